From an optimization exercise on the open Yosys and OpenROAD flow, aimed at small area; shortcuts taken in it are not production practice.
In this exercise RTL edits were held to simulation tests only and were not proved equivalent to the original.
Order is by start time. A run may have started before the one above it ended, and the first run may already hold edits.
Not every run is shown, and edits may drop behaviour that the tests do not exercise.
Power is estimated from default activity; no workload was simulated.

File: flow/run.sh
#!/bin/bash
# synth_recipe.tcl (not shown) runs the flow's synth.tcl, then flattens the netlist and writes it again
# the make line also repeats each setting of config.mk as NAME=value (left out here)
make -C /OpenROAD-flow-scripts/flow DESIGN_CONFIG=/design/flow/config.mk WORK_HOME=/design/flow/orfs CLKGATE_MAP_FILE= SYNTH_SCRIPT=/design/flow/synth_recipe.tcl finish
File: flow/config.mk
export PLATFORM = sky130hd
export DESIGN_NAME = Calculator
export DESIGN_NICKNAME = Calculator
export VERILOG_FILES = /design/flow/design.v
export SDC_FILE = /design/flow/constraint.sdc
export NUM_CORES = 4
export LEC_CHECK = 0
export CAP_MARGIN = 20
export CORE_MARGIN = 2
export CORE_UTILIZATION = 40
export SLEW_MARGIN = 20
File: flow/constraint.sdc
create_clock -name core_clock -period 20.0 [get_ports {clk}]
set_input_delay 4.0000 -clock core_clock [delete_from_list [all_inputs] [get_ports {clk}]]
set_output_delay 4.0000 -clock core_clock [all_outputs]
set_load 0.01 [all_outputs]
File: flow/design.v
module HADD(x,y,S,C);
input  x,y;
output  S,C;
assign S= x^y;
assign C=x&y; 
endmodule
module FADD(x,y,cin,sum,cout);  
input   cin,x,y;
output  sum,cout;
wire  w1,w2,w3;
HADD H1(x,y,w1,w2);
HADD H2(w1,cin,sum,w3);
assign cout=w2|w3;
endmodule
module ToEightBitExtender(in_data,sign,out_data);  
input [7:0] in_data;
input  sign;
output reg [7:0] out_data;
integer i;
always @(*) begin
if(in_data[7]==0|in_data[7]==1) out_data=in_data;
   else begin
 casez (in_data)
        8'b1???????: out_data = in_data;                     
        8'b01??????: out_data = {in_data[6:0], 1'b0};        
        8'b001?????: out_data = {in_data[5:0], 2'b0};         
        8'b0001????: out_data = {in_data[4:0], 3'b0};         
        8'b00001???: out_data = {in_data[3:0], 4'b0};        
        8'b000001??: out_data = {in_data[2:0], 5'b0};        
        8'b0000001?: out_data = {in_data[1:0], 6'b0};         
        8'b00000001: out_data = {in_data[0], 7'b0};          
        default: out_data = 8'b0;                             
  endcase
end
if (in_data==8'b0) out_data=out_data;
else if(~sign) out_data=~out_data+1;
end
endmodule
module OperatorPlus(ResNum,InpNum,ResSign,InpSign,res,sign_out);  
input [1:0] InpNum;
input [7:0] ResNum;
input ResSign,InpSign;
output [7:0] res;
output sign_out;
wire cout;
wire [7:0] ToNum1,ToNum2,temp_res;
wire [6:0] c;
ToEightBitExtender v1(ResNum,ResSign,ToNum1);
ToEightBitExtender v2(InpNum,InpSign,ToNum2);
FADD f1(ToNum1[0],ToNum2[0],1'b0,temp_res[0],c[0]);
FADD f2(ToNum1[1],ToNum2[1],c[0],temp_res[1],c[1]);
FADD f3(ToNum1[2],ToNum2[2],c[1],temp_res[2],c[2]);
FADD f4(ToNum1[3],ToNum2[3],c[2],temp_res[3],c[3]);
FADD f5(ToNum1[4],ToNum2[4],c[3],temp_res[4],c[4]); 
FADD f6(ToNum1[5],ToNum2[5],c[4],temp_res[5],c[5]);
FADD f7(ToNum1[6],ToNum2[6],c[5],temp_res[6],c[6]);
FADD f8(ToNum1[7],ToNum2[7],c[6],temp_res[7],cout);
assign {res,sign_out}=(InpSign==1&ResSign==1)? {temp_res,1'b1}:(((InpSign==0&ResSign==1)|(InpSign==1&ResSign==0))&cout==0&InpNum!=2'b0&ResNum!=8'b0)?{~temp_res+1'b1,1'b0} :(((InpSign==0&ResSign==1)|(InpSign==1&ResSign==0))&cout==1&InpNum!=2'b0&ResNum!=8'b0)?{temp_res,1'b1}:(InpSign==0&ResSign==0)? {~temp_res+1'b1,1'b0}:(((InpSign==0&ResSign==1)|(InpSign==1&ResSign==0))&InpNum==2'b0)?((ResSign==0)?{~temp_res+1'b1,1'b0}:{temp_res,1'b1}):(ResNum==8'b0)? ((InpSign==0)?{~temp_res+1'b1,1'b0}:{temp_res,1'b1}) :{8'b0,1'b1}; 
endmodule
module OperatorMinus(ResNum,InpNum,ResSign,InpSign,res,sign_out);
input [1:0] InpNum;
input [7:0] ResNum;
input InpSign,ResSign;
output [7:0] res;
output sign_out;
reg MSign1;
always @(*) begin
    if(ResSign==1&InpSign==1&InpNum==2'b0) MSign1=0;
    else MSign1=InpSign;
end
OperatorPlus p(ResNum,InpNum,ResSign,~MSign1,res,sign_out);
endmodule
module binary_to_bcd (binary_in,units,tens,hundreds);
    input [7:0] binary_in;  
    output reg [3:0] units;  
    output reg [3:0] tens;   
    output reg [3:0] hundreds ;
    reg [19:0] shift_register; 
    integer i;
    always @(*) begin
        shift_register = 20'b0;
        shift_register[7:0] = binary_in; 
        for (i = 0; i < 8; i = i + 1) begin
            if (shift_register[19:16] >= 5)
                shift_register[19:16] = shift_register[19:16] + 3; 
            if (shift_register[15:12] >= 5)
                shift_register[15:12] = shift_register[15:12] + 3; 
            if (shift_register[11:8] >= 5)
                shift_register[11:8] = shift_register[11:8] + 3; 
            shift_register = shift_register << 1;
        end
        hundreds = shift_register[19:16];
        tens = shift_register[15:12];
        units = shift_register[11:8];
    end
endmodule
module OperatorMultiply(a,b,sign1,sign2,p,sign_out);
    input [1:0] a;        
    input [6:0] b;         
    input sign1,sign2;           
    output [7:0] p;       
    output sign_out;
    wire [7:0] ToNum2; 
    wire [7:0] mo, me;
    wire [8:0] c;          
    ToEightBitExtender E2 (
        .in_data(b),
        .sign(1'b1),
        .out_data(ToNum2)
    );
    assign mo = ToNum2 & {8{a[0]}};            
    assign me = (ToNum2 & {8{a[1]}}) << 1;     
    FADD F0 (
        .x(mo[0]),
        .y(me[0]),
        .cin(1'b0),
        .sum(p[0]),
        .cout(c[0])
    );
    genvar i;
    generate
        for (i = 1; i < 8; i = i + 1) begin : FADD_loop
            FADD F1 (
                .x(mo[i]),   
                .y(me[i]),    
                .cin(c[i-1]), 
                .sum(p[i]),      
                .cout(c[i])    
            );
        end
    endgenerate
    assign sign_out = (a==2'b0 | b==7'b0)? (1'b1) : ~(sign1 ^ sign2);
endmodule
module OperatorDivision (
    input [7:0] Num,        
    input [1:0] Den, 
    input NumSign,
    input DenSign,      
    output reg [7:0] Division,
    output reg SignOut,
    output reg ZeroFlag 
);
    reg [8:0] Remainder;    
    reg [15:0] N;
    reg[7:0] TempDem;         
    reg [7:0] Diff;
    integer i;   
    wire [7:0]ToNum; 
    ToEightBitExtender T1(Num,1'b1,ToNum);
    always @(*) begin
        N = {8'b0,ToNum[7:0]};
        TempDem={6'b0,Den[1:0]};     
        SignOut= (Num==7'b0 | Den==2'b0) ? 1'b1 :~(NumSign^DenSign);  
        if (Den == 2'b00) begin
            Division = 8'b0;
            ZeroFlag = 1'b1;
        end else begin
          ZeroFlag = 1'b0; end
            for (i = 7; i >= 0; i = i - 1) begin
             N = N << 1;  
            Diff=N[15:8]-TempDem[7:0];
                if (Diff[7]==1'b1) begin
                    Division[i] = 1'b0; 
                end else begin
                    Division[i] = 1'b1;
                     N[15:8]=Diff; 
                end
            end
    end
endmodule
module Manager (
    input [1:0] num1,  
    input [7:0] num2, 
    input sign1, sign2,
    input  [1:0]operation_select,
    output [7:0] result, 
    output sign_out, 
    output reg ZeroFlag
);
    wire [7:0] add_res, sub_res,mul_res,div_res;
    wire add_sign, sub_sign,mul_sign,div_sign;
    OperatorPlus adder (num2,num1,sign2,sign1,add_res,add_sign);
    OperatorMinus subtractor (num2,num1,sign2,sign1,sub_res,sub_sign);
    OperatorMultiply multiplier (
        .a(num1),
        .b(num2),
        .sign1(sign1),
        .sign2(sign2),
        .p(mul_res),
        .sign_out(mul_sign)
    );
OperatorDivision Div( num2,num1,sign2,sign1,div_res,div_sign);
   always@(*)begin
     if(operation_select==2'b10&num1==0 ) ZeroFlag=1'b1;
    else ZeroFlag=1'b0;
    end
    assign result = (operation_select == 2'b00) ? add_res :
                    (operation_select == 2'b01) ? sub_res : (operation_select == 2'b11)?
                     mul_res : (ZeroFlag==1)? 8'b0 : div_res;
    assign sign_out = (operation_select == 2'b00) ? add_sign :
                      (operation_select == 2'b01) ? sub_sign :
                      (operation_select == 2'b11) ? mul_sign : div_sign;
endmodule
module seven_segment (
    input [3:0] inp,
    output reg [6:0] out 
);
    always @(*) begin
        case (inp)
           4'b0000: out=7'b1000000;
           4'b0001: out=7'b1111001;
           4'b0010: out=7'b0100100;
           4'b0011: out=7'b0110000;
           4'b0100: out=7'b0011001;
           4'b0101: out=7'b0010010;
           4'b0110: out=7'b0000010;
           4'b0111: out=7'b1111000;
           4'b1000: out=7'b0000000;
           4'b1001: out=7'b0010000;
           default: out=7'b1000000;
        endcase
    end
endmodule
module seven_segment_Sign (
    input inp,  
    output reg [6:0] out 
);
    always @(*) begin
        if (inp == 1'b0) out = 7'b0111111;
        else out = 7'b1111111;
    end
endmodule
module seven_segment_controller (
    input [7:0] final_result,   
    input [1:0] current_number, 
    output [6:0] seg1,  
    output [6:0] seg2,  
    output [6:0] seg3,  
    output [6:0] seg4  
);
    wire [3:0] result_units, result_tens, result_hundreds;
    wire [7:0] ToNum;
    reg [3:0] ToInp;
    always @(*)
    begin
        ToInp = {2'b0, current_number};
    end
    ToEightBitExtender T1 (final_result,1'b1,ToNum);
    binary_to_bcd bcd_converter (
        .binary_in(ToNum),
        .units(result_units),
        .tens(result_tens),
        .hundreds(result_hundreds)
    );
    seven_segment display1 (.inp(result_units), .out(seg1));
    seven_segment display2 (.inp(result_tens), .out(seg2));
    seven_segment display3 (.inp(result_hundreds), .out(seg3));
    seven_segment display4 (.inp(ToInp), .out(seg4));
endmodule
module Calculator (
    input clk,
    input rst,
    input [1:0] InpNum,        
    input InpSign,            
    input [1:0] OP,            
    output wire [6:0] InpSeg,  
    output reg [6:0] ResSegUnits,  
    output reg [6:0] ResSegTens,  
    output reg [6:0] ResSegHundreds,
    output wire [6:0]SignSeg,
	 output reg [6:0]ResSignSeg,
    output reg ZeroFlag,
    output reg SignFlag,
    output reg zeroResult
);
    reg[1:0] PreOP;
    reg[7:0] num2;     
    reg sign2;          
    wire[7:0] manager_result; 
    wire manager_sign_out;     
    wire[6:0] UnitSeg,TenSeg,HundSeg; 
    wire Zero_Flag;
	 wire [6:0] Res_Sign_seg;
    integer counter;
    Manager manager_inst (
        .num1(InpNum),
        .num2(num2),
        .sign1(InpSign),
        .sign2(sign2),
        .operation_select(PreOP),
        .result(manager_result),
        .sign_out(manager_sign_out),
        .ZeroFlag(Zero_Flag)
    );
seven_segment_controller ssc (
        .final_result(manager_result),
        .current_number(InpNum),
        .seg1(UnitSeg),
        .seg2(TenSeg),
        .seg3(HundSeg),
        .seg4(InpSeg)
    );
    seven_segment_Sign SS(
        .inp(InpSign),
        .out(SignSeg)
    );
	 seven_segment_Sign CC(
        .inp(manager_sign_out),
        .out(Res_Sign_seg)
    );
   always @(posedge clk) begin
        if(rst) counter <= 0;
        else if(counter==0)begin SignFlag=InpSign;  PreOP=OP; num2=InpNum; sign2=InpSign; counter=counter+1; end
        else if (counter < 4)
        begin           
            ResSegUnits<=UnitSeg;
            ResSegTens<=TenSeg;
            ResSegHundreds<=HundSeg;
            SignFlag<=manager_sign_out;
            num2 <= manager_result;        
            sign2 <= manager_sign_out;  
            PreOP<=OP;   
            ZeroFlag<=Zero_Flag;
				ResSignSeg<=Res_Sign_seg;
            if(num2==8'b0) zeroResult=1; else zeroResult=0;
            counter <= counter + 1;         
        end 
        else if (counter == 4)
        begin
            ResSegUnits<=UnitSeg;
            ResSegTens<=TenSeg;
            ResSegHundreds<=HundSeg;
            SignFlag<=manager_sign_out;
            ZeroFlag<=Zero_Flag;
				ResSignSeg<=Res_Sign_seg;
             if(num2==8'b0) zeroResult=1; else zeroResult=0;
            counter <= counter+1;
        end
   end
endmodule
==> results.yml, run 1 <==
timing:
  final.period_utilization_pct: 87.7
  fmax_mhz: 57.0
  tns_ns: 0
  hold_ws_ns: 0.487
  fin_worst_skew_ns: 0.0103
  rsz0062_at_grt: "no"
  fin_crit_ns: 17.54
  setup_violations: 0
  hold_viol: 0
  drv_slew: 0
  worst_pin_slew_ns: 1.10
  maxSlewHeadroom_pct: 26.0
die:
  num_rows: 51
  dieArea_sq_um: 21000
  die-width_um: 145
  initial_utilization_pct: 40.9
  die_h_um: 145
  num_io_pins: 52
  coreArea_sq_um: 19500
setup_path:
  critPathLaunchType: "primary input"
  cp_max_fo: 11
  path_class: "in -> reg"
  cpMostUsedCell: "ha_1"
  slowest_delay_ns: 0.89
  cp.arrival_ns: 17.62
  crit_slowest_cell: "clkdlybuf4s50_1"
  end_kind: "register"
  r2r_slack_ns: 6.19
  required_ns: 20.08
yosys:
  synthArstFlopShare_pct: 0
  syn_avg_cell_area_sq_um: 8.44
  yosysMostFrequentCell: "nor2_1"
  yosys.area.top_type: "edfxtp_1"
  seq_area_frac_synth_pct: 20.9
  synthFlopType: "edfxtp_1"
  ys_seq_elements: 66
  netlist.area_leader.share_pct: 12.8
  synth_enable_flop_cells: 34
  synth_area_sq_um: 7960
  synth_cell_type_count: 117
  synth_area_leaders: "edfxtp_1 13%, ha_1 10%, dfxtp_1 8.1%, fa_1 6.3%, nor2_1 4.5%"
  synth.yosys.warnings: 12
  synth_cells: 943
  synthTopCellsByCount: "96 x nor2_1, 84 x inv_1, 69 x nand2_1"
placed_design:
  port_buffers: 37
  dp_hpwl_um: 15000
  post_dp_cell_area_sq_um: 8460
  gp_congestion: 0.947
  dp_cells: 1220
layout:
  final_layout_size_suffix_gt1_share_pct: 9.68
  num-nets-final: 1062
  post-route-cell-area_sq_um: 8740
  area_growth_pct: 9.89
  n_antenna_cell: 0
  final_cells: 1236
detailed_routing:
  vias: 6985
  route.detailed.drc: 0
  firstDrtPassIters: 5
  ant_nets: 0
  viasPerCell: 5.65
  drt_iter0_drc: 593
  wl_per_cell_um: 15.9
  wl_um: 19700
clocking:
  post_cts_buffers: 0
  post_cts_resized: 0
  htree_levels: 3
  cts_root_buffer: "clkbuf_16"
  cts_inserted_buffers: 9
  clock-sinks: 66
  hold_buffers: 0
  cts_buffer_depth: 2
  clkTransAtPathRegs_ns: 0.06
  clk_latency_ns: 0.34
  cts_tree: "done"
global_route:
  first_global_vias: 6538
  grt_overflow_total: 0
  grt_start_max_net_pins: 35
  grt_usage_pct: 18.8
  grt_pass1_wl_um: 33000
  antenna_found_initial: 0
run:
  maxCapViolations: 0
hold_path:
  hold_path_class: "reg -> reg"
run_status:
  outcome: "timing/DRC/antenna clean"
-- per-layer routing --
layer | track usage (%) | up-vias | wire length [um] | part of all wire (%)
li1 | - | 3440 | - | -
met3 | 3.40 | 23 | 990 | 5.0
met5 | 0 | - | 0 | 0
met2 | 30.5 | 183 | 9050 | 46
met1 | 26.3 | 3339 | 9380 | 48
met4 | 3.61 | 0 | 226 | 1.2
-- stage by stage --
| stage | setup slack, ns | util [%] |
|---|---|---|
| 2_1_floorplan | 4.24 | - |
| 3_3_place_gp | 2.80 | 43.5 |
| 3_5_place_dp | 2.24 | 43.5 |
| 4_1_cts | 2.53 | 44.9 |
| 5_1_grt | 1.36 | 44.9 |
| 6_report | 2.46 | 44.9 |
-- final timing paths --
kind	start	cells past startpoint	end
worst max-delay path	InpNum[1]	52	ResSegUnits[3]$_SDFFCE_PN0P_
worst max register to register	num2[7]$_SDFFCE_PP0P_	53	ResSegUnits[3]$_SDFFCE_PN0P_
worst min-delay path	counter[31]$_SDFFE_PP0N_	2	counter[31]$_SDFFE_PP0N_
worst min register to register	counter[31]$_SDFFE_PP0N_	2	counter[31]$_SDFFE_PP0N_
-- worst max-delay path, delay by kind of cell --
| family | cells | cell delay [ns] |
|---|---|---|
| AOI/OAI and AO/OA | 18 | 4.73 |
| and+or+nand+nor | 13 | 3.38 |
| adders and majority gates | 9 | 2.54 |
| muxes | 6 | 1.54 |
| buffers and inverters | 6 | 1.40 |
-- cells by family (layout without fill, tap and decap cells) --
family	after synthesis	in the layout	share of synthesized area, %
flip-flops	66	66	20.9
XOR/XNOR	44	44	4.84
other	2	14	0.0944
buffers and inverters	131	147	7.86
AND/OR/NAND/NOR	336	336	22.5
multiplexers	35	35	5.03
AO/OA/AOI/OAI	239	239	22.3
adder cells (fa/ha/maj)	90	90	16.5
-- registers in the layout, indices dropped and copies added (netlist names), 2 cells and up --
signal and flops:
counter 32, num2 8, ResSegTens 7, ResSegUnits 7, ResSegHundreds 5, PreOP 2
-- layout make-up --
type                       instances  area, sq um
multi-input combinational        758         5720
fill                            1911        10700
inverter                          86          323
clock inverter                     5         26.3
clock buffer                      11          254
sequential                        66         1660
tap                              265          332
timing repair buffer              45          430
-- cells in the final DEF, fill, tap and decap left out, types with 10 or more instances in the layout --
| cell type | instances |
|---|---|
| nor2_1 | 96 |
| inv_1 | 84 |
| nand2_1 | 69 |
| ha_1 | 64 |
| o21ai_0 | 46 |
| a21oi_1 | 43 |
| clkdlybuf4s50_1 | 37 |
| edfxtp_1 | 34 |
| dfxtp_1 | 32 |
| nor3_1 | 31 |
| xor2_1 | 25 |
| fa_1 | 25 |
| nand3_1 | 19 |
| xnor2_1 | 19 |
| mux2i_1 | 17 |
| and3_1 | 14 |
| conb_1 | 14 |
| a31oi_1 | 13 |
| nor2b_1 | 11 |
| or3_1 | 11 |
| mux2_2 | 11 |
| nand2b_1 | 10 |
| o22ai_1 | 10 |
| clkbuf_16 | 10 |
Power of run 1 is not shown: default switching activity piles up to over one toggle a cycle in this logic, so the estimate is an artifact.
==> run 2: changes to the inputs <==
==> flow/design.v (replaced) <==
module Calculator (
    input clk,
    input rst,
    input [1:0] InpNum,
    input InpSign,
    input [1:0] OP,
    output [6:0] InpSeg,
    output [6:0] ResSegUnits,
    output [6:0] ResSegTens,
    output [6:0] ResSegHundreds,
    output [6:0] SignSeg,
    output [6:0] ResSignSeg,
    output reg ZeroFlag,
    output SignFlag,
    output reg zeroResult
);
    reg [2:0] c;
    reg [1:0] pop;
    reg [3:0] U, T;
    reg [1:0] H;
    reg S;
    function [6:0] seg;
        input [3:0] d;
        begin
            seg[0] = ~((~d[0] & ~d[2]) | (d[1]) | (d[0] & d[2]) | (d[3]));
            seg[1] = ~((~d[2]) | (~d[0] & ~d[1]) | (d[0] & d[1]));
            seg[2] = (~d[0] & d[1] & ~d[2]);
            seg[3] = (d[0] & ~d[1] & ~d[2] & ~d[3]) | (~d[0] & ~d[1] & d[2]) | (d[0] & d[1] & d[2]);
            seg[4] = (d[0]) | (~d[1] & d[2]);
            seg[5] = (d[0] & ~d[2] & ~d[3]) | (d[1] & ~d[2]) | (d[0] & d[1]);
            seg[6] = (~d[1] & ~d[2] & ~d[3]) | (d[0] & d[1] & d[2]);
        end
    endfunction
    wire [1:0] n = InpNum;
    wire s = InpSign;
    wire ld = ~c[2] & ~c[0];
    wire hold = c[2] & ~c[1];
    wire t = s ^ pop[0];
    wire same = (t == S);
    wire [1:0] m = pop[1] ? pop : {1'b0, ~same};
    wire nz = n[1] | n[0];
    wire Z = (T == 4'd0) && (U == 4'd0);
    wire smr = (T == 4'd0) && (U[3:2] == 2'd0);
    wire lt = smr && (U[1:0] < n);
    wire eq = smr && (U[1:0] == n);
    wire sas = same ? S : (lt ? ~S : ((eq & nz) ? 1'b1 : S));
    wire smd = (nz & ~Z) ? (S ~^ s) : 1'b1;
    wire sg = ld ? s : (pop[1] ? smd : sas);
    wire [9:0] nx;
    wire [1:0] r, k; wire [3:0] nu, nt; wire [1:0] nh;
    assign r[0] = (~T[0] & ~T[1] & ~T[2] & ~T[3] & ~m[1]) | (T[0] & ~n[0] & n[1] & ~m[0]) | (T[0] & ~T[1] & ~T[2] & n[1] & ~m[0]) | (~T[0] & T[2] & n[0] & n[1] & m[1]);
    assign r[1] = ~((~n[1]) | (~n[0]) | (m[0]) | (T[0] & ~T[2]) | (~T[0] & ~T[1] & ~T[3]));
    assign nu[0] = ~((U[0] & n[0] & ~m[1]) | (~U[0] & ~n[0] & ~m[1]) | (~n[0] & ~n[1] & m[1]) | (~U[0] & ~n[1] & m[1]) | (~U[1] & ~n[0] & m[1] & ~r[0]) | (~n[0] & m[0] & m[1]) | (~U[0] & m[0] & m[1]) | (U[1] & ~n[0] & m[1] & r[0]) | (~U[0] & ~U[1] & U[2] & n[0] & m[1] & r[0]) | (~U[0] & ~U[2] & n[0] & m[1] & ~r[0] & ~r[1]) | (~U[0] & U[2] & m[1] & r[1]) | (U[3] & n[0] & ~m[0] & m[1] & r[0]) | (U[1] & ~U[2] & ~m[0] & m[1] & r[0]) | (U[1] & U[2] & n[0] & n[1] & ~m[0] & m[1] & ~r[0] & ~r[1]) | (~U[1] & U[2] & ~m[0] & m[1] & r[1]) | (~U[0] & ~U[1] & ~U[3] & m[1] & r[1]) | (~U[1] & ~U[2] & ~U[3] & n[1] & ~m[0] & m[1] & ~r[0] & ~r[1]));
    assign nu[1] = ~((~U[1] & ~n[0] & ~n[1]) | (U[0] & U[1] & n[0] & ~n[1] & ~m[0] & ~m[1]) | (~U[0] & ~U[1] & ~n[1] & ~m[0]) | (U[3] & ~n[0] & ~m[0]) | (U[0] & ~U[1] & ~n[1] & m[0]) | (~U[0] & U[1] & n[0] & ~n[1] & m[0] & ~m[1]) | (U[1] & ~n[0] & n[1] & ~m[1]) | (~U[0] & ~U[1] & U[2] & n[0] & n[1] & m[0] & ~m[1]) | (~n[0] & ~n[1] & m[1]) | (~U[1] & ~n[1] & m[1]) | (U[0] & U[3] & ~n[0] & m[1]) | (U[1] & U[2] & n[0] & n[1] & m[0] & m[1]) | (U[0] & ~U[1] & ~U[3] & n[0] & n[1] & ~m[0] & ~m[1]) | (~U[1] & ~U[2] & ~n[0] & ~m[0] & m[1]) | (U[3] & ~m[0] & m[1] & r[1]) | (U[0] & U[2] & n[1] & m[0] & m[1]) | (~U[0] & U[1] & n[1] & ~m[0] & ~m[1]) | (U[0] & U[1] & n[0] & n[1] & m[0]) | (~U[0] & ~U[1] & ~U[2] & ~U[3] & m[0] & m[1]) | (~U[0] & U[3] & n[0] & n[1] & ~m[1]) | (U[1] & U[2] & n[1] & ~m[0] & r[0]) | (~U[1] & U[2] & n[0] & ~m[0] & m[1]) | (~U[2] & ~U[3] & n[1] & ~m[0] & m[1] & ~r[0] & ~r[1]) | (U[3] & ~n[1] & ~m[0]) | (~U[0] & U[3] & n[0] & m[0] & m[1]) | (~U[1] & U[2] & ~n[0] & m[0] & m[1]) | (~U[0] & ~U[2] & ~U[3] & ~n[0] & m[0] & m[1]) | (U[1] & U[2] & n[1] & ~m[0] & r[1]) | (~U[1] & ~U[2] & ~U[3] & ~n[1] & m[0]) | (U[1] & ~U[2] & n[1] & m[0] & ~m[1]) | (U[1] & n[0] & ~m[0] & m[1] & r[0]) | (~U[2] & ~U[3] & ~n[0] & n[1] & m[0] & ~m[1] & ~r[0]) | (U[1] & U[2] & n[1] & ~m[0] & ~m[1]) | (U[0] & ~U[1] & ~U[2] & ~U[3] & m[0] & ~m[1] & ~r[0]) | (U[0] & ~U[1] & ~U[2] & ~U[3] & ~n[0] & m[0] & ~m[1]));
    assign nu[2] = ~((~U[2] & ~n[0] & ~n[1]) | (U[0] & U[1] & U[2] & n[0] & ~m[0] & ~m[1]) | (~n[0] & ~n[1] & m[1]) | (U[3] & ~m[0] & ~m[1]) | (U[3] & ~n[0] & ~m[0] & r[0]) | (~U[2] & ~n[1] & m[1]) | (~U[1] & ~U[3] & ~n[0] & n[1] & m[0]) | (U[0] & ~U[2] & ~U[3] & n[0] & m[0]) | (~U[3] & n[1] & ~m[0] & m[1] & ~r[0] & ~r[1]) | (~U[0] & ~U[2] & ~U[3] & ~n[1]) | (U[1] & U[2] & n[1] & ~m[0] & ~m[1]) | (~U[0] & U[2] & n[0] & n[1] & m[0]) | (~U[0] & ~U[1] & ~U[2] & ~m[0] & ~m[1]) | (U[1] & ~U[2] & m[0] & ~m[1]) | (U[0] & ~U[1] & ~U[2] & ~n[1]) | (U[0] & ~U[1] & U[2] & n[0] & n[1] & ~m[1]) | (~U[0] & U[1] & U[2] & ~n[0] & m[1]) | (U[3] & n[0] & ~m[0] & ~r[0]) | (U[2] & ~m[0] & m[1] & r[1]) | (U[0] & U[3] & ~n[0] & m[0] & m[1]) | (~U[1] & ~U[2] & ~U[3] & m[0] & m[1]) | (~U[1] & ~U[2] & ~U[3] & ~n[0] & ~m[1]) | (U[1] & U[2] & n[0] & n[1] & m[0] & m[1]) | (~U[0] & ~U[1] & ~U[2] & ~U[3] & n[0] & r[0]) | (~U[0] & ~U[1] & U[2] & n[0] & m[0] & ~m[1]) | (U[1] & U[2] & ~n[0] & ~m[0] & m[1]) | (~U[1] & ~U[2] & ~U[3] & n[0] & m[1] & r[0]));
    assign nu[3] = ~((~U[3] & ~n[0] & ~n[1]) | (~U[0] & U[3] & n[0] & m[0] & ~m[1]) | (U[3] & n[1] & ~m[1]) | (U[2] & m[0] & ~m[1]) | (~n[0] & ~n[1] & m[1]) | (U[1] & ~n[0] & m[0]) | (U[0] & U[1] & n[0] & n[1] & ~m[1]) | (U[0] & U[2] & m[0]) | (~U[2] & ~U[3] & ~m[0]) | (~U[3] & ~n[1] & m[1]) | (~U[1] & n[0] & n[1] & m[0] & m[1]) | (~U[1] & U[2] & ~n[0] & ~m[0]) | (n[0] & n[1] & ~m[0] & m[1] & ~r[1]) | (~U[0] & ~U[2] & n[1] & m[0] & m[1]) | (~U[3] & m[0] & ~m[1] & r[0]) | (~U[1] & U[2] & ~n[1]) | (~U[0] & U[1] & ~n[1]) | (~U[0] & ~U[1] & n[0] & n[1] & ~m[1]) | (~U[2] & ~U[3] & ~n[0] & m[1]) | (~n[0] & ~m[0] & m[1] & ~r[0]) | (U[0] & U[3] & n[0] & ~m[0] & ~m[1]) | (U[0] & ~U[3] & ~n[1] & m[0]));
    assign k[0] = ~((~n[0] & ~n[1]) | (U[1] & ~n[1]) | (U[3] & m[0] & ~m[1]) | (~U[2] & ~U[3] & m[1]) | (~U[1] & ~U[3] & ~m[0]) | (U[1] & ~n[0] & ~m[1]) | (~n[1] & m[1]) | (U[2] & m[0] & ~m[1]) | (~U[2] & ~U[3] & r[0]) | (U[3] & n[0] & m[1]) | (~U[0] & ~U[3] & ~m[0]) | (U[0] & U[1] & n[0] & m[0]) | (~U[0] & U[3] & ~n[1]) | (~U[0] & ~U[1] & U[2] & ~n[0]) | (U[0] & U[1] & ~U[2]) | (U[0] & ~U[3] & ~n[1]));
    assign k[1] = ~((~m[1]) | (~n[1]) | (~n[0]) | (~U[1] & ~U[3]) | (U[1] & ~U[2]) | (~U[0] & U[2]));
    assign nt[0] = (~T[0] & k[0] & ~m[1]) | (T[0] & n[0] & ~n[1] & m[1]) | (T[0] & ~k[0] & ~m[1]) | (T[1] & ~n[0] & n[1] & ~m[0] & m[1]) | (k[0] & ~n[0] & m[0] & m[1]) | (T[0] & ~k[0] & n[0] & m[0]) | (~T[0] & k[0] & m[0]) | (T[2] & n[0] & n[1] & ~m[0] & m[1]) | (T[0] & T[1] & n[1] & ~m[0]);
    assign nt[1] = (T[1] & ~k[0] & ~m[1]) | (T[2] & ~n[0] & n[1] & ~m[0] & m[1]) | (T[3] & ~n[0] & n[1] & m[0]) | (T[0] & k[0] & ~m[0] & ~m[1]) | (T[1] & ~m[0] & ~m[1]) | (T[3] & n[0] & n[1] & ~m[0] & m[1]) | (T[0] & T[1] & ~m[1]) | (~T[0] & ~T[1] & k[1] & m[0]) | (T[1] & n[0] & ~n[1] & m[1]) | (T[0] & ~T[2] & ~n[0] & n[1] & m[0] & m[1]) | (T[2] & k[0] & n[0] & m[0]) | (~T[0] & T[1] & ~k[1] & n[0] & m[0] & m[1]) | (T[3] & k[0] & m[0]) | (T[0] & ~T[1] & ~k[0] & ~k[1] & n[0] & n[1] & m[0] & m[1]);
    assign nt[2] = (T[1] & ~n[0] & n[1] & m[0] & m[1]) | (T[2] & ~m[1]) | (T[3] & ~n[0] & n[1] & m[1]) | (~T[0] & T[1] & ~k[1] & n[1] & m[0] & m[1]) | (T[2] & n[0] & ~n[1]) | (T[0] & k[1] & m[0]) | (T[3] & n[1] & m[0]) | (T[0] & ~T[1] & k[0] & n[0] & m[0] & m[1]);
    assign nt[3] = (T[1] & k[1] & m[0]) | (T[0] & T[1] & ~k[0] & n[0] & n[1] & m[0] & m[1]) | (T[3] & n[0] & ~n[1]) | (T[3] & ~k[0] & ~m[1]) | (T[2] & k[0] & ~n[0] & m[0]);
    assign nh[0] = ~((~m[0]) | (~n[1]) | (~m[1]) | (~T[2] & ~T[3] & ~k[0]) | (k[0] & ~n[0]) | (~T[1] & ~T[2] & n[0]) | (~T[0] & T[1]));
    assign nh[1] = (T[3] & n[0] & n[1] & m[0] & m[1]);
    assign nx = ld ? {6'd0, 2'd0, n} : {nh, nt, nu};
    always @(posedge clk) begin
        if (rst) c <= 3'd0;
        else c <= {c[1] | c[2], c[0], ~c[2]};
        if (!hold) begin
            {H, T, U} <= nx;
            S <= sg;
            ZeroFlag <= (pop == 2'b10) && !nz;
            zeroResult <= Z;
        end
        pop <= OP;
    end
    assign ResSegUnits = seg(U);
    assign ResSegTens = seg(T);
    assign ResSegHundreds = seg({2'b0, H});
    assign InpSeg = seg({2'b0, n});
    assign SignSeg = {InpSign, 6'b111111};
    assign ResSignSeg = {S, 6'b111111};
    assign SignFlag = S;
endmodule
==> run 2 against run 1 <==
Now fails the layout checks on DRC; via count fell by 56%; worst hold slack got worse by 0.013 ns; utilization rose by 1.5 points.
==> results.yml, run 2 <==
pwr:
  switchingPower_mw: 0.120
  p_sw_share_pct: 48.0
  power_mw: 0.249
  ir_drop_v: 0.0000389
  p_seq_share_pct: 24.2
  power_density_nw_per_um2: 83.7
  p_int_mw: 0.130
  combPwrFrac_pct: 62.6
  clkPwrFrac_pct: 13.2
  cellLeakagePower_nw: 1.08
timing:
  fin_worst_skew_ns: 0.00762
  worst_pin_slew_ns: 1.00
  fin_crit_ns: 10.02
  maxSlewHeadroom_pct: 32.9
  hold_viol: 0
  drv_slew: 0
  rsz0062_at_grt: "no"
  final.period_utilization_pct: 50.1
  tns_ns: 0
  hold_ws_ns: 0.474
  fmax_mhz: 99.8
  setup_violations: 0
global_route:
  grt_overflow_total: 0
  grt_pass1_wl_um: 14400
  first_global_vias: 2647
  grt_usage_pct: 24.3
  grt_start_max_net_pins: 53
  antenna_found_initial: 0
clocking:
  cts_buffer_depth: 2
  cts_inserted_buffers: 3
  clk_latency_ns: 0.27
  cts_tree: "done"
  hold_buffers: 0
  htree_levels: 1
  post_cts_resized: 0
  clock-sinks: 18
  clkTransAtPathRegs_ns: 0.08
  cts_root_buffer: "clkbuf_8"
  post_cts_buffers: 0
die:
  initial_utilization_pct: 41.7
  die-width_um: 85.8
  die_h_um: 85.8
  num_io_pins: 52
  coreArea_sq_um: 6420
  num_rows: 29
  dieArea_sq_um: 7360
yosys:
  synth_area_sq_um: 2680
  yosys.area.top_type: "edfxtp_1"
  synth_enable_flop_cells: 13
  synth_area_leaders: "edfxtp_1 15%, buf_4 5.9%, nand2_1 5.2%, nor2_1 4.9%, a21oi_1 4.9%"
  ys_seq_elements: 18
  synth_cells: 384
  synth.yosys.warnings: 1
  synth_cell_type_count: 67
  synthTopCellsByCount: "37 x nand2_1, 35 x nor2_1, 26 x a21oi_1, 26 x o21ai_0, 22 x clkbuf_1"
  synthArstFlopShare_pct: 0
  syn_avg_cell_area_sq_um: 6.97
  synthFlopType: "edfxtp_1"
  seq_area_frac_synth_pct: 18.3
  yosysMostFrequentCell: "nand2_1"
  netlist.area_leader.share_pct: 14.6
detailed_routing:
  viasPerCell: 6.62
  vias: 3065
  wl_um: 8960
  firstDrtPassIters: 56
  ant_nets: 0
  drt_iter0_drc: 407
  wl_per_cell_um: 19.4
  route.detailed.drc: 1
layout:
  num-nets-final: 399
  area_growth_pct: 11.4
  n_antenna_cell: 0
  fillers: 679
  final_layout_size_suffix_gt1_share_pct: 5.96
  final_cell_mix: "37 x nand2_1, 37 x clkdlybuf4s50_1, 35 x nor2_1"
hold_path:
  hold_path_class: "reg -> reg"
setup_path:
  cp.arrival_ns: 6.02
  cpMostUsedCell: "clkdlybuf4s50_1"
  slowest_delay_ns: 0.58
  crit_slowest_cell: "clkdlybuf4s50_1"
  crit_chain: "clkdlybuf4s50_1 > buf_4 > inv_1 > nor2_1 > clkdlybuf4s50_1"
  cp_max_fo: 37
  end_kind: "output pin"
  critPathLaunchType: "primary input"
  path_class: "in -> out"
  required_ns: 16.00
placed_design:
  dp_hpwl_um: 5940
  port_buffers: 37
  gp_congestion: 0.960
run_status:
  outcome: "complete, but fails checks"
  failed_checks: "DRC"
run:
  maxCapViolations: 0
run 2: path summary, 6_finish.rpt:
kind                   start                 end  slack, ns  cells past startpoint
max                InpNum[0]           InpSeg[0]       9.98                      5
min          c[1]$_SDFF_PP0_     c[2]$_SDFF_PP0_       0.47                      2
max reg2reg      S$_DFFE_PP_  T[1]$_SDFFCE_PP0N_      17.11                      8
min reg2reg  c[1]$_SDFF_PP0_     c[2]$_SDFF_PP0_       0.47                      2
run 2: final cells by class:
cell class | count | area [sq um] | share of cell area [%]
clock buffers | 4 | 55.1 | 1.85
inverters | 13 | 48.8 | 1.64
multi-input cells | 307 | 1870 | 62.7
flip-flops and latches | 18 | 490 | 16.4
well taps | 77 | 96.3 | 3.23
repair buffers | 44 | 423 | 14.2
run 2: critical path, delay by kind of cell:
family,cells,cell delay [ns]
buf+inv,4,1.72
simple gates,1,0.27
run 2: kinds of logic after synthesis:
family / count (synthesis) / share of synthesized area (%)
AO/OA/AOI/OAI: 130 / 33.3
XOR/XNOR: 7 / 2.85
adder cells (fa/ha/maj): 5 / 2.34
buffers and inverters: 71 / 13.6
flip-flops: 18 / 18.3
multiplexers: 5 / 1.92
other: 2 / 0.281
AND/OR/NAND/NOR: 146 / 27.4
run 2: stage by stage:
| stage | std cells | instance area [sq um] | setup slack, ns | util [%] |
|---|---|---|---|---|
| global route | 463 | 2980 | 9.85 | 46.4 |
| global placement | 459 | 2930 | 10.05 | 45.6 |
| floorplan | 396 | 2720 | 11.18 | - |
| detailed placement | 459 | 2930 | 10.03 | 45.6 |
| CTS | 463 | 2980 | 10.01 | 46.4 |
| finish | 463 | 2980 | 9.98 | 46.4 |
run 2: power groups by stage:
stage          Combinational, mW  Clock [mW]  Sequential, mW
4_1_cts                    0.154      0.0328          0.0601
5_1_grt                    0.170      0.0334          0.0618
3_3_place_gp               0.154           0          0.0607
2_1_floorplan              0.113           0          0.0515
6_report                   0.156      0.0328          0.0604
3_5_place_dp               0.153           0          0.0609
run 2: per-layer routing:
metal | share of wire, % | global-route usage [%] | up-vias
li1 | - | - | 1399
met1 | 44 | 35.8 | 1469
met2 | 46 | 36.8 | 183
met3 | 9.6 | 3.85 | 14
met4 | 1.1 | 6.35 | 0
met5 | 0 | 0 | -
==> run 3: changes to the inputs <==
==> flow/design.v (replaced) <==
module Calculator (
    input clk,
    input rst,
    input [1:0] InpNum,
    input InpSign,
    input [1:0] OP,
    output [6:0] InpSeg,
    output [6:0] ResSegUnits,
    output [6:0] ResSegTens,
    output [6:0] ResSegHundreds,
    output [6:0] SignSeg,
    output [6:0] ResSignSeg,
    output reg ZeroFlag,
    output SignFlag,
    output reg zeroResult
);
    reg [2:0] c;
    reg [1:0] pop;
    reg [3:0] U, T;
    reg [1:0] H;
    reg S;
    wire [3:0] nU, nT;
    wire [1:0] nH;
    wire nS, nZF, nZR, hold;
    wire [2:0] nc;
    calc_comb cc (
        .U(U), .T(T), .H(H), .S(S), .pop(pop), .c(c), .n(InpNum), .s(InpSign),
        .nU(nU), .nT(nT), .nH(nH), .nS(nS), .nZF(nZF), .nZR(nZR), .nc(nc), .hold(hold), .rst(rst),
        .segU(ResSegUnits), .segT(ResSegTens), .segH(ResSegHundreds), .segI(InpSeg));
    always @(posedge clk) begin
        c <= nc;
        pop <= OP;
        if (!hold) begin
            U <= nU;
            T <= nT;
            H <= nH;
            S <= nS;
            ZeroFlag <= nZF;
            zeroResult <= nZR;
        end
    end
    assign SignSeg = {InpSign, 6'b111111};
    assign ResSignSeg = {S, 6'b111111};
    assign SignFlag = S;
endmodule
module calc_comb (
    input [3:0] U,
    input [3:0] T,
    input [1:0] H,
    input [1:0] pop,
    input [2:0] c,
    input [1:0] n,
    output [3:0] nU,
    output [3:0] nT,
    output [1:0] nH,
    output [2:0] nc,
    output [6:0] segU,
    output [6:0] segT,
    output [6:0] segH,
    output [6:0] segI,
    input S,
    input s,
    input rst,
    output nS,
    output nZF,
    output nZR,
    output hold
);
  wire _0000_;
  wire _0001_;
  wire _0002_;
  wire _0003_;
  wire _0004_;
  wire _0005_;
  wire _0006_;
  wire _0007_;
  wire _0008_;
  wire _0009_;
  wire _0010_;
  wire _0011_;
  wire _0012_;
  wire _0013_;
  wire _0014_;
  wire _0015_;
  wire _0016_;
  wire _0017_;
  wire _0018_;
  wire _0019_;
  wire _0020_;
  wire _0021_;
  wire _0022_;
  wire _0023_;
  wire _0024_;
  wire _0025_;
  wire _0026_;
  wire _0027_;
  wire _0028_;
  wire _0029_;
  wire _0030_;
  wire _0031_;
  wire _0032_;
  wire _0033_;
  wire _0034_;
  wire _0035_;
  wire _0036_;
  wire _0037_;
  wire _0038_;
  wire _0039_;
  wire _0040_;
  wire _0041_;
  wire _0042_;
  wire _0043_;
  wire _0044_;
  wire _0045_;
  wire _0046_;
  wire _0047_;
  wire _0048_;
  wire _0049_;
  wire _0050_;
  wire _0051_;
  wire _0052_;
  wire _0053_;
  wire _0054_;
  wire _0055_;
  wire _0056_;
  wire _0057_;
  wire _0058_;
  wire _0059_;
  wire _0060_;
  wire _0061_;
  wire _0062_;
  wire _0063_;
  wire _0064_;
  wire _0065_;
  wire _0066_;
  wire _0067_;
  wire _0068_;
  wire _0069_;
  wire _0070_;
  wire _0071_;
  wire _0072_;
  wire _0073_;
  wire _0074_;
  wire _0075_;
  wire _0076_;
  wire _0077_;
  wire _0078_;
  wire _0079_;
  wire _0080_;
  wire _0081_;
  wire _0082_;
  wire _0083_;
  wire _0084_;
  wire _0085_;
  wire _0086_;
  wire _0087_;
  wire _0088_;
  wire _0089_;
  wire _0090_;
  wire _0091_;
  wire _0092_;
  wire _0093_;
  wire _0094_;
  wire _0095_;
  wire _0096_;
  wire _0097_;
  wire _0098_;
  wire _0099_;
  wire _0100_;
  wire _0101_;
  wire _0102_;
  wire _0103_;
  wire _0104_;
  wire _0105_;
  wire _0106_;
  wire _0107_;
  wire _0108_;
  wire _0109_;
  wire _0110_;
  wire _0111_;
  wire _0112_;
  wire _0113_;
  wire _0114_;
  wire _0115_;
  wire _0116_;
  wire _0117_;
  wire _0118_;
  wire _0119_;
  wire _0120_;
  wire _0121_;
  wire _0122_;
  wire _0123_;
  wire _0124_;
  wire _0125_;
  wire _0126_;
  wire _0127_;
  wire _0128_;
  wire _0129_;
  wire _0130_;
  wire _0131_;
  wire _0132_;
  wire _0133_;
  wire _0134_;
  wire _0135_;
  wire _0136_;
  wire _0137_;
  wire _0138_;
  wire _0139_;
  wire _0140_;
  wire _0141_;
  wire _0142_;
  wire _0143_;
  wire _0144_;
  wire _0145_;
  wire _0146_;
  wire _0147_;
  wire _0148_;
  wire _0149_;
  wire _0150_;
  wire _0151_;
  wire _0152_;
  wire _0153_;
  wire _0154_;
  wire _0155_;
  wire _0156_;
  wire _0157_;
  wire _0158_;
  wire _0159_;
  wire _0160_;
  wire _0161_;
  wire _0162_;
  wire _0163_;
  wire _0164_;
  wire _0165_;
  wire _0166_;
  wire _0167_;
  wire _0168_;
  wire _0169_;
  wire _0170_;
  wire _0171_;
  wire _0172_;
  wire _0173_;
  wire _0174_;
  wire _0175_;
  wire _0176_;
  wire _0177_;
  wire _0178_;
  wire _0179_;
  wire _0180_;
  wire _0181_;
  wire _0182_;
  wire _0183_;
  wire _0184_;
  wire _0185_;
  wire _0186_;
  wire _0187_;
  wire _0188_;
  wire _0189_;
  wire _0190_;
  wire _0191_;
  wire _0192_;
  wire _0193_;
  wire _0194_;
  wire _0195_;
  wire _0196_;
  wire _0197_;
  wire _0198_;
  wire _0199_;
  wire _0200_;
  wire _0201_;
  wire _0202_;
  wire _0203_;
  wire _0204_;
  wire _0205_;
  wire _0206_;
  wire _0207_;
  wire _0208_;
  wire _0209_;
  wire _0210_;
  wire _0211_;
  wire _0212_;
  wire _0213_;
  wire _0214_;
  wire _0215_;
  wire _0216_;
  wire _0217_;
  wire _0218_;
  wire _0219_;
  wire _0220_;
  wire _0221_;
  wire _0222_;
  wire _0223_;
  wire _0224_;
  wire _0225_;
  wire _0226_;
  wire _0227_;
  wire _0228_;
  wire _0229_;
  wire _0230_;
  wire _0231_;
  wire _0232_;
  wire _0233_;
  wire _0234_;
  wire _0235_;
  wire _0236_;
  wire _0237_;
  wire _0238_;
  wire _0239_;
  wire _0240_;
  wire _0241_;
  wire _0242_;
  wire _0243_;
  wire _0244_;
  wire _0245_;
  wire _0246_;
  wire _0247_;
  wire _0248_;
  wire _0249_;
  wire _0250_;
  wire _0251_;
  wire _0252_;
  wire _0253_;
  wire _0254_;
  wire _0255_;
  wire _0256_;
  wire _0257_;
  wire _0258_;
  wire _0259_;
  wire _0260_;
  wire _0261_;
  wire _0262_;
  wire _0263_;
  wire _0264_;
  wire _0265_;
  wire _0266_;
  wire _0267_;
  wire _0268_;
  wire _0269_;
  wire _0270_;
  wire _0271_;
  wire _0272_;
  wire _0273_;
  wire _0274_;
  wire _0275_;
  wire _0276_;
  wire _0277_;
  wire _0278_;
  wire _0279_;
  wire _0280_;
  wire _0281_;
  wire _0282_;
  wire _0283_;
  wire _0284_;
  wire _0285_;
  wire _0286_;
  wire _0287_;
  wire _0288_;
  wire _0289_;
  wire _0290_;
  wire _0291_;
  wire _0292_;
  wire _0293_;
  wire _0294_;
  wire _0295_;
  wire _0296_;
  wire _0297_;
  wire _0298_;
  wire _0299_;
  wire _0300_;
  wire _0301_;
  wire _0302_;
  wire _0303_;
  wire _0304_;
  wire _0305_;
  wire _0306_;
  wire _0307_;
  wire _0308_;
  wire _0309_;
  wire _0310_;
  wire _0311_;
  wire _0312_;
  wire _0313_;
  wire _0314_;
  wire _0315_;
  wire _0316_;
  wire _0317_;
  wire _0318_;
  wire _0319_;
  wire _0320_;
  wire _0321_;
  wire _0322_;
  wire _0323_;
  wire _0324_;
  wire _0325_;
  wire _0326_;
  wire _0327_;
  wire _0328_;
  wire _0329_;
  wire _0330_;
  wire _0331_;
  wire _0332_;
  wire _0333_;
  wire _0334_;
  wire _0335_;
  wire _0336_;
  wire _0337_;
  wire _0338_;
  wire _0339_;
  wire _0340_;
  wire _0341_;
  wire _0342_;
  wire _0343_;
  wire _0344_;
  wire _0345_;
  wire _0346_;
  wire _0347_;
  wire _0348_;
  wire _0349_;
  wire _0350_;
  wire _0351_;
  wire _0352_;
  wire _0353_;
  wire _0354_;
  wire new_n101;
  wire new_n102;
  wire new_n103;
  wire new_n104;
  wire new_n105;
  wire new_n106;
  wire new_n107;
  wire new_n108;
  wire new_n109;
  wire new_n110;
  wire new_n111;
  wire new_n112;
  wire new_n113;
  wire new_n114;
  wire new_n115;
  wire new_n116;
  wire new_n117;
  wire new_n118;
  wire new_n119;
  wire new_n120;
  wire new_n121;
  wire new_n122;
  wire new_n123;
  wire new_n124;
  wire new_n125;
  wire new_n127;
  wire new_n128;
  wire new_n129;
  wire new_n130;
  wire new_n131;
  wire new_n132;
  wire new_n133;
  wire new_n134;
  wire new_n135;
  wire new_n136;
  wire new_n137;
  wire new_n138;
  wire new_n139;
  wire new_n140;
  wire new_n141;
  wire new_n142;
  wire new_n143;
  wire new_n144;
  wire new_n145;
  wire new_n146;
  wire new_n147;
  wire new_n148;
  wire new_n149;
  wire new_n150;
  wire new_n151;
  wire new_n152;
  wire new_n153;
  wire new_n154;
  wire new_n155;
  wire new_n156;
  wire new_n157;
  wire new_n158;
  wire new_n160;
  wire new_n161;
  wire new_n162;
  wire new_n163;
  wire new_n164;
  wire new_n165;
  wire new_n166;
  wire new_n167;
  wire new_n168;
  wire new_n169;
  wire new_n170;
  wire new_n171;
  wire new_n172;
  wire new_n173;
  wire new_n174;
  wire new_n175;
  wire new_n176;
  wire new_n177;
  wire new_n178;
  wire new_n179;
  wire new_n180;
  wire new_n181;
  wire new_n182;
  wire new_n183;
  wire new_n184;
  wire new_n185;
  wire new_n186;
  wire new_n187;
  wire new_n188;
  wire new_n189;
  wire new_n190;
  wire new_n191;
  wire new_n192;
  wire new_n193;
  wire new_n194;
  wire new_n195;
  wire new_n196;
  wire new_n197;
  wire new_n198;
  wire new_n199;
  wire new_n200;
  wire new_n201;
  wire new_n202;
  wire new_n204;
  wire new_n205;
  wire new_n206;
  wire new_n207;
  wire new_n208;
  wire new_n209;
  wire new_n210;
  wire new_n211;
  wire new_n212;
  wire new_n213;
  wire new_n214;
  wire new_n215;
  wire new_n216;
  wire new_n217;
  wire new_n218;
  wire new_n219;
  wire new_n220;
  wire new_n221;
  wire new_n222;
  wire new_n223;
  wire new_n224;
  wire new_n225;
  wire new_n226;
  wire new_n227;
  wire new_n228;
  wire new_n229;
  wire new_n230;
  wire new_n231;
  wire new_n232;
  wire new_n233;
  wire new_n234;
  wire new_n235;
  wire new_n236;
  wire new_n237;
  wire new_n238;
  wire new_n239;
  wire new_n241;
  wire new_n242;
  wire new_n243;
  wire new_n244;
  wire new_n246;
  wire new_n247;
  wire new_n248;
  wire new_n249;
  wire new_n250;
  wire new_n251;
  wire new_n252;
  wire new_n253;
  wire new_n254;
  wire new_n255;
  wire new_n256;
  wire new_n257;
  wire new_n258;
  wire new_n259;
  wire new_n260;
  wire new_n262;
  wire new_n263;
  wire new_n264;
  wire new_n265;
  wire new_n266;
  wire new_n267;
  wire new_n268;
  wire new_n269;
  wire new_n272;
  wire new_n273;
  wire new_n274;
  wire new_n275;
  wire new_n276;
  wire new_n277;
  wire new_n278;
  wire new_n279;
  wire new_n280;
  wire new_n281;
  wire new_n282;
  wire new_n283;
  wire new_n284;
  wire new_n285;
  wire new_n286;
  wire new_n288;
  wire new_n289;
  wire new_n290;
  wire new_n291;
  wire new_n292;
  wire new_n293;
  wire new_n294;
  wire new_n295;
  wire new_n296;
  wire new_n297;
  wire new_n298;
  wire new_n299;
  wire new_n300;
  wire new_n301;
  wire new_n302;
  wire new_n303;
  wire new_n305;
  wire new_n306;
  wire new_n307;
  wire new_n308;
  wire new_n309;
  wire new_n310;
  wire new_n311;
  wire new_n312;
  wire new_n313;
  wire new_n314;
  wire new_n316;
  wire new_n317;
  wire new_n318;
  wire new_n319;
  wire new_n320;
  wire new_n321;
  wire new_n322;
  wire new_n323;
  wire new_n325;
  wire new_n326;
  wire new_n327;
  wire new_n328;
  wire new_n329;
  wire new_n330;
  wire new_n331;
  wire new_n332;
  wire new_n333;
  wire new_n334;
  wire new_n335;
  wire new_n336;
  wire new_n337;
  wire new_n339;
  wire new_n340;
  wire new_n341;
  wire new_n342;
  wire new_n343;
  wire new_n344;
  wire new_n345;
  wire new_n346;
  wire new_n347;
  wire new_n348;
  wire new_n350;
  wire new_n351;
  wire new_n352;
  wire new_n353;
  wire new_n354;
  wire new_n355;
  wire new_n358;
  wire new_n359;
  wire new_n360;
  wire new_n361;
  wire new_n362;
  wire new_n363;
  wire new_n364;
  wire new_n365;
  wire new_n367;
  wire new_n368;
  wire new_n369;
  wire new_n370;
  wire new_n371;
  wire new_n372;
  wire new_n374;
  wire new_n378;
  wire new_n385;
  wire new_n388;
  wire new_n67;
  wire new_n68;
  wire new_n69;
  wire new_n70;
  wire new_n71;
  wire new_n72;
  wire new_n73;
  wire new_n74;
  wire new_n75;
  wire new_n76;
  wire new_n77;
  wire new_n78;
  wire new_n79;
  wire new_n81;
  wire new_n82;
  wire new_n83;
  wire new_n84;
  wire new_n85;
  wire new_n86;
  wire new_n87;
  wire new_n89;
  wire new_n90;
  wire new_n91;
  wire new_n92;
  wire new_n94;
  wire new_n95;
  wire new_n96;
  wire new_n97;
  wire new_n98;
  wire new_n99;
  assign new_n102 = new_n75 & _0000_;
  assign new_n103 = _0001_ & _0002_;
  assign new_n104 = _0003_ & _0004_;
  assign new_n105 = U[1]  & n[0] ;
  assign new_n106 = _0005_ & _0006_;
  assign new_n107 = _0007_ & new_n106;
  assign new_n108 = T[0]  & _0008_;
  assign new_n109 = _0009_ & _0010_;
  assign new_n110 = _0011_ & _0012_;
  assign new_n111 = _0013_ & _0014_;
  assign new_n112 = _0015_ & new_n111;
  assign new_n113 = _0016_ & new_n112;
  assign new_n114 = new_n70 & _0017_;
  assign new_n115 = U[0]  & n[0] ;
  assign new_n116 = pop[1]  & _0018_;
  assign new_n117 = new_n115 & new_n116;
  assign new_n118 = n[0]  & new_n68;
  assign new_n119 = _0019_ & _0020_;
  assign new_n120 = _0021_ & n[0] ;
  assign new_n121 = U[0]  & _0022_;
  assign new_n122 = _0023_ & _0024_;
  assign new_n123 = new_n119 & _0025_;
  assign new_n124 = _0026_ & _0027_;
  assign new_n125 = _0028_ & new_n124;
  assign new_n127 = U[1]  & n[1] ;
  assign new_n128 = _0030_ & _0031_;
  assign new_n129 = _0032_ & _0033_;
  assign new_n130 = _0034_ & _0035_;
  assign new_n131 = pop[0]  & s;
  assign new_n132 = _0036_ & _0037_;
  assign new_n133 = S & _0038_;
  assign new_n134 = _0039_ & new_n132;
  assign new_n135 = _0040_ & _0041_;
  assign new_n136 = new_n120 & _0042_;
  assign new_n137 = new_n115 & new_n135;
  assign new_n138 = _0043_ & _0044_;
  assign new_n139 = _0045_ & new_n138;
  assign new_n140 = new_n129 & _0046_;
  assign new_n141 = _0047_ & _0048_;
  assign new_n142 = _0049_ & _0050_;
  assign new_n143 = new_n139 & new_n142;
  assign new_n144 = n[1]  & _0051_;
  assign new_n145 = U[1]  & _0052_;
  assign new_n146 = _0053_ & _0054_;
  assign new_n147 = _0055_ & _0056_;
  assign new_n148 = _0057_ & new_n147;
  assign new_n149 = _0058_ & _0059_;
  assign new_n150 = new_n77 & new_n144;
  assign new_n151 = _0060_ & _0061_;
  assign new_n152 = _0062_ & new_n151;
  assign new_n153 = _0063_ & new_n152;
  assign new_n154 = _0064_ & new_n78;
  assign new_n155 = T[1]  & _0065_;
  assign new_n156 = _0066_ & _0067_;
  assign new_n157 = T[0]  & T[1] ;
  assign new_n158 = _0068_ & _0069_;
  assign segT[6]  = _0070_ & _0071_;
  assign new_n160 = new_n154 & segT[6] ;
  assign new_n161 = _0072_ & _0073_;
  assign new_n162 = new_n153 & new_n161;
  assign new_n163 = new_n135 & _0074_;
  assign new_n164 = _0075_ & new_n163;
  assign new_n165 = _0076_ & _0077_;
  assign new_n166 = _0078_ & _0079_;
  assign new_n167 = new_n153 & new_n166;
  assign new_n168 = new_n165 & _0080_;
  assign new_n169 = new_n141 & new_n168;
  assign new_n170 = _0081_ & _0082_;
  assign new_n171 = new_n119 & _0083_;
  assign new_n172 = _0084_ & new_n171;
  assign new_n173 = _0085_ & _0086_;
  assign new_n174 = new_n86 & new_n173;
  assign new_n175 = _0087_ & _0088_;
  assign new_n176 = _0089_ & _0090_;
  assign new_n177 = _0091_ & _0092_;
  assign new_n178 = new_n75 & _0093_;
  assign new_n179 = U[2]  & new_n107;
  assign new_n180 = _0094_ & _0095_;
  assign new_n181 = _0096_ & _0097_;
  assign new_n182 = _0098_ & _0099_;
  assign new_n183 = _0100_ & new_n182;
  assign new_n184 = new_n70 & _0101_;
  assign new_n185 = _0102_ & U[3] ;
  assign new_n186 = _0103_ & _0104_;
  assign new_n187 = _0105_ & _0106_;
  assign new_n188 = new_n97 & new_n106;
  assign new_n189 = _0107_ & n[0] ;
  assign new_n190 = new_n92 & new_n189;
  assign new_n191 = pop[0]  & n[1] ;
  assign new_n192 = new_n69 & new_n191;
  assign new_n193 = _0108_ & new_n192;
  assign new_n194 = _0109_ & new_n193;
  assign new_n195 = _0110_ & new_n194;
  assign new_n196 = U[3]  & _0111_;
  assign new_n197 = _0112_ & new_n105;
  assign new_n198 = _0113_ & new_n197;
  assign new_n199 = _0114_ & _0115_;
  assign new_n200 = _0116_ & new_n199;
  assign new_n201 = _0117_ & _0118_;
  assign new_n202 = _0119_ & new_n201;
  assign nU[1]  = _0120_ & new_n202;
  assign new_n204 = new_n78 & new_n141;
  assign new_n205 = U[2]  & _0121_;
  assign new_n206 = _0122_ & _0123_;
  assign new_n207 = new_n161 & _0124_;
  assign new_n208 = _0125_ & new_n207;
  assign new_n209 = U[3]  & _0126_;
  assign new_n210 = _0127_ & _0128_;
  assign new_n211 = _0129_ & _0130_;
  assign new_n212 = U[2]  & new_n211;
  assign new_n213 = new_n135 & _0131_;
  assign new_n214 = _0132_ & _0133_;
  assign new_n215 = new_n209 & _0134_;
  assign new_n216 = _0135_ & _0136_;
  assign new_n217 = _0137_ & _0138_;
  assign new_n218 = _0139_ & new_n217;
  assign new_n219 = _0140_ & _0141_;
  assign new_n220 = new_n119 & _0142_;
  assign new_n221 = n[1]  & new_n75;
  assign new_n222 = _0143_ & new_n108;
  assign new_n223 = _0144_ & _0145_;
  assign new_n224 = _0146_ & new_n223;
  assign new_n225 = _0147_ & _0148_;
  assign new_n226 = new_n78 & new_n225;
  assign new_n227 = U[1]  & _0149_;
  assign new_n228 = _0150_ & _0151_;
  assign new_n229 = new_n108 & _0152_;
  assign new_n230 = U[3]  & new_n103;
  assign new_n231 = new_n67 & _0153_;
  assign new_n232 = _0154_ & new_n231;
  assign new_n233 = _0155_ & new_n232;
  assign new_n234 = _0156_ & _0157_;
  assign new_n235 = _0158_ & _0159_;
  assign new_n236 = _0160_ & _0161_;
  assign new_n237 = _0162_ & _0163_;
  assign new_n238 = _0164_ & _0165_;
  assign new_n239 = new_n191 & _0166_;
  assign new_n241 = new_n69 & segI[5] ;
  assign new_n242 = _0167_ & new_n241;
  assign new_n243 = _0168_ & new_n242;
  assign new_n244 = _0169_ & new_n243;
  assign new_n246 = _0170_ & new_n225;
  assign new_n247 = n[1]  & _0171_;
  assign new_n248 = _0172_ & _0173_;
  assign new_n249 = U[0]  & U[2] ;
  assign new_n250 = pop[0]  & _0174_;
  assign new_n251 = _0175_ & new_n250;
  assign new_n252 = _0176_ & new_n251;
  assign new_n253 = _0177_ & _0178_;
  assign new_n254 = new_n241 & _0179_;
  assign new_n255 = U[3]  & _0180_;
  assign new_n256 = new_n153 & _0181_;
  assign new_n257 = _0182_ & new_n256;
  assign new_n258 = _0183_ & _0184_;
  assign new_n259 = new_n119 & _0185_;
  assign new_n260 = _0186_ & new_n259;
  assign new_n262 = U[2]  & new_n101;
  assign new_n263 = n[1]  & new_n262;
  assign new_n264 = _0187_ & _0188_;
  assign new_n265 = T[0]  & new_n263;
  assign new_n266 = n[0]  & _0189_;
  assign new_n267 = _0190_ & new_n266;
  assign new_n268 = U[2]  & _0191_;
  assign new_n269 = U[0]  & new_n79;
  assign segU[0]  = new_n173 & segU[3] ;
  assign new_n272 = _0192_ & _0193_;
  assign new_n273 = _0194_ & new_n272;
  assign new_n274 = _0195_ & _0196_;
  assign new_n275 = _0197_ & new_n274;
  assign new_n276 = _0198_ & n[0] ;
  assign new_n277 = T[1]  & _0199_;
  assign new_n278 = T[2]  & n[0] ;
  assign new_n279 = new_n67 & _0200_;
  assign new_n280 = _0201_ & new_n279;
  assign new_n281 = new_n241 & _0202_;
  assign new_n282 = _0203_ & new_n281;
  assign new_n283 = _0204_ & new_n165;
  assign new_n284 = T[0]  & _0205_;
  assign new_n285 = new_n119 & _0206_;
  assign new_n286 = _0207_ & new_n285;
  assign new_n288 = _0208_ & n[0] ;
  assign new_n289 = _0209_ & _0210_;
  assign new_n290 = T[1]  & new_n289;
  assign new_n291 = _0211_ & _0212_;
  assign new_n292 = T[0]  & _0213_;
  assign new_n293 = _0214_ & _0215_;
  assign new_n294 = _0216_ & new_n293;
  assign new_n295 = new_n288 & _0217_;
  assign new_n296 = _0218_ & _0219_;
  assign new_n297 = _0220_ & new_n296;
  assign new_n298 = new_n192 & _0221_;
  assign new_n299 = _0222_ & new_n298;
  assign new_n300 = T[3]  & n[0] ;
  assign new_n301 = T[2]  & _0223_;
  assign new_n302 = _0224_ & _0225_;
  assign new_n303 = new_n70 & _0226_;
  assign segI[0]  = n[0]  & _0227_;
  assign new_n305 = pop[1]  & _0228_;
  assign new_n306 = T[1]  & _0229_;
  assign new_n307 = _0230_ & new_n306;
  assign new_n308 = _0231_ & _0232_;
  assign new_n309 = _0233_ & new_n308;
  assign new_n310 = _0234_ & _0235_;
  assign new_n311 = new_n119 & _0236_;
  assign new_n312 = _0237_ & new_n311;
  assign new_n313 = new_n309 & _0238_;
  assign new_n314 = _0239_ & new_n312;
  assign nT[1]  = _0240_ & _0241_;
  assign new_n316 = T[2]  & _0242_;
  assign new_n317 = n[0]  & new_n289;
  assign new_n318 = T[1]  & _0243_;
  assign new_n319 = n[0]  & new_n292;
  assign new_n320 = _0244_ & _0245_;
  assign new_n321 = new_n318 & new_n319;
  assign new_n322 = new_n191 & _0246_;
  assign new_n323 = _0247_ & new_n322;
  assign segI[2]  = _0248_ & n[1] ;
  assign new_n325 = _0249_ & _0250_;
  assign new_n326 = T[3]  & _0251_;
  assign new_n327 = _0252_ & _0253_;
  assign new_n328 = _0254_ & new_n327;
  assign new_n329 = pop[1]  & _0255_;
  assign new_n330 = _0256_ & _0257_;
  assign new_n331 = _0258_ & _0259_;
  assign new_n332 = _0260_ & _0261_;
  assign new_n333 = _0262_ & new_n332;
  assign new_n334 = _0263_ & new_n333;
  assign new_n335 = _0264_ & new_n334;
  assign new_n336 = new_n330 & _0265_;
  assign new_n337 = _0266_ & _0267_;
  assign nT[2]  = _0268_ & new_n337;
  assign new_n339 = new_n84 & new_n334;
  assign new_n340 = T[3]  & _0269_;
  assign new_n341 = T[2]  & new_n273;
  assign new_n342 = T[1]  & new_n317;
  assign new_n343 = _0270_ & _0271_;
  assign new_n344 = new_n192 & _0272_;
  assign new_n345 = _0273_ & _0274_;
  assign new_n346 = _0275_ & new_n345;
  assign new_n347 = new_n339 & _0276_;
  assign new_n348 = _0277_ & _0278_;
  assign nT[3]  = _0279_ & new_n348;
  assign new_n350 = n[0]  & new_n262;
  assign new_n351 = new_n156 & _0280_;
  assign new_n352 = _0281_ & _0282_;
  assign new_n353 = _0283_ & _0284_;
  assign new_n354 = new_n192 & _0285_;
  assign new_n355 = _0286_ & new_n354;
  assign nH[0]  = _0287_ & new_n355;
  assign nH[1]  = new_n192 & new_n300;
  assign new_n358 = new_n147 & new_n160;
  assign new_n359 = S & _0288_;
  assign new_n360 = new_n132 & segI[5] ;
  assign new_n361 = _0289_ & new_n360;
  assign new_n362 = new_n160 & new_n361;
  assign new_n363 = new_n119 & _0290_;
  assign new_n364 = _0291_ & new_n363;
  assign new_n365 = _0292_ & new_n68;
  assign nZR = _0293_ & new_n160;
  assign new_n367 = _0294_ & s;
  assign new_n368 = S & _0295_;
  assign new_n369 = _0296_ & _0297_;
  assign new_n370 = new_n241 & _0298_;
  assign new_n371 = _0299_ & new_n370;
  assign new_n372 = _0300_ & _0301_;
  assign nS = _0302_ & new_n372;
  assign new_n374 = _0303_ & pop[1] ;
  assign nZF = _0304_ & new_n374;
  assign nc[0]  = _0305_ & _0306_;
  assign nc[1]  = c[0]  & _0307_;
  assign new_n378 = _0308_ & _0309_;
  assign nc[2]  = _0310_ & _0311_;
  assign hold = _0312_ & c[2] ;
  assign segU[2]  = U[1]  & new_n236;
  assign segT[0]  = _0313_ & new_n85;
  assign segT[1]  = T[2]  & new_n331;
  assign segT[2]  = _0314_ & new_n155;
  assign new_n385 = T[2]  & _0315_;
  assign new_n388 = T[0]  & _0316_;
  assign segH[0]  = H[0]  & _0317_;
  assign segH[2]  = _0318_ & H[1] ;
  assign new_n67 = _0319_ & n[1] ;
  assign new_n68 = _0320_ & _0321_;
  assign new_n69 = pop[1]  & _0322_;
  assign new_n70 = new_n67 & new_n69;
  assign new_n71 = _0324_ & _0323_;
  assign new_n72 = _0325_ & new_n71;
  assign new_n73 = T[0]  & _0326_;
  assign new_n74 = n[0]  & _0327_;
  assign new_n75 = _0328_ & new_n74;
  assign new_n76 = U[0]  & U[1] ;
  assign new_n77 = U[2]  & new_n76;
  assign new_n78 = _0329_ & _0330_;
  assign new_n79 = _0331_ & new_n78;
  assign new_n81 = _0332_ & _0333_;
  assign new_n82 = _0334_ & _0335_;
  assign new_n83 = _0336_ & T[2] ;
  assign new_n84 = _0337_ & _0338_;
  assign new_n85 = _0339_ & _0340_;
  assign new_n86 = n[0]  & _0341_;
  assign new_n87 = _0342_ & U[2] ;
  assign new_n89 = new_n86 & segU[4] ;
  assign new_n90 = _0343_ & new_n89;
  assign new_n91 = _0344_ & _0345_;
  assign new_n92 = _0346_ & _0347_;
  assign segU[1]  = U[2]  & new_n92;
  assign new_n94 = _0348_ & _0349_;
  assign new_n95 = n[0]  & new_n85;
  assign new_n96 = _0350_ & new_n95;
  assign new_n97 = _0351_ & U[2] ;
  assign new_n98 = U[1]  & _0352_;
  assign new_n99 = U[0]  & new_n78;
  assign new_n101 = _0353_ & _0354_;
  assign _0000_ = ~ new_n101;
  assign _0001_ = ~ T[0] ;
  assign _0002_ = ~ n[0] ;
  assign _0003_ = ~ U[1] ;
  assign _0004_ = ~ n[0] ;
  assign _0005_ = ~ new_n104;
  assign _0006_ = ~ new_n105;
  assign _0007_ = ~ new_n103;
  assign _0008_ = ~ n[0] ;
  assign _0009_ = ~ new_n106;
  assign _0010_ = ~ new_n108;
  assign _0011_ = ~ new_n107;
  assign _0012_ = ~ new_n109;
  assign _0013_ = ~ new_n102;
  assign _0014_ = ~ new_n110;
  assign _0015_ = ~ new_n96;
  assign _0016_ = ~ new_n90;
  assign _0017_ = ~ new_n113;
  assign _0018_ = ~ new_n67;
  assign _0019_ = ~ pop[1] ;
  assign _0020_ = ~ new_n68;
  assign _0021_ = ~ U[0] ;
  assign _0022_ = ~ n[0] ;
  assign _0023_ = ~ new_n120;
  assign _0024_ = ~ new_n121;
  assign _0025_ = ~ new_n122;
  assign _0026_ = ~ new_n118;
  assign _0027_ = ~ new_n123;
  assign _0028_ = ~ new_n117;
  assign _0029_ = ~ new_n125;
  assign _0030_ = ~ U[1] ;
  assign _0031_ = ~ n[1] ;
  assign _0032_ = ~ new_n127;
  assign _0033_ = ~ new_n128;
  assign _0034_ = ~ pop[0] ;
  assign _0035_ = ~ s;
  assign _0036_ = ~ new_n130;
  assign _0037_ = ~ new_n131;
  assign _0038_ = ~ new_n132;
  assign _0039_ = ~ S;
  assign _0040_ = ~ new_n133;
  assign _0041_ = ~ new_n134;
  assign _0042_ = ~ new_n135;
  assign _0043_ = ~ new_n136;
  assign _0044_ = ~ new_n137;
  assign _0045_ = ~ new_n129;
  assign _0046_ = ~ new_n138;
  assign _0047_ = ~ new_n139;
  assign _0048_ = ~ new_n140;
  assign _0049_ = ~ U[2] ;
  assign _0050_ = ~ n[1] ;
  assign _0051_ = ~ new_n121;
  assign _0052_ = ~ new_n144;
  assign _0053_ = ~ new_n120;
  assign _0054_ = ~ new_n129;
  assign _0055_ = ~ new_n145;
  assign _0056_ = ~ new_n146;
  assign _0057_ = ~ U[2] ;
  assign _0058_ = ~ new_n135;
  assign _0059_ = ~ new_n148;
  assign _0060_ = ~ new_n149;
  assign _0061_ = ~ new_n150;
  assign _0062_ = ~ new_n143;
  assign _0063_ = ~ U[3] ;
  assign _0064_ = ~ T[0] ;
  assign _0065_ = ~ T[2] ;
  assign _0066_ = ~ T[2] ;
  assign _0067_ = ~ T[3] ;
  assign _0068_ = ~ new_n156;
  assign _0069_ = ~ new_n157;
  assign _0070_ = ~ new_n155;
  assign _0071_ = ~ new_n158;
  assign _0072_ = ~ new_n135;
  assign _0073_ = ~ new_n160;
  assign _0074_ = ~ new_n143;
  assign _0075_ = ~ new_n153;
  assign _0076_ = ~ new_n162;
  assign _0077_ = ~ new_n164;
  assign _0078_ = ~ new_n122;
  assign _0079_ = ~ new_n135;
  assign _0080_ = ~ new_n167;
  assign _0081_ = ~ new_n141;
  assign _0082_ = ~ new_n168;
  assign _0083_ = ~ new_n170;
  assign _0084_ = ~ new_n169;
  assign _0085_ = ~ U[1] ;
  assign _0086_ = ~ U[3] ;
  assign _0087_ = ~ U[2] ;
  assign _0088_ = ~ new_n107;
  assign _0089_ = ~ new_n174;
  assign _0090_ = ~ new_n175;
  assign _0091_ = ~ new_n75;
  assign _0092_ = ~ new_n176;
  assign _0093_ = ~ new_n78;
  assign _0094_ = ~ new_n105;
  assign _0095_ = ~ new_n179;
  assign _0096_ = ~ new_n86;
  assign _0097_ = ~ new_n180;
  assign _0098_ = ~ new_n178;
  assign _0099_ = ~ new_n181;
  assign _0100_ = ~ new_n177;
  assign _0101_ = ~ new_n183;
  assign _0102_ = ~ U[0] ;
  assign _0103_ = ~ new_n99;
  assign _0104_ = ~ new_n185;
  assign _0105_ = ~ n[0] ;
  assign _0106_ = ~ new_n186;
  assign _0107_ = ~ U[2] ;
  assign _0108_ = ~ new_n190;
  assign _0109_ = ~ new_n188;
  assign _0110_ = ~ new_n187;
  assign _0111_ = ~ pop[0] ;
  assign _0112_ = ~ new_n68;
  assign _0113_ = ~ new_n196;
  assign _0114_ = ~ n[1] ;
  assign _0115_ = ~ new_n119;
  assign _0116_ = ~ new_n198;
  assign _0117_ = ~ new_n195;
  assign _0118_ = ~ new_n200;
  assign _0119_ = ~ new_n184;
  assign _0120_ = ~ new_n172;
  assign _0121_ = ~ new_n147;
  assign _0122_ = ~ new_n148;
  assign _0123_ = ~ new_n205;
  assign _0124_ = ~ new_n206;
  assign _0125_ = ~ new_n204;
  assign _0126_ = ~ new_n141;
  assign _0127_ = ~ new_n115;
  assign _0128_ = ~ new_n127;
  assign _0129_ = ~ new_n128;
  assign _0130_ = ~ new_n210;
  assign _0131_ = ~ new_n212;
  assign _0132_ = ~ new_n209;
  assign _0133_ = ~ new_n213;
  assign _0134_ = ~ new_n212;
  assign _0135_ = ~ U[2] ;
  assign _0136_ = ~ new_n211;
  assign _0137_ = ~ new_n215;
  assign _0138_ = ~ new_n216;
  assign _0139_ = ~ new_n214;
  assign _0140_ = ~ new_n208;
  assign _0141_ = ~ new_n218;
  assign _0142_ = ~ new_n219;
  assign _0143_ = ~ new_n87;
  assign _0144_ = ~ new_n142;
  assign _0145_ = ~ new_n222;
  assign _0146_ = ~ new_n221;
  assign _0147_ = ~ pop[0] ;
  assign _0148_ = ~ new_n224;
  assign _0149_ = ~ U[2] ;
  assign _0150_ = ~ new_n173;
  assign _0151_ = ~ new_n227;
  assign _0152_ = ~ new_n228;
  assign _0153_ = ~ new_n230;
  assign _0154_ = ~ new_n229;
  assign _0155_ = ~ new_n95;
  assign _0156_ = ~ new_n79;
  assign _0157_ = ~ new_n233;
  assign _0158_ = ~ new_n226;
  assign _0159_ = ~ new_n234;
  assign _0160_ = ~ U[0] ;
  assign _0161_ = ~ U[2] ;
  assign _0162_ = ~ new_n106;
  assign _0163_ = ~ new_n236;
  assign _0164_ = ~ new_n97;
  assign _0165_ = ~ new_n237;
  assign _0166_ = ~ new_n238;
  assign _0167_ = ~ new_n142;
  assign _0168_ = ~ new_n239;
  assign _0169_ = ~ new_n235;
  assign _0170_ = ~ new_n78;
  assign _0171_ = ~ new_n237;
  assign _0172_ = ~ U[3] ;
  assign _0173_ = ~ new_n144;
  assign _0174_ = ~ new_n249;
  assign _0175_ = ~ new_n248;
  assign _0176_ = ~ new_n247;
  assign _0177_ = ~ new_n246;
  assign _0178_ = ~ new_n252;
  assign _0179_ = ~ new_n253;
  assign _0180_ = ~ new_n152;
  assign _0181_ = ~ new_n220;
  assign _0182_ = ~ nU[1] ;
  assign _0183_ = ~ new_n255;
  assign _0184_ = ~ new_n257;
  assign _0185_ = ~ new_n160;
  assign _0186_ = ~ new_n258;
  assign _0187_ = ~ T[0] ;
  assign _0188_ = ~ new_n263;
  assign _0189_ = ~ new_n265;
  assign _0190_ = ~ new_n264;
  assign _0191_ = ~ new_n92;
  assign _0192_ = ~ n[0] ;
  assign _0193_ = ~ new_n78;
  assign _0194_ = ~ segU[0] ;
  assign _0195_ = ~ new_n67;
  assign _0196_ = ~ new_n273;
  assign _0197_ = ~ new_n267;
  assign _0198_ = ~ T[0] ;
  assign _0199_ = ~ new_n276;
  assign _0200_ = ~ new_n278;
  assign _0201_ = ~ new_n277;
  assign _0202_ = ~ new_n280;
  assign _0203_ = ~ new_n275;
  assign _0204_ = ~ T[0] ;
  assign _0205_ = ~ new_n165;
  assign _0206_ = ~ new_n284;
  assign _0207_ = ~ new_n283;
  assign _0208_ = ~ T[2] ;
  assign _0209_ = ~ new_n154;
  assign _0210_ = ~ new_n262;
  assign _0211_ = ~ T[1] ;
  assign _0212_ = ~ new_n289;
  assign _0213_ = ~ new_n78;
  assign _0214_ = ~ new_n291;
  assign _0215_ = ~ new_n292;
  assign _0216_ = ~ new_n290;
  assign _0217_ = ~ new_n294;
  assign _0218_ = ~ T[3] ;
  assign _0219_ = ~ n[0] ;
  assign _0220_ = ~ new_n73;
  assign _0221_ = ~ new_n297;
  assign _0222_ = ~ new_n295;
  assign _0223_ = ~ n[0] ;
  assign _0224_ = ~ new_n300;
  assign _0225_ = ~ new_n301;
  assign _0226_ = ~ new_n302;
  assign _0227_ = ~ n[1] ;
  assign _0228_ = ~ segI[0] ;
  assign _0229_ = ~ new_n68;
  assign _0230_ = ~ new_n305;
  assign _0231_ = ~ new_n303;
  assign _0232_ = ~ new_n307;
  assign _0233_ = ~ new_n299;
  assign _0234_ = ~ new_n154;
  assign _0235_ = ~ new_n292;
  assign _0236_ = ~ new_n310;
  assign _0237_ = ~ new_n165;
  assign _0238_ = ~ new_n312;
  assign _0239_ = ~ new_n309;
  assign _0240_ = ~ new_n313;
  assign _0241_ = ~ new_n314;
  assign _0242_ = ~ new_n305;
  assign _0243_ = ~ new_n317;
  assign _0244_ = ~ new_n318;
  assign _0245_ = ~ new_n319;
  assign _0246_ = ~ new_n321;
  assign _0247_ = ~ new_n320;
  assign _0248_ = ~ n[0] ;
  assign _0249_ = ~ new_n191;
  assign _0250_ = ~ segI[2] ;
  assign _0251_ = ~ new_n325;
  assign _0252_ = ~ new_n68;
  assign _0253_ = ~ new_n326;
  assign _0254_ = ~ new_n323;
  assign _0255_ = ~ new_n328;
  assign _0256_ = ~ new_n316;
  assign _0257_ = ~ new_n329;
  assign _0258_ = ~ new_n71;
  assign _0259_ = ~ new_n157;
  assign _0260_ = ~ pop[1] ;
  assign _0261_ = ~ new_n331;
  assign _0262_ = ~ new_n310;
  assign _0263_ = ~ new_n165;
  assign _0264_ = ~ new_n330;
  assign _0265_ = ~ new_n334;
  assign _0266_ = ~ new_n68;
  assign _0267_ = ~ new_n336;
  assign _0268_ = ~ new_n335;
  assign _0269_ = ~ new_n305;
  assign _0270_ = ~ new_n341;
  assign _0271_ = ~ new_n342;
  assign _0272_ = ~ new_n343;
  assign _0273_ = ~ new_n340;
  assign _0274_ = ~ new_n344;
  assign _0275_ = ~ new_n339;
  assign _0276_ = ~ new_n345;
  assign _0277_ = ~ new_n68;
  assign _0278_ = ~ new_n347;
  assign _0279_ = ~ new_n346;
  assign _0280_ = ~ new_n350;
  assign _0281_ = ~ T[1] ;
  assign _0282_ = ~ new_n288;
  assign _0283_ = ~ new_n157;
  assign _0284_ = ~ new_n352;
  assign _0285_ = ~ new_n353;
  assign _0286_ = ~ new_n273;
  assign _0287_ = ~ new_n351;
  assign _0288_ = ~ new_n358;
  assign _0289_ = ~ new_n145;
  assign _0290_ = ~ new_n362;
  assign _0291_ = ~ new_n359;
  assign _0292_ = ~ s;
  assign _0293_ = ~ segU[5] ;
  assign _0294_ = ~ S;
  assign _0295_ = ~ s;
  assign _0296_ = ~ new_n367;
  assign _0297_ = ~ new_n368;
  assign _0298_ = ~ new_n369;
  assign _0299_ = ~ nZR;
  assign _0300_ = ~ new_n365;
  assign _0301_ = ~ new_n371;
  assign _0302_ = ~ new_n364;
  assign _0303_ = ~ pop[0] ;
  assign _0304_ = ~ segI[5] ;
  assign _0305_ = ~ c[2] ;
  assign _0306_ = ~ rst;
  assign _0307_ = ~ rst;
  assign _0308_ = ~ c[1] ;
  assign _0309_ = ~ c[2] ;
  assign _0310_ = ~ rst;
  assign _0311_ = ~ new_n378;
  assign _0312_ = ~ c[1] ;
  assign _0313_ = ~ T[3] ;
  assign _0314_ = ~ T[0] ;
  assign _0315_ = ~ new_n331;
  assign _0316_ = ~ new_n158;
  assign _0317_ = ~ H[1] ;
  assign _0318_ = ~ H[0] ;
  assign segH[6]  = ~ H[1] ;
  assign segI[6]  = ~ n[1] ;
  assign _0319_ = ~ pop[0] ;
  assign _0320_ = ~ c[0] ;
  assign _0321_ = ~ c[2] ;
  assign _0322_ = ~ new_n68;
  assign _0323_ = ~ T[1] ;
  assign _0324_ = ~ T[0] ;
  assign _0325_ = ~ T[3] ;
  assign _0326_ = ~ T[2] ;
  assign _0327_ = ~ new_n73;
  assign _0328_ = ~ new_n72;
  assign _0329_ = ~ U[2] ;
  assign _0330_ = ~ U[3] ;
  assign _0331_ = ~ U[1] ;
  assign _0332_ = ~ new_n75;
  assign _0333_ = ~ segU[6] ;
  assign _0334_ = ~ U[3] ;
  assign _0335_ = ~ new_n81;
  assign _0336_ = ~ T[0] ;
  assign _0337_ = ~ new_n73;
  assign _0338_ = ~ new_n83;
  assign _0339_ = ~ T[1] ;
  assign _0340_ = ~ new_n84;
  assign _0341_ = ~ new_n85;
  assign _0342_ = ~ U[1] ;
  assign _0343_ = ~ new_n82;
  assign _0344_ = ~ U[0] ;
  assign _0345_ = ~ U[1] ;
  assign _0346_ = ~ new_n76;
  assign _0347_ = ~ new_n91;
  assign _0348_ = ~ segU[6] ;
  assign _0349_ = ~ segU[1] ;
  assign _0350_ = ~ new_n94;
  assign _0351_ = ~ U[0] ;
  assign _0352_ = ~ new_n97;
  assign _0353_ = ~ U[3] ;
  assign _0354_ = ~ segU[5] ;
  assign nU[0]  = new_n114 | _0029_;
  assign segI[5]  = n[0]  | n[1] ;
  assign nU[2]  = new_n220 | new_n244;
  assign nU[3]  = new_n254 | new_n260;
  assign segU[3]  = new_n268 | new_n269;
  assign nT[0]  = new_n282 | new_n286;
  assign segT[3]  = segT[0]  | new_n385;
  assign segT[4]  = T[0]  | new_n385;
  assign segT[5]  = new_n155 | new_n388;
  assign segH[5]  = H[0]  | H[1] ;
  assign segU[6]  = new_n77 | new_n79;
  assign segU[4]  = U[0]  | new_n87;
  assign segU[5]  = new_n98 | new_n99;
  assign segI[4]  = n[0] ;
  assign segI[3]  = segI[0] ;
  assign segI[1]  = 1'h0;
  assign segH[4]  = H[0] ;
  assign segH[3]  = segH[0] ;
  assign segH[1]  = 1'h0;
endmodule
--- a/flow/config.mk
+++ b/flow/config.mk
@@ -9,3 +9,3 @@
 export CORE_MARGIN = 2
-export CORE_UTILIZATION = 40
+export CORE_UTILIZATION = 25
 export SLEW_MARGIN = 20
==> run 3 against run 2 <==
The run now finishes clean; sequential cell count unchanged; power up 7.2%; global-route usage down 11 points; highest routed layer unchanged.
==> results.yml, run 3 <==
run_status:
  outcome: "timing/DRC/antenna clean"
timing:
  setup_violations: 0
  tns_ns: 0
  fin_crit_ns: 9.81
  hold_viol: 0
  drv_slew: 0
  hold_ws_ns: 0.466
  fin_worst_skew_ns: 0.00523
  final.period_utilization_pct: 49.1
  worst_pin_slew_ns: 0.682
  fmax_mhz: 102
  rsz0062_at_grt: "no"
  maxSlewHeadroom_pct: 54.4
yosys:
  synthFlopType: "edfxtp_1"
  syn_avg_cell_area_sq_um: 7.97
  synth_area_sq_um: 2210
  synth_enable_flop_cells: 13
  synthTopCellsByCount: "30 x nor2_1, 22 x buf_4, 18 x nand2_1, 18 x o21ai_0, 15 x inv_1"
  ys_seq_elements: 18
  yosysMostFrequentCell: "nor2_1"
  synth_cells: 278
  seq_area_frac_synth_pct: 22.1
  synth_area_leaders: "edfxtp_1 18%, ha_1 7.9%, buf_4 7.5%, nor2_1 5.1%, dfxtp_1 4.5%"
  netlist.area_leader.share_pct: 17.6
  yosys.area.top_type: "edfxtp_1"
  synthArstFlopShare_pct: 0
  synth.yosys.warnings: 1
  synth_cell_type_count: 62
setup_path:
  slowest_delay_ns: 0.91
  cp_max_fo: 19
  critPathLaunchType: "primary input"
  crit_buf_inv: 3
  cp_top_family: "buffers and inverters"
  path_class: "in -> out"
  cp.arrival_ns: 5.81
  crit_slowest_cell: "clkdlybuf4s50_1"
  required_ns: 16.00
  end_kind: "output pin"
  cpMostUsedCell: "clkdlybuf4s50_1"
  crit_chain: "clkdlybuf4s50_1 > inv_1 > nor2_1 > clkdlybuf4s50_1"
clocking:
  clk_latency_ns: 0.26
  htree_levels: 1
  cts_inserted_buffers: 3
  clkTransAtPathRegs_ns: 0.07
  cts_root_buffer: "clkbuf_8"
  clock-sinks: 18
  cts_tree: "done"
  post_cts_resized: 0
  post_cts_buffers: 0
  hold_buffers: 0
  cts_buffer_depth: 2
detailed_routing:
  firstDrtPassIters: 4
  viasPerCell: 5.29
  vias: 2126
  wl_um: 6390
  route.detailed.drc: 0
  ant_nets: 0
  drt_iter0_drc: 210
  wl_per_cell_um: 15.9
die:
  die_h_um: 98.1
  dieArea_sq_um: 9630
  die-width_um: 98.1
  initial_utilization_pct: 25.6
  num_io_pins: 52
  coreArea_sq_um: 8640
  num_rows: 34
pwr:
  power_density_nw_per_um2: 104
  ir_drop_v: 0.0000387
  cellLeakagePower_nw: 1.01
layout:
  final_cells: 402
  final_common_cell: "clkdlybuf4s50_1"
  post-route-cell-area_sq_um: 2570
  num-nets-final: 316
  n_antenna_cell: 0
  utilization_pct: 29.7
  final_layout_size_suffix_gt1_share_pct: 5.78
  final_cell_mix: "37 x clkdlybuf4s50_1, 30 x nor2_1, 18 x o21ai_0, 18 x nand2_1, 15 x inv_1"
  area_growth_pct: 15.9
global_route:
  first_global_vias: 1954
  antenna_found_initial: 0
  grt_start_max_net_pins: 30
  grt_overflow_total: 0
  grt_pass1_wl_um: 10200
  grt_usage_pct: 12.9
placed_design:
  dp_cells: 398
  gp_congestion: 0.921
  post_dp_cell_area_sq_um: 2510
  dp_hpwl_um: 4780
  port_buffers: 37
hold_path:
  hold_path_class: "reg -> reg"
run:
  maxCapViolations: 0
==> run 3: changes by cell type after synthesis, moves of 11 or more <==
cell	previous run	this run
nor3_1	19	7
clkbuf_1	22	6
o22ai_1	11	0
nand2_1	37	18
a21oi_1	26	13
==> run 3: kinds of logic after synthesis <==
group | synth area share, %
buf+inv | 14.5
mux | 1.92
flops | 22.1
compound gates | 25.0
fa+ha+maj | 7.91
xor+xnor | 5.08
other cells | 0.339
simple gates | 23.1
==> run 3: worst reg2reg max path, cell delays in order, from the launching register on <==
cell     delay (ns)
dfxtp_1        0.68
xnor3_2        0.51
mux2i_1        0.18
ha_1           0.16
nor3b_1        0.37
nor3_1         0.16
a41oi_1        0.30
mux2i_1        0.24
a21o_1         0.16
a21oi_2        0.05
==> run 3: worst paths after layout <==
| path | start | endpoint | slack (ns) | cells past startpoint |
|---|---|---|---|---|
| max | InpNum[1] | InpSeg[2] | 10.19 | 4 |
| max reg2reg | pop[0]$_DFF_P_ | U[3]$_DFFE_PN_ | 16.95 | 9 |
| min | c[1]$_DFF_P_ | c[2]$_DFF_P_ | 0.47 | 2 |
| min reg2reg | c[1]$_DFF_P_ | c[2]$_DFF_P_ | 0.47 | 2 |
==> run 3: per-stage QoR <==
| stage | worst slack, ns | total power, mW |
|---|---|---|
| after global routing | 10.07 | 0.287 |
| after floorplan | 11.20 | 0.179 |
| final | 10.19 | 0.268 |
| after global placement | 10.26 | 0.234 |
| after detailed placement | 10.20 | 0.235 |
| after CTS | 10.20 | 0.266 |
==> run 3: per-layer routing <==
metal  vias to the layer above  global-route usage (%)  wire, um
li1                       1008                       -         -
met1                      1032                    18.4      2990
met2                        80                    21.1      3060
met3                         6                    1.43       284
met4                         0                    2.88        61
met5                         -                       0         0
==> run 3: final cells by class <==
type | count | area (sq um)
Sequential cell | 18 | 490
Inverter | 16 | 60.1
Clock buffer | 4 | 55.1
Multi-Input combinational cell | 218 | 1450
Tap cell | 108 | 135
Fill cell | 955 | 6070
Timing Repair Buffer | 38 | 378
==> run 3: report_power, final <==
group	internal, mW	leakage (nW)	switching [mW]	total [mW]
combinational	0.0778	0.795	0.0904	0.168
clock	0.0175	0.0288	0.0127	0.0302
sequential	0.0488	0.187	0.0203	0.0691
==> run 4: changes to the inputs <==
==> flow/flow/run.sh (new file) <==
#!/bin/bash
# Own layout flow: the standard synthesis, then an area-oriented re-mapping of the
# combinational logic (registers and tie cells kept as the standard synthesis made them),
# then the standard layout with the smallest buffer on each port.
set -euo pipefail
W=$(pwd)
R=$W/orfs/results/$FLOW_PLATFORM/Calculator/base
LIB=$FLOW_HOME/platforms/$FLOW_PLATFORM/lib/sky130_fd_sc_hd__tt_025C_1v80.lib
bash standard.sh synth > $W/log_standard_synth.txt 2>&1
cp $R/1_2_yosys.v $W/std_1_2_yosys.v
cat > $W/remap.abc <<EOA
strash
&get -n
&deepsyn -T 60
&put
dch -f
map -a
topo
EOA
cat > $W/remap.ys <<EOY
read_liberty -ignore_miss_func $LIB
read_verilog $W/std_1_2_yosys.v
hierarchy -top $FLOW_TOP
blackbox sky130_fd_sc_hd__*df* sky130_fd_sc_hd__*dl* sky130_fd_sc_hd__conb_1
flatten
hierarchy -top $FLOW_TOP
opt_clean
abc -liberty $LIB -script $W/remap.abc -dont_use sky130_fd_sc_hd__probe* -dont_use sky130_fd_sc_hd__lpflow*
opt_clean
hilomap -singleton -hicell sky130_fd_sc_hd__conb_1 HI -locell sky130_fd_sc_hd__conb_1 LO
insbuf -buf sky130_fd_sc_hd__buf_4 A X
splitnets
opt_clean -purge
stat -liberty $LIB
write_verilog -noattr -nohex -nodec $R/1_2_yosys.v
EOY
yosys -s $W/remap.ys > $W/log_remap_yosys.txt 2>&1
touch $R/1_2_yosys.v
bash standard.sh 'BUFFER_PORTS_ARGS=-buffer_cell sky130_fd_sc_hd__buf_1' finish > $W/log_standard_finish.txt 2>&1
==> flow/standard.sh (new file) <==
#!/bin/bash
# synth_recipe.tcl (not shown) runs the flow's synth.tcl, then flattens the netlist and writes it again
# the make line also repeats each setting of config.mk as NAME=value (left out here)
make -C /OpenROAD-flow-scripts/flow DESIGN_CONFIG=/design/flow/config.mk WORK_HOME=/design/flow/orfs CLKGATE_MAP_FILE= SYNTH_SCRIPT=/design/flow/synth_recipe.tcl "${@:-finish}"
removed: flow/run.sh
==> run 4 against run 3 <==
Fmax grew 2.4%; final cell count grew 5.2%; utilization shrank 1.5 points; worst setup slack gained 0.23 ns; combinational power shrank 26%; clock power shrank 17%; global-route usage grew 2.1 points; sequential share of layout area grew 5.2 points; highest routed layer unchanged.
==> results.yml, run 4 <==
run_status:
  outcome: "timing/DRC/antenna clean"
run:
  maxCapViolations: 0
yosys:
  synth_cells: 290
  syn_avg_cell_area_sq_um: 6.23
  synth.yosys.warnings: 1
  synth_area_sq_um: 1810
global_route:
  first_global_vias: 1763
  grt_pass1_wl_um: 9290
  grt_usage_pct: 15.0
  antenna_found_initial: 0
  grt_start_max_net_pins: 18
  grt_overflow_total: 0
placed_design:
  dp_hpwl_um: 4610
  post_dp_cell_area_sq_um: 1970
  gp_congestion: 0.942
  port_buffers: 37
hold_path:
  min_from: "c[0]$_DFF_P_"
  hold_path_class: "reg -> reg"
die:
  die_h_um: 89.0
  dieArea_sq_um: 7930
  initial_utilization_pct: 25.3
  num_rows: 31
  die-width_um: 89.0
  num_io_pins: 52
  coreArea_sq_um: 7140
pwr:
  cellLeakagePower_nw: 0.727
  switchingPower_mw: 0.111
  p_sw_share_pct: 52.9
  p_int_mw: 0.0991
  combPwrFrac_pct: 58.8
  power_mw: 0.210
  p_seq_share_pct: 29.3
  clkPwrFrac_pct: 11.9
  ir_drop_v: 0.0000494
  power_density_nw_per_um2: 104
clocking:
  cts_root_buffer: "clkbuf_8"
  clk_latency_ns: 0.25
  clock-sinks: 18
  clkTransAtPathRegs_ns: 0.06
  post_cts_buffers: 0
  cts_tree: "done"
  cts_inserted_buffers: 3
  htree_levels: 1
  hold_buffers: 0
  post_cts_resized: 0
  cts_buffer_depth: 2
layout:
  n_antenna_cell: 0
  final_cell_mix: "64 x nor2_1, 48 x clkinv_1, 43 x nand2_1"
  final_common_cell: "nor2_1"
  final_layout_size_suffix_gt1_share_pct: 2.47
  area_growth_pct: 11.6
  num-nets-final: 332
  post-route-cell-area_sq_um: 2020
  fillers: 840
timing:
  tns_ns: 0
  drv_slew: 0
  fin_crit_ns: 9.58
  hold_ws_ns: 0.423
  fin_worst_skew_ns: 0.00492
  hold_viol: 0
  rsz0062_at_grt: "no"
  maxSlewHeadroom_pct: 56.5
  fmax_mhz: 104
  final.period_utilization_pct: 47.9
  worst_pin_slew_ns: 0.637
  setup_violations: 0
setup_path:
  end_kind: "output pin"
  cp_max_fo: 17
  critPathLaunchType: "primary input"
  path_class: "in -> out"
  required_ns: 16.00
  regToRegStartpoint: "T[0]$_DFFE_PN_"
  crit_start: "InpNum[0]"
  cp.arrival_ns: 5.58
detailed_routing:
  wl_um: 5950
  firstDrtPassIters: 5
  drt_iter0_drc: 147
  wl_per_cell_um: 14.1
  viasPerCell: 4.97
  vias: 2104
  route.detailed.drc: 0
  ant_nets: 0
-- run 4: path summary, 6_finish.rpt --
check                                 endpoint  slack (ns)  cells after the start
worst min-delay path              c[1]$_DFF_P_        0.42                      2
worst min register to register    c[1]$_DFF_P_        0.42                      2
worst max-delay path                 InpSeg[3]       10.42                      4
worst max register to register  U[3]$_DFFE_PN_       16.07                     17
-- run 4: final cells by class --
type                            count  area [sq um]  area share (%)
Timing Repair Buffer               38           146            7.25
Clock inverter                      1          3.75           0.186
Clock buffer                        3          41.3            2.05
Inverter                           47           176            8.74
Sequential cell                    18           490            24.3
Tap cell                           99           124            6.14
Multi-Input combinational cell    217          1040            51.3
-- run 4: power groups by stage --
stage | clock, mW | combinational (mW) | sequential [mW]
floorplan | 0 | 0.0876 | 0.0574
global placement | 0 | 0.121 | 0.0618
detailed placement | 0 | 0.122 | 0.0613
CTS | 0.0257 | 0.122 | 0.0609
global route | 0.0273 | 0.139 | 0.0623
finish | 0.0250 | 0.124 | 0.0616
-- run 4: metrics by stage --
stage,instances,worst slack (ns),utilization (%)
final,423,10.42,28.3
after global routing,423,10.27,28.3
after CTS,423,10.44,28.3
after detailed placement,419,10.45,27.6
after global placement,419,10.51,27.6
after floorplan,302,11.26,-
-- run 4: per-layer routing --
metal | up-vias | part of all wire [%] | GRT usage [%]
li1 | 1022 | - | -
met1 | 978 | 49 | 24.3
met2 | 100 | 43 | 21.6
met3 | 4 | 7.7 | 0.739
met4 | 0 | 0.29 | 3.26
met5 | - | 0 | 0
-- run 4: worst max-delay path, stage by stage --
cell and delay, ns:
buf_1 0.43, clkinv_1 0.59, nor2_1 0.37, buf_1 0.18
==> run 5: changes to the inputs <==
==> flow/design.v (replaced) <==
module Calculator (
    input clk,
    input rst,
    input [1:0] InpNum,
    input InpSign,
    input [1:0] OP,
    output [6:0] InpSeg,
    output [6:0] ResSegUnits,
    output [6:0] ResSegTens,
    output [6:0] ResSegHundreds,
    output [6:0] SignSeg,
    output [6:0] ResSignSeg,
    output reg ZeroFlag,
    output SignFlag,
    output reg zeroResult
);
    reg [2:0] c;
    reg [1:0] pop;
    reg [3:0] U, T;
    reg [1:0] H;
    reg S;
    wire [3:0] nU, nT;
    wire [1:0] nH;
    wire nS, nZF, nZR, hold;
    wire [2:0] nc;
    calc_comb cc (
        .U(U), .T(T), .H(H), .S(S), .pop(pop), .c(c), .ni(InpNum), .s(InpSign),
        .nU(nU), .nT(nT), .nH(nH), .nS(nS), .nZF(nZF), .nZR(nZR), .nc(nc), .hold(hold), .rst(rst),
        .segU(ResSegUnits), .segT(ResSegTens), .segH(ResSegHundreds), .segI(InpSeg));
    always @(posedge clk) begin
        c <= nc;
        pop <= OP;
        U <= nU;
        T <= nT;
        H <= nH;
        S <= nS;
        if (!hold) begin
            ZeroFlag <= nZF;
            zeroResult <= nZR;
        end
    end
    assign SignSeg = {InpSign, 6'b111111};
    assign ResSignSeg = {S, 6'b111111};
    assign SignFlag = S;
endmodule
module calc_comb (
    input [3:0] U,
    input [3:0] T,
    input [1:0] H,
    input [1:0] pop,
    input [2:0] c,
    input [1:0] ni,
    output [3:0] nU,
    output [3:0] nT,
    output [1:0] nH,
    output [2:0] nc,
    output [6:0] segU,
    output [6:0] segT,
    output [6:0] segH,
    output [6:0] segI,
    input S,
    input s,
    input rst,
    output nS,
    output nZF,
    output nZR,
    output hold
);
  wire _0000_;
  wire _0001_;
  wire _0002_;
  wire _0003_;
  wire _0004_;
  wire _0005_;
  wire _0006_;
  wire _0007_;
  wire _0008_;
  wire _0009_;
  wire _0010_;
  wire _0011_;
  wire _0012_;
  wire _0013_;
  wire _0014_;
  wire _0015_;
  wire _0016_;
  wire _0017_;
  wire _0018_;
  wire _0019_;
  wire _0020_;
  wire _0021_;
  wire _0022_;
  wire _0023_;
  wire _0024_;
  wire _0025_;
  wire _0026_;
  wire _0027_;
  wire _0028_;
  wire _0029_;
  wire _0030_;
  wire _0031_;
  wire _0032_;
  wire _0033_;
  wire _0034_;
  wire _0035_;
  wire _0036_;
  wire _0037_;
  wire _0038_;
  wire _0039_;
  wire _0040_;
  wire _0041_;
  wire _0042_;
  wire _0043_;
  wire _0044_;
  wire _0045_;
  wire _0046_;
  wire _0047_;
  wire _0048_;
  wire _0049_;
  wire _0050_;
  wire _0051_;
  wire _0052_;
  wire _0053_;
  wire _0054_;
  wire _0055_;
  wire _0056_;
  wire _0057_;
  wire _0058_;
  wire _0059_;
  wire _0060_;
  wire _0061_;
  wire _0062_;
  wire _0063_;
  wire _0064_;
  wire _0065_;
  wire _0066_;
  wire _0067_;
  wire _0068_;
  wire _0069_;
  wire _0070_;
  wire _0071_;
  wire _0072_;
  wire _0073_;
  wire _0074_;
  wire _0075_;
  wire _0076_;
  wire _0077_;
  wire _0078_;
  wire _0079_;
  wire _0080_;
  wire _0081_;
  wire _0082_;
  wire _0083_;
  wire _0084_;
  wire _0085_;
  wire _0086_;
  wire _0087_;
  wire _0088_;
  wire _0089_;
  wire _0090_;
  wire _0091_;
  wire _0092_;
  wire _0093_;
  wire _0094_;
  wire _0095_;
  wire _0096_;
  wire _0097_;
  wire _0098_;
  wire _0099_;
  wire _0100_;
  wire _0101_;
  wire _0102_;
  wire _0103_;
  wire _0104_;
  wire _0105_;
  wire _0106_;
  wire _0107_;
  wire _0108_;
  wire _0109_;
  wire _0110_;
  wire _0111_;
  wire _0112_;
  wire _0113_;
  wire _0114_;
  wire _0115_;
  wire _0116_;
  wire _0117_;
  wire _0118_;
  wire _0119_;
  wire _0120_;
  wire _0121_;
  wire _0122_;
  wire _0123_;
  wire _0124_;
  wire _0125_;
  wire _0126_;
  wire _0127_;
  wire _0128_;
  wire _0129_;
  wire _0130_;
  wire _0131_;
  wire _0132_;
  wire _0133_;
  wire _0134_;
  wire _0135_;
  wire _0136_;
  wire _0137_;
  wire _0138_;
  wire _0139_;
  wire _0140_;
  wire _0141_;
  wire _0142_;
  wire _0143_;
  wire _0144_;
  wire _0145_;
  wire _0146_;
  wire _0147_;
  wire _0148_;
  wire _0149_;
  wire _0150_;
  wire _0151_;
  wire _0152_;
  wire _0153_;
  wire _0154_;
  wire _0155_;
  wire _0156_;
  wire _0157_;
  wire _0158_;
  wire _0159_;
  wire _0160_;
  wire _0161_;
  wire _0162_;
  wire _0163_;
  wire _0164_;
  wire _0165_;
  wire _0166_;
  wire _0167_;
  wire _0168_;
  wire _0169_;
  wire _0170_;
  wire _0171_;
  wire _0172_;
  wire _0173_;
  wire _0174_;
  wire _0175_;
  wire _0176_;
  wire _0177_;
  wire _0178_;
  wire _0179_;
  wire _0180_;
  wire _0181_;
  wire _0182_;
  wire _0183_;
  wire _0184_;
  wire _0185_;
  wire _0186_;
  wire _0187_;
  wire _0188_;
  wire _0189_;
  wire _0190_;
  wire _0191_;
  wire _0192_;
  wire _0193_;
  wire _0194_;
  wire _0195_;
  wire _0196_;
  wire _0197_;
  wire _0198_;
  wire _0199_;
  wire _0200_;
  wire _0201_;
  wire _0202_;
  wire _0203_;
  wire _0204_;
  wire _0205_;
  wire _0206_;
  wire _0207_;
  wire _0208_;
  wire _0209_;
  wire _0210_;
  wire _0211_;
  wire _0212_;
  wire _0213_;
  wire _0214_;
  wire _0215_;
  wire _0216_;
  wire _0217_;
  wire _0218_;
  wire _0219_;
  wire _0220_;
  wire _0221_;
  wire _0222_;
  wire _0223_;
  wire _0224_;
  wire _0225_;
  wire _0226_;
  wire _0227_;
  wire _0228_;
  wire _0229_;
  wire _0230_;
  wire _0231_;
  wire _0232_;
  wire _0233_;
  wire _0234_;
  wire _0235_;
  wire _0236_;
  wire _0237_;
  wire _0238_;
  wire _0239_;
  wire _0240_;
  wire _0241_;
  wire _0242_;
  wire _0243_;
  wire _0244_;
  wire _0245_;
  wire _0246_;
  wire _0247_;
  wire _0248_;
  wire _0249_;
  wire _0250_;
  wire _0251_;
  wire _0252_;
  wire _0253_;
  wire _0254_;
  wire _0255_;
  wire _0256_;
  wire _0257_;
  wire _0258_;
  wire _0259_;
  wire _0260_;
  wire _0261_;
  wire _0262_;
  wire _0263_;
  wire _0264_;
  wire _0265_;
  wire _0266_;
  wire _0267_;
  wire _0268_;
  wire _0269_;
  wire _0270_;
  wire _0271_;
  wire _0272_;
  wire _0273_;
  wire _0274_;
  wire _0275_;
  wire _0276_;
  wire _0277_;
  wire _0278_;
  wire _0279_;
  wire _0280_;
  wire _0281_;
  wire _0282_;
  wire _0283_;
  wire _0284_;
  wire _0285_;
  wire _0286_;
  wire _0287_;
  wire _0288_;
  wire _0289_;
  wire _0290_;
  wire _0291_;
  wire _0292_;
  wire _0293_;
  wire _0294_;
  wire _0295_;
  wire _0296_;
  wire _0297_;
  wire _0298_;
  wire _0299_;
  wire _0300_;
  wire _0301_;
  wire _0302_;
  wire _0303_;
  wire _0304_;
  wire _0305_;
  wire _0306_;
  wire _0307_;
  wire _0308_;
  wire _0309_;
  wire _0310_;
  wire _0311_;
  wire _0312_;
  wire _0313_;
  wire _0314_;
  wire _0315_;
  wire _0316_;
  wire _0317_;
  wire _0318_;
  wire _0319_;
  wire _0320_;
  wire _0321_;
  wire _0322_;
  wire _0323_;
  wire _0324_;
  wire _0325_;
  wire _0326_;
  wire _0327_;
  wire _0328_;
  wire _0329_;
  wire _0330_;
  wire _0331_;
  wire _0332_;
  wire _0333_;
  wire _0334_;
  wire _0335_;
  wire _0336_;
  wire _0337_;
  wire _0338_;
  wire _0339_;
  wire _0340_;
  wire _0341_;
  wire _0342_;
  wire _0343_;
  wire _0344_;
  wire _0345_;
  wire _0346_;
  wire _0347_;
  wire _0348_;
  wire _0349_;
  wire _0350_;
  wire _0351_;
  wire _0352_;
  wire _0353_;
  wire _0354_;
  wire _0355_;
  wire _0356_;
  wire _0357_;
  wire _0358_;
  wire new_n100;
  wire new_n101;
  wire new_n102;
  wire new_n103;
  wire new_n104;
  wire new_n105;
  wire new_n106;
  wire new_n107;
  wire new_n109;
  wire new_n110;
  wire new_n111;
  wire new_n112;
  wire new_n113;
  wire new_n114;
  wire new_n115;
  wire new_n116;
  wire new_n117;
  wire new_n118;
  wire new_n119;
  wire new_n120;
  wire new_n121;
  wire new_n122;
  wire new_n123;
  wire new_n124;
  wire new_n125;
  wire new_n126;
  wire new_n128;
  wire new_n129;
  wire new_n130;
  wire new_n131;
  wire new_n132;
  wire new_n133;
  wire new_n134;
  wire new_n135;
  wire new_n136;
  wire new_n137;
  wire new_n138;
  wire new_n139;
  wire new_n140;
  wire new_n141;
  wire new_n142;
  wire new_n143;
  wire new_n144;
  wire new_n145;
  wire new_n146;
  wire new_n147;
  wire new_n148;
  wire new_n149;
  wire new_n150;
  wire new_n151;
  wire new_n152;
  wire new_n153;
  wire new_n154;
  wire new_n155;
  wire new_n156;
  wire new_n157;
  wire new_n158;
  wire new_n159;
  wire new_n160;
  wire new_n161;
  wire new_n162;
  wire new_n163;
  wire new_n164;
  wire new_n165;
  wire new_n166;
  wire new_n167;
  wire new_n168;
  wire new_n169;
  wire new_n170;
  wire new_n171;
  wire new_n172;
  wire new_n173;
  wire new_n174;
  wire new_n175;
  wire new_n176;
  wire new_n177;
  wire new_n178;
  wire new_n179;
  wire new_n180;
  wire new_n181;
  wire new_n182;
  wire new_n183;
  wire new_n184;
  wire new_n185;
  wire new_n186;
  wire new_n187;
  wire new_n188;
  wire new_n189;
  wire new_n190;
  wire new_n191;
  wire new_n192;
  wire new_n193;
  wire new_n194;
  wire new_n195;
  wire new_n196;
  wire new_n197;
  wire new_n198;
  wire new_n199;
  wire new_n200;
  wire new_n201;
  wire new_n202;
  wire new_n203;
  wire new_n204;
  wire new_n205;
  wire new_n206;
  wire new_n207;
  wire new_n208;
  wire new_n209;
  wire new_n210;
  wire new_n211;
  wire new_n213;
  wire new_n214;
  wire new_n215;
  wire new_n216;
  wire new_n217;
  wire new_n218;
  wire new_n219;
  wire new_n220;
  wire new_n221;
  wire new_n222;
  wire new_n224;
  wire new_n225;
  wire new_n226;
  wire new_n227;
  wire new_n228;
  wire new_n229;
  wire new_n230;
  wire new_n231;
  wire new_n232;
  wire new_n233;
  wire new_n234;
  wire new_n235;
  wire new_n236;
  wire new_n237;
  wire new_n238;
  wire new_n239;
  wire new_n240;
  wire new_n242;
  wire new_n243;
  wire new_n245;
  wire new_n246;
  wire new_n247;
  wire new_n248;
  wire new_n249;
  wire new_n250;
  wire new_n251;
  wire new_n252;
  wire new_n253;
  wire new_n254;
  wire new_n255;
  wire new_n256;
  wire new_n257;
  wire new_n258;
  wire new_n259;
  wire new_n260;
  wire new_n261;
  wire new_n262;
  wire new_n263;
  wire new_n264;
  wire new_n265;
  wire new_n267;
  wire new_n268;
  wire new_n269;
  wire new_n270;
  wire new_n271;
  wire new_n272;
  wire new_n273;
  wire new_n274;
  wire new_n275;
  wire new_n276;
  wire new_n277;
  wire new_n278;
  wire new_n279;
  wire new_n280;
  wire new_n281;
  wire new_n282;
  wire new_n283;
  wire new_n284;
  wire new_n285;
  wire new_n286;
  wire new_n287;
  wire new_n289;
  wire new_n290;
  wire new_n291;
  wire new_n292;
  wire new_n293;
  wire new_n294;
  wire new_n295;
  wire new_n296;
  wire new_n297;
  wire new_n298;
  wire new_n299;
  wire new_n300;
  wire new_n301;
  wire new_n302;
  wire new_n303;
  wire new_n304;
  wire new_n305;
  wire new_n306;
  wire new_n307;
  wire new_n308;
  wire new_n309;
  wire new_n310;
  wire new_n311;
  wire new_n312;
  wire new_n313;
  wire new_n314;
  wire new_n315;
  wire new_n317;
  wire new_n318;
  wire new_n319;
  wire new_n320;
  wire new_n321;
  wire new_n322;
  wire new_n323;
  wire new_n324;
  wire new_n325;
  wire new_n326;
  wire new_n327;
  wire new_n328;
  wire new_n329;
  wire new_n330;
  wire new_n331;
  wire new_n332;
  wire new_n333;
  wire new_n335;
  wire new_n336;
  wire new_n337;
  wire new_n338;
  wire new_n339;
  wire new_n340;
  wire new_n341;
  wire new_n342;
  wire new_n343;
  wire new_n344;
  wire new_n345;
  wire new_n346;
  wire new_n347;
  wire new_n348;
  wire new_n349;
  wire new_n351;
  wire new_n352;
  wire new_n353;
  wire new_n354;
  wire new_n355;
  wire new_n356;
  wire new_n357;
  wire new_n359;
  wire new_n360;
  wire new_n362;
  wire new_n363;
  wire new_n364;
  wire new_n365;
  wire new_n366;
  wire new_n367;
  wire new_n368;
  wire new_n369;
  wire new_n370;
  wire new_n371;
  wire new_n372;
  wire new_n373;
  wire new_n374;
  wire new_n375;
  wire new_n376;
  wire new_n378;
  wire new_n379;
  wire new_n380;
  wire new_n382;
  wire new_n386;
  wire new_n395;
  wire new_n396;
  wire new_n398;
  wire new_n401;
  wire new_n67;
  wire new_n69;
  wire new_n70;
  wire new_n71;
  wire new_n73;
  wire new_n74;
  wire new_n75;
  wire new_n76;
  wire new_n77;
  wire new_n78;
  wire new_n80;
  wire new_n81;
  wire new_n82;
  wire new_n83;
  wire new_n84;
  wire new_n85;
  wire new_n86;
  wire new_n87;
  wire new_n89;
  wire new_n90;
  wire new_n91;
  wire new_n92;
  wire new_n93;
  wire new_n94;
  wire new_n95;
  wire new_n96;
  wire new_n97;
  wire new_n98;
  wire new_n99;
  assign new_n100 = U[1]  & _0000_;
  assign new_n101 = _0001_ & _0002_;
  assign new_n102 = new_n97 & new_n101;
  assign new_n103 = new_n93 & _0003_;
  assign new_n104 = new_n91 & _0004_;
  assign new_n105 = new_n80 & new_n96;
  assign new_n106 = _0005_ & new_n99;
  assign new_n107 = U[1]  & _0006_;
  assign new_n109 = _0007_ & _0008_;
  assign new_n110 = new_n105 & _0009_;
  assign new_n111 = _0010_ & new_n103;
  assign new_n112 = _0011_ & _0012_;
  assign new_n113 = _0013_ & new_n112;
  assign new_n114 = new_n71 & _0014_;
  assign new_n115 = ni[0]  & _0015_;
  assign new_n116 = _0016_ & _0017_;
  assign new_n117 = U[0]  & new_n116;
  assign new_n118 = _0018_ & new_n117;
  assign new_n119 = _0019_ & ni[1] ;
  assign new_n120 = U[3]  & _0020_;
  assign new_n121 = new_n119 & _0021_;
  assign new_n122 = U[0]  & _0022_;
  assign new_n123 = new_n70 & _0023_;
  assign new_n124 = new_n115 & _0024_;
  assign new_n125 = _0025_ & new_n124;
  assign new_n126 = _0026_ & _0027_;
  assign new_n128 = _0029_ & _0030_;
  assign new_n129 = S & s;
  assign new_n130 = _0031_ & _0032_;
  assign new_n131 = pop[0]  & _0033_;
  assign new_n132 = _0034_ & new_n130;
  assign new_n133 = _0035_ & _0036_;
  assign new_n134 = _0037_ & new_n133;
  assign new_n135 = U[0]  & _0038_;
  assign new_n136 = new_n115 & _0039_;
  assign new_n137 = _0040_ & new_n136;
  assign new_n138 = ni[1]  & new_n137;
  assign new_n139 = ni[1]  & _0041_;
  assign new_n140 = _0042_ & _0043_;
  assign new_n141 = _0044_ & _0045_;
  assign new_n142 = U[1]  & _0046_;
  assign new_n143 = _0047_ & new_n141;
  assign new_n144 = _0048_ & _0049_;
  assign new_n145 = U[1]  & _0050_;
  assign new_n146 = _0051_ & new_n133;
  assign new_n147 = _0052_ & _0053_;
  assign new_n148 = _0054_ & new_n147;
  assign new_n149 = _0055_ & _0056_;
  assign new_n150 = _0057_ & new_n149;
  assign new_n151 = new_n144 & new_n150;
  assign new_n152 = new_n133 & _0058_;
  assign new_n153 = U[2]  & _0059_;
  assign new_n154 = _0060_ & new_n153;
  assign new_n155 = _0061_ & _0062_;
  assign new_n156 = new_n152 & _0063_;
  assign new_n157 = _0064_ & new_n115;
  assign new_n158 = _0065_ & new_n139;
  assign new_n159 = _0066_ & _0067_;
  assign new_n160 = _0068_ & ni[1] ;
  assign new_n161 = _0069_ & _0070_;
  assign new_n162 = _0071_ & _0072_;
  assign new_n163 = _0073_ & new_n162;
  assign new_n164 = _0074_ & new_n163;
  assign new_n165 = _0075_ & _0076_;
  assign new_n166 = new_n94 & new_n165;
  assign new_n167 = new_n164 & _0077_;
  assign new_n168 = _0078_ & _0079_;
  assign new_n169 = nU[0]  & new_n164;
  assign new_n170 = new_n168 & _0080_;
  assign new_n171 = _0081_ & _0082_;
  assign new_n172 = new_n144 & new_n170;
  assign new_n173 = new_n116 & _0083_;
  assign new_n174 = _0084_ & new_n173;
  assign new_n175 = _0085_ & _0086_;
  assign new_n176 = _0087_ & new_n175;
  assign new_n177 = _0088_ & _0089_;
  assign new_n178 = _0090_ & _0091_;
  assign new_n179 = segI[2]  & _0092_;
  assign new_n180 = _0093_ & _0094_;
  assign new_n181 = ni[1]  & _0095_;
  assign new_n182 = _0096_ & _0097_;
  assign new_n183 = _0098_ & ni[0] ;
  assign new_n184 = _0099_ & _0100_;
  assign new_n185 = _0101_ & _0102_;
  assign new_n186 = ni[1]  & new_n185;
  assign new_n187 = ni[0]  & _0103_;
  assign new_n188 = _0104_ & new_n187;
  assign new_n189 = _0105_ & _0106_;
  assign new_n190 = pop[0]  & new_n70;
  assign new_n191 = _0107_ & new_n190;
  assign new_n192 = ni[1]  & new_n67;
  assign new_n193 = segI[2]  & _0108_;
  assign new_n194 = U[2]  & ni[1] ;
  assign new_n195 = _0109_ & _0110_;
  assign new_n196 = _0111_ & _0112_;
  assign new_n197 = ni[0]  & _0113_;
  assign new_n198 = _0114_ & _0115_;
  assign new_n199 = U[1]  & new_n160;
  assign new_n200 = ni[0]  & new_n86;
  assign new_n201 = _0116_ & _0117_;
  assign new_n202 = _0118_ & _0119_;
  assign new_n203 = new_n93 & new_n202;
  assign new_n204 = _0120_ & _0121_;
  assign new_n205 = ni[0]  & _0122_;
  assign new_n206 = _0123_ & _0124_;
  assign new_n207 = _0125_ & _0126_;
  assign new_n208 = new_n71 & _0127_;
  assign new_n209 = new_n204 & new_n208;
  assign new_n210 = _0128_ & _0129_;
  assign new_n211 = _0130_ & new_n210;
  assign new_n213 = _0132_ & _0133_;
  assign new_n214 = new_n204 & _0134_;
  assign new_n215 = new_n85 & _0135_;
  assign new_n216 = T[0]  & _0136_;
  assign new_n217 = _0137_ & _0138_;
  assign new_n218 = segI[2]  & _0139_;
  assign new_n219 = _0140_ & new_n218;
  assign new_n220 = _0141_ & _0142_;
  assign new_n221 = _0143_ & new_n220;
  assign new_n222 = _0144_ & _0145_;
  assign segI[0]  = ni[0]  & _0146_;
  assign new_n224 = U[2]  & segI[0] ;
  assign new_n225 = pop[0]  & ni[1] ;
  assign new_n226 = U[1]  & _0147_;
  assign new_n227 = new_n185 & _0148_;
  assign new_n228 = new_n225 & _0149_;
  assign new_n229 = _0150_ & _0151_;
  assign new_n230 = new_n228 & new_n229;
  assign new_n231 = _0152_ & _0153_;
  assign new_n232 = _0154_ & new_n231;
  assign new_n233 = new_n70 & _0155_;
  assign new_n234 = new_n144 & _0156_;
  assign new_n235 = _0157_ & _0158_;
  assign new_n236 = _0159_ & new_n235;
  assign new_n237 = _0160_ & _0161_;
  assign new_n238 = new_n234 & new_n236;
  assign new_n239 = new_n116 & _0162_;
  assign new_n240 = _0163_ & new_n239;
  assign new_n242 = pop[0]  & new_n80;
  assign new_n243 = _0164_ & _0165_;
  assign new_n245 = new_n70 & segI[5] ;
  assign new_n246 = _0166_ & pop[0] ;
  assign new_n247 = U[2]  & _0167_;
  assign new_n248 = _0168_ & new_n247;
  assign new_n249 = _0169_ & _0170_;
  assign new_n250 = _0171_ & U[2] ;
  assign new_n251 = T[0]  & _0172_;
  assign new_n252 = new_n249 & _0173_;
  assign new_n253 = _0174_ & _0175_;
  assign new_n254 = _0176_ & new_n253;
  assign new_n255 = new_n245 & new_n254;
  assign new_n256 = _0177_ & new_n255;
  assign new_n257 = new_n133 & new_n144;
  assign new_n258 = _0178_ & _0179_;
  assign new_n259 = new_n153 & _0180_;
  assign new_n260 = U[3]  & new_n149;
  assign new_n261 = _0181_ & new_n260;
  assign new_n262 = _0182_ & _0183_;
  assign new_n263 = _0184_ & new_n262;
  assign new_n264 = new_n116 & _0185_;
  assign new_n265 = _0186_ & new_n264;
  assign new_n267 = _0187_ & _0188_;
  assign new_n268 = new_n109 & new_n205;
  assign new_n269 = _0189_ & _0190_;
  assign new_n270 = new_n225 & _0191_;
  assign new_n271 = T[0]  & ni[0] ;
  assign new_n272 = _0192_ & _0193_;
  assign new_n273 = T[0]  & T[1] ;
  assign new_n274 = T[2]  & ni[0] ;
  assign new_n275 = _0194_ & _0195_;
  assign new_n276 = T[1]  & _0196_;
  assign new_n277 = new_n119 & _0197_;
  assign new_n278 = new_n275 & new_n277;
  assign new_n279 = _0198_ & _0199_;
  assign new_n280 = _0200_ & _0201_;
  assign new_n281 = new_n270 & new_n279;
  assign new_n282 = new_n70 & _0202_;
  assign new_n283 = _0203_ & new_n282;
  assign new_n284 = _0204_ & new_n168;
  assign new_n285 = T[0]  & _0205_;
  assign new_n286 = new_n116 & _0206_;
  assign new_n287 = _0207_ & new_n286;
  assign new_n289 = _0208_ & _0209_;
  assign new_n290 = new_n175 & _0210_;
  assign new_n291 = new_n271 & _0211_;
  assign new_n292 = _0212_ & _0213_;
  assign new_n293 = new_n175 & _0214_;
  assign new_n294 = _0215_ & _0216_;
  assign new_n295 = _0217_ & _0218_;
  assign new_n296 = _0219_ & new_n295;
  assign new_n297 = new_n242 & _0220_;
  assign new_n298 = _0221_ & _0222_;
  assign new_n299 = _0223_ & _0224_;
  assign new_n300 = _0225_ & _0226_;
  assign new_n301 = _0227_ & _0228_;
  assign new_n302 = new_n119 & new_n300;
  assign new_n303 = _0229_ & _0230_;
  assign new_n304 = _0231_ & new_n303;
  assign new_n305 = _0232_ & _0233_;
  assign new_n306 = new_n245 & _0234_;
  assign new_n307 = _0235_ & new_n306;
  assign new_n308 = _0236_ & new_n307;
  assign new_n309 = _0237_ & _0238_;
  assign new_n310 = T[0]  & _0239_;
  assign new_n311 = _0240_ & _0241_;
  assign new_n312 = T[1]  & new_n311;
  assign new_n313 = _0242_ & _0243_;
  assign new_n314 = new_n116 & _0244_;
  assign new_n315 = _0245_ & new_n314;
  assign new_n317 = _0246_ & _0247_;
  assign new_n318 = _0248_ & T[1] ;
  assign new_n319 = new_n175 & new_n318;
  assign new_n320 = _0249_ & _0250_;
  assign new_n321 = _0251_ & new_n320;
  assign new_n322 = _0252_ & new_n321;
  assign new_n323 = _0253_ & _0254_;
  assign new_n324 = T[2]  & segI[0] ;
  assign new_n325 = _0255_ & _0256_;
  assign new_n326 = _0257_ & new_n119;
  assign new_n327 = new_n70 & _0258_;
  assign new_n328 = _0259_ & new_n327;
  assign new_n329 = _0260_ & new_n311;
  assign new_n330 = T[2]  & new_n329;
  assign new_n331 = _0261_ & _0262_;
  assign new_n332 = new_n116 & _0263_;
  assign new_n333 = _0264_ & new_n332;
  assign new_n335 = new_n83 & new_n329;
  assign new_n336 = _0265_ & _0266_;
  assign new_n337 = T[3]  & new_n335;
  assign new_n338 = new_n116 & _0267_;
  assign new_n339 = _0268_ & new_n338;
  assign new_n340 = T[3]  & new_n70;
  assign new_n341 = segI[0]  & new_n340;
  assign new_n342 = new_n70 & new_n225;
  assign new_n343 = T[2]  & new_n267;
  assign new_n344 = new_n175 & _0269_;
  assign new_n345 = T[1]  & _0270_;
  assign new_n346 = new_n269 & new_n345;
  assign new_n347 = _0271_ & _0272_;
  assign new_n348 = new_n342 & _0273_;
  assign new_n349 = _0274_ & _0275_;
  assign new_n351 = H[0]  & new_n116;
  assign new_n352 = new_n165 & _0277_;
  assign new_n353 = ni[0]  & new_n275;
  assign new_n354 = _0278_ & _0279_;
  assign new_n355 = new_n342 & new_n354;
  assign new_n356 = _0280_ & new_n355;
  assign new_n357 = _0281_ & new_n356;
  assign new_n359 = new_n242 & new_n340;
  assign new_n360 = H[1]  & new_n116;
  assign new_n362 = new_n163 & new_n166;
  assign new_n363 = S & _0282_;
  assign new_n364 = U[0]  & new_n226;
  assign new_n365 = _0283_ & _0284_;
  assign new_n366 = pop[0]  & s;
  assign new_n367 = _0285_ & _0286_;
  assign new_n368 = new_n166 & new_n367;
  assign new_n369 = _0287_ & new_n368;
  assign new_n370 = _0288_ & _0289_;
  assign new_n371 = new_n162 & _0290_;
  assign new_n372 = new_n369 & new_n371;
  assign new_n373 = new_n116 & _0291_;
  assign new_n374 = _0292_ & new_n373;
  assign new_n375 = _0293_ & new_n67;
  assign new_n376 = _0294_ & new_n87;
  assign nZR = new_n166 & new_n376;
  assign new_n378 = new_n130 & new_n245;
  assign new_n379 = _0295_ & new_n378;
  assign new_n380 = _0296_ & _0297_;
  assign nS = _0298_ & new_n380;
  assign new_n382 = _0299_ & pop[1] ;
  assign nZF = new_n370 & new_n382;
  assign nc[0]  = _0300_ & _0301_;
  assign nc[1]  = c[0]  & _0302_;
  assign new_n386 = _0303_ & _0304_;
  assign nc[2]  = _0305_ & _0306_;
  assign segU[0]  = new_n86 & _0307_;
  assign segU[2]  = U[1]  & new_n184;
  assign segT[0]  = _0309_ & new_n84;
  assign segT[1]  = T[2]  & new_n292;
  assign segT[2]  = _0310_ & new_n318;
  assign new_n395 = _0311_ & _0312_;
  assign new_n396 = T[1]  & _0313_;
  assign segT[6]  = _0314_ & _0315_;
  assign new_n398 = T[0]  & _0316_;
  assign segT[3]  = _0317_ & segT[4] ;
  assign new_n401 = _0318_ & _0319_;
  assign segT[5]  = _0320_ & _0321_;
  assign segH[0]  = H[0]  & _0322_;
  assign segH[2]  = _0323_ & H[1] ;
  assign new_n67 = _0324_ & _0325_;
  assign hold = _0326_ & c[2] ;
  assign new_n69 = pop[1]  & _0327_;
  assign new_n70 = _0328_ & new_n69;
  assign new_n71 = _0329_ & new_n70;
  assign segI[2]  = _0330_ & ni[1] ;
  assign new_n73 = U[1]  & segI[2] ;
  assign new_n74 = U[1]  & U[2] ;
  assign new_n75 = U[0]  & new_n74;
  assign new_n76 = _0331_ & U[2] ;
  assign new_n77 = _0332_ & new_n76;
  assign new_n78 = _0333_ & _0334_;
  assign segU[1]  = U[2]  & new_n78;
  assign new_n80 = ni[0]  & ni[1] ;
  assign new_n81 = T[0]  & _0335_;
  assign new_n82 = _0336_ & T[2] ;
  assign new_n83 = _0337_ & _0338_;
  assign new_n84 = _0339_ & _0340_;
  assign new_n85 = new_n80 & new_n84;
  assign new_n86 = _0341_ & _0342_;
  assign new_n87 = _0343_ & new_n86;
  assign new_n89 = new_n85 & _0344_;
  assign new_n90 = _0345_ & new_n89;
  assign new_n91 = _0346_ & _0347_;
  assign new_n92 = T[0]  & segI[2] ;
  assign new_n93 = _0348_ & _0349_;
  assign new_n94 = _0350_ & _0351_;
  assign new_n95 = _0352_ & new_n94;
  assign new_n96 = _0353_ & _0354_;
  assign new_n97 = new_n80 & _0355_;
  assign new_n98 = _0356_ & _0357_;
  assign new_n99 = U[0]  & _0358_;
  assign _0000_ = ~ new_n99;
  assign _0001_ = ~ new_n98;
  assign _0002_ = ~ new_n100;
  assign _0003_ = ~ new_n102;
  assign _0004_ = ~ new_n103;
  assign _0005_ = ~ U[3] ;
  assign _0006_ = ~ new_n76;
  assign _0007_ = ~ U[3] ;
  assign _0008_ = ~ segU[5] ;
  assign _0009_ = ~ new_n109;
  assign _0010_ = ~ new_n91;
  assign _0011_ = ~ new_n110;
  assign _0012_ = ~ new_n111;
  assign _0013_ = ~ new_n104;
  assign _0014_ = ~ new_n113;
  assign _0015_ = ~ hold;
  assign _0016_ = ~ new_n67;
  assign _0017_ = ~ new_n69;
  assign _0018_ = ~ new_n115;
  assign _0019_ = ~ pop[0] ;
  assign _0020_ = ~ new_n84;
  assign _0021_ = ~ new_n120;
  assign _0022_ = ~ new_n121;
  assign _0023_ = ~ new_n122;
  assign _0024_ = ~ new_n117;
  assign _0025_ = ~ new_n123;
  assign _0026_ = ~ new_n118;
  assign _0027_ = ~ new_n125;
  assign _0028_ = ~ new_n126;
  assign _0029_ = ~ S;
  assign _0030_ = ~ s;
  assign _0031_ = ~ new_n128;
  assign _0032_ = ~ new_n129;
  assign _0033_ = ~ new_n130;
  assign _0034_ = ~ pop[0] ;
  assign _0035_ = ~ new_n131;
  assign _0036_ = ~ new_n132;
  assign _0037_ = ~ U[0] ;
  assign _0038_ = ~ new_n133;
  assign _0039_ = ~ new_n135;
  assign _0040_ = ~ new_n134;
  assign _0041_ = ~ hold;
  assign _0042_ = ~ new_n137;
  assign _0043_ = ~ new_n139;
  assign _0044_ = ~ new_n138;
  assign _0045_ = ~ new_n140;
  assign _0046_ = ~ new_n141;
  assign _0047_ = ~ U[1] ;
  assign _0048_ = ~ new_n142;
  assign _0049_ = ~ new_n143;
  assign _0050_ = ~ new_n133;
  assign _0051_ = ~ U[1] ;
  assign _0052_ = ~ new_n145;
  assign _0053_ = ~ new_n146;
  assign _0054_ = ~ new_n140;
  assign _0055_ = ~ new_n138;
  assign _0056_ = ~ new_n148;
  assign _0057_ = ~ U[2] ;
  assign _0058_ = ~ new_n151;
  assign _0059_ = ~ new_n149;
  assign _0060_ = ~ new_n144;
  assign _0061_ = ~ U[3] ;
  assign _0062_ = ~ new_n154;
  assign _0063_ = ~ new_n155;
  assign _0064_ = ~ U[0] ;
  assign _0065_ = ~ U[1] ;
  assign _0066_ = ~ new_n157;
  assign _0067_ = ~ new_n158;
  assign _0068_ = ~ U[2] ;
  assign _0069_ = ~ new_n98;
  assign _0070_ = ~ new_n160;
  assign _0071_ = ~ U[3] ;
  assign _0072_ = ~ new_n161;
  assign _0073_ = ~ new_n159;
  assign _0074_ = ~ new_n133;
  assign _0075_ = ~ T[2] ;
  assign _0076_ = ~ T[3] ;
  assign _0077_ = ~ new_n166;
  assign _0078_ = ~ new_n156;
  assign _0079_ = ~ new_n167;
  assign _0080_ = ~ new_n169;
  assign _0081_ = ~ new_n144;
  assign _0082_ = ~ new_n170;
  assign _0083_ = ~ new_n172;
  assign _0084_ = ~ new_n171;
  assign _0085_ = ~ U[3] ;
  assign _0086_ = ~ new_n75;
  assign _0087_ = ~ segU[1] ;
  assign _0088_ = ~ U[0] ;
  assign _0089_ = ~ new_n176;
  assign _0090_ = ~ new_n106;
  assign _0091_ = ~ new_n177;
  assign _0092_ = ~ new_n178;
  assign _0093_ = ~ new_n76;
  assign _0094_ = ~ new_n99;
  assign _0095_ = ~ new_n180;
  assign _0096_ = ~ U[1] ;
  assign _0097_ = ~ new_n181;
  assign _0098_ = ~ U[1] ;
  assign _0099_ = ~ U[0] ;
  assign _0100_ = ~ U[2] ;
  assign _0101_ = ~ new_n183;
  assign _0102_ = ~ new_n184;
  assign _0103_ = ~ new_n186;
  assign _0104_ = ~ new_n182;
  assign _0105_ = ~ new_n179;
  assign _0106_ = ~ new_n188;
  assign _0107_ = ~ new_n189;
  assign _0108_ = ~ new_n98;
  assign _0109_ = ~ U[3] ;
  assign _0110_ = ~ new_n194;
  assign _0111_ = ~ new_n97;
  assign _0112_ = ~ new_n195;
  assign _0113_ = ~ new_n196;
  assign _0114_ = ~ new_n193;
  assign _0115_ = ~ new_n197;
  assign _0116_ = ~ new_n199;
  assign _0117_ = ~ new_n200;
  assign _0118_ = ~ new_n105;
  assign _0119_ = ~ new_n201;
  assign _0120_ = ~ new_n198;
  assign _0121_ = ~ new_n203;
  assign _0122_ = ~ new_n98;
  assign _0123_ = ~ new_n74;
  assign _0124_ = ~ new_n205;
  assign _0125_ = ~ new_n93;
  assign _0126_ = ~ new_n206;
  assign _0127_ = ~ new_n207;
  assign _0128_ = ~ new_n192;
  assign _0129_ = ~ new_n209;
  assign _0130_ = ~ new_n191;
  assign _0131_ = ~ new_n211;
  assign _0132_ = ~ new_n105;
  assign _0133_ = ~ new_n199;
  assign _0134_ = ~ new_n213;
  assign _0135_ = ~ new_n87;
  assign _0136_ = ~ new_n86;
  assign _0137_ = ~ U[3] ;
  assign _0138_ = ~ T[0] ;
  assign _0139_ = ~ new_n217;
  assign _0140_ = ~ new_n216;
  assign _0141_ = ~ new_n215;
  assign _0142_ = ~ new_n219;
  assign _0143_ = ~ new_n214;
  assign _0144_ = ~ pop[0] ;
  assign _0145_ = ~ new_n221;
  assign _0146_ = ~ ni[1] ;
  assign _0147_ = ~ ni[0] ;
  assign _0148_ = ~ new_n226;
  assign _0149_ = ~ new_n227;
  assign _0150_ = ~ new_n76;
  assign _0151_ = ~ new_n87;
  assign _0152_ = ~ new_n224;
  assign _0153_ = ~ new_n230;
  assign _0154_ = ~ new_n222;
  assign _0155_ = ~ new_n232;
  assign _0156_ = ~ new_n168;
  assign _0157_ = ~ new_n150;
  assign _0158_ = ~ new_n164;
  assign _0159_ = ~ new_n153;
  assign _0160_ = ~ new_n234;
  assign _0161_ = ~ new_n236;
  assign _0162_ = ~ new_n238;
  assign _0163_ = ~ new_n237;
  assign _0164_ = ~ new_n196;
  assign _0165_ = ~ new_n242;
  assign _0166_ = ~ U[0] ;
  assign _0167_ = ~ new_n119;
  assign _0168_ = ~ new_n246;
  assign _0169_ = ~ pop[0] ;
  assign _0170_ = ~ ni[0] ;
  assign _0171_ = ~ U[1] ;
  assign _0172_ = ~ new_n250;
  assign _0173_ = ~ new_n251;
  assign _0174_ = ~ new_n248;
  assign _0175_ = ~ new_n252;
  assign _0176_ = ~ new_n228;
  assign _0177_ = ~ new_n243;
  assign _0178_ = ~ U[3] ;
  assign _0179_ = ~ new_n257;
  assign _0180_ = ~ new_n258;
  assign _0181_ = ~ new_n152;
  assign _0182_ = ~ new_n167;
  assign _0183_ = ~ new_n261;
  assign _0184_ = ~ new_n259;
  assign _0185_ = ~ new_n234;
  assign _0186_ = ~ new_n263;
  assign _0187_ = ~ ni[0] ;
  assign _0188_ = ~ new_n176;
  assign _0189_ = ~ new_n267;
  assign _0190_ = ~ new_n268;
  assign _0191_ = ~ new_n269;
  assign _0192_ = ~ new_n119;
  assign _0193_ = ~ new_n271;
  assign _0194_ = ~ new_n273;
  assign _0195_ = ~ new_n274;
  assign _0196_ = ~ ni[0] ;
  assign _0197_ = ~ new_n276;
  assign _0198_ = ~ new_n272;
  assign _0199_ = ~ new_n278;
  assign _0200_ = ~ new_n270;
  assign _0201_ = ~ new_n279;
  assign _0202_ = ~ new_n281;
  assign _0203_ = ~ new_n280;
  assign _0204_ = ~ T[0] ;
  assign _0205_ = ~ new_n168;
  assign _0206_ = ~ new_n285;
  assign _0207_ = ~ new_n284;
  assign _0208_ = ~ T[1] ;
  assign _0209_ = ~ new_n269;
  assign _0210_ = ~ new_n289;
  assign _0211_ = ~ new_n290;
  assign _0212_ = ~ new_n94;
  assign _0213_ = ~ new_n273;
  assign _0214_ = ~ new_n292;
  assign _0215_ = ~ new_n94;
  assign _0216_ = ~ new_n175;
  assign _0217_ = ~ new_n293;
  assign _0218_ = ~ new_n294;
  assign _0219_ = ~ new_n291;
  assign _0220_ = ~ new_n296;
  assign _0221_ = ~ new_n249;
  assign _0222_ = ~ new_n297;
  assign _0223_ = ~ T[2] ;
  assign _0224_ = ~ new_n298;
  assign _0225_ = ~ ni[0] ;
  assign _0226_ = ~ new_n81;
  assign _0227_ = ~ new_n119;
  assign _0228_ = ~ new_n300;
  assign _0229_ = ~ T[3] ;
  assign _0230_ = ~ new_n302;
  assign _0231_ = ~ new_n301;
  assign _0232_ = ~ T[1] ;
  assign _0233_ = ~ ni[1] ;
  assign _0234_ = ~ new_n305;
  assign _0235_ = ~ new_n304;
  assign _0236_ = ~ new_n299;
  assign _0237_ = ~ T[0] ;
  assign _0238_ = ~ new_n167;
  assign _0239_ = ~ new_n156;
  assign _0240_ = ~ new_n309;
  assign _0241_ = ~ new_n310;
  assign _0242_ = ~ T[1] ;
  assign _0243_ = ~ new_n311;
  assign _0244_ = ~ new_n313;
  assign _0245_ = ~ new_n312;
  assign _0246_ = ~ segI[2] ;
  assign _0247_ = ~ new_n225;
  assign _0248_ = ~ T[0] ;
  assign _0249_ = ~ T[3] ;
  assign _0250_ = ~ new_n276;
  assign _0251_ = ~ new_n319;
  assign _0252_ = ~ new_n291;
  assign _0253_ = ~ new_n317;
  assign _0254_ = ~ new_n322;
  assign _0255_ = ~ new_n323;
  assign _0256_ = ~ new_n324;
  assign _0257_ = ~ T[3] ;
  assign _0258_ = ~ new_n326;
  assign _0259_ = ~ new_n325;
  assign _0260_ = ~ new_n292;
  assign _0261_ = ~ T[2] ;
  assign _0262_ = ~ new_n329;
  assign _0263_ = ~ new_n331;
  assign _0264_ = ~ new_n330;
  assign _0265_ = ~ T[3] ;
  assign _0266_ = ~ new_n335;
  assign _0267_ = ~ new_n337;
  assign _0268_ = ~ new_n336;
  assign _0269_ = ~ new_n271;
  assign _0270_ = ~ new_n344;
  assign _0271_ = ~ new_n343;
  assign _0272_ = ~ new_n346;
  assign _0273_ = ~ new_n347;
  assign _0274_ = ~ new_n341;
  assign _0275_ = ~ new_n348;
  assign _0276_ = ~ new_n349;
  assign _0277_ = ~ new_n268;
  assign _0278_ = ~ new_n318;
  assign _0279_ = ~ new_n353;
  assign _0280_ = ~ new_n267;
  assign _0281_ = ~ new_n352;
  assign _0282_ = ~ new_n362;
  assign _0283_ = ~ pop[0] ;
  assign _0284_ = ~ s;
  assign _0285_ = ~ new_n365;
  assign _0286_ = ~ new_n366;
  assign _0287_ = ~ new_n364;
  assign _0288_ = ~ new_n115;
  assign _0289_ = ~ new_n139;
  assign _0290_ = ~ new_n370;
  assign _0291_ = ~ new_n372;
  assign _0292_ = ~ new_n363;
  assign _0293_ = ~ s;
  assign _0294_ = ~ U[0] ;
  assign _0295_ = ~ nZR;
  assign _0296_ = ~ new_n375;
  assign _0297_ = ~ new_n379;
  assign _0298_ = ~ new_n374;
  assign _0299_ = ~ pop[0] ;
  assign _0300_ = ~ c[2] ;
  assign _0301_ = ~ rst;
  assign _0302_ = ~ rst;
  assign _0303_ = ~ c[1] ;
  assign _0304_ = ~ c[2] ;
  assign _0305_ = ~ rst;
  assign _0306_ = ~ new_n386;
  assign _0307_ = ~ new_n180;
  assign _0308_ = ~ new_n78;
  assign _0309_ = ~ T[3] ;
  assign _0310_ = ~ T[2] ;
  assign _0311_ = ~ new_n165;
  assign _0312_ = ~ new_n273;
  assign _0313_ = ~ T[2] ;
  assign _0314_ = ~ new_n395;
  assign _0315_ = ~ new_n396;
  assign _0316_ = ~ segT[6] ;
  assign _0317_ = ~ new_n398;
  assign _0318_ = ~ T[1] ;
  assign _0319_ = ~ segT[0] ;
  assign _0320_ = ~ new_n82;
  assign _0321_ = ~ new_n401;
  assign _0322_ = ~ H[1] ;
  assign _0323_ = ~ H[0] ;
  assign segH[6]  = ~ H[1] ;
  assign segI[6]  = ~ ni[1] ;
  assign _0324_ = ~ c[0] ;
  assign _0325_ = ~ c[2] ;
  assign _0326_ = ~ c[1] ;
  assign _0327_ = ~ hold;
  assign _0328_ = ~ new_n67;
  assign _0329_ = ~ pop[0] ;
  assign _0330_ = ~ ni[0] ;
  assign _0331_ = ~ U[0] ;
  assign _0332_ = ~ U[1] ;
  assign _0333_ = ~ new_n75;
  assign _0334_ = ~ new_n77;
  assign _0335_ = ~ T[2] ;
  assign _0336_ = ~ T[0] ;
  assign _0337_ = ~ new_n81;
  assign _0338_ = ~ new_n82;
  assign _0339_ = ~ T[1] ;
  assign _0340_ = ~ new_n83;
  assign _0341_ = ~ U[1] ;
  assign _0342_ = ~ U[3] ;
  assign _0343_ = ~ U[2] ;
  assign _0344_ = ~ segU[6] ;
  assign _0345_ = ~ segU[1] ;
  assign _0346_ = ~ new_n73;
  assign _0347_ = ~ new_n90;
  assign _0348_ = ~ new_n85;
  assign _0349_ = ~ new_n92;
  assign _0350_ = ~ T[0] ;
  assign _0351_ = ~ T[1] ;
  assign _0352_ = ~ T[3] ;
  assign _0353_ = ~ new_n81;
  assign _0354_ = ~ new_n95;
  assign _0355_ = ~ new_n96;
  assign _0356_ = ~ U[1] ;
  assign _0357_ = ~ U[2] ;
  assign _0358_ = ~ U[2] ;
  assign segU[5]  = new_n106 | new_n107;
  assign nU[0]  = new_n114 | _0028_;
  assign nU[1]  = new_n174 | _0131_;
  assign nU[2]  = new_n233 | new_n240;
  assign segI[5]  = ni[0]  | ni[1] ;
  assign nU[3]  = new_n256 | new_n265;
  assign nT[0]  = new_n283 | new_n287;
  assign nT[1]  = new_n308 | new_n315;
  assign nT[2]  = new_n328 | new_n333;
  assign nT[3]  = new_n339 | _0276_;
  assign nH[0]  = new_n351 | new_n357;
  assign nH[1]  = new_n359 | new_n360;
  assign segU[3]  = _0308_ | segU[0] ;
  assign segU[4]  = U[0]  | new_n250;
  assign segT[4]  = T[0]  | new_n84;
  assign segH[5]  = H[0]  | H[1] ;
  assign segU[6]  = new_n75 | new_n87;
  assign segI[4]  = ni[0] ;
  assign segI[3]  = segI[0] ;
  assign segI[1]  = 1'h0;
  assign segH[4]  = H[0] ;
  assign segH[3]  = segH[0] ;
  assign segH[1]  = 1'h0;
endmodule
==> run 5 against run 4 <==
Still clean; utilization down 0.057 points; die area fell by 5.4%; final area is 6.6% lower; critical endpoint is now InpSeg[0].
==> results.yml, run 5 <==
detailed_routing:
  drt_iter0_drc: 341
  route.detailed.drc: 0
  firstDrtPassIters: 7
  wl_per_cell_um: 12.9
  wl_um: 5180
  vias: 2049
  ant_nets: 0
  viasPerCell: 5.08
pwr:
  clkPwrFrac_pct: 15.1
  p_sw_share_pct: 52.7
  power_mw: 0.183
  p_int_mw: 0.0868
  p_seq_share_pct: 28.5
  cellLeakagePower_nw: 0.720
  combPwrFrac_pct: 56.4
  power_density_nw_per_um2: 97.2
  switchingPower_mw: 0.0966
  ir_drop_v: 0.0000233
timing:
  setup_violations: 0
  hold_viol: 0
  fin_worst_skew_ns: 0.00357
  fmax_mhz: 106
  drv_slew: 0
  setup_slack_ns: 10.57
  final.period_utilization_pct: 47.2
  rsz0062_at_grt: "no"
  worst_pin_slew_ns: 0.647
  tns_ns: 0
  maxSlewHeadroom_pct: 56.7
  fin_crit_ns: 9.43
die:
  die_h_um: 86.6
  num_rows: 30
  die-width_um: 86.6
  dieArea_sq_um: 7500
  initial_utilization_pct: 25.5
  num_io_pins: 52
  coreArea_sq_um: 6680
layout:
  num-nets-final: 331
  n_antenna_cell: 0
  multiInputGateArea_sq_um: 1030
  regArea_sq_um: 380
  final_cell_mix: "65 x nor2_1, 53 x clkinv_1, 37 x buf_1"
  area_growth_pct: 10.5
  final_layout_size_suffix_gt1_share_pct: 1.55
  fillers: 769
  final_common_cell: "nor2_1"
  utilization_pct: 28.2
global_route:
  antenna_found_initial: 0
  grt_start_max_net_pins: 17
  first_global_vias: 1812
  grt_overflow_total: 0
  grt_usage_pct: 13.8
  grt_pass1_wl_um: 8470
placed_design:
  dp_hpwl_um: 4170
  gp_congestion: 0.986
  port_buffers: 37
  pre_cts_slack_ns: 10.62
clocking:
  cts_root_buffer: "clkbuf_8"
  hold_buffers: 0
  clkTransAtPathRegs_ns: 0.08
  cts_tree: "done"
  post_cts_buffers: 0
  post_cts_resized: 0
  htree_levels: 1
  clk_latency_ns: 0.26
  cts_inserted_buffers: 3
  cts_buffer_depth: 2
  clock-sinks: 18
setup_path:
  required_ns: 16.00
  critPathLaunchType: "primary input"
  reg2reg_to: "U[1]$_DFF_P_"
  cpMostUsedCell: "buf_1"
  cp_max_fo: 16
  crit_slowest_cell: "clkinv_1"
  regToRegStartpoint: "T[0]$_DFF_P_"
  slowest_delay_ns: 0.49
  crit_end: "InpSeg[0]"
  cp.depth: 4
  cp.arrival_ns: 5.43
  crit_chain: "buf_1 > clkinv_1 > nor2_1 > buf_1"
  end_kind: "output pin"
  reg2reg_depth: 16
  r2r_slack_ns: 16.27
  cp_top_family: "buffers and inverters"
  crit_buf_inv: 3
  crit_start: "InpNum[0]"
  path_class: "in -> out"
yosys:
  syn_avg_cell_area_sq_um: 5.88
  synth.yosys.warnings: 1
  synth_area_sq_um: 1710
  synth_cells: 290
hold_path:
  hold_path_class: "reg -> reg"
run_status:
  outcome: "timing/DRC/antenna clean"
run:
  maxCapViolations: 0
==> run 5: layer usage <==
layer	track usage [%]	wire [um]
met2	22.1	2460
met3	2.86	369
met4	5.11	79
met1	18.1	2280
met5	0	0
==> run 5: power groups by stage <==
stage	Clock (mW)	Sequential (mW)	Combinational (mW)
floorplan	0	0.0510	0.0752
global placement	0	0.0530	0.103
detailed placement	0	0.0528	0.102
CTS	0.0278	0.0519	0.102
global route	0.0293	0.0533	0.117
finish	0.0278	0.0522	0.103
==> run 5: worst min-delay path by stage <==
| stage | start | end | slack (ns) | cells after the start |
|---|---|---|---|---|
| 2_1_floorplan | c[0]$_DFF_P_ | c[1]$_DFF_P_ | 0.40 | 2 |
| 3_3_place_gp | c[0]$_DFF_P_ | c[1]$_DFF_P_ | 0.41 | 2 |
| 3_5_place_dp | c[0]$_DFF_P_ | c[1]$_DFF_P_ | 0.41 | 2 |
| 4_1_cts | c[0]$_DFF_P_ | c[1]$_DFF_P_ | 0.42 | 2 |
| 5_1_grt | c[0]$_DFF_P_ | c[1]$_DFF_P_ | 0.44 | 2 |
| 6_report | c[0]$_DFF_P_ | c[1]$_DFF_P_ | 0.42 | 2 |
==> run 5: layout make-up <==
class                           instances  share of cell area [%]
Tap cell                               80                    5.31
Sequential cell                        18                    20.2
Timing Repair Buffer                   37                    7.37
Inverter                               52                    10.4
Clock buffer                            3                    2.19
Clock inverter                          1                   0.199
Multi-Input combinational cell        212                    54.4
==> run 5: tightest hold or removal path: stages (launching register included) <==
cell,delay (ns)
dfxtp_1,0.32
clkinv_1,0.04
nor2_1,0.03
==> run 5: through the flow <==
stage / cells / hold WS (ns) / area (sq um)
2_1_floorplan: 302 / 0.398 / 1750
3_3_place_gp: 399 / 0.409 / 1840
3_5_place_dp: 399 / 0.412 / 1840
4_1_cts: 403 / 0.423 / 1890
5_1_grt: 403 / 0.440 / 1890
6_report: 403 / 0.421 / 1890
==> run 6: changes to the inputs <==
==> flow/design.v (replaced) <==
module Calculator (
    input clk,
    input rst,
    input [1:0] InpNum,
    input InpSign,
    input [1:0] OP,
    output [6:0] InpSeg,
    output [6:0] ResSegUnits,
    output [6:0] ResSegTens,
    output [6:0] ResSegHundreds,
    output [6:0] SignSeg,
    output [6:0] ResSignSeg,
    output reg ZeroFlag,
    output SignFlag,
    output reg zeroResult
);
    reg [2:0] c;
    reg [1:0] pop;
    reg [3:0] U, T;
    reg S;
    wire [3:0] nU, nT;
    wire nS, nZF, nZR, hold;
    wire [2:0] nc;
    calc_comb cc (
        .U(U), .T(T), .S(S), .pop(pop), .c(c), .ni(InpNum), .s(InpSign),
        .nU(nU), .nT(nT), .nS(nS), .nZF(nZF), .nZR(nZR), .nc(nc), .hold(hold), .rst(rst),
        .segU(ResSegUnits), .segT(ResSegTens), .segH(ResSegHundreds), .segI(InpSeg));
    always @(posedge clk) begin
        c <= nc;
        pop <= OP;
        U <= nU;
        T <= nT;
        S <= nS;
        if (!hold) begin
            ZeroFlag <= nZF;
            zeroResult <= nZR;
        end
    end
    assign SignSeg = {InpSign, 6'b111111};
    assign ResSignSeg = {S, 6'b111111};
    assign SignFlag = S;
endmodule
module calc_comb (
    input [3:0] U,
    input [3:0] T,
    input [1:0] pop,
    input [2:0] c,
    input [1:0] ni,
    output [3:0] nU,
    output [3:0] nT,
    output [2:0] nc,
    output [6:0] segU,
    output [6:0] segT,
    output [6:0] segH,
    output [6:0] segI,
    input S,
    input s,
    input rst,
    output nS,
    output nZF,
    output nZR,
    output hold
);
  wire _000_;
  wire _001_;
  wire _002_;
  wire _003_;
  wire _004_;
  wire _005_;
  wire _006_;
  wire _007_;
  wire _008_;
  wire _009_;
  wire _010_;
  wire _011_;
  wire _012_;
  wire _013_;
  wire _014_;
  wire _015_;
  wire _016_;
  wire _017_;
  wire _018_;
  wire _019_;
  wire _020_;
  wire _021_;
  wire _022_;
  wire _023_;
  wire _024_;
  wire _025_;
  wire _026_;
  wire _027_;
  wire _028_;
  wire _029_;
  wire _030_;
  wire _031_;
  wire _032_;
  wire _033_;
  wire _034_;
  wire _035_;
  wire _036_;
  wire _037_;
  wire _038_;
  wire _039_;
  wire _040_;
  wire _041_;
  wire _042_;
  wire _043_;
  wire _044_;
  wire _045_;
  wire _046_;
  wire _047_;
  wire _048_;
  wire _049_;
  wire _050_;
  wire _051_;
  wire _052_;
  wire _053_;
  wire _054_;
  wire _055_;
  wire _056_;
  wire _057_;
  wire _058_;
  wire _059_;
  wire _060_;
  wire _061_;
  wire _062_;
  wire _063_;
  wire _064_;
  wire _065_;
  wire _066_;
  wire _067_;
  wire _068_;
  wire _069_;
  wire _070_;
  wire _071_;
  wire _072_;
  wire _073_;
  wire _074_;
  wire _075_;
  wire _076_;
  wire _077_;
  wire _078_;
  wire _079_;
  wire _080_;
  wire _081_;
  wire _082_;
  wire _083_;
  wire _084_;
  wire _085_;
  wire _086_;
  wire _087_;
  wire _088_;
  wire _089_;
  wire _090_;
  wire _091_;
  wire _092_;
  wire _093_;
  wire _094_;
  wire _095_;
  wire _096_;
  wire _097_;
  wire _098_;
  wire _099_;
  wire _100_;
  wire _101_;
  wire _102_;
  wire _103_;
  wire _104_;
  wire _105_;
  wire _106_;
  wire _107_;
  wire _108_;
  wire _109_;
  wire _110_;
  wire _111_;
  wire _112_;
  wire _113_;
  wire _114_;
  wire _115_;
  wire _116_;
  wire _117_;
  wire _118_;
  wire _119_;
  wire _120_;
  wire _121_;
  wire _122_;
  wire _123_;
  wire _124_;
  wire _125_;
  wire _126_;
  wire _127_;
  wire _128_;
  wire _129_;
  wire _130_;
  wire _131_;
  wire _132_;
  wire _133_;
  wire _134_;
  wire _135_;
  wire _136_;
  wire _137_;
  wire _138_;
  wire _139_;
  wire _140_;
  wire _141_;
  wire _142_;
  wire _143_;
  wire _144_;
  wire _145_;
  wire _146_;
  wire _147_;
  wire _148_;
  wire _149_;
  wire _150_;
  wire _151_;
  wire _152_;
  wire _153_;
  wire _154_;
  wire _155_;
  wire _156_;
  wire _157_;
  wire _158_;
  wire _159_;
  wire _160_;
  wire _161_;
  wire _162_;
  wire _163_;
  wire _164_;
  wire _165_;
  wire _166_;
  wire _167_;
  wire _168_;
  wire _169_;
  wire _170_;
  wire _171_;
  wire _172_;
  wire _173_;
  wire _174_;
  wire _175_;
  wire _176_;
  wire _177_;
  wire _178_;
  wire _179_;
  wire _180_;
  wire _181_;
  wire _182_;
  wire _183_;
  wire _184_;
  wire _185_;
  wire _186_;
  wire _187_;
  wire _188_;
  wire _189_;
  wire _190_;
  wire _191_;
  wire _192_;
  wire _193_;
  wire _194_;
  wire _195_;
  wire _196_;
  wire _197_;
  wire _198_;
  wire _199_;
  wire _200_;
  wire _201_;
  wire _202_;
  wire _203_;
  wire _204_;
  wire _205_;
  wire _206_;
  wire _207_;
  wire _208_;
  wire _209_;
  wire _210_;
  wire _211_;
  wire _212_;
  wire _213_;
  wire _214_;
  wire _215_;
  wire _216_;
  wire _217_;
  wire _218_;
  wire _219_;
  wire _220_;
  wire _221_;
  wire _222_;
  wire _223_;
  wire _224_;
  wire _225_;
  wire _226_;
  wire _227_;
  wire _228_;
  wire _229_;
  wire _230_;
  wire _231_;
  wire _232_;
  wire _233_;
  wire _234_;
  wire _235_;
  wire _236_;
  wire _237_;
  wire _238_;
  wire _239_;
  wire _240_;
  wire _241_;
  wire _242_;
  wire _243_;
  wire _244_;
  wire _245_;
  wire _246_;
  wire _247_;
  wire _248_;
  wire _249_;
  wire _250_;
  wire _251_;
  wire _252_;
  wire _253_;
  wire _254_;
  wire _255_;
  wire _256_;
  wire _257_;
  wire _258_;
  wire _259_;
  wire _260_;
  wire _261_;
  wire _262_;
  wire _263_;
  wire _264_;
  wire _265_;
  wire _266_;
  wire _267_;
  wire _268_;
  wire _269_;
  wire _270_;
  wire _271_;
  wire _272_;
  wire _273_;
  wire _274_;
  wire _275_;
  wire _276_;
  wire _277_;
  wire _278_;
  wire _279_;
  wire _280_;
  wire _281_;
  wire _282_;
  wire _283_;
  wire _284_;
  wire _285_;
  wire _286_;
  wire _287_;
  wire _288_;
  wire _289_;
  wire _290_;
  wire _291_;
  wire _292_;
  wire _293_;
  wire _294_;
  wire _295_;
  wire _296_;
  wire _297_;
  wire _298_;
  wire _299_;
  wire _300_;
  wire _301_;
  wire _302_;
  wire _303_;
  wire _304_;
  wire _305_;
  wire _306_;
  wire _307_;
  wire _308_;
  wire _309_;
  wire _310_;
  wire _311_;
  wire _312_;
  wire _313_;
  wire _314_;
  wire _315_;
  wire _316_;
  wire _317_;
  wire _318_;
  wire _319_;
  wire _320_;
  wire _321_;
  wire _322_;
  wire _323_;
  wire _324_;
  wire _325_;
  wire _326_;
  wire _327_;
  wire _328_;
  wire _329_;
  wire _330_;
  wire _331_;
  wire _332_;
  wire _333_;
  wire _334_;
  wire _335_;
  wire _336_;
  wire _337_;
  wire new_n100;
  wire new_n101;
  wire new_n102;
  wire new_n103;
  wire new_n104;
  wire new_n105;
  wire new_n106;
  wire new_n107;
  wire new_n108;
  wire new_n109;
  wire new_n110;
  wire new_n111;
  wire new_n112;
  wire new_n113;
  wire new_n114;
  wire new_n115;
  wire new_n116;
  wire new_n117;
  wire new_n118;
  wire new_n119;
  wire new_n120;
  wire new_n121;
  wire new_n123;
  wire new_n124;
  wire new_n125;
  wire new_n126;
  wire new_n127;
  wire new_n128;
  wire new_n129;
  wire new_n130;
  wire new_n131;
  wire new_n132;
  wire new_n133;
  wire new_n134;
  wire new_n135;
  wire new_n136;
  wire new_n137;
  wire new_n138;
  wire new_n139;
  wire new_n140;
  wire new_n141;
  wire new_n142;
  wire new_n143;
  wire new_n144;
  wire new_n145;
  wire new_n146;
  wire new_n147;
  wire new_n148;
  wire new_n149;
  wire new_n150;
  wire new_n151;
  wire new_n152;
  wire new_n153;
  wire new_n154;
  wire new_n155;
  wire new_n156;
  wire new_n157;
  wire new_n158;
  wire new_n159;
  wire new_n160;
  wire new_n161;
  wire new_n162;
  wire new_n163;
  wire new_n164;
  wire new_n165;
  wire new_n166;
  wire new_n167;
  wire new_n168;
  wire new_n169;
  wire new_n170;
  wire new_n172;
  wire new_n173;
  wire new_n174;
  wire new_n175;
  wire new_n176;
  wire new_n177;
  wire new_n178;
  wire new_n179;
  wire new_n180;
  wire new_n181;
  wire new_n182;
  wire new_n183;
  wire new_n184;
  wire new_n185;
  wire new_n186;
  wire new_n187;
  wire new_n188;
  wire new_n189;
  wire new_n190;
  wire new_n191;
  wire new_n192;
  wire new_n193;
  wire new_n194;
  wire new_n195;
  wire new_n196;
  wire new_n197;
  wire new_n199;
  wire new_n200;
  wire new_n201;
  wire new_n202;
  wire new_n203;
  wire new_n204;
  wire new_n205;
  wire new_n206;
  wire new_n207;
  wire new_n208;
  wire new_n209;
  wire new_n210;
  wire new_n211;
  wire new_n212;
  wire new_n213;
  wire new_n214;
  wire new_n215;
  wire new_n216;
  wire new_n217;
  wire new_n218;
  wire new_n219;
  wire new_n220;
  wire new_n221;
  wire new_n222;
  wire new_n223;
  wire new_n225;
  wire new_n226;
  wire new_n227;
  wire new_n228;
  wire new_n229;
  wire new_n230;
  wire new_n231;
  wire new_n232;
  wire new_n233;
  wire new_n234;
  wire new_n235;
  wire new_n236;
  wire new_n237;
  wire new_n238;
  wire new_n239;
  wire new_n240;
  wire new_n241;
  wire new_n242;
  wire new_n243;
  wire new_n245;
  wire new_n246;
  wire new_n247;
  wire new_n248;
  wire new_n249;
  wire new_n250;
  wire new_n251;
  wire new_n252;
  wire new_n253;
  wire new_n254;
  wire new_n255;
  wire new_n256;
  wire new_n257;
  wire new_n258;
  wire new_n259;
  wire new_n260;
  wire new_n261;
  wire new_n262;
  wire new_n263;
  wire new_n264;
  wire new_n265;
  wire new_n266;
  wire new_n267;
  wire new_n269;
  wire new_n270;
  wire new_n271;
  wire new_n272;
  wire new_n273;
  wire new_n274;
  wire new_n275;
  wire new_n276;
  wire new_n277;
  wire new_n278;
  wire new_n279;
  wire new_n280;
  wire new_n281;
  wire new_n282;
  wire new_n283;
  wire new_n284;
  wire new_n285;
  wire new_n286;
  wire new_n287;
  wire new_n288;
  wire new_n289;
  wire new_n290;
  wire new_n291;
  wire new_n292;
  wire new_n294;
  wire new_n295;
  wire new_n296;
  wire new_n297;
  wire new_n298;
  wire new_n299;
  wire new_n300;
  wire new_n301;
  wire new_n302;
  wire new_n303;
  wire new_n304;
  wire new_n305;
  wire new_n306;
  wire new_n307;
  wire new_n308;
  wire new_n309;
  wire new_n311;
  wire new_n312;
  wire new_n313;
  wire new_n314;
  wire new_n315;
  wire new_n316;
  wire new_n317;
  wire new_n318;
  wire new_n319;
  wire new_n320;
  wire new_n321;
  wire new_n322;
  wire new_n324;
  wire new_n325;
  wire new_n327;
  wire new_n328;
  wire new_n329;
  wire new_n330;
  wire new_n331;
  wire new_n332;
  wire new_n333;
  wire new_n334;
  wire new_n335;
  wire new_n337;
  wire new_n341;
  wire new_n343;
  wire new_n350;
  wire new_n351;
  wire new_n352;
  wire new_n357;
  wire new_n360;
  wire new_n361;
  wire new_n63;
  wire new_n65;
  wire new_n66;
  wire new_n67;
  wire new_n68;
  wire new_n69;
  wire new_n70;
  wire new_n71;
  wire new_n72;
  wire new_n73;
  wire new_n74;
  wire new_n75;
  wire new_n76;
  wire new_n77;
  wire new_n78;
  wire new_n79;
  wire new_n80;
  wire new_n81;
  wire new_n82;
  wire new_n83;
  wire new_n84;
  wire new_n85;
  wire new_n86;
  wire new_n87;
  wire new_n88;
  wire new_n89;
  wire new_n90;
  wire new_n91;
  wire new_n93;
  wire new_n94;
  wire new_n95;
  wire new_n96;
  wire new_n97;
  wire new_n98;
  wire new_n99;
  assign new_n101 = U[0]  & ni[0] ;
  assign new_n102 = _000_ & _001_;
  assign new_n103 = new_n101 & _002_;
  assign new_n104 = U[1]  & ni[0] ;
  assign new_n105 = _003_ & _004_;
  assign new_n106 = _005_ & _006_;
  assign new_n107 = _007_ & ni[0] ;
  assign new_n108 = new_n106 & _008_;
  assign new_n109 = _009_ & new_n108;
  assign new_n110 = _010_ & _011_;
  assign new_n111 = _012_ & _013_;
  assign new_n112 = U[2]  & ni[0] ;
  assign new_n113 = _014_ & _015_;
  assign new_n114 = new_n112 & _016_;
  assign new_n115 = ni[0]  & _017_;
  assign new_n116 = _018_ & _019_;
  assign new_n117 = _020_ & _021_;
  assign new_n118 = new_n100 & _022_;
  assign new_n119 = new_n68 & _023_;
  assign new_n120 = _024_ & new_n119;
  assign new_n121 = _025_ & new_n120;
  assign nU[0]  = _026_ & _027_;
  assign new_n123 = new_n85 & new_n86;
  assign new_n124 = new_n86 & _028_;
  assign new_n125 = _029_ & _030_;
  assign new_n126 = _031_ & _032_;
  assign new_n127 = U[1]  & _033_;
  assign new_n128 = U[2]  & new_n105;
  assign new_n129 = _034_ & new_n106;
  assign new_n130 = _035_ & _036_;
  assign new_n131 = _037_ & new_n130;
  assign new_n132 = _038_ & _039_;
  assign new_n133 = _040_ & _041_;
  assign new_n134 = U[3]  & _042_;
  assign new_n135 = _043_ & new_n134;
  assign new_n136 = new_n69 & new_n86;
  assign new_n137 = pop[0]  & _044_;
  assign new_n138 = _045_ & new_n137;
  assign new_n139 = _046_ & U[2] ;
  assign new_n140 = new_n106 & new_n139;
  assign new_n141 = _047_ & _048_;
  assign new_n142 = new_n107 & new_n141;
  assign new_n143 = _049_ & _050_;
  assign new_n144 = new_n138 & new_n143;
  assign new_n145 = new_n65 & _051_;
  assign new_n146 = _052_ & new_n145;
  assign new_n147 = _053_ & _054_;
  assign new_n148 = ni[1]  & _055_;
  assign new_n149 = _056_ & _057_;
  assign new_n150 = S & s;
  assign new_n151 = _058_ & _059_;
  assign new_n152 = pop[0]  & _060_;
  assign new_n153 = _061_ & new_n151;
  assign new_n154 = _062_ & _063_;
  assign new_n155 = new_n71 & _064_;
  assign new_n156 = new_n101 & new_n154;
  assign new_n157 = _065_ & _066_;
  assign new_n158 = ni[1]  & _067_;
  assign new_n159 = _068_ & new_n157;
  assign new_n160 = new_n75 & _069_;
  assign new_n161 = _070_ & new_n160;
  assign new_n162 = _071_ & new_n161;
  assign new_n163 = U[1]  & _072_;
  assign new_n164 = _073_ & _074_;
  assign new_n165 = new_n154 & new_n160;
  assign new_n166 = _075_ & new_n165;
  assign new_n167 = _076_ & _077_;
  assign new_n168 = U[3]  & _078_;
  assign new_n169 = new_n164 & _079_;
  assign new_n170 = new_n154 & _080_;
  assign new_n172 = new_n65 & _081_;
  assign new_n173 = _082_ & _083_;
  assign new_n174 = _084_ & new_n173;
  assign new_n175 = U[2]  & new_n166;
  assign new_n176 = _085_ & _086_;
  assign new_n177 = new_n174 & _087_;
  assign new_n178 = new_n170 & new_n177;
  assign new_n179 = _088_ & _089_;
  assign new_n180 = ni[1]  & _090_;
  assign new_n181 = U[1]  & _091_;
  assign new_n182 = new_n75 & segI[5] ;
  assign new_n183 = _092_ & new_n182;
  assign new_n184 = _093_ & new_n183;
  assign new_n185 = _094_ & new_n184;
  assign new_n186 = new_n86 & new_n185;
  assign new_n187 = new_n81 & new_n97;
  assign new_n188 = new_n86 & new_n187;
  assign new_n189 = new_n173 & _095_;
  assign new_n190 = new_n186 & new_n189;
  assign new_n191 = _096_ & _097_;
  assign new_n192 = _098_ & new_n186;
  assign new_n193 = new_n191 & _099_;
  assign new_n194 = _100_ & _101_;
  assign new_n195 = new_n164 & new_n193;
  assign new_n196 = new_n174 & _102_;
  assign new_n197 = _103_ & new_n196;
  assign new_n199 = new_n164 & _104_;
  assign new_n200 = _105_ & new_n185;
  assign new_n201 = U[3]  & new_n200;
  assign new_n202 = _106_ & _107_;
  assign new_n203 = _108_ & _109_;
  assign new_n204 = new_n173 & _110_;
  assign new_n205 = _111_ & new_n204;
  assign new_n206 = _112_ & new_n205;
  assign new_n207 = new_n199 & _113_;
  assign new_n208 = _114_ & _115_;
  assign new_n209 = _116_ & new_n208;
  assign new_n210 = pop[0]  & new_n67;
  assign new_n211 = U[0]  & _117_;
  assign new_n212 = _118_ & _119_;
  assign new_n213 = _120_ & new_n212;
  assign new_n214 = new_n210 & _121_;
  assign new_n215 = _122_ & _123_;
  assign new_n216 = _124_ & new_n105;
  assign new_n217 = _125_ & _126_;
  assign new_n218 = _127_ & new_n217;
  assign new_n219 = new_n100 & new_n218;
  assign new_n220 = _128_ & _129_;
  assign new_n221 = new_n68 & _130_;
  assign new_n222 = _131_ & new_n221;
  assign new_n223 = _132_ & _133_;
  assign nU[2]  = _134_ & new_n223;
  assign new_n225 = new_n177 & _135_;
  assign new_n226 = _136_ & new_n225;
  assign new_n227 = U[3]  & _137_;
  assign new_n228 = new_n175 & new_n227;
  assign new_n229 = _138_ & _139_;
  assign new_n230 = _140_ & _141_;
  assign new_n231 = U[0]  & _142_;
  assign new_n232 = _143_ & _144_;
  assign new_n233 = _145_ & _146_;
  assign new_n234 = _147_ & new_n233;
  assign new_n235 = new_n210 & new_n234;
  assign new_n236 = _148_ & U[2] ;
  assign new_n237 = T[0]  & _149_;
  assign new_n238 = _150_ & new_n237;
  assign new_n239 = _151_ & _152_;
  assign new_n240 = _153_ & _154_;
  assign new_n241 = new_n68 & new_n240;
  assign new_n242 = _155_ & _156_;
  assign new_n243 = _157_ & new_n242;
  assign new_n245 = _159_ & new_n216;
  assign new_n246 = _160_ & _161_;
  assign new_n247 = _162_ & _163_;
  assign new_n248 = T[0]  & _164_;
  assign new_n249 = _165_ & _166_;
  assign new_n250 = U[2]  & new_n90;
  assign new_n251 = _167_ & _168_;
  assign new_n252 = T[0]  & _169_;
  assign new_n253 = new_n112 & new_n252;
  assign new_n254 = new_n251 & new_n253;
  assign new_n255 = _170_ & ni[0] ;
  assign new_n256 = _171_ & new_n255;
  assign new_n257 = _172_ & _173_;
  assign new_n258 = new_n210 & new_n257;
  assign new_n259 = _174_ & new_n258;
  assign new_n260 = T[0]  & new_n174;
  assign new_n261 = T[1]  & _175_;
  assign new_n262 = _176_ & _177_;
  assign new_n263 = new_n68 & _178_;
  assign new_n264 = _179_ & _180_;
  assign new_n265 = _181_ & new_n264;
  assign new_n266 = new_n191 & _182_;
  assign new_n267 = _183_ & new_n265;
  assign new_n269 = T[1]  & new_n173;
  assign new_n270 = _184_ & _185_;
  assign new_n271 = T[3]  & _186_;
  assign new_n272 = _187_ & _188_;
  assign new_n273 = _189_ & new_n272;
  assign new_n274 = new_n210 & new_n273;
  assign new_n275 = _190_ & new_n256;
  assign new_n276 = new_n107 & new_n252;
  assign new_n277 = _191_ & _192_;
  assign new_n278 = T[1]  & _193_;
  assign new_n279 = _194_ & _195_;
  assign new_n280 = new_n251 & _196_;
  assign new_n281 = _197_ & _198_;
  assign new_n282 = new_n274 & new_n281;
  assign new_n283 = _199_ & _200_;
  assign new_n284 = _201_ & ni[0] ;
  assign new_n285 = _202_ & _203_;
  assign new_n286 = new_n68 & _204_;
  assign new_n287 = T[0]  & _205_;
  assign new_n288 = _206_ & _207_;
  assign new_n289 = _208_ & _209_;
  assign new_n290 = _210_ & _211_;
  assign new_n291 = new_n283 & _212_;
  assign new_n292 = _213_ & new_n290;
  assign nT[1]  = _214_ & _215_;
  assign new_n294 = _216_ & T[1] ;
  assign new_n295 = _217_ & _218_;
  assign new_n296 = new_n289 & new_n295;
  assign new_n297 = T[2]  & new_n296;
  assign new_n298 = _219_ & _220_;
  assign new_n299 = new_n174 & _221_;
  assign new_n300 = _222_ & new_n299;
  assign new_n301 = _223_ & _224_;
  assign new_n302 = _225_ & new_n301;
  assign new_n303 = _226_ & _227_;
  assign new_n304 = _228_ & _229_;
  assign new_n305 = T[1]  & new_n304;
  assign new_n306 = _230_ & _231_;
  assign new_n307 = _232_ & _233_;
  assign new_n308 = new_n67 & _234_;
  assign new_n309 = _235_ & new_n308;
  assign new_n311 = T[1]  & _236_;
  assign new_n312 = _237_ & _238_;
  assign new_n313 = new_n210 & _239_;
  assign new_n314 = _240_ & T[2] ;
  assign new_n315 = T[1]  & _241_;
  assign new_n316 = _242_ & _243_;
  assign new_n317 = new_n296 & new_n316;
  assign new_n318 = _244_ & new_n317;
  assign new_n319 = T[3]  & _245_;
  assign new_n320 = _246_ & _247_;
  assign new_n321 = _248_ & new_n173;
  assign new_n322 = _249_ & new_n321;
  assign new_n324 = _250_ & new_n63;
  assign new_n325 = new_n184 & new_n188;
  assign nZR = _251_ & new_n188;
  assign new_n327 = new_n151 & _252_;
  assign new_n328 = new_n65 & _253_;
  assign new_n329 = S & _254_;
  assign new_n330 = _255_ & _256_;
  assign new_n331 = new_n186 & _257_;
  assign new_n332 = new_n325 & _258_;
  assign new_n333 = _259_ & _260_;
  assign new_n334 = new_n173 & _261_;
  assign new_n335 = _262_ & new_n334;
  assign nS = _263_ & _264_;
  assign new_n337 = _265_ & pop[1] ;
  assign nZF = _266_ & new_n337;
  assign nc[0]  = _267_ & _268_;
  assign nc[1]  = c[0]  & _269_;
  assign new_n341 = _270_ & _271_;
  assign nc[2]  = _272_ & _273_;
  assign new_n343 = U[2]  & _274_;
  assign segU[0]  = new_n251 & segU[3] ;
  assign segU[1]  = U[2]  & new_n141;
  assign segU[2]  = _275_ & new_n89;
  assign new_n350 = _276_ & new_n314;
  assign new_n351 = T[0]  & _277_;
  assign new_n352 = new_n316 & new_n351;
  assign segT[0]  = _278_ & segT[3] ;
  assign segT[1]  = T[2]  & _279_;
  assign segT[2]  = _280_ & new_n315;
  assign new_n357 = _281_ & _282_;
  assign new_n360 = _284_ & _285_;
  assign new_n361 = _286_ & _287_;
  assign segT[6]  = _288_ & new_n361;
  assign segH[0]  = T[1]  & T[3] ;
  assign segH[2]  = T[3]  & new_n314;
  assign segH[5]  = T[3]  & _289_;
  assign segI[0]  = ni[0]  & _290_;
  assign segI[2]  = _291_ & ni[1] ;
  assign new_n63 = _292_ & _293_;
  assign hold = _294_ & c[2] ;
  assign new_n65 = pop[1]  & _295_;
  assign new_n66 = ni[1]  & new_n65;
  assign new_n67 = _296_ & new_n66;
  assign new_n68 = _297_ & new_n67;
  assign new_n69 = U[0]  & _298_;
  assign new_n70 = _299_ & new_n69;
  assign new_n71 = _300_ & ni[0] ;
  assign new_n72 = _301_ & new_n71;
  assign new_n73 = _302_ & _303_;
  assign new_n74 = _304_ & _305_;
  assign new_n75 = _306_ & _307_;
  assign new_n76 = U[0]  & _308_;
  assign new_n77 = _309_ & _310_;
  assign new_n78 = ni[0]  & _311_;
  assign new_n79 = _312_ & _313_;
  assign new_n80 = _314_ & new_n79;
  assign new_n81 = _315_ & _316_;
  assign new_n82 = _317_ & new_n81;
  assign new_n83 = T[0]  & _318_;
  assign new_n84 = ni[0]  & _319_;
  assign new_n85 = _320_ & new_n84;
  assign new_n86 = _321_ & _322_;
  assign new_n87 = _323_ & new_n86;
  assign new_n88 = U[0]  & new_n87;
  assign new_n89 = U[1]  & _324_;
  assign new_n90 = U[0]  & U[1] ;
  assign new_n91 = _325_ & _326_;
  assign new_n93 = _328_ & _329_;
  assign new_n94 = new_n85 & _330_;
  assign new_n95 = T[2]  & ni[0] ;
  assign new_n96 = _331_ & _332_;
  assign new_n97 = _333_ & _334_;
  assign new_n98 = T[0]  & ni[0] ;
  assign new_n99 = _335_ & new_n98;
  assign new_n100 = _336_ & _337_;
  assign _000_ = ~ U[3] ;
  assign _001_ = ~ new_n89;
  assign _002_ = ~ new_n102;
  assign _003_ = ~ U[1] ;
  assign _004_ = ~ ni[0] ;
  assign _005_ = ~ new_n104;
  assign _006_ = ~ new_n105;
  assign _007_ = ~ U[2] ;
  assign _008_ = ~ new_n107;
  assign _009_ = ~ new_n85;
  assign _010_ = ~ new_n103;
  assign _011_ = ~ new_n109;
  assign _012_ = ~ new_n100;
  assign _013_ = ~ new_n110;
  assign _014_ = ~ U[0] ;
  assign _015_ = ~ U[1] ;
  assign _016_ = ~ new_n113;
  assign _017_ = ~ new_n86;
  assign _018_ = ~ U[1] ;
  assign _019_ = ~ new_n115;
  assign _020_ = ~ new_n114;
  assign _021_ = ~ new_n116;
  assign _022_ = ~ new_n117;
  assign _023_ = ~ new_n118;
  assign _024_ = ~ new_n111;
  assign _025_ = ~ new_n94;
  assign _026_ = ~ new_n80;
  assign _027_ = ~ new_n121;
  assign _028_ = ~ new_n100;
  assign _029_ = ~ new_n85;
  assign _030_ = ~ new_n124;
  assign _031_ = ~ new_n123;
  assign _032_ = ~ new_n125;
  assign _033_ = ~ new_n100;
  assign _034_ = ~ U[2] ;
  assign _035_ = ~ new_n128;
  assign _036_ = ~ new_n129;
  assign _037_ = ~ new_n127;
  assign _038_ = ~ new_n126;
  assign _039_ = ~ new_n131;
  assign _040_ = ~ pop[0] ;
  assign _041_ = ~ new_n132;
  assign _042_ = ~ ni[0] ;
  assign _043_ = ~ U[0] ;
  assign _044_ = ~ new_n136;
  assign _045_ = ~ new_n135;
  assign _046_ = ~ U[0] ;
  assign _047_ = ~ new_n90;
  assign _048_ = ~ new_n113;
  assign _049_ = ~ new_n140;
  assign _050_ = ~ new_n142;
  assign _051_ = ~ new_n144;
  assign _052_ = ~ new_n133;
  assign _053_ = ~ new_n63;
  assign _054_ = ~ new_n146;
  assign _055_ = ~ new_n147;
  assign _056_ = ~ S;
  assign _057_ = ~ s;
  assign _058_ = ~ new_n149;
  assign _059_ = ~ new_n150;
  assign _060_ = ~ new_n151;
  assign _061_ = ~ pop[0] ;
  assign _062_ = ~ new_n152;
  assign _063_ = ~ new_n153;
  assign _064_ = ~ new_n154;
  assign _065_ = ~ new_n155;
  assign _066_ = ~ new_n156;
  assign _067_ = ~ new_n157;
  assign _068_ = ~ ni[1] ;
  assign _069_ = ~ new_n159;
  assign _070_ = ~ new_n158;
  assign _071_ = ~ U[1] ;
  assign _072_ = ~ new_n161;
  assign _073_ = ~ new_n162;
  assign _074_ = ~ new_n163;
  assign _075_ = ~ new_n162;
  assign _076_ = ~ U[2] ;
  assign _077_ = ~ new_n166;
  assign _078_ = ~ new_n167;
  assign _079_ = ~ new_n168;
  assign _080_ = ~ new_n169;
  assign _081_ = ~ segI[5] ;
  assign _082_ = ~ new_n63;
  assign _083_ = ~ new_n172;
  assign _084_ = ~ new_n66;
  assign _085_ = ~ U[3] ;
  assign _086_ = ~ new_n175;
  assign _087_ = ~ new_n176;
  assign _088_ = ~ new_n71;
  assign _089_ = ~ new_n162;
  assign _090_ = ~ new_n69;
  assign _091_ = ~ new_n180;
  assign _092_ = ~ new_n181;
  assign _093_ = ~ new_n154;
  assign _094_ = ~ new_n179;
  assign _095_ = ~ new_n188;
  assign _096_ = ~ new_n178;
  assign _097_ = ~ new_n190;
  assign _098_ = ~ new_n79;
  assign _099_ = ~ new_n192;
  assign _100_ = ~ new_n164;
  assign _101_ = ~ new_n193;
  assign _102_ = ~ new_n195;
  assign _103_ = ~ new_n194;
  assign _104_ = ~ new_n191;
  assign _105_ = ~ U[2] ;
  assign _106_ = ~ new_n167;
  assign _107_ = ~ new_n185;
  assign _108_ = ~ new_n201;
  assign _109_ = ~ new_n202;
  assign _110_ = ~ new_n175;
  assign _111_ = ~ new_n203;
  assign _112_ = ~ new_n199;
  assign _113_ = ~ new_n205;
  assign _114_ = ~ new_n67;
  assign _115_ = ~ new_n207;
  assign _116_ = ~ new_n206;
  assign _117_ = ~ new_n106;
  assign _118_ = ~ new_n87;
  assign _119_ = ~ new_n139;
  assign _120_ = ~ new_n211;
  assign _121_ = ~ new_n213;
  assign _122_ = ~ new_n100;
  assign _123_ = ~ new_n134;
  assign _124_ = ~ U[3] ;
  assign _125_ = ~ new_n89;
  assign _126_ = ~ new_n115;
  assign _127_ = ~ new_n216;
  assign _128_ = ~ new_n215;
  assign _129_ = ~ new_n219;
  assign _130_ = ~ new_n123;
  assign _131_ = ~ new_n220;
  assign _132_ = ~ new_n214;
  assign _133_ = ~ new_n222;
  assign _134_ = ~ new_n209;
  assign _135_ = ~ new_n200;
  assign _136_ = ~ new_n170;
  assign _137_ = ~ new_n63;
  assign _138_ = ~ new_n190;
  assign _139_ = ~ new_n228;
  assign _140_ = ~ new_n164;
  assign _141_ = ~ new_n229;
  assign _142_ = ~ U[2] ;
  assign _143_ = ~ new_n139;
  assign _144_ = ~ new_n231;
  assign _145_ = ~ new_n106;
  assign _146_ = ~ new_n136;
  assign _147_ = ~ new_n232;
  assign _148_ = ~ U[1] ;
  assign _149_ = ~ ni[0] ;
  assign _150_ = ~ new_n236;
  assign _151_ = ~ new_n85;
  assign _152_ = ~ new_n238;
  assign _153_ = ~ new_n86;
  assign _154_ = ~ new_n239;
  assign _155_ = ~ new_n235;
  assign _156_ = ~ new_n241;
  assign _157_ = ~ new_n230;
  assign _158_ = ~ new_n243;
  assign _159_ = ~ U[0] ;
  assign _160_ = ~ new_n86;
  assign _161_ = ~ new_n245;
  assign _162_ = ~ T[2] ;
  assign _163_ = ~ ni[0] ;
  assign _164_ = ~ new_n247;
  assign _165_ = ~ new_n246;
  assign _166_ = ~ new_n248;
  assign _167_ = ~ U[3] ;
  assign _168_ = ~ new_n250;
  assign _169_ = ~ T[1] ;
  assign _170_ = ~ T[0] ;
  assign _171_ = ~ new_n251;
  assign _172_ = ~ new_n254;
  assign _173_ = ~ new_n256;
  assign _174_ = ~ new_n249;
  assign _175_ = ~ new_n255;
  assign _176_ = ~ new_n95;
  assign _177_ = ~ new_n261;
  assign _178_ = ~ new_n262;
  assign _179_ = ~ new_n260;
  assign _180_ = ~ new_n263;
  assign _181_ = ~ new_n259;
  assign _182_ = ~ new_n265;
  assign _183_ = ~ new_n191;
  assign _184_ = ~ new_n67;
  assign _185_ = ~ new_n269;
  assign _186_ = ~ ni[0] ;
  assign _187_ = ~ new_n95;
  assign _188_ = ~ new_n237;
  assign _189_ = ~ new_n271;
  assign _190_ = ~ T[1] ;
  assign _191_ = ~ new_n112;
  assign _192_ = ~ new_n255;
  assign _193_ = ~ new_n277;
  assign _194_ = ~ new_n276;
  assign _195_ = ~ new_n278;
  assign _196_ = ~ new_n279;
  assign _197_ = ~ new_n275;
  assign _198_ = ~ new_n280;
  assign _199_ = ~ new_n270;
  assign _200_ = ~ new_n282;
  assign _201_ = ~ T[3] ;
  assign _202_ = ~ new_n247;
  assign _203_ = ~ new_n284;
  assign _204_ = ~ new_n285;
  assign _205_ = ~ new_n178;
  assign _206_ = ~ T[0] ;
  assign _207_ = ~ new_n190;
  assign _208_ = ~ new_n287;
  assign _209_ = ~ new_n288;
  assign _210_ = ~ new_n286;
  assign _211_ = ~ new_n289;
  assign _212_ = ~ new_n290;
  assign _213_ = ~ new_n283;
  assign _214_ = ~ new_n291;
  assign _215_ = ~ new_n292;
  assign _216_ = ~ T[0] ;
  assign _217_ = ~ new_n252;
  assign _218_ = ~ new_n294;
  assign _219_ = ~ T[2] ;
  assign _220_ = ~ new_n296;
  assign _221_ = ~ new_n298;
  assign _222_ = ~ new_n297;
  assign _223_ = ~ T[2] ;
  assign _224_ = ~ T[3] ;
  assign _225_ = ~ new_n115;
  assign _226_ = ~ new_n81;
  assign _227_ = ~ new_n302;
  assign _228_ = ~ new_n98;
  assign _229_ = ~ new_n256;
  assign _230_ = ~ new_n303;
  assign _231_ = ~ new_n305;
  assign _232_ = ~ pop[0] ;
  assign _233_ = ~ new_n271;
  assign _234_ = ~ new_n307;
  assign _235_ = ~ new_n306;
  assign _236_ = ~ new_n304;
  assign _237_ = ~ T[2] ;
  assign _238_ = ~ new_n311;
  assign _239_ = ~ new_n312;
  assign _240_ = ~ T[1] ;
  assign _241_ = ~ T[2] ;
  assign _242_ = ~ new_n314;
  assign _243_ = ~ new_n315;
  assign _244_ = ~ T[3] ;
  assign _245_ = ~ new_n317;
  assign _246_ = ~ new_n318;
  assign _247_ = ~ new_n319;
  assign _248_ = ~ new_n68;
  assign _249_ = ~ new_n320;
  assign _250_ = ~ s;
  assign _251_ = ~ segU[5] ;
  assign _252_ = ~ nZR;
  assign _253_ = ~ new_n327;
  assign _254_ = ~ new_n65;
  assign _255_ = ~ new_n328;
  assign _256_ = ~ new_n329;
  assign _257_ = ~ new_n330;
  assign _258_ = ~ new_n331;
  assign _259_ = ~ new_n325;
  assign _260_ = ~ new_n330;
  assign _261_ = ~ new_n333;
  assign _262_ = ~ new_n332;
  assign _263_ = ~ new_n324;
  assign _264_ = ~ new_n335;
  assign _265_ = ~ pop[0] ;
  assign _266_ = ~ segI[5] ;
  assign _267_ = ~ c[2] ;
  assign _268_ = ~ rst;
  assign _269_ = ~ rst;
  assign _270_ = ~ c[1] ;
  assign _271_ = ~ c[2] ;
  assign _272_ = ~ rst;
  assign _273_ = ~ new_n341;
  assign _274_ = ~ new_n141;
  assign _275_ = ~ U[0] ;
  assign _276_ = ~ T[0] ;
  assign _277_ = ~ T[3] ;
  assign _278_ = ~ T[1] ;
  assign _279_ = ~ new_n295;
  assign _280_ = ~ T[0] ;
  assign _281_ = ~ new_n83;
  assign _282_ = ~ new_n314;
  assign _283_ = ~ new_n357;
  assign _284_ = ~ T[1] ;
  assign _285_ = ~ new_n301;
  assign _286_ = ~ new_n294;
  assign _287_ = ~ new_n315;
  assign _288_ = ~ new_n360;
  assign _289_ = ~ new_n97;
  assign _290_ = ~ ni[1] ;
  assign _291_ = ~ ni[0] ;
  assign segH[6]  = ~ segH[2] ;
  assign segI[6]  = ~ ni[1] ;
  assign _292_ = ~ c[0] ;
  assign _293_ = ~ c[2] ;
  assign _294_ = ~ c[1] ;
  assign _295_ = ~ hold;
  assign _296_ = ~ new_n63;
  assign _297_ = ~ pop[0] ;
  assign _298_ = ~ ni[0] ;
  assign _299_ = ~ new_n63;
  assign _300_ = ~ U[0] ;
  assign _301_ = ~ hold;
  assign _302_ = ~ new_n70;
  assign _303_ = ~ new_n72;
  assign _304_ = ~ new_n65;
  assign _305_ = ~ new_n73;
  assign _306_ = ~ pop[1] ;
  assign _307_ = ~ hold;
  assign _308_ = ~ new_n75;
  assign _309_ = ~ new_n63;
  assign _310_ = ~ new_n76;
  assign _311_ = ~ new_n77;
  assign _312_ = ~ new_n74;
  assign _313_ = ~ new_n78;
  assign _314_ = ~ new_n68;
  assign _315_ = ~ T[0] ;
  assign _316_ = ~ T[3] ;
  assign _317_ = ~ T[1] ;
  assign _318_ = ~ T[2] ;
  assign _319_ = ~ new_n83;
  assign _320_ = ~ new_n82;
  assign _321_ = ~ U[2] ;
  assign _322_ = ~ U[3] ;
  assign _323_ = ~ U[1] ;
  assign _324_ = ~ U[2] ;
  assign _325_ = ~ new_n89;
  assign _326_ = ~ new_n90;
  assign _327_ = ~ new_n91;
  assign _328_ = ~ U[3] ;
  assign _329_ = ~ segU[5] ;
  assign _330_ = ~ new_n93;
  assign _331_ = ~ T[0] ;
  assign _332_ = ~ new_n95;
  assign _333_ = ~ T[1] ;
  assign _334_ = ~ T[2] ;
  assign _335_ = ~ new_n97;
  assign _336_ = ~ new_n96;
  assign _337_ = ~ new_n99;
  assign segI[5]  = ni[0]  | ni[1] ;
  assign nU[1]  = new_n148 | new_n197;
  assign nU[3]  = new_n226 | _158_;
  assign nT[0]  = new_n266 | new_n267;
  assign nT[2]  = new_n300 | new_n309;
  assign nT[3]  = new_n313 | new_n322;
  assign segU[3]  = new_n88 | new_n343;
  assign segU[4]  = U[0]  | new_n236;
  assign segU[6]  = new_n87 | new_n250;
  assign segT[3]  = new_n350 | new_n352;
  assign segT[4]  = new_n351 | _283_;
  assign segT[5]  = new_n315 | new_n352;
  assign segU[5]  = new_n88 | _327_;
  assign segI[4]  = ni[0] ;
  assign segI[3]  = segI[0] ;
  assign segI[1]  = 1'h0;
  assign segH[4]  = segH[0] ;
  assign segH[3]  = segH[0] ;
  assign segH[1]  = 1'h0;
endmodule
==> run 6 against run 5 <==
Wire length decreased by 7.4%; global-route usage increased by 0.26 points; power decreased by 7.8%; still clean; utilization increased by 0.89 points; final cell count decreased by 6.7%; largest cell class unchanged; sequential cell count decreased by 2; die area decreased by 7.6%; first-iteration DRC count decreased by 42%; register-to-register slack improved by 0.03 ns; critical path depth unchanged; count of clock-buffer cells in the layout increased by 1.
==> results.yml, run 6 <==
yosys:
  syn_avg_cell_area_sq_um: 5.86
  synth_area_sq_um: 1570
  synth_cells: 268
  synth.yosys.warnings: 1
layout:
  final_common_cell: "nor2_1"
  final_cells: 376
  fillers: 675
  area_growth_pct: 11.0
  num-nets-final: 309
  final_layout_size_suffix_gt1_share_pct: 1.99
  n_antenna_cell: 0
  final_cell_mix: "59 x nor2_1, 40 x clkinv_1, 37 x buf_1"
setup_path:
  cp.depth: 4
  reg2reg_to: "T[3]$_DFF_P_"
  path_class: "in -> out"
  r2r_slack_ns: 16.30
  reg2reg_depth: 18
  cp.arrival_ns: 5.56
  crit_buf_inv: 3
  slowest_delay_ns: 0.56
  required_ns: 16.00
  regToRegStartpoint: "pop[0]$_DFF_P_"
  cp_max_fo: 15
  end_kind: "output pin"
  critPathLaunchType: "primary input"
  cp_top_family: "buffers and inverters"
  crit_slowest_cell: "clkinv_1"
  cpMostUsedCell: "buf_1"
  crit_chain: "buf_1 > clkinv_1 > nor2_1 > buf_1"
clocking:
  cts_inserted_buffers: 3
  cts_tree: "done"
  post_cts_resized: 0
  post_cts_buffers: 0
  clkTransAtPathRegs_ns: 0.06
  hold_buffers: 0
  cts_root_buffer: "clkbuf_8"
  clock-sinks: 16
  clk_latency_ns: 0.26
  cts_buffer_depth: 2
  htree_levels: 1
detailed_routing:
  ant_nets: 0
  route.detailed.drc: 0
  wl_um: 4800
  drt_iter0_drc: 199
  viasPerCell: 4.97
  vias: 1869
  firstDrtPassIters: 5
  wl_per_cell_um: 12.8
run:
  maxCapViolations: 0
timing:
  maxSlewHeadroom_pct: 49.7
  worst_pin_slew_ns: 0.746
  fin_crit_ns: 9.56
  drv_slew: 0
  fmax_mhz: 105
  hold_viol: 0
  fin_worst_skew_ns: 0.0102
  hold_ws_ns: 0.423
  tns_ns: 0
  rsz0062_at_grt: "no"
  final.period_utilization_pct: 47.8
  setup_violations: 0
die:
  num_io_pins: 52
  dieArea_sq_um: 6940
  coreArea_sq_um: 5990
  initial_utilization_pct: 26.2
  die-width_um: 83.3
  num_rows: 28
  die_h_um: 83.3
pwr:
  combPwrFrac_pct: 55.5
  power_mw: 0.169
  p_seq_share_pct: 28.5
  p_sw_share_pct: 52.0
  clkPwrFrac_pct: 16.1
  p_int_mw: 0.0812
  cellLeakagePower_nw: 0.640
  switchingPower_mw: 0.0878
  power_density_nw_per_um2: 96.9
  ir_drop_v: 0.0000242
run_status:
  outcome: "timing/DRC/antenna clean"
global_route:
  antenna_found_initial: 0
  grt_usage_pct: 14.0
  grt_start_max_net_pins: 16
  grt_pass1_wl_um: 8010
  grt_overflow_total: 0
  first_global_vias: 1629
placed_design:
  dp_hpwl_um: 3900
  dp_cells: 372
  gp_congestion: 0.917
  port_buffers: 37
hold_path:
  min_from: "c[0]$_DFF_P_"
  hold_path_class: "reg -> reg"
  min_to: "c[1]$_DFF_P_"
  whs_path_depth: 2
==> run 6: changes by cell type in the layout (fill, tap and decap cells not counted), moves of 3 or more <==
cell      change
clkinv_1     -13
nor2_1        -6
nor3_1        +5
a21oi_1       +3
o211ai_1      -3
==> run 6: power by group through the flow <==
stage          Combinational [mW]  Sequential, mW  Clock, mW
2_1_floorplan              0.0684          0.0467          0
3_3_place_gp               0.0947          0.0490          0
3_5_place_dp               0.0934          0.0485          0
4_1_cts                    0.0939          0.0478     0.0275
5_1_grt                     0.107          0.0493     0.0288
6_report                   0.0938          0.0482     0.0272
==> run 6: worst max path at each step <==
stage                         start        end  slack [ns]
final                     InpNum[0]  InpSeg[3]       10.44
after floorplan           InpNum[0]  InpSeg[3]       11.32
after detailed placement  InpNum[0]  InpSeg[0]       10.45
after global routing      InpNum[0]  InpSeg[3]       10.26
after global placement    InpNum[0]  InpSeg[0]       10.51
after CTS                 InpNum[0]  InpSeg[0]       10.44
==> run 6: area by class of cell <==
class	count	area, sq um	area share [%]
multi-input cells	204	976	56.0
flip-flops and latches	16	340	19.5
inverters	40	150	8.61
repair buffers	37	139	7.96
well taps	75	93.8	5.38
clock buffers	4	45.0	2.58
==> run 6: worst min-delay path, delay by kind of cell, from the launching register on <==
kind	cells	cell delay (ns)
flip-flops	1	0.32
AND/OR/NAND/NOR	1	0.03
buffers and inverters	1	0.04
==> run 6: metrics by stage <==
step / util, % / instance area (sq um) / worst slack (ns)
finish: 29.1 / 1740 / 10.44
global placement: 28.4 / 1700 / 10.51
global route: 29.1 / 1740 / 10.26
floorplan: - / 1620 / 11.32
CTS: 29.1 / 1740 / 10.44
detailed placement: 28.4 / 1700 / 10.45
==> run 6: metal layers <==
layer	routed length (um)	global-route usage (%)
met4	108	4.92
met5	0	0
met1	2110	19.0
met2	2240	22.1
met3	335	2.78
==> run 7: changes to the inputs <==
--- a/flow/flow/run.sh
+++ b/flow/flow/run.sh
@@ -38,2 +38,2 @@
 touch $R/1_2_yosys.v
-bash standard.sh 'BUFFER_PORTS_ARGS=-buffer_cell sky130_fd_sc_hd__buf_1' finish > $W/log_standard_finish.txt 2>&1
+bash standard.sh 'BUFFER_PORTS_ARGS=-buffer_cell sky130_fd_sc_hd__buf_1' SKIP_REPAIR_TIE_FANOUT=1 finish > $W/log_standard_finish.txt 2>&1
==> run 7 against run 6 <==
Synthesized area is the same; power grew 0.14%; count of clock-buffer cells in the layout shrank 1; non-clock buffer count grew 1; synthesized cell count is the same; sequential cell count is the same.
==> results.yml, run 7 <==
pwr:
  cellLeakagePower_nw: 0.606
  power_density_nw_per_um2: 99.2
  ir_drop_v: 0.0000339
setup_path:
  required_ns: 16.00
  slowest_delay_ns: 0.40
  end_kind: "output pin"
  cp_top_family: "buffers and inverters"
  cp_max_fo: 15
  cpMostUsedCell: "buf_1"
  crit_buf_inv: 4
  crit_slowest_cell: "clkinv_1"
  crit_chain: "buf_1 > buf_4 > clkinv_1 > nor2_1 > buf_1"
  cp.arrival_ns: 5.17
  path_class: "in -> out"
  critPathLaunchType: "primary input"
detailed_routing:
  wl_per_cell_um: 13.4
  ant_nets: 0
  route.detailed.drc: 0
  vias: 1803
  firstDrtPassIters: 4
  viasPerCell: 4.94
  wl_um: 4890
  drt_iter0_drc: 108
layout:
  final_cell_mix: "59 x nor2_1, 41 x clkinv_1, 37 x buf_1"
  final_layout_size_suffix_gt1_share_pct: 2.41
  n_antenna_cell: 0
  num-nets-final: 298
  final_cells: 365
  final_common_cell: "nor2_1"
  area_growth_pct: 8.60
clocking:
  post_cts_buffers: 0
  cts_root_buffer: "clkbuf_8"
  cts_inserted_buffers: 3
  cts_buffer_depth: 2
  post_cts_resized: 0
  hold_buffers: 0
  cts_tree: "done"
  clock-sinks: 16
  clkTransAtPathRegs_ns: 0.08
  htree_levels: 1
  clk_latency_ns: 0.26
placed_design:
  dp_cells: 361
  gp_congestion: 0.879
  port_buffers: 37
  dp_hpwl_um: 3810
global_route:
  grt_pass1_wl_um: 8050
  first_global_vias: 1713
  antenna_found_initial: 0
  grt_start_max_net_pins: 16
  grt_usage_pct: 14.0
  grt_overflow_total: 0
timing:
  hold_viol: 0
  tns_ns: 0
  fin_crit_ns: 9.17
  drv_slew: 0
  fmax_mhz: 109
  rsz0062_at_grt: "no"
  maxSlewHeadroom_pct: 52.7
  fin_worst_skew_ns: 0.00363
  setup_violations: 0
  final.period_utilization_pct: 45.9
  worst_pin_slew_ns: 0.702
die:
  die_h_um: 83.3
  num_rows: 28
  num_io_pins: 52
  dieArea_sq_um: 6940
  die-width_um: 83.3
  coreArea_sq_um: 5990
  initial_utilization_pct: 26.2
run:
  maxCapViolations: 0
yosys:
  synth_area_sq_um: 1570
  synth_cells: 268
  syn_avg_cell_area_sq_um: 5.86
  synth.yosys.warnings: 1
hold_path:
  hold_path_class: "reg -> reg"
run_status:
  outcome: "timing/DRC/antenna clean"
-- run 7: cell type report --
| type | count | area [sq um] |
|---|---|---|
| clock inverters | 1 | 3.75 |
| clock buffers | 3 | 41.3 |
| fillers | 693 | 4280 |
| inverters | 40 | 150 |
| repair buffers | 38 | 146 |
| well taps | 75 | 93.8 |
| multi-input cells | 192 | 931 |
| flip-flops and latches | 16 | 340 |
-- run 7: per-stage QoR --
stage / total power [mW] / worst slack (ns) / cell area [sq um] / hold slack (ns) / util, %
after floorplan: 0.115 / 11.32 / 1570 / 0.398 / -
after global placement: 0.143 / 10.89 / 1660 / 0.412 / 27.7
after detailed placement: 0.142 / 10.84 / 1660 / 0.425 / 27.7
after CTS: 0.169 / 10.84 / 1710 / 0.437 / 28.5
after global routing: 0.185 / 10.70 / 1710 / 0.445 / 28.5
final: 0.169 / 10.83 / 1710 / 0.428 / 28.5
-- run 7: power breakdown --
part           switching, mW  total, mW  internal (mW)  leakage, nW
registers            0.00990     0.0484         0.0385        0.138
clock network         0.0136     0.0273         0.0137       0.0231
logic                 0.0649     0.0936         0.0287        0.445
total                 0.0885      0.169         0.0809        0.606
-- run 7: final timing paths --
kind	cells after the start	to	from	slack, ns
setup / recovery	5	InpSeg[3]	InpNum[0]	10.83
hold / removal	2	c[1]$_DFF_P_	c[0]$_DFF_P_	0.43
setup reg to reg	18	T[3]$_DFF_P_	pop[0]$_DFF_P_	16.32
hold reg to reg	2	c[1]$_DFF_P_	c[0]$_DFF_P_	0.43
-- run 7: metal layers --
layer	part of all wire, %	GRT usage [%]	wire, um
met5	0	0	0
met4	1.6	4.17	76
met3	6.5	3.18	316
met2	50	25.4	2430
met1	42	16.2	2070
-- run 7: worst reg2reg max path: cells and delay by family, from the launching register on --
family	cells	cell delay, ns
buffers and inverters	4	0.50
XOR/XNOR	1	0.18
AO/OA/AOI/OAI	6	1.56
flip-flops	1	0.41
AND/OR/NAND/NOR	7	0.93
==> run 8: changes to the inputs <==
==> flow/flow/run.sh (replaced) <==
#!/bin/bash
# Own layout flow: the standard synthesis, then an area-oriented re-mapping of the
# combinational logic (registers and tie cells kept as the standard synthesis made them),
# then the standard layout with the smallest buffer on each port, and one tie cell per
# constant value instead of one per constant output.
set -uo pipefail
W=$(pwd)
R=$W/orfs/results/$FLOW_PLATFORM/Calculator/base
LIB=$FLOW_HOME/platforms/$FLOW_PLATFORM/lib/sky130_fd_sc_hd__tt_025C_1v80.lib
bash standard.sh synth > $W/log_standard_synth.txt 2>&1 || exit 1
cp $R/1_2_yosys.v $W/std_1_2_yosys.v
# candidate ABC scripts for the re-mapping; the smallest result that completes is used
# (mfs3 sometimes stops on an internal assertion, so several seeds and a plain one are tried)
for i in 1 2 3 4 5; do
  printf 'strash\n&get -n\n&deepsyn -T 20 -S %d\n&put\ndch -f\nmap -a\ntopo\nmfs3 -ae\ntopo\nmfs3 -aer\ntopo\n' $((i*7)) > $W/remap$i.abc
done
printf 'strash\n&get -n\n&deepsyn -T 20\n&put\ndch -f\nmap -a\ntopo\n' > $W/remap6.abc
best=""; besta=""
for i in 1 2 3 4 5 6; do
cat > $W/remap$i.ys <<EOY
read_liberty -ignore_miss_func $LIB
read_verilog $W/std_1_2_yosys.v
hierarchy -top $FLOW_TOP
blackbox sky130_fd_sc_hd__*df* sky130_fd_sc_hd__conb_1
flatten
hierarchy -top $FLOW_TOP
opt_clean
abc -liberty $LIB -script $W/remap$i.abc -dont_use sky130_fd_sc_hd__probe* -dont_use sky130_fd_sc_hd__lpflow*
opt_clean
tee -o $W/remap$i.stat stat -liberty $LIB
hilomap -singleton -hicell sky130_fd_sc_hd__conb_1 HI -locell sky130_fd_sc_hd__conb_1 LO
insbuf -buf sky130_fd_sc_hd__buf_4 A X
splitnets
opt_clean -purge
write_verilog -noattr -nohex -nodec $W/remap$i.v
EOY
  if yosys -s $W/remap$i.ys > $W/log_remap${i}_yosys.txt 2>&1 && [ -s $W/remap$i.v ]; then
    a=$(awk '/Chip area/{print $NF}' $W/remap$i.stat)
    echo "remap $i: area $a" >> $W/log_remap_choice.txt
    if [ -z "$best" ] || awk "BEGIN{exit !($a < $besta)}"; then best=$i; besta=$a; fi
  else
    echo "remap $i: failed" >> $W/log_remap_choice.txt
  fi
done
if [ -n "$best" ]; then
  echo "using remap $best" >> $W/log_remap_choice.txt
  cp $W/remap$best.v $R/1_2_yosys.v
  touch $R/1_2_yosys.v
fi
bash standard.sh 'BUFFER_PORTS_ARGS=-buffer_cell sky130_fd_sc_hd__buf_1' SKIP_REPAIR_TIE_FANOUT=1 finish > $W/log_standard_finish.txt 2>&1
--- a/flow/config.mk
+++ b/flow/config.mk
@@ -10,2 +10,3 @@
 export CORE_UTILIZATION = 25
+export CTS_BUF_LIST = sky130_fd_sc_hd__clkbuf_4
 export SLEW_MARGIN = 20
==> run 8 against run 7 <==
Critical path depth did not move; final area fell by 0.73%; power fell by 21%; utilization fell by 0.37 points; critical path type unchanged; largest cell class unchanged.
==> results.yml, run 8 <==
pwr:
  power_density_nw_per_um2: 78.9
  clkPwrFrac_pct: 14.3
  cellLeakagePower_nw: 0.609
  p_int_mw: 0.0662
  switchingPower_mw: 0.0674
  ir_drop_v: 0.0000305
  p_seq_share_pct: 33.5
  combPwrFrac_pct: 52.2
  p_sw_share_pct: 50.5
  power_mw: 0.134
yosys:
  synth_cells: 265
  synth.yosys.warnings: 1
  synth_area_sq_um: 1580
  syn_avg_cell_area_sq_um: 5.95
global_route:
  grt_usage_pct: 12.7
  first_global_vias: 1555
  grt_overflow_total: 0
  antenna_found_initial: 0
  grt_pass1_wl_um: 7420
  grt_start_max_net_pins: 18
layout:
  final_common_cell: "nor2_1"
  post-route-cell-area_sq_um: 1690
  regArea_sq_um: 340
  final_cell_mix: "56 x nor2_1, 46 x clkinv_1, 37 x buf_1"
  fillers: 712
  area_growth_pct: 7.37
  n_antenna_cell: 0
  utilization_pct: 28.1
  multiInputGateArea_sq_um: 918
  final_cells: 362
  final_layout_size_suffix_gt1_share_pct: 2.09
  num-nets-final: 295
setup_path:
  cp_top_family: "buffers and inverters"
  cpMostUsedCell: "buf_1"
  slowest_delay_ns: 0.39
  crit_chain: "buf_1 > buf_4 > clkinv_1 > nor2_1 > buf_1"
  end_kind: "output pin"
  cp.arrival_ns: 5.17
  path_class: "in -> out"
  crit_slowest_cell: "clkinv_1"
  required_ns: 16.00
  critPathLaunchType: "primary input"
  crit_buf_inv: 4
  cp_max_fo: 17
clocking:
  cts_inserted_buffers: 3
  htree_levels: 1
  clock-sinks: 16
  cts_tree: "done"
  post_cts_resized: 0
  clk_latency_ns: 0.30
  cts_root_buffer: "clkbuf_4"
  post_cts_buffers: 0
  clkTransAtPathRegs_ns: 0.10
  hold_buffers: 0
  cts_buffer_depth: 2
timing:
  rsz0062_at_grt: "no"
  fin_worst_skew_ns: 0.000832
  drv_slew: 0
  fmax_mhz: 109
  hold_ws_ns: 0.428
  tns_ns: 0
  fin_crit_ns: 9.17
  final.period_utilization_pct: 45.8
  setup_violations: 0
  hold_viol: 0
  setup_slack_ns: 10.83
run_status:
  outcome: "timing/DRC/antenna clean"
placed_design:
  dp_hpwl_um: 3590
  port_buffers: 37
  post_dp_cell_area_sq_um: 1670
  pre_cts_slack_ns: 10.84
  gp_congestion: 0.881
  dp_cells: 358
detailed_routing:
  route.detailed.drc: 0
  ant_nets: 0
  wl_um: 4520
  drt_iter0_drc: 120
  vias: 1801
  viasPerCell: 4.98
  wl_per_cell_um: 12.5
  firstDrtPassIters: 4
die:
  die-width_um: 83.4
  die_h_um: 83.4
  num_rows: 28
  initial_utilization_pct: 26.2
  num_io_pins: 52
  dieArea_sq_um: 6960
  coreArea_sq_um: 6030
hold_path:
  hold_path_class: "reg -> reg"
run:
  maxCapViolations: 0
## run 8: final timing paths
path                            slack (ns)  cells after the start           start            to
worst max-delay path                 10.83                      5       InpNum[0]     InpSeg[3]
worst min-delay path                  0.43                      2    c[0]$_DFF_P_  c[1]$_DFF_P_
worst max register to register       16.54                     22  pop[0]$_DFF_P_  T[3]$_DFF_P_
worst min register to register        0.43                      2    c[0]$_DFF_P_  c[1]$_DFF_P_
## run 8: metal layers
| metal | GRT usage [%] | routed length (um) | vias up |
|---|---|---|---|
| met5 | 0 | 0 | - |
| met2 | 18.6 | 1910 | 91 |
| met1 | 18.2 | 2110 | 775 |
| met4 | 3.37 | 95 | 0 |
| li1 | - | - | 922 |
| met3 | 3.38 | 404 | 13 |
## run 8: power by group through the flow
stage	Combinational, mW	Clock [mW]	Sequential [mW]
6_report	0.0698	0.0191	0.0448
5_1_grt	0.0783	0.0211	0.0453
3_5_place_dp	0.0691	0	0.0452
4_1_cts	0.0694	0.0199	0.0444
2_1_floorplan	0.0526	0	0.0439
3_3_place_gp	0.0689	0	0.0453
## run 8: cell type report
cell class / instances / share of cell area, %
multi-input cells: 184 / 54.2
repair buffers: 38 / 8.64
well taps: 75 / 5.54
inverters: 45 / 9.97
clock buffers: 3 / 1.33
clock inverters: 1 / 0.222
flip-flops and latches: 16 / 20.1
## run 8: tightest hold or removal path, cell delays in order (launching register included)
cell      delay [ns]
dfxtp_1         0.33
clkinv_1        0.04
nor2_1          0.03
==> run 9: changes to the inputs <==
--- a/flow/flow/run.sh
+++ b/flow/flow/run.sh
@@ -13,8 +13,9 @@
 # (mfs3 sometimes stops on an internal assertion, so several seeds and a plain one are tried)
-for i in 1 2 3 4 5; do
-  printf 'strash\n&get -n\n&deepsyn -T 20 -S %d\n&put\ndch -f\nmap -a\ntopo\nmfs3 -ae\ntopo\nmfs3 -aer\ntopo\n' $((i*7)) > $W/remap$i.abc
+for i in 1 2 3 4 5 6; do
+  if [ $((i % 2)) = 1 ]; then m='mfs3 -a'; else m='mfs3 -ae'; fi
+  printf 'strash\n&get -n\n&deepsyn -T 20\n&put\ndch -f\nmap -a\ntopo\n%s\ntopo\n' "$m" > $W/remap$i.abc
 done
-printf 'strash\n&get -n\n&deepsyn -T 20\n&put\ndch -f\nmap -a\ntopo\n' > $W/remap6.abc
+printf 'strash\n&get -n\n&deepsyn -T 20\n&put\ndch -f\nmap -a\ntopo\n' > $W/remap7.abc
 best=""; besta=""
-for i in 1 2 3 4 5 6; do
+for i in 1 2 3 4 5 6 7; do
 cat > $W/remap$i.ys <<EOY
==> run 9 against run 8 <==
Still clean on timing, DRC and antenna; power up 8.7%; die area fell by 2.4%; sequential power is 4.9% higher; utilization decreased by 0.30 points; count of clock-buffer cells in the layout did not move; final cell count fell by 7.2%; fmax shrank 4.8%; sequential share of layout area grew 0.58 points; largest cell class unchanged.
==> results.yml, run 9 <==
clocking:
  htree_levels: 1
  cts_inserted_buffers: 3
  cts_root_buffer: "clkbuf_4"
  clk_latency_ns: 0.31
  hold_buffers: 0
  post_cts_resized: 0
  cts_tree: "done"
  cts_buffer_depth: 2
  post_cts_buffers: 0
  clock-sinks: 16
  clkTransAtPathRegs_ns: 0.10
placed_design:
  port_buffers: 37
  pre_cts_slack_ns: 10.43
  post_dp_cell_area_sq_um: 1620
  dp_hpwl_um: 3440
  dp_cells: 332
  gp_congestion: 0.928
pwr:
  p_sw_share_pct: 50.7
  p_int_mw: 0.0715
  combPwrFrac_pct: 54.3
  switchingPower_mw: 0.0737
  power_density_nw_per_um2: 88.2
  power_mw: 0.145
  p_seq_share_pct: 32.4
  ir_drop_v: 0.0000357
  cellLeakagePower_nw: 0.572
  clkPwrFrac_pct: 13.3
setup_path:
  regToRegStartpoint: "pop[0]$_DFF_P_"
  critPathLaunchType: "primary input"
  cp_max_fo: 15
  path_class: "in -> out"
  cp.arrival_ns: 5.63
  required_ns: 16.00
  crit_start: "InpNum[0]"
  end_kind: "output pin"
detailed_routing:
  viasPerCell: 5.04
  firstDrtPassIters: 5
  drt_iter0_drc: 124
  vias: 1695
  wl_met2_um: 1930
  dr_wl_met3_um: 320
  wl_per_cell_um: 13.1
  ant_nets: 0
  wl_met1_um: 2090
  routed.top_layer: "met4"
  route.detailed.drc: 0
  wl_um: 4390
timing:
  maxSlewHeadroom_pct: 53.2
  fmax_mhz: 104
  worst_pin_slew_ns: 0.702
  setup_slack_ns: 10.37
  hold_ws_ns: 0.473
  rsz0062_at_grt: "no"
  tns_ns: 0
  setup_violations: 0
  fin_worst_skew_ns: 0.0215
  hold_viol: 0
  fin_crit_ns: 9.63
  final.period_utilization_pct: 48.2
  drv_slew: 0
die:
  initial_utilization_pct: 26.0
  dieArea_sq_um: 6790
  num_rows: 28
  num_io_pins: 52
  die-width_um: 82.4
  coreArea_sq_um: 5920
  die_h_um: 82.4
yosys:
  synth_area_sq_um: 1540
  synth_cells: 240
  synth.yosys.warnings: 1
  syn_avg_cell_area_sq_um: 6.41
global_route:
  grt_pass1_wl_um: 6840
  grt_usage_pct: 12.8
  grt_overflow_total: 0
  antenna_found_initial: 0
  grt_start_max_net_pins: 16
  first_global_vias: 1444
layout:
  final_cell_mix: "45 x nor2_1, 37 x buf_1, 27 x clkinv_1"
  final_common_cell: "nor2_1"
  post-route-cell-area_sq_um: 1650
  num-nets-final: 269
  area_growth_pct: 7.08
  n_antenna_cell: 0
  final_layout_size_suffix_gt1_share_pct: 1.15
  multiInputGateArea_sq_um: 950
  utilization_pct: 27.8
  fillers: 667
  regArea_sq_um: 340
  final_cells: 336
run_status:
  outcome: "timing/DRC/antenna clean"
hold_path:
  hold_path_class: "reg -> reg"
  min_from: "c[1]$_DFF_P_"
run:
  maxCapViolations: 0
==> run 9: cell count changes in the layout (fill, tap and decap cells not counted), sizes merged, moves of 5 or more <==
cell and delta:
and2 +7, clkinv -19, nand2 -12, nand2b +5
nor2 -11, nor2b +5
==> run 9: metal layers <==
layer | up-vias | GRT usage [%]
met4 | 0 | 3.50
met2 | 65 | 19.4
met5 | - | 0
li1 | 861 | -
met1 | 765 | 18.1
met3 | 4 | 2.83
==> run 9: final timing paths <==
check	slack, ns	end	cells past startpoint
max	10.37	InpSeg[0]	4
min	0.47	c[2]$_DFF_P_	2
min reg2reg	0.47	c[2]$_DFF_P_	2
max reg2reg	16.76	T[3]$_DFF_P_	15
==> run 9: cell type report <==
type	count	share of cell area, %
inverter	26	5.93
multi-input combinational	178	57.7
tap	75	5.70
timing repair buffer	37	8.43
clock buffer	3	1.37
clock inverter	1	0.228
sequential	16	20.7
==> run 9: power groups by stage <==
stage / registers [mW] / clock network [mW] / logic (mW)
3_5_place_dp: 0.0478 / 0 / 0.0786
2_1_floorplan: 0.0456 / 0 / 0.0597
6_report: 0.0470 / 0.0193 / 0.0788
4_1_cts: 0.0469 / 0.0195 / 0.0787
3_3_place_gp: 0.0475 / 0 / 0.0782
5_1_grt: 0.0477 / 0.0215 / 0.0893
==> run 9: worst max-delay path: stages <==
cell	delay [ns]
buf_1	0.52
clkinv_1	0.60
nor2_1	0.32
buf_1	0.18
==> run 10: changes to the inputs <==
--- a/flow/flow/run.sh
+++ b/flow/flow/run.sh
@@ -13,9 +13,14 @@
 # (mfs3 sometimes stops on an internal assertion, so several seeds and a plain one are tried)
+S1='dch -f\namap -F 5 -A 4\ntopo\nmfs3 -ae\ntopo'
+S2='dch -f\namap -F 5 -A 4\ntopo\nmfs3 -a\ntopo'
+S3='dch -f\namap -F 10 -A 10\ntopo\nmfs3 -a\ntopo'
+S4='dch -f\namap -F 5 -A 4\ntopo'
+S5='dch -f\nmap -a\ntopo\nmfs3 -a\ntopo'
+S6='dch -f\nmap -a\ntopo'
 for i in 1 2 3 4 5 6; do
-  if [ $((i % 2)) = 1 ]; then m='mfs3 -a'; else m='mfs3 -ae'; fi
-  printf 'strash\n&get -n\n&deepsyn -T 20\n&put\ndch -f\nmap -a\ntopo\n%s\ntopo\n' "$m" > $W/remap$i.abc
+  eval "m=\$S$i"
+  printf 'strash\n&get -n\n&deepsyn -T 20\n&put\n%b\n' "$m" > $W/remap$i.abc
 done
-printf 'strash\n&get -n\n&deepsyn -T 20\n&put\ndch -f\nmap -a\ntopo\n' > $W/remap7.abc
 best=""; besta=""
-for i in 1 2 3 4 5 6 7; do
+for i in 1 2 3 4 5 6; do
 cat > $W/remap$i.ys <<EOY
@@ -32,3 +37,3 @@
 hilomap -singleton -hicell sky130_fd_sc_hd__conb_1 HI -locell sky130_fd_sc_hd__conb_1 LO
-insbuf -buf sky130_fd_sc_hd__buf_4 A X
+insbuf -buf sky130_fd_sc_hd__buf_1 A X
 splitnets
--- a/flow/config.mk
+++ b/flow/config.mk
@@ -10,3 +10,3 @@
 export CORE_UTILIZATION = 25
-export CTS_BUF_LIST = sky130_fd_sc_hd__clkbuf_4
+export CTS_BUF_LIST = sky130_fd_sc_hd__clkbuf_4 sky130_fd_sc_hd__clkbuf_8
 export SLEW_MARGIN = 20
==> run 10 against run 9 <==
Still clean on timing, DRC and antenna; sequential cell count is the same; sequential power shrank 3%; worst hold slack lost 0.014 ns; first-iteration DRC count is 69% higher; critical path type unchanged.
==> results.yml, run 10 <==
detailed_routing:
  wl_per_cell_um: 13.5
  drt_iter0_drc: 210
  viasPerCell: 5.14
  ant_nets: 0
  wl_um: 4530
  firstDrtPassIters: 4
  vias: 1726
  route.detailed.drc: 0
placed_design:
  port_buffers: 37
  gp_congestion: 0.874
  dp_hpwl_um: 3500
die:
  die_h_um: 79.8
  num_rows: 27
  num_io_pins: 52
  initial_utilization_pct: 25.9
  die-width_um: 79.8
  dieArea_sq_um: 6370
  coreArea_sq_um: 5540
setup_path:
  cp.arrival_ns: 5.10
  end_kind: "output pin"
  path_class: "in -> out"
  required_ns: 16.00
  cp_max_fo: 18
  critPathLaunchType: "primary input"
layout:
  final_cell_mix: "52 x nor2_1, 37 x buf_1, 32 x clkinv_1"
  utilization_pct: 29.7
  area_growth_pct: 14.4
  final_layout_size_suffix_gt1_share_pct: 1.52
  fillers: 653
  num-nets-final: 272
  n_antenna_cell: 0
  final_common_cell: "nor2_1"
timing:
  fin_worst_skew_ns: 0.00994
  setup_violations: 0
  tns_ns: 0
  hold_ws_ns: 0.459
  worst_pin_slew_ns: 0.629
  drv_slew: 0
  hold_viol: 0
  final.period_utilization_pct: 45.5
  fin_crit_ns: 9.10
  fmax_mhz: 110
  rsz0062_at_grt: "no"
  maxSlewHeadroom_pct: 57.7
yosys:
  synth_cells: 242
  synth_area_sq_um: 1440
  synth.yosys.warnings: 1
  syn_avg_cell_area_sq_um: 5.94
global_route:
  antenna_found_initial: 0
  first_global_vias: 1580
  grt_start_max_net_pins: 19
  grt_overflow_total: 0
  grt_usage_pct: 14.5
  grt_pass1_wl_um: 7500
pwr:
  cellLeakagePower_nw: 0.554
  power_density_nw_per_um2: 88.0
  ir_drop_v: 0.0000309
  power_mw: 0.145
clocking:
  clock-sinks: 16
  htree_levels: 1
  post_cts_buffers: 0
  cts_buffer_depth: 2
  clk_latency_ns: 0.25
  post_cts_resized: 0
  cts_tree: "done"
  hold_buffers: 0
  cts_inserted_buffers: 3
  clkTransAtPathRegs_ns: 0.06
  cts_root_buffer: "clkbuf_8"
run_status:
  outcome: "timing/DRC/antenna clean"
hold_path:
  hold_path_class: "reg -> reg"
run:
  maxCapViolations: 0
-- run 10: cell type report --
type	count	area [sq um]	area share, %
Clock buffer	3	41.3	2.51
Sequential cell	16	340	20.7
Tap cell	72	90.1	5.48
Multi-Input combinational cell	175	905	55.1
Timing Repair Buffer	38	146	8.91
Inverter	31	116	7.08
Clock inverter	1	3.75	0.228
-- run 10: power by group --
group	total, mW	switching [mW]	internal [mW]	leakage [nW]
logic	0.0739	0.0503	0.0236	0.393
clock network	0.0253	0.0117	0.0136	0.0231
registers	0.0454	0.00766	0.0377	0.138
-- run 10: metal layers --
layer | up-vias | global-route usage, % | share of wire, %
met5 | - | 0 | 0
met4 | 0 | 2.88 | 0.75
met3 | 4 | 3.28 | 7.5
met2 | 65 | 24.0 | 46
met1 | 775 | 19.4 | 46
li1 | 882 | - | -
-- run 10: through the flow --
| stage | cell area [sq um] | std cells | worst slack [ns] |
|---|---|---|---|
| detailed placement | 1600 | 332 | 10.93 |
| global placement | 1600 | 332 | 10.96 |
| floorplan | 1440 | 242 | 11.37 |
| CTS | 1640 | 336 | 10.93 |
| global route | 1640 | 336 | 10.83 |
| finish | 1640 | 336 | 10.90 |
-- run 10: path summary, 6_finish.rpt --
check	startpoint	end	slack (ns)	cells past startpoint
setup reg to reg	S$_DFF_P_	T[3]$_DFF_P_	15.49	21
hold / removal	c[2]$_DFF_P_	c[0]$_DFF_P_	0.46	1
setup / recovery	InpNum[0]	InpSeg[0]	10.90	5
hold reg to reg	c[2]$_DFF_P_	c[0]$_DFF_P_	0.46	1
-- run 10: worst max-delay path: stages --
cell and delay, ns:
buf_1 0.07, buf_4 0.23, clkinv_1 0.33, nor2_1 0.29, buf_1 0.18
==> run 11: changes to the inputs <==
--- a/flow/flow/run.sh
+++ b/flow/flow/run.sh
@@ -19,8 +19,12 @@
 S6='dch -f\nmap -a\ntopo'
-for i in 1 2 3 4 5 6; do
-  eval "m=\$S$i"
-  printf 'strash\n&get -n\n&deepsyn -T 20\n&put\n%b\n' "$m" > $W/remap$i.abc
+# each mapping script with the default &deepsyn seed, and the first one with a few more seeds
+N=0
+for ks in 1:0 2:0 3:0 4:0 5:0 6:0 1:5 1:17 1:29 1:41 1:53 1:67; do
+  N=$((N+1))
+  k=${ks%%:*}; sd=${ks##*:}
+  eval "m=\$S$k"
+  printf 'strash\n&get -n\n&deepsyn -T 20 -S %d\n&put\n%b\n' $sd "$m" > $W/remap$N.abc
 done
-best=""; besta=""
-for i in 1 2 3 4 5 6; do
+run_one() {
+local i=$1
 cat > $W/remap$i.ys <<EOY
@@ -42,3 +46,12 @@
 EOY
-  if yosys -s $W/remap$i.ys > $W/log_remap${i}_yosys.txt 2>&1 && [ -s $W/remap$i.v ]; then
+yosys -s $W/remap$i.ys > $W/log_remap${i}_yosys.txt 2>&1
+}
+for i in $(seq 1 $N); do
+  run_one $i &
+  if [ $((i % 4)) = 0 ]; then wait; fi
+done
+wait
+best=""; besta=""
+for i in $(seq 1 $N); do
+  if [ -s $W/remap$i.v ] && [ -s $W/remap$i.stat ] && ! grep -q "ERROR" $W/log_remap${i}_yosys.txt; then
     a=$(awk '/Chip area/{print $NF}' $W/remap$i.stat)
--- a/flow/config.mk
+++ b/flow/config.mk
@@ -10,3 +10,5 @@
 export CORE_UTILIZATION = 25
-export CTS_BUF_LIST = sky130_fd_sc_hd__clkbuf_4 sky130_fd_sc_hd__clkbuf_8
+export CTS_BUF_LIST = sky130_fd_sc_hd__clkbuf_4
+export CTS_CLUSTER_DIAMETER = 40
+export CTS_CLUSTER_SIZE = 8
 export SLEW_MARGIN = 20
==> run 11 against run 10 <==
Still clean on timing, DRC and antenna; wire length is 1.9% higher; clock skew is 0.0049 ns lower; sequential power is 31% higher; first-iteration DRC count shrank 39%; worst setup slack worse by 0.011 ns; count of clock-buffer cells in the layout is the same; synthesized area grew 2.1%; fmax fell by 0.11%; sequential share of layout area is 0.23 points lower; register-to-register slack improved by 1.3 ns; critical path depth is the same; worst hold slack improved by 0.0022 ns; critical endpoint unchanged.
==> results.yml, run 11 <==
layout:
  n_antenna_cell: 0
  area_growth_pct: 13.3
  post-route-cell-area_sq_um: 1660
  final_common_cell: "nor2_1"
  num-nets-final: 274
  final_cells: 338
  fillers: 625
  final_cell_mix: "50 x nor2_1, 37 x buf_1, 30 x clkinv_1"
  final_layout_size_suffix_gt1_share_pct: 1.88
clocking:
  cts_root_buffer: "clkbuf_4"
  cts_tree: "done"
  cts_buffer_depth: 2
  hold_buffers: 0
  post_cts_resized: 0
  clock-sinks: 16
  post_cts_buffers: 0
  clkTransAtPathRegs_ns: 0.09
  clk_latency_ns: 0.29
  cts_inserted_buffers: 3
  htree_levels: 1
timing:
  hold_viol: 0
  fmax_mhz: 110
  rsz0062_at_grt: "no"
  drv_slew: 0
  hold_ws_ns: 0.461
  final.period_utilization_pct: 45.5
  setup_violations: 0
  tns_ns: 0
  fin_crit_ns: 9.11
  maxSlewHeadroom_pct: 65.2
  worst_pin_slew_ns: 0.521
  fin_worst_skew_ns: 0.00501
setup_path:
  end_kind: "output pin"
  required_ns: 16.00
  path_class: "in -> out"
  cp_max_fo: 17
  critPathLaunchType: "primary input"
  cp.arrival_ns: 5.11
placed_design:
  port_buffers: 37
  gp_congestion: 0.874
  post_dp_cell_area_sq_um: 1640
  dp_hpwl_um: 3610
  dp_cells: 334
pwr:
  cellLeakagePower_nw: 0.538
  ir_drop_v: 0.0000347
  p_seq_share_pct: 27.6
  p_int_mw: 0.0960
  power_density_nw_per_um2: 129
  clkPwrFrac_pct: 8.3
  switchingPower_mw: 0.119
  p_sw_share_pct: 55.4
  combPwrFrac_pct: 64.1
detailed_routing:
  firstDrtPassIters: 4
  route.detailed.drc: 0
  wl_um: 4620
  vias: 1786
  viasPerCell: 5.28
  drt_iter0_drc: 128
  ant_nets: 0
  wl_per_cell_um: 13.7
die:
  num_io_pins: 52
  die_h_um: 80.6
  die-width_um: 80.6
  dieArea_sq_um: 6490
  initial_utilization_pct: 26.3
  coreArea_sq_um: 5570
  num_rows: 27
global_route:
  grt_start_max_net_pins: 18
  antenna_found_initial: 0
  grt_usage_pct: 14.3
  first_global_vias: 1599
  grt_pass1_wl_um: 7320
  grt_overflow_total: 0
yosys:
  synth_cells: 243
  synth_area_sq_um: 1470
  syn_avg_cell_area_sq_um: 6.03
  synth.yosys.warnings: 1
hold_path:
  hold_path_class: "reg -> reg"
run:
  maxCapViolations: 0
run_status:
  outcome: "timing/DRC/antenna clean"
-- run 11: cell types whose count changed in the layout (fill, tap and decap cells not counted), moves of 3 or more --
cell / previous run / this run
nand2_1: 19 / 6
o22ai_1: 8 / 14
a21oi_1: 11 / 23
nor3_1: 6 / 11
o221ai_1: 5 / 1
clkbuf_8: 3 / 0
clkbuf_4: 0 / 3
-- run 11: critical path: stages --
cell	delay (ns)
buf_1	0.07
buf_4	0.20
clkinv_1	0.38
nor2_1	0.28
buf_1	0.18
-- run 11: metrics by stage --
stage	utilization [%]	setup slack, ns	power, mW
3_3_place_gp	29.3	10.94	0.196
3_5_place_dp	29.3	10.91	0.196
2_1_floorplan	-	11.27	0.156
4_1_cts	29.8	10.91	0.214
6_report	29.8	10.89	0.215
5_1_grt	29.8	10.79	0.235
-- run 11: path summary, 6_finish.rpt --
check,startpoint,end,slack [ns],cells past startpoint
setup / recovery,InpNum[0],InpSeg[0],10.89,5
hold / removal,c[1]$_DFF_P_,c[2]$_DFF_P_,0.46,2
setup reg to reg,S$_DFF_P_,U[1]$_DFF_P_,16.76,13
hold reg to reg,c[1]$_DFF_P_,c[2]$_DFF_P_,0.46,2
-- run 11: per-layer routing --
metal / vias up / share of wire, % / GRT usage (%) / wire length (um)
met2: 62 / 46 / 23.8 / 2120
met4: 0 / 1.2 / 4.07 / 57
met1: 809 / 45 / 18.1 / 2070
li1: 906 / - / - / -
met3: 9 / 7.9 / 3.37 / 364
met5: - / 0 / 0 / 0
-- run 11: layout make-up --
| type | count | area, sq um | share of cell area [%] |
|---|---|---|---|
| Tap cell | 72 | 90.1 | 5.42 |
| Clock inverter | 1 | 3.75 | 0.226 |
| Timing Repair Buffer | 39 | 154 | 9.26 |
| Sequential cell | 16 | 340 | 20.5 |
| Inverter | 29 | 109 | 6.55 |
| Clock buffer | 3 | 22.5 | 1.36 |
| Multi-Input combinational cell | 178 | 942 | 56.7 |
-- run 11: power by group through the flow --
stage / combinational [mW] / sequential [mW] / clock [mW]
after floorplan: 0.102 / 0.0545 / 0
after global placement: 0.136 / 0.0598 / 0
after detailed placement: 0.137 / 0.0595 / 0
after CTS: 0.137 / 0.0586 / 0.0182
after global routing: 0.154 / 0.0611 / 0.0194
final: 0.138 / 0.0594 / 0.0178
==> run 12: changes to the inputs <==
--- a/flow/config.mk
+++ b/flow/config.mk
@@ -11,4 +11,3 @@
 export CTS_BUF_LIST = sky130_fd_sc_hd__clkbuf_4
-export CTS_CLUSTER_DIAMETER = 40
-export CTS_CLUSTER_SIZE = 8
+export CTS_CLUSTER_SIZE = 6
 export SLEW_MARGIN = 20
==> run 12 against run 11 <==
Sequential share of layout area unchanged; clock power about the same; critical path type unchanged; count of clock-buffer cells in the layout unchanged; fmax unchanged; clock skew unchanged; first-iteration DRC count unchanged; worst hold slack unchanged.
==> results.yml, run 12 <==
global_route:
  grtUsageMet2_pct: 23.8
  grt_pass1_wl_um: 7320
  first_global_vias: 1599
  grt_usage_pct: 14.3
  antenna_found_initial: 0
  grt_util_met1_pct: 18.1
  grt_util_met3_pct: 3.37
  grt_overflow_total: 0
  busiest_layer: "met2"
  grt_start_max_net_pins: 18
clocking:
  cts_inserted_buffers: 3
  cts_buffer_depth: 2
  clock-sinks: 16
  post_cts_resized: 0
  cts_root_buffer: "clkbuf_4"
  clkTransAtPathRegs_ns: 0.09
  post_cts_buffers: 0
  htree_levels: 1
  clk_latency_ns: 0.29
  cts_tree: "done"
  hold_buffers: 0
layout:
  final_cell_mix: "50 x nor2_1, 37 x buf_1, 30 x clkinv_1"
  final_layout_size_suffix_gt1_share_pct: 1.88
  fillers: 625
  num-nets-final: 274
  area_growth_pct: 13.3
  n_antenna_cell: 0
  final_common_cell: "nor2_1"
pwr:
  power_density_nw_per_um2: 129
  ir_drop_v: 0.0000347
  cellLeakagePower_nw: 0.538
die:
  coreArea_sq_um: 5570
  dieArea_sq_um: 6490
  die_h_um: 80.6
  initial_utilization_pct: 26.3
  die-width_um: 80.6
  num_rows: 27
  num_io_pins: 52
detailed_routing:
  viasPerCell: 5.28
  route.detailed.drc: 0
  ant_nets: 0
  drt_iter0_drc: 128
  wl_per_cell_um: 13.7
  wl_um: 4620
  vias: 1786
  firstDrtPassIters: 4
hold_path:
  hold_path_class: "reg -> reg"
yosys:
  synth.yosys.warnings: 1
  synth_cells: 243
  syn_avg_cell_area_sq_um: 6.03
  synth_area_sq_um: 1470
timing:
  drv_slew: 0
  fmax_mhz: 110
  fin_worst_skew_ns: 0.00501
  setup_violations: 0
  setup_slack_ns: 10.89
  fin_crit_ns: 9.11
  tns_ns: 0
  hold_viol: 0
  worst_pin_slew_ns: 0.521
  maxSlewHeadroom_pct: 65.2
  final.period_utilization_pct: 45.5
  rsz0062_at_grt: "no"
placed_design:
  port_buffers: 37
  pre_cts_slack_ns: 10.91
  gp_congestion: 0.874
  dp_hpwl_um: 3610
setup_path:
  end_kind: "output pin"
  cp_max_fo: 17
  required_ns: 16.00
  path_class: "in -> out"
  cp.arrival_ns: 5.11
  critPathLaunchType: "primary input"
run_status:
  outcome: "timing/DRC/antenna clean"
run:
  maxCapViolations: 0
==> run 12: final timing paths <==
check / slack (ns) / cells past startpoint / to / startpoint
max: 10.89 / 5 / InpSeg[0] / InpNum[0]
min: 0.46 / 2 / c[2]$_DFF_P_ / c[1]$_DFF_P_
max reg2reg: 16.76 / 13 / U[1]$_DFF_P_ / S$_DFF_P_
min reg2reg: 0.46 / 2 / c[2]$_DFF_P_ / c[1]$_DFF_P_
==> run 12: layer usage <==
layer | vias to the layer above | routed length, um
met5 | - | 0
met4 | 0 | 57
met3 | 9 | 364
met2 | 62 | 2120
met1 | 809 | 2070
li1 | 906 | -
==> run 12: stage by stage <==
step	power [mW]	std cells	hold slack, ns	util (%)	cell area [sq um]
6_report	0.215	338	0.461	29.8	1660
5_1_grt	0.235	338	0.483	29.8	1660
4_1_cts	0.214	338	0.470	29.8	1660
3_5_place_dp	0.196	334	0.447	29.3	1640
3_3_place_gp	0.196	334	0.443	29.3	1640
2_1_floorplan	0.156	243	0.426	-	1470
==> run 12: cell type report <==
type	count	area, sq um	area share (%)
Timing Repair Buffer	39	154	9.26
Clock buffer	3	22.5	1.36
Multi-Input combinational cell	178	942	56.7
Sequential cell	16	340	20.5
Inverter	29	109	6.55
Clock inverter	1	3.75	0.226
Tap cell	72	90.1	5.42
==> run 12: worst max-delay path: stages <==
cell and delay (ns):
buf_1 0.07, buf_4 0.20, clkinv_1 0.38, nor2_1 0.28
buf_1 0.18
==> run 12: power breakdown <==
group	switching, mW	internal [mW]	leakage, nW	total, mW
clock	0.0105	0.00727	0.0154	0.0178
sequential	0.0191	0.0403	0.140	0.0594
combinational	0.0895	0.0484	0.383	0.138
total	0.119	0.0960	0.538	0.215
==> run 13: changes to the inputs <==
==> flow/design.v (replaced) <==
module Calculator (
    input clk,
    input rst,
    input [1:0] InpNum,
    input InpSign,
    input [1:0] OP,
    output [6:0] InpSeg,
    output [6:0] ResSegUnits,
    output [6:0] ResSegTens,
    output [6:0] ResSegHundreds,
    output [6:0] SignSeg,
    output [6:0] ResSignSeg,
    output reg ZeroFlag,
    output SignFlag,
    output reg zeroResult
);
    reg [2:0] c;
    reg [1:0] pop;
    reg [3:0] U, T;
    reg S;
    wire [3:0] nU, nT;
    wire nS, nZF, nZR, hold;
    wire [2:0] nc;
    calc_comb cc (
        .U(U), .T(T), .S(S), .pop(pop), .c(c), .ni(InpNum), .s(InpSign),
        .nU(nU), .nT(nT), .nS(nS), .nZF(nZF), .nZR(nZR), .nc(nc), .hold(hold), .rst(rst),
        .segU(ResSegUnits), .segT(ResSegTens), .segH(ResSegHundreds), .segI(InpSeg));
    always @(posedge clk) begin
        c <= nc;
        pop <= OP;
        U <= nU;
        T <= nT;
        S <= nS;
        if (!hold) begin
            ZeroFlag <= nZF;
            zeroResult <= nZR;
        end
    end
    assign SignSeg = {InpSign, 6'b111111};
    assign ResSignSeg = {S, 6'b111111};
    assign SignFlag = S;
endmodule
module calc_comb (
    input [3:0] U,
    input [3:0] T,
    input [1:0] pop,
    input [2:0] c,
    input [1:0] ni,
    output [3:0] nU,
    output [3:0] nT,
    output [2:0] nc,
    output [6:0] segU,
    output [6:0] segT,
    output [6:0] segH,
    output [6:0] segI,
    input S,
    input s,
    input rst,
    output nS,
    output nZF,
    output nZR,
    output hold
);
  wire _000_;
  wire _001_;
  wire _002_;
  wire _003_;
  wire _004_;
  wire _005_;
  wire _006_;
  wire _007_;
  wire _008_;
  wire _009_;
  wire _010_;
  wire _011_;
  wire _012_;
  wire _013_;
  wire _014_;
  wire _015_;
  wire _016_;
  wire _017_;
  wire _018_;
  wire _019_;
  wire _020_;
  wire _021_;
  wire _022_;
  wire _023_;
  wire _024_;
  wire _025_;
  wire _026_;
  wire _027_;
  wire _028_;
  wire _029_;
  wire _030_;
  wire _031_;
  wire _032_;
  wire _033_;
  wire _034_;
  wire _035_;
  wire _036_;
  wire _037_;
  wire _038_;
  wire _039_;
  wire _040_;
  wire _041_;
  wire _042_;
  wire _043_;
  wire _044_;
  wire _045_;
  wire _046_;
  wire _047_;
  wire _048_;
  wire _049_;
  wire _050_;
  wire _051_;
  wire _052_;
  wire _053_;
  wire _054_;
  wire _055_;
  wire _056_;
  wire _057_;
  wire _058_;
  wire _059_;
  wire _060_;
  wire _061_;
  wire _062_;
  wire _063_;
  wire _064_;
  wire _065_;
  wire _066_;
  wire _067_;
  wire _068_;
  wire _069_;
  wire _070_;
  wire _071_;
  wire _072_;
  wire _073_;
  wire _074_;
  wire _075_;
  wire _076_;
  wire _077_;
  wire _078_;
  wire _079_;
  wire _080_;
  wire _081_;
  wire _082_;
  wire _083_;
  wire _084_;
  wire _085_;
  wire _086_;
  wire _087_;
  wire _088_;
  wire _089_;
  wire _090_;
  wire _091_;
  wire _092_;
  wire _093_;
  wire _094_;
  wire _095_;
  wire _096_;
  wire _097_;
  wire _098_;
  wire _099_;
  wire _100_;
  wire _101_;
  wire _102_;
  wire _103_;
  wire _104_;
  wire _105_;
  wire _106_;
  wire _107_;
  wire _108_;
  wire _109_;
  wire _110_;
  wire _111_;
  wire _112_;
  wire _113_;
  wire _114_;
  wire _115_;
  wire _116_;
  wire _117_;
  wire _118_;
  wire _119_;
  wire _120_;
  wire _121_;
  wire _122_;
  wire _123_;
  wire _124_;
  wire _125_;
  wire _126_;
  wire _127_;
  wire _128_;
  wire _129_;
  wire _130_;
  wire _131_;
  wire _132_;
  wire _133_;
  wire _134_;
  wire _135_;
  wire _136_;
  wire _137_;
  wire _138_;
  wire _139_;
  wire _140_;
  wire _141_;
  wire _142_;
  wire _143_;
  wire _144_;
  wire _145_;
  wire _146_;
  wire _147_;
  wire _148_;
  wire _149_;
  wire _150_;
  wire _151_;
  wire _152_;
  wire _153_;
  wire _154_;
  wire _155_;
  wire _156_;
  wire _157_;
  wire _158_;
  wire _159_;
  wire _160_;
  wire _161_;
  wire _162_;
  wire _163_;
  wire _164_;
  wire _165_;
  wire _166_;
  wire _167_;
  wire _168_;
  wire _169_;
  wire _170_;
  wire _171_;
  wire _172_;
  wire _173_;
  wire _174_;
  wire _175_;
  wire _176_;
  wire _177_;
  wire _178_;
  wire _179_;
  wire _180_;
  wire _181_;
  wire _182_;
  wire _183_;
  wire _184_;
  wire _185_;
  wire _186_;
  wire _187_;
  wire _188_;
  wire _189_;
  wire _190_;
  wire _191_;
  wire _192_;
  wire _193_;
  wire _194_;
  wire _195_;
  wire _196_;
  wire _197_;
  wire _198_;
  wire _199_;
  wire _200_;
  wire _201_;
  wire _202_;
  wire _203_;
  wire _204_;
  wire _205_;
  wire _206_;
  wire _207_;
  wire _208_;
  wire _209_;
  wire _210_;
  wire _211_;
  wire _212_;
  wire _213_;
  wire _214_;
  wire _215_;
  wire _216_;
  wire _217_;
  wire _218_;
  wire _219_;
  wire _220_;
  wire _221_;
  wire _222_;
  wire _223_;
  wire _224_;
  wire _225_;
  wire _226_;
  wire _227_;
  wire _228_;
  wire _229_;
  wire _230_;
  wire _231_;
  wire _232_;
  wire _233_;
  wire _234_;
  wire _235_;
  wire _236_;
  wire _237_;
  wire _238_;
  wire _239_;
  wire _240_;
  wire _241_;
  wire _242_;
  wire _243_;
  wire _244_;
  wire _245_;
  wire _246_;
  wire _247_;
  wire _248_;
  wire _249_;
  wire _250_;
  wire _251_;
  wire _252_;
  wire _253_;
  wire _254_;
  wire _255_;
  wire _256_;
  wire _257_;
  wire _258_;
  wire _259_;
  wire _260_;
  wire _261_;
  wire _262_;
  wire _263_;
  wire _264_;
  wire _265_;
  wire _266_;
  wire _267_;
  wire _268_;
  wire _269_;
  wire _270_;
  wire _271_;
  wire _272_;
  wire _273_;
  wire _274_;
  wire _275_;
  wire _276_;
  wire _277_;
  wire _278_;
  wire _279_;
  wire _280_;
  wire _281_;
  wire _282_;
  wire _283_;
  wire _284_;
  wire _285_;
  wire _286_;
  wire _287_;
  wire _288_;
  wire _289_;
  wire _290_;
  wire _291_;
  wire _292_;
  wire _293_;
  wire _294_;
  wire _295_;
  wire _296_;
  wire _297_;
  wire _298_;
  wire _299_;
  wire _300_;
  wire _301_;
  wire _302_;
  wire _303_;
  wire _304_;
  wire _305_;
  wire _306_;
  wire _307_;
  wire _308_;
  wire _309_;
  wire _310_;
  wire _311_;
  wire _312_;
  wire _313_;
  wire _314_;
  wire _315_;
  wire _316_;
  wire _317_;
  wire _318_;
  wire _319_;
  wire _320_;
  wire _321_;
  wire _322_;
  wire _323_;
  wire _324_;
  wire _325_;
  wire _326_;
  wire _327_;
  wire _328_;
  wire _329_;
  wire _330_;
  wire _331_;
  wire _332_;
  wire _333_;
  wire _334_;
  wire _335_;
  wire _336_;
  wire _337_;
  wire _338_;
  wire _339_;
  wire _340_;
  wire _341_;
  wire _342_;
  wire _343_;
  wire new_n100;
  wire new_n101;
  wire new_n102;
  wire new_n103;
  wire new_n104;
  wire new_n105;
  wire new_n107;
  wire new_n108;
  wire new_n109;
  wire new_n110;
  wire new_n111;
  wire new_n112;
  wire new_n113;
  wire new_n114;
  wire new_n116;
  wire new_n117;
  wire new_n118;
  wire new_n119;
  wire new_n120;
  wire new_n121;
  wire new_n122;
  wire new_n123;
  wire new_n124;
  wire new_n125;
  wire new_n126;
  wire new_n128;
  wire new_n129;
  wire new_n130;
  wire new_n131;
  wire new_n132;
  wire new_n133;
  wire new_n134;
  wire new_n135;
  wire new_n136;
  wire new_n137;
  wire new_n138;
  wire new_n139;
  wire new_n140;
  wire new_n141;
  wire new_n142;
  wire new_n143;
  wire new_n144;
  wire new_n145;
  wire new_n146;
  wire new_n147;
  wire new_n148;
  wire new_n149;
  wire new_n150;
  wire new_n151;
  wire new_n152;
  wire new_n153;
  wire new_n154;
  wire new_n155;
  wire new_n156;
  wire new_n157;
  wire new_n158;
  wire new_n159;
  wire new_n160;
  wire new_n161;
  wire new_n162;
  wire new_n163;
  wire new_n164;
  wire new_n165;
  wire new_n166;
  wire new_n167;
  wire new_n168;
  wire new_n169;
  wire new_n170;
  wire new_n171;
  wire new_n172;
  wire new_n173;
  wire new_n174;
  wire new_n175;
  wire new_n176;
  wire new_n177;
  wire new_n178;
  wire new_n179;
  wire new_n180;
  wire new_n181;
  wire new_n182;
  wire new_n183;
  wire new_n184;
  wire new_n185;
  wire new_n186;
  wire new_n187;
  wire new_n188;
  wire new_n189;
  wire new_n190;
  wire new_n191;
  wire new_n194;
  wire new_n196;
  wire new_n197;
  wire new_n198;
  wire new_n199;
  wire new_n200;
  wire new_n201;
  wire new_n202;
  wire new_n203;
  wire new_n204;
  wire new_n205;
  wire new_n206;
  wire new_n207;
  wire new_n208;
  wire new_n209;
  wire new_n210;
  wire new_n211;
  wire new_n212;
  wire new_n213;
  wire new_n214;
  wire new_n215;
  wire new_n216;
  wire new_n217;
  wire new_n218;
  wire new_n219;
  wire new_n220;
  wire new_n221;
  wire new_n222;
  wire new_n224;
  wire new_n225;
  wire new_n226;
  wire new_n227;
  wire new_n228;
  wire new_n229;
  wire new_n230;
  wire new_n231;
  wire new_n232;
  wire new_n234;
  wire new_n235;
  wire new_n236;
  wire new_n237;
  wire new_n238;
  wire new_n239;
  wire new_n240;
  wire new_n241;
  wire new_n242;
  wire new_n243;
  wire new_n244;
  wire new_n245;
  wire new_n246;
  wire new_n247;
  wire new_n249;
  wire new_n250;
  wire new_n251;
  wire new_n252;
  wire new_n253;
  wire new_n254;
  wire new_n255;
  wire new_n256;
  wire new_n257;
  wire new_n258;
  wire new_n259;
  wire new_n261;
  wire new_n262;
  wire new_n263;
  wire new_n264;
  wire new_n265;
  wire new_n266;
  wire new_n267;
  wire new_n268;
  wire new_n269;
  wire new_n270;
  wire new_n271;
  wire new_n272;
  wire new_n274;
  wire new_n275;
  wire new_n276;
  wire new_n277;
  wire new_n278;
  wire new_n279;
  wire new_n280;
  wire new_n281;
  wire new_n282;
  wire new_n283;
  wire new_n284;
  wire new_n285;
  wire new_n286;
  wire new_n287;
  wire new_n288;
  wire new_n289;
  wire new_n290;
  wire new_n291;
  wire new_n292;
  wire new_n293;
  wire new_n294;
  wire new_n295;
  wire new_n297;
  wire new_n298;
  wire new_n299;
  wire new_n300;
  wire new_n301;
  wire new_n302;
  wire new_n303;
  wire new_n304;
  wire new_n305;
  wire new_n306;
  wire new_n307;
  wire new_n309;
  wire new_n310;
  wire new_n311;
  wire new_n312;
  wire new_n313;
  wire new_n314;
  wire new_n315;
  wire new_n316;
  wire new_n317;
  wire new_n318;
  wire new_n319;
  wire new_n320;
  wire new_n322;
  wire new_n324;
  wire new_n325;
  wire new_n326;
  wire new_n327;
  wire new_n328;
  wire new_n329;
  wire new_n330;
  wire new_n331;
  wire new_n332;
  wire new_n333;
  wire new_n334;
  wire new_n335;
  wire new_n336;
  wire new_n337;
  wire new_n338;
  wire new_n339;
  wire new_n340;
  wire new_n341;
  wire new_n343;
  wire new_n347;
  wire new_n353;
  wire new_n354;
  wire new_n355;
  wire new_n360;
  wire new_n363;
  wire new_n63;
  wire new_n64;
  wire new_n65;
  wire new_n66;
  wire new_n67;
  wire new_n68;
  wire new_n69;
  wire new_n70;
  wire new_n71;
  wire new_n72;
  wire new_n73;
  wire new_n74;
  wire new_n75;
  wire new_n76;
  wire new_n77;
  wire new_n78;
  wire new_n79;
  wire new_n80;
  wire new_n81;
  wire new_n82;
  wire new_n83;
  wire new_n84;
  wire new_n85;
  wire new_n86;
  wire new_n87;
  wire new_n88;
  wire new_n89;
  wire new_n90;
  wire new_n91;
  wire new_n92;
  wire new_n93;
  wire new_n94;
  wire new_n95;
  wire new_n97;
  wire new_n98;
  wire new_n99;
  assign new_n101 = _000_ & new_n100;
  assign new_n102 = _001_ & _002_;
  assign new_n103 = _003_ & _004_;
  assign new_n104 = _005_ & U[2] ;
  assign new_n105 = _006_ & _007_;
  assign segU[6]  = _008_ & new_n105;
  assign new_n107 = U[0]  & segU[6] ;
  assign new_n108 = new_n86 & _009_;
  assign new_n109 = _010_ & new_n108;
  assign new_n110 = new_n70 & new_n92;
  assign new_n111 = _011_ & _012_;
  assign new_n112 = new_n101 & new_n111;
  assign new_n113 = _013_ & new_n112;
  assign new_n114 = ni[0]  & new_n95;
  assign segI[0]  = ni[0]  & _014_;
  assign new_n116 = new_n97 & _015_;
  assign new_n117 = _016_ & _017_;
  assign new_n118 = pop[0]  & ni[0] ;
  assign new_n119 = _018_ & _019_;
  assign new_n120 = _020_ & ni[0] ;
  assign new_n121 = _021_ & new_n120;
  assign new_n122 = _022_ & _023_;
  assign new_n123 = U[0]  & _024_;
  assign new_n124 = _025_ & _026_;
  assign new_n125 = _027_ & _028_;
  assign new_n126 = _029_ & _030_;
  assign new_n128 = _032_ & _033_;
  assign new_n129 = new_n93 & new_n128;
  assign new_n130 = U[1]  & _034_;
  assign new_n131 = U[2]  & new_n76;
  assign new_n132 = _035_ & _036_;
  assign new_n133 = _037_ & _038_;
  assign new_n134 = _039_ & _040_;
  assign new_n135 = new_n86 & _041_;
  assign new_n136 = _042_ & _043_;
  assign new_n137 = _044_ & new_n136;
  assign new_n138 = _045_ & new_n137;
  assign new_n139 = ni[0]  & new_n66;
  assign new_n140 = new_n73 & _046_;
  assign new_n141 = _047_ & new_n140;
  assign new_n142 = _048_ & _049_;
  assign new_n143 = _050_ & new_n142;
  assign new_n144 = U[0]  & _051_;
  assign new_n145 = pop[0]  & _052_;
  assign new_n146 = _053_ & new_n145;
  assign new_n147 = _054_ & _055_;
  assign new_n148 = _056_ & new_n147;
  assign new_n149 = new_n99 & _057_;
  assign new_n150 = ni[1]  & _058_;
  assign new_n151 = _059_ & _060_;
  assign new_n152 = pop[0]  & s;
  assign new_n153 = _061_ & _062_;
  assign new_n154 = _063_ & _064_;
  assign new_n155 = S & new_n153;
  assign new_n156 = _065_ & _066_;
  assign new_n157 = U[0]  & new_n156;
  assign new_n158 = _067_ & _068_;
  assign new_n159 = new_n121 & _069_;
  assign new_n160 = _070_ & new_n159;
  assign new_n161 = _071_ & _072_;
  assign new_n162 = ni[1]  & new_n160;
  assign new_n163 = _073_ & _074_;
  assign new_n164 = U[1]  & new_n163;
  assign new_n165 = _075_ & _076_;
  assign new_n166 = _077_ & _078_;
  assign new_n167 = U[1]  & _079_;
  assign new_n168 = _080_ & new_n156;
  assign new_n169 = _081_ & _082_;
  assign new_n170 = _083_ & new_n169;
  assign new_n171 = _084_ & _085_;
  assign new_n172 = _086_ & new_n171;
  assign new_n173 = _087_ & new_n171;
  assign new_n174 = _088_ & _089_;
  assign new_n175 = new_n172 & new_n174;
  assign new_n176 = new_n80 & new_n89;
  assign new_n177 = new_n175 & _090_;
  assign new_n178 = _091_ & _092_;
  assign new_n179 = _093_ & new_n178;
  assign new_n180 = U[3]  & _094_;
  assign new_n181 = U[2]  & new_n171;
  assign new_n182 = new_n166 & new_n181;
  assign new_n183 = _095_ & _096_;
  assign new_n184 = _097_ & _098_;
  assign new_n185 = _099_ & _100_;
  assign new_n186 = new_n125 & new_n175;
  assign new_n187 = new_n185 & _101_;
  assign new_n188 = new_n166 & _102_;
  assign new_n189 = _103_ & new_n187;
  assign new_n190 = new_n117 & _104_;
  assign new_n191 = _105_ & new_n190;
  assign new_n194 = new_n128 & new_n176;
  assign nZR = _106_ & new_n194;
  assign new_n196 = U[2]  & _107_;
  assign new_n197 = _108_ & _109_;
  assign new_n198 = _110_ & _111_;
  assign new_n199 = _112_ & new_n184;
  assign new_n200 = _113_ & new_n199;
  assign new_n201 = new_n198 & _114_;
  assign new_n202 = _115_ & _116_;
  assign new_n203 = new_n166 & new_n175;
  assign new_n204 = new_n117 & _117_;
  assign new_n205 = _118_ & new_n204;
  assign new_n206 = new_n71 & _119_;
  assign new_n207 = new_n86 & new_n128;
  assign new_n208 = _120_ & new_n63;
  assign new_n209 = ni[0]  & _121_;
  assign new_n210 = _122_ & _123_;
  assign new_n211 = _124_ & new_n210;
  assign new_n212 = new_n92 & _125_;
  assign new_n213 = _126_ & _127_;
  assign new_n214 = _128_ & new_n213;
  assign new_n215 = new_n101 & _129_;
  assign new_n216 = pop[0]  & new_n100;
  assign new_n217 = _130_ & new_n128;
  assign new_n218 = new_n216 & _131_;
  assign new_n219 = U[0]  & _132_;
  assign new_n220 = _133_ & _134_;
  assign new_n221 = new_n218 & new_n220;
  assign new_n222 = _135_ & _136_;
  assign new_n224 = U[3]  & new_n173;
  assign new_n225 = _138_ & _139_;
  assign new_n226 = _140_ & new_n225;
  assign new_n227 = new_n117 & new_n226;
  assign new_n228 = new_n185 & new_n227;
  assign new_n229 = new_n79 & new_n117;
  assign new_n230 = new_n166 & new_n229;
  assign new_n231 = _141_ & new_n230;
  assign new_n232 = _142_ & new_n231;
  assign segI[2]  = _143_ & ni[1] ;
  assign new_n234 = _144_ & segI[2] ;
  assign new_n235 = _145_ & _146_;
  assign new_n236 = _147_ & new_n116;
  assign new_n237 = _148_ & _149_;
  assign new_n238 = _150_ & _151_;
  assign new_n239 = _152_ & _153_;
  assign new_n240 = _154_ & new_n239;
  assign new_n241 = new_n236 & new_n240;
  assign new_n242 = _155_ & new_n241;
  assign new_n243 = _156_ & _157_;
  assign new_n244 = _158_ & _159_;
  assign new_n245 = new_n218 & new_n244;
  assign new_n246 = _160_ & _161_;
  assign new_n247 = _162_ & new_n246;
  assign new_n249 = T[0]  & _164_;
  assign new_n250 = _165_ & new_n185;
  assign new_n251 = new_n117 & _166_;
  assign new_n252 = _167_ & new_n251;
  assign new_n253 = T[0]  & T[1] ;
  assign new_n254 = ni[0]  & new_n253;
  assign new_n255 = T[1]  & segI[2] ;
  assign new_n256 = _168_ & _169_;
  assign new_n257 = _170_ & _171_;
  assign new_n258 = _172_ & _173_;
  assign new_n259 = new_n236 & _174_;
  assign segU[1]  = _175_ & _176_;
  assign new_n261 = _177_ & _178_;
  assign new_n262 = _179_ & _180_;
  assign new_n263 = _181_ & _182_;
  assign new_n264 = _183_ & _184_;
  assign new_n265 = ni[0]  & _185_;
  assign new_n266 = new_n262 & _186_;
  assign new_n267 = T[0]  & _187_;
  assign new_n268 = _188_ & new_n267;
  assign new_n269 = _189_ & _190_;
  assign new_n270 = _191_ & new_n269;
  assign new_n271 = new_n216 & _192_;
  assign new_n272 = _193_ & _194_;
  assign new_n274 = _196_ & new_n265;
  assign new_n275 = _197_ & _198_;
  assign new_n276 = _199_ & _200_;
  assign new_n277 = _201_ & _202_;
  assign new_n278 = _203_ & _204_;
  assign new_n279 = _205_ & _206_;
  assign new_n280 = _207_ & new_n279;
  assign new_n281 = _208_ & new_n280;
  assign new_n282 = _209_ & new_n278;
  assign new_n283 = new_n184 & new_n253;
  assign new_n284 = _210_ & _211_;
  assign new_n285 = _212_ & new_n284;
  assign new_n286 = T[0]  & _213_;
  assign new_n287 = new_n265 & _214_;
  assign new_n288 = _215_ & new_n287;
  assign new_n289 = _216_ & _217_;
  assign new_n290 = new_n216 & _218_;
  assign new_n291 = new_n117 & new_n285;
  assign new_n292 = _219_ & ni[0] ;
  assign new_n293 = _220_ & _221_;
  assign new_n294 = new_n101 & new_n293;
  assign new_n295 = _222_ & _223_;
  assign new_n297 = T[3]  & _225_;
  assign new_n298 = pop[0]  & _226_;
  assign new_n299 = _227_ & new_n298;
  assign new_n300 = _228_ & _229_;
  assign new_n301 = new_n100 & _230_;
  assign new_n302 = new_n177 & new_n278;
  assign new_n303 = _231_ & _232_;
  assign new_n304 = _233_ & new_n303;
  assign new_n305 = T[2]  & _234_;
  assign new_n306 = new_n117 & _235_;
  assign new_n307 = _236_ & new_n306;
  assign new_n309 = _237_ & _238_;
  assign new_n310 = T[1]  & new_n265;
  assign new_n311 = new_n309 & _239_;
  assign new_n312 = new_n216 & _240_;
  assign new_n313 = T[1]  & _241_;
  assign new_n314 = _242_ & T[2] ;
  assign new_n315 = _243_ & _244_;
  assign new_n316 = _245_ & new_n315;
  assign new_n317 = _246_ & _247_;
  assign new_n318 = T[3]  & new_n316;
  assign new_n319 = new_n117 & _248_;
  assign new_n320 = _249_ & new_n319;
  assign new_n322 = _250_ & _251_;
  assign new_n324 = _252_ & segI[5] ;
  assign new_n325 = _253_ & new_n324;
  assign new_n326 = _254_ & _255_;
  assign new_n327 = _256_ & _257_;
  assign new_n328 = s & _258_;
  assign new_n329 = _259_ & _260_;
  assign new_n330 = _261_ & new_n329;
  assign new_n331 = new_n175 & new_n176;
  assign new_n332 = S & _262_;
  assign new_n333 = U[0]  & _263_;
  assign new_n334 = ni[1]  & _264_;
  assign new_n335 = U[1]  & _265_;
  assign new_n336 = _266_ & segI[5] ;
  assign new_n337 = new_n153 & new_n336;
  assign new_n338 = new_n194 & new_n337;
  assign new_n339 = _267_ & new_n338;
  assign new_n340 = new_n98 & _268_;
  assign new_n341 = _269_ & new_n340;
  assign nS = _270_ & _271_;
  assign new_n343 = _272_ & pop[1] ;
  assign nZF = _273_ & new_n343;
  assign nc[0]  = _274_ & _275_;
  assign nc[1]  = c[0]  & _276_;
  assign new_n347 = _277_ & _278_;
  assign nc[2]  = _279_ & _280_;
  assign segU[0]  = new_n102 & _281_;
  assign segU[2]  = _282_ & new_n66;
  assign new_n353 = T[0]  & _283_;
  assign new_n354 = new_n315 & new_n353;
  assign new_n355 = _284_ & new_n314;
  assign segT[0]  = _285_ & segT[3] ;
  assign segT[1]  = T[2]  & new_n279;
  assign segT[2]  = _286_ & new_n313;
  assign new_n360 = _287_ & _288_;
  assign new_n363 = _290_ & _291_;
  assign segT[6]  = _292_ & _293_;
  assign segH[0]  = T[1]  & T[3] ;
  assign segH[2]  = T[3]  & new_n314;
  assign segH[5]  = T[3]  & _294_;
  assign new_n63 = _295_ & _296_;
  assign new_n64 = _297_ & U[2] ;
  assign new_n65 = _298_ & new_n64;
  assign new_n66 = U[1]  & _299_;
  assign new_n67 = _300_ & ni[0] ;
  assign new_n68 = _301_ & new_n67;
  assign new_n69 = _302_ & new_n68;
  assign new_n70 = _303_ & _304_;
  assign new_n71 = U[3]  & _305_;
  assign new_n72 = U[0]  & _306_;
  assign new_n73 = _307_ & _308_;
  assign new_n74 = new_n70 & _309_;
  assign new_n75 = U[1]  & ni[0] ;
  assign new_n76 = _310_ & _311_;
  assign new_n77 = _312_ & ni[0] ;
  assign new_n78 = new_n76 & _313_;
  assign new_n79 = _314_ & _315_;
  assign new_n80 = _316_ & _317_;
  assign new_n81 = _318_ & _319_;
  assign new_n82 = _320_ & _321_;
  assign new_n83 = _322_ & _323_;
  assign new_n84 = T[0]  & _324_;
  assign new_n85 = ni[0]  & _325_;
  assign new_n86 = _326_ & new_n85;
  assign new_n87 = T[2]  & ni[0] ;
  assign new_n88 = _327_ & _328_;
  assign new_n89 = _329_ & _330_;
  assign new_n90 = ni[0]  & _331_;
  assign new_n91 = T[0]  & new_n90;
  assign new_n92 = _332_ & _333_;
  assign new_n93 = _334_ & _335_;
  assign new_n94 = new_n79 & new_n93;
  assign new_n95 = _336_ & _337_;
  assign hold = _338_ & c[2] ;
  assign new_n97 = pop[1]  & _339_;
  assign new_n98 = _340_ & _341_;
  assign new_n99 = ni[1]  & _342_;
  assign new_n100 = _343_ & new_n99;
  assign _000_ = ~ pop[0] ;
  assign _001_ = ~ U[1] ;
  assign _002_ = ~ U[3] ;
  assign _003_ = ~ U[2] ;
  assign _004_ = ~ new_n102;
  assign _005_ = ~ U[0] ;
  assign _006_ = ~ new_n64;
  assign _007_ = ~ new_n104;
  assign _008_ = ~ new_n103;
  assign _009_ = ~ new_n103;
  assign _010_ = ~ new_n107;
  assign _011_ = ~ new_n109;
  assign _012_ = ~ new_n110;
  assign _013_ = ~ new_n94;
  assign _014_ = ~ ni[1] ;
  assign _015_ = ~ segI[0] ;
  assign _016_ = ~ new_n95;
  assign _017_ = ~ new_n116;
  assign _018_ = ~ new_n117;
  assign _019_ = ~ new_n118;
  assign _020_ = ~ pop[1] ;
  assign _021_ = ~ hold;
  assign _022_ = ~ new_n119;
  assign _023_ = ~ new_n121;
  assign _024_ = ~ new_n122;
  assign _025_ = ~ U[0] ;
  assign _026_ = ~ new_n121;
  assign _027_ = ~ new_n123;
  assign _028_ = ~ new_n124;
  assign _029_ = ~ new_n114;
  assign _030_ = ~ new_n125;
  assign _031_ = ~ new_n126;
  assign _032_ = ~ U[2] ;
  assign _033_ = ~ U[3] ;
  assign _034_ = ~ new_n92;
  assign _035_ = ~ new_n64;
  assign _036_ = ~ new_n76;
  assign _037_ = ~ new_n131;
  assign _038_ = ~ new_n132;
  assign _039_ = ~ new_n130;
  assign _040_ = ~ new_n133;
  assign _041_ = ~ new_n128;
  assign _042_ = ~ pop[0] ;
  assign _043_ = ~ new_n135;
  assign _044_ = ~ new_n134;
  assign _045_ = ~ new_n129;
  assign _046_ = ~ new_n139;
  assign _047_ = ~ new_n131;
  assign _048_ = ~ U[2] ;
  assign _049_ = ~ new_n71;
  assign _050_ = ~ new_n75;
  assign _051_ = ~ new_n143;
  assign _052_ = ~ new_n144;
  assign _053_ = ~ new_n141;
  assign _054_ = ~ new_n95;
  assign _055_ = ~ new_n146;
  assign _056_ = ~ new_n138;
  assign _057_ = ~ new_n148;
  assign _058_ = ~ hold;
  assign _059_ = ~ pop[0] ;
  assign _060_ = ~ s;
  assign _061_ = ~ new_n151;
  assign _062_ = ~ new_n152;
  assign _063_ = ~ S;
  assign _064_ = ~ new_n153;
  assign _065_ = ~ new_n154;
  assign _066_ = ~ new_n155;
  assign _067_ = ~ U[0] ;
  assign _068_ = ~ new_n156;
  assign _069_ = ~ new_n158;
  assign _070_ = ~ new_n157;
  assign _071_ = ~ new_n150;
  assign _072_ = ~ new_n160;
  assign _073_ = ~ new_n161;
  assign _074_ = ~ new_n162;
  assign _075_ = ~ U[1] ;
  assign _076_ = ~ new_n163;
  assign _077_ = ~ new_n164;
  assign _078_ = ~ new_n165;
  assign _079_ = ~ new_n156;
  assign _080_ = ~ U[1] ;
  assign _081_ = ~ new_n167;
  assign _082_ = ~ new_n168;
  assign _083_ = ~ new_n162;
  assign _084_ = ~ new_n161;
  assign _085_ = ~ new_n170;
  assign _086_ = ~ U[2] ;
  assign _087_ = ~ new_n156;
  assign _088_ = ~ U[3] ;
  assign _089_ = ~ new_n173;
  assign _090_ = ~ new_n176;
  assign _091_ = ~ U[2] ;
  assign _092_ = ~ new_n171;
  assign _093_ = ~ new_n166;
  assign _094_ = ~ new_n179;
  assign _095_ = ~ new_n180;
  assign _096_ = ~ new_n182;
  assign _097_ = ~ new_n156;
  assign _098_ = ~ new_n183;
  assign _099_ = ~ new_n177;
  assign _100_ = ~ new_n184;
  assign _101_ = ~ new_n186;
  assign _102_ = ~ new_n187;
  assign _103_ = ~ new_n166;
  assign _104_ = ~ new_n189;
  assign _105_ = ~ new_n188;
  assign _106_ = ~ segU[5] ;
  assign _107_ = ~ new_n171;
  assign _108_ = ~ new_n172;
  assign _109_ = ~ new_n196;
  assign _110_ = ~ nZR;
  assign _111_ = ~ new_n197;
  assign _112_ = ~ new_n166;
  assign _113_ = ~ new_n198;
  assign _114_ = ~ new_n199;
  assign _115_ = ~ new_n200;
  assign _116_ = ~ new_n201;
  assign _117_ = ~ new_n203;
  assign _118_ = ~ new_n202;
  assign _119_ = ~ new_n92;
  assign _120_ = ~ U[3] ;
  assign _121_ = ~ new_n128;
  assign _122_ = ~ new_n66;
  assign _123_ = ~ new_n209;
  assign _124_ = ~ new_n208;
  assign _125_ = ~ new_n211;
  assign _126_ = ~ new_n207;
  assign _127_ = ~ new_n212;
  assign _128_ = ~ new_n206;
  assign _129_ = ~ new_n214;
  assign _130_ = ~ U[1] ;
  assign _131_ = ~ new_n217;
  assign _132_ = ~ new_n76;
  assign _133_ = ~ new_n104;
  assign _134_ = ~ new_n219;
  assign _135_ = ~ new_n215;
  assign _136_ = ~ new_n221;
  assign _137_ = ~ new_n222;
  assign _138_ = ~ new_n172;
  assign _139_ = ~ new_n174;
  assign _140_ = ~ new_n224;
  assign _141_ = ~ new_n226;
  assign _142_ = ~ new_n185;
  assign _143_ = ~ ni[0] ;
  assign _144_ = ~ new_n64;
  assign _145_ = ~ new_n86;
  assign _146_ = ~ new_n234;
  assign _147_ = ~ new_n95;
  assign _148_ = ~ T[2] ;
  assign _149_ = ~ segI[2] ;
  assign _150_ = ~ T[0] ;
  assign _151_ = ~ new_n237;
  assign _152_ = ~ pop[0] ;
  assign _153_ = ~ new_n128;
  assign _154_ = ~ new_n238;
  assign _155_ = ~ new_n235;
  assign _156_ = ~ new_n72;
  assign _157_ = ~ new_n104;
  assign _158_ = ~ new_n76;
  assign _159_ = ~ new_n243;
  assign _160_ = ~ new_n242;
  assign _161_ = ~ new_n245;
  assign _162_ = ~ new_n232;
  assign _163_ = ~ new_n247;
  assign _164_ = ~ new_n185;
  assign _165_ = ~ T[0] ;
  assign _166_ = ~ new_n250;
  assign _167_ = ~ new_n249;
  assign _168_ = ~ new_n87;
  assign _169_ = ~ new_n255;
  assign _170_ = ~ pop[0] ;
  assign _171_ = ~ new_n256;
  assign _172_ = ~ new_n254;
  assign _173_ = ~ new_n257;
  assign _174_ = ~ new_n258;
  assign _175_ = ~ new_n65;
  assign _176_ = ~ new_n105;
  assign _177_ = ~ new_n131;
  assign _178_ = ~ segU[1] ;
  assign _179_ = ~ U[3] ;
  assign _180_ = ~ new_n261;
  assign _181_ = ~ new_n128;
  assign _182_ = ~ new_n262;
  assign _183_ = ~ T[0] ;
  assign _184_ = ~ new_n263;
  assign _185_ = ~ new_n264;
  assign _186_ = ~ new_n265;
  assign _187_ = ~ new_n81;
  assign _188_ = ~ new_n262;
  assign _189_ = ~ new_n71;
  assign _190_ = ~ new_n268;
  assign _191_ = ~ new_n266;
  assign _192_ = ~ new_n270;
  assign _193_ = ~ new_n259;
  assign _194_ = ~ new_n271;
  assign _195_ = ~ new_n272;
  assign _196_ = ~ new_n262;
  assign _197_ = ~ ni[0] ;
  assign _198_ = ~ new_n80;
  assign _199_ = ~ new_n90;
  assign _200_ = ~ new_n275;
  assign _201_ = ~ new_n274;
  assign _202_ = ~ new_n276;
  assign _203_ = ~ T[0] ;
  assign _204_ = ~ T[1] ;
  assign _205_ = ~ new_n253;
  assign _206_ = ~ new_n278;
  assign _207_ = ~ new_n184;
  assign _208_ = ~ new_n250;
  assign _209_ = ~ new_n177;
  assign _210_ = ~ new_n282;
  assign _211_ = ~ new_n283;
  assign _212_ = ~ new_n281;
  assign _213_ = ~ new_n128;
  assign _214_ = ~ new_n286;
  assign _215_ = ~ new_n285;
  assign _216_ = ~ new_n277;
  assign _217_ = ~ new_n288;
  assign _218_ = ~ new_n289;
  assign _219_ = ~ T[3] ;
  assign _220_ = ~ new_n81;
  assign _221_ = ~ new_n292;
  assign _222_ = ~ new_n291;
  assign _223_ = ~ new_n294;
  assign _224_ = ~ new_n295;
  assign _225_ = ~ ni[0] ;
  assign _226_ = ~ new_n83;
  assign _227_ = ~ new_n287;
  assign _228_ = ~ new_n297;
  assign _229_ = ~ new_n299;
  assign _230_ = ~ new_n300;
  assign _231_ = ~ new_n283;
  assign _232_ = ~ new_n302;
  assign _233_ = ~ T[2] ;
  assign _234_ = ~ new_n303;
  assign _235_ = ~ new_n305;
  assign _236_ = ~ new_n304;
  assign _237_ = ~ T[2] ;
  assign _238_ = ~ T[3] ;
  assign _239_ = ~ new_n310;
  assign _240_ = ~ new_n311;
  assign _241_ = ~ T[2] ;
  assign _242_ = ~ T[1] ;
  assign _243_ = ~ new_n313;
  assign _244_ = ~ new_n314;
  assign _245_ = ~ new_n303;
  assign _246_ = ~ T[3] ;
  assign _247_ = ~ new_n316;
  assign _248_ = ~ new_n318;
  assign _249_ = ~ new_n317;
  assign _250_ = ~ S;
  assign _251_ = ~ s;
  assign _252_ = ~ new_n322;
  assign _253_ = ~ nZR;
  assign _254_ = ~ new_n95;
  assign _255_ = ~ new_n325;
  assign _256_ = ~ S;
  assign _257_ = ~ new_n95;
  assign _258_ = ~ new_n327;
  assign _259_ = ~ new_n98;
  assign _260_ = ~ new_n328;
  assign _261_ = ~ new_n326;
  assign _262_ = ~ new_n331;
  assign _263_ = ~ ni[0] ;
  assign _264_ = ~ new_n333;
  assign _265_ = ~ new_n334;
  assign _266_ = ~ hold;
  assign _267_ = ~ new_n335;
  assign _268_ = ~ new_n339;
  assign _269_ = ~ new_n332;
  assign _270_ = ~ new_n330;
  assign _271_ = ~ new_n341;
  assign _272_ = ~ pop[0] ;
  assign _273_ = ~ segI[5] ;
  assign _274_ = ~ c[2] ;
  assign _275_ = ~ rst;
  assign _276_ = ~ rst;
  assign _277_ = ~ c[1] ;
  assign _278_ = ~ c[2] ;
  assign _279_ = ~ rst;
  assign _280_ = ~ new_n347;
  assign _281_ = ~ new_n243;
  assign _282_ = ~ U[0] ;
  assign _283_ = ~ T[3] ;
  assign _284_ = ~ T[0] ;
  assign _285_ = ~ T[1] ;
  assign _286_ = ~ T[0] ;
  assign _287_ = ~ new_n84;
  assign _288_ = ~ new_n314;
  assign _289_ = ~ new_n360;
  assign _290_ = ~ new_n253;
  assign _291_ = ~ new_n309;
  assign _292_ = ~ new_n313;
  assign _293_ = ~ new_n363;
  assign _294_ = ~ new_n89;
  assign segH[6]  = ~ segH[2] ;
  assign segI[6]  = ~ ni[1] ;
  assign _295_ = ~ U[1] ;
  assign _296_ = ~ ni[0] ;
  assign _297_ = ~ U[1] ;
  assign _298_ = ~ U[0] ;
  assign _299_ = ~ U[2] ;
  assign _300_ = ~ U[3] ;
  assign _301_ = ~ new_n66;
  assign _302_ = ~ new_n65;
  assign _303_ = ~ new_n63;
  assign _304_ = ~ new_n69;
  assign _305_ = ~ ni[0] ;
  assign _306_ = ~ U[2] ;
  assign _307_ = ~ new_n71;
  assign _308_ = ~ new_n72;
  assign _309_ = ~ new_n73;
  assign _310_ = ~ new_n63;
  assign _311_ = ~ new_n75;
  assign _312_ = ~ U[2] ;
  assign _313_ = ~ new_n77;
  assign _314_ = ~ new_n74;
  assign _315_ = ~ new_n78;
  assign _316_ = ~ T[0] ;
  assign _317_ = ~ T[3] ;
  assign _318_ = ~ T[2] ;
  assign _319_ = ~ ni[0] ;
  assign _320_ = ~ new_n80;
  assign _321_ = ~ new_n81;
  assign _322_ = ~ T[1] ;
  assign _323_ = ~ new_n82;
  assign _324_ = ~ T[2] ;
  assign _325_ = ~ new_n84;
  assign _326_ = ~ new_n83;
  assign _327_ = ~ T[0] ;
  assign _328_ = ~ new_n87;
  assign _329_ = ~ T[1] ;
  assign _330_ = ~ T[2] ;
  assign _331_ = ~ new_n89;
  assign _332_ = ~ new_n88;
  assign _333_ = ~ new_n91;
  assign _334_ = ~ new_n86;
  assign _335_ = ~ new_n92;
  assign _336_ = ~ c[0] ;
  assign _337_ = ~ c[2] ;
  assign _338_ = ~ c[1] ;
  assign _339_ = ~ hold;
  assign _340_ = ~ new_n95;
  assign _341_ = ~ new_n97;
  assign _342_ = ~ new_n98;
  assign _343_ = ~ new_n95;
  assign nU[0]  = new_n113 | _031_;
  assign nU[1]  = new_n149 | new_n191;
  assign segU[5]  = new_n66 | new_n107;
  assign nU[2]  = new_n205 | _137_;
  assign nU[3]  = new_n228 | _163_;
  assign nT[0]  = new_n252 | _195_;
  assign nT[1]  = new_n290 | _224_;
  assign nT[2]  = new_n301 | new_n307;
  assign nT[3]  = new_n312 | new_n320;
  assign segI[5]  = ni[0]  | ni[1] ;
  assign segU[3]  = new_n65 | new_n107;
  assign segU[4]  = U[0]  | new_n64;
  assign segT[3]  = new_n354 | new_n355;
  assign segT[4]  = new_n353 | _289_;
  assign segT[5]  = new_n313 | new_n354;
  assign segI[4]  = ni[0] ;
  assign segI[3]  = segI[0] ;
  assign segI[1]  = 1'h0;
  assign segH[4]  = segH[0] ;
  assign segH[3]  = segH[0] ;
  assign segH[1]  = 1'h0;
endmodule
--- a/flow/flow/run.sh
+++ b/flow/flow/run.sh
@@ -25,3 +25,3 @@
   eval "m=\$S$k"
-  printf 'strash\n&get -n\n&deepsyn -T 20 -S %d\n&put\n%b\n' $sd "$m" > $W/remap$N.abc
+  printf 'strash\n&get -n\n&deepsyn -T 30 -S %d\n&put\n%b\n' $sd "$m" > $W/remap$N.abc
 done
--- a/flow/config.mk
+++ b/flow/config.mk
@@ -11,3 +11,2 @@
 export CTS_BUF_LIST = sky130_fd_sc_hd__clkbuf_4
-export CTS_CLUSTER_SIZE = 6
 export SLEW_MARGIN = 20
==> run 13 against run 12 <==
Global-route usage down 0.22 points; clock skew rose by 0.0053 ns; first-iteration DRC count is 10% higher; power shrank 32%; worst setup slack better by 0.053 ns; still clean; largest power group unchanged; synthesized area shrank 2.4%; critical endpoint is now InpSeg[3]; sequential power decreased by 21%.
==> results.yml, run 13 <==
run_status:
  outcome: "timing/DRC/antenna clean"
clocking:
  hold_buffers: 0
  cts_root_buffer: "clkbuf_4"
  cts_tree: "done"
  clock-sinks: 16
  cts_inserted_buffers: 3
  cts_buffer_depth: 2
  htree_levels: 1
  post_cts_resized: 0
  clk_latency_ns: 0.29
  clkTransAtPathRegs_ns: 0.08
  post_cts_buffers: 0
die:
  num_io_pins: 52
  die-width_um: 79.7
  coreArea_sq_um: 5510
  dieArea_sq_um: 6350
  initial_utilization_pct: 26.0
  num_rows: 27
  die_h_um: 79.7
layout:
  utilization_pct: 29.5
  fillers: 637
  final_cell_mix: "50 x nor2_1, 37 x buf_1, 28 x o21ai_0"
  num-nets-final: 267
  area_growth_pct: 13.4
  final_cells: 331
  final_common_cell: "nor2_1"
  post-route-cell-area_sq_um: 1620
  regArea_sq_um: 340
  final_layout_size_suffix_gt1_share_pct: 1.93
  multiInputGateArea_sq_um: 922
  n_antenna_cell: 0
global_route:
  first_global_vias: 1568
  antenna_found_initial: 0
  grt_pass1_wl_um: 7180
  grt_start_max_net_pins: 18
  grt_overflow_total: 0
  grt_usage_pct: 14.0
setup_path:
  critPathLaunchType: "primary input"
  r2r_slack_ns: 16.30
  regToRegStartpoint: "pop[0]$_DFF_P_"
  reg2reg_depth: 18
  cp_max_fo: 17
  reg2reg_to: "T[2]$_DFF_P_"
  required_ns: 16.00
  cp.arrival_ns: 5.06
  path_class: "in -> out"
  end_kind: "output pin"
pwr:
  power_density_nw_per_um2: 89.9
  power_mw: 0.146
  ir_drop_v: 0.0000208
  cellLeakagePower_nw: 0.544
detailed_routing:
  wl_um: 4440
  viasPerCell: 5.37
  route.detailed.drc: 0
  ant_nets: 0
  vias: 1778
  firstDrtPassIters: 6
  wl_per_cell_um: 13.4
  drt_iter0_drc: 141
yosys:
  synth_area_sq_um: 1430
  synth.yosys.warnings: 1
  synth_cells: 237
  syn_avg_cell_area_sq_um: 6.04
timing:
  setup_slack_ns: 10.94
  hold_ws_ns: 0.454
  fmax_mhz: 110
  tns_ns: 0
  worst_pin_slew_ns: 0.575
  fin_crit_ns: 9.06
  hold_viol: 0
  maxSlewHeadroom_pct: 61.5
  rsz0062_at_grt: "no"
  drv_slew: 0
  setup_violations: 0
  fin_worst_skew_ns: 0.0103
  final.period_utilization_pct: 45.3
placed_design:
  port_buffers: 37
  dp_cells: 327
  gp_congestion: 0.898
  pre_cts_slack_ns: 10.93
  dp_hpwl_um: 3380
  post_dp_cell_area_sq_um: 1590
hold_path:
  min_to: "c[0]$_DFF_P_"
  whs_path_depth: 1
  min_from: "c[2]$_DFF_P_"
  hold_path_class: "reg -> reg"
run:
  maxCapViolations: 0
run 13: worst max-delay path, cell delays in order:
cell      delay [ns]
buf_1           0.06
buf_4           0.21
clkinv_1        0.34
nor2_1          0.26
buf_1           0.17
run 13: metal layers:
layer	global-route usage, %	share of wire [%]	vias up
met4	3.79	1.3	0
met5	0	0	-
met3	3.39	10	6
met2	23.3	45	104
li1	-	-	878
met1	18.1	43	790
run 13: how the worst max path moves through the flow:
stage | startpoint | to | slack, ns | cells after the start
6_report | InpNum[0] | InpSeg[3] | 10.94 | 5
5_1_grt | InpNum[0] | InpSeg[0] | 10.77 | 5
4_1_cts | InpNum[0] | InpSeg[0] | 10.93 | 5
3_5_place_dp | InpNum[0] | InpSeg[0] | 10.93 | 5
3_3_place_gp | InpNum[0] | InpSeg[0] | 10.95 | 5
2_1_floorplan | InpNum[0] | InpSeg[3] | 11.33 | 3
run 13: layout make-up:
type	instances	share of cell area [%]
well taps	72	5.55
inverters	25	5.78
multi-input cells	176	56.8
repair buffers	38	9.02
flip-flops and latches	16	21.0
clock buffers	4	1.85
run 13: power by group:
part           internal (mW)  switching [mW]  total (mW)
clock network        0.00911         0.00991      0.0190
logic                 0.0264          0.0533      0.0797
registers             0.0375         0.00957      0.0471
total                 0.0731          0.0728       0.146
==> run 14: changes to the inputs <==
==> flow/design.v: back to that of run 6 <==
==> run 14 against run 13 <==
Final area about the same; worst setup slack worse by 0.022 ns; first-iteration DRC count up 43%; non-clock buffer count unchanged; utilization down 0.16 points; critical path depth unchanged; clock power down 2%; via count down 2.2%; clock skew up 0.012 ns; final cell count up 1.5%; still clean; sequential power down 4%.
==> results.yml, run 14 <==
run_status:
  outcome: "timing/DRC/antenna clean"
timing:
  tns_ns: 0
  drv_slew: 0
  setup_violations: 0
  maxSlewHeadroom_pct: 58.6
  final.period_utilization_pct: 45.4
  rsz0062_at_grt: "no"
  hold_viol: 0
  fin_worst_skew_ns: 0.0223
  fmax_mhz: 110
  worst_pin_slew_ns: 0.615
  fin_crit_ns: 9.08
detailed_routing:
  viasPerCell: 5.17
  wl_met2_um: 2100
  route.detailed.drc: 0
  wl_um: 4530
  ant_nets: 0
  dr_wl_met3_um: 331
  wl_per_cell_um: 13.5
  drt_iter0_drc: 201
  firstDrtPassIters: 4
  wl_met1_um: 2060
  vias: 1738
  routed.top_layer: "met4"
setup_path:
  crit_slowest_cell: "clkinv_1"
  critPathLaunchType: "primary input"
  path_class: "in -> out"
  required_ns: 16.00
  cpMostUsedCell: "buf_1"
  end_kind: "output pin"
  r2r_slack_ns: 15.48
  regToRegStartpoint: "S$_DFF_P_"
  crit_buf_inv: 4
  cp_top_family: "buffers and inverters"
  cp.arrival_ns: 5.08
  reg2reg_to: "T[3]$_DFF_P_"
  cp_max_fo: 18
  slowest_delay_ns: 0.32
  crit_chain: "buf_1 > buf_4 > clkinv_1 > nor2_1 > buf_1"
  reg2reg_depth: 21
layout:
  fillers: 655
  area_growth_pct: 13.1
  final_common_cell: "nor2_1"
  final_layout_size_suffix_gt1_share_pct: 1.52
  num-nets-final: 272
  multiInputGateArea_sq_um: 905
  n_antenna_cell: 0
  regArea_sq_um: 340
  final_cell_mix: "52 x nor2_1, 37 x buf_1, 32 x clkinv_1"
clocking:
  clk_latency_ns: 0.30
  cts_tree: "done"
  post_cts_resized: 0
  cts_buffer_depth: 2
  clkTransAtPathRegs_ns: 0.12
  cts_inserted_buffers: 3
  post_cts_buffers: 0
  clock-sinks: 16
  cts_root_buffer: "clkbuf_4"
  htree_levels: 1
  hold_buffers: 0
run:
  maxCapViolations: 0
yosys:
  syn_avg_cell_area_sq_um: 5.94
  synth.yosys.warnings: 1
  synth_area_sq_um: 1440
  synth_cells: 242
die:
  coreArea_sq_um: 5540
  initial_utilization_pct: 25.9
  dieArea_sq_um: 6370
  die_h_um: 79.8
  num_io_pins: 52
  die-width_um: 79.8
  num_rows: 27
hold_path:
  hold_path_class: "reg -> reg"
  min_from: "c[0]$_DFF_P_"
  min_to: "c[1]$_DFF_P_"
  whs_path_depth: 1
pwr:
  power_mw: 0.138
  ir_drop_v: 0.0000265
  cellLeakagePower_nw: 0.546
  power_density_nw_per_um2: 84.8
placed_design:
  gp_congestion: 0.874
  dp_hpwl_um: 3500
  port_buffers: 37
global_route:
  grt_pass1_wl_um: 7470
  grt_overflow_total: 0
  grt_start_max_net_pins: 19
  grt_usage_pct: 14.5
  first_global_vias: 1579
  antenna_found_initial: 0
run 14: cell count changes in the layout (fill, tap and decap cells not counted), sizes merged, moves of 3 or more:
cell    delta
o21bai     -3
clkinv     +7
a22oi      +3
o22ai      +3
a21oi      -7
run 14: cell type report:
cell class / count / share of cell area, %
clock buffer: 3 / 1.39
clock inverter: 1 / 0.231
inverter: 31 / 7.16
multi-input combinational: 175 / 55.7
sequential: 16 / 21.0
tap: 72 / 5.55
timing repair buffer: 38 / 9.01
run 14: worst max path at each step:
stage | startpoint | end | cells past startpoint
floorplan | InpNum[0] | InpSeg[3] | 3
global placement | InpNum[0] | InpSeg[3] | 5
detailed placement | InpNum[0] | InpSeg[0] | 5
CTS | InpNum[0] | InpSeg[0] | 5
global route | InpNum[0] | InpSeg[0] | 5
finish | InpNum[0] | InpSeg[0] | 5
run 14: per-stage QoR:
stage          area [sq um]  utilization, %  hold WS [ns]  cells  setup WS (ns)
6_report               1620            29.3         0.448    336          10.92
5_1_grt                1620            29.3         0.488    336          10.83
4_1_cts                1620            29.3         0.461    336          10.93
3_5_place_dp           1600            28.8         0.451    332          10.93
3_3_place_gp           1600            28.8         0.445    332          10.96
2_1_floorplan          1440               -         0.426    242          11.37
run 14: report_power, final:
part	internal [mW]	switching, mW
clock network	0.00725	0.0114
logic	0.0236	0.0502
registers	0.0377	0.00763
run 14: metal layers:
layer	track usage (%)	up-vias
li1	-	880
met1	19.2	789
met2	24.0	63
met3	3.28	6
met4	2.88	0
met5	0	-
==> run 15: changes to the inputs <==
--- a/flow/config.mk
+++ b/flow/config.mk
@@ -9,4 +9,5 @@
 export CORE_MARGIN = 2
-export CORE_UTILIZATION = 25
+export CORE_UTILIZATION = 30
 export CTS_BUF_LIST = sky130_fd_sc_hd__clkbuf_4
+export PLACE_DENSITY = 0.75
 export SLEW_MARGIN = 20
==> run 15 against run 14 <==
First-iteration DRC count down 19%; synthesized cell count unchanged; power rose by 0.72%; utilization up 5.1 points; worst hold slack gained 0.022 ns; wire length down 6.7%; final cell count decreased by 5.4%; sequential cell count did not move; register-to-register slack lost 0.08 ns; fmax grew 2.4%; clock power increased by 8%; non-clock buffer count unchanged.
==> results.yml, run 15 <==
run_status:
  outcome: "timing/DRC/antenna clean"
timing:
  fmax_mhz: 113
  tns_ns: 0
  final.period_utilization_pct: 44.3
  hold_viol: 0
  rsz0062_at_grt: "no"
  hold_ws_ns: 0.470
  fin_crit_ns: 8.87
  worst_pin_slew_ns: 0.633
  fin_worst_skew_ns: 0.0231
  maxSlewHeadroom_pct: 57.4
  setup_slack_ns: 11.13
  setup_violations: 0
  drv_slew: 0
setup_path:
  crit_start: "InpNum[0]"
  cp.arrival_ns: 4.87
  critPathLaunchType: "primary input"
  slowest_delay_ns: 0.30
  cp_max_fo: 11
  crit_chain: "buf_1 > clkinv_1 > nor2_1 > buf_1"
  end_kind: "output pin"
  required_ns: 16.00
  crit_slowest_cell: "nor2_1"
  regToRegStartpoint: "S$_DFF_P_"
  path_class: "in -> out"
  cpMostUsedCell: "buf_1"
clocking:
  cts_buffer_depth: 2
  clk_latency_ns: 0.30
  post_cts_buffers: 0
  hold_buffers: 0
  post_cts_resized: 0
  htree_levels: 1
  cts_inserted_buffers: 3
  clkTransAtPathRegs_ns: 0.08
  cts_root_buffer: "clkbuf_4"
  clock-sinks: 16
  cts_tree: "done"
layout:
  multiInputGateArea_sq_um: 905
  num-nets-final: 272
  area_growth_pct: 11.8
  final_common_cell: "nor2_1"
  regArea_sq_um: 340
  utilization_pct: 34.4
  n_antenna_cell: 0
  fillers: 520
  final_cell_mix: "52 x nor2_1, 37 x buf_1, 31 x clkinv_1"
  final_layout_size_suffix_gt1_share_pct: 1.89
  post-route-cell-area_sq_um: 1610
die:
  die-width_um: 73.2
  initial_utilization_pct: 30.8
  die_h_um: 73.2
  dieArea_sq_um: 5360
  coreArea_sq_um: 4660
  num_rows: 25
  num_io_pins: 52
pwr:
  cellLeakagePower_nw: 0.549
  ir_drop_v: 0.0000307
  power_density_nw_per_um2: 86.4
placed_design:
  pre_cts_slack_ns: 11.15
  post_dp_cell_area_sq_um: 1580
  gp_congestion: 0.925
  dp_hpwl_um: 3270
  port_buffers: 37
detailed_routing:
  wl_um: 4220
  ant_nets: 0
  vias: 1805
  wl_per_cell_um: 13.3
  viasPerCell: 5.68
  drt_iter0_drc: 163
  firstDrtPassIters: 5
  route.detailed.drc: 0
run:
  maxCapViolations: 0
yosys:
  synth_cells: 242
  synth.yosys.warnings: 1
  synth_area_sq_um: 1440
  syn_avg_cell_area_sq_um: 5.94
global_route:
  grt_overflow_total: 0
  grt_usage_pct: 16.0
  grt_pass1_wl_um: 6910
  first_global_vias: 1510
  grt_start_max_net_pins: 18
  antenna_found_initial: 0
hold_path:
  min_from: "c[2]$_DFF_P_"
  hold_path_class: "reg -> reg"
## run 15: final cells by class
type	instances	share of cell area, %
Inverter	31	7.25
Clock buffer	4	1.87
Tap cell	54	4.21
Multi-Input combinational cell	175	56.4
Timing Repair Buffer	38	9.12
Sequential cell	16	21.2
## run 15: layer usage
metal	global-route usage [%]	wire [um]	vias up
met2	25.5	1890	84
met1	21.9	1970	821
met4	3.70	48	0
li1	-	-	889
met5	0	0	-
met3	3.59	320	11
## run 15: final timing paths
path	to	slack, ns	cells after the start
max reg2reg	T[3]$_DFF_P_	15.40	21
max	InpSeg[0]	11.13	4
min	c[0]$_DFF_P_	0.47	1
min reg2reg	c[0]$_DFF_P_	0.47	1
## run 15: power by group
group          total, mW  switching (mW)  internal (mW)
registers         0.0455         0.00781         0.0377
logic             0.0732          0.0496         0.0236
clock network     0.0200          0.0109        0.00911
## run 15: critical path: cells and delay by family
family / cells / cell delay, ns
buffers and inverters: 3 / 0.56
and+or+nand+nor: 1 / 0.30
## run 15: through the flow
step,cells,total power [mW]
floorplan,242,0.0975
global placement,314,0.117
detailed placement,314,0.118
CTS,318,0.139
global route,318,0.150
finish,318,0.139
==> run 16: changes to the inputs <==
--- a/flow/config.mk
+++ b/flow/config.mk
@@ -9,5 +9,5 @@
 export CORE_MARGIN = 2
-export CORE_UTILIZATION = 30
+export CORE_UTILIZATION = 25
 export CTS_BUF_LIST = sky130_fd_sc_hd__clkbuf_4
-export PLACE_DENSITY = 0.75
+export PLACE_DENSITY = 0.8
 export SLEW_MARGIN = 20
==> run 16 against run 15 <==
Via count rose by 1.4%; final cell count rose by 4.7%; global-route usage shrank 1.8 points; sequential power hardly changed; register-to-register slack worse by 0.07 ns; synthesized area up 0.44%; wire length increased by 7.5%; critical path depth grew 1; power increased by 3.2%; sequential share of layout area down 0.33 points; final area up 1.6%; critical endpoint unchanged.
==> results.yml, run 16 <==
yosys:
  synth.yosys.warnings: 1
  synth_cells: 239
  synth_area_sq_um: 1440
  syn_avg_cell_area_sq_um: 6.04
detailed_routing:
  firstDrtPassIters: 5
  ant_nets: 0
  wl_um: 4540
  route.detailed.drc: 0
  wl_per_cell_um: 13.6
  drt_iter0_drc: 138
  vias: 1830
  viasPerCell: 5.50
layout:
  fillers: 643
  num-nets-final: 269
  final_layout_size_suffix_gt1_share_pct: 1.53
  multiInputGateArea_sq_um: 922
  final_cell_mix: "48 x nor2_1, 37 x buf_1, 29 x clkinv_1"
  final_common_cell: "nor2_1"
  n_antenna_cell: 0
  utilization_pct: 29.4
  regArea_sq_um: 340
  area_growth_pct: 13.0
global_route:
  grt_overflow_total: 0
  antenna_found_initial: 0
  grt_start_max_net_pins: 22
  grt_pass1_wl_um: 7490
  first_global_vias: 1646
  grt_usage_pct: 14.2
pwr:
  cellLeakagePower_nw: 0.547
  p_int_mw: 0.0703
  p_sw_share_pct: 50.9
  power_density_nw_per_um2: 87.8
  ir_drop_v: 0.0000350
  p_seq_share_pct: 31.7
  switchingPower_mw: 0.0729
  combPwrFrac_pct: 55.8
  clkPwrFrac_pct: 12.5
run:
  maxCapViolations: 0
die:
  coreArea_sq_um: 5540
  dieArea_sq_um: 6390
  die-width_um: 80.0
  initial_utilization_pct: 26.0
  num_io_pins: 52
  die_h_um: 80.0
  num_rows: 27
clocking:
  clock-sinks: 16
  clk_latency_ns: 0.28
  cts_root_buffer: "clkbuf_4"
  clkTransAtPathRegs_ns: 0.10
  cts_buffer_depth: 2
  post_cts_buffers: 0
  htree_levels: 1
  hold_buffers: 0
  post_cts_resized: 0
  cts_inserted_buffers: 3
  cts_tree: "done"
timing:
  fin_crit_ns: 9.09
  fmax_mhz: 110
  fin_worst_skew_ns: 0.000845
  hold_viol: 0
  final.period_utilization_pct: 45.4
  hold_ws_ns: 0.471
  setup_violations: 0
  worst_pin_slew_ns: 0.754
  drv_slew: 0
  maxSlewHeadroom_pct: 49.1
  rsz0062_at_grt: "no"
  tns_ns: 0
setup_path:
  cp_max_fo: 21
  critPathLaunchType: "primary input"
  path_class: "in -> out"
  cp.arrival_ns: 5.09
  end_kind: "output pin"
  required_ns: 16.00
placed_design:
  dp_hpwl_um: 3450
  port_buffers: 37
  gp_congestion: 0.912
run_status:
  outcome: "timing/DRC/antenna clean"
hold_path:
  hold_path_class: "reg -> reg"
run 16: layout make-up:
| cell class | instances | area share (%) |
|---|---|---|
| Clock buffer | 3 | 1.38 |
| Clock inverter | 1 | 0.230 |
| Inverter | 28 | 6.45 |
| Multi-Input combinational cell | 175 | 56.6 |
| Sequential cell | 16 | 20.9 |
| Tap cell | 72 | 5.53 |
| Timing Repair Buffer | 38 | 8.98 |
run 16: critical path, stage by stage:
cell      delay, ns
buf_1          0.07
buf_4          0.25
clkinv_1       0.31
nor2_1         0.27
buf_1          0.17
run 16: per-layer routing:
metal  vias up  GRT usage, %  wire (um)
li1        877             -          -
met2       144          24.8       2180
met4         0          5.25         95
met1       795          17.7       1770
met5         -             0          0
met3        14          1.81        490
run 16: worst paths after layout:
| path | startpoint | endpoint | slack [ns] | cells past startpoint |
|---|---|---|---|---|
| min reg2reg | c[1]$_DFF_P_ | c[2]$_DFF_P_ | 0.47 | 2 |
| max | InpNum[0] | InpSeg[0] | 10.91 | 5 |
| min | c[1]$_DFF_P_ | c[2]$_DFF_P_ | 0.47 | 2 |
| max reg2reg | S$_DFF_P_ | T[3]$_DFF_P_ | 15.33 | 19 |
run 16: power groups by stage:
stage	clock, mW	combinational, mW	sequential [mW]
after detailed placement	0	0.0777	0.0458
after global placement	0	0.0771	0.0456
after global routing	0.0203	0.0884	0.0460
after floorplan	0	0.0559	0.0446
after CTS	0.0186	0.0784	0.0450
final	0.0179	0.0799	0.0454
run 16: stage by stage:
step           total power [mW]  area (sq um)  setup slack (ns)  cells
6_report                  0.143          1630             10.91    333
5_1_grt                   0.155          1630             10.79    333
4_1_cts                   0.142          1630             10.98    333
3_5_place_dp              0.124          1600             10.98    329
3_3_place_gp              0.123          1600             11.01    329
2_1_floorplan             0.101          1440             11.40    239

-- what the ideal ports hide --
How much do the figures lean on ideal ports? The routed layouts below were timed once more, with nothing changed but the port constraints. Step 1 assumes that a clkbuf_16 drives the clock port and a buf_2 every other input. Step 2 also shifts input and output timing later by t, the mid clock arrival at the registers, as if the neighbouring blocks saw the same clock. Slacks: no drivers / after step 1 / after step 2; pairs: no drivers / after step 1.
run	t (ns)	setup WS [ns]	clock arrival spread, ns
run 1	0.372	2.462 / 2.466 / 2.094	0.011 / 0.010
run 2	0.289	9.978 / 9.955 / 9.955	0.008 / 0.008
run 3	0.279	10.187 / 10.162 / 10.162	0.005 / 0.005
run 4	0.270	10.416 / 10.393 / 10.393	0.005 / 0.005
run 5	0.281	10.565 / 10.544 / 10.544	0.004 / 0.004
run 6	0.286	10.439 / 10.413 / 10.413	0.010 / 0.010
run 7	0.286	10.826 / 10.804 / 10.804	0.004 / 0.004
run 8	0.326	10.833 / 10.809 / 10.809	0.001 / 0.001
run 9	0.318	10.366 / 10.336 / 10.336	0.021 / 0.022
run 10	0.270	10.902 / 10.880 / 10.880	0.010 / 0.010
run 11	0.317	10.892 / 10.869 / 10.869	0.005 / 0.005
run 12	0.317	10.892 / 10.869 / 10.869	0.005 / 0.005
run 13	0.307	10.945 / 10.923 / 10.923	0.010 / 0.011
run 14	0.309	10.923 / 10.900 / 10.900	0.023 / 0.022
run 15	0.309	11.135 / 11.113 / 11.113	0.023 / 0.023
run 16	0.307	10.914 / 10.890 / 10.890	0.001 / 0.001
The setup slack of run 1, which loses most, moves by +0.004 ns with the drivers and by -0.368 ns with both steps.
